This design comes from an exercise in tuning for small area and a short achievable clock period on the open sky130 flow, not from production work.
At most, simulation tests tie the RTL to the original design; equivalence was not proved.
Runs are listed by start time; runs that overlapped did not see each other's results, and the first one shown may already differ from the original design.
Some runs may be left out. An edit can pass the tests and still lose a function that they never use.
The RTL of runs 1 to 12, 16 to 23, 25, 26, 28, 29, 36, 45, 46, 48, 58, 60, 61, 63 and 68 to 70 was laid out without a check of its function.
Power is estimated from default activity; no workload was simulated.

==> design/flow/run.sh <==
#!/bin/bash
# synth_recipe.tcl (not shown) runs the flow's synth.tcl, then flattens the netlist and writes it again
# the make line also repeats each setting of config.mk as NAME=value (left out here)
make -C /OpenROAD-flow-scripts/flow DESIGN_CONFIG=/design/flow/config.mk WORK_HOME=/design/flow/orfs CLKGATE_MAP_FILE= SYNTH_SCRIPT=/design/flow/synth_recipe.tcl finish
==> design/flow/config.mk <==
export PLATFORM = sky130hd
export DESIGN_NAME = fp_add
export DESIGN_NICKNAME = fp_add
export VERILOG_FILES = /design/flow/design.v
export SDC_FILE = /design/flow/constraint.sdc
export NUM_CORES = 8
export LEC_CHECK = 0
export CAP_MARGIN = 20
export CORE_MARGIN = 2
export CORE_UTILIZATION = 40
export SLEW_MARGIN = 20
==> design/flow/constraint.sdc <==
create_clock -name core_clock -period 12.5 [get_ports {clk}]
set_input_delay 2.5000 -clock core_clock [delete_from_list [all_inputs] [get_ports {clk}]]
set_output_delay 2.5000 -clock core_clock [all_outputs]
set_load 0.01 [all_outputs]
==> design/flow/design.v <==
module fp_add#(
    parameter pDATA_WIDTH = 64,
    parameter pEXP_WIDTH  = 11, 
    parameter pFRAC_WIDTH = 52
)
(
    in_A,
    in_B,
    clk,
    rst_n,
    in_valid,
    result,
    out_valid
);
input  [(pDATA_WIDTH-1):0]          in_A ;
input  [(pDATA_WIDTH-1):0]          in_B ;
input                               clk  ;
input                               rst_n ;
input                               in_valid ;
output [(pDATA_WIDTH-1):0]          result;
output                              out_valid ;   
localparam pADDER_WIDTH = pFRAC_WIDTH*2+3;
localparam LOD_WIDTH    = 11'd128;
wire[(pFRAC_WIDTH):0]               frac_a;
wire[(pFRAC_WIDTH):0]               frac_b;
wire                                sign_a;
wire                                sign_b;
wire                                hid_a;
wire                                hid_b;
wire[(pEXP_WIDTH-1):0]              exp_a;
wire[(pEXP_WIDTH-1):0]              exp_b;
wire[(pEXP_WIDTH-1):0]              exp_diff_ab;
wire[(pEXP_WIDTH-1):0]              exp_diff_ba;
wire                                exp_compare;
wire                                inf_a;
wire                                inf_b;
wire                                NaN  ;
wire                                mantissa_nonzero_a;
wire                                mantissa_nonzero_b;
reg [(pEXP_WIDTH-1):0]              pip1_exp_diff_ab ;
reg [(pEXP_WIDTH-1):0]              pip1_exp_diff_ba ;
reg [(pEXP_WIDTH-1):0]              pip1_exp_a  ;     
reg [(pEXP_WIDTH-1):0]              pip1_exp_b  ;        
reg [(pFRAC_WIDTH):0]               pip1_frac_a ;     
reg [(pFRAC_WIDTH):0]               pip1_frac_b ;
reg                                 pip1_sign_a ;     
reg                                 pip1_sign_b ;    
reg                                 pip1_inf_a ;
reg                                 pip1_inf_b ;
reg                                 pip1_NaN   ;
reg                                 pip1_exp_compare ;
reg                                 pip1_v; 
wire[(pADDER_WIDTH-1):0]            frac_a_expand;      
wire[(pADDER_WIDTH-1):0]            frac_b_expand;
wire[(pADDER_WIDTH-1):0]            frac_a_shifted;      
wire[(pADDER_WIDTH-1):0]            frac_b_shifted;  
wire[(pEXP_WIDTH-1):0]              exp_diff; 
reg [1:0]                           op;
wire[1:0]                           sign_ab;
reg [(pADDER_WIDTH-1):0]            pip2_frac_a;
reg [(pADDER_WIDTH-1):0]            pip2_frac_b;
reg [1:0]                           pip2_op;
reg [1:0]                           pip2_sign_ab;
reg [(pEXP_WIDTH-1):0]              pip2_exp ;
reg                                 pip2_v ;
reg                                 pip2_inf_a ;
reg                                 pip2_inf_b ;
reg                                 pip2_NaN   ;
wire signed[(pADDER_WIDTH-1):0]     frac_a_add_b;
wire signed[(pADDER_WIDTH-1):0]     frac_a_sub_b;
wire signed[(pADDER_WIDTH-1):0]     frac_b_sub_a;
reg  signed[(pADDER_WIDTH-1):0]     frac_result ;
reg [1:0]                           pip3_op;
reg [(pADDER_WIDTH-1):0]            pip3_frac_result;
reg [(pEXP_WIDTH-1):0]              pip3_exp;
reg                                 pip3_v;
reg [1:0]                           pip3_sign_ab ;
reg                                 pip3_inf_a ;
reg                                 pip3_inf_b ;
reg                                 pip3_NaN   ;
wire                                inf_case  ;
wire                                lsb         ;
wire                                guard_bit   ;
wire                                round_bit   ;
wire                                sticky_bit  ;
reg                                 result_sign ;
wire[(pADDER_WIDTH-1):0]            frac_abs    ;
wire[(LOD_WIDTH-1):0]               frac_abs_expand;
wire[(pADDER_WIDTH-1):0]            frac_normal_0;
wire[(pEXP_WIDTH-1)  :0]            exp_normal_0 ;
wire                                frac_sign;
wire[(pEXP_WIDTH-1):0]              shift;
wire[(pEXP_WIDTH-1):0]              shift_amount;
wire[(pEXP_WIDTH-1):0]              shift_frac;
wire[(pEXP_WIDTH-1):0]              maximum_shift;
reg                                 pip4_lsb;
reg                                 pip4_sticky;
reg                                 pip4_guard;
reg                                 pip4_round;
reg                                 pip4_result_sign;
reg [(pEXP_WIDTH-1)  :0]            pip4_exp ;
reg [(pFRAC_WIDTH-1):0]             pip4_frac;
reg                                 pip4_v;
reg                                 pip4_inf;
reg                                 pip4_NaN;
wire[(pFRAC_WIDTH) :0]              frac_normal_0_expand;
wire[(pFRAC_WIDTH) :0]              frac_rounded;
reg                                 round_op;
wire[(pFRAC_WIDTH) :0]              frac_normal_1;
wire[(pEXP_WIDTH-1):0]              exp_normal_1;
reg                                 pip5_result_sign;
reg [(pEXP_WIDTH-1):0]              pip5_exp;
reg [(pFRAC_WIDTH-1):0]             pip5_frac;
reg                                 pip5_v;
wire                                pip5_result_sign_nxt;
wire                                nonzero_case ;
assign NaN    = (in_A[pDATA_WIDTH-1] != in_B[pDATA_WIDTH-1])? ((inf_a & inf_b) | ( ((inf_a & mantissa_nonzero_a) | (inf_b & mantissa_nonzero_b)) )) : ((inf_a & mantissa_nonzero_a) | (inf_b & mantissa_nonzero_b));
assign exp_a  = in_A[(pDATA_WIDTH-2) : pFRAC_WIDTH]; 
assign exp_b  = in_B[(pDATA_WIDTH-2) : pFRAC_WIDTH];
assign hid_a  = |exp_a;
assign hid_b  = |exp_b;
assign inf_a  = &(exp_a);
assign inf_b  = &(exp_b);
assign frac_a = {hid_a , in_A[(pFRAC_WIDTH-1) : 0]};     
assign frac_b = {hid_b , in_B[(pFRAC_WIDTH-1) : 0]};     
assign mantissa_nonzero_a  = (| (in_A[(pFRAC_WIDTH-1):0]));
assign mantissa_nonzero_b  = (| (in_B[(pFRAC_WIDTH-1):0]));
assign sign_a = in_A[pDATA_WIDTH-1];
assign sign_b = in_B[pDATA_WIDTH-1];
assign exp_compare = (exp_a > exp_b)? 1'b1 : 1'b0;
assign exp_diff_ab = exp_a - exp_b ;
assign exp_diff_ba = exp_b - exp_a ;
always @(posedge clk or negedge rst_n) begin
    if(!rst_n)begin
        pip1_exp_compare <= 1'b0;
        pip1_exp_diff_ab <= {(pEXP_WIDTH){1'b0}}; 
        pip1_exp_diff_ba <= {(pEXP_WIDTH){1'b0}}; 
        pip1_NaN         <= 1'b0;
        pip1_inf_a       <= 1'b0 ;
        pip1_inf_b       <= 1'b0 ;
        pip1_frac_a      <= {(pFRAC_WIDTH+1){1'b0}} ;
        pip1_frac_b      <= {(pFRAC_WIDTH+1){1'b0}} ;
        pip1_sign_a      <= 1'b0;
        pip1_sign_b      <= 1'b0;
        pip1_exp_a       <= {(pEXP_WIDTH){1'b0}};
        pip1_exp_b       <= {(pEXP_WIDTH){1'b0}};
        pip1_v           <= 1'b0;
    end else begin
        pip1_exp_compare <= exp_compare;
        pip1_exp_diff_ab <= exp_diff_ab;
        pip1_exp_diff_ba <= exp_diff_ba;
        pip1_NaN         <= NaN ;
        pip1_inf_a       <= inf_a ;
        pip1_inf_b       <= inf_b ;
        pip1_frac_a      <= frac_a ;
        pip1_frac_b      <= frac_b ;
        pip1_sign_a      <= sign_a;
        pip1_sign_b      <= sign_b;
        pip1_exp_a       <= exp_a ;
        pip1_exp_b       <= exp_b ;
        pip1_v           <= in_valid;
    end
end
assign exp_diff       = (pip1_exp_compare)?   pip1_exp_diff_ab : pip1_exp_diff_ba;
assign frac_a_expand  = (|pip1_exp_a)?  {2'b00 ,pip1_frac_a , {(pADDER_WIDTH-pFRAC_WIDTH-3){1'b0}}} : {1'b0 ,pip1_frac_a , {(pADDER_WIDTH-pFRAC_WIDTH-2){1'b0}}};
assign frac_b_expand  = (|pip1_exp_b)?  {2'b00 ,pip1_frac_b , {(pADDER_WIDTH-pFRAC_WIDTH-3){1'b0}}} : {1'b0 ,pip1_frac_b , {(pADDER_WIDTH-pFRAC_WIDTH-2){1'b0}}};
assign frac_a_shifted = (pip1_exp_compare)?              frac_a_expand  : (frac_a_expand >> exp_diff);
assign frac_b_shifted = (pip1_exp_compare)? (frac_b_expand >> exp_diff) : frac_b_expand;
localparam negA_negB    = 2'b11;
localparam negA_posB    = 2'b10;
localparam posA_negB    = 2'b01;
localparam posA_posB    = 2'b00;
localparam A_SUB_B      = 2'd1 ;
localparam B_SUB_A      = 2'd2 ;
localparam A_ADD_B      = 2'd3 ;
assign sign_ab          = {pip1_sign_a , pip1_sign_b};
always @(*) begin
    case(sign_ab)
        negA_negB : op = A_ADD_B;
        negA_posB : op = B_SUB_A;
        posA_negB : op = A_SUB_B;
        posA_posB : op = A_ADD_B;
        default   : op = 2'd0;
    endcase
end
always @(posedge clk or negedge rst_n)begin
    if(!rst_n)begin
        pip2_op           <= 2'd0;
        pip2_NaN          <= 1'b0 ;
        pip2_inf_a        <= 1'b0 ;
        pip2_inf_b        <= 1'b0 ;
        pip2_sign_ab      <= 2'd0;
        pip2_frac_a       <= {(pADDER_WIDTH){1'b0}};
        pip2_frac_b       <= {(pADDER_WIDTH){1'b0}};
        pip2_exp          <= {(pEXP_WIDTH){1'b0}};
        pip2_v            <= 1'b0;
    end else begin
        pip2_op           <= op;
        pip2_sign_ab      <= sign_ab;
        pip2_NaN          <= pip1_NaN   ;
        pip2_inf_a        <= pip1_inf_a ;
        pip2_inf_b        <= pip1_inf_b ;
        pip2_frac_a       <= frac_a_shifted ;
        pip2_frac_b       <= frac_b_shifted ;
        pip2_exp          <= (pip1_exp_compare)? pip1_exp_a : pip1_exp_b ;
        pip2_v            <= pip1_v;
    end
end
    add_107  add107_01(
        .in_A( pip2_frac_a  ),
        .in_B( pip2_frac_b  ),
        .result( frac_a_add_b )
    );
    sub_107 sub_107_00(
        .in_A( pip2_frac_a  ),
        .in_B( pip2_frac_b  ),
        .result( frac_a_sub_b )
    );
    sub_107 sub_107_01(
        .in_A( pip2_frac_b  ),
        .in_B( pip2_frac_a  ),
        .result( frac_b_sub_a )
    );
always @(*)begin
    case(pip2_op)
            A_ADD_B : frac_result = frac_a_add_b;
            A_SUB_B : frac_result = frac_a_sub_b;
            B_SUB_A : frac_result = frac_b_sub_a;
            default : frac_result = frac_a_add_b;
    endcase
end
always @(posedge clk or negedge rst_n) begin
    if(!rst_n)begin
        pip3_NaN         <= 1'b0 ;
        pip3_inf_a       <= 1'b0 ;
        pip3_inf_b       <= 1'b0 ;
        pip3_frac_result <= {(pADDER_WIDTH){1'b0}};
        pip3_exp         <= {(pEXP_WIDTH){1'b0}};
        pip3_sign_ab     <= 2'd0;
        pip3_v           <= 1'b0;
    end else begin
        pip3_NaN         <= pip2_NaN   ;
        pip3_inf_a       <= pip2_inf_a ;
        pip3_inf_b       <= pip2_inf_b ;
        pip3_frac_result <= frac_result;
        pip3_exp         <= pip2_exp;
        pip3_sign_ab     <= pip2_sign_ab;
        pip3_v           <= pip2_v;
    end
end
localparam  postive      = 1'b0;
localparam  negative     = 1'b1;
assign frac_sign     = pip3_frac_result[pADDER_WIDTH-1];                                                                         
assign frac_abs      = (frac_sign)?  (((~ pip3_frac_result) + {{(pADDER_WIDTH-1){1'b0}} , 1'b1})) : (pip3_frac_result );           
assign inf_case      = pip3_inf_a | pip3_inf_b ;
assign maximum_shift = pADDER_WIDTH-1;                                                                                          
assign frac_normal_0 =   (shift > 1)?       (frac_abs << shift_amount) : (frac_abs >> 1) ;
assign exp_normal_0  =  (shift < pADDER_WIDTH)? ( (shift > 1)?    (pip3_exp - shift_amount)  : (pip3_exp + 1) ): {(pEXP_WIDTH){1'b0}}  ;
assign shift_amount  = (shift_frac > pip3_exp)?       pip3_exp  : shift_frac ;
assign shift_frac    = (shift > 1)?                 (shift - 2) : {(pEXP_WIDTH){1'b0}} ;
assign frac_abs_expand = {frac_abs , {(LOD_WIDTH-pADDER_WIDTH){1'b0}}};
LOD_128 #(LOD_WIDTH , pEXP_WIDTH) compute_zero_num(.A(frac_abs_expand) , .position(shift));
assign lsb           = frac_normal_0[(pADDER_WIDTH-pFRAC_WIDTH-3)];
assign guard_bit     = frac_normal_0[(pADDER_WIDTH-pFRAC_WIDTH-4)];
assign round_bit     = frac_normal_0[(pADDER_WIDTH-pFRAC_WIDTH-5)];
assign sticky_bit    = | frac_normal_0[(pADDER_WIDTH-pFRAC_WIDTH-6) : 0];
always @(*) begin
    if(pip3_inf_a || pip3_inf_b)begin
        result_sign = (pip3_inf_a)?  pip3_sign_ab[1] : pip3_sign_ab[0] ;   
    end else begin
        case(pip3_sign_ab)
            posA_negB : result_sign = (frac_sign)?  negative : postive;
            posA_posB : result_sign = postive ;
            negA_negB : result_sign = negative;
            negA_posB : result_sign = (frac_sign)?  negative : postive;
        endcase
    end
end
always @(posedge clk or negedge rst_n) begin
    if(!rst_n)begin
        pip4_NaN         <= 1'b0;
        pip4_inf         <= 1'b0;
        pip4_lsb         <= 1'b0;
        pip4_sticky      <= 1'b0;
        pip4_guard       <= 1'b0;
        pip4_round       <= 1'b0;
        pip4_exp         <= {(pEXP_WIDTH){1'b0}};
        pip4_frac        <= {(pFRAC_WIDTH){1'b0}};
        pip4_result_sign <= 1'b0;
        pip4_v           <= 1'b0;
    end else begin
        pip4_NaN         <= pip3_NaN;
        pip4_inf         <= inf_case;
        pip4_lsb         <= lsb;
        pip4_sticky      <= sticky_bit;
        pip4_guard       <= guard_bit;
        pip4_round       <= round_bit;
        pip4_exp         <= exp_normal_0;
        pip4_frac        <= frac_normal_0[(pADDER_WIDTH-4):(pADDER_WIDTH-pFRAC_WIDTH-3)];
        pip4_result_sign <= result_sign;
        pip4_v           <= pip3_v;
    end
end
localparam  ROUNDING        = 1'b0;
localparam  NO_ROUNDING     = 1'b1;
assign frac_normal_0_expand = {1'b0 , pip4_frac};
assign frac_rounded         = (round_op == ROUNDING)?  (frac_normal_0_expand + {{(pFRAC_WIDTH){1'b0}} , 1'b1}) : frac_normal_0_expand ;
assign frac_normal_1        = (pip4_NaN)? {{(pFRAC_WIDTH){1'b0}} , 1'b1} : ((pip4_inf)?  {(pFRAC_WIDTH+1){1'b0}} : ( (frac_rounded[pFRAC_WIDTH])?  {(pFRAC_WIDTH+1){1'b0}} : frac_rounded ) );   
assign exp_normal_1         = (pip4_NaN)? {(pEXP_WIDTH){1'b1}}           : ((pip4_inf)?  {(pEXP_WIDTH){1'b1}}    : ( (frac_rounded[pFRAC_WIDTH])?  (pip4_exp + {{(pEXP_WIDTH-1){1'b0}} , 1'b1})  : pip4_exp));
assign pip5_result_sign_nxt = (pip4_NaN)? 1'b0                           : pip4_result_sign;
always @(*) begin
    if(pip4_guard)begin
        round_op = (! pip4_lsb)?  ((pip4_round | pip4_sticky )? ROUNDING : NO_ROUNDING ) : ROUNDING;
    end else begin
        round_op = NO_ROUNDING;
    end
end
always @(posedge clk or negedge rst_n) begin
    if(!rst_n)begin
        pip5_result_sign <= 1'b0;
        pip5_exp         <= {(pEXP_WIDTH){1'b0}};
        pip5_frac        <= {(pFRAC_WIDTH){1'b0}};
        pip5_v           <= 1'b0;
    end else begin
        pip5_result_sign <= pip5_result_sign_nxt ;
        pip5_exp         <= exp_normal_1;
        pip5_frac        <= frac_normal_1[(pFRAC_WIDTH-1): 0];
        pip5_v           <= pip4_v;
    end
end
assign nonzero_case  = (| pip5_exp) | (| pip5_frac) ;
assign result        = (| pip5_exp)? {( pip5_result_sign & nonzero_case ) , pip5_exp , pip5_frac} : {( pip5_result_sign & nonzero_case ) , pip5_exp , (pip5_frac>>1)};
assign out_valid     = pip5_v;
endmodule
    module add_107 (
        input [106:0] in_A,
        input [106:0] in_B,
        output[106:0] result
    );
    wire[111:0]     result_expand;
    wire[111:0]     in_A_expand;
    wire[111:0]     in_B_expand;
    wire[7:0]       part_A[0:13];
    wire[7:0]       part_B[0:13];
    wire[8:0]       result_predict_zero[0:13];
    wire[8:0]       result_predict_one [0:13];
    wire            logic_one;
    wire            logic_zero;
    wire[8:0]       r[0:13];            
    assign logic_one   = 1'b1;
    assign logic_zero  = 1'b0;
    assign in_A_expand = {5'd0 ,in_A};
    assign in_B_expand = {5'd0 ,in_B};
    genvar i;
    generate
        for(i=0 ; i<14 ; i=i+1)begin : GEN_PART
            assign part_A[i] = in_A_expand[(8*i+7):(8*i)] ;
            assign part_B[i] = in_B_expand[(8*i+7):(8*i)] ;
        end
    endgenerate
        CLA_8 CLA8_zero(
            .Cin(logic_zero),
            .A( part_A[0] ),
            .B( part_B[0] ),
            .result(result_predict_zero[0])
        );
    genvar j;
    generate
        for(j=1 ; j<14 ; j=j+1)begin : GEN_CLA8
            CLA_8 CLA8_0(
                    .Cin(logic_zero),
                    .A( part_A[j] ),
                    .B( part_B[j] ),
                    .result(result_predict_zero[j])
            );
            CLA_8 CLA8_1(
                    .Cin(logic_one),
                    .A( part_A[j] ),
                    .B( part_B[j] ),
                    .result(result_predict_one[j])
            );
        end
    endgenerate
    assign r[0] = result_predict_zero[0];
    genvar k ;
    generate 
        for(k=1 ; k<14 ; k=k+1)begin : GEN_result
            assign r[k] = (r[k-1][8])? result_predict_one[k] : result_predict_zero[k];
        end
    endgenerate
    assign result_expand    = {r[13][7:0] , r[12][7:0] , r[11][7:0] , r[10][7:0],
                            r[9][7:0]  , r[8][7:0]  , r[7][7:0]  , r[6][7:0],
                            r[5][7:0]  , r[4][7:0]  , r[3][7:0]  , r[2][7:0],
                            r[1][7:0]  , r[0][7:0]  };
    assign result           = result_expand[106:0];
    endmodule
    module sub_107 (
        input [106:0] in_A,
        input [106:0] in_B,
        output[106:0] result
    );
    wire[106:0]     in_B_inv;
    wire[106:0]     logic_one_L;
    wire[106:0]     in_B_sub;
    wire[111:0]     result_expand;
    wire[111:0]     in_A_expand;
    wire[111:0]     in_B_expand;
    wire[7:0]       part_A[0:13];
    wire[7:0]       part_B[0:13];
    wire[8:0]       result_predict_zero[0:13];
    wire[8:0]       result_predict_one [0:13];
    wire            logic_one;
    wire            logic_zero;
    wire[8:0]       r[0:13];            
    assign in_B_inv     = ~in_B;
    assign logic_one_L  = {106'd0 , 1'b1};
    assign logic_one   = 1'b1;
    assign logic_zero  = 1'b0;
    assign in_A_expand = {5'd0     , in_A};
    assign in_B_expand = {5'b11111 , in_B_sub };
    add_107 adder(
        . in_A(in_B_inv ),
        . in_B(logic_one_L ),
        . result(in_B_sub)
    );
    genvar i;
    generate
        for(i=0 ; i<14 ; i=i+1)begin : GEN_PART
            assign part_A[i] = in_A_expand[(8*i+7):(8*i)] ;
            assign part_B[i] = in_B_expand[(8*i+7):(8*i)] ;
        end
    endgenerate
        CLA_8 CLA8_zero(
            .Cin(logic_zero),
            .A( part_A[0] ),
            .B( part_B[0] ),
            .result(result_predict_zero[0])
        );
    genvar j;
    generate
        for(j=1 ; j<14 ; j=j+1)begin : GEN_CLA8
            CLA_8 CLA8_0(
                    .Cin(logic_zero),
                    .A( part_A[j] ),
                    .B( part_B[j] ),
                    .result(result_predict_zero[j])
            );
            CLA_8 CLA8_1(
                    .Cin(logic_one),
                    .A( part_A[j] ),
                    .B( part_B[j] ),
                    .result(result_predict_one[j])
            );
        end
    endgenerate
    assign r[0] = result_predict_zero[0];
    genvar k ;
    generate 
        for(k=1 ; k<14 ; k=k+1)begin : GEN_result
            assign r[k] = (r[k-1][8])? result_predict_one[k] : result_predict_zero[k];
        end
    endgenerate
    assign result_expand    = {r[13][7:0] , r[12][7:0] , r[11][7:0] , r[10][7:0],
                            r[9][7:0]  , r[8][7:0]  , r[7][7:0]  , r[6][7:0],
                            r[5][7:0]  , r[4][7:0]  , r[3][7:0]  , r[2][7:0],
                            r[1][7:0]  , r[0][7:0]  };
    assign result           = result_expand[106:0];
    endmodule
module CLA_8(
    input  wire        Cin,
    input  wire [7:0]  A,
    input  wire [7:0]  B,
    output wire [8:0]  result
);
    reg [7:0] G, P, S;
    reg [8:0] C;  
    integer i;
    assign result = {C[8], S};
    always @(*) begin
        C[1] = G[0] | (P[0] & C[0]);
        C[2] = G[1] | (P[1] & G[0]) | (P[1] & P[0] & C[0]);
        C[3] = G[2] | (P[2] & G[1]) | (P[2] & P[1] & G[0]) | (P[2] & P[1] & P[0] & C[0]);
        C[4] = G[3] | (P[3] & G[2]) | (P[3] & P[2] & G[1]) | (P[3] & P[2] & P[1] & G[0]) | (P[3] & P[2] & P[1] & P[0] & C[0]);
        C[5] = G[4] | (P[4] & G[3]) | (P[4] & P[3] & G[2]) | (P[4] & P[3] & P[2] & G[1]) | (P[4] & P[3] & P[2] & P[1] & G[0]) | (P[4] & P[3] & P[2] & P[1] & P[0] & C[0]);
        C[6] = G[5] | (P[5] & G[4]) | (P[5] & P[4] & G[3]) | (P[5] & P[4] & P[3] & G[2]) | (P[5] & P[4] & P[3] & P[2] & G[1]) | (P[5] & P[4] & P[3] & P[2] & P[1] & G[0]) | (P[5] & P[4] & P[3] & P[2] & P[1] & P[0] & C[0]);
        C[7] = G[6] | (P[6] & G[5]) | (P[6] & P[5] & G[4]) | (P[6] & P[5] & P[4] & G[3]) | (P[6] & P[5] & P[4] & P[3] & G[2]) | (P[6] & P[5] & P[4] & P[3] & P[2] & G[1]) | (P[6] & P[5] & P[4] & P[3] & P[2] & P[1] & G[0]) | (P[6] & P[5] & P[4] & P[3] & P[2] & P[1] & P[0] & C[0]);
        C[8] = G[7] | (P[7] & G[6]) | (P[7] & P[6] & G[5]) | (P[7] & P[6] & P[5] & G[4]) | (P[7] & P[6] & P[5] & P[4] & G[3]) | (P[7] & P[6] & P[5] & P[4] & P[3] & G[2]) | (P[7] & P[6] & P[5] & P[4] & P[3] & P[2] & G[1]) | (P[7] & P[6] & P[5] & P[4] & P[3] & P[2] & P[1] & G[0]) | (P[7] & P[6] & P[5] & P[4] & P[3] & P[2] & P[1] & P[0] & C[0]);
    end
    always @(*)begin
        C[0] = Cin;
    end
    always @(*) begin
        for (i = 0; i < 8; i = i + 1) begin
            G[i] = A[i] & B[i];
            P[i] = A[i] ^ B[i];
        end
    end
    always @(*) begin
        for (i = 0; i < 8; i = i + 1)begin
            S[i] = P[i] ^ C[i];
        end
    end
endmodule
module LOD_128 #(
    parameter pDATA_WIDTH    = 128,
    parameter pCOUNTER_WIDTH = 11
)(
    input [(pDATA_WIDTH-1)   :0] A,
    output[(pCOUNTER_WIDTH-1):0] position
);
localparam pSECOND_WIDTH  = pDATA_WIDTH  /2;    
localparam pTHIRD_WIDTH   = pSECOND_WIDTH/2;    
localparam pFOURTH_WIDTH  = pTHIRD_WIDTH /2;    
localparam pFIFTH_WIDTH   = pFOURTH_WIDTH/2;    
localparam pSIXTH_WIDTH   = pFIFTH_WIDTH/2 ;    
localparam pSEVENTH_WIDTH = pSIXTH_WIDTH/2 ;    
wire [6:0]                  data_chk;
wire [(pSECOND_WIDTH-1):0]  part_1;
wire [(pTHIRD_WIDTH-1):0]   part_2;
wire [(pFOURTH_WIDTH-1):0]  part_3;
wire [(pFIFTH_WIDTH-1):0]   part_4;
wire [(pSIXTH_WIDTH-1):0]   part_5;
wire [(pSEVENTH_WIDTH-1):0] part_6;
assign data_chk[6] = |A     [(pDATA_WIDTH-1):pSECOND_WIDTH];   
assign data_chk[5] = |part_1[(pSECOND_WIDTH-1): pTHIRD_WIDTH];
assign data_chk[4] = |part_2[(pTHIRD_WIDTH-1) : pFOURTH_WIDTH];
assign data_chk[3] = |part_3[(pFOURTH_WIDTH-1): pFIFTH_WIDTH ];
assign data_chk[2] = |part_4[(pFIFTH_WIDTH-1) : pSIXTH_WIDTH ];
assign data_chk[1] = |part_5[(pSIXTH_WIDTH-1) : pSEVENTH_WIDTH];
assign data_chk[0] = |part_6[(pSEVENTH_WIDTH-1)];
assign	part_1	 = (data_chk[6]) ?      A[(pDATA_WIDTH-1):pSECOND_WIDTH]    :      A[(pSECOND_WIDTH-1):0]; 
assign	part_2 	 = (data_chk[5]) ? part_1[(pSECOND_WIDTH-1):pTHIRD_WIDTH]   : part_1[(pTHIRD_WIDTH-1):0];		
assign	part_3 	 = (data_chk[4]) ? part_2[(pTHIRD_WIDTH-1) :pFOURTH_WIDTH]  : part_2[(pFOURTH_WIDTH-1):0];		
assign	part_4 	 = (data_chk[3]) ? part_3[(pFOURTH_WIDTH-1):pFIFTH_WIDTH]   : part_3[(pFIFTH_WIDTH-1 ):0];		
assign  part_5   = (data_chk[2]) ? part_4[(pFIFTH_WIDTH-1 ):pSIXTH_WIDTH]   : part_4[(pSIXTH_WIDTH-1):0];		
assign  part_6   = (data_chk[1]) ? part_5[(pSIXTH_WIDTH-1) :pSEVENTH_WIDTH] : part_5[(pSEVENTH_WIDTH-1):0];		
assign 	position = (|A) ? {{(pCOUNTER_WIDTH-7){1'b0}}, ~data_chk} : {{(pCOUNTER_WIDTH-8){1'b0}} , 8'd128} ;
endmodule
==> impl_metrics.json, run 1 <==
{
  "cts_max_level": 3,
  "combPwrFrac": 0.763,
  "final_util": 0.482,
  "io_pins": 196,
  "worstMarginPinSlew_ns": 1.26,
  "worstSetupEndpointType": "flip-flop",
  "path_clk_slew_ns": 0.06,
  "multi_input_area_sq_mm": 0.0448,
  "placedCellCount": 10200,
  "crit_required_ns": 13.15,
  "crit_path_end": "pip4_frac[30]$_DFF_PN0_",
  "synthArstFlopShare": 1.00,
  "internal_power_w": 0.0110,
  "power_density_mw_per_mm2": 303,
  "arrival_ns": 12.75,
  "drt-pass1-iter-count": 6,
  "synthesis.area_sq_mm": 0.0629,
  "initial_core_util": 0.402,
  "routed-via-count": 64400,
  "period_share": 0.968,
  "drv_slew": 0,
  "cts_tree": "yes",
  "postCtsHoldBufs": 0,
  "fin_crit_ns": 12.09,
  "slew-limit-headroom": 0.153,
  "port_buffers": 195,
  "grt.overflow.total": 0,
  "antenna_found_initial": 34,
  "remaining_drc_errors": 0,
  "path_common_cell": "buf_4",
  "fp.dieArea_sq_mm": 0.160,
  "synth.avg_cell_area_sq_um": 8.24,
  "grt_usage": 0.370,
  "routabilityCongestion": 1.07,
  "layout-drive-gt1-share": 0.153,
  "reg2reg_depth": 57,
  "grt_max_degree": 169,
  "cts_buffers": 76,
  "coreArea_sq_mm": 0.156,
  "clockRootBuffer": "clkbuf_16",
  "p_switching_w": 0.0118,
  "seq_area_sq_mm": 0.0162,
  "rows": 145,
  "cp-startpoint": "pip3_frac_result[69]$_DFF_PN0_",
  "grt_pass1_wl_mm": 438,
  "outcome": "no timing/DRC/antenna violations",
  "clk-insertion-delay-late_ns": 0.72,
  "ys_seq_area_frac": 0.257,
  "routed_wl_mm": 308,
  "drtIter0Drc": 6715,
  "cap_violations": 0,
  "ys_warn_count": 4,
  "synthDistinctLibCells": 103,
  "area_growth_pct": 19.8,
  "dp_hpwl_mm": 249,
  "place_area_sq_mm": 0.0720,
  "seq_power_share": 0.133,
  "max_freq_mhz": 82.7,
  "synth_seq_cells": 646,
  "slowest_delay_ns": 0.56,
  "cp_max_fo": 22,
  "peakVddDrop_v": 0.000279,
  "power_frac_clock": 0.104,
  "fillers": 15200,
  "finalNetCount": 8828,
  "cp-start-kind": "flip-flop",
  "synth_edf_count": 0,
  "cts_buffer_depth": 3,
  "r2r_end": "pip4_frac[30]$_DFF_PN0_",
  "hold_viol_final": 0,
  "die_y_um": 400,
  "min_path_type": "flip-flop to flip-flop",
  "swShare": 0.519,
  "drtAntennaViolNets": 0,
  "cts_num_sinks": 646,
  "final_area_sq_mm": 0.0753,
  "worstHoldStart": "pip3_v$_DFF_PN0_",
  "syn_inst": 7624,
  "final_cells": 10400,
  "vias_per_cell": 6.20,
  "synth_flop_cell": "dfrtp_1",
  "setup_viol": 0,
  "skew_ns": 0.0420,
  "wire_per_inst_um": 29.7,
  "total_leakage_power_nw": 34.2,
  "reg2reg_slack_ns": 0.41,
  "first_global_vias": 62100,
  "dieWidth_um": 400,
  "r2r-start": "pip3_frac_result[69]$_DFF_PN0_",
  "crit_type": "flip-flop to flip-flop",
  "synth_nets": 8196,
  "slowest_stage": "or4_1"
}
==> per-stage QoR <==
stage	setup TNS (ns)	hold WS, ns	worst slack [ns]	total power, W
2_1_floorplan	0	0.331	0.0261	0.0113
3_3_place_gp	-0.228	0.333	-0.163	0.0198
3_5_place_dp	-0.0380	0.335	-0.0380	0.0198
4_1_cts	0	0.348	0.119	0.0222
5_1_grt	-0.0654	0.354	-0.0546	0.0237
6_report	0	0.347	0.406	0.0228
==> power by group through the flow <==
| stage | sequential [W] | combinational [W] | clock [W] |
|---|---|---|---|
| 3_5_place_dp | 0.00303 | 0.0167 | 0 |
| 2_1_floorplan | 0.00282 | 0.00849 | 0 |
| 5_1_grt | 0.00306 | 0.0182 | 0.00251 |
| 3_3_place_gp | 0.00302 | 0.0168 | 0 |
| 6_report | 0.00302 | 0.0174 | 0.00238 |
| 4_1_cts | 0.00300 | 0.0168 | 0.00242 |
==> what timing repair did <==
item | CTS | global route
gates cloned | 0 | 3
resized for setup | 3 | 72
setup buffers | 0 | 25
pin swaps | 0 | 18
endpoints found under the setup margin | 3 | 53
==> synthesized netlist by cell type, types with 114 or more instances <==
cell type | n | area share
nor3_1 | 142 | 0.011
nor2_1 | 777 | 0.046
xor2_1 | 284 | 0.040
nor4_1 | 117 | 0.012
inv_1 | 236 | 0.014
mux2i_1 | 659 | 0.10
mux2_2 | 152 | 0.027
a221oi_1 | 114 | 0.016
o22ai_1 | 134 | 0.013
a21o_1 | 148 | 0.018
xnor2_1 | 363 | 0.051
nand2_1 | 629 | 0.038
clkbuf_1 | 315 | 0.019
a21oi_1 | 480 | 0.038
o21ai_0 | 405 | 0.032
dfrtp_1 | 646 | 0.26
nand3_1 | 211 | 0.017
ha_1 | 435 | 0.087
==> cell type report <==
class                           count  share of cell area
Clock inverter                     38             0.00769
Clock buffer                       99              0.0279
Sequential cell                   646               0.215
Timing Repair Buffer              987               0.108
Multi-Input combinational cell   6308               0.595
Antenna cell                        9            0.000299
Tap cell                         2058              0.0342
Inverter                          237              0.0119
==> worst min path at each step <==
stage | cells past startpoint | to | slack [ns]
after CTS | 0 | pip3_inf_b$_DFF_PN0_ | 0.35
after global placement | 0 | pip5_v$_DFF_PN0_ | 0.33
after detailed placement | 0 | pip3_inf_b$_DFF_PN0_ | 0.33
after global routing | 0 | pip3_sign_ab[0]$_DFF_PN0_ | 0.35
after floorplan | 0 | pip2_NaN$_DFF_PN0_ | 0.33
final | 0 | pip4_v$_DFF_PN0_ | 0.35
==> routing by layer <==
layer	up-vias	track usage	wire (um)
met3	867	0.0551	20800
met1	31300	0.450	120000
met2	3008	0.595	139000
li1	29200	-	-
met4	8	0.278	27600
met5	-	0	48
==> flip-flops by register name, indices dropped and copies added, names as in the netlist, 52 cells and up <==
name	count
pip4_frac	52
pip1_frac_b	53
pip5_frac	52
pip2_frac_a	106
pip3_frac_result	107
pip1_frac_a	53
pip2_frac_b	106
==> kinds of logic (layout without fill, tap and decap cells) <==
logic type,after synthesis,after routing,synth area share
AO/OA/AOI/OAI,1940,1940,0.203
XOR/XNOR,647,647,0.0902
adder cells (fa/ha/maj),441,441,0.0885
buffers and inverters,673,1361,0.0414
flip-flops,646,646,0.257
multiplexers,811,811,0.132
other,0,9,0
AND/OR/NAND/NOR,2466,2469,0.187
==> critical path: cells and delay by family, from the launching register on <==
| family | cells | cell delay (ns) |
|---|---|---|
| AO/OA/AOI/OAI | 22 | 5.08 |
| XOR/XNOR | 1 | 0.35 |
| adder cells (fa/ha/maj) | 2 | 0.45 |
| buffers and inverters | 11 | 1.71 |
| flip-flops | 1 | 0.45 |
| multiplexers | 1 | 0.45 |
| AND/OR/NAND/NOR | 20 | 3.50 |
==> layout by cell type (no fill, tap or decap), drive strengths merged, types with 34 or more instances in the layout <==
cell | synthesis | final
a21o | 148 | 148
nor3 | 144 | 144
mux2i | 659 | 659
and2 | 44 | 44
a211oi | 50 | 50
nand4 | 94 | 94
or3 | 74 | 74
a221oi | 114 | 114
a21oi | 480 | 480
o211ai | 56 | 56
and3 | 56 | 56
dfrtp | 646 | 646
o21a | 50 | 50
clkdlybuf4s50 | 0 | 194
clkbuf | 315 | 100
nor4 | 131 | 131
nand2 | 629 | 629
a31o | 43 | 43
nor2b | 113 | 113
nor2 | 777 | 777
o221ai | 34 | 34
inv | 237 | 243
o21ai | 412 | 412
ha | 435 | 435
a22oi | 73 | 73
nand2b | 70 | 70
a31oi | 42 | 42
o31ai | 43 | 43
mux2 | 152 | 152
nand3 | 212 | 212
or4 | 40 | 43
o22ai | 134 | 134
xnor2 | 363 | 363
buf | 121 | 792
xor2 | 284 | 284
==> run 2, diff against run 1 <==
==> design/flow/design.v (replaced) <==
module fp_add #(
    parameter pDATA_WIDTH = 64,
    parameter pEXP_WIDTH  = 11,
    parameter pFRAC_WIDTH = 52
) (
    input  [(pDATA_WIDTH-1):0] in_A,
    input  [(pDATA_WIDTH-1):0] in_B,
    input                      clk,
    input                      rst_n,
    input                      in_valid,
    output [(pDATA_WIDTH-1):0] result,
    output                     out_valid
);
    reg v_in;
    always @(posedge clk or negedge rst_n)
        if (!rst_n) v_in <= 1'b0;
        else v_in <= in_valid;
    reg [63:0] A_in;
    always @(posedge clk) A_in <= in_A;
    reg [63:0] B_in;
    always @(posedge clk) B_in <= in_B;
    wire [10:0] ea_s0 = A_in[62:52];
    wire [10:0] eb_s0 = B_in[62:52];
    wire ha_s0 = |ea_s0;
    wire hb_s0 = |eb_s0;
    wire xa_s0 = &ea_s0;
    wire xb_s0 = &eb_s0;
    wire mza_s0 = ~|A_in[51:0];
    wire mzb_s0 = ~|B_in[51:0];
    wire nan_s0 = (xa_s0 & ~mza_s0) | (xb_s0 & ~mzb_s0) | (xa_s0 & xb_s0 & (A_in[63] ^ B_in[63]));
    wire inf_s0 = xa_s0 | xb_s0;
    wire isg_s0 = xa_s0 ? A_in[63] : B_in[63];
    wire swap_s0 = A_in[62:0] < B_in[62:0];
    wire [11:0] dab_s0 = {1'b0, ea_s0} - {1'b0, eb_s0};
    wire [10:0] dba_s0 = eb_s0 - ea_s0;
    wire [10:0] dd_s0 = dab_s0[11] ? dba_s0 : dab_s0[10:0];
    wire [5:0] sh_s0 = (|dd_s0[10:6]) ? 6'd63 : dd_s0[5:0];
    wire [52:0] bm_s0 = swap_s0 ? {hb_s0, B_in[51:0]} : {ha_s0, A_in[51:0]};
    wire [52:0] sm_s0 = swap_s0 ? {ha_s0, A_in[51:0]} : {hb_s0, B_in[51:0]};
    wire [10:0] be_s0 = swap_s0 ? eb_s0 : ea_s0;
    wire bs_s0 = swap_s0 ? B_in[63] : A_in[63];
    wire sub_s0 = A_in[63] ^ B_in[63];
    reg v_a;
    always @(posedge clk or negedge rst_n)
        if (!rst_n) v_a <= 1'b0;
        else v_a <= v_in;
    reg [10:0] be_a;
    always @(posedge clk) be_a <= be_s0;
    reg [52:0] bm_a;
    always @(posedge clk) bm_a <= bm_s0;
    reg bs_a;
    always @(posedge clk) bs_a <= bs_s0;
    reg inf_a;
    always @(posedge clk) inf_a <= inf_s0;
    reg isg_a;
    always @(posedge clk) isg_a <= isg_s0;
    reg nan_a;
    always @(posedge clk) nan_a <= nan_s0;
    reg [5:0] sh_a;
    always @(posedge clk) sh_a <= sh_s0;
    reg [52:0] sm_a;
    always @(posedge clk) sm_a <= sm_s0;
    reg sub_a;
    always @(posedge clk) sub_a <= sub_s0;
    wire [55:0] al0_s1 = {sm_a, 3'b000} >> sh_a;
    wire [52:0] stkv_s1;
    genvar gi_1;
    for (gi_1 = 0; gi_1 < 53; gi_1 = gi_1 + 1) begin : g_stk_1
        assign stkv_s1[gi_1] = sm_a[gi_1] & (sh_a >= gi_1 + 3);
    end
    wire [55:0] al_s1 = {al0_s1[55:1], |stkv_s1};
    wire [56:0] sum_s2 = {1'b0, bm_a, 3'b000} + ({1'b0, al_s1} ^ {57{sub_a}}) + {56'd0, sub_a};
    reg v_c;
    always @(posedge clk or negedge rst_n)
        if (!rst_n) v_c <= 1'b0;
        else v_c <= v_a;
    reg [10:0] be_c;
    always @(posedge clk) be_c <= be_a;
    reg bs_c;
    always @(posedge clk) bs_c <= bs_a;
    reg inf_c;
    always @(posedge clk) inf_c <= inf_a;
    reg isg_c;
    always @(posedge clk) isg_c <= isg_a;
    reg nan_c;
    always @(posedge clk) nan_c <= nan_a;
    reg [56:0] sum_c;
    always @(posedge clk) sum_c <= sum_s2;
    wire z5_s3 = ~|sum_c[56:25];
    wire [56:0] n1_s3 = z5_s3 ? {sum_c[24:0], 32'd0} : sum_c;
    wire z4_s3 = ~|n1_s3[56:41];
    wire [56:0] n2_s3 = z4_s3 ? {n1_s3[40:0], 16'd0} : n1_s3;
    wire z3_s4 = ~|n2_s3[56:49];
    wire [56:0] n3_s4 = z3_s4 ? {n2_s3[48:0], 8'd0} : n2_s3;
    wire z2_s4 = ~|n3_s4[56:53];
    wire [56:0] n4_s4 = z2_s4 ? {n3_s4[52:0], 4'd0} : n3_s4;
    reg v_n2;
    always @(posedge clk or negedge rst_n)
        if (!rst_n) v_n2 <= 1'b0;
        else v_n2 <= v_c;
    reg [10:0] be_n2;
    always @(posedge clk) be_n2 <= be_c;
    reg bs_n2;
    always @(posedge clk) bs_n2 <= bs_c;
    reg inf_n2;
    always @(posedge clk) inf_n2 <= inf_c;
    reg isg_n2;
    always @(posedge clk) isg_n2 <= isg_c;
    reg [56:0] n4_n2;
    always @(posedge clk) n4_n2 <= n4_s4;
    reg nan_n2;
    always @(posedge clk) nan_n2 <= nan_c;
    reg z2_n2;
    always @(posedge clk) z2_n2 <= z2_s4;
    reg z3_n2;
    always @(posedge clk) z3_n2 <= z3_s4;
    reg z4_n2;
    always @(posedge clk) z4_n2 <= z4_s3;
    reg z5_n2;
    always @(posedge clk) z5_n2 <= z5_s3;
    wire z1_s5 = ~|n4_n2[56:55];
    wire [56:0] n5_s5 = z1_s5 ? {n4_n2[54:0], 2'd0} : n4_n2;
    wire z0_s5 = ~n5_s5[56];
    wire [56:0] n6_s5 = z0_s5 ? {n5_s5[55:0], 1'd0} : n5_s5;
    wire [5:0] lz_s5 = {z5_n2, z4_n2, z3_n2, z2_n2, z1_s5, z0_s5};
    wire zero_s5 = ~n6_s5[56];
    wire [10:0] e1_s5 = be_n2 + 11'd1 - {5'd0, lz_s5};
    wire [52:0] mant_s5 = n6_s5[56:4];
    wire rup_s5 = n6_s5[3] & (n6_s5[4] | |n6_s5[2:0]);
    wire [53:0] mr_s6 = {1'b0, mant_s5} + {53'd0, rup_s5};
    wire [10:0] e2_s6 = e1_s5 + {10'd0, mr_s6[53]};
    wire [63:0] res_s6 = nan_n2 ? 64'h7FF0000000000001 :
                         inf_n2 ? {isg_n2, 11'h7FF, 52'd0} :
                         zero_s5 ? 64'd0 : {bs_n2, e2_s6, mr_s6[51:0]};
    reg v_o;
    always @(posedge clk or negedge rst_n)
        if (!rst_n) v_o <= 1'b0;
        else v_o <= v_n2;
    reg [63:0] res_o;
    always @(posedge clk) res_o <= res_s6;
    assign result = res_o;
    assign out_valid = v_o;
endmodule
==> run 2 against run 1 <==
Effect of this change:
- synthesized area fell by 57%
- register-to-register slack improved by 5.2 ns
- flip-flop and latch count fell by 173
- wire length fell by 72%
- total power fell by 73%
- maximum frequency rose by 76%
- final cell count fell by 60%
- critical path type unchanged
- combinational power fell by 86%
- global-route usage fell by 13 points
- clock skew fell by 0.011 ns
==> impl_metrics.json, run 2 <==
{
  "outcome": "no timing/DRC/antenna violations",
  "slowest_delay_ns": 0.55,
  "power_density_mw_per_mm2": 197,
  "cts_tree": "yes",
  "drtIter0Drc": 2022,
  "fin_setup_tns_ns": 0,
  "seq_area_sq_mm": 0.00950,
  "drv_slew": 0,
  "synth_compound_area_frac": 0.189,
  "arrival_ns": 7.33,
  "whs_path_depth": 0,
  "wl_met3_mm": 4.82,
  "dp_slack_ns": 5.53,
  "peakVddDrop_v": 0.000120,
  "slew-limit-headroom": 0.284,
  "placedCellCount": 4098,
  "final_area_sq_mm": 0.0315,
  "swShare": 0.383,
  "p_comb_w": 0.00239,
  "skew_ns": 0.0306,
  "area_growth_pct": 15.7,
  "slowest_stage": "or4b_4",
  "worstSetupEndpointType": "flip-flop",
  "cts_resized": 0,
  "total_leakage_power_nw": 13.0,
  "cts_num_sinks": 473,
  "holdPathEnd": "be_n2[0]$_DFF_P_",
  "dr.max_layer_used": "met4",
  "yosys-top-cells-count": "468 x dfxtp_1, 356 x nand2_1, 263 x a21oi_1",
  "ys_top_cells_by_area": "dfxtp_1 34%, ha_1 6.6%, mux2_2 5.6%",
  "dieWidth_um": 265,
  "synth_nets": 3466,
  "grt_pass1_wl_mm": 132,
  "max_freq_mhz": 145,
  "worstHoldStart": "be_c[0]$_DFF_P_",
  "cts_max_level": 2,
  "synthesis.area_sq_mm": 0.0272,
  "post-synth-top-count-cell": "dfxtp_1",
  "final_cells": 4190,
  "rows": 95,
  "seq_power_share": 0.371,
  "grt.busiest_layer": "met2",
  "drt-pass1-iter-count": 5,
  "p_switching_w": 0.00238,
  "fin_ws_ns": 5.61,
  "synthDistinctLibCells": 88,
  "wl_met2_mm": 40.8,
  "clockRootBuffer": "clkbuf_16",
  "reg_top3": "A_in: 64 flops, B_in: 64 flops, res_o: 64 flops",
  "ys_warn_count": 1,
  "ys_seq_area_frac": 0.349,
  "place_area_sq_mm": 0.0298,
  "grt.overflow.total": 0,
  "antenna_found_initial": 1,
  "die_y_um": 265,
  "grt_max_degree": 85,
  "synth.top_cell.area_share": 0.344,
  "cts_buffers": 51,
  "reg2reg_slack_ns": 5.61,
  "post_cts_buffers": 0,
  "fin_crit_ns": 6.89,
  "clk-insertion-delay-late_ns": 0.61,
  "routed_wl_mm": 86.2,
  "fp.dieArea_sq_mm": 0.0701,
  "internal_power_w": 0.00383,
  "period_share": 0.551,
  "power_frac_clock": 0.245,
  "yosys.area_share.simple": 0.163,
  "grt_use_met1": 0.296,
  "final_common_cell": "dfxtp_1",
  "coreArea_sq_mm": 0.0673
}
run 2: cells by family (layout without fill, tap and decap cells):
group | Yosys count | after routing
fa+ha+maj | 147 | 147
compound gates | 824 | 824
xor+xnor | 163 | 163
buf+inv | 324 | 453
simple gates | 950 | 950
flops | 473 | 473
mux | 307 | 307
run 2: per-stage QoR:
step | total power [W] | util
6_report | 0.00621 | 0.468
5_1_grt | 0.00658 | 0.468
4_1_cts | 0.00623 | 0.468
3_5_place_dp | 0.00470 | 0.443
3_3_place_gp | 0.00469 | 0.443
2_1_floorplan | 0.00380 | -
run 2: worst max-delay path by stage:
stage	start	end	slack (ns)	cells past startpoint
after floorplan	sh_a[1]$_SDFF_PP1_	sum_c[48]$_DFF_P_	7.04	24
after CTS	n4_n2[56]$_DFF_P_	res_o[61]$_SDFF_PP1_	5.51	26
after detailed placement	n4_n2[56]$_DFF_P_	res_o[61]$_SDFF_PP1_	5.53	26
final	n4_n2[56]$_DFF_P_	res_o[61]$_SDFF_PP1_	5.61	26
after global placement	n4_n2[56]$_DFF_P_	res_o[61]$_SDFF_PP1_	5.63	26
after global routing	n4_n2[56]$_DFF_P_	res_o[61]$_SDFF_PP1_	5.12	26
run 2: cell type report:
type / count / share of cell area
Clock inverter: 27 / 0.00858
Inverter: 135 / 0.0163
Clock buffer: 65 / 0.0455
Tap cell: 873 / 0.0347
Multi-Input combinational cell: 2391 / 0.524
Sequential cell: 473 / 0.302
Timing Repair Buffer: 226 / 0.0694
==> run 3, diff against run 2 <==
==> design/flow/design.v (replaced) <==
module fp_add #(
    parameter pDATA_WIDTH = 64,
    parameter pEXP_WIDTH  = 11,
    parameter pFRAC_WIDTH = 52
) (
    input  [(pDATA_WIDTH-1):0] in_A,
    input  [(pDATA_WIDTH-1):0] in_B,
    input                      clk,
    input                      rst_n,
    input                      in_valid,
    output [(pDATA_WIDTH-1):0] result,
    output                     out_valid
);
    reg v_in;
    always @(posedge clk or negedge rst_n)
        if (!rst_n) v_in <= 1'b0;
        else v_in <= in_valid;
    reg [63:0] A_in;
    always @(posedge clk) A_in <= in_A;
    reg [63:0] B_in;
    always @(posedge clk) B_in <= in_B;
    wire [10:0] ea_s0 = A_in[62:52];
    wire [10:0] eb_s0 = B_in[62:52];
    wire ha_s0 = |ea_s0;
    wire hb_s0 = |eb_s0;
    wire xa_s0 = &ea_s0;
    wire xb_s0 = &eb_s0;
    wire mza_s0 = ~|A_in[51:0];
    wire mzb_s0 = ~|B_in[51:0];
    wire nan_s0 = (xa_s0 & ~mza_s0) | (xb_s0 & ~mzb_s0) | (xa_s0 & xb_s0 & (A_in[63] ^ B_in[63]));
    wire inf_s0 = xa_s0 | xb_s0;
    wire isg_s0 = xa_s0 ? A_in[63] : B_in[63];
    wire swap_s0 = A_in[62:0] < B_in[62:0];
    wire [11:0] dab_s0 = {1'b0, ea_s0} - {1'b0, eb_s0};
    wire [10:0] dba_s0 = eb_s0 - ea_s0;
    wire [10:0] dd_s0 = dab_s0[11] ? dba_s0 : dab_s0[10:0];
    wire [5:0] sh_s0 = (|dd_s0[10:6]) ? 6'd63 : dd_s0[5:0];
    wire [52:0] bm_s0 = swap_s0 ? {hb_s0, B_in[51:0]} : {ha_s0, A_in[51:0]};
    wire [52:0] sm_s0 = swap_s0 ? {ha_s0, A_in[51:0]} : {hb_s0, B_in[51:0]};
    wire [10:0] be_s0 = swap_s0 ? eb_s0 : ea_s0;
    wire bs_s0 = swap_s0 ? B_in[63] : A_in[63];
    wire sub_s0 = A_in[63] ^ B_in[63];
    wire [55:0] al0_s1 = {sm_s0, 3'b000} >> sh_s0;
    wire [52:0] stkv_s1;
    genvar gi_1;
    for (gi_1 = 0; gi_1 < 53; gi_1 = gi_1 + 1) begin : g_stk_1
        assign stkv_s1[gi_1] = sm_s0[gi_1] & (sh_s0 >= gi_1 + 3);
    end
    wire [55:0] al_s1 = {al0_s1[55:1], |stkv_s1};
    reg v_b;
    always @(posedge clk or negedge rst_n)
        if (!rst_n) v_b <= 1'b0;
        else v_b <= v_in;
    reg [55:0] al_b;
    always @(posedge clk) al_b <= al_s1;
    reg [10:0] be_b;
    always @(posedge clk) be_b <= be_s0;
    reg [52:0] bm_b;
    always @(posedge clk) bm_b <= bm_s0;
    reg bs_b;
    always @(posedge clk) bs_b <= bs_s0;
    reg inf_b;
    always @(posedge clk) inf_b <= inf_s0;
    reg isg_b;
    always @(posedge clk) isg_b <= isg_s0;
    reg nan_b;
    always @(posedge clk) nan_b <= nan_s0;
    reg sub_b;
    always @(posedge clk) sub_b <= sub_s0;
    wire [56:0] sum_s2 = {1'b0, bm_b, 3'b000} + ({1'b0, al_b} ^ {57{sub_b}}) + {56'd0, sub_b};
    wire z5_s3 = ~|sum_s2[56:25];
    wire [56:0] n1_s3 = z5_s3 ? {sum_s2[24:0], 32'd0} : sum_s2;
    wire z4_s3 = ~|n1_s3[56:41];
    wire [56:0] n2_s3 = z4_s3 ? {n1_s3[40:0], 16'd0} : n1_s3;
    reg v_n1;
    always @(posedge clk or negedge rst_n)
        if (!rst_n) v_n1 <= 1'b0;
        else v_n1 <= v_b;
    reg [10:0] be_n1;
    always @(posedge clk) be_n1 <= be_b;
    reg bs_n1;
    always @(posedge clk) bs_n1 <= bs_b;
    reg inf_n1;
    always @(posedge clk) inf_n1 <= inf_b;
    reg isg_n1;
    always @(posedge clk) isg_n1 <= isg_b;
    reg [56:0] n2_n1;
    always @(posedge clk) n2_n1 <= n2_s3;
    reg nan_n1;
    always @(posedge clk) nan_n1 <= nan_b;
    reg z4_n1;
    always @(posedge clk) z4_n1 <= z4_s3;
    reg z5_n1;
    always @(posedge clk) z5_n1 <= z5_s3;
    wire z3_s4 = ~|n2_n1[56:49];
    wire [56:0] n3_s4 = z3_s4 ? {n2_n1[48:0], 8'd0} : n2_n1;
    wire z2_s4 = ~|n3_s4[56:53];
    wire [56:0] n4_s4 = z2_s4 ? {n3_s4[52:0], 4'd0} : n3_s4;
    wire z1_s5 = ~|n4_s4[56:55];
    wire [56:0] n5_s5 = z1_s5 ? {n4_s4[54:0], 2'd0} : n4_s4;
    wire z0_s5 = ~n5_s5[56];
    wire [56:0] n6_s5 = z0_s5 ? {n5_s5[55:0], 1'd0} : n5_s5;
    wire [5:0] lz_s5 = {z5_n1, z4_n1, z3_s4, z2_s4, z1_s5, z0_s5};
    wire zero_s5 = ~n6_s5[56];
    wire [10:0] e1_s5 = be_n1 + 11'd1 - {5'd0, lz_s5};
    wire [52:0] mant_s5 = n6_s5[56:4];
    wire rup_s5 = n6_s5[3] & (n6_s5[4] | |n6_s5[2:0]);
    wire [53:0] mr_s6 = {1'b0, mant_s5} + {53'd0, rup_s5};
    wire [10:0] e2_s6 = e1_s5 + {10'd0, mr_s6[53]};
    wire [63:0] res_s6 = nan_n1 ? 64'h7FF0000000000001 :
                         inf_n1 ? {isg_n1, 11'h7FF, 52'd0} :
                         zero_s5 ? 64'd0 : {bs_n1, e2_s6, mr_s6[51:0]};
    reg v_o;
    always @(posedge clk or negedge rst_n)
        if (!rst_n) v_o <= 1'b0;
        else v_o <= v_n1;
    reg [63:0] res_o;
    always @(posedge clk) res_o <= res_s6;
    assign result = res_o;
    assign out_valid = v_o;
endmodule
==> run 3 against run 2 <==
Effect of this change:
- maximum frequency decreased by 7.1%
- clock skew decreased by 0.012 ns
- first-iteration DRC count is 53% higher
- synthesized cell count rose by 4.1%
- clock-buffer cell count decreased by 8
- worst setup slack lost 0.52 ns
- critical path depth increased by 2
- non-clock buffer count up 3
- final cell count up 2.7%
- combinational power grew 31%
- flip-flop and latch count decreased by 78
- global-route usage grew 6.3 points
- largest power group unchanged
==> impl_metrics.json, run 3 <==
{
  "outcome": "no timing/DRC/antenna violations",
  "grt_pass1_wl_mm": 155,
  "synthesis.area_sq_mm": 0.0264,
  "grt_use_met1": 0.386,
  "synth_nets": 3596,
  "reg_top3": "A_in: 64 flops, B_in: 64 flops, res_o: 64 flops",
  "p_switching_w": 0.00276,
  "placedCellCount": 4221,
  "grt_max_degree": 85,
  "vias_per_cell": 6.00,
  "slowest_delay_ns": 0.92,
  "seq_power_share": 0.281,
  "routed_wl_mm": 105,
  "crit_path_end": "res_o[61]$_SDFF_PP1_",
  "clk-insertion-delay-late_ns": 0.59,
  "slew-limit-headroom": 0.167,
  "fin_crit_ns": 7.41,
  "peakVddDrop_v": 0.000100,
  "final_area_sq_mm": 0.0305,
  "path_depth": 28,
  "wl_met2_mm": 46.3,
  "post-synth-top-count-cell": "dfxtp_1",
  "fp.dieArea_sq_mm": 0.0682,
  "die_y_um": 261,
  "worstHoldStart": "be_b[6]$_DFF_P_",
  "power_density_mw_per_mm2": 206,
  "cts_num_sinks": 395,
  "n_antenna_cell": 0,
  "total_leakage_power_nw": 12.5,
  "swShare": 0.438,
  "cp-startpoint": "n2_n1[45]$_DFF_P_",
  "area_growth_pct": 15.6,
  "post_cts_buffers": 0,
  "clockRootBuffer": "clkbuf_16",
  "cts_max_level": 2,
  "final_util": 0.465,
  "ys_seq_area_frac": 0.300,
  "antenna_found_initial": 2,
  "fillers": 6557,
  "synthDistinctLibCells": 97,
  "dr.max_layer_used": "met5",
  "grt.overflow.total": 0,
  "arrival_ns": 7.84,
  "coreArea_sq_mm": 0.0656,
  "dieWidth_um": 261,
  "reg2reg_slack_ns": 5.09,
  "worstSetupEndpointType": "flip-flop",
  "p_total_w": 0.00630,
  "power_frac_clock": 0.221,
  "drt-pass1-iter-count": 6,
  "final_cells": 4304,
  "cts_resized": 0,
  "drv_slew": 0,
  "synth.top_cell.area_share": 0.296,
  "r2r_end": "res_o[61]$_SDFF_PP1_",
  "final_common_cell": "dfxtp_1",
  "internal_power_w": 0.00354,
  "p_comb_w": 0.00313,
  "max_freq_mhz": 135,
  "drtIter0Drc": 3093,
  "slowest_stage": "a2111oi_1",
  "grtUsageMet3": 0.0373,
  "ys_warn_count": 1,
  "whs_path_depth": 0,
  "wl_met3_mm": 7.33,
  "period_share": 0.593,
  "yosys-top-cells-count": "391 x dfxtp_1, 345 x nand2_1, 336 x nor2_1",
  "ys_top_cells_by_area": "dfxtp_1 30%, mux2i_1 6.9%, ha_1 6.8%",
  "cts_tree": "yes",
  "holdPathEnd": "be_n1[6]$_DFF_P_",
  "grt.busiest_layer": "met2"
}
run 3: cell count changes after synthesis, moves of 25 or more:
| cell | change |
|---|---|
| mux2_2 | -58 |
| xor2_1 | +51 |
| mux2i_1 | +37 |
| o22ai_1 | +36 |
| o21ai_0 | +61 |
| a21oi_1 | -26 |
| dfxtp_1 | -77 |
| xnor2_1 | -60 |
| nor3_1 | +30 |
| a211oi_1 | +25 |
| nor2_1 | +105 |
run 3: cell type report:
| type | count | area (sq um) | share of cell area |
|---|---|---|---|
| Clock buffer | 57 | 1270 | 0.0417 |
| Sequential cell | 395 | 7930 | 0.260 |
| Clock inverter | 26 | 312 | 0.0102 |
| Multi-Input combinational cell | 2608 | 17300 | 0.566 |
| Timing Repair Buffer | 229 | 2210 | 0.0723 |
| Tap cell | 864 | 1080 | 0.0354 |
| Inverter | 125 | 469 | 0.0154 |
run 3: stage by stage:
| stage | setup slack, ns | hold WS, ns |
|---|---|---|
| detailed placement | 5.14 | 0.312 |
| global route | 4.53 | 0.329 |
| CTS | 5.11 | 0.325 |
| finish | 5.09 | 0.324 |
| global placement | 5.30 | 0.311 |
| floorplan | 6.82 | 0.310 |
run 3: kinds of logic (layout without fill, tap and decap cells):
| group | after synthesis | count (layout) | share of synthesized area |
|---|---|---|---|
| mux | 261 | 261 | 0.104 |
| fa+ha+maj | 148 | 148 | 0.0711 |
| buf+inv | 315 | 437 | 0.0495 |
| xor+xnor | 154 | 154 | 0.0510 |
| flops | 395 | 395 | 0.300 |
| simple gates | 1080 | 1080 | 0.193 |
| compound gates | 965 | 965 | 0.232 |
==> run 4, diff against run 3 <==
==> design/flow/design.v (replaced) <==
module fp_add #(
    parameter pDATA_WIDTH = 64,
    parameter pEXP_WIDTH  = 11,
    parameter pFRAC_WIDTH = 52
) (
    input  [(pDATA_WIDTH-1):0] in_A,
    input  [(pDATA_WIDTH-1):0] in_B,
    input                      clk,
    input                      rst_n,
    input                      in_valid,
    output [(pDATA_WIDTH-1):0] result,
    output                     out_valid
);
    reg v_in;
    always @(posedge clk or negedge rst_n)
        if (!rst_n) v_in <= 1'b0;
        else v_in <= in_valid;
    reg [63:0] A_in;
    always @(posedge clk) A_in <= in_A;
    reg [63:0] B_in;
    always @(posedge clk) B_in <= in_B;
    wire [10:0] ea_s0 = A_in[62:52];
    wire [10:0] eb_s0 = B_in[62:52];
    wire ha_s0 = |ea_s0;
    wire hb_s0 = |eb_s0;
    wire xa_s0 = &ea_s0;
    wire xb_s0 = &eb_s0;
    wire mza_s0 = ~|A_in[51:0];
    wire mzb_s0 = ~|B_in[51:0];
    wire nan_s0 = (xa_s0 & ~mza_s0) | (xb_s0 & ~mzb_s0) | (xa_s0 & xb_s0 & (A_in[63] ^ B_in[63]));
    wire inf_s0 = xa_s0 | xb_s0;
    wire isg_s0 = xa_s0 ? A_in[63] : B_in[63];
    wire swap_s0 = A_in[62:0] < B_in[62:0];
    wire [11:0] dab_s0 = {1'b0, ea_s0} - {1'b0, eb_s0};
    wire [10:0] dba_s0 = eb_s0 - ea_s0;
    wire [10:0] dd_s0 = dab_s0[11] ? dba_s0 : dab_s0[10:0];
    wire [5:0] sh_s0 = (|dd_s0[10:6]) ? 6'd63 : dd_s0[5:0];
    wire [52:0] bm_s0 = swap_s0 ? {hb_s0, B_in[51:0]} : {ha_s0, A_in[51:0]};
    wire [52:0] sm_s0 = swap_s0 ? {ha_s0, A_in[51:0]} : {hb_s0, B_in[51:0]};
    wire [10:0] be_s0 = swap_s0 ? eb_s0 : ea_s0;
    wire bs_s0 = swap_s0 ? B_in[63] : A_in[63];
    wire sub_s0 = A_in[63] ^ B_in[63];
    reg v_a;
    always @(posedge clk or negedge rst_n)
        if (!rst_n) v_a <= 1'b0;
        else v_a <= v_in;
    reg [10:0] be_a;
    always @(posedge clk) be_a <= be_s0;
    reg [52:0] bm_a;
    always @(posedge clk) bm_a <= bm_s0;
    reg bs_a;
    always @(posedge clk) bs_a <= bs_s0;
    reg inf_a;
    always @(posedge clk) inf_a <= inf_s0;
    reg isg_a;
    always @(posedge clk) isg_a <= isg_s0;
    reg nan_a;
    always @(posedge clk) nan_a <= nan_s0;
    reg [5:0] sh_a;
    always @(posedge clk) sh_a <= sh_s0;
    reg [52:0] sm_a;
    always @(posedge clk) sm_a <= sm_s0;
    reg sub_a;
    always @(posedge clk) sub_a <= sub_s0;
    wire [55:0] al0_s1 = {sm_a, 3'b000} >> sh_a;
    wire [52:0] stkv_s1;
    genvar gi_1;
    for (gi_1 = 0; gi_1 < 53; gi_1 = gi_1 + 1) begin : g_stk_1
        assign stkv_s1[gi_1] = sm_a[gi_1] & (sh_a >= gi_1 + 3);
    end
    wire [55:0] al_s1 = {al0_s1[55:1], |stkv_s1};
    reg v_b;
    always @(posedge clk or negedge rst_n)
        if (!rst_n) v_b <= 1'b0;
        else v_b <= v_a;
    reg [55:0] al_b;
    always @(posedge clk) al_b <= al_s1;
    reg [10:0] be_b;
    always @(posedge clk) be_b <= be_a;
    reg [52:0] bm_b;
    always @(posedge clk) bm_b <= bm_a;
    reg bs_b;
    always @(posedge clk) bs_b <= bs_a;
    reg inf_b;
    always @(posedge clk) inf_b <= inf_a;
    reg isg_b;
    always @(posedge clk) isg_b <= isg_a;
    reg nan_b;
    always @(posedge clk) nan_b <= nan_a;
    reg sub_b;
    always @(posedge clk) sub_b <= sub_a;
    wire [56:0] sum_s2 = {1'b0, bm_b, 3'b000} + ({1'b0, al_b} ^ {57{sub_b}}) + {56'd0, sub_b};
    reg v_c;
    always @(posedge clk or negedge rst_n)
        if (!rst_n) v_c <= 1'b0;
        else v_c <= v_b;
    reg [10:0] be_c;
    always @(posedge clk) be_c <= be_b;
    reg bs_c;
    always @(posedge clk) bs_c <= bs_b;
    reg inf_c;
    always @(posedge clk) inf_c <= inf_b;
    reg isg_c;
    always @(posedge clk) isg_c <= isg_b;
    reg nan_c;
    always @(posedge clk) nan_c <= nan_b;
    reg [56:0] sum_c;
    always @(posedge clk) sum_c <= sum_s2;
    wire z5_s3 = ~|sum_c[56:25];
    wire [56:0] n1_s3 = z5_s3 ? {sum_c[24:0], 32'd0} : sum_c;
    wire z4_s3 = ~|n1_s3[56:41];
    wire [56:0] n2_s3 = z4_s3 ? {n1_s3[40:0], 16'd0} : n1_s3;
    reg v_n1;
    always @(posedge clk or negedge rst_n)
        if (!rst_n) v_n1 <= 1'b0;
        else v_n1 <= v_c;
    reg [10:0] be_n1;
    always @(posedge clk) be_n1 <= be_c;
    reg bs_n1;
    always @(posedge clk) bs_n1 <= bs_c;
    reg inf_n1;
    always @(posedge clk) inf_n1 <= inf_c;
    reg isg_n1;
    always @(posedge clk) isg_n1 <= isg_c;
    reg [56:0] n2_n1;
    always @(posedge clk) n2_n1 <= n2_s3;
    reg nan_n1;
    always @(posedge clk) nan_n1 <= nan_c;
    reg z4_n1;
    always @(posedge clk) z4_n1 <= z4_s3;
    reg z5_n1;
    always @(posedge clk) z5_n1 <= z5_s3;
    wire z3_s4 = ~|n2_n1[56:49];
    wire [56:0] n3_s4 = z3_s4 ? {n2_n1[48:0], 8'd0} : n2_n1;
    wire z2_s4 = ~|n3_s4[56:53];
    wire [56:0] n4_s4 = z2_s4 ? {n3_s4[52:0], 4'd0} : n3_s4;
    reg v_n2;
    always @(posedge clk or negedge rst_n)
        if (!rst_n) v_n2 <= 1'b0;
        else v_n2 <= v_n1;
    reg [10:0] be_n2;
    always @(posedge clk) be_n2 <= be_n1;
    reg bs_n2;
    always @(posedge clk) bs_n2 <= bs_n1;
    reg inf_n2;
    always @(posedge clk) inf_n2 <= inf_n1;
    reg isg_n2;
    always @(posedge clk) isg_n2 <= isg_n1;
    reg [56:0] n4_n2;
    always @(posedge clk) n4_n2 <= n4_s4;
    reg nan_n2;
    always @(posedge clk) nan_n2 <= nan_n1;
    reg z2_n2;
    always @(posedge clk) z2_n2 <= z2_s4;
    reg z3_n2;
    always @(posedge clk) z3_n2 <= z3_s4;
    reg z4_n2;
    always @(posedge clk) z4_n2 <= z4_n1;
    reg z5_n2;
    always @(posedge clk) z5_n2 <= z5_n1;
    wire z1_s5 = ~|n4_n2[56:55];
    wire [56:0] n5_s5 = z1_s5 ? {n4_n2[54:0], 2'd0} : n4_n2;
    wire z0_s5 = ~n5_s5[56];
    wire [56:0] n6_s5 = z0_s5 ? {n5_s5[55:0], 1'd0} : n5_s5;
    wire [5:0] lz_s5 = {z5_n2, z4_n2, z3_n2, z2_n2, z1_s5, z0_s5};
    wire zero_s5 = ~n6_s5[56];
    wire [10:0] e1_s5 = be_n2 + 11'd1 - {5'd0, lz_s5};
    wire [52:0] mant_s5 = n6_s5[56:4];
    wire rup_s5 = n6_s5[3] & (n6_s5[4] | |n6_s5[2:0]);
    reg v_r;
    always @(posedge clk or negedge rst_n)
        if (!rst_n) v_r <= 1'b0;
        else v_r <= v_n2;
    reg bs_r;
    always @(posedge clk) bs_r <= bs_n2;
    reg [10:0] e1_r;
    always @(posedge clk) e1_r <= e1_s5;
    reg inf_r;
    always @(posedge clk) inf_r <= inf_n2;
    reg isg_r;
    always @(posedge clk) isg_r <= isg_n2;
    reg [52:0] mant_r;
    always @(posedge clk) mant_r <= mant_s5;
    reg nan_r;
    always @(posedge clk) nan_r <= nan_n2;
    reg rup_r;
    always @(posedge clk) rup_r <= rup_s5;
    reg zero_r;
    always @(posedge clk) zero_r <= zero_s5;
    wire [53:0] mr_s6 = {1'b0, mant_r} + {53'd0, rup_r};
    wire [10:0] e2_s6 = e1_r + {10'd0, mr_s6[53]};
    wire [63:0] res_s6 = nan_r ? 64'h7FF0000000000001 :
                         inf_r ? {isg_r, 11'h7FF, 52'd0} :
                         zero_r ? 64'd0 : {bs_r, e2_s6, mr_s6[51:0]};
    reg v_o;
    always @(posedge clk or negedge rst_n)
        if (!rst_n) v_o <= 1'b0;
        else v_o <= v_r;
    reg [63:0] res_o;
    always @(posedge clk) res_o <= res_s6;
    assign result = res_o;
    assign out_valid = v_o;
endmodule
==> run 4 against run 3 <==
Effect of this change:
- utilization is 1.4 points higher
- largest power group is now sequential cells
- largest cell class unchanged
- first-iteration DRC count is 49% lower
- critical endpoint is now bm_a[36]$_DFF_P_
- still clean
- sequential power is 97% higher
==> impl_metrics.json, run 4 <==
{
  "outcome": "no timing/DRC/antenna violations",
  "swShare": 0.309,
  "synth_nets": 3393,
  "power_frac_clock": 0.317,
  "cts_max_level": 3,
  "grt.overflow.total": 0,
  "drtIter0Drc": 1575,
  "slowest_stage": "o21ai_0",
  "period_share": 0.361,
  "synth.top_cell.area_share": 0.471,
  "drtAntennaViolNets": 0,
  "fin_crit_ns": 4.52,
  "post-synth-top-count-cell": "dfxtp_1",
  "path_depth": 10,
  "initial_core_util": 0.404,
  "whs_ns": 0.320,
  "r2r_end": "bm_a[36]$_DFF_P_",
  "antenna_found_initial": 2,
  "cp-startpoint": "B_in[37]$_DFF_P_",
  "peakVddDrop_v": 0.000115,
  "slew-limit-headroom": 0.283,
  "vias_per_cell": 5.24,
  "routed_wl_mm": 87.3,
  "area_growth_pct": 18.5,
  "ys_seq_area_frac": 0.477,
  "power_density_mw_per_mm2": 218,
  "dieWidth_um": 284,
  "holdPathEnd": "bm_b[20]$_DFF_P_",
  "r2r-start": "B_in[37]$_DFF_P_",
  "max_freq_mhz": 221,
  "coreArea_sq_mm": 0.0775,
  "mostFrequentLayoutCells": "731 x dfxtp_1, 268 x nand2_1, 206 x mux2i_1, 201 x nor2_1, 195 x clkdlybuf4s50_1",
  "ys_top_cells_by_area": "dfxtp_1 47%, mux2i_1 6.6%, ha_1 6.0%",
  "p_switching_w": 0.00249,
  "yosys-top-cells-count": "737 x dfxtp_1, 268 x nand2_1, 206 x mux2i_1",
  "reg2reg_slack_ns": 7.98,
  "post_cts_buffers": 0,
  "dp_slack_ns": 8.17,
  "final_common_cell": "dfxtp_1",
  "crit_path_end": "bm_a[36]$_DFF_P_",
  "synthesis.area_sq_mm": 0.0313,
  "final_util": 0.479,
  "seq_power_share": 0.431,
  "grt_max_degree": 79,
  "clk-insertion-delay-late_ns": 0.62,
  "total_leakage_power_nw": 15.6,
  "arrival_ns": 5.02,
  "fillers": 7258,
  "worstHoldStart": "bm_a[20]$_DFF_P_",
  "drv_slew": 0,
  "worstMarginPinSlew_ns": 1.07,
  "fp.dieArea_sq_mm": 0.0806,
  "cts_num_sinks": 745,
  "internal_power_w": 0.00559,
  "grt_pass1_wl_mm": 133,
  "drt-pass1-iter-count": 6,
  "clockRootBuffer": "clkbuf_16",
  "whs_path_depth": 0,
  "cts_resized": 0,
  "hold_viol_final": 0,
  "ys_warn_count": 1,
  "rsz0062_at_grt": "false",
  "die_y_um": 284,
  "worstSetupEndpointType": "flip-flop",
  "p_total_w": 0.00809,
  "fin_ws_ns": 7.98,
  "reg_top3": "A_in: 64 flops, B_in: 64 flops, res_o: 64 flops",
  "synthDistinctLibCells": 83,
  "slowest_delay_ns": 0.92,
  "cts_tree": "yes",
  "n_antenna_cell": 0
}
-- run 4: stage by stage --
stage                     cell area (sq um)  instances
final                                 37100       4363
after CTS                             37100       4362
after floorplan                       31300       3109
after global routing                  37100       4363
after global placement                34200       4219
after detailed placement              34200       4219
-- run 4: per-layer routing --
layer,GRT usage,vias to the layer above,share of wire
met3,0.0291,209,0.042
li1,-,11300,-
met2,0.367,719,0.49
met4,0.113,0,0.057
met5,0,-,0
met1,0.256,10700,0.41
-- run 4: final cells by class --
class / count / area (sq um) / share of cell area
well taps: 1040 / 1300 / 0.0351
clock inverters: 39 / 646 / 0.0174
clock buffers: 104 / 2260 / 0.0610
flip-flops and latches: 745 / 15000 / 0.403
multi-input cells: 2096 / 15400 / 0.414
inverters: 124 / 465 / 0.0125
repair buffers: 215 / 2110 / 0.0567
-- run 4: cell families (layout without fill, tap and decap cells) --
logic type	Yosys count	in the layout	share of synthesized area
XOR/XNOR	184	184	0.0514
adder cells (fa/ha/maj)	155	155	0.0625
flip-flops	745	745	0.477
multiplexers	363	363	0.135
AND/OR/NAND/NOR	783	783	0.118
AO/OA/AOI/OAI	611	611	0.122
buffers and inverters	268	482	0.0334
-- run 4: power by group through the flow --
stage / Clock (W) / Sequential, W / Combinational (W)
6_report: 0.00256 / 0.00349 / 0.00203
5_1_grt: 0.00272 / 0.00355 / 0.00223
4_1_cts: 0.00262 / 0.00348 / 0.00204
3_5_place_dp: 0 / 0.00354 / 0.00203
3_3_place_gp: 0 / 0.00353 / 0.00203
2_1_floorplan: 0 / 0.00339 / 0.00133
==> run 5, diff against run 4 <==
--- a/design/flow/config.mk
+++ b/design/flow/config.mk
@@ -5,6 +5,7 @@
 export SDC_FILE = /design/flow/constraint.sdc
 export NUM_CORES = 8
 export LEC_CHECK = 0
+export ABC_AREA = 1
 export CAP_MARGIN = 20
 export CORE_MARGIN = 2
 export CORE_UTILIZATION = 40
==> run 5 against run 4 <==
Effect of this change:
- maximum frequency is 13% higher
- highest routed layer unchanged
- clock power up 2%
- flip-flop and latch count unchanged
- clock skew grew 0.032 ns
- final cell count rose by 36%
- via count rose by 31%
- cell area is 8.3% higher
- non-clock buffer count grew 1
- global-route usage increased by 4.1 points
- largest power group unchanged
- still clean
==> impl_metrics.json, run 5 <==
{
  "outcome": "no timing/DRC/antenna violations",
  "power_density_mw_per_mm2": 219,
  "p_comb_w": 0.00269,
  "wirelength_met1_mm": 48.7,
  "initial_core_util": 0.403,
  "worstSetupEndpointType": "output port",
  "coreArea_sq_mm": 0.0851,
  "worstMarginPinSlew_ns": 1.09,
  "synth_seq_cells": 745,
  "cts_num_sinks": 745,
  "post-synth-top-count-cell": "nand2_1",
  "clk-insertion-delay-late_ns": 0.67,
  "synth.top_cell.area_share": 0.429,
  "r2r-start": "B_in[45]$_DFF_P_",
  "grt_use_met1": 0.319,
  "crit_chain": "clkdlybuf4s50_1",
  "slowest_delay_ns": 0.53,
  "wl_met2_mm": 55.1,
  "worstHoldStart": "be_a[7]$_DFF_P_",
  "dr.max_layer_used": "met4",
  "grt_max_degree": 90,
  "holdPathEnd": "be_b[7]$_DFF_P_",
  "final_util": 0.472,
  "synthDistinctLibCells": 53,
  "routed_wl_mm": 115,
  "yosys-top-cells-count": "1222 x nand2_1, 737 x dfxtp_1, 480 x inv_1",
  "grt.busiest_layer": "met2",
  "peakVddDrop_v": 0.000129,
  "drt-pass1-iter-count": 6,
  "antenna_found_initial": 5,
  "cts_max_level": 3,
  "hold_viol_final": 0,
  "dieWidth_um": 297,
  "wl_met3_mm": 5.26,
  "grt_pass1_wl_mm": 173,
  "drtAntennaViolNets": 0,
  "area_growth_pct": 16.9,
  "cts_tree": "yes",
  "maxPowerGroup": "sequential cells",
  "p_seq_w": 0.00349,
  "swShare": 0.361,
  "vias_per_cell": 5.06,
  "power_frac_clock": 0.296,
  "fin_crit_ns": 4.01,
  "synthesis.area_sq_mm": 0.0344,
  "whs_path_depth": 0,
  "grtUsageMet2": 0.436,
  "drtIter0Drc": 2261,
  "grt.overflow.total": 0,
  "total_leakage_power_nw": 18.8,
  "rsz0062_at_grt": "false",
  "post_cts_buffers": 0,
  "ys_warn_count": 1,
  "grtUsageMet3": 0.0281,
  "max_freq_mhz": 249,
  "synth_nets": 4844,
  "p_switching_w": 0.00317,
  "period_share": 0.321,
  "reg2reg_slack_ns": 8.51,
  "pg_clk_w": 0.00260,
  "r2r_end": "bm_a[32]$_DFF_P_",
  "ys_seq_area_frac": 0.435,
  "n_antenna_cell": 0,
  "final_common_cell": "nand2_1",
  "drv_slew": 0,
  "internal_power_w": 0.00561,
  "arrival_ns": 1.51,
  "fp.dieArea_sq_mm": 0.0882,
  "slew-limit-headroom": 0.273,
  "slowest_stage": "clkdlybuf4s50_1",
  "seq_power_share": 0.397
}
## run 5: final cells by class
cell class	instances	area, sq um
multi-input combinational	3173	16900
sequential	745	15000
tap	1144	1430
clock buffer	106	2230
clock inverter	45	736
fill	8656	45000
timing repair buffer	216	2110
inverter	487	1830
## run 5: metrics by stage
stage          hold WS, ns  cells  setup slack (ns)  cell area (sq um)  total power (W)
2_1_floorplan        0.310   4560              9.62              34400          0.00509
3_3_place_gp         0.310   5765              8.63              37200          0.00622
3_5_place_dp         0.312   5765              8.63              37200          0.00621
4_1_cts              0.281   5916              8.44              40200          0.00883
5_1_grt              0.282   5916              8.33              40200          0.00928
6_report             0.291   5916              8.49              40200          0.00879
## run 5: worst max path at each step
stage,slack [ns],start,cells after the start,endpoint
2_1_floorplan,9.62,v_o$_DFF_PN0_,0,out_valid
3_3_place_gp,8.63,B_in[45]$_DFF_P_,11,bm_a[43]$_DFF_P_
3_5_place_dp,8.63,B_in[46]$_DFF_P_,11,sm_a[30]$_DFF_P_
4_1_cts,8.44,res_o[20]$_SDFF_PP0_,1,result[20]
5_1_grt,8.33,A_in[55]$_DFF_P_,12,bm_a[41]$_DFF_P_
6_report,8.49,res_o[20]$_SDFF_PP0_,1,result[20]
## run 5: cell families (layout without fill, tap and decap cells)
logic type,after synthesis,count (layout),share of synthesized area
and+or+nand+nor,2154,2154,0.266
DFF,745,745,0.435
buffers and inverters,642,854,0.0746
AOI/OAI and AO/OA,603,603,0.0955
adders and majority gates,153,153,0.0564
muxes,142,142,0.0414
xor gates and xnor gates,121,121,0.0311
## Run 6: large edit since run 5, in outline
design/flow/design.v: 203 -> 274 lines; modules unchanged: 0
  fp_add: edited, 203 -> 199 lines, not shown
  fpa_add: new, 29 lines, not shown
  fpa_inc: new, 25 lines, not shown
  fpa_lt: new, 21 lines
==> module fpa_lt as of run 6 <==
module fpa_lt #(parameter N = 8) (
    input  [N-1:0] a,
    input  [N-1:0] b,
    output         lt
);
    localparam L = $clog2(N);
    localparam W = 1 << L;
    wire [W-1:0] g0 = {{(W-N){1'b0}}, ~a & b};
    wire [W-1:0] e0 = {{(W-N){1'b1}}, ~(a ^ b)};
    wire [2*W-1:0] G, E;
    assign G[W +: W] = g0;
    assign E[W +: W] = e0;
    genvar i;
    generate
        for (i = 1; i < W; i = i + 1) begin : nd
            assign G[i] = G[2*i+1] | (E[2*i+1] & G[2*i]);
            assign E[i] = E[2*i+1] & E[2*i];
        end
    endgenerate
    assign lt = G[1];
endmodule
removed: design/flow/run.sh
==> design/flow/flow/run.sh (new file) <==
#!/bin/bash
# Standard layout, with timing repair aimed at a tighter period than the clock constraint.
bash standard.sh SETUP_SLACK_MARGIN=8.8 finish > standard.log 2>&1
==> design/flow/standard.sh (new file) <==
#!/bin/bash
# synth_recipe.tcl (not shown) runs the flow's synth.tcl, then flattens the netlist and writes it again
# the make line also repeats each setting of config.mk as NAME=value (left out here)
make -C /OpenROAD-flow-scripts/flow DESIGN_CONFIG=/design/flow/config.mk WORK_HOME=/design/flow/orfs CLKGATE_MAP_FILE= SYNTH_SCRIPT=/design/flow/synth_recipe.tcl "${@:-finish}"
--- a/design/flow/config.mk
+++ b/design/flow/config.mk
@@ -5,7 +5,6 @@
 export SDC_FILE = /design/flow/constraint.sdc
 export NUM_CORES = 8
 export LEC_CHECK = 0
-export ABC_AREA = 1
 export CAP_MARGIN = 20
 export CORE_MARGIN = 2
 export CORE_UTILIZATION = 40
==> run 6 against run 5 <==
Effect of this change:
- final cell count shrank 30%
- clock-buffer cell count grew 5
- utilization grew 0.31 points
- clock power shrank 11%
- cell area shrank 10%
- combinational power shrank 34%
- flip-flop and latch count shrank 6
- via count shrank 27%
- critical path depth is the same
- register-to-register slack gained 0.41 ns
- largest cell class is now registers
- largest power group unchanged
- highest routed layer unchanged
==> impl_metrics.json, run 6 <==
{
  "post-synth-top-count-cell": "dfxtp_1",
  "slew-limit-headroom": 0.239,
  "io_pins": 196,
  "drt-pass1-iter-count": 7,
  "synth_nets": 3243,
  "arrival_ns": 1.16,
  "die_y_um": 280,
  "clk-insertion-delay-late_ns": 0.64,
  "fillers": 7089,
  "synth_seq_cells": 739,
  "ys_warn_count": 1,
  "synth_compound_area_frac": 0.109,
  "rsz0062_at_grt": "true",
  "synth.mux.area_fraction": 0.138,
  "final_cells": 4170,
  "yosys.area_share.simple": 0.120,
  "wl_met3_mm": 3.79,
  "r2r-start": "A_in[1]$_DFF_P_",
  "wl_met2_mm": 39.8,
  "placedCellCount": 4018,
  "critPathBufInv": 1,
  "coreArea_sq_mm": 0.0758,
  "max_freq_mhz": 273,
  "grt.busiest_layer": "met2",
  "post_cts_buffers": 5,
  "slowest_delay_ns": 0.30,
  "cp-startpoint": "res_o[40]$_SDFF_PP0_",
  "fp.dieArea_sq_mm": 0.0787,
  "p_total_w": 0.00755,
  "grt.overflow.total": 0,
  "routed_wl_mm": 83.1,
  "whs_path_depth": 0,
  "wirelength_met1_mm": 35.8,
  "power_density_mw_per_mm2": 210,
  "synth-xor-area-share": 0.0447,
  "outcome": "no timing/DRC/antenna violations",
  "whs_ns": 0.323,
  "cts_max_level": 3,
  "dr.max_layer_used": "met4",
  "worstHoldStart": "be_n1[6]$_DFF_P_",
  "final_util": 0.475,
  "cp-start-kind": "flip-flop",
  "total_leakage_power_nw": 15.3,
  "crit_path_end": "result[40]",
  "period_share": 0.293,
  "r2r_end": "bm_a[46]$_DFF_P_",
  "final_common_cell": "dfxtp_1",
  "antenna_found_initial": 5,
  "dp_slack_ns": 8.01,
  "holdPathEnd": "be_n2[6]$_DFF_P_",
  "slowest_stage": "dfxtp_1",
  "dieWidth_um": 280,
  "ys_seq_area_frac": 0.485,
  "grtUsageMet2": 0.357,
  "reg2reg_slack_ns": 8.92,
  "synthDistinctLibCells": 90,
  "hold_viol_final": 0,
  "synthAdderAreaFrac": 0.0678,
  "synthesis.area_sq_mm": 0.0306,
  "fin_crit_ns": 3.66,
  "drv_slew": 0,
  "drtAntennaViolNets": 0,
  "crit_chain": "clkdlybuf4s15_1",
  "vias_per_cell": 5.24,
  "synth.top_cell.area_share": 0.479,
  "cts_num_sinks": 739,
  "grt_max_degree": 83,
  "peakVddDrop_v": 0.000100,
  "final_area_sq_mm": 0.0360,
  "drtIter0Drc": 1219,
  "area_growth_pct": 17.8
}
[run 6: cell types whose count changed after synthesis, moves of 28 or more]
| cell | previous run | this run |
|---|---|---|
| nand2_1 | 1222 | 232 |
| inv_1 | 480 | 126 |
| nand3_1 | 324 | 47 |
| nor2_1 | 373 | 187 |
| o21ai_0 | 310 | 132 |
| mux2_2 | 1 | 111 |
| mux2i_1 | 141 | 220 |
| and2_1 | 3 | 47 |
| xnor2_1 | 18 | 56 |
| a21o_1 | 5 | 39 |
| buf_2 | 55 | 24 |
| mux4_2 | 0 | 31 |
| a21oi_1 | 179 | 151 |
[run 6: report_power, final]
group	leakage, nW	total [W]	internal [W]	switching (W)
Clock	1.27	0.00232	0.00137	0.000948
Sequential	6.23	0.00346	0.00297	0.000491
Combinational	7.81	0.00177	0.000854	0.000919
Total	15.3	0.00755	0.00520	0.00236
[run 6: logic make-up after synthesis]
logic type,count (synthesis)
compound gates,524
flops,739
simple gates,748
fa+ha+maj,159
buf+inv,261
mux,368
xor+xnor,156
[run 6: area by class of cell]
cell class | instances | area (sq um) | area share
Antenna cell | 1 | 2.50 | 0.0000695
Clock buffer | 111 | 2260 | 0.0627
Clock inverter | 28 | 345 | 0.00959
Inverter | 133 | 503 | 0.0140
Multi-Input combinational cell | 1956 | 14800 | 0.410
Sequential cell | 739 | 14900 | 0.413
Tap cell | 978 | 1220 | 0.0340
Timing Repair Buffer | 224 | 2050 | 0.0569
==> run 7, diff against run 6 <==
==> design/flow/run.sh (new file) <==
#!/bin/bash
# synth_recipe.tcl (not shown) runs the flow's synth.tcl, then flattens the netlist and writes it again
# the make line also repeats each setting of config.mk as NAME=value (left out here)
make -C /OpenROAD-flow-scripts/flow DESIGN_CONFIG=/design/flow/config.mk WORK_HOME=/design/flow/orfs CLKGATE_MAP_FILE= SYNTH_SCRIPT=/design/flow/synth_recipe.tcl finish
removed: design/flow/flow/run.sh
removed: design/flow/standard.sh
==> run 7 against run 6 <==
Effect of this change:
- still clean
- cell area about the same
- synthesized area unchanged
- wire length decreased by 0.74%
- synthesized cell count unchanged
- sequential share of layout area about the same
- maximum frequency decreased by 14%
- critical path type is now flip-flop to flip-flop
==> impl_metrics.json, run 7 <==
{
  "drtIter0Drc": 1250,
  "inv_count": 133,
  "arrival_ns": 4.80,
  "multi_input_area_sq_mm": 0.0147,
  "r2r_end": "sm_a[1]$_DFF_P_",
  "p_total_w": 0.00761,
  "clk-insertion-delay-late_ns": 0.64,
  "ys_seq_area_frac": 0.485,
  "wl_met2_mm": 39.4,
  "synth_compound_area_frac": 0.109,
  "synth.top_cell.area_share": 0.479,
  "post_cts_buffers": 0,
  "final_util": 0.475,
  "clk_share": 0.0723,
  "placedCellCount": 4018,
  "period_share": 0.342,
  "fp.dieArea_sq_mm": 0.0787,
  "outcome": "no timing/DRC/antenna violations",
  "swShare": 0.309,
  "post-synth-top-count-cell": "dfxtp_1",
  "worstHoldStart": "be_b[0]$_DFF_P_",
  "seq-cell-share": 0.412,
  "max_freq_mhz": 234,
  "yosys.area_share.simple": 0.120,
  "slowest_delay_ns": 0.78,
  "largest_class": "registers",
  "synth.mux.area_fraction": 0.138,
  "crit_chain": "inv_1, ha_1, and3b_1, o21a_1, o21ai_1, a21oi_1, o41ai_1, a21oi_2, nor2_4, buf_16, buf_4, mux2_2",
  "die_y_um": 280,
  "tap_cells": 978,
  "seq_area_sq_mm": 0.0148,
  "comb.multi_input.count": 1955,
  "drt-pass1-iter-count": 6,
  "grt.overflow.total": 0,
  "peakVddDrop_v": 0.000100,
  "hold_viol_final": 0,
  "slew-limit-headroom": 0.236,
  "nonClkBufAreaFrac": 0.0595,
  "power_frac_clock": 0.305,
  "vias_per_cell": 5.23,
  "clockBufferCount": 111,
  "critPathBufInv": 3,
  "routed_wl_mm": 82.5,
  "grt_max_degree": 83,
  "area_growth_pct": 17.7,
  "dr.max_layer_used": "met4",
  "wirelength_met1_mm": 35.9,
  "coreArea_sq_mm": 0.0758,
  "cts_num_sinks": 739,
  "synthAdderAreaFrac": 0.0678,
  "holdPathEnd": "be_c[0]$_DFF_P_",
  "multi_input_area_share": 0.408,
  "seq_power_share": 0.454,
  "cts_max_level": 3,
  "final_cells": 4160,
  "antenna_found_initial": 5,
  "synth_nets": 3243,
  "cp-start-kind": "flip-flop",
  "total_leakage_power_nw": 15.2,
  "non_clock_buffer_count": 215,
  "slowest_stage": "buf_4",
  "wl_met3_mm": 3.57,
  "r2r-start": "A_in[1]$_DFF_P_",
  "final_area_sq_mm": 0.0360,
  "synth_seq_cells": 739,
  "fin_crit_ns": 4.27,
  "internal_power_w": 0.00526,
  "p_switching_w": 0.00235,
  "rsz0062_at_grt": "false",
  "whs_path_depth": 0,
  "synth-xor-area-share": 0.0447
}
-- run 7: cell counts after synthesis --
No cell type changed its count.
-- run 7: layer usage --
| layer | up-vias | GRT usage |
|---|---|---|
| met1 | 10100 | 0.256 |
| met5 | - | 0 |
| met4 | 0 | 0.0924 |
| met3 | 189 | 0.0306 |
| met2 | 638 | 0.355 |
| li1 | 10800 | - |
-- run 7: how the worst max path moves through the flow --
stage	to	slack, ns	cells after the start
final	sm_a[1]$_DFF_P_	8.23	12
after global routing	sm_a[21]$_DFF_P_	8.04	12
after CTS	sm_a[2]$_DFF_P_	7.98	11
after detailed placement	sm_a[1]$_DFF_P_	8.01	11
after global placement	bm_a[3]$_DFF_P_	8.08	11
after floorplan	sum_c[53]$_DFF_P_	8.99	12
-- run 7: worst register-to-register path: cells and delay by family, from the launching register on --
family / cells / cell delay [ns]
AO/OA/AOI/OAI: 5 / 1.18
multiplexers: 1 / 0.55
buffers and inverters: 3 / 1.08
adder cells (fa/ha/maj): 1 / 0.28
flip-flops: 1 / 0.37
AND/OR/NAND/NOR: 2 / 0.71
-- run 7: power by group through the flow --
stage / registers, W / logic, W / clock network [W]
floorplan: 0.00334 / 0.00123 / 0
global route: 0.00352 / 0.00203 / 0.00247
CTS: 0.00346 / 0.00184 / 0.00238
finish: 0.00346 / 0.00183 / 0.00232
detailed placement: 0.00351 / 0.00183 / 0
global placement: 0.00349 / 0.00181 / 0
==> run 8, diff against run 7 <==
==> design/flow/flow/run.sh (new file) <==
#!/bin/bash
bash standard.sh SETUP_SLACK_MARGIN=8.8 CTS_CLUSTER_SIZE=30 CTS_CLUSTER_DIAMETER=100 "BUFFER_PORTS_ARGS=-buffer_cell sky130_fd_sc_hd__buf_2" CORE_UTILIZATION=65 finish > standard.log 2>&1
==> design/flow/standard.sh (new file) <==
#!/bin/bash
# synth_recipe.tcl (not shown) runs the flow's synth.tcl, then flattens the netlist and writes it again
# the make line also repeats each setting of config.mk as NAME=value (left out here)
make -C /OpenROAD-flow-scripts/flow DESIGN_CONFIG=/design/flow/config.mk WORK_HOME=/design/flow/orfs CLKGATE_MAP_FILE= SYNTH_SCRIPT=/design/flow/synth_recipe.tcl "${@:-finish}"
removed: design/flow/run.sh
==> run 8 against run 7 <==
Effect of this change:
- combinational power down 5%
- global-route usage up 10 points
- non-clock buffer count up 5
- register-to-register slack better by 0.65 ns
- maximum frequency up 18%
- highest routed layer unchanged
- sequential power about the same
- largest cell class unchanged
- still clean on timing, DRC and antenna
- final cell count down 11%
==> impl_metrics.json, run 8 <==
{
  "outcome": "no timing/DRC/antenna violations",
  "p_comb_w": 0.00174,
  "routed_wl_mm": 78.4,
  "critPathBufInv": 1,
  "clk_share": 0.0226,
  "cts_buffers": 28,
  "p_total_w": 0.00627,
  "tap_cells": 607,
  "grtUsageMet3": 0.0359,
  "peakVddDrop_v": 0.000230,
  "wl_met3_mm": 4.17,
  "slowest_delay_ns": 0.34,
  "antenna_found_initial": 5,
  "seq_area_sq_mm": 0.0148,
  "cp-start-kind": "flip-flop",
  "drt-pass1-iter-count": 7,
  "cts_num_sinks": 739,
  "min_path_type": "flip-flop to flip-flop",
  "cts_max_level": 1,
  "fp.dieArea_sq_mm": 0.0488,
  "fin_crit_ns": 3.62,
  "post-synth-top-count-cell": "dfxtp_1",
  "seq-cell-share": 0.453,
  "clockBufferCount": 31,
  "ys_top_cells_by_area": "dfxtp_1 48%, mux2i_1 7.2%, ha_1 5.9%",
  "drv_slew": 0,
  "worstMarginPinSlew_ns": 1.05,
  "ys_seq_area_frac": 0.485,
  "hold_viol_final": 0,
  "slew-limit-headroom": 0.300,
  "multi_input_area_share": 0.449,
  "power_frac_clock": 0.172,
  "grt_use_met1": 0.378,
  "arrival_ns": 4.10,
  "synth.top_cell.area_share": 0.479,
  "p_switching_w": 0.00209,
  "total_leakage_power_nw": 14.3,
  "rsz0062_at_grt": "true",
  "vias_per_cell": 6.00,
  "grt_max_degree": 83,
  "crit_chain": "ha_2, nand3_4, nor4_4, nand4_1, nor2_2, nand4_1, nor4_2, and3_1, nand3_1, ha_2, inv_2, and3_4, and3_4, and3_4, and3_4, nand2_1, xor2_1, o21ai_1",
  "final_cells": 3691,
  "remaining_drc_errors": 0,
  "largest_class": "registers",
  "maxPowerGroup": "sequential cells",
  "synth_nets": 3243,
  "swShare": 0.333,
  "internal_power_w": 0.00418,
  "comb.multi_input.count": 1956,
  "synth.avg_cell_area_sq_um": 10.3,
  "drtIter0Drc": 1690,
  "placedCellCount": 3646,
  "inv_count": 133,
  "wirelength_met1_mm": 31.0,
  "pg_clk_w": 0.00108,
  "period_share": 0.290,
  "first_global_vias": 21700,
  "grtUsageMet2": 0.545,
  "grt.busiest_layer": "met2",
  "slowest_stage": "nor4_2",
  "max_freq_mhz": 276,
  "non_clock_buffer_count": 220,
  "nonClkBufAreaFrac": 0.0366,
  "seq_power_share": 0.550,
  "multi_input_area_sq_mm": 0.0147,
  "final_util": 0.706,
  "clk-insertion-delay-late_ns": 0.62,
  "die_y_um": 221,
  "grt.overflow.total": 0,
  "wl_met2_mm": 38.5,
  "synth_seq_cells": 739
}
==> run 8: cell count changes in the layout (fill, tap and decap cells not counted), sizes merged <==
cell,delta
buf,+200
clkdlybuf4s50,-195
clkbuf,-80
clkinv,-10
inv,-6
bufinv,-5
clkinvlp,-4
diode,+1
nor2,+1
==> run 8: worst paths after layout <==
kind | from | endpoint | slack, ns | cells after the start
hold reg to reg | be_b[7]$_DFF_P_ | be_c[7]$_DFF_P_ | 0.33 | 0
setup / recovery | rup_r$_DFF_P_ | res_o[62]$_SDFF_PP1_ | 8.88 | 18
max in group asynchronous | rst_n | v_a$_DFF_PN0_ | 10.63 | 1
min in group asynchronous | rst_n | v_n2$_DFF_PN0_ | 1.71 | 1
setup reg to reg | rup_r$_DFF_P_ | res_o[62]$_SDFF_PP1_ | 8.88 | 18
hold / removal | be_b[7]$_DFF_P_ | be_c[7]$_DFF_P_ | 0.33 | 0
==> run 8: cell families after synthesis <==
family | count (synthesis) | share of synthesized area
adder cells (fa/ha/maj) | 159 | 0.0678
multiplexers | 368 | 0.138
buffers and inverters | 261 | 0.0355
AND/OR/NAND/NOR | 748 | 0.120
flip-flops | 739 | 0.485
XOR/XNOR | 156 | 0.0447
AO/OA/AOI/OAI | 524 | 0.109
==> run 8: what timing repair did <==
action                     CTS  global route
cloned                       1             0
resized for setup           10            12
setup endpoints to repair   95            19
pin swaps                    6             7
setup buffers                4             2
hold buffers                 0             0
==> run 9, diff against run 8 <==
==> design/flow/flow/run.sh (replaced) <==
#!/bin/bash
bash standard.sh SETUP_SLACK_MARGIN=9.2 finish > standard.log 2>&1
==> run 9 against run 8 <==
Effect of this change:
- register-to-register slack better by 0.23 ns
- hold slack worse by 0.0045 ns
- sequential share of layout area is 4.4 points lower
- flip-flop and latch count stayed put
- clock-buffer cell count is 81 higher
- synthesized cell count stayed put
- final cell count is 13% higher
- largest cell class is now multi-input combinational cells
- highest routed layer unchanged
==> impl_metrics.json, run 9 <==
{
  "rsz0062_at_grt": "true",
  "ys_seq_area_frac": 0.485,
  "cts_num_sinks": 739,
  "path_depth": 1,
  "slew-limit-headroom": 0.321,
  "r2r-start": "mant_r[10]$_DFF_P_",
  "critPathBufInv": 1,
  "synth.top_cell.area_share": 0.479,
  "layout-drive-gt1-share": 0.151,
  "post_cts_buffers": 15,
  "arrival_ns": 1.10,
  "drtIter0Drc": 1604,
  "first_global_vias": 22000,
  "syn_inst": 2955,
  "postCtsHoldBufs": 0,
  "hold_viol_final": 0,
  "drv_slew": 0,
  "coreArea_sq_mm": 0.0758,
  "dieWidth_um": 280,
  "fin_setup_tns_ns": 0,
  "cp-start-kind": "flip-flop",
  "peakVddDrop_v": 0.000108,
  "clk-insertion-delay-late_ns": 0.62,
  "crit_chain": "buf_6",
  "setup_viol": 0,
  "worstHoldStart": "be_n1[0]$_DFF_P_",
  "yosys-top-cells-count": "731 x dfxtp_1, 232 x nand2_1, 220 x mux2i_1",
  "post-synth-top-count-cell": "dfxtp_1",
  "period_share": 0.288,
  "ys_top_cells_by_area": "dfxtp_1 48%, mux2i_1 7.2%, ha_1 5.9%",
  "slowest_delay_ns": 0.37,
  "final_util": 0.480,
  "crit_path_end": "out_valid",
  "grt.overflow.total": 0,
  "die_y_um": 280,
  "grt_max_degree": 78,
  "reg2reg_depth": 17,
  "routabilityCongestion": 0.933,
  "holdPathEnd": "be_n2[0]$_DFF_P_",
  "antenna_found_initial": 9,
  "cts_max_level": 3,
  "drtAntennaViolNets": 0,
  "vias_per_cell": 5.30,
  "synth_nets": 3243,
  "fin_crit_ns": 3.60,
  "dp_hpwl_mm": 64.9,
  "port_buffers": 195,
  "cap_violations": 0,
  "crit_required_ns": 10.00,
  "p_total_w": 0.00766,
  "remaining_drc_errors": 0,
  "routed_wl_mm": 85.1,
  "synth_seq_cells": 739,
  "whs_path_depth": 0,
  "synthesis.area_sq_mm": 0.0306,
  "worstMarginPinSlew_ns": 1.01,
  "total_leakage_power_nw": 15.5,
  "r2r_end": "res_o[62]$_SDFF_PP1_",
  "fp.dieArea_sq_mm": 0.0787,
  "cp-startpoint": "v_o$_DFF_PN0_",
  "max_freq_mhz": 278,
  "slowest_stage": "dfrtp_1",
  "synth.avg_cell_area_sq_um": 10.3,
  "crit_family": "flip-flops",
  "reg2reg_slack_ns": 9.11,
  "outcome": "no timing/DRC/antenna violations",
  "cts_buffers": 79,
  "drt-pass1-iter-count": 5,
  "min_path_type": "flip-flop to flip-flop",
  "area_growth_pct": 19.0,
  "cts_resized": 322
}
## run 9: cell types whose count changed in the layout (fill, tap and decap cells not counted), sizes merged
cell           change
clkdlybuf4s50    +130
buf              -115
clkbuf            +82
clkinv             +8
inv                +6
bufinv             +5
clkinvlp           +4
bufbuf             +1
diode              -1
nor2               -1
## run 9: logic make-up (layout without fill, tap and decap cells)
| group | Yosys count | after routing | synth area share |
|---|---|---|---|
| flops | 739 | 739 | 0.485 |
| compound gates | 524 | 524 | 0.109 |
| buf+inv | 261 | 508 | 0.0355 |
| fa+ha+maj | 159 | 159 | 0.0678 |
| other cells | 0 | 1 | 0 |
| mux | 368 | 368 | 0.138 |
| simple gates | 748 | 748 | 0.120 |
| xor+xnor | 156 | 156 | 0.0447 |
## run 9: per-layer routing
layer  GRT usage  share of wire  up-vias
met5           0              0        -
met4      0.0899          0.040        0
met3      0.0281          0.049      172
met2       0.373           0.49      674
met1       0.262           0.42    10500
li1            -              -    10800
## run 9: power breakdown
group | internal [W] | total, W | switching, W
registers | 0.00298 | 0.00347 | 0.000492
logic | 0.000882 | 0.00183 | 0.000943
clock network | 0.00142 | 0.00237 | 0.000943
## run 9: layout make-up
cell class / count / area (sq um)
diodes: 1 / 2.50
clock buffers: 112 / 2370
clock inverters: 26 / 308
fillers: 7058 / 39400
inverters: 133 / 508
multi-input cells: 1955 / 14900
flip-flops and latches: 739 / 14900
well taps: 978 / 1220
repair buffers: 237 / 2180
## run 9: through the flow
step	worst slack, ns	cells
floorplan	9.23	2955
global placement	8.15	4017
detailed placement	8.01	4017
CTS	8.85	4172
global route	8.86	4180
finish	8.90	4181
==> run 10, diff against run 9 <==
==> design/flow/design.v (replaced) <==
module fp_add #(
    parameter pDATA_WIDTH = 64,
    parameter pEXP_WIDTH  = 11,
    parameter pFRAC_WIDTH = 52
) (
    input  [(pDATA_WIDTH-1):0] in_A,
    input  [(pDATA_WIDTH-1):0] in_B,
    input                      clk,
    input                      rst_n,
    input                      in_valid,
    output [(pDATA_WIDTH-1):0] result,
    output                     out_valid
);
    reg v_pre;
    always @(posedge clk or negedge rst_n)
        if (!rst_n) v_pre <= 1'b0;
        else v_pre <= in_valid;
    reg [63:0] A_pre;
    always @(posedge clk) A_pre <= in_A;
    reg [63:0] B_pre;
    always @(posedge clk) B_pre <= in_B;
    wire [10:0] ea_s0 = A_pre[62:52];
    wire [10:0] eb_s0 = B_pre[62:52];
    wire xa_s0 = &ea_s0;
    wire xb_s0 = &eb_s0;
    wire mza_s0 = ~|A_pre[51:0];
    wire mzb_s0 = ~|B_pre[51:0];
    wire nan_s0 = (xa_s0 & ~mza_s0) | (xb_s0 & ~mzb_s0) | (xa_s0 & xb_s0 & (A_pre[63] ^ B_pre[63]));
    wire spec_s0 = xa_s0 | xb_s0;
    wire isg_s0 = xa_s0 ? A_pre[63] : B_pre[63];
    wire mlt_s0;
    fpa_lt #(.N(52)) u_mlt_0 (.a(A_pre[51:0]), .b(B_pre[51:0]), .lt(mlt_s0));
    wire eeq_s0 = (ea_s0 == eb_s0);
    wire [11:0] dab_s0;
    wire [10:0] dba_s0;
    fpa_add #(.N(12)) u_dab_0 (.a({1'b0, ea_s0}), .b({1'b1, ~eb_s0}), .ci(1'b1), .s(dab_s0));
    fpa_add #(.N(11)) u_dba_0 (.a(eb_s0), .b(~ea_s0), .ci(1'b1), .s(dba_s0));
    wire elt_s0 = dab_s0[11];
    wire [5:0] cab_s0 = (|dab_s0[10:6]) ? 6'd63 : dab_s0[5:0];
    wire [5:0] cba_s0 = (|dba_s0[10:6]) ? 6'd63 : dba_s0[5:0];
    reg v_al;
    always @(posedge clk or negedge rst_n)
        if (!rst_n) v_al <= 1'b0;
        else v_al <= v_pre;
    reg [63:0] A_al;
    always @(posedge clk) A_al <= A_pre;
    reg [63:0] B_al;
    always @(posedge clk) B_al <= B_pre;
    reg [5:0] cab_al;
    always @(posedge clk) cab_al <= cab_s0;
    reg [5:0] cba_al;
    always @(posedge clk) cba_al <= cba_s0;
    reg eeq_al;
    always @(posedge clk) eeq_al <= eeq_s0;
    reg elt_al;
    always @(posedge clk) elt_al <= elt_s0;
    reg isg_al;
    always @(posedge clk) isg_al <= isg_s0;
    reg mlt_al;
    always @(posedge clk) mlt_al <= mlt_s0;
    reg nan_al;
    always @(posedge clk) nan_al <= nan_s0;
    reg spec_al;
    always @(posedge clk) spec_al <= spec_s0;
    wire swap_s1 = elt_al | (eeq_al & mlt_al);
    wire [5:0] sh_s1 = elt_al ? cba_al : cab_al;
    wire ha_s1 = |A_al[62:52];
    wire hb_s1 = |B_al[62:52];
    wire [52:0] bm_s1 = swap_s1 ? {hb_s1, B_al[51:0]} : {ha_s1, A_al[51:0]};
    wire [52:0] sm_s1 = swap_s1 ? {ha_s1, A_al[51:0]} : {hb_s1, B_al[51:0]};
    wire [10:0] be_s1 = swap_s1 ? B_al[62:52] : A_al[62:52];
    wire sgn_s1 = spec_al ? isg_al : (swap_s1 ? B_al[63] : A_al[63]);
    wire sub_s1 = A_al[63] ^ B_al[63];
    wire [55:0] al0_s1 = {sm_s1, 3'b000} >> sh_s1;
    wire [52:0] stkv_s1;
    genvar gi_1;
    for (gi_1 = 0; gi_1 < 53; gi_1 = gi_1 + 1) begin : g_stk_1
        assign stkv_s1[gi_1] = sm_s1[gi_1] & (sh_s1 >= gi_1 + 3);
    end
    wire [56:0] alx_s1 = {1'b0, al0_s1[55:1], |stkv_s1} ^ {57{sub_s1}};
    reg v_add;
    always @(posedge clk or negedge rst_n)
        if (!rst_n) v_add <= 1'b0;
        else v_add <= v_al;
    reg [56:0] alx_add;
    always @(posedge clk) alx_add <= alx_s1;
    reg [10:0] be_add;
    always @(posedge clk) be_add <= be_s1;
    reg [52:0] bm_add;
    always @(posedge clk) bm_add <= bm_s1;
    reg nan_add;
    always @(posedge clk) nan_add <= nan_al;
    reg sgn_add;
    always @(posedge clk) sgn_add <= sgn_s1;
    reg spec_add;
    always @(posedge clk) spec_add <= spec_al;
    reg sub_add;
    always @(posedge clk) sub_add <= sub_s1;
    wire [56:0] sum_s2;
    fpa_add #(.N(57)) u_add_2 (.a({1'b0, bm_add, 3'b000}), .b(alx_add), .ci(sub_add), .s(sum_s2));
    reg v_n1;
    always @(posedge clk or negedge rst_n)
        if (!rst_n) v_n1 <= 1'b0;
        else v_n1 <= v_add;
    reg [10:0] be_n1;
    always @(posedge clk) be_n1 <= be_add;
    reg nan_n1;
    always @(posedge clk) nan_n1 <= nan_add;
    reg sgn_n1;
    always @(posedge clk) sgn_n1 <= sgn_add;
    reg spec_n1;
    always @(posedge clk) spec_n1 <= spec_add;
    reg [56:0] sum_n1;
    always @(posedge clk) sum_n1 <= sum_s2;
    wire z5_s3 = ~|sum_n1[56:25];
    wire [56:0] n1_s3 = z5_s3 ? {sum_n1[24:0], 32'd0} : sum_n1;
    wire z4_s3 = ~|n1_s3[56:41];
    wire [56:0] n2_s3 = z4_s3 ? {n1_s3[40:0], 16'd0} : n1_s3;
    wire z3_s4 = ~|n2_s3[56:49];
    wire [56:0] n3_s4 = z3_s4 ? {n2_s3[48:0], 8'd0} : n2_s3;
    reg v_n3;
    always @(posedge clk or negedge rst_n)
        if (!rst_n) v_n3 <= 1'b0;
        else v_n3 <= v_n1;
    reg [10:0] be_n3;
    always @(posedge clk) be_n3 <= be_n1;
    reg [56:0] n3_n3;
    always @(posedge clk) n3_n3 <= n3_s4;
    reg nan_n3;
    always @(posedge clk) nan_n3 <= nan_n1;
    reg sgn_n3;
    always @(posedge clk) sgn_n3 <= sgn_n1;
    reg spec_n3;
    always @(posedge clk) spec_n3 <= spec_n1;
    reg z3_n3;
    always @(posedge clk) z3_n3 <= z3_s4;
    reg z4_n3;
    always @(posedge clk) z4_n3 <= z4_s3;
    reg z5_n3;
    always @(posedge clk) z5_n3 <= z5_s3;
    wire z2_s5 = ~|n3_n3[56:53];
    wire [56:0] n4_s5 = z2_s5 ? {n3_n3[52:0], 4'd0} : n3_n3;
    wire z1_s6 = ~|n4_s5[56:55];
    wire [56:0] n5_s6 = z1_s6 ? {n4_s5[54:0], 2'd0} : n4_s5;
    wire z0_s6 = ~n5_s6[56];
    wire [56:0] n6_s6 = z0_s6 ? {n5_s6[55:0], 1'd0} : n5_s6;
    wire [5:0] lz_s6 = {z5_n3, z4_n3, z3_n3, z2_s5, z1_s6, z0_s6};
    wire zero_s6 = ~n6_s6[56];
    wire [10:0] e1_s6;
    fpa_add #(.N(11)) u_e1_6 (.a(be_n3), .b({5'b11111, ~lz_s6}), .ci(1'b1), .s(e1_s6));
    wire [52:0] mant_s6 = n6_s6[56:4];
    wire rup_s6 = n6_s6[3] & (n6_s6[4] | |n6_s6[2:0]);
    reg v_r;
    always @(posedge clk or negedge rst_n)
        if (!rst_n) v_r <= 1'b0;
        else v_r <= v_n3;
    reg [10:0] e1_r;
    always @(posedge clk) e1_r <= e1_s6;
    reg [52:0] mant_r;
    always @(posedge clk) mant_r <= mant_s6;
    reg nan_r;
    always @(posedge clk) nan_r <= nan_n3;
    reg rup_r;
    always @(posedge clk) rup_r <= rup_s6;
    reg sgn_r;
    always @(posedge clk) sgn_r <= sgn_n3;
    reg spec_r;
    always @(posedge clk) spec_r <= spec_n3;
    reg zero_r;
    always @(posedge clk) zero_r <= zero_s6;
    wire [52:0] mr_s7;
    wire mc_s7;
    fpa_inc #(.N(53)) u_inc_7 (.a(mant_r), .ci(rup_r), .s(mr_s7), .co(mc_s7));
    wire [10:0] e2_s7;
    fpa_add #(.N(11)) u_einc_7 (.a(e1_r), .b({10'd0, mc_s7}), .ci(1'b1), .s(e2_s7));
    wire [63:0] res_s7 = nan_r ? 64'h7FF0000000000001 :
                       spec_r ? {sgn_r, 11'h7FF, 52'd0} :
                       zero_r ? 64'd0 : {sgn_r, e2_s7, mr_s7[51:0]};
    reg v_o;
    always @(posedge clk or negedge rst_n)
        if (!rst_n) v_o <= 1'b0;
        else v_o <= v_r;
    reg [63:0] res_o;
    always @(posedge clk) res_o <= res_s7;
    assign result = res_o;
    assign out_valid = v_o;
endmodule
module fpa_add #(parameter N = 8) (
    input  [N-1:0] a,
    input  [N-1:0] b,
    input          ci,
    output [N-1:0] s
);
    localparam M = N + 1;
    localparam L = $clog2(M);
    wire [M-1:0] g0 = {a & b, ci};
    wire [M-1:0] p0 = {a ^ b, 1'b0};
    wire [(L+1)*M-1:0] G, P;
    assign G[M-1:0] = g0;
    assign P[M-1:0] = p0;
    genvar l, i;
    generate
        for (l = 0; l < L; l = l + 1) begin : lv
            for (i = 0; i < M; i = i + 1) begin : bt
                if ((i >> l) & 1) begin : c
                    assign G[(l+1)*M+i] = G[l*M+i] | (P[l*M+i] & G[l*M+((i>>l)<<l)-1]);
                    assign P[(l+1)*M+i] = P[l*M+i] & P[l*M+((i>>l)<<l)-1];
                end else begin : w
                    assign G[(l+1)*M+i] = G[l*M+i];
                    assign P[(l+1)*M+i] = P[l*M+i];
                end
            end
        end
    endgenerate
    assign s = p0[M-1:1] ^ G[L*M +: N];
endmodule
module fpa_inc #(parameter N = 8) (
    input  [N-1:0] a,
    input          ci,
    output [N-1:0] s,
    output         co
);
    localparam M = N + 1;
    localparam L = $clog2(M);
    wire [(L+1)*M-1:0] P;
    assign P[M-1:0] = {a, ci};
    genvar l, i;
    generate
        for (l = 0; l < L; l = l + 1) begin : lv
            for (i = 0; i < M; i = i + 1) begin : bt
                if ((i >> l) & 1) begin : c
                    assign P[(l+1)*M+i] = P[l*M+i] & P[l*M+((i>>l)<<l)-1];
                end else begin : w
                    assign P[(l+1)*M+i] = P[l*M+i];
                end
            end
        end
    endgenerate
    assign s = a ^ P[L*M +: N];
    assign co = P[L*M+N];
endmodule
module fpa_lt #(parameter N = 8) (
    input  [N-1:0] a,
    input  [N-1:0] b,
    output         lt
);
    localparam L = $clog2(N);
    localparam W = 1 << L;
    wire [W-1:0] g0 = {{(W-N){1'b0}}, ~a & b};
    wire [W-1:0] e0 = {{(W-N){1'b1}}, ~(a ^ b)};
    wire [2*W-1:0] G, E;
    assign G[W +: W] = g0;
    assign E[W +: W] = e0;
    genvar i;
    generate
        for (i = 1; i < W; i = i + 1) begin : nd
            assign G[i] = G[2*i+1] | (E[2*i+1] & G[2*i]);
            assign E[i] = E[2*i+1] & E[2*i];
        end
    endgenerate
    assign lt = G[1];
endmodule
==> design/flow/flow/run.sh (replaced) <==
#!/bin/bash
# The standard layout (standard.sh), with timing repair aimed 9.0 ns above the required slack.
bash standard.sh SETUP_SLACK_MARGIN=9.0 finish > standard.log 2>&1
==> run 10 against run 9 <==
Effect of this change:
- still clean on timing, DRC and antenna
- clock-buffer cell count fell by 14
- global-route usage rose by 1.6 points
- maximum frequency rose by 0.33%
- via count rose by 9.8%
- cell area rose by 2.9%
- register-to-register slack got worse by 0.05 ns
- sequential power fell by 8.6%
- hold slack improved by 0.0026 ns
- critical path depth did not move
- final cell count rose by 6.7%
- non-clock buffer count rose by 13
- critical endpoint unchanged
- highest routed layer unchanged
==> impl_metrics.json, run 10 <==
{
  "outcome": "no timing/DRC/antenna violations",
  "n_antenna_cell": 0,
  "drv_slew": 0,
  "grt_use_met1": 0.283,
  "drtAntennaViolNets": 0,
  "grtUsageMet2": 0.381,
  "fin_crit_ns": 3.59,
  "vias_per_cell": 5.46,
  "cts_resized": 354,
  "p_total_w": 0.00739,
  "die_y_um": 283,
  "min_path_type": "flip-flop to flip-flop",
  "syn_inst": 3183,
  "yosys-top-cells-count": "676 x dfxtp_1, 509 x nand2_1, 246 x mux2i_1",
  "grt.busiest_layer": "met2",
  "fp.dieArea_sq_mm": 0.0803,
  "setup_viol": 0,
  "crit_family": "flip-flops",
  "combPwrFrac": 0.269,
  "slowest_stage": "dfrtp_1",
  "arrival_ns": 1.09,
  "p_comb_w": 0.00199,
  "grt.overflow.total": 0,
  "fin_ws_ns": 8.91,
  "drt-pass1-iter-count": 6,
  "cp-start-kind": "flip-flop",
  "routed_wl_mm": 94.2,
  "crit_required_ns": 10.00,
  "dp_slack_ns": 7.83,
  "synth_seq_cells": 683,
  "cts_num_sinks": 683,
  "ys_warn_count": 1,
  "post_cts_buffers": 7,
  "period_share": 0.287,
  "power_frac_clock": 0.303,
  "slew-limit-headroom": 0.328,
  "first_global_vias": 23800,
  "swShare": 0.327,
  "ys_seq_area_frac": 0.439,
  "dieWidth_um": 283,
  "hold_viol_final": 0,
  "total_leakage_power_nw": 15.4,
  "area_growth_pct": 20.0,
  "max_freq_mhz": 279,
  "drtIter0Drc": 2113,
  "placedCellCount": 4297,
  "maxPowerGroup": "sequential cells",
  "crit_chain": "buf_2",
  "ys_top_cells_by_area": "dfxtp_1 43%, mux2i_1 7.9%, mux4_2 6.6%",
  "critPathBufInv": 1,
  "cts_max_level": 3,
  "antenna_found_initial": 0,
  "grtUsageMet3": 0.0413,
  "synthDistinctLibCells": 91,
  "rsz0062_at_grt": "true",
  "synth_nets": 3470,
  "remaining_drc_errors": 0,
  "fin_setup_tns_ns": 0,
  "final_util": 0.484,
  "pg_clk_w": 0.00224,
  "worstMarginPinSlew_ns": 1.01,
  "synth.avg_cell_area_sq_um": 9.80,
  "seq_power_share": 0.428,
  "internal_power_w": 0.00497,
  "postCtsHoldBufs": 0,
  "routabilityCongestion": 0.963,
  "post-synth-top-count-cell": "dfxtp_1",
  "coreArea_sq_mm": 0.0773,
  "synth.top_cell.area_share": 0.434,
  "grt_max_degree": 74,
  "layout-drive-gt1-share": 0.143
}
## run 10: path summary, 6_finish.rpt
kind                                    start           endpoint  slack (ns)  cells after the start
min in group asynchronous               rst_n    v_pre$_DFF_PN0_        2.15                      1
setup / recovery                v_o$_DFF_PN0_          out_valid        8.91                      1
setup reg to reg           sum_n1[41]$_DFF_P_  n3_n3[24]$_DFF_P_        9.06                     10
max in group asynchronous               rst_n      v_r$_DFF_PN0_       10.11                      1
hold / removal               be_n1[4]$_DFF_P_   be_n3[4]$_DFF_P_        0.32                      0
hold reg to reg              be_n1[4]$_DFF_P_   be_n3[4]$_DFF_P_        0.32                      0
## run 10: layout make-up
cell class,count,area [sq um]
clock inverters,36,457
repair buffers,250,2610
clock buffers,98,2080
fillers,7273,39900
inverters,123,474
multi-input cells,2231,16800
well taps,1040,1300
flip-flops and latches,683,13800
## run 10: worst register-to-register path: cells and delay by family (launching register included)
kind                   cells  cell delay (ns)
AOI/OAI and AO/OA          3             0.74
buffers and inverters      3             0.88
DFF                        1             0.32
muxes                      1             0.21
and+or+nand+nor            3             1.21
## run 10: logic make-up (layout without fill, tap and decap cells)
group,count (synthesis),after routing,share of synthesized area
compound gates,498,498,0.103
xor+xnor,162,162,0.0455
fa+ha+maj,156,156,0.0654
buf+inv,270,507,0.0377
flops,683,683,0.439
mux,365,365,0.157
simple gates,1049,1050,0.153
## run 10: per-layer routing
metal | part of all wire | vias up
met4 | 0.058 | 0
met2 | 0.47 | 1084
met3 | 0.069 | 305
met5 | 0 | -
li1 | - | 11700
met1 | 0.40 | 11300
==> run 11, diff against run 10 <==
--- a/design/flow/design.v
+++ b/design/flow/design.v
@@ -11,25 +11,17 @@
     output [(pDATA_WIDTH-1):0] result,
     output                     out_valid
 );
-    reg v_pre;
-    always @(posedge clk or negedge rst_n)
-        if (!rst_n) v_pre <= 1'b0;
-        else v_pre <= in_valid;
-    reg [63:0] A_pre;
-    always @(posedge clk) A_pre <= in_A;
-    reg [63:0] B_pre;
-    always @(posedge clk) B_pre <= in_B;
-    wire [10:0] ea_s0 = A_pre[62:52];
-    wire [10:0] eb_s0 = B_pre[62:52];
+    wire [10:0] ea_s0 = in_A[62:52];
+    wire [10:0] eb_s0 = in_B[62:52];
     wire xa_s0 = &ea_s0;
     wire xb_s0 = &eb_s0;
-    wire mza_s0 = ~|A_pre[51:0];
-    wire mzb_s0 = ~|B_pre[51:0];
-    wire nan_s0 = (xa_s0 & ~mza_s0) | (xb_s0 & ~mzb_s0) | (xa_s0 & xb_s0 & (A_pre[63] ^ B_pre[63]));
+    wire mza_s0 = ~|in_A[51:0];
+    wire mzb_s0 = ~|in_B[51:0];
+    wire nan_s0 = (xa_s0 & ~mza_s0) | (xb_s0 & ~mzb_s0) | (xa_s0 & xb_s0 & (in_A[63] ^ in_B[63]));
     wire spec_s0 = xa_s0 | xb_s0;
-    wire isg_s0 = xa_s0 ? A_pre[63] : B_pre[63];
+    wire isg_s0 = xa_s0 ? in_A[63] : in_B[63];
     wire mlt_s0;
-    fpa_lt #(.N(52)) u_mlt_0 (.a(A_pre[51:0]), .b(B_pre[51:0]), .lt(mlt_s0));
+    fpa_lt #(.N(52)) u_mlt_0 (.a(in_A[51:0]), .b(in_B[51:0]), .lt(mlt_s0));
     wire eeq_s0 = (ea_s0 == eb_s0);
     wire [11:0] dab_s0;
     wire [10:0] dba_s0;
@@ -41,11 +33,11 @@
     reg v_al;
     always @(posedge clk or negedge rst_n)
         if (!rst_n) v_al <= 1'b0;
-        else v_al <= v_pre;
+        else v_al <= in_valid;
     reg [63:0] A_al;
-    always @(posedge clk) A_al <= A_pre;
+    always @(posedge clk) A_al <= in_A;
     reg [63:0] B_al;
-    always @(posedge clk) B_al <= B_pre;
+    always @(posedge clk) B_al <= in_B;
     reg [5:0] cab_al;
     always @(posedge clk) cab_al <= cab_s0;
     reg [5:0] cba_al;
==> run 11 against run 10 <==
Effect of this change:
- wire length fell by 5.4%
- die area fell by 8.2%
- utilization rose by 0.25 points
- non-clock buffer count rose by 14
- still clean
- maximum frequency fell by 12%
- critical path depth rose by 12
- total power fell by 14%
- clock-buffer cell count fell by 16
- worst setup slack got worse by 0.47 ns
==> impl_metrics.json, run 11 <==
{
  "outcome": "no timing/DRC/antenna violations",
  "p_comb_w": 0.00195,
  "antenna_found_initial": 3,
  "p_total_w": 0.00636,
  "post-synth-top-count-cell": "dfxtp_1",
  "coreArea_sq_mm": 0.0711,
  "yosys-top-cells-count": "548 x dfxtp_1, 509 x nand2_1, 246 x mux2i_1",
  "ys_seq_area_frac": 0.389,
  "crit_required_ns": 13.02,
  "setup_viol": 0,
  "synth.top_cell.area_share": 0.383,
  "fin_setup_tns_ns": 0,
  "period_share": 0.325,
  "max_freq_mhz": 246,
  "first_global_vias": 22300,
  "routabilityCongestion": 0.964,
  "final_util": 0.487,
  "total_leakage_power_nw": 14.4,
  "ys_warn_count": 1,
  "internal_power_w": 0.00415,
  "reg2reg_depth": 18,
  "fp.dieArea_sq_mm": 0.0737,
  "synthDistinctLibCells": 91,
  "post_cts_buffers": 26,
  "layout-drive-gt1-share": 0.177,
  "area_growth_pct": 21.0,
  "drtAntennaViolNets": 0,
  "cp-start-kind": "input pin",
  "ys_top_cells_by_area": "dfxtp_1 38%, mux2i_1 8.6%, mux4_2 7.2%",
  "worstHoldStart": "sgn_add$_DFF_P_",
  "grtUsageMet3": 0.0337,
  "combPwrFrac": 0.306,
  "hold_viol_final": 0,
  "routed_wl_mm": 89.1,
  "grt_max_degree": 74,
  "drt-pass1-iter-count": 6,
  "seq_power_share": 0.419,
  "synth_seq_cells": 554,
  "r2r_end": "res_o[62]$_SDFF_PP1_",
  "die_y_um": 271,
  "drtIter0Drc": 2022,
  "wirelength_met1_mm": 36.8,
  "reg2reg_slack_ns": 9.02,
  "maxPowerGroup": "sequential cells",
  "placedCellCount": 4079,
  "drv_slew": 0,
  "swShare": 0.347,
  "holdPathEnd": "sgn_n1$_DFF_P_",
  "cts_max_level": 2,
  "grt.busiest_layer": "met2",
  "synth.avg_cell_area_sq_um": 9.37,
  "wl_met2_mm": 41.0,
  "power_frac_clock": 0.275,
  "fin_crit_ns": 4.06,
  "vias_per_cell": 5.56,
  "r2r-start": "mant_r[0]$_DFF_P_",
  "path_clk_slew_ns": 0.07,
  "whs_path_depth": 0,
  "dr.max_layer_used": "met5",
  "cts_buffers": 58,
  "cts_resized": 593,
  "slew-limit-headroom": 0.322,
  "min_path_type": "flip-flop to flip-flop",
  "arrival_ns": 4.57,
  "dp_slack_ns": 6.97,
  "grt.overflow.total": 0,
  "rsz0062_at_grt": "true",
  "grt_use_met1": 0.298,
  "dieWidth_um": 271,
  "fin_ws_ns": 8.44,
  "grtUsageMet2": 0.385
}
## run 11: cell types whose count changed after synthesis
cell,change
buf_1,-2
buf_2,+1
clkbuf_1,+1
dfrtp_1,-1
dfxtp_1,-128
## run 11: cell type report
type                       count  area [sq um]
clock inverter                26           300
clock buffer                  82          1690
fill                        6712         36500
timing repair buffer         264          2480
multi-input combinational   2230         17300
sequential                   554         11100
antenna                        1          2.50
inverter                     123           494
tap                          950          1190
## run 11: worst max-delay path by stage
stage	from	end	slack [ns]	cells past startpoint
floorplan	in_A[53]	cba_al[3]$_SDFF_PP1_	7.97	11
global placement	in_A[53]	cba_al[4]$_SDFF_PP1_	6.99	12
detailed placement	in_A[53]	cba_al[3]$_SDFF_PP1_	6.97	12
CTS	in_A[53]	cba_al[3]$_SDFF_PP1_	8.43	12
global route	in_A[53]	cba_al[0]$_SDFF_PP1_	8.26	13
finish	in_A[53]	cba_al[3]$_SDFF_PP1_	8.44	13
## run 11: cell families (layout without fill, tap and decap cells)
group,Yosys count,in the layout,synth area share
and+or+nand+nor,1049,1049,0.166
DFF,554,554,0.389
AOI/OAI and AO/OA,498,498,0.112
muxes,365,365,0.171
buffers and inverters,270,495,0.0411
xor gates and xnor gates,162,162,0.0496
adders and majority gates,156,156,0.0713
other,0,1,0
## run 11: worst max-delay path, cell delays in order
cell	delay (ns)
buf_12	0.09
inv_12	0.03
ha_4	0.25
nor2b_4	0.14
o21ai_2	0.07
a21o_1	0.18
a211oi_2	0.29
nor2_2	0.08
fa_2	0.36
xor2_1	0.15
o211ai_1	0.15
a21oi_4	0.21
nand2b_1	0.08
## Run 12: large edit since run 11, in outline
design/flow/design.v: 254 -> 239 lines; modules unchanged: 3
  fp_add: edited, 179 -> 164 lines, shown in part
==> module fp_add, changes in run 12, first 31 of 194 lines <==
@@ -20,9 +20,6 @@
     wire nan_s0 = (xa_s0 & ~mza_s0) | (xb_s0 & ~mzb_s0) | (xa_s0 & xb_s0 & (in_A[63] ^ in_B[63]));
     wire spec_s0 = xa_s0 | xb_s0;
     wire isg_s0 = xa_s0 ? in_A[63] : in_B[63];
-    wire mlt_s0;
-    fpa_lt #(.N(52)) u_mlt_0 (.a(in_A[51:0]), .b(in_B[51:0]), .lt(mlt_s0));
-    wire eeq_s0 = (ea_s0 == eb_s0);
     wire [11:0] dab_s0;
     wire [10:0] dba_s0;
     fpa_add #(.N(12)) u_dab_0 (.a({1'b0, ea_s0}), .b({1'b1, ~eb_s0}), .ci(1'b1), .s(dab_s0));
@@ -42,25 +39,25 @@
     always @(posedge clk) cab_al <= cab_s0;
     reg [5:0] cba_al;
     always @(posedge clk) cba_al <= cba_s0;
-    reg eeq_al;
-    always @(posedge clk) eeq_al <= eeq_s0;
     reg elt_al;
     always @(posedge clk) elt_al <= elt_s0;
     reg isg_al;
     always @(posedge clk) isg_al <= isg_s0;
-    reg mlt_al;
-    always @(posedge clk) mlt_al <= mlt_s0;
     reg nan_al;
     always @(posedge clk) nan_al <= nan_s0;
     reg spec_al;
     always @(posedge clk) spec_al <= spec_s0;
-    wire swap_s1 = elt_al | (eeq_al & mlt_al);
     wire [5:0] sh_s1 = elt_al ? cba_al : cab_al;
+    wire eeq_s1 = ~|cab_al;
     wire ha_s1 = |A_al[62:52];
     wire hb_s1 = |B_al[62:52];
==> design/flow/flow/run.sh (replaced) <==
#!/bin/bash
# The standard layout (standard.sh) with these changes:
#  - timing repair aimed well below the clock period (SETUP_SLACK_MARGIN);
#  - larger clock-tree sink clusters; port buffers of type buf_2; higher utilization.
bash standard.sh ADDER_MAP_FILE= SETUP_SLACK_MARGIN=9.2 CTS_CLUSTER_SIZE=30 CTS_CLUSTER_DIAMETER=100 \
  "BUFFER_PORTS_ARGS=-buffer_cell sky130_fd_sc_hd__buf_2" CORE_UTILIZATION=65 finish > standard.log 2>&1
--- a/design/flow/config.mk
+++ b/design/flow/config.mk
@@ -5,6 +5,7 @@
 export SDC_FILE = /design/flow/constraint.sdc
 export NUM_CORES = 8
 export LEC_CHECK = 0
+export ABC_AREA = 1
 export CAP_MARGIN = 20
 export CORE_MARGIN = 2
 export CORE_UTILIZATION = 40
==> run 12 against run 11 <==
Effect of this change:
- hold slack better by 0.021 ns
- cell area down 13%
- global-route usage up 19 points
- synthesized cell count up 30%
- still clean
- total power down 1.8%
- final cell count up 10%
- clock power down 53%
- clock-buffer cell count down 59
- sequential share of layout area up 0.25 points
- maximum frequency up 2.0%
- register-to-register slack better by 0.21 ns
- die area down 42%
==> impl_metrics.json, run 12 <==
{
  "arrival_ns": 4.46,
  "r2r-start": "n4_n4[55]$_DFF_P_",
  "first_global_vias": 26300,
  "cp-startpoint": "in_B[53]",
  "post_cts_buffers": 30,
  "setup_viol": 0,
  "largest_class": "multi-input combinational cells",
  "fin_setup_tns_ns": 0,
  "cp-start-kind": "input pin",
  "seq-cell-share": 0.324,
  "synth_seq_cells": 482,
  "non_clock_buffer_count": 277,
  "total_leakage_power_nw": 14.2,
  "critPathBufInv": 4,
  "drt-pass1-iter-count": 14,
  "grt_use_met1": 0.538,
  "crit_chain": "buf_12, inv_12, nor2_4, nor2_4, buf_4, nand2_4, a31oi_4, nand2_1, nand2_2, a21oi_2, o21ai_2, nand2_2, nand2_4, a21oi_1, xor2_1, inv_2, nand4_1",
  "wl_met2_mm": 42.5,
  "n_antenna_cell": 0,
  "seq_cells": 482,
  "seq_area_sq_mm": 0.00974,
  "wirelength_met1_mm": 37.0,
  "layout-drive-gt1-share": 0.145,
  "post-synth-top-count-cell": "nand2_1",
  "grtUsageMet2": 0.672,
  "fp.dieArea_sq_mm": 0.0426,
  "grt_max_degree": 123,
  "drtIter0Drc": 3679,
  "comb.multi_input.count": 2922,
  "area_growth_pct": 12.6,
  "slowest_stage": "a21oi_1",
  "crit_required_ns": 12.98,
  "grtUsageMet3": 0.107,
  "min_path_type": "flip-flop to flip-flop",
  "ys_top_cells_by_area": "dfxtp_1 36%, nand2_1 17%, o21ai_0 7.6%",
  "cts_resized": 147,
  "crit_family": "simple AND/OR/NAND/NOR gates",
  "cts_max_level": 1,
  "max_freq_mhz": 251,
  "ys_warn_count": 1,
  "clk_share": 0.0191,
  "inv_count": 412,
  "routed_wl_mm": 97.1,
  "multi_input_area_sq_mm": 0.0152,
  "synth.top_cell.area_share": 0.358,
  "final_util": 0.738,
  "dieWidth_um": 206,
  "antenna_found_initial": 4,
  "fin_crit_ns": 3.98,
  "die_y_um": 206,
  "multi_input_area_share": 0.508,
  "nonClkBufAreaFrac": 0.0721,
  "dr.max_layer_used": "met4",
  "fillers": 3019,
  "slew-limit-headroom": 0.309,
  "cts_buffers": 20,
  "period_share": 0.318,
  "grt.overflow.total": 0,
  "worstHoldStart": "be1_add[3]$_DFF_P_",
  "coreArea_sq_mm": 0.0406,
  "synthDistinctLibCells": 73,
  "synth_edf_count": 0,
  "drtAntennaViolNets": 0,
  "clockBufferCount": 23,
  "tap_cells": 532,
  "synth.avg_cell_area_sq_um": 6.73,
  "hold_viol_final": 0,
  "path_clk_slew_ns": 0.12,
  "vias_per_cell": 6.18,
  "outcome": "no timing/DRC/antenna violations",
  "slowest_delay_ns": 0.25
}
[run 12: cell types whose count changed in the layout (fill, tap and decap cells not counted), sizes merged, moves of 121 or more]
cell / delta
nor2: +213
nand2: +690
xor2: +121
mux2i: -231
o21ai: +339
inv: +276
buf: +123
ha: -144
[run 12: stage by stage]
step / total power [W] / setup WS (ns) / cell area [sq um]
final: 0.00625 / 8.52 / 30000
after global routing: 0.00655 / 8.47 / 30000
after CTS: 0.00582 / 8.68 / 29100
after detailed placement: 0.00483 / 7.59 / 27600
after global placement: 0.00474 / 7.60 / 27600
after floorplan: 0.00413 / 8.30 / 26700
[run 12: path summary, 6_finish.rpt]
check                                            end  slack (ns)  depth (start not counted)
worst min register to register     be1_n1[3]$_DFF_P_        0.34                          0
worst min-delay path               be1_n1[3]$_DFF_P_        0.34                          0
worst max-delay path            cab_al[1]$_SDFF_PP1_        8.52                         17
worst max register to register     res_o[46]$_DFF_P_        9.23                         15
max in group asynchronous             v_n1$_DFF_PN0_       10.66                          1
min in group asynchronous             v_al$_DFF_PN0_        1.72                          1
[run 12: cells by family (layout without fill, tap and decap cells)]
logic type               Yosys count  after routing  synth area share
AO/OA/AOI/OAI                    699            699             0.148
XOR/XNOR                         227            227            0.0746
adder cells (fa/ha/maj)            1              1          0.000376
buffers and inverters            568            716            0.0923
flip-flops                       482            482             0.363
multiplexers                      17             17           0.00639
AND/OR/NAND/NOR                 1965           1978             0.316
[run 12: report_power, final]
part | leakage (nW) | switching [W] | internal, W
sequential | 4.05 | 0.000258 | 0.00194
clock | 0.280 | 0.000506 | 0.000308
combinational | 9.85 | 0.00215 | 0.00109
==> run 13, diff against run 12 <==
--- a/design/flow/design.v
+++ b/design/flow/design.v
@@ -20,13 +20,12 @@
     wire nan_s0 = (xa_s0 & ~mza_s0) | (xb_s0 & ~mzb_s0) | (xa_s0 & xb_s0 & (in_A[63] ^ in_B[63]));
     wire spec_s0 = xa_s0 | xb_s0;
     wire isg_s0 = xa_s0 ? in_A[63] : in_B[63];
-    wire [11:0] dab_s0;
-    wire [10:0] dba_s0;
-    fpa_add #(.N(12)) u_dab_0 (.a({1'b0, ea_s0}), .b({1'b1, ~eb_s0}), .ci(1'b1), .s(dab_s0));
-    fpa_add #(.N(11)) u_dba_0 (.a(eb_s0), .b(~ea_s0), .ci(1'b1), .s(dba_s0));
-    wire elt_s0 = dab_s0[11];
-    wire [5:0] cab_s0 = (|dab_s0[10:6]) ? 6'd63 : dab_s0[5:0];
-    wire [5:0] cba_s0 = (|dba_s0[10:6]) ? 6'd63 : dba_s0[5:0];
+    wire [5:0] dab_s0;
+    wire [5:0] dba_s0;
+    fpa_add #(.N(6)) u_dab_0 (.a(ea_s0[5:0]), .b(~eb_s0[5:0]), .ci(1'b1), .s(dab_s0));
+    fpa_add #(.N(6)) u_dba_0 (.a(eb_s0[5:0]), .b(~ea_s0[5:0]), .ci(1'b1), .s(dba_s0));
+    wire elt_s0;
+    fpa_lt #(.N(11)) u_elt_0 (.a(ea_s0), .b(eb_s0), .lt(elt_s0));
     reg v_al;
     always @(posedge clk or negedge rst_n)
         if (!rst_n) v_al <= 1'b0;
@@ -35,10 +34,10 @@
     always @(posedge clk) A_al <= in_A;
     reg [63:0] B_al;
     always @(posedge clk) B_al <= in_B;
-    reg [5:0] cab_al;
-    always @(posedge clk) cab_al <= cab_s0;
-    reg [5:0] cba_al;
-    always @(posedge clk) cba_al <= cba_s0;
+    reg [5:0] dab_al;
+    always @(posedge clk) dab_al <= dab_s0;
+    reg [5:0] dba_al;
+    always @(posedge clk) dba_al <= dba_s0;
     reg elt_al;
     always @(posedge clk) elt_al <= elt_s0;
     reg isg_al;
@@ -47,8 +46,13 @@
     always @(posedge clk) nan_al <= nan_s0;
     reg spec_al;
     always @(posedge clk) spec_al <= spec_s0;
-    wire [5:0] sh_s1 = elt_al ? cba_al : cab_al;
-    wire eeq_s1 = ~|cab_al;
+    wire [5:0] sh_s1 = elt_al ? dba_al : dab_al;
+    wire [5:0] hab_s1;
+    wire [5:0] hba_s1;
+    fpa_add #(.N(6)) u_hab_1 (.a({1'b0, A_al[62:58]}), .b({1'b1, ~B_al[62:58]}), .ci(A_al[57:52] >= B_al[57:52]), .s(hab_s1));
+    fpa_add #(.N(6)) u_hba_1 (.a({1'b0, B_al[62:58]}), .b({1'b1, ~A_al[62:58]}), .ci(B_al[57:52] >= A_al[57:52]), .s(hba_s1));
+    wire sat_s1 = (~hab_s1[5] & |hab_s1[4:0]) | (~hba_s1[5] & |hba_s1[4:0]);
+    wire eeq_s1 = (A_al[62:52] == B_al[62:52]);
     wire ha_s1 = |A_al[62:52];
     wire hb_s1 = |B_al[62:52];
     wire [52:0] bm_s1 = elt_al ? {hb_s1, B_al[51:0]} : {ha_s1, A_al[51:0]};
@@ -57,7 +61,7 @@
     wire mlt_s1;
     fpa_lt #(.N(52)) u_mlt_1 (.a(A_al[51:0]), .b(B_al[51:0]), .lt(mlt_s1));
     wire swap_s1 = elt_al | (eeq_s1 & mlt_s1);
-    wire swm_s1 = eeq_s1 & (mlt_s1 ^ elt_al);
+    wire swm_s1 = eeq_s1 & mlt_s1;
     wire sgn_s1 = spec_al ? isg_al : (swap_s1 ? B_al[63] : A_al[63]);
     wire sub_s1 = A_al[63] ^ B_al[63];
     wire [55:0] al0_s1 = {sm_s1, 3'b000} >> sh_s1;
@@ -66,7 +70,7 @@
     for (gi_1 = 0; gi_1 < 53; gi_1 = gi_1 + 1) begin : g_stk_1
         assign stkv_s1[gi_1] = sm_s1[gi_1] & (sh_s1 >= gi_1 + 3);
     end
-    wire [55:0] al_s1 = {al0_s1[55:1], |stkv_s1};
+    wire [55:0] al_s1 = sat_s1 ? {55'd0, |sm_s1} : {al0_s1[55:1], |stkv_s1};
     wire [10:0] be1_s1;
     fpa_inc #(.N(11)) u_be1_1 (.a(be_s1), .ci(1'b1), .s(be1_s1), .co());
     reg v_add;
@@ -169,7 +173,7 @@
     output [N-1:0] s
 );
     localparam M = N + 1;
-    localparam L = $clog2(M);
+    localparam L = (M <= 2) ? 1 : (M <= 4) ? 2 : (M <= 8) ? 3 : (M <= 16) ? 4 : (M <= 32) ? 5 : (M <= 64) ? 6 : 7;
     wire [M-1:0] g0 = {a & b, ci};
     wire [M-1:0] p0 = {a ^ b, 1'b0};
     wire [(L+1)*M-1:0] G, P;
@@ -198,7 +202,7 @@
     output         co
 );
     localparam M = N + 1;
-    localparam L = $clog2(M);
+    localparam L = (M <= 2) ? 1 : (M <= 4) ? 2 : (M <= 8) ? 3 : (M <= 16) ? 4 : (M <= 32) ? 5 : (M <= 64) ? 6 : 7;
     wire [(L+1)*M-1:0] P;
     assign P[M-1:0] = {a, ci};
     genvar l, i;
@@ -221,7 +225,7 @@
     input  [N-1:0] b,
     output         lt
 );
-    localparam L = $clog2(N);
+    localparam L = (N <= 2) ? 1 : (N <= 4) ? 2 : (N <= 8) ? 3 : (N <= 16) ? 4 : (N <= 32) ? 5 : (N <= 64) ? 6 : 7;
     localparam W = 1 << L;
     wire [W-1:0] g0 = {{(W-N){1'b0}}, ~a & b};
     wire [W-1:0] e0 = {{(W-N){1'b1}}, ~(a ^ b)};
==> design/flow/flow/run.sh (replaced) <==
#!/bin/bash
bash standard.sh ADDER_MAP_FILE= SETUP_SLACK_MARGIN=9.2 \
  "CTS_ARGS=-sink_clustering_enable -repair_clock_nets -sink_clustering_size 24 -sink_clustering_max_diameter 80 -dont_use_dummy_load" \
  "BUFFER_PORTS_ARGS=-buffer_cell sky130_fd_sc_hd__buf_2" finish > standard.log 2>&1
--- a/design/flow/config.mk
+++ b/design/flow/config.mk
@@ -8,5 +8,5 @@
 export ABC_AREA = 1
 export CAP_MARGIN = 20
 export CORE_MARGIN = 2
-export CORE_UTILIZATION = 40
+export CORE_UTILIZATION = 50
 export SLEW_MARGIN = 20
==> run 13 against run 12 <==
Effect of this change:
- largest power group unchanged
- combinational power shrank 4%
- synthesized area up 1.8%
- synthesized cell count grew 3.4%
- non-clock buffer count increased by 1
- clock skew rose by 0.011 ns
- critical path type is now flip-flop to output port
==> impl_metrics.json, run 13 <==
{
  "crit_family": "flip-flops",
  "p_switching_w": 0.00279,
  "fin_ws_ns": 8.92,
  "swShare": 0.443,
  "final_area_sq_mm": 0.0307,
  "fin_setup_tns_ns": 0,
  "coreArea_sq_mm": 0.0537,
  "grtUsageMet3": 0.0553,
  "grt_max_degree": 83,
  "routed_wl_mm": 88.4,
  "path_clk_slew_ns": 0.08,
  "total_leakage_power_nw": 14.8,
  "power_density_mw_per_mm2": 205,
  "grtUsageMet2": 0.460,
  "pg_clk_w": 0.00100,
  "fp.dieArea_sq_mm": 0.0561,
  "drt-pass1-iter-count": 6,
  "min_path_type": "flip-flop to flip-flop",
  "ys_top_cells_by_area": "dfxtp_1 35%, nand2_1 18%, o21ai_0 7.5%",
  "crit_chain": "buf_2",
  "placedCellCount": 4844,
  "rsz0062_at_grt": "true",
  "wirelength_met1_mm": 41.6,
  "grt_use_met1": 0.432,
  "place_area_sq_mm": 0.0283,
  "setup_viol": 0,
  "dp_slack_ns": 7.96,
  "wl_met2_mm": 37.0,
  "drtIter0Drc": 2522,
  "vias_per_cell": 5.38,
  "period_share": 0.286,
  "internal_power_w": 0.00351,
  "cts_buffers": 34,
  "n_antenna_cell": 0,
  "layout-drive-gt1-share": 0.126,
  "dr.max_layer_used": "met4",
  "p_total_w": 0.00631,
  "slowest_delay_ns": 0.37,
  "seq_power_share": 0.348,
  "arrival_ns": 1.08,
  "drtAntennaViolNets": 0,
  "routed-via-count": 26600,
  "slowest_stage": "dfrtp_1",
  "max_freq_mhz": 279,
  "hold_viol_final": 0,
  "synth_seq_cells": 481,
  "post-synth-top-count-cell": "nand2_1",
  "synth.avg_cell_area_sq_um": 6.62,
  "synth.top_cell.area_share": 0.351,
  "power_frac_clock": 0.159,
  "cts_max_level": 2,
  "cp-start-kind": "flip-flop",
  "synthDistinctLibCells": 74,
  "critPathBufInv": 1,
  "crit_required_ns": 10.00,
  "synth_edf_count": 0,
  "p_comb_w": 0.00311,
  "post_cts_buffers": 11,
  "maxPowerGroup": "combinational logic",
  "mostFrequentLayoutCells": "1256 x nand2_1, 458 x dfxtp_1, 395 x inv_1, 383 x o21ai_0, 363 x nor2_1",
  "outcome": "no timing/DRC/antenna violations",
  "fin_crit_ns": 3.58,
  "die_y_um": 237,
  "grt.overflow.total": 0,
  "synth_flop_cell": "dfxtp_1",
  "first_global_vias": 24000,
  "p_seq_w": 0.00219,
  "cts_resized": 84,
  "final_util": 0.572,
  "slew-limit-headroom": 0.204,
  "antenna_found_initial": 1
}
[run 13: changes by cell type after synthesis, sizes merged, moves of 10 or more]
cell	delta
nand2	+82
inv	+21
mux2i	+11
a31oi	+15
or2	-16
xor2	-10
nand3	+14
[run 13: path summary, 6_finish.rpt]
| kind | startpoint | to | slack [ns] | cells after the start |
|---|---|---|---|---|
| max | v_o$_DFF_PN0_ | out_valid | 8.92 | 1 |
| max in group asynchronous | rst_n | v_o$_DFF_PN0_ | 10.65 | 1 |
| max reg2reg | elt_al$_DFF_P_ | al_add[0]$_DFF_P_ | 9.14 | 18 |
| min | be1_add[3]$_DFF_P_ | be1_n1[3]$_DFF_P_ | 0.32 | 0 |
| min in group asynchronous | rst_n | v_add$_DFF_PN0_ | 1.72 | 1 |
| min reg2reg | be1_add[3]$_DFF_P_ | be1_n1[3]$_DFF_P_ | 0.32 | 0 |
[run 13: layout make-up]
| cell class | instances | area (sq um) |
|---|---|---|
| fill | 5435 | 23000 |
| multi-input combinational | 3028 | 15500 |
| sequential | 481 | 9680 |
| timing repair buffer | 278 | 2060 |
| inverter | 432 | 1700 |
| tap | 696 | 871 |
| clock buffer | 34 | 851 |
[run 13: cell families after synthesis]
family	synth area share
AO/OA/AOI/OAI	0.147
AND/OR/NAND/NOR	0.321
XOR/XNOR	0.0723
multiplexers	0.0103
flip-flops	0.356
buffers and inverters	0.0938
==> run 14, diff against run 13 <==
==> design/flow/flow/run.sh (replaced) <==
#!/bin/bash
bash standard.sh ADDER_MAP_FILE= SETUP_SLACK_MARGIN=9.2 \
  "CTS_ARGS=-sink_clustering_enable -repair_clock_nets -sink_clustering_size 24 -sink_clustering_max_diameter 80 -sink_clustering_levels 1" \
  "BUFFER_PORTS_ARGS=-buffer_cell sky130_fd_sc_hd__buf_2" finish > standard.log 2>&1
==> run 14 against run 13 <==
Effect of this change:
- highest routed layer unchanged
- still clean on timing, DRC and antenna
- die area is the same
- maximum frequency shrank 0.28%
- largest power group unchanged
- combinational power is essentially flat
- worst setup slack lost 0.010 ns
- cell area grew 0.84%
- critical path type unchanged
- sequential power is essentially flat
- first-iteration DRC count grew 1.5%
- total power grew 3.8%
- clock-buffer cell count grew 3
==> impl_metrics.json, run 14 <==
{
  "path_clk_slew_ns": 0.09,
  "slew-limit-headroom": 0.212,
  "cts_max_level": 2,
  "synth.mux.area_fraction": 0.0103,
  "n_antenna_cell": 0,
  "yosys.area_share.simple": 0.321,
  "seq_area_sq_mm": 0.00968,
  "multi_input_area_sq_mm": 0.0155,
  "layout-drive-gt1-share": 0.129,
  "p_total_w": 0.00655,
  "power_density_mw_per_mm2": 211,
  "synth_top_family_by_area": "simple AND/OR/NAND/NOR gates",
  "post-synth-top-count-cell": "nand2_1",
  "seq_cells": 481,
  "critPathBufInv": 1,
  "ys_top_cells_by_area": "dfxtp_1 35%, nand2_1 18%, o21ai_0 7.5%",
  "crit_required_ns": 10.00,
  "min_path_type": "flip-flop to flip-flop",
  "multi_input_area_share": 0.500,
  "first_global_vias": 24000,
  "fin_ws_ns": 8.91,
  "drtAntennaViolNets": 0,
  "crit_chain": "buf_2",
  "inv_count": 432,
  "period_share": 0.287,
  "die_y_um": 237,
  "synthDistinctLibCells": 74,
  "dp_hpwl_mm": 65.5,
  "synth.avg_cell_area_sq_um": 6.62,
  "mostFrequentLayoutCells": "1255 x nand2_1, 459 x dfxtp_1, 395 x inv_1, 383 x o21ai_0, 362 x nor2_1",
  "synth_compound_area_frac": 0.147,
  "fp.dieArea_sq_mm": 0.0561,
  "routed-via-count": 26600,
  "clockBufferCount": 37,
  "clk_share": 0.0397,
  "crit_family": "flip-flops",
  "synthesis.area_sq_mm": 0.0271,
  "comb.multi_input.count": 3027,
  "coreArea_sq_mm": 0.0537,
  "synth_seq_cells": 481,
  "grt.overflow.total": 0,
  "synth-xor-area-share": 0.0723,
  "slowest_stage": "dfrtp_1",
  "clockRootBuffer": "clkbuf_16",
  "cts_buffers": 34,
  "fin_crit_ns": 3.59,
  "routed_wl_mm": 88.2,
  "final_area_sq_mm": 0.0310,
  "vias_per_cell": 5.36,
  "hold_viol_final": 0,
  "dp_slack_ns": 7.96,
  "cts_buffer_depth": 3,
  "arrival_ns": 1.09,
  "antenna_found_initial": 1,
  "tap_cells": 696,
  "synth_edf_count": 0,
  "fillers": 5405,
  "outcome": "no timing/DRC/antenna violations",
  "cp-start-kind": "flip-flop",
  "synth.top_cell.area_share": 0.351,
  "synth_nets": 4225,
  "place_area_sq_mm": 0.0283,
  "placedCellCount": 4844,
  "non_clock_buffer_count": 270,
  "synth_flop_cell": "dfxtp_1",
  "slowest_delay_ns": 0.38,
  "drt-pass1-iter-count": 9,
  "synthAdderAreaFrac": 0,
  "drtIter0Drc": 2560,
  "total_leakage_power_nw": 15.0,
  "largest_class": "multi-input combinational cells"
}
==> run 14: layer usage <==
metal,track usage,vias to the layer above,part of all wire
met5,0,-,0
met4,0.0786,0,0.026
met3,0.0535,135,0.086
met2,0.463,946,0.42
met1,0.434,12100,0.47
li1,-,13400,-
==> run 14: repair_timing <==
action / 4_1_cts / 5_1_grt
cloned: 6 / 14
buffers inserted: 9 / 33
pin swaps: 11 / 34
setup endpoints to repair: 279 / 246
gates resized for setup: 74 / 117
==> run 14: power by group <==
group / leakage [nW] / switching [W] / internal, W
Clock: 0.592 / 0.000618 / 0.000632
Combinational: 10.3 / 0.00203 / 0.00108
Sequential: 4.05 / 0.000239 / 0.00195
Total: 15.0 / 0.00289 / 0.00366
==> run 14: final timing paths <==
kind | start | slack, ns | end | depth (start not counted)
max | v_o$_DFF_PN0_ | 8.91 | out_valid | 1
min | be1_add[10]$_DFF_P_ | 0.33 | be1_n1[10]$_DFF_P_ | 0
max reg2reg | elt_al$_DFF_P_ | 9.12 | al_add[0]$_DFF_P_ | 18
min reg2reg | be1_add[10]$_DFF_P_ | 0.33 | be1_n1[10]$_DFF_P_ | 0
max in group asynchronous | rst_n | 10.65 | v_o$_DFF_PN0_ | 1
min in group asynchronous | rst_n | 1.72 | v_add$_DFF_PN0_ | 1
==> run 14: through the flow <==
step	hold slack (ns)	utilization
3_3_place_gp	0.310	0.527
3_5_place_dp	0.312	0.527
4_1_cts	0.333	0.558
5_1_grt	0.335	0.577
2_1_floorplan	0.310	-
6_report	0.332	0.577
==> run 15, diff against run 14 <==
==> design/flow/flow/run.sh (replaced) <==
#!/bin/bash
# The standard layout (standard.sh) with these changes:
#  - timing repair aimed well below the clock period (SETUP_SLACK_MARGIN);
#  - larger clock-tree sink clusters; port buffers of type buf_2.
bash standard.sh ADDER_MAP_FILE= SETUP_SLACK_MARGIN=9.2 CTS_CLUSTER_SIZE=30 CTS_CLUSTER_DIAMETER=100 \
  "BUFFER_PORTS_ARGS=-buffer_cell sky130_fd_sc_hd__buf_2" finish > standard.log 2>&1
==> run 15 against run 14 <==
Effect of this change:
- non-clock buffer count grew 8
- clock power shrank 24%
- cell area fell by 1.3%
- clock-buffer cell count fell by 10
- wire length is 0.70% lower
- synthesized cell count is the same
- still clean
- combinational power hardly changed
- critical endpoint unchanged
- clock skew grew 0.0066 ns
- hold slack better by 0.0011 ns
- sequential power hardly changed
==> impl_metrics.json, run 15 <==
{
  "total_leakage_power_nw": 14.8,
  "whs_ns": 0.333,
  "mostFrequentLayoutCells": "1256 x nand2_1, 456 x dfxtp_1, 395 x inv_1, 381 x o21ai_0, 362 x nor2_1",
  "final_common_cell": "nand2_1",
  "die_y_um": 237,
  "grtUsageMet2": 0.460,
  "slew-limit-headroom": 0.243,
  "period_share": 0.288,
  "cts_buffer_depth": 3,
  "fp.dieArea_sq_mm": 0.0561,
  "final_util": 0.569,
  "clockRootBuffer": "clkbuf_16",
  "final_area_sq_mm": 0.0306,
  "crit_family": "flip-flops",
  "grt_use_met1": 0.427,
  "hold_viol_final": 0,
  "clk-insertion-delay-late_ns": 0.60,
  "coreArea_sq_mm": 0.0537,
  "placedCellCount": 4844,
  "cp-start-kind": "flip-flop",
  "fillers": 5417,
  "grt.overflow.total": 0,
  "cts_resized": 70,
  "synth_seq_cells": 481,
  "vias_per_cell": 5.34,
  "outcome": "no timing/DRC/antenna violations",
  "wl_met3_mm": 7.90,
  "wl_met2_mm": 36.8,
  "first_global_vias": 23900,
  "synth_nets": 4225,
  "finalNetCount": 4375,
  "drtAntennaViolNets": 0,
  "io_pins": 196,
  "dp_hpwl_mm": 65.5,
  "drt-pass1-iter-count": 7,
  "antenna_found_initial": 5,
  "synthDistinctLibCells": 74,
  "place_area_sq_mm": 0.0283,
  "cts_buffers": 24,
  "p_total_w": 0.00625,
  "post-synth-top-count-cell": "nand2_1",
  "slowest_stage": "dfrtp_1",
  "crit_chain": "buf_2",
  "drtIter0Drc": 2646,
  "dr.max_layer_used": "met4",
  "min_path_type": "flip-flop to flip-flop",
  "grt.busiest_layer": "met2",
  "routed_wl_mm": 87.6,
  "arrival_ns": 1.09,
  "ys_top_cells_by_area": "dfxtp_1 35%, nand2_1 18%, o21ai_0 7.5%",
  "critPathBufInv": 1,
  "routed-via-count": 26500,
  "layout-drive-gt1-share": 0.126,
  "fin_crit_ns": 3.59,
  "initial_core_util": 0.505,
  "synth.avg_cell_area_sq_um": 6.62,
  "post_cts_buffers": 9,
  "synth_edf_count": 0,
  "synthesis.area_sq_mm": 0.0271,
  "rows": 85,
  "path_clk_slew_ns": 0.10,
  "synth.top_cell.area_share": 0.351,
  "synth_flop_cell": "dfxtp_1",
  "slowest_delay_ns": 0.38,
  "cts_max_level": 1,
  "dp_slack_ns": 7.96,
  "power_density_mw_per_mm2": 205,
  "wirelength_met1_mm": 40.8,
  "grtUsageMet3": 0.0569,
  "grt_max_degree": 83,
  "crit_required_ns": 10.00
}
[run 15: kinds of logic after synthesis]
family | synth area share
flip-flops | 0.356
multiplexers | 0.0103
AND/OR/NAND/NOR | 0.321
buffers and inverters | 0.0938
AO/OA/AOI/OAI | 0.147
XOR/XNOR | 0.0723
[run 15: final timing paths]
kind / cells after the start / to / slack (ns) / start
setup / recovery: 1 / out_valid / 8.91 / v_o$_DFF_PN0_
hold / removal: 0 / spec_n1$_DFF_P_ / 0.33 / spec_add$_DFF_P_
setup reg to reg: 19 / al_add[0]$_DFF_P_ / 9.15 / elt_al$_DFF_P_
hold reg to reg: 0 / spec_n1$_DFF_P_ / 0.33 / spec_add$_DFF_P_
max in group asynchronous: 1 / v_o$_DFF_PN0_ / 10.66 / rst_n
min in group asynchronous: 1 / v_al$_DFF_PN0_ / 1.72 / rst_n
[run 15: area by class of cell]
cell class / count / area, sq um / share of cell area
Antenna cell: 1 / 2.50 / 0.0000819
Clock buffer: 27 / 633 / 0.0207
Clock inverter: 13 / 186 / 0.00610
Inverter: 432 / 1690 / 0.0554
Multi-Input combinational cell: 3026 / 15500 / 0.506
Sequential cell: 481 / 9690 / 0.317
Tap cell: 696 / 871 / 0.0285
Timing Repair Buffer: 278 / 2020 / 0.0661
Timing Repair inverter: 1 / 5.00 / 0.000164
[run 15: where the power goes]
group	total [W]	internal (W)	switching, W
Combinational	0.00311	0.00108	0.00203
Sequential	0.00219	0.00195	0.000241
Clock	0.000953	0.000395	0.000558
==> run 16: too many edits to list; what changed since run 15 <==
design/flow/design.v: 243 -> 298 lines; modules unchanged: 3
  fp_add: edited, 168 -> 159 lines, not shown
  fpa_eac: new, 35 lines, not shown
  fpa_incb: new, 29 lines
==> module fpa_incb as of run 16 <==
module fpa_incb #(parameter N = 8, parameter B = 4) (
    input  [N-1:0] a,
    input          ci,
    output [N-1:0] s
);
    localparam NB = (N + B - 1) / B;
    wire [NB*B-1:0] ax = {{(NB*B-N){1'b0}}, a};
    wire [NB-1:0] ball;
    wire [NB-1:0] ps;
    genvar i, j;
    generate
        for (i = 0; i < NB; i = i + 1) begin : bl
            assign ball[i] = &ax[i*B +: B];
        end
    endgenerate
    fpa_inc #(.N(NB)) u_pre (.a(ball), .ci(ci), .s(ps), .co());
    wire [NB*B-1:0] sx;
    generate
        for (i = 0; i < NB; i = i + 1) begin : bs
            wire [B:0] c;
            assign c[0] = ps[i] ^ ball[i];
            for (j = 0; j < B; j = j + 1) begin : bt
                assign c[j+1] = c[j] & ax[i*B+j];
                assign sx[i*B+j] = ax[i*B+j] ^ c[j];
            end
        end
    endgenerate
    assign s = sx[N-1:0];
endmodule
==> run 16 against run 15 <==
Effect of this change:
- non-clock buffer count grew 37
- maximum frequency fell by 0.45%
- total power up 1.5%
==> impl_metrics.json, run 16 <==
{
  "cts_buffer_depth": 3,
  "fp.dieArea_sq_mm": 0.0555,
  "rows": 84,
  "total_leakage_power_nw": 15.9,
  "wl_met2_mm": 43.6,
  "p_total_w": 0.00635,
  "final_common_cell": "nand2_1",
  "synth_nets": 4383,
  "cp-start-kind": "flip-flop",
  "ys_top_cells_by_area": "dfxtp_1 35%, nand2_1 21%, o21ai_0 6.3%",
  "crit_required_ns": 10.00,
  "clk-insertion-delay-late_ns": 0.61,
  "combPwrFrac": 0.498,
  "slowest_stage": "dfrtp_1",
  "n_antenna_cell": 0,
  "finalNetCount": 4543,
  "reg2reg_depth": 23,
  "synth_seq_cells": 476,
  "synthDistinctLibCells": 59,
  "rsz0062_at_grt": "true",
  "grt.busiest_layer": "met2",
  "internal_power_w": 0.00347,
  "synth_flop_cell": "dfxtp_1",
  "pg_clk_w": 0.000991,
  "cts_buffers": 24,
  "synth.top_cell.area_share": 0.352,
  "place_area_sq_mm": 0.0279,
  "power_density_mw_per_mm2": 204,
  "p_comb_w": 0.00316,
  "fin_crit_ns": 3.61,
  "reg2reg_slack_ns": 9.13,
  "clockRootBuffer": "clkbuf_16",
  "synth_edf_count": 0,
  "slowest_delay_ns": 0.37,
  "crit_chain": "buf_2",
  "grtUsageMet3": 0.0279,
  "grt_use_met1": 0.359,
  "wirelength_met1_mm": 36.1,
  "whs_path_depth": 0,
  "outcome": "no timing/DRC/antenna violations",
  "drt-pass1-iter-count": 7,
  "maxPowerGroup": "combinational logic",
  "synth.avg_cell_area_sq_um": 6.31,
  "dp_hpwl_mm": 65.9,
  "initial_core_util": 0.508,
  "antenna_found_initial": 0,
  "mostFrequentLayoutCells": "1489 x nand2_1, 455 x dfxtp_1, 407 x inv_1, 359 x nor2_1, 318 x o21ai_0",
  "p_switching_w": 0.00288,
  "arrival_ns": 1.11,
  "wl_met3_mm": 4.90,
  "path_clk_slew_ns": 0.11,
  "slew-limit-headroom": 0.463,
  "coreArea_sq_mm": 0.0528,
  "fillers": 5237,
  "layout-drive-gt1-share": 0.137,
  "final_area_sq_mm": 0.0311,
  "min_path_type": "flip-flop to flip-flop",
  "routed-via-count": 26700,
  "crit_family": "flip-flops",
  "whs_ns": 0.338,
  "first_global_vias": 24500,
  "routed_wl_mm": 90.9,
  "swShare": 0.454,
  "drtIter0Drc": 2143,
  "drtAntennaViolNets": 0,
  "critPathBufInv": 1,
  "synthesis.area_sq_mm": 0.0268,
  "power_frac_clock": 0.156,
  "period_share": 0.289,
  "dp_slack_ns": 7.59,
  "grt.overflow.total": 0
}
run 16: layout make-up:
type / count / area, sq um / area share
Inverter: 442 / 1730 / 0.0555
Clock buffer: 29 / 651 / 0.0209
Timing Repair inverter: 2 / 15.0 / 0.000483
Sequential cell: 476 / 9580 / 0.308
Tap cell: 688 / 861 / 0.0277
Timing Repair Buffer: 315 / 2720 / 0.0876
Clock inverter: 11 / 209 / 0.00672
Multi-Input combinational cell: 3151 / 15300 / 0.493
run 16: kinds of logic after synthesis:
logic type	share of synthesized area
AOI/OAI and AO/OA	0.106
xor gates and xnor gates	0.0450
buffers and inverters	0.0994
DFF	0.356
muxes	0.0108
and+or+nand+nor	0.382
run 16: path summary, 6_finish.rpt:
| kind | end | startpoint |
|---|---|---|
| max | out_valid | v_o$_DFF_PN0_ |
| min | eh_n4[1]$_DFF_P_ | bex_n1[1]$_SDFF_PP1_ |
| max reg2reg | al_add[0]$_DFF_P_ | B_al[60]$_DFF_P_ |
| min reg2reg | eh_n4[1]$_DFF_P_ | bex_n1[1]$_SDFF_PP1_ |
| max in group asynchronous | v_n1$_DFF_PN0_ | rst_n |
| min in group asynchronous | v_o$_DFF_PN0_ | rst_n |
run 16: timing repair:
action,in CTS,in global routing
buffers inserted,37,33
endpoints found under the setup margin,294,236
pin swaps,29,25
cloned,14,18
resized for setup,159,126
==> run 17, diff against run 16 <==
==> design/flow/flow/run.sh (replaced) <==
#!/bin/bash
# The standard layout (standard.sh) with these changes:
#  - synthesis: synth_recipe.tcl with flow/map.abc as ABC's script (delay-constrained area
#    mapping), and without the full/half-adder extraction step (ADDER_MAP_FILE empty);
#  - timing repair aimed well below the clock period (SETUP_SLACK_MARGIN);
#  - larger clock-tree sink clusters; port buffers of type buf_2.
{ head -n 1 synth_recipe.tcl; cat flow/abc_override.tcl; tail -n +2 synth_recipe.tcl; } > synth_custom.tcl
bash standard.sh SYNTH_SCRIPT=$PWD/synth_custom.tcl ADDER_MAP_FILE= SETUP_SLACK_MARGIN=9.2 \
  "CTS_ARGS=-sink_clustering_enable -repair_clock_nets -sink_clustering_size 24 -sink_clustering_max_diameter 80" \
  "BUFFER_PORTS_ARGS=-buffer_cell sky130_fd_sc_hd__buf_2" finish > standard.log 2>&1
==> design/flow/flow/abc_override.tcl (new file) <==
# Use flow/map.abc as the ABC script of the standard synthesis (everything else unchanged).
proc abc {args} {
  set i [lsearch -exact $args -script]
  if {$i >= 0} { lset args [expr {$i + 1}] [file normalize flow/map.abc] }
  yosys abc {*}$args
}
==> design/flow/flow/map.abc (new file) <==
strash
dch
map -D 2500
topo
stime -c
buffer -c
upsize -c -D 2500
dnsize -c -D 2500
==> run 17 against run 16 <==
Effect of this change:
- the run now fails in synthesis
==> impl_metrics.json, run 17 <==
{
  "stop_stage": "synthesis",
  "ys_warn_count": 1,
  "outcome": "stopped before the end",
  "error_line": "ERROR: ABC script did not complete successfully"
}
==> run 18, diff against run 17 <==
==> design/flow/flow/map.abc (replaced) <==
strash
dch
map -D 2000
topo
stime -c
buffer -c
upsize -c -D 2000
dnsize -c -D 2000
==> run 18 against run 17 <==
Effect of this change:
- the flow again stops in synthesis
==> impl_metrics.json, run 18 <==
{
  "outcome": "stopped before the end",
  "error_line": "ERROR: ABC script did not complete successfully",
  "stop_stage": "synthesis",
  "ys_warn_count": 1
}
==> run 19, diff against run 18 <==
--- a/design/flow/flow/run.sh
+++ b/design/flow/flow/run.sh
@@ -5,6 +5,7 @@
 #  - timing repair aimed well below the clock period (SETUP_SLACK_MARGIN);
 #  - larger clock-tree sink clusters; port buffers of type buf_2.
 { head -n 1 synth_recipe.tcl; cat flow/abc_override.tcl; tail -n +2 synth_recipe.tcl; } > synth_custom.tcl
+export FLOW_ABC_SCRIPT=$PWD/flow/map.abc
 bash standard.sh SYNTH_SCRIPT=$PWD/synth_custom.tcl ADDER_MAP_FILE= SETUP_SLACK_MARGIN=9.2 \
   "CTS_ARGS=-sink_clustering_enable -repair_clock_nets -sink_clustering_size 24 -sink_clustering_max_diameter 80" \
   "BUFFER_PORTS_ARGS=-buffer_cell sky130_fd_sc_hd__buf_2" finish > standard.log 2>&1
==> design/flow/flow/abc_override.tcl (replaced) <==
# Use map.abc (in the flow folder) as the ABC script of the standard synthesis.
proc abc {args} {
  set i [lsearch -exact $args -script]
  if {$i >= 0} { lset args [expr {$i + 1}] $::env(FLOW_ABC_SCRIPT) }
  yosys abc {*}$args
}
==> run 19 against run 18 <==
Effect of this change:
- the run now finishes clean
==> impl_metrics.json, run 19 <==
{
  "routed_wl_mm": 113,
  "post-synth-top-count-cell": "nand2_1",
  "max_freq_mhz": 245,
  "yosysTopAreaCell": "dfxtp_1",
  "clk-insertion-delay-late_ns": 0.65,
  "yosys-top-cells-count": "1095 x nand2_1, 471 x dfxtp_1, 437 x inv_1",
  "grt_usage": 0.374,
  "final_area_sq_mm": 0.0361,
  "power_density_mw_per_mm2": 218,
  "grt_pass1_wl_mm": 154,
  "cts_buffer_depth": 3,
  "remaining_drc_errors": 0,
  "cp-start-kind": "flip-flop",
  "area_growth_pct": 39.7,
  "worstSetupEndpointType": "flip-flop",
  "whs_path_depth": 0,
  "slowest_delay_ns": 0.51,
  "p_total_w": 0.00784,
  "ys_warn_count": 1,
  "wirelength_met1_mm": 41.5,
  "worstMarginPinSlew_ns": 1.14,
  "port_buffers": 195,
  "peakVddDrop_v": 0.000148,
  "grt_max_degree": 74,
  "final_common_cell": "nand2_1",
  "crit_chain": "buf_12, buf_16, xnor2_4, and2_4, nor2_4, inv_2, nor3_4, nand2_2, nor3_4, nand2_4, inv_2, nand2_4, nor3_4, nor2_4, buf_12, buf_8, buf_12, buf_12, nand2_8, nand2_2, nand4_1, nand2_1, nor2_2",
  "period_share": 0.327,
  "reg2reg_depth": 23,
  "whs_ns": 0.332,
  "final_cells": 5027,
  "reg2reg_slack_ns": 8.41,
  "cts_tree": "yes",
  "synth_nets": 4051,
  "place_area_sq_mm": 0.0270,
  "crit_type": "flip-flop to flip-flop",
  "synth_seq_cells": 476,
  "ys_top_cells_by_area": "dfxtp_1 37%, nand2_1 16%, o21ai_0 7.7%",
  "worstHoldStart": "bex_n1[0]$_SDFF_PP1_",
  "cap_violations": 0,
  "postCtsHoldBufs": 0,
  "path_common_cell": "buf_12",
  "mostFrequentLayoutCells": "944 x nand2_1, 416 x dfxtp_1, 414 x inv_1, 283 x o21ai_0, 271 x nor2_1",
  "synth_flop_cell": "dfxtp_1",
  "min_path_type": "flip-flop to flip-flop",
  "fin_ws_ns": 8.41,
  "cts_max_level": 1,
  "final_util": 0.704,
  "rsz0062_at_grt": "true",
  "grt.overflow.total": 0,
  "crit_family": "simple AND/OR/NAND/NOR gates",
  "ys_seq_area_frac": 0.370,
  "wire_per_inst_um": 22.5,
  "total_leakage_power_nw": 16.7,
  "reg_top3": "A_al: 64 flops, B_al: 64 flops, res_o: 64 flops",
  "clockRootBuffer": "clkbuf_16",
  "outcome": "no timing/DRC/antenna violations",
  "coreArea_sq_mm": 0.0512,
  "synth.avg_cell_area_sq_um": 6.58,
  "r2r_end": "sum_n1[36]$_SDFF_PP0_",
  "synth_edf_count": 0,
  "dp_hpwl_mm": 68.7,
  "wl_met3_mm": 11.8,
  "cts_buffers": 30,
  "slowest_stage": "dfxtp_4",
  "dp_slack_ns": 6.17,
  "slew-limit-headroom": 0.232,
  "dr.max_layer_used": "met5",
  "placedCellCount": 4633,
  "path_clk_slew_ns": 0.09,
  "drv_slew": 0,
  "rows": 83
}
[run 19: cell type report]
type                            instances  area (sq um)
Tap cell                              680           851
Inverter                              465          1880
Timing Repair Buffer                  517          5240
Sequential cell                       476          9640
Multi-Input combinational cell       2812         17100
Clock buffer                           34           818
Antenna cell                            7          17.5
Clock inverter                         16           206
Timing Repair inverter                 20           273
Fill cell                            4001         15100
[run 19: power breakdown]
group          switching [W]  internal [W]  leakage (nW)  total, W
registers           0.000336       0.00196          4.02   0.00229
logic                0.00277       0.00168          12.2   0.00445
clock network       0.000605      0.000498         0.494   0.00110
total                0.00371       0.00413          16.7   0.00784
[run 19: routing by layer]
layer,vias to the layer above,global-route usage
met2,1807,0.621
li1,13500,-
met1,13700,0.452
met5,-,0
met4,2,0.210
met3,577,0.0743
[run 19: logic make-up after synthesis]
kind of cell	count (synthesis)	share of synthesized area
fa+ha+maj	2	0.000776
compound gates	755	0.163
simple gates	1883	0.309
flops	476	0.370
xor+xnor	129	0.0441
mux	30	0.0117
buf+inv	645	0.101
[run 19: worst max-delay path by stage]
stage | slack (ns) | end | depth (start not counted)
detailed placement | 6.17 | n4_n4[54]$_DFF_P_ | 19
global placement | 6.34 | n4_n4[55]$_DFF_P_ | 19
floorplan | 8.77 | elt_al$_DFF_P_ | 10
CTS | 8.87 | out_valid | 1
finish | 8.41 | sum_n1[36]$_SDFF_PP0_ | 23
global route | 8.42 | sum_n1[36]$_SDFF_PP0_ | 23
[run 19: repair_timing]
item,4_1_cts,5_1_grt
pin swaps,162,219
setup endpoints to repair,301,262
gates cloned,59,15
resized for setup,620,553
setup buffers,139,124
==> run 20, diff against run 19 <==
==> design/flow/flow/map.abc (replaced) <==
strash
dch
map -D 2500
topo
stime -c
buffer -c
upsize -c -D 2500
dnsize -c -D 2500
==> run 20 against run 19 <==
Effect of this change:
- final cell count decreased by 5.8%
- wire length decreased by 3.5%
- sequential power about the same
- flip-flop and latch count did not move
- via count is 6.1% lower
- synthesized cell count down 7.7%
- critical endpoint is now sum_n1[47]$_SDFF_PP0_
- hold slack improved by 0.0025 ns
- global-route usage is 0.28 points higher
- critical path depth shrank 2
- clock-buffer cell count shrank 2
- highest routed layer unchanged
==> impl_metrics.json, run 20 <==
{
  "worstHoldStart": "bex_n1[2]$_SDFF_PP1_",
  "path_depth": 21,
  "slew-limit-headroom": 0.218,
  "max_freq_mhz": 231,
  "synth_seq_cells": 476,
  "area_growth_pct": 41.3,
  "cts_tree": "yes",
  "p_switching_w": 0.00368,
  "ys_warn_count": 1,
  "p_comb_w": 0.00452,
  "p_seq_w": 0.00232,
  "post_cts_buffers": 202,
  "cts_resized": 626,
  "port_buffers": 195,
  "ys_top_cells_by_area": "dfxtp_1 38%, nand2_1 12%, o21ai_0 8.9%",
  "clk-insertion-delay-late_ns": 0.64,
  "final_util": 0.717,
  "mostFrequentLayoutCells": "705 x nand2_1, 420 x dfxtp_1, 397 x inv_1, 316 x nor2_1, 314 x o21ai_0",
  "routed_wl_mm": 109,
  "reg2reg_depth": 21,
  "outcome": "no timing/DRC/antenna violations",
  "pg_clk_w": 0.00101,
  "crit_path_end": "sum_n1[47]$_SDFF_PP0_",
  "worstMarginPinSlew_ns": 1.16,
  "yosys-top-cells-count": "776 x nand2_1, 471 x dfxtp_1, 444 x o21ai_0",
  "place_area_sq_mm": 0.0262,
  "rows": 81,
  "post-synth-top-count-cell": "nand2_1",
  "yosysTopAreaCell": "dfxtp_1",
  "cap_violations": 0,
  "final_area_sq_mm": 0.0352,
  "synth_nets": 3748,
  "cts_buffer_depth": 3,
  "path_clk_slew_ns": 0.09,
  "peakVddDrop_v": 0.000128,
  "remaining_drc_errors": 0,
  "placedCellCount": 4340,
  "final_cells": 4736,
  "seq_power_share": 0.295,
  "cts_max_level": 1,
  "power_frac_clock": 0.129,
  "whs_ns": 0.334,
  "worstSetupEndpointType": "flip-flop",
  "fillers": 3665,
  "reg_top3": "A_al: 64 flops, B_al: 64 flops, res_o: 64 flops",
  "final_common_cell": "nand2_1",
  "total_leakage_power_nw": 16.0,
  "p_total_w": 0.00785,
  "coreArea_sq_mm": 0.0491
}
run 20: cell count changes in the layout (fill, tap and decap cells not counted), sizes merged, moves of 21 or more:
| cell | delta |
|---|---|
| a21oi | +89 |
| a22oi | -39 |
| buf | +49 |
| inv | -22 |
| nand2 | -319 |
| nand3 | -40 |
| nand4 | -29 |
| o21ai | +55 |
| or2 | -21 |
run 20: logic make-up (layout without fill, tap and decap cells):
| group | count (synthesis) | count (layout) | share of synthesized area |
|---|---|---|---|
| and+or+nand+nor | 1483 | 1490 | 0.255 |
| AOI/OAI and AO/OA | 833 | 833 | 0.184 |
| buffers and inverters | 625 | 1069 | 0.103 |
| DFF | 476 | 476 | 0.384 |
| xor gates and xnor gates | 162 | 162 | 0.0591 |
| muxes | 37 | 37 | 0.0149 |
| adders and majority gates | 1 | 1 | 0.000402 |
| other | 0 | 4 | 0 |
run 20: metal layers:
metal | global-route usage | up-vias | part of all wire
li1 | - | 12500 | -
met1 | 0.427 | 12800 | 0.35
met2 | 0.651 | 1747 | 0.47
met3 | 0.0621 | 645 | 0.089
met4 | 0.253 | 6 | 0.087
met5 | 0 | - | 0.00035
run 20: cell type report:
class	instances	area [sq um]	area share
diodes	4	10.0	0.000285
clock buffers	32	736	0.0209
clock inverters	12	183	0.00519
inverters	462	1840	0.0524
multi-input cells	2523	16100	0.458
flip-flops and latches	476	9640	0.274
well taps	664	831	0.0236
repair buffers	558	5770	0.164
repair inverters	5	48.8	0.00139
==> run 21, diff against run 20 <==
--- a/design/flow/config.mk
+++ b/design/flow/config.mk
@@ -8,5 +8,5 @@
 export ABC_AREA = 1
 export CAP_MARGIN = 20
 export CORE_MARGIN = 2
-export CORE_UTILIZATION = 50
+export CORE_UTILIZATION = 60
 export SLEW_MARGIN = 20
==> run 21 against run 20 <==
Effect of this change:
- the run now fails in global routing
- synthesized area unchanged
- synthesized cell count unchanged
==> impl_metrics.json, run 21 <==
{
  "outcome": "stopped before the end",
  "stop_stage": "global routing",
  "error_line": "[ERROR GRT-0232] Routing congestion too high. Check the congestion heatmap in the GUI.",
  "ys_warn_count": 1,
  "ys_top_cells_by_area": "dfxtp_1 38%, nand2_1 12%, o21ai_0 8.9%",
  "port_buffers": 195,
  "post-synth-top-count-cell": "nand2_1",
  "cts_buffer_depth": 3,
  "dp_slack_ns": 6.92,
  "die_y_um": 208,
  "synthesis.area_sq_mm": 0.0249,
  "routabilityCongestion": 0.996,
  "grt.overflow.total": 19,
  "io_pins": 196,
  "syn_inst": 3617,
  "yosysTopAreaCell": "dfxtp_1",
  "synth.top_cell.area_share": 0.379,
  "cts_num_sinks": 476,
  "cts_max_level": 1,
  "cts_buffers": 30,
  "worst_path_end_type": "sequential cell input",
  "grt_max_degree": 136,
  "yosys-top-cells-count": "776 x nand2_1, 471 x dfxtp_1, 444 x o21ai_0",
  "clockRootBuffer": "clkbuf_16",
  "ys_seq_area_frac": 0.384,
  "synth.avg_cell_area_sq_um": 6.88,
  "synth_seq_cells": 476,
  "placedCellCount": 4204,
  "grt-worst-endpoint": "sum_n1[30]$_SDFF_PP0_/D",
  "synth_flop_cell": "dfxtp_1",
  "dp_hpwl_mm": 62.5,
  "grt_usage": 0.676,
  "dieWidth_um": 208,
  "synth_nets": 3748,
  "rows": 74,
  "synthDistinctLibCells": 73,
  "postCtsHoldBufs": 0,
  "antenna_found_initial": 22,
  "place_area_sq_mm": 0.0260,
  "synth_edf_count": 0,
  "synthArstFlopShare": 0.0105,
  "initial_core_util": 0.608
}
[run 21: cell counts after synthesis]
No cell type changed its count.
[run 21: logic make-up after synthesis]
group | count (synthesis) | synth area share
AND/OR/NAND/NOR | 1483 | 0.255
AO/OA/AOI/OAI | 833 | 0.184
buffers and inverters | 625 | 0.103
flip-flops | 476 | 0.384
XOR/XNOR | 162 | 0.0591
multiplexers | 37 | 0.0149
adder cells (fa/ha/maj) | 1 | 0.000402
[run 21: routing by layer]
layer / GRT overflow / global-route usage
met5: 2 / 0.246
met4: 6 / 0.669
met3: 4 / 0.510
met2: 7 / 0.870
met1: 0 / 0.659
[run 21: per-stage QoR]
stage | utilization | hold WS [ns]
floorplan | - | 0.310
global placement | 0.634 | 0.316
detailed placement | 0.634 | 0.318
CTS | 0.758 | 0.338
[run 21: how the worst max path moves through the flow]
stage               slack (ns)  cells past startpoint                end
floorplan                 8.77                     10     elt_al$_DFF_P_
detailed placement        6.92                     18  n4_n4[44]$_DFF_P_
CTS                       8.89                     23  n4_n4[44]$_DFF_P_
global placement          6.96                     18  n4_n4[44]$_DFF_P_
[run 21: repair_timing]
| item | in CTS |
|---|---|
| resized for setup | 466 |
| buffers inserted | 177 |
| gates cloned | 37 |
| pin swaps | 122 |
| endpoints found under the setup margin | 290 |
[run 21: power groups by stage]
stage	clock network [W]	registers, W	logic, W
detailed placement	0	0.00226	0.00274
floorplan	0	0.00216	0.00200
CTS	0.00110	0.00225	0.00342
global placement	0	0.00226	0.00268
==> run 22, diff against run 21 <==
--- a/design/flow/design.v
+++ b/design/flow/design.v
@@ -15,10 +15,10 @@
     wire [10:0] eb_s0 = in_B[62:52];
     wire [6:0] dab_s0;
     wire [6:0] dba_s0;
+    wire [5:0] dh_s0;
     fpa_add #(.N(7)) u_dab_0 (.a({1'b0, ea_s0[5:0]}), .b({1'b1, ~eb_s0[5:0]}), .ci(1'b1), .s(dab_s0));
     fpa_add #(.N(7)) u_dba_0 (.a({1'b0, eb_s0[5:0]}), .b({1'b1, ~ea_s0[5:0]}), .ci(1'b1), .s(dba_s0));
-    wire elt_s0;
-    fpa_lt #(.N(11)) u_elt_0 (.a(ea_s0), .b(eb_s0), .lt(elt_s0));
+    fpa_add #(.N(6)) u_dh_0 (.a({1'b0, ea_s0[10:6]}), .b({1'b1, ~eb_s0[10:6]}), .ci(1'b1), .s(dh_s0));
     reg v_al;
     always @(posedge clk or negedge rst_n)
         if (!rst_n) v_al <= 1'b0;
@@ -31,8 +31,8 @@
     always @(posedge clk) dab_al <= dab_s0;
     reg [6:0] dba_al;
     always @(posedge clk) dba_al <= dba_s0;
-    reg elt_al;
-    always @(posedge clk) elt_al <= elt_s0;
+    reg [5:0] dh_al;
+    always @(posedge clk) dh_al <= dh_s0;
     wire xa_s1 = &A_al[62:52];
     wire xb_s1 = &B_al[62:52];
     wire mza_s1 = ~|A_al[51:0];
@@ -40,19 +40,19 @@
     wire nan_s1 = (xa_s1 & ~mza_s1) | (xb_s1 & ~mzb_s1) | (xa_s1 & xb_s1 & (A_al[63] ^ B_al[63]));
     wire spec_s1 = xa_s1 | xb_s1;
     wire isg_s1 = xa_s1 ? A_al[63] : B_al[63];
-    wire [5:0] sh_s1 = elt_al ? dba_al[5:0] : dab_al[5:0];
-    wire [5:0] hab_s1;
-    wire [5:0] hba_s1;
-    fpa_add #(.N(6)) u_hab_1 (.a({1'b0, A_al[62:58]}), .b({1'b1, ~B_al[62:58]}), .ci(~dab_al[6]), .s(hab_s1));
-    fpa_add #(.N(6)) u_hba_1 (.a({1'b0, B_al[62:58]}), .b({1'b1, ~A_al[62:58]}), .ci(~dba_al[6]), .s(hba_s1));
-    wire sat_s1 = (~hab_s1[5] & |hab_s1[4:0]) | (~hba_s1[5] & |hba_s1[4:0]);
+    wire dh0_s1 = ~|dh_al;
+    wire dh1_s1 = (dh_al == 6'd1);
+    wire dhm_s1 = (dh_al == 6'h3F);
+    wire elt_s1 = dh_al[5] | (dh0_s1 & dab_al[6]);
+    wire sat_s1 = (~dh_al[5] & ~dh0_s1 & ~dh1_s1) | (dh1_s1 & ~dab_al[6]) | (dh_al[5] & ~dhm_s1) | (dhm_s1 & ~dba_al[6]);
+    wire [5:0] sh_s1 = elt_s1 ? dba_al[5:0] : dab_al[5:0];
     wire ha_s1 = |A_al[62:52];
     wire hb_s1 = |B_al[62:52];
-    wire [52:0] bm_s1 = elt_al ? {hb_s1, B_al[51:0]} : {ha_s1, A_al[51:0]};
-    wire [52:0] sm_s1 = elt_al ? {ha_s1, A_al[51:0]} : {hb_s1, B_al[51:0]};
-    wire [10:0] be_s1 = elt_al ? B_al[62:52] : A_al[62:52];
-    wire sgb_s1 = nan_s1 ? 1'b0 : (spec_s1 ? isg_s1 : (elt_al ? B_al[63] : A_al[63]));
-    wire sgs_s1 = elt_al ? A_al[63] : B_al[63];
+    wire [52:0] bm_s1 = elt_s1 ? {hb_s1, B_al[51:0]} : {ha_s1, A_al[51:0]};
+    wire [52:0] sm_s1 = elt_s1 ? {ha_s1, A_al[51:0]} : {hb_s1, B_al[51:0]};
+    wire [10:0] be_s1 = elt_s1 ? B_al[62:52] : A_al[62:52];
+    wire sgb_s1 = nan_s1 ? 1'b0 : (spec_s1 ? isg_s1 : (elt_s1 ? B_al[63] : A_al[63]));
+    wire sgs_s1 = elt_s1 ? A_al[63] : B_al[63];
     wire sub_s1 = A_al[63] ^ B_al[63];
     wire [55:0] r0_s1 = {sm_s1, 3'b000};
     wire [55:0] r1_s1 = sh_s1[0] ? {1'd0, r0_s1[55:1]} : r0_s1;
==> design/flow/flow/run.sh (replaced) <==
#!/bin/bash
bash standard.sh ADDER_MAP_FILE= SETUP_SLACK_MARGIN=9.2 \
  "CTS_ARGS=-sink_clustering_enable -repair_clock_nets -sink_clustering_size 24 -sink_clustering_max_diameter 80 -dont_use_dummy_load" \
  "BUFFER_PORTS_ARGS=-buffer_cell sky130_fd_sc_hd__buf_2" finish > standard.log 2>&1
--- a/design/flow/config.mk
+++ b/design/flow/config.mk
@@ -8,5 +8,5 @@
 export ABC_AREA = 1
 export CAP_MARGIN = 20
 export CORE_MARGIN = 2
-export CORE_UTILIZATION = 60
+export CORE_UTILIZATION = 50
 export SLEW_MARGIN = 20
removed: design/flow/flow/abc_override.tcl
removed: design/flow/flow/map.abc
==> run 22 against run 21 <==
Effect of this change:
- the run now finishes clean
- synthesized cell count grew 14%
- synthesized area grew 7.0%
==> impl_metrics.json, run 22 <==
{
  "ys_warn_count": 1,
  "dp_hpwl_mm": 72.9,
  "dp_slack_ns": 7.42,
  "total_leakage_power_nw": 16.1,
  "clockRootBuffer": "clkbuf_16",
  "cts_max_level": 1,
  "largest_class": "multi-input combinational cells",
  "synth.top_cell.area_share": 0.358,
  "port_buffers": 195,
  "synth_flop_cell": "dfxtp_1",
  "max_freq_mhz": 277,
  "yosysTopAreaCell": "dfxtp_1",
  "cp-start-kind": "flip-flop",
  "post-synth-top-count-cell": "nand2_1",
  "ys_seq_area_frac": 0.362,
  "postCtsHoldBufs": 0,
  "crit_chain": "buf_2",
  "synth.mux.area_fraction": 0.000376,
  "syn_inst": 4126,
  "synthArstFlopShare": 0.0104,
  "n_antenna_cell": 1,
  "final_area_sq_mm": 0.0327,
  "outcome": "no timing/DRC/antenna violations",
  "synth.avg_cell_area_sq_um": 6.46,
  "routabilityCongestion": 0.987,
  "synth_edf_count": 0,
  "coreArea_sq_mm": 0.0527,
  "synth_seq_cells": 481,
  "cts_tree": "yes",
  "wire_per_inst_um": 20.8,
  "ys_top_cells_by_area": "dfxtp_1 36%, nand2_1 17%, nand3_1 12%",
  "grt.overflow.total": 0,
  "grt_max_degree": 85,
  "io_pins": 196,
  "synthesis.area_sq_mm": 0.0266,
  "cts_buffer_depth": 3,
  "placedCellCount": 4850,
  "clk-insertion-delay-late_ns": 0.66,
  "cts_resized": 220,
  "synthAdderAreaFrac": 0,
  "fillers": 5069,
  "synth-xor-area-share": 0.0573,
  "yosys.area_share.simple": 0.396,
  "reg_top3": "A_al: 64 flops, B_al: 64 flops, res_o: 64 flops",
  "antenna_found_initial": 3,
  "die_y_um": 235,
  "min_path_type": "flip-flop to flip-flop",
  "synth_nets": 4257,
  "rows": 84,
  "synth_top_family_by_area": "simple AND/OR/NAND/NOR gates",
  "dieWidth_um": 235,
  "multi_input_area_sq_mm": 0.0159,
  "cts_num_sinks": 481,
  "reg2reg_slack_ns": 9.12,
  "cts_buffers": 31,
  "initial_core_util": 0.506,
  "first_global_vias": 25000,
  "yosys-top-cells-count": "1214 x nand2_1, 649 x nand3_1, 476 x dfxtp_1",
  "drv_slew": 0,
  "post_cts_buffers": 36,
  "place_area_sq_mm": 0.0279,
  "rsz0062_at_grt": "true",
  "synthDistinctLibCells": 57,
  "slowest_delay_ns": 0.37,
  "synth_compound_area_frac": 0.0894,
  "drt-pass1-iter-count": 7,
  "drtIter0Drc": 3130,
  "grt_usage": 0.346,
  "worstSetupEndpointType": "output port",
  "worstHoldStart": "bex_n1[3]$_SDFF_PP1_",
  "multi_input_area_share": 0.485
}
==> run 22: changes by cell type after synthesis, moves of 23 or more <==
cell | before | now
nand3_1 | 51 | 649
nand2_1 | 776 | 1214
o21ai_0 | 444 | 265
a21oi_1 | 228 | 105
nor2_1 | 401 | 338
mux2i_1 | 37 | 1
a31oi_1 | 36 | 5
inv_1 | 426 | 398
buf_2 | 21 | 47
nand4_1 | 56 | 30
o21ai_1 | 39 | 16
==> run 22: metal layers <==
| metal | vias up | track usage | wire length, um |
|---|---|---|---|
| met2 | 1376 | 0.584 | 48900 |
| li1 | 13600 | - | - |
| met3 | 311 | 0.0490 | 8650 |
| met4 | 0 | 0.166 | 6560 |
| met5 | - | 0 | 0 |
| met1 | 12900 | 0.434 | 40800 |
==> run 22: where the power goes <==
group | total (W) | internal (W) | switching (W) | leakage [nW]
clock network | 0.000951 | 0.000434 | 0.000516 | 0.382
logic | 0.00357 | 0.00130 | 0.00227 | 11.6
registers | 0.00231 | 0.00197 | 0.000342 | 4.06
==> run 22: how the worst max path moves through the flow <==
stage / from / endpoint / slack (ns)
2_1_floorplan: in_B[53] / dab_al[5]$_DFF_P_ / 8.99
3_3_place_gp: dh_al[2]$_DFF_P_ / al_add[15]$_DFF_P_ / 7.47
3_5_place_dp: sub_add$_DFF_P_ / sum_n1[11]$_SDFF_PP0_ / 7.42
4_1_cts: v_o$_DFF_PN0_ / out_valid / 8.88
5_1_grt: v_o$_DFF_PN0_ / out_valid / 8.85
6_report: v_o$_DFF_PN0_ / out_valid / 8.89
==> run 23, diff against run 22 <==
--- a/design/flow/design.v
+++ b/design/flow/design.v
@@ -19,6 +19,12 @@
     fpa_add #(.N(7)) u_dab_0 (.a({1'b0, ea_s0[5:0]}), .b({1'b1, ~eb_s0[5:0]}), .ci(1'b1), .s(dab_s0));
     fpa_add #(.N(7)) u_dba_0 (.a({1'b0, eb_s0[5:0]}), .b({1'b1, ~ea_s0[5:0]}), .ci(1'b1), .s(dba_s0));
     fpa_add #(.N(6)) u_dh_0 (.a({1'b0, ea_s0[10:6]}), .b({1'b1, ~eb_s0[10:6]}), .ci(1'b1), .s(dh_s0));
+    wire dh0_s0 = ~|dh_s0;
+    wire dh1_s0 = (dh_s0 == 6'd1);
+    wire dhm_s0 = (dh_s0 == 6'h3F);
+    wire elt_s0 = dh_s0[5] | (dh0_s0 & dab_s0[6]);
+    wire sat_s0 = (~dh_s0[5] & ~dh0_s0 & ~dh1_s0) | (dh1_s0 & ~dab_s0[6]) | (dh_s0[5] & ~dhm_s0) | (dhm_s0 & ~dba_s0[6]);
+    wire [5:0] sh_s0 = elt_s0 ? dba_s0[5:0] : dab_s0[5:0];
     reg v_al;
     always @(posedge clk or negedge rst_n)
         if (!rst_n) v_al <= 1'b0;
@@ -27,12 +33,12 @@
     always @(posedge clk) A_al <= in_A;
     reg [63:0] B_al;
     always @(posedge clk) B_al <= in_B;
-    reg [6:0] dab_al;
-    always @(posedge clk) dab_al <= dab_s0;
-    reg [6:0] dba_al;
-    always @(posedge clk) dba_al <= dba_s0;
-    reg [5:0] dh_al;
-    always @(posedge clk) dh_al <= dh_s0;
+    reg elt_al;
+    always @(posedge clk) elt_al <= elt_s0;
+    reg sat_al;
+    always @(posedge clk) sat_al <= sat_s0;
+    reg [5:0] sh_al;
+    always @(posedge clk) sh_al <= sh_s0;
     wire xa_s1 = &A_al[62:52];
     wire xb_s1 = &B_al[62:52];
     wire mza_s1 = ~|A_al[51:0];
@@ -40,30 +46,24 @@
     wire nan_s1 = (xa_s1 & ~mza_s1) | (xb_s1 & ~mzb_s1) | (xa_s1 & xb_s1 & (A_al[63] ^ B_al[63]));
     wire spec_s1 = xa_s1 | xb_s1;
     wire isg_s1 = xa_s1 ? A_al[63] : B_al[63];
-    wire dh0_s1 = ~|dh_al;
-    wire dh1_s1 = (dh_al == 6'd1);
-    wire dhm_s1 = (dh_al == 6'h3F);
-    wire elt_s1 = dh_al[5] | (dh0_s1 & dab_al[6]);
-    wire sat_s1 = (~dh_al[5] & ~dh0_s1 & ~dh1_s1) | (dh1_s1 & ~dab_al[6]) | (dh_al[5] & ~dhm_s1) | (dhm_s1 & ~dba_al[6]);
-    wire [5:0] sh_s1 = elt_s1 ? dba_al[5:0] : dab_al[5:0];
     wire ha_s1 = |A_al[62:52];
     wire hb_s1 = |B_al[62:52];
-    wire [52:0] bm_s1 = elt_s1 ? {hb_s1, B_al[51:0]} : {ha_s1, A_al[51:0]};
-    wire [52:0] sm_s1 = elt_s1 ? {ha_s1, A_al[51:0]} : {hb_s1, B_al[51:0]};
-    wire [10:0] be_s1 = elt_s1 ? B_al[62:52] : A_al[62:52];
-    wire sgb_s1 = nan_s1 ? 1'b0 : (spec_s1 ? isg_s1 : (elt_s1 ? B_al[63] : A_al[63]));
-    wire sgs_s1 = elt_s1 ? A_al[63] : B_al[63];
+    wire [52:0] bm_s1 = elt_al ? {hb_s1, B_al[51:0]} : {ha_s1, A_al[51:0]};
+    wire [52:0] sm_s1 = elt_al ? {ha_s1, A_al[51:0]} : {hb_s1, B_al[51:0]};
+    wire [10:0] be_s1 = elt_al ? B_al[62:52] : A_al[62:52];
+    wire sgb_s1 = nan_s1 ? 1'b0 : (spec_s1 ? isg_s1 : (elt_al ? B_al[63] : A_al[63]));
+    wire sgs_s1 = elt_al ? A_al[63] : B_al[63];
     wire sub_s1 = A_al[63] ^ B_al[63];
     wire [55:0] r0_s1 = {sm_s1, 3'b000};
-    wire [55:0] r1_s1 = sh_s1[0] ? {1'd0, r0_s1[55:1]} : r0_s1;
-    wire t1_s1 = sh_s1[0] & r0_s1[0];
-    wire [55:0] r2_s1 = sh_s1[1] ? {2'd0, r1_s1[55:2]} : r1_s1;
-    wire t2_s1 = sh_s1[1] & |r1_s1[1:0];
-    wire [55:0] r3_s1 = sh_s1[2] ? {4'd0, r2_s1[55:4]} : r2_s1;
-    wire t3_s1 = sh_s1[2] & |r2_s1[3:0];
-    wire s3_s1 = sh_s1[3] | sat_s1;
-    wire s4_s1 = sh_s1[4] | sat_s1;
-    wire s5_s1 = sh_s1[5] | sat_s1;
+    wire [55:0] r1_s1 = sh_al[0] ? {1'd0, r0_s1[55:1]} : r0_s1;
+    wire t1_s1 = sh_al[0] & r0_s1[0];
+    wire [55:0] r2_s1 = sh_al[1] ? {2'd0, r1_s1[55:2]} : r1_s1;
+    wire t2_s1 = sh_al[1] & |r1_s1[1:0];
+    wire [55:0] r3_s1 = sh_al[2] ? {4'd0, r2_s1[55:4]} : r2_s1;
+    wire t3_s1 = sh_al[2] & |r2_s1[3:0];
+    wire s3_s1 = sh_al[3] | sat_al;
+    wire s4_s1 = sh_al[4] | sat_al;
+    wire s5_s1 = sh_al[5] | sat_al;
     wire [55:0] r4_s1 = s3_s1 ? {8'd0, r3_s1[55:8]} : r3_s1;
     wire t4_s1 = s3_s1 & |r3_s1[7:0];
     wire [55:0] r5_s1 = s4_s1 ? {16'd0, r4_s1[55:16]} : r4_s1;
==> run 23 against run 22 <==
Effect of this change:
- sequential share of layout area increased by 0.37 points
- sequential power decreased by 5%
- maximum frequency decreased by 3.0%
- critical path type is now input pin to flip-flop
- critical endpoint is now sh_al[2]$_DFF_P_
- largest cell class unchanged
- highest routed layer unchanged
==> impl_metrics.json, run 23 <==
{
  "hold_viol_final": 0,
  "yosys-top-cells-count": "1361 x nand2_1, 465 x dfxtp_1, 452 x inv_1",
  "coreArea_sq_mm": 0.0516,
  "io_pins": 196,
  "die_y_um": 233,
  "crit_chain": "buf_2, inv_2, nor2_4, inv_2, nand2_2, nor2_2, a22oi_1, inv_1, a21oi_2, inv_2, a21oi_4, nand3_4, nand2_4, mux2i_2, xnor2_1",
  "max_freq_mhz": 269,
  "combPwrFrac": 0.506,
  "syn_inst": 4160,
  "synth_seq_cells": 470,
  "synth_nets": 4291,
  "worstHoldStart": "bex_n1[0]$_SDFF_PP1_",
  "synth.top_cell.area_share": 0.354,
  "slowest_delay_ns": 0.23,
  "total_leakage_power_nw": 15.7,
  "clockRootBuffer": "clkbuf_16",
  "port_buffers": 195,
  "synthDistinctLibCells": 60,
  "synth_flop_cell": "dfxtp_1",
  "drtIter0Drc": 2168,
  "seq_power_share": 0.347,
  "place_area_sq_mm": 0.0274,
  "reg_top3": "A_al: 64 flops, B_al: 64 flops, res_o: 64 flops",
  "worstSetupEndpointType": "flip-flop",
  "ys_top_cells_by_area": "dfxtp_1 35%, nand2_1 19%, nand3_1 7.2%",
  "wire_per_inst_um": 18.2,
  "cts_buffers": 31,
  "dieWidth_um": 233,
  "layout-drive-gt1-share": 0.177,
  "ys_seq_area_frac": 0.359,
  "synth.avg_cell_area_sq_um": 6.31,
  "synth_edf_count": 0,
  "ys_warn_count": 1,
  "grtUsageMet3": 0.0342,
  "grt.busiest_layer": "met2",
  "wl_met2_mm": 45.8,
  "first_global_vias": 24300,
  "cp-startpoint": "in_A[53]",
  "cts_num_sinks": 470,
  "drv_slew": 0,
  "cts_tree": "yes",
  "internal_power_w": 0.00354,
  "cp-start-kind": "input pin",
  "pg_clk_w": 0.000933,
  "dr.max_layer_used": "met4",
  "drt-pass1-iter-count": 8,
  "wl_met3_mm": 5.19,
  "wirelength_met1_mm": 35.4,
  "p_switching_w": 0.00282,
  "cts_max_level": 1,
  "grt.overflow.total": 0,
  "grt_usage": 0.316,
  "grt_max_degree": 127,
  "r2r-start": "sub_add$_DFF_P_",
  "crit_path_end": "sh_al[2]$_DFF_P_",
  "final_area_sq_mm": 0.0316,
  "grtUsageMet2": 0.577,
  "routabilityCongestion": 0.997,
  "reg2reg_slack_ns": 9.18,
  "p_seq_w": 0.00220,
  "cts_buffer_depth": 3,
  "routed-via-count": 27000,
  "maxPowerGroup": "combinational logic",
  "p_comb_w": 0.00322,
  "dp_hpwl_mm": 64.9,
  "clk-insertion-delay-late_ns": 0.63,
  "grt_use_met1": 0.363,
  "outcome": "no timing/DRC/antenna violations",
  "swShare": 0.443,
  "rows": 83,
  "antenna_found_initial": 2
}
-- run 23: worst register-to-register path: stages (launching register included) --
cell and delay [ns]:
dfxtp_4 0.41, buf_4 0.17, clkbuf_16 0.21, xnor2_2 0.25, nand2b_4 0.18, nand2_1 0.14
nor2_1 0.23, nand2_2 0.15, nor2_1 0.13, nand2_1 0.11, nor2_4 0.18, nand2_8 0.09
nand2_8 0.09, nand2_8 0.09, nand3_4 0.12, buf_12 0.19, buf_8 0.14, xnor2_4 0.06
nand2_1 0.06, nand2_1 0.06, nor2_2 0.18
-- run 23: through the flow --
stage	hold WS, ns	utilization	setup WS, ns	instances	power [W]
after CTS	0.333	0.567	8.83	4950	0.00592
after global placement	0.312	0.532	7.01	4871	0.00482
final	0.333	0.613	8.78	5064	0.00635
after floorplan	0.310	-	8.39	4160	0.00404
after global routing	0.338	0.613	8.68	5064	0.00681
after detailed placement	0.312	0.532	7.01	4871	0.00483
-- run 23: layout make-up --
cell class	instances	share of cell area
Timing Repair inverter	1	0.000633
Antenna cell	1	0.0000791
Timing Repair Buffer	358	0.0985
Inverter	467	0.0578
Tap cell	680	0.0269
Multi-Input combinational cell	3056	0.491
Sequential cell	470	0.301
Clock buffer	31	0.0245
-- run 23: kinds of logic after synthesis --
kind of cell / synth area share
simple gates: 0.369
buf+inv: 0.0998
compound gates: 0.118
flops: 0.359
xor+xnor: 0.0490
mux: 0.00496
-- run 23: what timing repair did --
item                       CTS  global route
hold buffers                 0             0
buffers inserted            32            96
pin swaps                   25            94
gates cloned                16            16
setup endpoints to repair  255           225
resized for setup          134           358
==> run 24, diff against run 23 <==
==> design/flow/design.v: back to that of run 13 <==
==> design/flow/flow/run.sh (replaced) <==
#!/bin/bash
bash standard.sh ADDER_MAP_FILE= SETUP_SLACK_MARGIN=8.95 \
  "CTS_ARGS=-sink_clustering_enable -repair_clock_nets -sink_clustering_size 24 -sink_clustering_max_diameter 80 -dont_use_dummy_load" \
  "BUFFER_PORTS_ARGS=-buffer_cell sky130_fd_sc_hd__buf_2" finish > standard.log 2>&1
==> run 24 against run 23 <==
Effect of this change:
- final cell count shrank 3.3%
- hold slack lost 0.0058 ns
- wire length shrank 8.5%
- combinational power shrank 8.1%
- utilization shrank 5.9 points
- synthesized cell count shrank 1.6%
- die area grew 3.2%
- register-to-register slack lost 0.15 ns
- clock skew grew 0.0034 ns
- via count shrank 4.1%
==> impl_metrics.json, run 24 <==
{
  "outcome": "no timing/DRC/antenna violations",
  "ys_warn_count": 1,
  "drv_slew": 0,
  "synth.top_cell.area_share": 0.351,
  "syn_inst": 4094,
  "rows": 85,
  "routed-via-count": 25900,
  "p_total_w": 0.00609,
  "synthAdderAreaFrac": 0,
  "grt_usage": 0.289,
  "grt_use_met1": 0.425,
  "yosys.area_share.simple": 0.321,
  "wire_per_inst_um": 17.2,
  "ys_top_cells_by_area": "dfxtp_1 35%, nand2_1 18%, o21ai_0 7.5%",
  "worstSetupEndpointType": "output port",
  "drtIter0Drc": 2209,
  "synth-xor-area-share": 0.0723,
  "synth.avg_cell_area_sq_um": 6.62,
  "swShare": 0.442,
  "ys_seq_area_frac": 0.356,
  "die_y_um": 237,
  "cp-start-kind": "flip-flop",
  "routabilityCongestion": 0.971,
  "hold_viol_final": 0,
  "coreArea_sq_mm": 0.0537,
  "place_area_sq_mm": 0.0283,
  "cts_tree": "yes",
  "p_comb_w": 0.00296,
  "placedCellCount": 4844,
  "fin_ws_ns": 8.89,
  "layout-drive-gt1-share": 0.108,
  "synth_seq_cells": 481,
  "crit_chain": "buf_2",
  "reg_top3": "A_al: 64 flops, B_al: 64 flops, res_o: 64 flops",
  "final_cells": 4899,
  "synth.mux.area_fraction": 0.0103,
  "clk-insertion-delay-late_ns": 0.63,
  "n_antenna_cell": 0,
  "slowest_delay_ns": 0.36,
  "grtUsageMet2": 0.438,
  "p_seq_w": 0.00220,
  "combPwrFrac": 0.486,
  "final_area_sq_mm": 0.0298,
  "seq_power_share": 0.360,
  "dieWidth_um": 237,
  "slew-limit-headroom": 0.217,
  "synthDistinctLibCells": 74,
  "power_density_mw_per_mm2": 205,
  "port_buffers": 195,
  "cts_max_level": 1,
  "drt-pass1-iter-count": 9,
  "maxPowerGroup": "combinational logic",
  "cts_buffers": 31,
  "whs_ns": 0.327,
  "p_switching_w": 0.00269,
  "dp_slack_ns": 7.90,
  "total_leakage_power_nw": 14.4,
  "first_global_vias": 23400,
  "synth_compound_area_frac": 0.147,
  "clockRootBuffer": "clkbuf_16",
  "cts_num_sinks": 481,
  "grt.overflow.total": 0,
  "max_freq_mhz": 277,
  "yosys-top-cells-count": "1264 x nand2_1, 476 x dfxtp_1, 404 x o21ai_0",
  "dp_hpwl_mm": 65.0,
  "synth_nets": 4225,
  "antenna_found_initial": 3,
  "io_pins": 196,
  "grt_max_degree": 89,
  "synth_top_family_by_area": "simple AND/OR/NAND/NOR gates",
  "grt.busiest_layer": "met2"
}
-- run 24: cell count changes after synthesis, sizes merged, moves of 32 or more --
cell   previous run  this run
a21oi           135        86
nor2            357       393
xor2             69       159
nand2          1371      1274
inv             461       425
a31oi            13        45
nand3           381       177
o21ai           368       456
-- run 24: cell type report --
cell class | count | area, sq um
Fill cell | 5556 | 24000
Multi-Input combinational cell | 3021 | 15200
Sequential cell | 481 | 9690
Inverter | 432 | 1680
Timing Repair Buffer | 237 | 1550
Tap cell | 696 | 871
Clock buffer | 31 | 776
Timing Repair inverter | 1 | 5.00
-- run 24: worst paths after layout --
path	cells after the start	endpoint	start	slack, ns
worst max-delay path	1	out_valid	v_o$_DFF_PN0_	8.89
max in group asynchronous	1	v_o$_DFF_PN0_	rst_n	10.69
min in group asynchronous	1	v_add$_DFF_PN0_	rst_n	1.68
worst min-delay path	0	be1_n1[9]$_DFF_P_	be1_add[9]$_DFF_P_	0.33
worst max register to register	14	al_add[7]$_SDFF_PP0_	elt_al$_DFF_P_	9.03
worst min register to register	0	be1_n1[9]$_DFF_P_	be1_add[9]$_DFF_P_	0.33
-- run 24: per-layer routing --
layer | vias up | routed length (um)
met2 | 834 | 35800
met5 | - | 0
met4 | 0 | 1970
li1 | 13300 | -
met1 | 11600 | 39900
met3 | 123 | 6540
-- run 24: repair_timing --
item                                    in CTS  in global routing
cloned                                       3                  5
pin swaps                                    4                  6
resized for setup                           53                 66
endpoints found under the setup margin     242                238
hold buffers                                 0                  0
setup buffers                                1                 15
==> run 25, diff against run 24 <==
==> design/flow/design.v: back to that of run 23 <==
==> run 25 against run 24 <==
Effect of this change:
- still clean on timing, DRC and antenna
- maximum frequency down 2.5%
- wire length up 3.3%
- combinational power down 1%
- synthesized cell count up 1.6%
- global-route usage up 1.9 points
- synthesized area down 3.1%
- clock-buffer cell count unchanged
- die area down 3.1%
- first-iteration DRC count down 6.6%
- critical path depth up 13
- largest cell class unchanged
==> impl_metrics.json, run 25 <==
{
  "outcome": "no timing/DRC/antenna violations",
  "grt_usage": 0.308,
  "ys_seq_area_frac": 0.359,
  "synth.avg_cell_area_sq_um": 6.31,
  "syn_inst": 4160,
  "cts_max_level": 1,
  "antenna_found_initial": 1,
  "final_area_sq_mm": 0.0299,
  "hold_viol_final": 0,
  "r2r-start": "sum_n1[40]$_SDFF_PP0_",
  "die_y_um": 233,
  "critPathBufInv": 4,
  "whs_ns": 0.333,
  "worstSetupEndpointType": "flip-flop",
  "drv_slew": 0,
  "whs_path_depth": 0,
  "synthDistinctLibCells": 60,
  "p_switching_w": 0.00266,
  "clk-insertion-delay-late_ns": 0.63,
  "seq_area_sq_mm": 0.00949,
  "p_total_w": 0.00604,
  "ys_top_cells_by_area": "dfxtp_1 35%, nand2_1 19%, nand3_1 7.2%",
  "power_density_mw_per_mm2": 202,
  "port_buffers": 195,
  "cts_tree": "yes",
  "routabilityCongestion": 0.997,
  "place_area_sq_mm": 0.0274,
  "slew-limit-headroom": 0.317,
  "rows": 83,
  "routed-via-count": 26100,
  "io_pins": 196,
  "first_global_vias": 24000,
  "grt_max_degree": 127,
  "ys_warn_count": 1,
  "dp_slack_ns": 7.01,
  "drt-pass1-iter-count": 7,
  "synth.top_cell.area_share": 0.354,
  "drtIter0Drc": 2063,
  "fin_ws_ns": 8.80,
  "cap_violations": 0,
  "dieWidth_um": 233,
  "reg_top3": "A_al: 64 flops, B_al: 64 flops, res_o: 64 flops",
  "cts_buffers": 31,
  "holdPathEnd": "eh_n4[0]$_DFF_P_",
  "final_cells": 4973,
  "worstHoldStart": "bex_n1[0]$_SDFF_PP1_",
  "cts_num_sinks": 470,
  "seq_power_share": 0.363,
  "fillers": 5213,
  "swShare": 0.440,
  "yosys-top-cells-count": "1361 x nand2_1, 465 x dfxtp_1, 452 x inv_1",
  "clockRootBuffer": "clkbuf_16",
  "synth_nets": 4291,
  "synth_seq_cells": 470,
  "p_comb_w": 0.00292,
  "total_leakage_power_nw": 15.0,
  "placedCellCount": 4871,
  "max_freq_mhz": 270,
  "r2r_end": "n4_n4[40]$_DFF_P_",
  "crit_chain": "buf_2, inv_2, nand2_1, nand2_2, nor2_2, a22oi_1, inv_1, a21oi_2, inv_2, a21oi_4, nand3_4, nand2_4, mux2i_2, xnor2_1",
  "slowest_delay_ns": 0.23,
  "maxPowerGroup": "combinational logic",
  "multi_input_area_sq_mm": 0.0148,
  "cp-start-kind": "input pin",
  "wire_per_inst_um": 17.5,
  "reg2reg_depth": 24,
  "coreArea_sq_mm": 0.0516,
  "combPwrFrac": 0.483,
  "layout-drive-gt1-share": 0.125,
  "reg2reg_slack_ns": 9.09,
  "dp_hpwl_mm": 64.9
}
[run 25: changes by cell type after synthesis, sizes merged, moves of 49 or more]
cell / delta
o21ai: -88
nand3: +204
xor2: -90
nand2: +97
a21oi: +49
[run 25: layer usage]
metal	GRT usage	wire, um
met5	0	0
met4	0.147	4800
met1	0.357	34500
met3	0.0302	4390
met2	0.566	43300
[run 25: what timing repair did]
| item | in CTS | in global routing |
|---|---|---|
| gates resized for setup | 84 | 168 |
| endpoints found under the setup margin | 238 | 224 |
| cloned | 10 | 9 |
| setup buffers | 16 | 33 |
| pin swaps | 19 | 28 |
| hold buffers | 0 | 0 |
[run 25: worst max-delay path by stage]
stage | end | slack [ns] | depth (start not counted)
floorplan | sh_al[2]$_DFF_P_ | 8.39 | 13
detailed placement | sum_n1[29]$_SDFF_PP0_ | 7.01 | 21
global route | sh_al[2]$_DFF_P_ | 8.68 | 15
finish | sh_al[2]$_DFF_P_ | 8.80 | 14
global placement | sum_n1[22]$_SDFF_PP0_ | 7.01 | 21
CTS | sh_al[2]$_DFF_P_ | 8.83 | 14
[run 25: cell type report]
cell class,count,area share
Antenna cell,2,0.000167
Clock buffer,31,0.0260
Inverter,467,0.0600
Multi-Input combinational cell,3051,0.496
Sequential cell,470,0.318
Tap cell,680,0.0285
Timing Repair Buffer,272,0.0716
[run 25: logic make-up after synthesis]
logic type      synth area share
compound gates             0.118
xor+xnor                  0.0490
buf+inv                   0.0998
flops                      0.359
mux                      0.00496
simple gates               0.369
==> run 26, diff against run 25 <==
==> design/flow/design.v: back to that of run 22 <==
==> run 26 against run 25 <==
Effect of this change:
- hold slack about the same
- largest cell class unchanged
- maximum frequency up 2.1%
- final cell count down 0.36%
- synthesized cell count down 0.82%
- cell area up 1.6%
- critical path type is now flip-flop to output port
- clock-buffer cell count unchanged
- critical path depth down 13
==> impl_metrics.json, run 26 <==
{
  "synthesis.area_sq_mm": 0.0266,
  "seq_area_sq_mm": 0.00972,
  "slew-limit-headroom": 0.180,
  "io_pins": 196,
  "routabilityCongestion": 0.974,
  "antenna_found_initial": 3,
  "postCtsHoldBufs": 0,
  "swShare": 0.456,
  "hold_viol_final": 0,
  "routed_wl_mm": 96.4,
  "grt_usage": 0.323,
  "die_y_um": 235,
  "final_cells": 4955,
  "total_leakage_power_nw": 15.0,
  "yosys.area_share.simple": 0.396,
  "drtIter0Drc": 2482,
  "port_buffers": 195,
  "multi_input_area_sq_mm": 0.0150,
  "clk-insertion-delay-late_ns": 0.63,
  "syn_inst": 4126,
  "wire_per_inst_um": 19.5,
  "combPwrFrac": 0.503,
  "maxPowerGroup": "combinational logic",
  "worstSetupEndpointType": "output port",
  "synth.mux.area_fraction": 0.000376,
  "synth.avg_cell_area_sq_um": 6.46,
  "layout-drive-gt1-share": 0.130,
  "synth-xor-area-share": 0.0573,
  "critPathBufInv": 1,
  "synth_compound_area_frac": 0.0894,
  "synth_nets": 4257,
  "cts_tree": "yes",
  "fillers": 5262,
  "cap_violations": 0,
  "synthAdderAreaFrac": 0,
  "slowest_delay_ns": 0.38,
  "initial_core_util": 0.506,
  "p_switching_w": 0.00294,
  "seq_power_share": 0.351,
  "dieWidth_um": 235,
  "drtAntennaViolNets": 0,
  "max_freq_mhz": 276,
  "power_density_mw_per_mm2": 213,
  "vias_per_cell": 5.39,
  "clockRootBuffer": "clkbuf_16",
  "routed-via-count": 26700,
  "crit_chain": "buf_2",
  "reg_top3": "A_al: 64 flops, B_al: 64 flops, res_o: 64 flops",
  "placedCellCount": 4850,
  "synth_top_family_by_area": "simple AND/OR/NAND/NOR gates",
  "rows": 84,
  "whs_ns": 0.333,
  "synth_seq_cells": 481,
  "fin_ws_ns": 8.87,
  "dp_hpwl_mm": 71.6,
  "dp_slack_ns": 7.13,
  "p_comb_w": 0.00325,
  "cts_buffers": 31,
  "synthDistinctLibCells": 57,
  "coreArea_sq_mm": 0.0527,
  "yosys-top-cells-count": "1214 x nand2_1, 649 x nand3_1, 476 x dfxtp_1",
  "ys_seq_area_frac": 0.362,
  "first_global_vias": 23900,
  "drv_slew": 0,
  "cp-start-kind": "flip-flop",
  "synth.top_cell.area_share": 0.358,
  "outcome": "no timing/DRC/antenna violations",
  "cts_num_sinks": 481,
  "grt_max_degree": 94,
  "ys_warn_count": 1,
  "p_total_w": 0.00645
}
run 26: final timing paths:
check	start	end	slack, ns	depth (start not counted)
setup reg to reg	sub_add$_DFF_P_	sum_n1[23]$_SDFF_PP0_	9.04	19
max in group asynchronous	rst_n	v_n1$_DFF_PN0_	10.68	1
hold / removal	bex_n1[3]$_SDFF_PP1_	eh_n4[3]$_DFF_P_	0.33	0
min in group asynchronous	rst_n	v_o$_DFF_PN0_	1.69	1
setup / recovery	v_o$_DFF_PN0_	out_valid	8.87	1
hold reg to reg	bex_n1[3]$_SDFF_PP1_	eh_n4[3]$_DFF_P_	0.33	0
run 26: what timing repair did:
item                                    4_1_cts  5_1_grt
setup buffers                                20       27
endpoints found under the setup margin      274      228
resized for setup                           145      101
pin swaps                                     4       16
gates cloned                                  6       20
run 26: kinds of logic after synthesis:
| group | after synthesis |
|---|---|
| xor gates and xnor gates | 167 |
| and+or+nand+nor | 2426 |
| buffers and inverters | 609 |
| DFF | 481 |
| AOI/OAI and AO/OA | 442 |
| muxes | 1 |
run 26: layout make-up:
class	instances	area share
repair buffers	282	0.0794
diodes	1	0.0000824
flip-flops and latches	481	0.320
multi-input cells	3046	0.493
inverters	426	0.0540
well taps	688	0.0283
clock buffers	31	0.0255
run 26: metal layers:
layer	track usage	part of all wire
met5	0	0.00013
met4	0.146	0.052
met3	0.0417	0.061
met2	0.546	0.47
met1	0.412	0.41
run 26: metrics by stage:
stage | util | cell area [sq um]
floorplan | - | 26700
global placement | 0.529 | 27900
detailed placement | 0.529 | 27900
CTS | 0.559 | 29400
global route | 0.577 | 30400
finish | 0.577 | 30400
==> run 27, diff against run 26 <==
==> design/flow/design.v: back to that of run 13 <==
--- a/design/flow/config.mk
+++ b/design/flow/config.mk
@@ -8,5 +8,5 @@
 export ABC_AREA = 1
 export CAP_MARGIN = 20
 export CORE_MARGIN = 2
-export CORE_UTILIZATION = 50
+export CORE_UTILIZATION = 55
 export SLEW_MARGIN = 20
==> run 27 against run 26 <==
Effect of this change:
- synthesized area rose by 1.8%
- global-route usage fell by 1.0 points
- critical path depth did not move
- via count fell by 2.1%
- critical path type unchanged
==> impl_metrics.json, run 27 <==
{
  "cts_buffers": 34,
  "cp-startpoint": "v_o$_DFF_PN0_",
  "total_leakage_power_nw": 14.3,
  "power_density_mw_per_mm2": 207,
  "clk-insertion-delay-late_ns": 0.58,
  "routabilityCongestion": 1.01,
  "wl_met2_mm": 33.9,
  "postCtsHoldBufs": 0,
  "reg2reg_slack_ns": 9.12,
  "post_cts_buffers": 2,
  "ys_seq_area_frac": 0.356,
  "dp_hpwl_mm": 63.1,
  "whs_path_depth": 0,
  "io_pins": 196,
  "die_y_um": 226,
  "vias_per_cell": 5.38,
  "initial_core_util": 0.555,
  "synthesis.area_sq_mm": 0.0271,
  "outcome": "no timing/DRC/antenna violations",
  "whs_ns": 0.316,
  "rows": 81,
  "worstHoldStart": "be1_add[2]$_DFF_P_",
  "wirelength_met1_mm": 38.2,
  "final_common_cell": "nand2_1",
  "n_antenna_cell": 0,
  "dieWidth_um": 226,
  "routed_wl_mm": 82.1,
  "path_depth": 1,
  "reg_top3": "A_al: 64 flops, B_al: 64 flops, res_o: 64 flops",
  "place_area_sq_mm": 0.0282,
  "drtIter0Drc": 2584,
  "cts_num_sinks": 481,
  "first_global_vias": 23400,
  "holdPathEnd": "be1_n1[2]$_DFF_P_",
  "synthDistinctLibCells": 74,
  "grt.busiest_layer": "met2",
  "port_buffers": 195,
  "max_freq_mhz": 281,
  "r2r_end": "al_add[0]$_DFF_P_",
  "synth_seq_cells": 481,
  "reg2reg_depth": 13,
  "cap_violations": 0,
  "clockRootBuffer": "clkbuf_16",
  "p_total_w": 0.00610,
  "grtUsageMet3": 0.0631,
  "routed-via-count": 26100,
  "dr.max_layer_used": "met5",
  "remaining_drc_errors": 0,
  "r2r-start": "elt_al$_DFF_P_",
  "worstSetupEndpointType": "output port",
  "syn_inst": 4094,
  "slew-limit-headroom": 0.265,
  "grt_usage": 0.313,
  "coreArea_sq_mm": 0.0488,
  "final_area_sq_mm": 0.0295,
  "synth.avg_cell_area_sq_um": 6.62,
  "hold_viol_final": 0,
  "fp.dieArea_sq_mm": 0.0511,
  "ys_warn_count": 1,
  "yosys-top-cells-count": "1264 x nand2_1, 476 x dfxtp_1, 404 x o21ai_0",
  "cts_tree": "yes",
  "cts_resized": 27,
  "grt_use_met1": 0.447,
  "cp-start-kind": "flip-flop",
  "synth.top_cell.area_share": 0.351,
  "slowest_delay_ns": 0.36,
  "grt_max_degree": 82,
  "drtAntennaViolNets": 0,
  "crit_path_end": "out_valid",
  "drv_slew": 0,
  "critPathBufInv": 1
}
## run 27: cell types whose count changed after synthesis, moves of 29 or more
cell	before	now
nand2_1	1214	1264
a31oi_1	5	40
clkbuf_1	102	73
o21ai_1	16	48
nand3_1	649	174
o21ai_0	265	404
xor2_1	96	158
nor2_1	338	374
## run 27: final cells by class
| type | instances | area [sq um] |
|---|---|---|
| Tap cell | 664 | 831 |
| Clock buffer | 34 | 851 |
| Inverter | 432 | 1670 |
| Fill cell | 4886 | 19300 |
| Timing Repair Buffer | 222 | 1310 |
| Multi-Input combinational cell | 3024 | 15200 |
| Sequential cell | 481 | 9670 |
## run 27: stage by stage
step | utilization | std cells | setup slack (ns)
2_1_floorplan | - | 4094 | 8.81
3_5_place_dp | 0.578 | 4811 | 7.85
6_report | 0.604 | 4857 | 8.94
4_1_cts | 0.598 | 4849 | 8.91
5_1_grt | 0.604 | 4857 | 8.89
3_3_place_gp | 0.578 | 4811 | 7.93
## run 27: where the power goes
part           switching [W]  total (W)  leakage [nW]  internal [W]
Clock               0.000517    0.00100         0.419      0.000483
Combinational        0.00194    0.00292          9.83      0.000979
Sequential          0.000234    0.00218          4.05       0.00195
Total                0.00269    0.00610          14.3       0.00341
## run 27: cell families (layout without fill, tap and decap cells)
kind of cell    Yosys count  after routing  synth area share
simple gates           2060           2068             0.321
compound gates          705            705             0.147
xor+xnor                223            223            0.0723
mux                      28             28            0.0103
flops                   481            481             0.356
buf+inv                 597            688            0.0938
--- run 28: outline of the changes from run 27 ---
design/flow/design.v: 243 -> 238 lines; modules unchanged: 3
  fp_add: edited, 168 -> 163 lines, not shown
--- a/design/flow/config.mk
+++ b/design/flow/config.mk
@@ -8,5 +8,5 @@
 export ABC_AREA = 1
 export CAP_MARGIN = 20
 export CORE_MARGIN = 2
-export CORE_UTILIZATION = 55
+export CORE_UTILIZATION = 50
 export SLEW_MARGIN = 20
==> run 28 against run 27 <==
Effect of this change:
- combinational power is 9.2% lower
- register-to-register slack better by 0.09 ns
- clock-buffer cell count is 5 lower
- via count fell by 1.9%
- synthesized cell count grew 3.3%
- wire length rose by 2.0%
- first-iteration DRC count fell by 19%
- hold slack better by 0.0020 ns
- flip-flop and latch count fell by 5
- sequential power hardly changed
==> impl_metrics.json, run 28 <==
{
  "outcome": "no timing/DRC/antenna violations",
  "yosys-top-cells-count": "1383 x nand2_1, 471 x dfxtp_1, 457 x inv_1",
  "r2r_end": "al_add[0]$_DFF_P_",
  "port_buffers": 195,
  "dieWidth_um": 237,
  "worstSetupEndpointType": "output port",
  "cts_buffers": 29,
  "total_leakage_power_nw": 15.1,
  "path_depth": 1,
  "rows": 85,
  "fin_ws_ns": 8.93,
  "p_switching_w": 0.00247,
  "r2r-start": "A_al[60]$_DFF_P_",
  "power_density_mw_per_mm2": 190,
  "path_clk_slew_ns": 0.09,
  "synth_seq_cells": 476,
  "routed_wl_mm": 83.7,
  "coreArea_sq_mm": 0.0536,
  "drtAntennaViolNets": 0,
  "synth.avg_cell_area_sq_um": 6.39,
  "syn_inst": 4231,
  "remaining_drc_errors": 0,
  "whs_ns": 0.318,
  "rsz0062_at_grt": "true",
  "final_util": 0.558,
  "initial_core_util": 0.504,
  "holdPathEnd": "sgn_n1$_DFF_P_",
  "slew-limit-headroom": 0.243,
  "hold_viol_final": 0,
  "postCtsHoldBufs": 0,
  "seq_power_share": 0.377,
  "final_common_cell": "nand2_1",
  "combPwrFrac": 0.465,
  "grt_max_degree": 119,
  "cts_num_sinks": 476,
  "reg2reg_depth": 19,
  "swShare": 0.434,
  "whs_path_depth": 0,
  "pg_clk_w": 0.000898,
  "synth.top_cell.area_share": 0.349,
  "io_pins": 196,
  "reg_top3": "A_al: 64 flops, B_al: 64 flops, res_o: 64 flops",
  "reg2reg_slack_ns": 9.21,
  "drv_slew": 0,
  "die_y_um": 237,
  "routed-via-count": 25600,
  "placedCellCount": 4968,
  "ys_seq_area_frac": 0.353,
  "drtIter0Drc": 2098,
  "synthesis.area_sq_mm": 0.0270,
  "cts_tree": "yes",
  "slowest_delay_ns": 0.36,
  "cap_violations": 0,
  "maxPowerGroup": "combinational logic",
  "final_area_sq_mm": 0.0299,
  "p_comb_w": 0.00265,
  "cp-startpoint": "v_o$_DFF_PN0_",
  "fillers": 5437,
  "p_total_w": 0.00570,
  "arrival_ns": 1.07,
  "internal_power_w": 0.00322,
  "area_growth_pct": 10.6,
  "critPathBufInv": 1,
  "clk-insertion-delay-late_ns": 0.61,
  "routabilityCongestion": 0.992,
  "dp_slack_ns": 7.88,
  "worstHoldStart": "sgn_add$_SDFF_PP0_",
  "power_frac_clock": 0.158,
  "synthDistinctLibCells": 59,
  "vias_per_cell": 5.09,
  "grt_usage": 0.281
}
-- run 28: cell count changes after synthesis, moves of 10 or more --
cell / before / now
o21ai_1: 48 / 36
clkbuf_1: 73 / 89
o22ai_1: 24 / 7
xnor2_1: 64 / 40
inv_1: 403 / 457
o211ai_1: 14 / 4
a21oi_1: 85 / 111
nand2_1: 1264 / 1383
nand3_1: 174 / 259
o21ai_0: 404 / 388
a31oi_1: 40 / 18
nand4_1: 29 / 58
nor3_2: 11 / 1
-- run 28: layout make-up --
| class | instances | area [sq um] | share of cell area |
|---|---|---|---|
| antenna | 7 | 17.5 | 0.000585 |
| multi-input combinational | 3107 | 15100 | 0.505 |
| sequential | 476 | 9570 | 0.320 |
| clock buffer | 29 | 726 | 0.0243 |
| timing repair buffer | 247 | 1800 | 0.0602 |
| tap | 696 | 871 | 0.0291 |
| timing repair inverter | 2 | 12.5 | 0.000418 |
| inverter | 476 | 1800 | 0.0601 |
-- run 28: what timing repair did --
item | CTS | global route
gates cloned | 2 | 17
resized for setup | 47 | 75
setup endpoints to repair | 221 | 189
pin swaps | 1 | 12
setup buffers | 9 | 8
-- run 28: logic make-up after synthesis --
group                     count (synthesis)  share of synthesized area
and+or+nand+nor                        2266                      0.353
muxes                                    19                    0.00703
AOI/OAI and AO/OA                       624                      0.124
DFF                                     476                      0.353
xor gates and xnor gates                190                     0.0615
buffers and inverters                   656                      0.101
-- run 28: layer usage --
layer,track usage,share of wire,up-vias
met2,0.471,0.46,776
li1,-,-,13600
met1,0.350,0.42,11100
met5,0,0.00013,-
met3,0.0295,0.046,228
met4,0.168,0.069,2
==> run 29, diff against run 28 <==
--- a/design/flow/design.v
+++ b/design/flow/design.v
@@ -15,10 +15,10 @@
     wire [10:0] eb_s0 = in_B[62:52];
     wire [6:0] dab_s0;
     wire [6:0] dba_s0;
+    wire [5:0] dh_s0;
     fpa_add #(.N(7)) u_dab_0 (.a({1'b0, ea_s0[5:0]}), .b({1'b1, ~eb_s0[5:0]}), .ci(1'b1), .s(dab_s0));
     fpa_add #(.N(7)) u_dba_0 (.a({1'b0, eb_s0[5:0]}), .b({1'b1, ~ea_s0[5:0]}), .ci(1'b1), .s(dba_s0));
-    wire elt_s0;
-    fpa_lt #(.N(11)) u_elt_0 (.a(ea_s0), .b(eb_s0), .lt(elt_s0));
+    fpa_add #(.N(6)) u_dh_0 (.a({1'b0, ea_s0[10:6]}), .b({1'b1, ~eb_s0[10:6]}), .ci(1'b1), .s(dh_s0));
     reg v_al;
     always @(posedge clk or negedge rst_n)
         if (!rst_n) v_al <= 1'b0;
@@ -31,8 +31,8 @@
     always @(posedge clk) dab_al <= dab_s0;
     reg [6:0] dba_al;
     always @(posedge clk) dba_al <= dba_s0;
-    reg elt_al;
-    always @(posedge clk) elt_al <= elt_s0;
+    reg [5:0] dh_al;
+    always @(posedge clk) dh_al <= dh_s0;
     wire xa_s1 = &A_al[62:52];
     wire xb_s1 = &B_al[62:52];
     wire mza_s1 = ~|A_al[51:0];
@@ -40,21 +40,21 @@
     wire nan_s1 = (xa_s1 & ~mza_s1) | (xb_s1 & ~mzb_s1) | (xa_s1 & xb_s1 & (A_al[63] ^ B_al[63]));
     wire spec_s1 = xa_s1 | xb_s1;
     wire isg_s1 = xa_s1 ? A_al[63] : B_al[63];
-    wire [5:0] sh_s1 = elt_al ? dba_al[5:0] : dab_al[5:0];
-    wire [5:0] hab_s1;
-    wire [5:0] hba_s1;
-    fpa_add #(.N(6)) u_hab_1 (.a({1'b0, A_al[62:58]}), .b({1'b1, ~B_al[62:58]}), .ci(~dab_al[6]), .s(hab_s1));
-    fpa_add #(.N(6)) u_hba_1 (.a({1'b0, B_al[62:58]}), .b({1'b1, ~A_al[62:58]}), .ci(~dba_al[6]), .s(hba_s1));
-    wire sat_s1 = (~hab_s1[5] & |hab_s1[4:0]) | (~hba_s1[5] & |hba_s1[4:0]);
-    wire eeq_s1 = (A_al[62:52] == B_al[62:52]);
+    wire dh0_s1 = ~|dh_al;
+    wire dh1_s1 = (dh_al == 6'd1);
+    wire dhm_s1 = (dh_al == 6'h3F);
+    wire elt_s1 = dh_al[5] | (dh0_s1 & dab_al[6]);
+    wire sat_s1 = (~dh_al[5] & ~dh0_s1 & ~dh1_s1) | (dh1_s1 & ~dab_al[6]) | (dh_al[5] & ~dhm_s1) | (dhm_s1 & ~dba_al[6]);
+    wire [5:0] sh_s1 = elt_s1 ? dba_al[5:0] : dab_al[5:0];
+    wire eeq_s1 = dh0_s1 & ~|dab_al[5:0];
     wire ha_s1 = |A_al[62:52];
     wire hb_s1 = |B_al[62:52];
-    wire [52:0] bm_s1 = elt_al ? {hb_s1, B_al[51:0]} : {ha_s1, A_al[51:0]};
-    wire [52:0] sm_s1 = elt_al ? {ha_s1, A_al[51:0]} : {hb_s1, B_al[51:0]};
-    wire [10:0] be_s1 = elt_al ? B_al[62:52] : A_al[62:52];
+    wire [52:0] bm_s1 = elt_s1 ? {hb_s1, B_al[51:0]} : {ha_s1, A_al[51:0]};
+    wire [52:0] sm_s1 = elt_s1 ? {ha_s1, A_al[51:0]} : {hb_s1, B_al[51:0]};
+    wire [10:0] be_s1 = elt_s1 ? B_al[62:52] : A_al[62:52];
     wire mlt_s1;
     fpa_lt #(.N(52)) u_mlt_1 (.a(A_al[51:0]), .b(B_al[51:0]), .lt(mlt_s1));
-    wire swap_s1 = elt_al | (eeq_s1 & mlt_s1);
+    wire swap_s1 = elt_s1 | (eeq_s1 & mlt_s1);
     wire swm_s1 = eeq_s1 & mlt_s1;
     wire sgn_s1 = nan_s1 ? 1'b0 : (spec_s1 ? isg_s1 : (swap_s1 ? B_al[63] : A_al[63]));
     wire sub_s1 = A_al[63] ^ B_al[63];
==> run 29 against run 28 <==
Effect of this change:
- hold slack better by 0.012 ns
- total power up 1.5%
- die area down 1.4%
- clock-buffer cell count down 2
- critical endpoint unchanged
- largest cell class unchanged
==> impl_metrics.json, run 29 <==
{
  "cap_violations": 0,
  "p_switching_w": 0.00253,
  "cts_num_sinks": 481,
  "grt.busiest_layer": "met2",
  "port_buffers": 195,
  "grt_usage": 0.305,
  "area_growth_pct": 11.5,
  "routed_wl_mm": 90.2,
  "die_y_um": 235,
  "drv_slew": 0,
  "wirelength_met1_mm": 36.8,
  "path_clk_slew_ns": 0.09,
  "rows": 84,
  "synth.top_cell.area_share": 0.358,
  "power_frac_clock": 0.150,
  "grt_max_degree": 82,
  "fin_ws_ns": 8.90,
  "combPwrFrac": 0.479,
  "yosys-top-cells-count": "1076 x nand2_1, 644 x nand3_1, 476 x dfxtp_1",
  "final_common_cell": "nand2_1",
  "n_antenna_cell": 0,
  "worstHoldStart": "bex_n1[0]$_SDFF_PP1_",
  "drtAntennaViolNets": 0,
  "reg2reg_slack_ns": 9.11,
  "placedCellCount": 4790,
  "dp_slack_ns": 7.60,
  "grtUsageMet2": 0.543,
  "remaining_drc_errors": 0,
  "period_share": 0.288,
  "reg2reg_depth": 16,
  "hold_viol_final": 0,
  "synth_top_family_by_area": "simple AND/OR/NAND/NOR gates",
  "worstSetupEndpointType": "output port",
  "crit_type": "flip-flop to output port",
  "outcome": "no timing/DRC/antenna violations",
  "critPathBufInv": 1,
  "routabilityCongestion": 1.03,
  "path_depth": 1,
  "swShare": 0.438,
  "dr.max_layer_used": "met4",
  "internal_power_w": 0.00325,
  "dieWidth_um": 235,
  "synth_compound_area_frac": 0.103,
  "whs_path_depth": 0,
  "r2r-start": "dh_al[5]$_DFF_P_",
  "coreArea_sq_mm": 0.0527,
  "synth-xor-area-share": 0.0667,
  "vias_per_cell": 5.43,
  "grtUsageMet3": 0.0278,
  "io_pins": 196,
  "grt_use_met1": 0.373,
  "slowest_delay_ns": 0.36,
  "whs_ns": 0.330,
  "synthDistinctLibCells": 58,
  "max_freq_mhz": 278,
  "routed-via-count": 26400,
  "cts_tree": "yes",
  "cp-startpoint": "v_o$_DFF_PN0_",
  "p_total_w": 0.00578,
  "total_leakage_power_nw": 14.6,
  "wl_met3_mm": 4.70,
  "synthAdderAreaFrac": 0.000751,
  "wl_met2_mm": 44.0,
  "arrival_ns": 1.10,
  "synth_seq_cells": 481,
  "syn_inst": 4058,
  "slew-limit-headroom": 0.278,
  "yosys.area_share.simple": 0.375,
  "synth.mux.area_fraction": 0.000751,
  "rsz0062_at_grt": "true",
  "final_util": 0.564
}
run 29: cell count changes after synthesis, sizes merged, moves of 7 or more:
cell | before | now
nor2 | 385 | 329
nor4 | 40 | 29
nand2 | 1398 | 1088
nor3b | 3 | 10
nand4 | 59 | 51
a21oi | 112 | 120
buf | 91 | 77
o21ai | 432 | 321
a31oi | 19 | 8
xnor2 | 40 | 54
inv | 472 | 425
mux2i | 19 | 2
nand3 | 263 | 646
run 29: final cells by class:
cell class	count	area (sq um)
Inverter	428	1650
Sequential cell	481	9670
Clock buffer	27	676
Multi-Input combinational cell	2987	15000
Fill cell	5375	23000
Timing Repair Buffer	257	1830
Tap cell	688	861
run 29: timing repair:
item,in CTS,in global routing
pin swaps,6,13
setup endpoints to repair,262,196
buffers inserted,7,27
hold buffers,0,0
gates resized for setup,67,76
gates cloned,7,10
hold endpoints to repair,0,0
run 29: cell families (layout without fill, tap and decap cells):
kind of cell,Yosys count,after routing
muxes,2,2
and+or+nand+nor,2263,2273
DFF,481,481
xor gates and xnor gates,203,203
adders and majority gates,2,2
AOI/OAI and AO/OA,507,507
buffers and inverters,600,712
run 29: power by group through the flow:
stage               clock network [W]  logic [W]  registers [W]
floorplan                           0    0.00187        0.00215
CTS                          0.000889    0.00263        0.00214
global placement                    0    0.00258        0.00217
detailed placement                  0    0.00258        0.00218
global route                 0.000934    0.00308        0.00218
finish                       0.000868    0.00277        0.00215
==> run 30, diff against run 29 <==
--- a/design/flow/design.v
+++ b/design/flow/design.v
@@ -19,6 +19,7 @@
     fpa_add #(.N(7)) u_dab_0 (.a({1'b0, ea_s0[5:0]}), .b({1'b1, ~eb_s0[5:0]}), .ci(1'b1), .s(dab_s0));
     fpa_add #(.N(7)) u_dba_0 (.a({1'b0, eb_s0[5:0]}), .b({1'b1, ~ea_s0[5:0]}), .ci(1'b1), .s(dba_s0));
     fpa_add #(.N(6)) u_dh_0 (.a({1'b0, ea_s0[10:6]}), .b({1'b1, ~eb_s0[10:6]}), .ci(1'b1), .s(dh_s0));
+    wire elt_s0 = dh_s0[5] | (~|dh_s0 & dab_s0[6]);
     reg v_al;
     always @(posedge clk or negedge rst_n)
         if (!rst_n) v_al <= 1'b0;
@@ -33,6 +34,8 @@
     always @(posedge clk) dba_al <= dba_s0;
     reg [5:0] dh_al;
     always @(posedge clk) dh_al <= dh_s0;
+    reg elt_al;
+    always @(posedge clk) elt_al <= elt_s0;
     wire xa_s1 = &A_al[62:52];
     wire xb_s1 = &B_al[62:52];
     wire mza_s1 = ~|A_al[51:0];
@@ -43,18 +46,17 @@
     wire dh0_s1 = ~|dh_al;
     wire dh1_s1 = (dh_al == 6'd1);
     wire dhm_s1 = (dh_al == 6'h3F);
-    wire elt_s1 = dh_al[5] | (dh0_s1 & dab_al[6]);
     wire sat_s1 = (~dh_al[5] & ~dh0_s1 & ~dh1_s1) | (dh1_s1 & ~dab_al[6]) | (dh_al[5] & ~dhm_s1) | (dhm_s1 & ~dba_al[6]);
-    wire [5:0] sh_s1 = elt_s1 ? dba_al[5:0] : dab_al[5:0];
+    wire [5:0] sh_s1 = elt_al ? dba_al[5:0] : dab_al[5:0];
     wire eeq_s1 = dh0_s1 & ~|dab_al[5:0];
     wire ha_s1 = |A_al[62:52];
     wire hb_s1 = |B_al[62:52];
-    wire [52:0] bm_s1 = elt_s1 ? {hb_s1, B_al[51:0]} : {ha_s1, A_al[51:0]};
-    wire [52:0] sm_s1 = elt_s1 ? {ha_s1, A_al[51:0]} : {hb_s1, B_al[51:0]};
-    wire [10:0] be_s1 = elt_s1 ? B_al[62:52] : A_al[62:52];
+    wire [52:0] bm_s1 = elt_al ? {hb_s1, B_al[51:0]} : {ha_s1, A_al[51:0]};
+    wire [52:0] sm_s1 = elt_al ? {ha_s1, A_al[51:0]} : {hb_s1, B_al[51:0]};
+    wire [10:0] be_s1 = elt_al ? B_al[62:52] : A_al[62:52];
     wire mlt_s1;
     fpa_lt #(.N(52)) u_mlt_1 (.a(A_al[51:0]), .b(B_al[51:0]), .lt(mlt_s1));
-    wire swap_s1 = elt_s1 | (eeq_s1 & mlt_s1);
+    wire swap_s1 = elt_al | (eeq_s1 & mlt_s1);
     wire swm_s1 = eeq_s1 & mlt_s1;
     wire sgn_s1 = nan_s1 ? 1'b0 : (spec_s1 ? isg_s1 : (swap_s1 ? B_al[63] : A_al[63]));
     wire sub_s1 = A_al[63] ^ B_al[63];
==> run 30 against run 29 <==
Effect of this change:
- die area increased by 0.86%
- flip-flop and latch count is 1 higher
- maximum frequency is 0.59% lower
- total power down 9.1%
- non-clock buffer count shrank 38
- synthesized area rose by 0.88%
- clock power increased by 5.6%
- worst setup slack got worse by 0.021 ns
- clock skew rose by 0.014 ns
- first-iteration DRC count down 15%
==> impl_metrics.json, run 30 <==
{
  "outcome": "no timing/DRC/antenna violations",
  "fillers": 5569,
  "ys_warn_count": 1,
  "wl_met3_mm": 5.82,
  "crit_required_ns": 10.00,
  "rsz0062_at_grt": "true",
  "grt_pass1_wl_mm": 121,
  "synthDistinctLibCells": 66,
  "place_area_sq_mm": 0.0280,
  "p_total_w": 0.00525,
  "dp_slack_ns": 8.16,
  "synth.avg_cell_area_sq_um": 6.60,
  "worstSetupEndpointType": "output port",
  "whs_ns": 0.285,
  "vias_per_cell": 5.17,
  "routabilityCongestion": 1.00,
  "dr.max_layer_used": "met4",
  "synth_seq_cells": 482,
  "yosys-top-cells-count": "1265 x nand2_1, 477 x dfxtp_1, 414 x inv_1",
  "cts_buffer_depth": 3,
  "routed_wl_mm": 79.5,
  "area_growth_pct": 9.14,
  "n_antenna_cell": 0,
  "dp_hpwl_mm": 61.3,
  "path_clk_slew_ns": 0.09,
  "final_common_cell": "nand2_1",
  "routed-via-count": 25000,
  "arrival_ns": 1.12,
  "hold_viol_final": 0,
  "placedCellCount": 4803,
  "cap_violations": 0,
  "grtUsageMet3": 0.0466,
  "power_density_mw_per_mm2": 179,
  "grtUsageMet2": 0.410,
  "yosysTopAreaCell": "dfxtp_1",
  "max_freq_mhz": 276,
  "grt_max_degree": 111,
  "cts_num_sinks": 482,
  "syn_inst": 4070,
  "slew-limit-headroom": 0.211,
  "die_y_um": 236,
  "drv_slew": 0,
  "io_pins": 196,
  "crit_type": "flip-flop to output port",
  "slowest_delay_ns": 0.37,
  "critPathBufInv": 1,
  "wl_met2_mm": 33.3,
  "final_area_sq_mm": 0.0293,
  "fin_ws_ns": 8.88,
  "remaining_drc_errors": 0,
  "synthesis.area_sq_mm": 0.0269,
  "cts_tree": "yes",
  "coreArea_sq_mm": 0.0529,
  "drtIter0Drc": 2048,
  "initial_core_util": 0.508,
  "rows": 84,
  "port_buffers": 195,
  "ys_seq_area_frac": 0.360,
  "grt.busiest_layer": "met2",
  "postCtsHoldBufs": 0,
  "drtAntennaViolNets": 0,
  "total_leakage_power_nw": 14.5,
  "grt_usage": 0.271,
  "grt.overflow.total": 0,
  "wirelength_met1_mm": 38.4,
  "grt_use_met1": 0.398,
  "dieWidth_um": 236,
  "setup_viol": 0,
  "period_share": 0.290,
  "synth.top_cell.area_share": 0.355,
  "final_util": 0.555
}
[run 30: where the power goes]
part           switching [W]  leakage [nW]  internal (W)
sequential          0.000234          4.06       0.00189
combinational        0.00144          10.1      0.000776
clock               0.000495         0.370      0.000421
total                0.00217          14.5       0.00309
[run 30: final timing paths]
path | cells after the start | slack, ns | startpoint | endpoint
min in group asynchronous | 1 | 1.67 | rst_n | v_al$_DFF_PN0_
min reg2reg | 0 | 0.28 | sgn_add$_SDFF_PP0_ | sgn_n1$_DFF_P_
max in group asynchronous | 1 | 10.69 | rst_n | v_n4$_DFF_PN0_
min | 0 | 0.28 | sgn_add$_SDFF_PP0_ | sgn_n1$_DFF_P_
max reg2reg | 16 | 9.12 | sum_n1[28]$_SDFF_PP0_ | n4_n4[54]$_DFF_P_
max | 1 | 8.88 | v_o$_DFF_PN0_ | out_valid
[run 30: area by class of cell]
type | count | area [sq um] | share of cell area
clock buffer | 30 | 751 | 0.0256
timing repair buffer | 219 | 1460 | 0.0499
sequential | 482 | 9710 | 0.331
inverter | 435 | 1660 | 0.0566
tap | 688 | 861 | 0.0293
multi-input combinational | 2990 | 14900 | 0.508
[run 30: logic make-up after synthesis]
logic type,synth area share
buffers and inverters,0.0962
multiplexers,0.00894
XOR/XNOR,0.0696
flip-flops,0.360
AO/OA/AOI/OAI,0.123
AND/OR/NAND/NOR,0.342
[run 30: what timing repair did]
| item | CTS | global route |
|---|---|---|
| setup buffers | 0 | 1 |
| resized for setup | 38 | 80 |
| gates cloned | 1 | 9 |
| pin swaps | 1 | 6 |
| setup endpoints to repair | 225 | 187 |
==> run 31, diff against run 30 <==
--- a/design/flow/config.mk
+++ b/design/flow/config.mk
@@ -8,5 +8,5 @@
 export ABC_AREA = 1
 export CAP_MARGIN = 20
 export CORE_MARGIN = 2
-export CORE_UTILIZATION = 50
+export CORE_UTILIZATION = 65
 export SLEW_MARGIN = 20
==> run 31 against run 30 <==
Effect of this change:
- critical endpoint unchanged
- register-to-register slack got worse by 0.03 ns
- final cell count fell by 3.2%
- synthesized area unchanged
- critical path type unchanged
==> impl_metrics.json, run 31 <==
{
  "syn_inst": 4070,
  "crit_required_ns": 10.00,
  "postCtsHoldBufs": 0,
  "crit_family": "flip-flops",
  "period_share": 0.290,
  "area_growth_pct": 8.33,
  "synthesis.area_sq_mm": 0.0269,
  "tap_cells": 532,
  "grt_max_degree": 123,
  "coreArea_sq_mm": 0.0408,
  "non_clock_buffer_count": 223,
  "dp_slack_ns": 8.20,
  "clockBufferCount": 28,
  "nonClkBufAreaFrac": 0.0509,
  "cts_tree": "yes",
  "place_area_sq_mm": 0.0278,
  "multi_input_area_sq_mm": 0.0149,
  "drt-pass1-iter-count": 8,
  "vias_per_cell": 5.47,
  "arrival_ns": 1.13,
  "multi_input_area_share": 0.511,
  "dieWidth_um": 207,
  "routed-via-count": 25700,
  "whs_ns": 0.334,
  "final_area_sq_mm": 0.0291,
  "seq_cells": 482,
  "seq_area_sq_mm": 0.00972,
  "cts_num_sinks": 482,
  "yosys-top-cells-count": "1265 x nand2_1, 477 x dfxtp_1, 414 x inv_1",
  "outcome": "no timing/DRC/antenna violations",
  "grt_pass1_wl_mm": 118,
  "fillers": 3615,
  "placedCellCount": 4646,
  "slowest_delay_ns": 0.37,
  "rows": 74,
  "max_freq_mhz": 276,
  "ys_seq_area_frac": 0.360,
  "drtAntennaViolNets": 0,
  "power_density_mw_per_mm2": 179,
  "critPathBufInv": 1,
  "port_buffers": 195,
  "n_antenna_cell": 0,
  "path_clk_slew_ns": 0.09,
  "clk_share": 0.0241,
  "hold_viol_final": 0,
  "total_leakage_power_nw": 14.5,
  "post-synth-top-count-cell": "nand2_1",
  "rsz0062_at_grt": "true",
  "io_pins": 196,
  "dp_hpwl_mm": 57.2,
  "p_switching_w": 0.00216,
  "synth.top_cell.area_share": 0.355,
  "grt.overflow.total": 0,
  "p_total_w": 0.00522,
  "cap_violations": 0,
  "fp.dieArea_sq_mm": 0.0430,
  "die_y_um": 207,
  "remaining_drc_errors": 0,
  "slew-limit-headroom": 0.319,
  "synth_seq_cells": 482,
  "synthDistinctLibCells": 66,
  "setup_viol": 0,
  "routabilityCongestion": 1.01,
  "final_common_cell": "nand2_1",
  "ys_warn_count": 1,
  "largest_class": "multi-input combinational cells",
  "synth.avg_cell_area_sq_um": 6.60,
  "comb.multi_input.count": 2989,
  "yosysTopAreaCell": "dfxtp_1",
  "seq_power_share": 0.407,
  "seq-cell-share": 0.334
}
## run 31: metal layers
layer	track usage	share of wire
met1	0.473	0.44
met2	0.533	0.44
met3	0.0490	0.088
met4	0.104	0.032
met5	0	0.00041
## run 31: cells by family (layout without fill, tap and decap cells)
logic type / count (synthesis) / after routing / share of synthesized area
simple gates: 2145 / 2152 / 0.342
compound gates: 611 / 611 / 0.123
buf+inv: 606 / 686 / 0.0962
flops: 482 / 482 / 0.360
xor+xnor: 202 / 202 / 0.0696
mux: 24 / 24 / 0.00894
## run 31: final timing paths
path / startpoint / end / slack [ns] / cells past startpoint
max in group asynchronous: rst_n / v_o$_DFF_PN0_ / 10.71 / 1
worst min register to register: bex_n1[3]$_SDFF_PP1_ / eh_n4[3]$_DFF_P_ / 0.33 / 0
min in group asynchronous: rst_n / v_al$_DFF_PN0_ / 1.67 / 1
worst max register to register: elt_al$_DFF_P_ / al_add[3]$_DFF_P_ / 9.09 / 14
worst min-delay path: bex_n1[3]$_SDFF_PP1_ / eh_n4[3]$_DFF_P_ / 0.33 / 0
worst max-delay path: v_o$_DFF_PN0_ / out_valid / 8.87 / 1
## run 31: power by group through the flow
stage	combinational (W)	sequential (W)	clock (W)
global placement	0.00206	0.00213	0
global route	0.00249	0.00215	0.000950
detailed placement	0.00207	0.00213	0
floorplan	0.00154	0.00209	0
finish	0.00221	0.00212	0.000889
CTS	0.00213	0.00211	0.000897
## run 31: what timing repair did
action,CTS,global route
gates cloned,3,5
setup buffers,1,6
endpoints found under the setup margin,235,211
gates resized for setup,49,59
pin swaps,3,7
==> run 32, diff against run 31 <==
--- a/design/flow/config.mk
+++ b/design/flow/config.mk
@@ -8,5 +8,5 @@
 export ABC_AREA = 1
 export CAP_MARGIN = 20
 export CORE_MARGIN = 2
-export CORE_UTILIZATION = 65
+export CORE_UTILIZATION = 55
 export SLEW_MARGIN = 20
==> run 32 against run 31 <==
Effect of this change:
- sequential power barely moved
- critical path type unchanged
- wire length rose by 3.4%
- utilization shrank 11 points
- total power barely moved
- combinational power grew 2%
- hold slack worse by 0.036 ns
- flip-flop and latch count unchanged
- cell area increased by 0.57%
- global-route usage decreased by 3.9 points
- synthesized area is the same
- worst setup slack improved by 0.0076 ns
- critical endpoint unchanged
- clock-buffer cell count fell by 1
==> impl_metrics.json, run 32 <==
{
  "finalNetCount": 4295,
  "synth-xor-area-share": 0.0696,
  "dr.max_layer_used": "met4",
  "period_share": 0.290,
  "grtUsageMet3": 0.0295,
  "max_freq_mhz": 276,
  "area_growth_pct": 8.95,
  "placedCellCount": 4733,
  "wl_met3_mm": 5.38,
  "outcome": "no timing/DRC/antenna violations",
  "synth_seq_cells": 482,
  "post-synth-top-count-cell": "nand2_1",
  "yosys.area_share.simple": 0.342,
  "vias_per_cell": 5.28,
  "seq_power_share": 0.405,
  "grtUsageMet2": 0.459,
  "grt.overflow.total": 0,
  "port_buffers": 195,
  "cap_violations": 0,
  "setup_viol": 0,
  "place_area_sq_mm": 0.0279,
  "final_common_cell": "nand2_1",
  "crit_family": "flip-flops",
  "wirelength_met1_mm": 37.2,
  "p_comb_w": 0.00225,
  "grt_max_degree": 125,
  "die_y_um": 225,
  "synth_nets": 4201,
  "synth.mux.area_fraction": 0.00894,
  "p_seq_w": 0.00211,
  "dieWidth_um": 225,
  "grt_pass1_wl_mm": 120,
  "synthAdderAreaFrac": 0,
  "maxPowerGroup": "combinational logic",
  "syn_inst": 4070,
  "yosys-top-cells-count": "1265 x nand2_1, 477 x dfxtp_1, 414 x inv_1",
  "arrival_ns": 1.12,
  "synthesis.area_sq_mm": 0.0269,
  "synthDistinctLibCells": 66,
  "hold_viol_final": 0,
  "remaining_drc_errors": 0,
  "cts_tree": "yes",
  "drt-pass1-iter-count": 8,
  "wl_met2_mm": 33.5,
  "grt.busiest_layer": "met2",
  "io_pins": 196,
  "p_total_w": 0.00522,
  "path_clk_slew_ns": 0.09,
  "crit_required_ns": 10.00,
  "pg_clk_w": 0.000858,
  "synth_compound_area_frac": 0.123,
  "slowest_delay_ns": 0.38,
  "worstSetupEndpointType": "output port",
  "power_density_mw_per_mm2": 178,
  "routed_wl_mm": 77.9,
  "postCtsHoldBufs": 0,
  "dp_hpwl_mm": 59.5,
  "yosysTopAreaCell": "dfxtp_1",
  "synth_top_family_by_area": "simple AND/OR/NAND/NOR gates",
  "routed-via-count": 25300,
  "ys_warn_count": 1,
  "rows": 81,
  "cts_num_sinks": 482,
  "routabilityCongestion": 0.970,
  "dp_slack_ns": 8.22,
  "p_switching_w": 0.00216,
  "ys_seq_area_frac": 0.360,
  "coreArea_sq_mm": 0.0485,
  "rsz0062_at_grt": "true",
  "synth.top_cell.area_share": 0.355,
  "cts_buffer_depth": 3
}
## run 32: worst register-to-register path: cells and delay by family (launching register included)
kind | cells | cell delay [ns]
simple gates | 9 | 1.05
flops | 1 | 0.43
buf+inv | 5 | 0.92
compound gates | 3 | 0.81
## run 32: worst paths after layout
kind,slack (ns),end,from,cells past startpoint
max reg2reg,9.15,al_add[0]$_DFF_P_,elt_al$_DFF_P_,17
min,0.30,sgn_n1$_DFF_P_,sgn_add$_SDFF_PP0_,0
min in group asynchronous,1.69,v_o$_DFF_PN0_,rst_n,1
max in group asynchronous,10.68,v_n1$_DFF_PN0_,rst_n,1
min reg2reg,0.30,sgn_n1$_DFF_P_,sgn_add$_SDFF_PP0_,0
max,8.88,out_valid,v_o$_DFF_PN0_,1
## run 32: kinds of logic after synthesis
logic type / after synthesis
flops: 482
buf+inv: 606
xor+xnor: 202
compound gates: 611
mux: 24
simple gates: 2145
## run 32: area by class of cell
| class | instances | area (sq um) | area share |
|---|---|---|---|
| Sequential cell | 482 | 9720 | 0.332 |
| Tap cell | 622 | 778 | 0.0266 |
| Multi-Input combinational cell | 2994 | 14900 | 0.510 |
| Inverter | 435 | 1660 | 0.0567 |
| Antenna cell | 2 | 5.00 | 0.000171 |
| Clock buffer | 27 | 676 | 0.0231 |
| Timing Repair Buffer | 224 | 1500 | 0.0511 |
## run 32: what timing repair did
item / CTS / global route
gates cloned: 4 / 8
endpoints found under the setup margin: 216 / 173
gates resized for setup: 32 / 93
buffers inserted: 4 / 8
hold endpoints to repair: 0 / 0
pin swaps: 2 / 8
==> run 33, diff against run 32 <==
--- a/design/flow/config.mk
+++ b/design/flow/config.mk
@@ -8,5 +8,5 @@
 export ABC_AREA = 1
 export CAP_MARGIN = 20
 export CORE_MARGIN = 2
-export CORE_UTILIZATION = 55
+export CORE_UTILIZATION = 60
 export SLEW_MARGIN = 20
==> run 33 against run 32 <==
Effect of this change:
- clock skew rose by 0.013 ns
- non-clock buffer count decreased by 1
- combinational power down 2%
- clock power up 0.5%
- critical path depth is the same
- cell area decreased by 0.63%
- critical path type unchanged
- largest power group unchanged
- still clean
==> impl_metrics.json, run 33 <==
{
  "grt_pass1_wl_mm": 119,
  "power_density_mw_per_mm2": 178,
  "cts_buffers": 27,
  "period_share": 0.289,
  "grt.overflow.total": 0,
  "rsz0062_at_grt": "true",
  "wirelength_met1_mm": 34.9,
  "reg2reg_depth": 15,
  "postCtsHoldBufs": 0,
  "cts_num_sinks": 482,
  "grtUsageMet3": 0.0444,
  "wl_met3_mm": 5.98,
  "dr.max_layer_used": "met5",
  "whs_path_depth": 0,
  "dp_slack_ns": 8.24,
  "die_y_um": 216,
  "reg2reg_slack_ns": 9.02,
  "routabilityCongestion": 1.02,
  "remaining_drc_errors": 0,
  "n_antenna_cell": 0,
  "final_common_cell": "nand2_1",
  "syn_inst": 4070,
  "hold_viol_final": 0,
  "port_buffers": 195,
  "p_total_w": 0.00517,
  "rows": 77,
  "max_freq_mhz": 277,
  "path_clk_slew_ns": 0.09,
  "post-synth-top-count-cell": "nand2_1",
  "finalNetCount": 4290,
  "grtUsageMet2": 0.483,
  "crit_required_ns": 10.00,
  "synthDistinctLibCells": 66,
  "setup_viol": 0,
  "cts_resized": 32,
  "p_switching_w": 0.00213,
  "synth.top_cell.area_share": 0.355,
  "r2r-start": "elt_al$_DFF_P_",
  "vias_per_cell": 5.35,
  "crit_family": "flip-flops",
  "synth_nets": 4201,
  "cts_buffer_depth": 3,
  "grt_max_degree": 97,
  "worstSetupEndpointType": "output port",
  "holdPathEnd": "sgn_n1$_DFF_P_",
  "drt-pass1-iter-count": 6,
  "slowest_delay_ns": 0.36,
  "routed-via-count": 25400,
  "yosys-top-cells-count": "1265 x nand2_1, 477 x dfxtp_1, 414 x inv_1",
  "cts_tree": "yes",
  "r2r_end": "al_add[0]$_DFF_P_",
  "coreArea_sq_mm": 0.0442,
  "post_cts_buffers": 2,
  "yosysTopAreaCell": "dfxtp_1",
  "ys_warn_count": 1,
  "place_area_sq_mm": 0.0279,
  "synth_seq_cells": 482,
  "wl_met2_mm": 31.9,
  "dieWidth_um": 216,
  "grt.busiest_layer": "met2",
  "io_pins": 196,
  "arrival_ns": 1.11,
  "dp_hpwl_mm": 57.6,
  "ys_seq_area_frac": 0.360,
  "clockRootBuffer": "clkbuf_16",
  "cap_violations": 0,
  "worstHoldStart": "sgn_add$_SDFF_PP0_",
  "routed_wl_mm": 74.9,
  "synthesis.area_sq_mm": 0.0269,
  "seq_power_share": 0.408,
  "outcome": "no timing/DRC/antenna violations"
}
==> run 33: layout make-up <==
class                           instances  area, sq um  area share
Clock buffer                           27          676      0.0232
Inverter                              435         1660      0.0570
Multi-Input combinational cell       2990        14900       0.512
Sequential cell                       482         9710       0.334
Tap cell                              592          741      0.0255
Timing Repair Buffer                  223         1430      0.0490
==> run 33: worst max path at each step <==
stage                                startpoint             endpoint  slack (ns)  depth (start not counted)
after CTS                         v_o$_DFF_PN0_            out_valid        8.87                          1
after floorplan                        in_B[53]       elt_al$_DFF_P_        8.84                         10
final                             v_o$_DFF_PN0_            out_valid        8.89                          1
after global routing              v_o$_DFF_PN0_            out_valid        8.85                          1
after detailed placement  sum_n1[56]$_SDFF_PP1_  n4_n4[3]$_SDFF_PN0_        8.24                         22
after global placement    sum_n1[41]$_SDFF_PP0_    n4_n4[43]$_DFF_P_        8.34                         22
==> run 33: power groups by stage <==
| stage | combinational, W | clock [W] | sequential, W |
|---|---|---|---|
| 5_1_grt | 0.00248 | 0.000930 | 0.00214 |
| 3_3_place_gp | 0.00208 | 0 | 0.00213 |
| 2_1_floorplan | 0.00154 | 0 | 0.00209 |
| 6_report | 0.00220 | 0.000862 | 0.00211 |
| 4_1_cts | 0.00212 | 0.000875 | 0.00209 |
| 3_5_place_dp | 0.00208 | 0 | 0.00212 |
==> run 33: logic make-up (layout without fill, tap and decap cells) <==
logic type      after synthesis  after routing  synth area share
buf+inv                     606            685            0.0962
simple gates               2145           2153             0.342
xor+xnor                    202            202            0.0696
flops                       482            482             0.360
mux                          24             24           0.00894
compound gates              611            611             0.123
==> run 34, diff against run 33 <==
==> design/flow/flow/run.sh (replaced) <==
#!/bin/bash
bash standard.sh ADDER_MAP_FILE= SETUP_SLACK_MARGIN=8.9 \
  "CTS_ARGS=-sink_clustering_enable -repair_clock_nets -sink_clustering_size 24 -sink_clustering_max_diameter 80 -dont_use_dummy_load" \
  "BUFFER_PORTS_ARGS=-buffer_cell sky130_fd_sc_hd__buf_2" finish > standard.log 2>&1
==> run 34 against run 33 <==
Effect of this change:
- sequential share of layout area is 0.089 points higher
- first-iteration DRC count is 3.8% lower
- critical path type unchanged
- still clean on timing, DRC and antenna
- total power is 0.57% lower
- maximum frequency hardly changed
- largest power group unchanged
- sequential power hardly changed
- largest cell class unchanged
- final cell count hardly changed
- combinational power hardly changed
==> impl_metrics.json, run 34 <==
{
  "critPathBufInv": 1,
  "dr.max_layer_used": "met5",
  "max_freq_mhz": 277,
  "routabilityCongestion": 1.02,
  "place_area_sq_mm": 0.0279,
  "drt-pass1-iter-count": 6,
  "skew_ns": 0.0701,
  "grt_pass1_wl_mm": 118,
  "placedCellCount": 4707,
  "cts_buffer_depth": 3,
  "drtAntennaViolNets": 0,
  "worstHoldStart": "sgn_add$_SDFF_PP0_",
  "clockRootBuffer": "clkbuf_16",
  "remaining_drc_errors": 0,
  "n_antenna_cell": 0,
  "period_share": 0.289,
  "ys_seq_area_frac": 0.360,
  "synthesis.area_sq_mm": 0.0269,
  "coreArea_sq_mm": 0.0442,
  "final_common_cell": "nand2_1",
  "port_buffers": 195,
  "yosysTopAreaCell": "dfxtp_1",
  "worstSetupEndpointType": "output port",
  "die_y_um": 216,
  "cts_buffers": 27,
  "wirelength_met1_mm": 34.7,
  "post-synth-top-count-cell": "nand2_1",
  "holdPathEnd": "sgn_n1$_DFF_P_",
  "hold_viol_final": 0,
  "final_cells": 4747,
  "dieWidth_um": 216,
  "routed_wl_mm": 74.6,
  "syn_inst": 4070,
  "finalNetCount": 4288,
  "crit_required_ns": 10.00,
  "synth_seq_cells": 482,
  "dp_hpwl_mm": 57.6,
  "vias_per_cell": 5.34,
  "p_total_w": 0.00514,
  "slowest_delay_ns": 0.36,
  "cts_num_sinks": 482,
  "ys_warn_count": 1,
  "rsz0062_at_grt": "true",
  "path_clk_slew_ns": 0.09,
  "r2r_end": "al_add[0]$_DFF_P_",
  "dp_slack_ns": 8.24,
  "io_pins": 196,
  "reg2reg_depth": 18,
  "cts_tree": "yes",
  "synth_nets": 4201,
  "whs_path_depth": 0,
  "drv_slew": 0,
  "wl_met3_mm": 6.05,
  "power_density_mw_per_mm2": 177,
  "arrival_ns": 1.11,
  "outcome": "no timing/DRC/antenna violations",
  "synthDistinctLibCells": 66,
  "synth.top_cell.area_share": 0.355,
  "yosys-top-cells-count": "1265 x nand2_1, 477 x dfxtp_1, 414 x inv_1",
  "synth_edf_count": 0,
  "setup_viol": 0,
  "r2r-start": "dh_al[5]$_DFF_P_",
  "grt_max_degree": 97,
  "grt.overflow.total": 0,
  "rows": 77,
  "grtUsageMet2": 0.478,
  "wl_met2_mm": 31.7,
  "grtUsageMet3": 0.0455,
  "grt.busiest_layer": "met2",
  "reg2reg_slack_ns": 9.14,
  "routed-via-count": 25300
}
-- run 34: cell counts after synthesis --
No cell type changed its count.
-- run 34: what timing repair did --
item	in CTS	in global routing
gates resized for setup	23	61
pin swaps	1	6
buffers inserted	2	3
cloned	1	7
setup endpoints to repair	147	142
-- run 34: cells by family after synthesis --
family,after synthesis,share of synthesized area
muxes,24,0.00894
DFF,482,0.360
and+or+nand+nor,2145,0.342
AOI/OAI and AO/OA,611,0.123
xor gates and xnor gates,202,0.0696
buffers and inverters,606,0.0962
-- run 34: layout make-up --
type                            instances  area (sq um)
Clock buffer                           27           676
Fill cell                            4213         15200
Inverter                              435          1660
Multi-Input combinational cell       2990         14900
Sequential cell                       482          9710
Tap cell                              592           741
Timing Repair Buffer                  221          1350
-- run 34: power breakdown --
| part | switching (W) | internal, W |
|---|---|---|
| logic | 0.00142 | 0.000751 |
| registers | 0.000220 | 0.00189 |
| clock network | 0.000478 | 0.000382 |
-- run 34: worst max-delay path by stage --
stage	slack [ns]	end	start	cells past startpoint
2_1_floorplan	8.84	elt_al$_DFF_P_	in_B[53]	10
3_3_place_gp	8.34	n4_n4[43]$_DFF_P_	sum_n1[41]$_SDFF_PP0_	22
3_5_place_dp	8.24	n4_n4[3]$_SDFF_PN0_	sum_n1[56]$_SDFF_PP1_	22
4_1_cts	8.87	out_valid	v_o$_DFF_PN0_	1
5_1_grt	8.85	out_valid	v_o$_DFF_PN0_	1
6_report	8.89	out_valid	v_o$_DFF_PN0_	1
==> run 35, diff against run 34 <==
==> design/flow/flow/run.sh (replaced) <==
#!/bin/bash
bash standard.sh ADDER_MAP_FILE= SETUP_SLACK_MARGIN=8.9 \
  "CTS_ARGS=-sink_clustering_enable -repair_clock_nets -sink_clustering_size 16 -sink_clustering_max_diameter 60 -dont_use_dummy_load -buf_list sky130_fd_sc_hd__clkbuf_8 -root_buf sky130_fd_sc_hd__clkbuf_16" \
  "BUFFER_PORTS_ARGS=-buffer_cell sky130_fd_sc_hd__buf_2" finish > standard.log 2>&1
==> run 35 against run 34 <==
Effect of this change:
- still clean on timing, DRC and antenna
- via count increased by 0.47%
- global-route usage increased by 0.18 points
- synthesized cell count unchanged
- first-iteration DRC count is 0.83% lower
- sequential share of layout area is 0.071 points higher
- total power shrank 1.6%
- flip-flop and latch count stayed put
- critical path type unchanged
==> impl_metrics.json, run 35 <==
{
  "port_buffers": 195,
  "synthDistinctLibCells": 66,
  "cts_num_sinks": 482,
  "period_share": 0.284,
  "die_y_um": 216,
  "worstHoldStart": "sgn_add$_SDFF_PP0_",
  "non_clock_buffer_count": 223,
  "synthesis.area_sq_mm": 0.0269,
  "synth_edf_count": 0,
  "final_common_cell": "nand2_1",
  "synth.mux.area_fraction": 0.00894,
  "io_pins": 196,
  "finalNetCount": 4303,
  "power_density_mw_per_mm2": 175,
  "dp_slack_ns": 8.24,
  "comb.multi_input.count": 2989,
  "hold_viol_final": 0,
  "synthAdderAreaFrac": 0,
  "wirelength_met1_mm": 35.0,
  "synth_top_family_by_area": "simple AND/OR/NAND/NOR gates",
  "coreArea_sq_mm": 0.0442,
  "seq_area_sq_mm": 0.00969,
  "remaining_drc_errors": 0,
  "dp_hpwl_mm": 57.6,
  "syn_inst": 4070,
  "routed_wl_mm": 74.4,
  "setup_viol": 0,
  "reg2reg_depth": 14,
  "seq_cells": 482,
  "whs_path_depth": 0,
  "drv_slew": 0,
  "grt.overflow.total": 0,
  "tap_cells": 592,
  "reg2reg_slack_ns": 9.13,
  "r2r_end": "al_add[3]$_DFF_P_",
  "seq_power_share": 0.415,
  "vias_per_cell": 5.34,
  "clockRootBuffer": "clkbuf_16",
  "drtAntennaViolNets": 0,
  "max_freq_mhz": 282,
  "critPathBufInv": 1,
  "power_frac_clock": 0.160,
  "outcome": "no timing/DRC/antenna violations",
  "yosys-top-cells-count": "1265 x nand2_1, 477 x dfxtp_1, 414 x inv_1",
  "yosys.area_share.simple": 0.342,
  "wl_met2_mm": 31.4,
  "post-synth-top-count-cell": "nand2_1",
  "synth_compound_area_frac": 0.123,
  "yosysTopAreaCell": "dfxtp_1",
  "grt_pass1_wl_mm": 118,
  "dr.max_layer_used": "met4",
  "rsz0062_at_grt": "false",
  "dieWidth_um": 216,
  "r2r-start": "elt_al$_DFF_P_",
  "nonClkBufAreaFrac": 0.0450,
  "internal_power_w": 0.00294,
  "place_area_sq_mm": 0.0279,
  "arrival_ns": 1.05,
  "grt_max_degree": 97,
  "cts_tree": "yes",
  "cts_buffer_depth": 3,
  "synth_seq_cells": 482,
  "largest_class": "multi-input combinational cells",
  "combPwrFrac": 0.425,
  "path_clk_slew_ns": 0.09,
  "slowest_delay_ns": 0.36,
  "ys_seq_area_frac": 0.360,
  "cts_buffers": 41,
  "p_total_w": 0.00505,
  "fillers": 4223,
  "routabilityCongestion": 1.02
}
## run 35: cell count changes in the layout (fill, tap and decap cells not counted), sizes merged
cell,previous run,this run
buf,219,221
nor2,362,361
clkbuf,29,43
## run 35: worst max path at each step
stage | start | end | slack, ns | depth (start not counted)
final | v_o$_DFF_PN0_ | out_valid | 8.95 | 1
after global routing | sum_n1[31]$_SDFF_PP0_ | n4_n4[1]$_SDFF_PN0_ | 8.90 | 23
after CTS | v_o$_DFF_PN0_ | out_valid | 8.92 | 1
after detailed placement | sum_n1[56]$_SDFF_PP1_ | n4_n4[3]$_SDFF_PN0_ | 8.24 | 22
after global placement | sum_n1[41]$_SDFF_PP0_ | n4_n4[43]$_DFF_P_ | 8.34 | 22
after floorplan | in_B[53] | elt_al$_DFF_P_ | 8.84 | 10
## run 35: power by group through the flow
stage          logic (W)  registers (W)  clock network (W)
4_1_cts          0.00211        0.00209           0.000834
3_5_place_dp     0.00208        0.00212                  0
2_1_floorplan    0.00154        0.00209                  0
3_3_place_gp     0.00208        0.00213                  0
6_report         0.00215        0.00210           0.000811
5_1_grt          0.00244        0.00212           0.000886
## run 35: metal layers
layer  up-vias  GRT usage
met2       899      0.475
li1      13100          -
met3       149     0.0471
met4         0     0.0977
met5         -          0
met1     11300      0.460
## run 35: timing repair
item	CTS	global route
buffers inserted	2	5
resized for setup	15	41
endpoints found under the setup margin	138	119
endpoints found under the hold margin	0	0
gates cloned	1	6
pin swaps	1	7
## run 35: logic make-up after synthesis
family	Yosys count
compound gates	611
xor+xnor	202
buf+inv	606
flops	482
mux	24
simple gates	2145
==> run 36, diff against run 35 <==
--- a/design/flow/design.v
+++ b/design/flow/design.v
@@ -13,13 +13,19 @@
 );
     wire [10:0] ea_s0 = in_A[62:52];
     wire [10:0] eb_s0 = in_B[62:52];
-    wire [6:0] dab_s0;
-    wire [6:0] dba_s0;
+    wire [6:0] dabx_s0;
+    wire [6:0] dbax_s0;
     wire [5:0] dh_s0;
-    fpa_add #(.N(7)) u_dab_0 (.a({1'b0, ea_s0[5:0]}), .b({1'b1, ~eb_s0[5:0]}), .ci(1'b1), .s(dab_s0));
-    fpa_add #(.N(7)) u_dba_0 (.a({1'b0, eb_s0[5:0]}), .b({1'b1, ~ea_s0[5:0]}), .ci(1'b1), .s(dba_s0));
+    fpa_add #(.N(7)) u_dab_0 (.a({1'b0, ea_s0[5:0]}), .b({1'b1, ~eb_s0[5:0]}), .ci(1'b1), .s(dabx_s0));
+    fpa_add #(.N(7)) u_dba_0 (.a({1'b0, eb_s0[5:0]}), .b({1'b1, ~ea_s0[5:0]}), .ci(1'b1), .s(dbax_s0));
+    wire [5:0] dab_s0 = dabx_s0[5:0];
+    wire [5:0] dba_s0 = dbax_s0[5:0];
     fpa_add #(.N(6)) u_dh_0 (.a({1'b0, ea_s0[10:6]}), .b({1'b1, ~eb_s0[10:6]}), .ci(1'b1), .s(dh_s0));
-    wire elt_s0 = dh_s0[5] | (~|dh_s0 & dab_s0[6]);
+    wire dh0_s0 = ~|dh_s0;
+    wire dh1_s0 = (dh_s0 == 6'd1);
+    wire dhm_s0 = (dh_s0 == 6'h3F);
+    wire elt_s0 = dh_s0[5] | (dh0_s0 & dabx_s0[6]);
+    wire sat_s0 = (~dh_s0[5] & ~dh0_s0 & ~dh1_s0) | (dh1_s0 & ~dabx_s0[6]) | (dh_s0[5] & ~dhm_s0) | (dhm_s0 & ~dbax_s0[6]);
     reg v_al;
     always @(posedge clk or negedge rst_n)
         if (!rst_n) v_al <= 1'b0;
@@ -28,14 +34,14 @@
     always @(posedge clk) A_al <= in_A;
     reg [63:0] B_al;
     always @(posedge clk) B_al <= in_B;
-    reg [6:0] dab_al;
+    reg [5:0] dab_al;
     always @(posedge clk) dab_al <= dab_s0;
-    reg [6:0] dba_al;
+    reg [5:0] dba_al;
     always @(posedge clk) dba_al <= dba_s0;
-    reg [5:0] dh_al;
-    always @(posedge clk) dh_al <= dh_s0;
     reg elt_al;
     always @(posedge clk) elt_al <= elt_s0;
+    reg sat_al;
+    always @(posedge clk) sat_al <= sat_s0;
     wire xa_s1 = &A_al[62:52];
     wire xb_s1 = &B_al[62:52];
     wire mza_s1 = ~|A_al[51:0];
@@ -43,12 +49,8 @@
     wire nan_s1 = (xa_s1 & ~mza_s1) | (xb_s1 & ~mzb_s1) | (xa_s1 & xb_s1 & (A_al[63] ^ B_al[63]));
     wire spec_s1 = xa_s1 | xb_s1;
     wire isg_s1 = xa_s1 ? A_al[63] : B_al[63];
-    wire dh0_s1 = ~|dh_al;
-    wire dh1_s1 = (dh_al == 6'd1);
-    wire dhm_s1 = (dh_al == 6'h3F);
-    wire sat_s1 = (~dh_al[5] & ~dh0_s1 & ~dh1_s1) | (dh1_s1 & ~dab_al[6]) | (dh_al[5] & ~dhm_s1) | (dhm_s1 & ~dba_al[6]);
-    wire [5:0] sh_s1 = elt_al ? dba_al[5:0] : dab_al[5:0];
-    wire eeq_s1 = dh0_s1 & ~|dab_al[5:0];
+    wire [5:0] sh_s1 = elt_al ? dba_al : dab_al;
+    wire eeq_s1 = (A_al[62:52] == B_al[62:52]);
     wire ha_s1 = |A_al[62:52];
     wire hb_s1 = |B_al[62:52];
     wire [52:0] bm_s1 = elt_al ? {hb_s1, B_al[51:0]} : {ha_s1, A_al[51:0]};
@@ -67,9 +69,9 @@
     wire t2_s1 = sh_s1[1] & |r1_s1[1:0];
     wire [55:0] r3_s1 = sh_s1[2] ? {4'd0, r2_s1[55:4]} : r2_s1;
     wire t3_s1 = sh_s1[2] & |r2_s1[3:0];
-    wire s3_s1 = sh_s1[3] | sat_s1;
-    wire s4_s1 = sh_s1[4] | sat_s1;
-    wire s5_s1 = sh_s1[5] | sat_s1;
+    wire s3_s1 = sh_s1[3] | sat_al;
+    wire s4_s1 = sh_s1[4] | sat_al;
+    wire s5_s1 = sh_s1[5] | sat_al;
     wire [55:0] r4_s1 = s3_s1 ? {8'd0, r3_s1[55:8]} : r3_s1;
     wire t4_s1 = s3_s1 & |r3_s1[7:0];
     wire [55:0] r5_s1 = s4_s1 ? {16'd0, r4_s1[55:16]} : r4_s1;
@@ -152,7 +154,7 @@
     wire fs_s6 = sgn_n4 & ~zero_s6;
     wire fr_s6 = rup_s6;
     wire [62:0] mr_s7;
-    fpa_inc #(.N(63)) u_inc_7 (.a({fe_s6, fm_s6}), .ci(fr_s6), .s(mr_s7), .co());
+    fpa_incb #(.N(63), .B(4)) u_inc_7 (.a({fe_s6, fm_s6}), .ci(fr_s6), .s(mr_s7));
     wire [63:0] res_s7 = {fs_s6, mr_s7};
     reg v_o;
     always @(posedge clk or negedge rst_n)
@@ -162,6 +164,35 @@
     always @(posedge clk) res_o <= res_s7;
     assign result = res_o;
     assign out_valid = v_o;
+endmodule
+module fpa_incb #(parameter N = 8, parameter B = 4) (
+    input  [N-1:0] a,
+    input          ci,
+    output [N-1:0] s
+);
+    localparam NB = (N + B - 1) / B;
+    wire [NB*B-1:0] ax = {{(NB*B-N){1'b0}}, a};
+    wire [NB-1:0] ball;
+    wire [NB-1:0] ps;
+    genvar i, j;
+    generate
+        for (i = 0; i < NB; i = i + 1) begin : bl
+            assign ball[i] = &ax[i*B +: B];
+        end
+    endgenerate
+    fpa_inc #(.N(NB)) u_pre (.a(ball), .ci(ci), .s(ps), .co());
+    wire [NB*B-1:0] sx;
+    generate
+        for (i = 0; i < NB; i = i + 1) begin : bs
+            wire [B:0] c;
+            assign c[0] = ps[i] ^ ball[i];
+            for (j = 0; j < B; j = j + 1) begin : bt
+                assign c[j+1] = c[j] & ax[i*B+j];
+                assign sx[i*B+j] = ax[i*B+j] ^ c[j];
+            end
+        end
+    endgenerate
+    assign s = sx[N-1:0];
 endmodule
 module fpa_add #(parameter N = 8) (
     input  [N-1:0] a,
==> design/flow/flow/run.sh (replaced) <==
#!/bin/bash
bash standard.sh ADDER_MAP_FILE= SETUP_SLACK_MARGIN=8.9 \
  "CTS_ARGS=-sink_clustering_enable -repair_clock_nets -sink_clustering_size 24 -sink_clustering_max_diameter 80 -dont_use_dummy_load" \
  "BUFFER_PORTS_ARGS=-buffer_cell sky130_fd_sc_hd__buf_2" finish > standard.log 2>&1
==> run 36 against run 35 <==
Effect of this change:
- register-to-register slack got worse by 0.02 ns
- first-iteration DRC count decreased by 5.7%
- global-route usage fell by 0.52 points
- maximum frequency is 2.3% lower
- cell area up 1.4%
- utilization rose by 0.65 points
- hold slack better by 0.021 ns
- sequential power up 2%
- clock skew is 0.0048 ns higher
- critical path type unchanged
- total power is 11% higher
==> impl_metrics.json, run 36 <==
{
  "outcome": "no timing/DRC/antenna violations",
  "drtAntennaViolNets": 0,
  "grt_max_degree": 130,
  "port_buffers": 195,
  "cts_tree": "yes",
  "reg_top3": "A_al: 64 flops, B_al: 64 flops, res_o: 64 flops",
  "cts_buffer_depth": 3,
  "fillers": 4248,
  "clockRootBuffer": "clkbuf_16",
  "dieWidth_um": 217,
  "die_y_um": 217,
  "maxPowerGroup": "combinational logic",
  "path_clk_slew_ns": 0.08,
  "final_common_cell": "nand2_1",
  "crit_family": "flip-flops",
  "p_seq_w": 0.00215,
  "coreArea_sq_mm": 0.0444,
  "synth_edf_count": 0,
  "vias_per_cell": 5.35,
  "cp-start-kind": "flip-flop",
  "routed_wl_mm": 74.6,
  "wl_met2_mm": 31.2,
  "p_total_w": 0.00562,
  "max_freq_mhz": 276,
  "dr.max_layer_used": "met5",
  "antenna_found_initial": 6,
  "combPwrFrac": 0.452,
  "drv_slew": 0,
  "setup_viol": 0,
  "ys_seq_area_frac": 0.352,
  "cts_num_sinks": 475,
  "synthesis.area_sq_mm": 0.0271,
  "place_area_sq_mm": 0.0281,
  "wirelength_met1_mm": 35.3,
  "arrival_ns": 1.13,
  "grt.overflow.total": 0,
  "power_density_mw_per_mm2": 192,
  "peakVddDrop_v": 0.000152,
  "critPathBufInv": 1,
  "synthDistinctLibCells": 68,
  "internal_power_w": 0.00322,
  "p_comb_w": 0.00254,
  "seq_power_share": 0.382,
  "area_growth_pct": 8.07,
  "period_share": 0.290,
  "io_pins": 196,
  "slew-limit-headroom": 0.388,
  "dp_hpwl_mm": 58.0,
  "dp_slack_ns": 8.30,
  "finalNetCount": 4315,
  "ys_top_cells_by_area": "dfxtp_1 35%, nand2_1 16%, o21ai_0 6.4%",
  "power_frac_clock": 0.166,
  "slowest_delay_ns": 0.38,
  "initial_core_util": 0.610,
  "cp_max_fo": 1,
  "cts_buffers": 31,
  "grt_pass1_wl_mm": 117,
  "crit_required_ns": 10.00,
  "post-synth-top-count-cell": "nand2_1",
  "rsz0062_at_grt": "true",
  "fp.dieArea_sq_mm": 0.0469,
  "routabilityCongestion": 1.00,
  "pg_clk_w": 0.000932,
  "yosysTopAreaCell": "dfxtp_1",
  "yosys-top-cells-count": "1183 x nand2_1, 470 x dfxtp_1, 447 x inv_1",
  "synth_seq_cells": 475,
  "final_cells": 4774,
  "seq_area_sq_mm": 0.00956,
  "hold_viol_final": 0,
  "syn_inst": 4093,
  "remaining_drc_errors": 0
}
==> run 36: final cells by class <==
class / count / area share
sequential: 475 / 0.326
multi-input combinational: 2982 / 0.511
inverter: 466 / 0.0603
timing repair buffer: 228 / 0.0504
tap: 592 / 0.0253
clock buffer: 31 / 0.0265
==> run 36: final timing paths <==
check | to | startpoint | cells past startpoint | slack, ns
min reg2reg | sgn_n1$_DFF_P_ | sgn_add$_SDFF_PP0_ | 0 | 0.33
min in group asynchronous | v_al$_DFF_PN0_ | rst_n | 1 | 1.67
max in group asynchronous | v_n4$_DFF_PN0_ | rst_n | 1 | 10.70
max | out_valid | v_o$_DFF_PN0_ | 1 | 8.87
min | sgn_n1$_DFF_P_ | sgn_add$_SDFF_PP0_ | 0 | 0.33
max reg2reg | al_add[0]$_DFF_P_ | elt_al$_DFF_P_ | 17 | 9.11
==> run 36: timing repair <==
item / in CTS / in global routing
gates resized for setup: 26 / 60
cloned: 0 / 4
setup buffers: 4 / 2
pin swaps: 0 / 2
endpoints found under the setup margin: 121 / 160
==> run 36: cell families after synthesis <==
family | count (synthesis) | synth area share
xor gates and xnor gates | 211 | 0.0701
muxes | 19 | 0.00706
AOI/OAI and AO/OA | 654 | 0.134
buffers and inverters | 638 | 0.102
and+or+nand+nor | 2096 | 0.335
DFF | 475 | 0.352
==> run 36: layer usage <==
layer	global-route usage	up-vias
met5	0	-
met4	0.0680	2
met3	0.0509	96
met2	0.469	940
met1	0.459	11300
li1	-	13200
==> run 37, diff against run 36 <==
==> design/flow/design.v: back to that of run 30 <==
==> design/flow/flow/run.sh (replaced) <==
#!/bin/bash
# The standard layout (standard.sh) with these changes:
#  - timing repair aimed below the clock period (SETUP_SLACK_MARGIN);
#  - clock tree with sink clusters of at most 24; port buffers of type buf_2.
{ head -n 1 synth_recipe.tcl; cat flow/abc_override.tcl; tail -n +2 synth_recipe.tcl; } > synth_custom.tcl
export FLOW_ABC_SCRIPT=$PWD/flow/map.abc
bash standard.sh SYNTH_SCRIPT=$PWD/synth_custom.tcl ADDER_MAP_FILE= SETUP_SLACK_MARGIN=8.9 \
  "CTS_ARGS=-sink_clustering_enable -repair_clock_nets -sink_clustering_size 24 -sink_clustering_max_diameter 80 -dont_use_dummy_load" \
  "BUFFER_PORTS_ARGS=-buffer_cell sky130_fd_sc_hd__buf_2" finish > standard.log 2>&1
==> design/flow/flow/abc_override.tcl (new file) <==
# Use map.abc (in the flow folder) as the ABC script of the standard synthesis.
proc abc {args} {
  set i [lsearch -exact $args -script]
  if {$i >= 0} { lset args [expr {$i + 1}] $::env(FLOW_ABC_SCRIPT) }
  yosys abc {*}$args
}
==> design/flow/flow/map.abc (new file) <==
strash
balance
rewrite
refactor
balance
rewrite
rewrite -z
balance
refactor -z
rewrite -z
balance
dch
map -B 0.9
topo
stime -c
buffer -c
upsize -c
dnsize -c
==> run 37 against run 36 <==
Effect of this change:
- critical path depth did not move
- clock skew fell by 0.0049 ns
- die area shrank 1.5%
- sequential share of layout area rose by 0.87 points
- clock power decreased by 4.2%
- total power is 6.7% lower
- wire length up 1.7%
- utilization fell by 0.26 points
- via count decreased by 0.30%
- final cell count decreased by 0.54%
- critical endpoint unchanged
==> impl_metrics.json, run 37 <==
{
  "outcome": "no timing/DRC/antenna violations",
  "cts_buffers": 29,
  "yosys.area_share.simple": 0.336,
  "slowest_delay_ns": 0.38,
  "cts_tree": "yes",
  "synth_edf_count": 0,
  "reg2reg_slack_ns": 9.09,
  "coreArea_sq_mm": 0.0440,
  "seq_power_share": 0.397,
  "drv_slew": 0,
  "crit_family": "flip-flops",
  "cts_num_sinks": 482,
  "slew-limit-headroom": 0.370,
  "reg2reg_depth": 16,
  "seq_cells": 482,
  "dieWidth_um": 215,
  "holdPathEnd": "eh_n4[0]$_DFF_P_",
  "dp_hpwl_mm": 58.7,
  "non_clock_buffer_count": 226,
  "crit_required_ns": 10.00,
  "hold_viol_final": 0,
  "comb.multi_input.count": 2911,
  "syn_inst": 4065,
  "clockBufferCount": 29,
  "synth_seq_cells": 482,
  "clockRootBuffer": "clkbuf_16",
  "seq_area_sq_mm": 0.00969,
  "seq-cell-share": 0.335,
  "die_y_um": 215,
  "power_density_mw_per_mm2": 181,
  "area_growth_pct": 8.38,
  "p_total_w": 0.00524,
  "port_buffers": 195,
  "whs_path_depth": 0,
  "critPathBufInv": 1,
  "r2r-start": "elt_al$_DFF_P_",
  "combPwrFrac": 0.432,
  "initial_core_util": 0.606,
  "r2r_end": "al_add[0]$_DFF_P_",
  "clk_share": 0.0251,
  "setup_viol": 0,
  "grt_max_degree": 121,
  "synthAdderAreaFrac": 0,
  "vias_per_cell": 5.36,
  "tap_cells": 592,
  "synth-xor-area-share": 0.0545,
  "synth_compound_area_frac": 0.137,
  "finalNetCount": 4289,
  "arrival_ns": 1.10,
  "cp_max_fo": 1,
  "internal_power_w": 0.00306,
  "power_frac_clock": 0.170,
  "multi_input_area_share": 0.499,
  "p_seq_w": 0.00208,
  "pg_clk_w": 0.000893,
  "reg_top3": "A_al: 64 flops, B_al: 64 flops, res_o: 64 flops",
  "max_freq_mhz": 278,
  "yosysTopAreaCell": "dfxtp_1",
  "grt.overflow.total": 0,
  "fp.dieArea_sq_mm": 0.0462,
  "inv_count": 508,
  "worstHoldStart": "bex_n1[0]$_SDFF_PP1_",
  "synthesis.area_sq_mm": 0.0267,
  "nonClkBufAreaFrac": 0.0487,
  "drtAntennaViolNets": 0,
  "yosys-top-cells-count": "1247 x nand2_1, 483 x inv_1, 477 x dfxtp_1",
  "grt_pass1_wl_mm": 117,
  "routabilityCongestion": 0.970,
  "remaining_drc_errors": 0,
  "post-synth-top-count-cell": "nand2_1",
  "synth.mux.area_fraction": 0.00637
}
-- run 37: cell types whose count changed after synthesis, sizes merged, moves of 9 or more --
cell    previous run  this run
xor2             173        57
xnor2             38       109
o21ai            431       393
o22ai              9        30
nor2             365       291
o211ai            50        69
inv              462       501
and2              12         2
buf               90        81
nand2           1202      1264
-- run 37: stage by stage --
step,cell area [sq um],hold slack (ns),setup WS (ns)
finish,28900,0.337,8.90
global route,28900,0.339,8.82
CTS,28600,0.338,8.89
detailed placement,27800,0.312,8.27
global placement,27800,0.311,8.29
floorplan,26700,0.310,8.78
-- run 37: routing by layer --
metal  part of all wire  track usage  routed length, um
met5                  0            0                  0
met2               0.47        0.538              35700
met1               0.44        0.416              33000
met4              0.037        0.104               2770
met3              0.058       0.0292               4390
-- run 37: worst max path at each step --
stage                                      from                   to  slack [ns]  cells past startpoint
after floorplan                        in_B[58]       elt_al$_DFF_P_        8.78                     11
after global placement    sum_n1[29]$_SDFF_PP0_  n4_n4[1]$_SDFF_PN0_        8.29                     23
after detailed placement  sum_n1[29]$_SDFF_PP0_  n4_n4[3]$_SDFF_PN0_        8.27                     23
after CTS                         v_o$_DFF_PN0_            out_valid        8.89                      1
after global routing             elt_al$_DFF_P_    al_add[0]$_DFF_P_        8.82                     18
final                             v_o$_DFF_PN0_            out_valid        8.90                      1
-- run 37: repair_timing --
action                                  in CTS  in global routing
gates resized for setup                     20                 54
pin swaps                                    1                  6
endpoints found under the setup margin     155                142
buffers inserted                             0                  6
endpoints found under the hold margin        0                  0
cloned                                       1                  7
==> run 38, diff against run 37 <==
==> design/flow/flow/run.sh (replaced) <==
#!/bin/bash
bash standard.sh ADDER_MAP_FILE= SETUP_SLACK_MARGIN=8.9 \
  "CTS_ARGS=-sink_clustering_enable -repair_clock_nets -sink_clustering_size 16 -sink_clustering_max_diameter 60 -dont_use_dummy_load " \
  "BUFFER_PORTS_ARGS=-buffer_cell sky130_fd_sc_hd__buf_2" finish > standard.log 2>&1
removed: design/flow/flow/abc_override.tcl
removed: design/flow/flow/map.abc
==> run 38 against run 37 <==
Effect of this change:
- flip-flop and latch count did not move
- worst setup slack better by 0.040 ns
- final cell count up 0.29%
- largest cell class unchanged
==> impl_metrics.json, run 38 <==
{
  "outcome": "no timing/DRC/antenna violations",
  "reg2reg_slack_ns": 9.13,
  "slowest_delay_ns": 0.35,
  "hold_viol_final": 0,
  "r2r_end": "al_add[3]$_DFF_P_",
  "cp-startpoint": "v_o$_DFF_PN0_",
  "crit_required_ns": 10.00,
  "reg2reg_depth": 14,
  "syn_inst": 4070,
  "wire_per_inst_um": 15.8,
  "grt.overflow.total": 0,
  "synth_flop_cell": "dfxtp_1",
  "synth_seq_cells": 482,
  "remaining_drc_errors": 0,
  "grt.busiest_layer": "met2",
  "ys_warn_count": 1,
  "dr.max_layer_used": "met5",
  "crit_path_end": "out_valid",
  "die_y_um": 216,
  "wl_met2_mm": 32.1,
  "grt_use_met1": 0.459,
  "finalNetCount": 4303,
  "power_density_mw_per_mm2": 182,
  "coreArea_sq_mm": 0.0442,
  "tap_cells": 592,
  "reg_top3": "A_al: 64 flops, B_al: 64 flops, res_o: 64 flops",
  "dieWidth_um": 216,
  "wl_met3_mm": 6.03,
  "grt_pass1_wl_mm": 119,
  "port_buffers": 195,
  "clockRootBuffer": "clkbuf_16",
  "synth_edf_count": 0,
  "area_growth_pct": 8.93,
  "initial_core_util": 0.608,
  "max_freq_mhz": 281,
  "wirelength_met1_mm": 34.8,
  "drv_slew": 0,
  "setup_viol": 0,
  "arrival_ns": 1.06,
  "critPathBufInv": 1,
  "drtAntennaViolNets": 0,
  "grtUsageMet2": 0.485,
  "vias_per_cell": 5.36,
  "grt_max_degree": 97,
  "clockBufferCount": 41,
  "cts_buffer_depth": 3,
  "fp.dieArea_sq_mm": 0.0465,
  "cts_num_sinks": 482,
  "nonClkBufAreaFrac": 0.0444,
  "grtUsageMet3": 0.0489,
  "slew-limit-headroom": 0.240,
  "post-synth-top-count-cell": "nand2_1",
  "rsz0062_at_grt": "true",
  "cts_tree": "yes",
  "routabilityCongestion": 1.02,
  "worstHoldStart": "sgn_add$_SDFF_PP0_",
  "multi_input_area_share": 0.508,
  "final_util": 0.662,
  "seq_area_sq_mm": 0.00968,
  "fin_setup_tns_ns": 0,
  "path_depth": 1,
  "holdPathEnd": "sgn_n1$_DFF_P_",
  "whs_path_depth": 0,
  "inv_count": 435,
  "seq_cells": 482,
  "dp_hpwl_mm": 57.6,
  "cp_max_fo": 1,
  "synthesis.area_sq_mm": 0.0269,
  "crit_family": "flip-flops",
  "non_clock_buffer_count": 223,
  "clk_share": 0.0350
}
run 38: cell count changes in the layout (fill, tap and decap cells not counted), moves of 17 or more:
cell	delta
nor2_1	+58
o21ai_1	-28
o21ai_0	+61
xnor2_1	-61
xor2_1	+86
or2_2	-29
inv_1	-70
o22ai_1	-22
nand2_1	+17
o211ai_1	-61
run 38: cells by family (layout without fill, tap and decap cells):
family | after synthesis | count (layout) | synth area share
xor gates and xnor gates | 202 | 202 | 0.0696
AOI/OAI and AO/OA | 611 | 611 | 0.123
muxes | 24 | 24 | 0.00894
DFF | 482 | 482 | 0.360
buffers and inverters | 606 | 699 | 0.0962
and+or+nand+nor | 2145 | 2152 | 0.342
run 38: what timing repair did:
item	CTS	global route
gates resized for setup	15	39
cloned	1	6
hold buffers	0	0
endpoints found under the setup margin	137	119
setup buffers	2	5
pin swaps	1	7
run 38: power by group:
part	switching [W]	internal [W]
clock	0.000516	0.000577
combinational	0.00142	0.000728
sequential	0.000216	0.00188
total	0.00215	0.00319
run 38: through the flow:
step / worst slack, ns / cells / area [sq um] / total power [W] / hold slack [ns]
floorplan: 8.84 / 4070 / 26900 / 0.00363 / 0.310
global placement: 8.34 / 4707 / 27900 / 0.00420 / 0.310
detailed placement: 8.24 / 4707 / 27900 / 0.00420 / 0.314
CTS: 8.91 / 4751 / 29100 / 0.00532 / 0.309
global route: 8.89 / 4762 / 29300 / 0.00574 / 0.319
finish: 8.94 / 4762 / 29300 / 0.00534 / 0.309
==> run 39, diff against run 38 <==
==> design/flow/flow/run.sh (replaced) <==
#!/bin/bash
bash standard.sh ADDER_MAP_FILE= SETUP_SLACK_MARGIN=8.9 \
  "CTS_ARGS=-sink_clustering_enable -repair_clock_nets -sink_clustering_size 12 -sink_clustering_max_diameter 50 -dont_use_dummy_load -buf_list sky130_fd_sc_hd__clkbuf_8 -root_buf sky130_fd_sc_hd__clkbuf_16" \
  "BUFFER_PORTS_ARGS=-buffer_cell sky130_fd_sc_hd__buf_2" finish > standard.log 2>&1
==> run 39 against run 38 <==
Effect of this change:
- synthesized cell count stayed put
- sequential share of layout area is 0.29 points higher
- non-clock buffer count shrank 1
- critical endpoint unchanged
==> impl_metrics.json, run 39 <==
{
  "syn_inst": 4070,
  "grt_max_degree": 97,
  "reg2reg_slack_ns": 9.16,
  "crit_family": "flip-flops",
  "cts_num_sinks": 482,
  "critPathBufInv": 1,
  "slew-limit-headroom": 0.101,
  "cts_resized": 14,
  "vias_per_cell": 5.37,
  "holdPathEnd": "sgn_n1$_DFF_P_",
  "setup_viol": 0,
  "post_cts_buffers": 2,
  "p_seq_w": 0.00210,
  "synth.avg_cell_area_sq_um": 6.60,
  "drtAntennaViolNets": 0,
  "finalNetCount": 4314,
  "slowest_delay_ns": 0.36,
  "power_density_mw_per_mm2": 178,
  "combPwrFrac": 0.416,
  "pg_clk_w": 0.000922,
  "dp_hpwl_mm": 57.6,
  "synth_flop_cell": "dfxtp_1",
  "outcome": "no timing/DRC/antenna violations",
  "ys_warn_count": 1,
  "cts_tree": "yes",
  "r2r_end": "sum_n1[35]$_SDFF_PP0_",
  "die_y_um": 216,
  "synth-xor-area-share": 0.0696,
  "port_buffers": 195,
  "path_depth": 1,
  "coreArea_sq_mm": 0.0442,
  "skew_ns": 0.0635,
  "swShare": 0.415,
  "fp.dieArea_sq_mm": 0.0465,
  "rsz0062_at_grt": "false",
  "p_switching_w": 0.00214,
  "synth_compound_area_frac": 0.123,
  "cp_max_fo": 1,
  "whs_path_depth": 0,
  "wire_per_inst_um": 15.7,
  "arrival_ns": 1.05,
  "worstSetupEndpointType": "output port",
  "routabilityCongestion": 1.02,
  "internal_power_w": 0.00302,
  "postCtsHoldBufs": 0,
  "remaining_drc_errors": 0,
  "p_total_w": 0.00517,
  "hold_viol_final": 0,
  "clockRootBuffer": "clkbuf_16",
  "grt_pass1_wl_mm": 119,
  "dieWidth_um": 216,
  "maxPowerGroup": "combinational logic",
  "p_comb_w": 0.00215,
  "reg_top3": "A_al: 64 flops, B_al: 64 flops, res_o: 64 flops",
  "grt_usage": 0.316,
  "dp_slack_ns": 8.24,
  "initial_core_util": 0.608,
  "power_frac_clock": 0.179,
  "fin_setup_tns_ns": 0,
  "seq_power_share": 0.406,
  "fin_ws_ns": 8.95,
  "crit_required_ns": 10.00,
  "synth_edf_count": 0,
  "max_freq_mhz": 282,
  "cts_buffer_depth": 3,
  "synthesis.area_sq_mm": 0.0269,
  "synth_top_family_by_area": "simple AND/OR/NAND/NOR gates",
  "post-synth-top-count-cell": "nand2_1",
  "drv_slew": 0,
  "area_growth_pct": 7.99,
  "worstHoldStart": "sgn_add$_SDFF_PP0_"
}
-- run 39: changes by cell type in the layout (fill, tap and decap cells not counted), sizes merged --
cell,change
clkbuf,+14
buf,-3
-- run 39: final cells by class --
type | instances | area (sq um) | area share
sequential | 482 | 9680 | 0.334
inverter | 435 | 1660 | 0.0570
timing repair buffer | 222 | 1280 | 0.0443
tap | 592 | 741 | 0.0255
multi-input combinational | 2989 | 14900 | 0.513
clock buffer | 53 | 786 | 0.0271
-- run 39: how the worst max path moves through the flow --
stage	startpoint	endpoint	slack (ns)
final	v_o$_DFF_PN0_	out_valid	8.95
after detailed placement	sum_n1[56]$_SDFF_PP1_	n4_n4[3]$_SDFF_PN0_	8.24
after floorplan	in_B[53]	elt_al$_DFF_P_	8.84
after CTS	n4_n4[55]$_DFF_P_	res_o[54]$_DFF_P_	8.91
after global routing	sum_n1[31]$_SDFF_PP0_	n4_n4[1]$_SDFF_PN0_	8.89
after global placement	sum_n1[41]$_SDFF_PP0_	n4_n4[43]$_DFF_P_	8.34
-- run 39: metrics by stage --
stage,std cells,util,area [sq um],hold WS (ns)
after floorplan,4070,-,26900,0.310
after global placement,4707,0.632,27900,0.310
after detailed placement,4707,0.632,27900,0.314
after CTS,4763,0.652,28800,0.314
after global routing,4773,0.656,29000,0.323
final,4773,0.656,29000,0.319
-- run 39: routing by layer --
layer | track usage | vias up | share of wire
li1 | - | 13100 | -
met1 | 0.459 | 11400 | 0.47
met2 | 0.478 | 965 | 0.42
met3 | 0.0536 | 146 | 0.083
met4 | 0.0961 | 2 | 0.029
met5 | 0 | - | 0.00017
==> run 40, diff against run 39 <==
==> design/flow/flow/run.sh (replaced) <==
#!/bin/bash
bash standard.sh ADDER_MAP_FILE= SETUP_SLACK_MARGIN=8.9 \
  "CTS_ARGS=-sink_clustering_enable -repair_clock_nets -sink_clustering_size 20 -sink_clustering_max_diameter 70 -dont_use_dummy_load -buf_list sky130_fd_sc_hd__clkbuf_8 -root_buf sky130_fd_sc_hd__clkbuf_16" \
  "BUFFER_PORTS_ARGS=-buffer_cell sky130_fd_sc_hd__buf_2" finish > standard.log 2>&1
==> run 40 against run 39 <==
Effect of this change:
- cell area is 0.73% lower
- flip-flop and latch count stayed put
- total power is 2.9% lower
- sequential share of layout area is 0.26 points higher
- synthesized area stayed put
- utilization is 0.48 points lower
- non-clock buffer count is 2 higher
- clock-buffer cell count is 17 lower
- hold slack worse by 0.029 ns
- die area stayed put
==> impl_metrics.json, run 40 <==
{
  "outcome": "no timing/DRC/antenna violations",
  "coreArea_sq_mm": 0.0442,
  "post-synth-top-count-cell": "nand2_1",
  "routed_wl_mm": 74.4,
  "area_growth_pct": 7.20,
  "seq_area_sq_mm": 0.00969,
  "multi_input_area_sq_mm": 0.0149,
  "vias_per_cell": 5.33,
  "power_density_mw_per_mm2": 174,
  "largest_class": "multi-input combinational cells",
  "cp_max_fo": 1,
  "slew-limit-headroom": 0.254,
  "synthesis.area_sq_mm": 0.0269,
  "reg_top3": "A_al: 64 flops, B_al: 64 flops, res_o: 64 flops",
  "cts_num_sinks": 482,
  "synthArstFlopShare": 0.0104,
  "worstHoldStart": "sgn_add$_SDFF_PP0_",
  "path_depth": 1,
  "initial_core_util": 0.608,
  "r2r_end": "al_add[3]$_DFF_P_",
  "die_y_um": 216,
  "yosys-top-cells-count": "1265 x nand2_1, 477 x dfxtp_1, 414 x inv_1",
  "postCtsHoldBufs": 0,
  "wire_per_inst_um": 15.6,
  "arrival_ns": 1.06,
  "whs_path_depth": 0,
  "syn_inst": 4070,
  "drv_slew": 0,
  "clockRootBuffer": "clkbuf_16",
  "fp.dieArea_sq_mm": 0.0465,
  "port_buffers": 195,
  "nonClkBufAreaFrac": 0.0457,
  "multi_input_area_share": 0.516,
  "skew_ns": 0.0909,
  "ys_warn_count": 1,
  "slowest_delay_ns": 0.37,
  "crit_required_ns": 10.00,
  "finalNetCount": 4298,
  "final_area_sq_mm": 0.0288,
  "crit_family": "flip-flops",
  "synth_edf_count": 0,
  "clockBufferCount": 36,
  "reg2reg_slack_ns": 9.11,
  "holdPathEnd": "sgn_n1$_DFF_P_",
  "place_area_sq_mm": 0.0279,
  "fillers": 4222,
  "dieWidth_um": 216,
  "routabilityCongestion": 1.02,
  "cp-startpoint": "v_o$_DFF_PN0_",
  "comb.multi_input.count": 2988,
  "grt_max_degree": 97,
  "fin_setup_tns_ns": 0,
  "worstSetupEndpointType": "output port",
  "seq_cells": 482,
  "max_freq_mhz": 281,
  "cts_buffer_depth": 3,
  "hold_viol_final": 0,
  "inv_count": 435,
  "setup_viol": 0,
  "non_clock_buffer_count": 224,
  "n_antenna_cell": 1,
  "total_leakage_power_nw": 14.4,
  "dp_hpwl_mm": 57.6,
  "crit_path_end": "out_valid",
  "critPathBufInv": 1,
  "tap_cells": 592,
  "remaining_drc_errors": 0,
  "grt_pass1_wl_mm": 118,
  "rsz0062_at_grt": "true",
  "synth.avg_cell_area_sq_um": 6.60,
  "cts_tree": "yes"
}
[run 40: cell types whose count changed in the layout (fill, tap and decap cells not counted), sizes merged]
cell and delta:
clkbuf -20, diode +1, nand3 -1, buf +5
[run 40: metal layers]
layer,share of wire,vias up,global-route usage
met4,0.029,0,0.0975
met5,0,-,0
met2,0.42,878,0.474
met1,0.47,11300,0.461
li1,-,13100,-
met3,0.077,129,0.0469
[run 40: timing repair]
action                                  in CTS  in global routing
gates resized for setup                     15                 45
pin swaps                                    1                  8
cloned                                       1                  5
endpoints found under the setup margin     137                119
buffers inserted                             2                  6
[run 40: cells by family (layout without fill, tap and decap cells)]
kind of cell,Yosys count,count (layout),share of synthesized area
AOI/OAI and AO/OA,611,611,0.123
xor gates and xnor gates,202,202,0.0696
buffers and inverters,606,695,0.0962
DFF,482,482,0.360
muxes,24,24,0.00894
other,0,1,0
and+or+nand+nor,2145,2151,0.342
[run 40: stage by stage]
stage,power (W),setup WS [ns],hold slack [ns],instances,util
2_1_floorplan,0.00363,8.84,0.310,4070,-
3_3_place_gp,0.00420,8.34,0.310,4707,0.632
3_5_place_dp,0.00420,8.24,0.314,4707,0.632
4_1_cts,0.00499,8.90,0.284,4746,0.646
5_1_grt,0.00541,8.90,0.284,4757,0.652
6_report,0.00502,8.94,0.290,4758,0.652
[run 40: report_power, final]
part / switching [W] / internal (W)
clock network: 0.000481 / 0.000297
logic: 0.00141 / 0.000729
registers: 0.000215 / 0.00188
total: 0.00211 / 0.00291
==> run 41, diff against run 40 <==
==> design/flow/flow/run.sh (replaced) <==
#!/bin/bash
bash standard.sh ADDER_MAP_FILE= SETUP_SLACK_MARGIN=8.9 \
  "CTS_ARGS=-sink_clustering_enable -repair_clock_nets -sink_clustering_size 16 -sink_clustering_max_diameter 60 -dont_use_dummy_load -buf_list sky130_fd_sc_hd__clkbuf_8 -root_buf sky130_fd_sc_hd__clkbuf_16" \
  "BUFFER_PORTS_ARGS=-buffer_cell sky130_fd_sc_hd__buf_2" finish > standard.log 2>&1
--- a/design/flow/config.mk
+++ b/design/flow/config.mk
@@ -9,4 +9,5 @@
 export CAP_MARGIN = 20
 export CORE_MARGIN = 2
 export CORE_UTILIZATION = 60
+export PLACE_DENSITY = 0.75
 export SLEW_MARGIN = 20
==> run 41 against run 40 <==
Effect of this change:
- critical path depth stayed put
- highest routed layer is now met5
- still clean
- largest cell class unchanged
- cell area shrank 0.20%
- die area unchanged
- critical endpoint unchanged
- non-clock buffer count shrank 3
- sequential share of layout area grew 0.054 points
==> impl_metrics.json, run 41 <==
{
  "wirelength_met1_mm": 33.5,
  "port_buffers": 195,
  "synthesis.area_sq_mm": 0.0269,
  "outcome": "no timing/DRC/antenna violations",
  "n_antenna_cell": 0,
  "coreArea_sq_mm": 0.0442,
  "setup_viol": 0,
  "wire_per_inst_um": 15.2,
  "die_y_um": 216,
  "rsz0062_at_grt": "true",
  "routed_wl_mm": 72.4,
  "skew_ns": 0.0505,
  "slew-limit-headroom": 0.211,
  "internal_power_w": 0.00292,
  "slowest_delay_ns": 0.37,
  "cp_max_fo": 1,
  "remaining_drc_errors": 0,
  "hold_viol_final": 0,
  "initial_core_util": 0.608,
  "dieWidth_um": 216,
  "final_cells": 4756,
  "grt_use_met1": 0.432,
  "synth_compound_area_frac": 0.123,
  "syn_inst": 4070,
  "finalNetCount": 4297,
  "arrival_ns": 1.06,
  "final_area_sq_mm": 0.0288,
  "yosys.area_share.simple": 0.342,
  "synth_top_family_by_area": "simple AND/OR/NAND/NOR gates",
  "crit_family": "flip-flops",
  "swShare": 0.416,
  "dr.max_layer_used": "met5",
  "p_switching_w": 0.00208,
  "crit_required_ns": 10.00,
  "ys_warn_count": 1,
  "yosys-top-cells-count": "1265 x nand2_1, 477 x dfxtp_1, 414 x inv_1",
  "drv_slew": 0,
  "grt_pass1_wl_mm": 115,
  "fin_setup_tns_ns": 0,
  "final_util": 0.650,
  "routabilityCongestion": 1.02,
  "reg_top3": "A_al: 64 flops, B_al: 64 flops, res_o: 64 flops",
  "p_total_w": 0.00500,
  "grtUsageMet2": 0.470,
  "max_freq_mhz": 281,
  "dp_slack_ns": 8.43,
  "worstSetupEndpointType": "output port",
  "place_area_sq_mm": 0.0279,
  "grtUsageMet3": 0.0560,
  "synth.avg_cell_area_sq_um": 6.60,
  "whs_ns": 0.329,
  "synth-xor-area-share": 0.0696,
  "critPathBufInv": 1,
  "post-synth-top-count-cell": "nand2_1",
  "crit_type": "flip-flop to output port",
  "power_frac_clock": 0.158,
  "dp_hpwl_mm": 56.1,
  "cts_num_sinks": 482,
  "placedCellCount": 4707,
  "synthArstFlopShare": 0.0104,
  "seq_power_share": 0.418,
  "synthAdderAreaFrac": 0,
  "cts_tree": "yes",
  "fin_ws_ns": 8.94,
  "total_leakage_power_nw": 14.4,
  "synth.mux.area_fraction": 0.00894,
  "vias_per_cell": 5.29,
  "power_density_mw_per_mm2": 174,
  "postCtsHoldBufs": 0,
  "grt.busiest_layer": "met2",
  "wl_met3_mm": 5.52
}
run 41: cell type report:
type,instances,area (sq um)
inverters,435,1660
clock buffers,39,593
flip-flops and latches,482,9680
repair buffers,221,1240
well taps,592,741
fillers,4215,15500
multi-input cells,2987,14800
run 41: logic make-up after synthesis:
group,Yosys count
DFF,482
AOI/OAI and AO/OA,611
xor gates and xnor gates,202
buffers and inverters,606
muxes,24
and+or+nand+nor,2145
run 41: worst paths after layout:
| check | slack [ns] | cells after the start | startpoint | endpoint |
|---|---|---|---|---|
| max in group asynchronous | 10.65 | 1 | rst_n | v_al$_DFF_PN0_ |
| min reg2reg | 0.33 | 0 | bex_n1[0]$_SDFF_PP1_ | eh_n4[0]$_DFF_P_ |
| max | 8.94 | 1 | v_o$_DFF_PN0_ | out_valid |
| min | 0.33 | 0 | bex_n1[0]$_SDFF_PP1_ | eh_n4[0]$_DFF_P_ |
| max reg2reg | 9.11 | 19 | elt_al$_DFF_P_ | al_add[0]$_DFF_P_ |
| min in group asynchronous | 1.73 | 1 | rst_n | v_o$_DFF_PN0_ |
run 41: power groups by stage:
stage | logic [W] | clock network (W) | registers, W
after floorplan | 0.00154 | 0 | 0.00209
final | 0.00212 | 0.000789 | 0.00209
after global placement | 0.00206 | 0 | 0.00212
after global routing | 0.00241 | 0.000867 | 0.00212
after detailed placement | 0.00206 | 0 | 0.00212
after CTS | 0.00208 | 0.000810 | 0.00209
run 41: what timing repair did:
action / 4_1_cts / 5_1_grt
setup buffers: 0 / 5
resized for setup: 14 / 25
setup endpoints to repair: 142 / 130
pin swaps: 0 / 6
gates cloned: 0 / 5
==> run 42, diff against run 41 <==
--- a/design/flow/config.mk
+++ b/design/flow/config.mk
@@ -9,5 +9,6 @@
 export CAP_MARGIN = 20
 export CORE_MARGIN = 2
 export CORE_UTILIZATION = 60
-export PLACE_DENSITY = 0.75
+export GPL_ROUTABILITY_DRIVEN = 0
+export PLACE_DENSITY = 0.7
 export SLEW_MARGIN = 20
==> run 42 against run 41 <==
Effect of this change:
- critical endpoint unchanged
- combinational power about the same
- still clean on timing, DRC and antenna
- clock skew rose by 0.022 ns
- critical path type unchanged
- non-clock buffer count grew 4
- first-iteration DRC count rose by 8.2%
- critical path depth unchanged
- total power rose by 1.4%
==> impl_metrics.json, run 42 <==
{
  "hold_viol_final": 0,
  "seq-cell-share": 0.335,
  "cts_tree": "yes",
  "placedCellCount": 4706,
  "multi_input_area_share": 0.514,
  "synth_top_family_by_area": "simple AND/OR/NAND/NOR gates",
  "remaining_drc_errors": 0,
  "wl_met3_mm": 6.68,
  "seq_power_share": 0.415,
  "synth_compound_area_frac": 0.123,
  "grt.busiest_layer": "met2",
  "place_area_sq_mm": 0.0279,
  "drv_slew": 0,
  "setup_viol": 0,
  "arrival_ns": 1.05,
  "grtUsageMet2": 0.477,
  "skew_ns": 0.0728,
  "comb.multi_input.count": 2989,
  "rsz0062_at_grt": "true",
  "initial_core_util": 0.608,
  "syn_inst": 4070,
  "yosys.area_share.simple": 0.342,
  "total_leakage_power_nw": 14.4,
  "p_switching_w": 0.00212,
  "p_total_w": 0.00507,
  "finalNetCount": 4308,
  "first_global_vias": 22900,
  "synth.mux.area_fraction": 0.00894,
  "yosys-top-cells-count": "1265 x nand2_1, 477 x dfxtp_1, 414 x inv_1",
  "coreArea_sq_mm": 0.0442,
  "dp_hpwl_mm": 56.9,
  "synth-xor-area-share": 0.0696,
  "grtUsageMet3": 0.0647,
  "swShare": 0.419,
  "nonClkBufAreaFrac": 0.0462,
  "slowest_delay_ns": 0.37,
  "seq_cells": 482,
  "reg_top3": "A_al: 64 flops, B_al: 64 flops, res_o: 64 flops",
  "dieWidth_um": 216,
  "synthesis.area_sq_mm": 0.0269,
  "port_buffers": 195,
  "max_freq_mhz": 281,
  "multi_input_area_sq_mm": 0.0149,
  "tap_cells": 592,
  "crit_family": "flip-flops",
  "clk_share": 0.0219,
  "ys_seq_area_frac": 0.360,
  "fillers": 4208,
  "non_clock_buffer_count": 225,
  "wire_per_inst_um": 15.6,
  "grt_use_met1": 0.446,
  "synth.avg_cell_area_sq_um": 6.60,
  "outcome": "no timing/DRC/antenna violations",
  "crit_required_ns": 10.00,
  "post-synth-top-count-cell": "nand2_1",
  "final_area_sq_mm": 0.0289,
  "power_density_mw_per_mm2": 175,
  "internal_power_w": 0.00295,
  "synthAdderAreaFrac": 0,
  "routed_wl_mm": 74.5,
  "whs_ns": 0.277,
  "final_cells": 4767,
  "cp_max_fo": 1,
  "slew-limit-headroom": 0.278,
  "power_frac_clock": 0.161,
  "grt_pass1_wl_mm": 118,
  "seq_area_sq_mm": 0.00968,
  "synthArstFlopShare": 0.0104,
  "die_y_um": 216,
  "postCtsHoldBufs": 0,
  "vias_per_cell": 5.35
}
==> run 42: through the flow <==
stage                      util  setup WS, ns
after floorplan               -          8.84
after global placement    0.631          8.40
after detailed placement  0.631          8.25
after CTS                 0.648          8.91
after global routing      0.654          8.88
final                     0.654          8.95
==> run 42: worst paths after layout <==
kind	startpoint	end	slack [ns]	cells past startpoint
max	v_o$_DFF_PN0_	out_valid	8.95	1
min	sgn_add$_SDFF_PP0_	sgn_n1$_DFF_P_	0.28	0
max reg2reg	sum_n1[28]$_SDFF_PP0_	n4_n4[55]$_DFF_P_	9.11	17
min reg2reg	sgn_add$_SDFF_PP0_	sgn_n1$_DFF_P_	0.28	0
max in group asynchronous	rst_n	v_add$_DFF_PN0_	10.63	1
min in group asynchronous	rst_n	v_o$_DFF_PN0_	1.73	1
==> run 42: worst register-to-register path: cells and delay by family (launching register included) <==
family                 cells  cell delay, ns
buffers and inverters      2            0.74
and+or+nand+nor           13            1.56
DFF                        1            0.43
AOI/OAI and AO/OA          2            0.63
==> run 42: what timing repair did <==
action,CTS,global route
setup endpoints to repair,127,102
gates cloned,3,7
setup buffers,0,9
gates resized for setup,15,37
pin swaps,2,6
==> run 42: power groups by stage <==
stage / Sequential, W / Clock (W) / Combinational [W]
finish: 0.00210 / 0.000817 / 0.00215
global route: 0.00213 / 0.000899 / 0.00243
CTS: 0.00209 / 0.000839 / 0.00210
detailed placement: 0.00212 / 0 / 0.00208
global placement: 0.00213 / 0 / 0.00207
floorplan: 0.00209 / 0 / 0.00154
==> run 43, diff against run 42 <==
==> design/flow/flow/run.sh (replaced) <==
#!/bin/bash
bash standard.sh ADDER_MAP_FILE= SETUP_SLACK_MARGIN=8.9 \
  "CTS_ARGS=-sink_clustering_enable -repair_clock_nets -sink_clustering_size 16 -sink_clustering_max_diameter 60 -dont_use_dummy_load -buf_list sky130_fd_sc_hd__clkbuf_8 -root_buf sky130_fd_sc_hd__clkbuf_16" \
  POST_GLOBAL_PLACE_TCL=$PWD/flow/post_gpl.tcl "BUFFER_PORTS_ARGS=-buffer_cell sky130_fd_sc_hd__buf_1" finish > standard.log 2>&1
==> design/flow/flow/post_gpl.tcl (new file) <==
# POST_GLOBAL_PLACE hook: every port got a buf_1 buffer (BUFFER_PORTS_ARGS); make the
# output ports' buffers buf_2, which drive the output load faster.
foreach port [get_ports -filter "direction == output"] {
  set net [get_nets [get_full_name $port]]
  foreach pin [get_pins -of_objects $net -filter "direction == output"] {
    set inst [get_cells -of_objects $pin]
    if {[get_property $inst ref_name] eq "sky130_fd_sc_hd__buf_1"} {
      replace_cell $inst sky130_fd_sc_hd__buf_2
    }
  }
}
--- a/design/flow/config.mk
+++ b/design/flow/config.mk
@@ -9,6 +9,4 @@
 export CAP_MARGIN = 20
 export CORE_MARGIN = 2
 export CORE_UTILIZATION = 60
-export GPL_ROUTABILITY_DRIVEN = 0
-export PLACE_DENSITY = 0.7
 export SLEW_MARGIN = 20
==> run 43 against run 42 <==
Effect of this change:
- still clean
- via count down 1.2%
- sequential power about the same
- wire length is 1.3% lower
==> impl_metrics.json, run 43 <==
{
  "synth.top_cell.area_share": 0.355,
  "power_density_mw_per_mm2": 176,
  "path_depth": 1,
  "slew-limit-headroom": 0.266,
  "synth_flop_cell": "dfxtp_1",
  "cp-startpoint": "v_o$_DFF_PN0_",
  "crit_required_ns": 10.00,
  "grt.busiest_layer": "met2",
  "placedCellCount": 4708,
  "io_pins": 196,
  "final_cells": 4757,
  "fillers": 4324,
  "arrival_ns": 1.05,
  "whs_path_depth": 0,
  "max_freq_mhz": 281,
  "crit_path_end": "out_valid",
  "synthesis.area_sq_mm": 0.0269,
  "rsz0062_at_grt": "true",
  "grtUsageMet2": 0.470,
  "hold_viol_final": 0,
  "r2r-start": "elt_al$_DFF_P_",
  "remaining_drc_errors": 0,
  "vias_per_cell": 5.30,
  "reg2reg_depth": 20,
  "cp-start-kind": "flip-flop",
  "crit_chain": "buf_2",
  "wire_per_inst_um": 15.5,
  "die_y_um": 216,
  "wl_met3_mm": 5.88,
  "total_leakage_power_nw": 14.0,
  "coreArea_sq_mm": 0.0442,
  "routed_wl_mm": 73.5,
  "grt_usage": 0.309,
  "setup_viol": 0,
  "layout-drive-gt1-share": 0.0807,
  "reg2reg_slack_ns": 9.11,
  "grt_use_met1": 0.453,
  "grt_pass1_wl_mm": 116,
  "fin_setup_tns_ns": 0,
  "r2r_end": "al_add[0]$_DFF_P_",
  "postCtsHoldBufs": 0,
  "outcome": "no timing/DRC/antenna violations",
  "skew_ns": 0.0465,
  "ys_seq_area_frac": 0.360,
  "cts_resized": 14,
  "grt.overflow.total": 0,
  "synth.avg_cell_area_sq_um": 6.60,
  "p_total_w": 0.00504,
  "seq_area_sq_mm": 0.00968,
  "reg_top3": "A_al: 64 flops, B_al: 64 flops, res_o: 64 flops",
  "yosys-top-cells-count": "1265 x nand2_1, 477 x dfxtp_1, 414 x inv_1",
  "drtIter0Drc": 2641,
  "post-synth-top-count-cell": "nand2_1",
  "syn_inst": 4070,
  "slowest_delay_ns": 0.38,
  "dp_hpwl_mm": 56.9,
  "first_global_vias": 22500,
  "dieWidth_um": 216,
  "grtUsageMet3": 0.0474,
  "cts_tree": "yes",
  "cp_max_fo": 1,
  "crit_family": "flip-flops",
  "initial_core_util": 0.608,
  "slowest_stage": "dfrtp_1",
  "port_buffers": 195,
  "post_cts_buffers": 0,
  "drv_slew": 0,
  "synthArstFlopShare": 0.0104,
  "whs_ns": 0.296,
  "finalNetCount": 4298,
  "multi_input_area_sq_mm": 0.0149
}
run 43: final cells by class:
type,count,share of cell area
Multi-Input combinational cell,2988,0.519
Sequential cell,482,0.338
Inverter,435,0.0578
Timing Repair Buffer,219,0.0377
Tap cell,592,0.0259
Clock buffer,41,0.0217
run 43: kinds of logic after synthesis:
family                 Yosys count  share of synthesized area
XOR/XNOR                       202                     0.0696
flip-flops                     482                      0.360
AND/OR/NAND/NOR               2145                      0.342
buffers and inverters          606                     0.0962
AO/OA/AOI/OAI                  611                      0.123
multiplexers                    24                    0.00894
run 43: worst min path at each step:
stage,start,end
finish,sgn_n1$_DFF_P_,sgn_n4$_DFF_P_
floorplan,bex_n1[0]$_SDFF_PP1_,eh_n4[0]$_DFF_P_
CTS,sgn_n1$_DFF_P_,sgn_n4$_DFF_P_
global route,sgn_n1$_DFF_P_,sgn_n4$_DFF_P_
detailed placement,bex_n1[2]$_SDFF_PP1_,eh_n4[2]$_DFF_P_
global placement,sgn_add$_SDFF_PP0_,sgn_n1$_DFF_P_
run 43: stage by stage:
| step | area (sq um) | util | worst slack [ns] |
|---|---|---|---|
| 2_1_floorplan | 26900 | - | 8.84 |
| 3_3_place_gp | 27700 | 0.626 | 8.34 |
| 3_5_place_dp | 27800 | 0.628 | 8.30 |
| 4_1_cts | 28500 | 0.644 | 8.87 |
| 5_1_grt | 28600 | 0.648 | 8.89 |
| 6_report | 28600 | 0.648 | 8.95 |
run 43: power breakdown:
part	leakage (nW)	switching [W]	internal [W]
Clock	0.320	0.000485	0.000332
Combinational	9.65	0.00141	0.000721
Sequential	4.06	0.000213	0.00188
==> run 44, diff against run 43 <==
==> design/flow/design.v: back to that of run 13 <==
==> design/flow/flow/run.sh (replaced) <==
#!/bin/bash
bash standard.sh ADDER_MAP_FILE= SETUP_SLACK_MARGIN=8.9 \
  "CTS_ARGS=-sink_clustering_enable -repair_clock_nets -sink_clustering_size 16 -sink_clustering_max_diameter 60 -dont_use_dummy_load -buf_list sky130_fd_sc_hd__clkbuf_8 -root_buf sky130_fd_sc_hd__clkbuf_16" \
  "BUFFER_PORTS_ARGS=-buffer_cell sky130_fd_sc_hd__buf_2" finish > standard.log 2>&1
removed: design/flow/flow/post_gpl.tcl
==> run 44 against run 43 <==
Effect of this change:
- synthesized area grew 0.87%
- sequential share of layout area shrank 0.84 points
- critical path type unchanged
- die area grew 0.85%
- utilization grew 1.3 points
- combinational power grew 38%
- total power grew 18%
- global-route usage grew 2.6 points
- wire length grew 11%
- hold slack gained 0.021 ns
- largest cell class unchanged
==> impl_metrics.json, run 44 <==
{
  "grt_usage": 0.334,
  "remaining_drc_errors": 0,
  "first_global_vias": 23700,
  "path_depth": 1,
  "r2r-start": "elt_al$_DFF_P_",
  "seq_power_share": 0.364,
  "dp_slack_ns": 7.35,
  "crit_chain": "buf_2",
  "io_pins": 196,
  "wire_per_inst_um": 16.9,
  "hold_viol_final": 0,
  "setup_viol": 0,
  "holdPathEnd": "eh_n4[1]$_DFF_P_",
  "path_clk_slew_ns": 0.09,
  "drtIter0Drc": 2503,
  "vias_per_cell": 5.51,
  "syn_inst": 4094,
  "reg_top3": "A_al: 64 flops, B_al: 64 flops, res_o: 64 flops",
  "total_leakage_power_nw": 14.3,
  "layout-drive-gt1-share": 0.106,
  "slew-limit-headroom": 0.246,
  "finalNetCount": 4347,
  "swShare": 0.450,
  "synth.avg_cell_area_sq_um": 6.62,
  "combPwrFrac": 0.494,
  "crit_required_ns": 10.00,
  "die_y_um": 217,
  "max_freq_mhz": 280,
  "wl_met3_mm": 8.01,
  "reg2reg_depth": 11,
  "coreArea_sq_mm": 0.0444,
  "yosys-top-cells-count": "1264 x nand2_1, 476 x dfxtp_1, 404 x o21ai_0",
  "fin_ws_ns": 8.93,
  "placedCellCount": 4737,
  "fin_setup_tns_ns": 0,
  "rsz0062_at_grt": "true",
  "final_area_sq_mm": 0.0293,
  "port_buffers": 195,
  "synthesis.area_sq_mm": 0.0271,
  "dp_hpwl_mm": 61.4,
  "maxPowerGroup": "combinational logic",
  "grt_pass1_wl_mm": 124,
  "routed_wl_mm": 81.4,
  "p_switching_w": 0.00269,
  "outcome": "no timing/DRC/antenna violations",
  "slowest_delay_ns": 0.38,
  "grt.overflow.total": 0,
  "post-synth-top-count-cell": "nand2_1",
  "power_density_mw_per_mm2": 204,
  "worstHoldStart": "be1_n1[1]$_DFF_P_",
  "whs_path_depth": 0,
  "arrival_ns": 1.07,
  "crit_family": "flip-flops",
  "drv_slew": 0,
  "cts_num_sinks": 481,
  "p_seq_w": 0.00217,
  "place_area_sq_mm": 0.0281,
  "fillers": 4215,
  "cp_max_fo": 1,
  "synth_flop_cell": "dfxtp_1",
  "skew_ns": 0.0650,
  "pg_clk_w": 0.000848,
  "mostFrequentLayoutCells": "1259 x nand2_1, 473 x dfxtp_1, 400 x o21ai_0, 396 x inv_1, 369 x nor2_1",
  "reg2reg_slack_ns": 8.98,
  "synth.top_cell.area_share": 0.351,
  "cts_tree": "yes",
  "initial_core_util": 0.610,
  "p_comb_w": 0.00295,
  "ys_seq_area_frac": 0.356,
  "cp-start-kind": "flip-flop",
  "whs_ns": 0.317
}
[run 44: worst max path at each step]
stage	from	to	slack [ns]
global placement	sum_n1[56]$_DFF_P_	n4_n4[3]$_SDFF_PN0_	7.46
floorplan	in_B[52]	elt_al$_DFF_P_	8.81
global route	elt_al$_DFF_P_	al_add[0]$_DFF_P_	8.84
finish	v_o$_DFF_PN0_	out_valid	8.93
detailed placement	sum_n1[56]$_DFF_P_	n4_n4[3]$_SDFF_PN0_	7.35
CTS	v_o$_DFF_PN0_	out_valid	8.90
[run 44: layout make-up]
class	instances	area, sq um	area share
antenna	1	2.50	0.0000853
clock buffer	43	648	0.0221
inverter	432	1670	0.0570
multi-input combinational	3026	15200	0.519
sequential	481	9670	0.330
tap	592	741	0.0253
timing repair buffer	231	1370	0.0466
timing repair inverter	1	5.00	0.000171
[run 44: kinds of logic after synthesis]
group / count (synthesis) / share of synthesized area
AO/OA/AOI/OAI: 705 / 0.147
XOR/XNOR: 223 / 0.0723
AND/OR/NAND/NOR: 2060 / 0.321
buffers and inverters: 597 / 0.0938
flip-flops: 481 / 0.356
multiplexers: 28 / 0.0103
[run 44: timing repair]
action / 4_1_cts / 5_1_grt
resized for setup: 32 / 36
cloned: 4 / 8
setup buffers: 1 / 13
setup endpoints to repair: 191 / 168
pin swaps: 3 / 11
[run 44: metal layers]
layer / vias to the layer above / GRT usage
li1: 13300 / -
met5: - / 0
met3: 174 / 0.0712
met2: 1123 / 0.512
met4: 0 / 0.114
met1: 11800 / 0.467
==> run 45, diff against run 44 <==
==> design/flow/design.v: back to that of run 36 <==
==> run 45 against run 44 <==
Effect of this change:
- global-route usage is 2.3 points lower
- flip-flop and latch count is 6 lower
- register-to-register slack better by 0.13 ns
- clock power is 2.5% lower
- die area hardly changed
- combinational power is 15% lower
- largest cell class unchanged
- critical path depth stayed put
- synthesized area hardly changed
- total power is 8.3% lower
- cell area is 0.82% lower
- clock skew is 0.00093 ns lower
==> impl_metrics.json, run 45 <==
{
  "combPwrFrac": 0.459,
  "power_density_mw_per_mm2": 188,
  "cp_max_fo": 1,
  "maxPowerGroup": "combinational logic",
  "wl_met3_mm": 6.79,
  "grt_pass1_wl_mm": 117,
  "fin_setup_tns_ns": 0,
  "remaining_drc_errors": 0,
  "port_buffers": 195,
  "placedCellCount": 4733,
  "reg_top3": "A_al: 64 flops, B_al: 64 flops, res_o: 64 flops",
  "synth.mux.area_fraction": 0.00706,
  "grt_usage": 0.311,
  "slew-limit-headroom": 0.375,
  "cts_num_sinks": 475,
  "crit_chain": "buf_2",
  "cts_buffers": 43,
  "io_pins": 196,
  "crit_required_ns": 10.00,
  "reg2reg_slack_ns": 9.11,
  "rsz0062_at_grt": "true",
  "cp-startpoint": "v_o$_DFF_PN0_",
  "outcome": "no timing/DRC/antenna violations",
  "path_clk_slew_ns": 0.09,
  "p_switching_w": 0.00238,
  "skew_ns": 0.0641,
  "wire_per_inst_um": 15.5,
  "synth-xor-area-share": 0.0701,
  "cp-start-kind": "flip-flop",
  "path_depth": 1,
  "final_area_sq_mm": 0.0291,
  "layout-drive-gt1-share": 0.116,
  "worstHoldStart": "sgn_add$_SDFF_PP0_",
  "pg_clk_w": 0.000827,
  "syn_inst": 4093,
  "initial_core_util": 0.610,
  "setup_viol": 0,
  "hold_viol_final": 0,
  "crit_family": "flip-flops",
  "p_comb_w": 0.00251,
  "routed_wl_mm": 74.4,
  "slowest_delay_ns": 0.37,
  "die_y_um": 217,
  "swShare": 0.434,
  "whs_path_depth": 0,
  "seq_power_share": 0.390,
  "r2r-start": "elt_al$_DFF_P_",
  "arrival_ns": 1.06,
  "drv_slew": 0,
  "yosys.area_share.simple": 0.335,
  "synth_flop_cell": "dfxtp_1",
  "ys_seq_area_frac": 0.352,
  "reg2reg_depth": 16,
  "grt.overflow.total": 0,
  "crit_path_end": "out_valid",
  "max_freq_mhz": 281,
  "finalNetCount": 4328,
  "synthesis.area_sq_mm": 0.0271,
  "synth_compound_area_frac": 0.134,
  "first_global_vias": 22700,
  "dp_hpwl_mm": 58.0,
  "drtIter0Drc": 2669,
  "place_area_sq_mm": 0.0281,
  "holdPathEnd": "sgn_n1$_DFF_P_",
  "wirelength_met1_mm": 35.2,
  "synth_top_family_by_area": "simple AND/OR/NAND/NOR gates",
  "yosys-top-cells-count": "1183 x nand2_1, 470 x dfxtp_1, 447 x inv_1",
  "p_seq_w": 0.00214,
  "synth.top_cell.area_share": 0.347,
  "total_leakage_power_nw": 14.6,
  "post-synth-top-count-cell": "nand2_1"
}
## run 45: cell count changes after synthesis, sizes merged, moves of 18 or more
cell / change
o211ai: +36
xnor2: -26
nor3: -20
nand2: -72
nand4: +18
a21oi: +25
or2: +43
nor2: -28
nand3: +115
o21ai: -25
inv: +37
a31oi: -37
## run 45: cell type report
type,instances,area [sq um]
flip-flops and latches,475,9540
multi-input cells,2982,15000
repair buffers,229,1390
well taps,592,741
inverters,466,1770
fillers,4279,15300
clock buffers,43,648
## run 45: repair_timing
action / in CTS / in global routing
pin swaps: 0 / 3
setup buffers: 5 / 2
gates resized for setup: 14 / 42
gates cloned: 0 / 4
setup endpoints to repair: 111 / 155
## run 45: per-stage QoR
stage / setup slack, ns / hold WS [ns]
after floorplan: 8.75 / 0.310
after global placement: 8.36 / 0.310
after detailed placement: 8.30 / 0.312
after CTS: 8.81 / 0.327
after global routing: 8.84 / 0.334
final: 8.94 / 0.327
## run 45: layer usage
metal  vias up  track usage
met5         -            0
met4         6       0.0756
met3       120       0.0651
met2       890        0.465
met1     11300        0.456
li1      13200            -
## run 45: worst reg2reg max path, cell delays in order (launching register included)
cell and delay (ns):
dfxtp_4 0.47, inv_2 0.21, or2_2 0.36, o21ai_4 0.08, buf_12 0.28, clkinvlp_4 0.26
buf_4 0.19, or2_2 0.31, a21oi_1 0.40, nand2_1 0.09, nand2_1 0.12, o21ai_0 0.12
nand2_1 0.12, nor2_1 0.05, nand3_1 0.10, o21bai_1 0.07, nand2_1 0.06
==> run 46, diff against run 45 <==
==> design/flow/design.v: back to that of run 28 <==
==> run 46 against run 45 <==
Effect of this change:
- still clean on timing, DRC and antenna
- wire length is 5.5% higher
- worst setup slack improved by 0.0081 ns
- clock skew rose by 0.0056 ns
- first-iteration DRC count decreased by 24%
- die area is 0.24% lower
- final cell count up 3.3%
- non-clock buffer count is 14 higher
- sequential power about the same
- clock power grew 1%
- largest power group unchanged
==> impl_metrics.json, run 46 <==
{
  "dp_slack_ns": 8.03,
  "synth_flop_cell": "dfxtp_1",
  "reg2reg_depth": 16,
  "initial_core_util": 0.610,
  "cts_buffers": 43,
  "slowest_delay_ns": 0.36,
  "final_area_sq_mm": 0.0294,
  "final_util": 0.663,
  "grt_usage": 0.321,
  "cp-start-kind": "flip-flop",
  "fp.dieArea_sq_mm": 0.0468,
  "drtIter0Drc": 2033,
  "r2r-start": "elt_al$_DFF_P_",
  "crit_family": "flip-flops",
  "hold_viol_final": 0,
  "swShare": 0.437,
  "seq_power_share": 0.386,
  "whs_path_depth": 0,
  "drv_slew": 0,
  "port_buffers": 195,
  "yosys-top-cells-count": "1383 x nand2_1, 471 x dfxtp_1, 457 x inv_1",
  "maxPowerGroup": "combinational logic",
  "cp-startpoint": "v_o$_DFF_PN0_",
  "p_seq_w": 0.00214,
  "whs_ns": 0.333,
  "cts_tree": "yes",
  "wire_per_inst_um": 15.9,
  "reg_top3": "A_al: 64 flops, B_al: 64 flops, res_o: 64 flops",
  "rsz0062_at_grt": "true",
  "combPwrFrac": 0.463,
  "fin_ws_ns": 8.95,
  "syn_inst": 4231,
  "peakVddDrop_v": 0.000124,
  "fin_setup_tns_ns": 0,
  "cp_max_fo": 1,
  "skew_ns": 0.0696,
  "first_global_vias": 23200,
  "cts_num_sinks": 476,
  "io_pins": 196,
  "layout-drive-gt1-share": 0.100,
  "outcome": "no timing/DRC/antenna violations",
  "post-synth-top-count-cell": "nand2_1",
  "arrival_ns": 1.05,
  "p_comb_w": 0.00257,
  "path_depth": 1,
  "crit_chain": "buf_2",
  "grt.overflow.total": 0,
  "place_area_sq_mm": 0.0281,
  "max_freq_mhz": 281,
  "power_density_mw_per_mm2": 189,
  "crit_required_ns": 10.00,
  "grt_pass1_wl_mm": 120,
  "ys_seq_area_frac": 0.353,
  "dieWidth_um": 216,
  "setup_viol": 0,
  "synthDistinctLibCells": 59,
  "die_y_um": 216,
  "dp_hpwl_mm": 60.0,
  "finalNetCount": 4478,
  "placedCellCount": 4863,
  "reg2reg_slack_ns": 9.02,
  "clockRootBuffer": "clkbuf_16",
  "final_common_cell": "nand2_1",
  "holdPathEnd": "eh_n4[3]$_DFF_P_",
  "synth.top_cell.area_share": 0.349,
  "p_switching_w": 0.00242,
  "remaining_drc_errors": 0,
  "worstHoldStart": "bex_n1[3]$_SDFF_PP1_",
  "synthesis.area_sq_mm": 0.0270,
  "synth.avg_cell_area_sq_um": 6.39,
  "total_leakage_power_nw": 14.9
}
-- run 46: per-layer routing --
metal / GRT usage / vias to the layer above / part of all wire / wire length, um
met2: 0.548 / 907 / 0.47 / 36800
met5: 0 / - / 0 / 0
met3: 0.0533 / 278 / 0.059 / 4590
met1: 0.379 / 11300 / 0.40 / 31700
met4: 0.193 / 0 / 0.070 / 5490
li1: - / 13600 / - / -
-- run 46: cell type report --
class                      instances  area, sq um
tap                              592          741
fill                            4260        14900
timing repair buffer             243         1570
clock buffer                      43          648
sequential                       476         9570
multi-input combinational       3105        15000
inverter                         476         1800
timing repair inverter             2         12.5
antenna                            6         15.0
-- run 46: repair_timing --
| item | in CTS | in global routing |
|---|---|---|
| gates resized for setup | 36 | 46 |
| setup endpoints to repair | 166 | 139 |
| pin swaps | 3 | 8 |
| gates cloned | 3 | 10 |
| buffers inserted | 4 | 14 |
| hold buffers | 0 | 0 |
-- run 46: cell families (layout without fill, tap and decap cells) --
| family | count (synthesis) | count (layout) | synth area share |
|---|---|---|---|
| XOR/XNOR | 190 | 190 | 0.0615 |
| other | 0 | 6 | 0 |
| AND/OR/NAND/NOR | 2266 | 2272 | 0.353 |
| AO/OA/AOI/OAI | 624 | 624 | 0.124 |
| flip-flops | 476 | 476 | 0.353 |
| multiplexers | 19 | 19 | 0.00703 |
| buffers and inverters | 656 | 764 | 0.101 |
==> run 47, diff against run 46 <==
--- a/design/flow/design.v
+++ b/design/flow/design.v
@@ -15,10 +15,11 @@
     wire [10:0] eb_s0 = in_B[62:52];
     wire [6:0] dab_s0;
     wire [6:0] dba_s0;
+    wire [5:0] dh_s0;
     fpa_add #(.N(7)) u_dab_0 (.a({1'b0, ea_s0[5:0]}), .b({1'b1, ~eb_s0[5:0]}), .ci(1'b1), .s(dab_s0));
     fpa_add #(.N(7)) u_dba_0 (.a({1'b0, eb_s0[5:0]}), .b({1'b1, ~ea_s0[5:0]}), .ci(1'b1), .s(dba_s0));
-    wire elt_s0;
-    fpa_lt #(.N(11)) u_elt_0 (.a(ea_s0), .b(eb_s0), .lt(elt_s0));
+    fpa_add #(.N(6)) u_dh_0 (.a({1'b0, ea_s0[10:6]}), .b({1'b1, ~eb_s0[10:6]}), .ci(1'b1), .s(dh_s0));
+    wire elt_s0 = dh_s0[5] | (~|dh_s0 & dab_s0[6]);
     reg v_al;
     always @(posedge clk or negedge rst_n)
         if (!rst_n) v_al <= 1'b0;
@@ -31,6 +32,8 @@
     always @(posedge clk) dab_al <= dab_s0;
     reg [6:0] dba_al;
     always @(posedge clk) dba_al <= dba_s0;
+    reg [5:0] dh_al;
+    always @(posedge clk) dh_al <= dh_s0;
     reg elt_al;
     always @(posedge clk) elt_al <= elt_s0;
     wire xa_s1 = &A_al[62:52];
@@ -40,13 +43,12 @@
     wire nan_s1 = (xa_s1 & ~mza_s1) | (xb_s1 & ~mzb_s1) | (xa_s1 & xb_s1 & (A_al[63] ^ B_al[63]));
     wire spec_s1 = xa_s1 | xb_s1;
     wire isg_s1 = xa_s1 ? A_al[63] : B_al[63];
+    wire dh0_s1 = ~|dh_al;
+    wire dh1_s1 = (dh_al == 6'd1);
+    wire dhm_s1 = (dh_al == 6'h3F);
+    wire sat_s1 = (~dh_al[5] & ~dh0_s1 & ~dh1_s1) | (dh1_s1 & ~dab_al[6]) | (dh_al[5] & ~dhm_s1) | (dhm_s1 & ~dba_al[6]);
     wire [5:0] sh_s1 = elt_al ? dba_al[5:0] : dab_al[5:0];
-    wire [5:0] hab_s1;
-    wire [5:0] hba_s1;
-    fpa_add #(.N(6)) u_hab_1 (.a({1'b0, A_al[62:58]}), .b({1'b1, ~B_al[62:58]}), .ci(~dab_al[6]), .s(hab_s1));
-    fpa_add #(.N(6)) u_hba_1 (.a({1'b0, B_al[62:58]}), .b({1'b1, ~A_al[62:58]}), .ci(~dba_al[6]), .s(hba_s1));
-    wire sat_s1 = (~hab_s1[5] & |hab_s1[4:0]) | (~hba_s1[5] & |hba_s1[4:0]);
-    wire eeq_s1 = (A_al[62:52] == B_al[62:52]);
+    wire eeq_s1 = dh0_s1 & ~|dab_al[5:0];
     wire ha_s1 = |A_al[62:52];
     wire hb_s1 = |B_al[62:52];
     wire [52:0] bm_s1 = elt_al ? {hb_s1, B_al[51:0]} : {ha_s1, A_al[51:0]};
==> design/flow/flow/run.sh (replaced) <==
#!/bin/bash
# The standard layout (standard.sh), with these changes:
#  - timing repair aimed below the clock period (SETUP_SLACK_MARGIN);
#  - clock tree: sink clusters of at most 16 flip-flops, clkbuf_8 below a clkbuf_16 root;
#  - port buffers: buf_1 on every port (BUFFER_PORTS_ARGS), then flow/post_gpl.tcl makes the
#    output ports' buffers buf_2.
# standard.sh's make output goes to standard.log; each step's full log is under orfs/logs.
bash standard.sh ADDER_MAP_FILE= SETUP_SLACK_MARGIN=8.9 \
  "CTS_ARGS=-sink_clustering_enable -repair_clock_nets -sink_clustering_size 16 -sink_clustering_max_diameter 60 -dont_use_dummy_load -buf_list sky130_fd_sc_hd__clkbuf_8 -root_buf sky130_fd_sc_hd__clkbuf_16" \
  POST_GLOBAL_PLACE_TCL=$PWD/flow/post_gpl.tcl "BUFFER_PORTS_ARGS=-buffer_cell sky130_fd_sc_hd__buf_1" finish > standard.log 2>&1
==> design/flow/flow/post_gpl.tcl (new file) <==
# POST_GLOBAL_PLACE hook: every port got a buf_1 buffer (BUFFER_PORTS_ARGS); make the
# output ports' buffers buf_2, which drive the output load faster.
foreach port [get_ports -filter "direction == output"] {
  set net [get_nets [get_full_name $port]]
  foreach pin [get_pins -of_objects $net -filter "direction == output"] {
    set inst [get_cells -of_objects $pin]
    if {[get_property $inst ref_name] eq "sky130_fd_sc_hd__buf_1"} {
      replace_cell $inst sky130_fd_sc_hd__buf_2
    }
  }
}
==> run 47 against run 46 <==
Effect of this change:
- synthesized area shrank 0.60%
- maximum frequency is essentially flat
- hold slack got worse by 0.037 ns
- still clean
- flip-flop and latch count increased by 6
==> impl_metrics.json, run 47 <==
{
  "path_depth": 1,
  "die_y_um": 216,
  "multi_input_area_sq_mm": 0.0149,
  "max_freq_mhz": 281,
  "cts_num_sinks": 482,
  "r2r-start": "elt_al$_DFF_P_",
  "slowest_delay_ns": 0.38,
  "rsz0062_at_grt": "true",
  "grt_usage": 0.309,
  "grt_pass1_wl_mm": 116,
  "reg_top3": "A_al: 64 flops, B_al: 64 flops, res_o: 64 flops",
  "placedCellCount": 4708,
  "synth_flop_cell": "dfxtp_1",
  "fillers": 4324,
  "peakVddDrop_v": 0.000141,
  "crit_chain": "buf_2",
  "crit_required_ns": 10.00,
  "drv_slew": 0,
  "setup_viol": 0,
  "wire_per_inst_um": 15.5,
  "fp.dieArea_sq_mm": 0.0465,
  "cts_max_level": 2,
  "layout-drive-gt1-share": 0.0807,
  "initial_core_util": 0.608,
  "synth.avg_cell_area_sq_um": 6.60,
  "fin_setup_tns_ns": 0,
  "synth.top_cell.area_share": 0.355,
  "dieWidth_um": 216,
  "seq_area_sq_mm": 0.00968,
  "total_leakage_power_nw": 14.0,
  "hold_viol_final": 0,
  "cp-startpoint": "v_o$_DFF_PN0_",
  "synthDistinctLibCells": 66,
  "power_density_mw_per_mm2": 176,
  "cp-start-kind": "flip-flop",
  "fin_ws_ns": 8.95,
  "finalNetCount": 4298,
  "grt.overflow.total": 0,
  "holdPathEnd": "sgn_n4$_DFF_P_",
  "ys_top_cells_by_area": "dfxtp_1 36%, nand2_1 18%, o21ai_0 6.8%",
  "postCtsHoldBufs": 0,
  "place_area_sq_mm": 0.0278,
  "final_common_cell": "nand2_1",
  "dp_hpwl_mm": 56.9,
  "reg2reg_slack_ns": 9.11,
  "cts_buffers": 41,
  "cp_max_fo": 1,
  "drtIter0Drc": 2641,
  "final_area_sq_mm": 0.0286,
  "port_buffers": 195,
  "ys_seq_area_frac": 0.360,
  "worstHoldStart": "sgn_n1$_DFF_P_",
  "period_share": 0.284,
  "synthesis.area_sq_mm": 0.0269,
  "yosysTopAreaCell": "dfxtp_1",
  "remaining_drc_errors": 0,
  "clockRootBuffer": "clkbuf_16",
  "reg2reg_depth": 20,
  "arrival_ns": 1.05,
  "n_antenna_cell": 0,
  "skew_ns": 0.0465,
  "syn_inst": 4070,
  "outcome": "no timing/DRC/antenna violations",
  "whs_path_depth": 0,
  "dp_slack_ns": 8.30,
  "cts_tree": "yes",
  "crit_family": "flip-flops",
  "ys_warn_count": 1,
  "post-synth-top-count-cell": "nand2_1",
  "io_pins": 196,
  "first_global_vias": 22500
}
run 47: final cells by class:
| type | instances | area share |
|---|---|---|
| repair buffers | 219 | 0.0377 |
| clock buffers | 41 | 0.0217 |
| multi-input cells | 2988 | 0.519 |
| flip-flops and latches | 482 | 0.338 |
| inverters | 435 | 0.0578 |
| well taps | 592 | 0.0259 |
run 47: what timing repair did:
action                     CTS  global route
hold endpoints to repair     0             0
cloned                       1             5
setup endpoints to repair  128           121
setup buffers                0             2
pin swaps                    1             5
resized for setup           14            31
run 47: power by group:
part | switching [W] | total (W) | leakage [nW] | internal [W]
registers | 0.000213 | 0.00209 | 4.06 | 0.00188
clock network | 0.000485 | 0.000816 | 0.320 | 0.000332
logic | 0.00141 | 0.00213 | 9.65 | 0.000721
run 47: cells by family after synthesis:
| logic type | share of synthesized area |
|---|---|
| buffers and inverters | 0.0962 |
| muxes | 0.00894 |
| and+or+nand+nor | 0.342 |
| DFF | 0.360 |
| AOI/OAI and AO/OA | 0.123 |
| xor gates and xnor gates | 0.0696 |
run 47: metal layers:
metal | up-vias | share of wire | global-route usage
met5 | - | 0 | 0
met3 | 125 | 0.080 | 0.0474
met1 | 11100 | 0.47 | 0.453
met4 | 0 | 0.024 | 0.0839
li1 | 13100 | - | -
met2 | 894 | 0.42 | 0.470
run 47: metrics by stage:
stage	util	power [W]	hold slack, ns
finish	0.648	0.00504	0.296
global route	0.648	0.00542	0.305
CTS	0.644	0.00502	0.301
detailed placement	0.628	0.00419	0.312
global placement	0.626	0.00417	0.311
floorplan	-	0.00363	0.310
==> run 48, diff against run 47 <==
--- a/design/flow/design.v
+++ b/design/flow/design.v
@@ -152,7 +152,7 @@
     wire fs_s6 = sgn_n4 & ~zero_s6;
     wire fr_s6 = rup_s6;
     wire [62:0] mr_s7;
-    fpa_inc #(.N(63)) u_inc_7 (.a({fe_s6, fm_s6}), .ci(fr_s6), .s(mr_s7), .co());
+    fpa_incb #(.N(63), .B(8)) u_inc_7 (.a({fe_s6, fm_s6}), .ci(fr_s6), .s(mr_s7));
     wire [63:0] res_s7 = {fs_s6, mr_s7};
     reg v_o;
     always @(posedge clk or negedge rst_n)
@@ -162,6 +162,35 @@
     always @(posedge clk) res_o <= res_s7;
     assign result = res_o;
     assign out_valid = v_o;
+endmodule
+module fpa_incb #(parameter N = 8, parameter B = 4) (
+    input  [N-1:0] a,
+    input          ci,
+    output [N-1:0] s
+);
+    localparam NB = (N + B - 1) / B;
+    wire [NB*B-1:0] ax = {{(NB*B-N){1'b0}}, a};
+    wire [NB-1:0] ball;
+    wire [NB-1:0] ps;
+    genvar i, j;
+    generate
+        for (i = 0; i < NB; i = i + 1) begin : bl
+            assign ball[i] = &ax[i*B +: B];
+        end
+    endgenerate
+    fpa_inc #(.N(NB)) u_pre (.a(ball), .ci(ci), .s(ps), .co());
+    wire [NB*B-1:0] sx;
+    generate
+        for (i = 0; i < NB; i = i + 1) begin : bs
+            wire [B:0] c;
+            assign c[0] = ps[i] ^ ball[i];
+            for (j = 0; j < B; j = j + 1) begin : bt
+                assign c[j+1] = c[j] & ax[i*B+j];
+                assign sx[i*B+j] = ax[i*B+j] ^ c[j];
+            end
+        end
+    endgenerate
+    assign s = sx[N-1:0];
 endmodule
 module fpa_add #(parameter N = 8) (
     input  [N-1:0] a,
==> design/flow/flow/run.sh (replaced) <==
#!/bin/bash
bash standard.sh ADDER_MAP_FILE= SETUP_SLACK_MARGIN=8.9 \
  "CTS_ARGS=-sink_clustering_enable -repair_clock_nets -sink_clustering_size 16 -sink_clustering_max_diameter 60 -dont_use_dummy_load -buf_list sky130_fd_sc_hd__clkbuf_8 -root_buf sky130_fd_sc_hd__clkbuf_16" \
  POST_GLOBAL_PLACE_TCL=$PWD/flow/post_gpl.tcl "BUFFER_PORTS_ARGS=-buffer_cell sky130_fd_sc_hd__buf_1" finish > standard.log 2>&1
==> run 48 against run 47 <==
Effect of this change:
- critical endpoint unchanged
- critical path type unchanged
- clock skew up 0.044 ns
- die area down 0.32%
- highest routed layer unchanged
- maximum frequency shrank 0.39%
- still clean
==> impl_metrics.json, run 48 <==
{
  "grt.overflow.total": 0,
  "setup_viol": 0,
  "internal_power_w": 0.00314,
  "crit_chain": "buf_2",
  "seq_area_sq_mm": 0.00969,
  "power_frac_clock": 0.150,
  "post-synth-top-count-cell": "nand2_1",
  "synth_seq_cells": 482,
  "synth-xor-area-share": 0.0627,
  "placedCellCount": 4753,
  "hold_viol_final": 0,
  "synth_top_family_by_area": "simple AND/OR/NAND/NOR gates",
  "period_share": 0.285,
  "syn_inst": 4112,
  "n_antenna_cell": 0,
  "drv_slew": 0,
  "rsz0062_at_grt": "false",
  "ys_warn_count": 1,
  "synth.avg_cell_area_sq_um": 6.52,
  "fin_ws_ns": 8.93,
  "remaining_drc_errors": 0,
  "cts_buffers": 43,
  "yosys.area_share.simple": 0.336,
  "combPwrFrac": 0.468,
  "port_buffers": 195,
  "multi_input_area_sq_mm": 0.0147,
  "cp-start-kind": "flip-flop",
  "final_area_sq_mm": 0.0289,
  "finalNetCount": 4366,
  "synthDistinctLibCells": 61,
  "grt_usage": 0.320,
  "reg_top3": "A_al: 64 flops, B_al: 64 flops, res_o: 64 flops",
  "ys_seq_area_frac": 0.361,
  "peakVddDrop_v": 0.000151,
  "die_y_um": 215,
  "seq_power_share": 0.382,
  "max_freq_mhz": 280,
  "wire_per_inst_um": 16.0,
  "slowest_delay_ns": 0.37,
  "drtIter0Drc": 2592,
  "cts_max_level": 2,
  "crit_family": "flip-flops",
  "postCtsHoldBufs": 0,
  "synth.mux.area_fraction": 0.00971,
  "cp_max_fo": 1,
  "fin_setup_tns_ns": 0,
  "post_cts_buffers": 3,
  "initial_core_util": 0.607,
  "synth.top_cell.area_share": 0.356,
  "first_global_vias": 22400,
  "cts_tree": "yes",
  "dp_hpwl_mm": 58.9,
  "dp_slack_ns": 8.04,
  "final_util": 0.656,
  "power_density_mw_per_mm2": 194,
  "total_leakage_power_nw": 14.5,
  "synth_compound_area_frac": 0.132,
  "yosysTopAreaCell": "dfxtp_1",
  "grt_pass1_wl_mm": 118,
  "layout-drive-gt1-share": 0.0796,
  "cts_num_sinks": 482,
  "dieWidth_um": 215,
  "place_area_sq_mm": 0.0277,
  "swShare": 0.441,
  "fillers": 4277,
  "outcome": "no timing/DRC/antenna violations",
  "fp.dieArea_sq_mm": 0.0464,
  "synth_flop_cell": "dfxtp_1",
  "whs_ns": 0.305,
  "arrival_ns": 1.07,
  "skew_ns": 0.0908
}
## run 48: area by class of cell
class,instances,area share
Sequential cell,482,0.335
Timing Repair Buffer,235,0.0452
Multi-Input combinational cell,2987,0.508
Clock buffer,43,0.0224
Timing Repair inverter,2,0.000432
Tap cell,592,0.0256
Inverter,484,0.0640
## run 48: final timing paths
kind	from	endpoint	slack [ns]	cells after the start
max in group asynchronous	rst_n	v_n1$_DFF_PN0_	10.55	1
min in group asynchronous	rst_n	v_o$_DFF_PN0_	1.75	1
worst min register to register	sgn_add$_SDFF_PP0_	sgn_n1$_DFF_P_	0.30	0
worst max register to register	elt_al$_DFF_P_	al_add[0]$_DFF_P_	9.10	16
worst max-delay path	v_o$_DFF_PN0_	out_valid	8.93	1
worst min-delay path	sgn_add$_SDFF_PP0_	sgn_n1$_DFF_P_	0.30	0
## run 48: per-layer routing
layer / up-vias / track usage / share of wire
met3: 127 / 0.0689 / 0.092
li1: 13200 / - / -
met1: 11300 / 0.445 / 0.45
met2: 924 / 0.505 / 0.44
met5: - / 0 / 0
met4: 0 / 0.0814 / 0.025
## run 48: power by group through the flow
stage / logic (W) / registers [W] / clock network [W]
global route: 0.00295 / 0.00218 / 0.000923
finish: 0.00263 / 0.00215 / 0.000843
detailed placement: 0.00251 / 0.00218 / 0
global placement: 0.00247 / 0.00218 / 0
floorplan: 0.00184 / 0.00215 / 0
CTS: 0.00254 / 0.00215 / 0.000862
==> run 49, diff against run 48 <==
--- a/design/flow/design.v
+++ b/design/flow/design.v
@@ -152,7 +152,7 @@
     wire fs_s6 = sgn_n4 & ~zero_s6;
     wire fr_s6 = rup_s6;
     wire [62:0] mr_s7;
-    fpa_incb #(.N(63), .B(8)) u_inc_7 (.a({fe_s6, fm_s6}), .ci(fr_s6), .s(mr_s7));
+    fpa_inc #(.N(63)) u_inc_7 (.a({fe_s6, fm_s6}), .ci(fr_s6), .s(mr_s7), .co());
     wire [63:0] res_s7 = {fs_s6, mr_s7};
     reg v_o;
     always @(posedge clk or negedge rst_n)
@@ -162,35 +162,6 @@
     always @(posedge clk) res_o <= res_s7;
     assign result = res_o;
     assign out_valid = v_o;
-endmodule
-module fpa_incb #(parameter N = 8, parameter B = 4) (
-    input  [N-1:0] a,
-    input          ci,
-    output [N-1:0] s
-);
-    localparam NB = (N + B - 1) / B;
-    wire [NB*B-1:0] ax = {{(NB*B-N){1'b0}}, a};
-    wire [NB-1:0] ball;
-    wire [NB-1:0] ps;
-    genvar i, j;
-    generate
-        for (i = 0; i < NB; i = i + 1) begin : bl
-            assign ball[i] = &ax[i*B +: B];
-        end
-    endgenerate
-    fpa_inc #(.N(NB)) u_pre (.a(ball), .ci(ci), .s(ps), .co());
-    wire [NB*B-1:0] sx;
-    generate
-        for (i = 0; i < NB; i = i + 1) begin : bs
-            wire [B:0] c;
-            assign c[0] = ps[i] ^ ball[i];
-            for (j = 0; j < B; j = j + 1) begin : bt
-                assign c[j+1] = c[j] & ax[i*B+j];
-                assign sx[i*B+j] = ax[i*B+j] ^ c[j];
-            end
-        end
-    endgenerate
-    assign s = sx[N-1:0];
 endmodule
 module fpa_add #(parameter N = 8) (
     input  [N-1:0] a,
==> design/flow/flow/run.sh (replaced) <==
#!/bin/bash
bash standard.sh ADDER_MAP_FILE= SETUP_SLACK_MARGIN=8.9 \
  "CTS_ARGS=-sink_clustering_enable -repair_clock_nets -sink_clustering_size 16 -sink_clustering_max_diameter 40 -dont_use_dummy_load -buf_list sky130_fd_sc_hd__clkbuf_8 -root_buf sky130_fd_sc_hd__clkbuf_16" \
  POST_GLOBAL_PLACE_TCL=$PWD/flow/post_gpl.tcl "BUFFER_PORTS_ARGS=-buffer_cell sky130_fd_sc_hd__buf_1" finish > standard.log 2>&1
==> run 49 against run 48 <==
Effect of this change:
- still clean on timing, DRC and antenna
- synthesized cell count fell by 1.0%
- total power fell by 7.4%
- register-to-register slack got worse by 0.02 ns
- first-iteration DRC count rose by 3.8%
- cell area barely moved
- sequential share of layout area barely moved
- critical path depth did not move
- utilization fell by 0.13 points
- non-clock buffer count fell by 15
- die area rose by 0.32%
- wire length fell by 4.5%
- synthesized area rose by 0.32%
==> impl_metrics.json, run 49 <==
{
  "grtUsageMet3": 0.0521,
  "rsz0062_at_grt": "true",
  "layout-drive-gt1-share": 0.0853,
  "cp_max_fo": 1,
  "place_area_sq_mm": 0.0278,
  "post-synth-top-count-cell": "nand2_1",
  "coreArea_sq_mm": 0.0442,
  "peakVddDrop_v": 0.000136,
  "outcome": "no timing/DRC/antenna violations",
  "total_leakage_power_nw": 14.2,
  "r2r-start": "elt_al$_DFF_P_",
  "synth.top_cell.area_share": 0.355,
  "yosys-top-cells-count": "1265 x nand2_1, 477 x dfxtp_1, 414 x inv_1",
  "rows": 77,
  "placedCellCount": 4708,
  "dr.max_layer_used": "met4",
  "grtUsageMet2": 0.471,
  "drv_slew": 0,
  "synthDistinctLibCells": 66,
  "postCtsHoldBufs": 0,
  "cp-start-kind": "flip-flop",
  "grt.overflow.total": 0,
  "max_freq_mhz": 279,
  "syn_inst": 4070,
  "power_frac_clock": 0.188,
  "synth.avg_cell_area_sq_um": 6.60,
  "cts_buffers": 61,
  "crit_family": "flip-flops",
  "cts_buffer_depth": 3,
  "hold_viol_final": 0,
  "wl_met3_mm": 6.00,
  "yosysTopAreaCell": "dfxtp_1",
  "wirelength_met1_mm": 34.7,
  "setup_viol": 0,
  "combPwrFrac": 0.410,
  "holdPathEnd": "sgn_n4$_DFF_P_",
  "cts_num_sinks": 482,
  "reg2reg_slack_ns": 9.08,
  "grt_pass1_wl_mm": 117,
  "dieWidth_um": 216,
  "cts_tree": "yes",
  "swShare": 0.410,
  "cp-startpoint": "v_o$_DFF_PN0_",
  "first_global_vias": 22800,
  "wl_met2_mm": 31.1,
  "seq_power_share": 0.402,
  "reg_top3": "A_al: 64 flops, B_al: 64 flops, res_o: 64 flops",
  "dp_hpwl_mm": 56.9,
  "dp_slack_ns": 8.30,
  "power_density_mw_per_mm2": 180,
  "arrival_ns": 1.09,
  "final_util": 0.654,
  "die_y_um": 216,
  "port_buffers": 195,
  "remaining_drc_errors": 0,
  "min_path_type": "flip-flop to flip-flop",
  "fin_setup_tns_ns": 0,
  "grt_use_met1": 0.453,
  "cts_max_level": 2,
  "worstHoldStart": "sgn_n1$_DFF_P_",
  "slowest_delay_ns": 0.37,
  "whs_ns": 0.283,
  "drtIter0Drc": 2691,
  "final_area_sq_mm": 0.0289,
  "ys_warn_count": 1,
  "ys_seq_area_frac": 0.360,
  "internal_power_w": 0.00307,
  "whs_path_depth": 0,
  "synth_flop_cell": "dfxtp_1",
  "wire_per_inst_um": 15.5,
  "period_share": 0.287
}
[run 49: cell families (layout without fill, tap and decap cells)]
group,Yosys count,after routing,synth area share
flops,482,482,0.360
xor+xnor,202,202,0.0696
compound gates,611,611,0.123
simple gates,2145,2151,0.342
mux,24,24,0.00894
buf+inv,606,716,0.0962
[run 49: power groups by stage]
stage / Sequential [W] / Combinational (W) / Clock (W)
final: 0.00210 / 0.00213 / 0.000978
after detailed placement: 0.00212 / 0.00208 / 0
after floorplan: 0.00209 / 0.00154 / 0
after global placement: 0.00212 / 0.00205 / 0
after CTS: 0.00209 / 0.00209 / 0.000997
after global routing: 0.00212 / 0.00242 / 0.00106
[run 49: layout make-up]
type                    count  area (sq um)
flip-flops and latches    482          9680
clock buffers              61           896
repair buffers            220          1090
fillers                  4283         15300
inverters                 435          1660
well taps                 592           741
multi-input cells        2988         14900
[run 49: timing repair]
item                                    CTS  global route
buffers inserted                          0             3
gates cloned                              2             4
gates resized for setup                  12            35
endpoints found under the setup margin  128           127
pin swaps                                 2             6
hold endpoints to repair                  0             0
[run 49: worst max path at each step]
stage / end / slack (ns) / cells past startpoint
after floorplan: elt_al$_DFF_P_ / 8.84 / 10
after global placement: n4_n4[43]$_DFF_P_ / 8.34 / 23
after detailed placement: elt_al$_DFF_P_ / 8.30 / 11
after CTS: out_valid / 8.89 / 1
after global routing: al_add[0]$_DFF_P_ / 8.85 / 19
final: out_valid / 8.91 / 1
==> run 50, diff against run 49 <==
==> design/flow/flow/run.sh (replaced) <==
#!/bin/bash
bash standard.sh ADDER_MAP_FILE= SETUP_SLACK_MARGIN=8.9 \
  "CTS_ARGS=-sink_clustering_enable -repair_clock_nets -sink_clustering_size 14 -sink_clustering_max_diameter 50 -balance_levels -dont_use_dummy_load -buf_list sky130_fd_sc_hd__clkbuf_8 -root_buf sky130_fd_sc_hd__clkbuf_16" \
  POST_GLOBAL_PLACE_TCL=$PWD/flow/post_gpl.tcl "BUFFER_PORTS_ARGS=-buffer_cell sky130_fd_sc_hd__buf_1" finish > standard.log 2>&1
==> run 50 against run 49 <==
Effect of this change:
- still clean on timing, DRC and antenna
- clock skew shrank 0.020 ns
- register-to-register slack gained 0.02 ns
- via count shrank 0.37%
- global-route usage is essentially flat
- utilization shrank 0.37 points
- synthesized area is the same
- sequential power is essentially flat
- total power shrank 1.9%
- clock power shrank about 10%
- cell area shrank 0.57%
- highest routed layer unchanged
==> impl_metrics.json, run 50 <==
{
  "yosys-top-cells-count": "1265 x nand2_1, 477 x dfxtp_1, 414 x inv_1",
  "slowest_delay_ns": 0.38,
  "synthesis.area_sq_mm": 0.0269,
  "post-synth-top-count-cell": "nand2_1",
  "wire_per_inst_um": 15.5,
  "grtUsageMet3": 0.0517,
  "placedCellCount": 4708,
  "fillers": 4304,
  "clockRootBuffer": "clkbuf_16",
  "final_area_sq_mm": 0.0288,
  "whs_ns": 0.275,
  "peakVddDrop_v": 0.000130,
  "setup_viol": 0,
  "postCtsHoldBufs": 0,
  "yosysTopAreaCell": "dfxtp_1",
  "synthDistinctLibCells": 66,
  "ys_seq_area_frac": 0.360,
  "min_path_type": "flip-flop to flip-flop",
  "drtIter0Drc": 2499,
  "remaining_drc_errors": 0,
  "grtUsageMet2": 0.471,
  "final_common_cell": "nand2_1",
  "cp_max_fo": 1,
  "cts_buffers": 49,
  "max_freq_mhz": 280,
  "final_util": 0.651,
  "syn_inst": 4070,
  "outcome": "no timing/DRC/antenna violations",
  "synth.top_cell.area_share": 0.355,
  "synth_flop_cell": "dfxtp_1",
  "clk-insertion-delay-late_ns": 0.56,
  "rsz0062_at_grt": "true",
  "cts_num_sinks": 482,
  "slowest_stage": "dfrtp_1",
  "arrival_ns": 1.07,
  "synth_nets": 4201,
  "cts_buffer_depth": 3,
  "cts_tree": "yes",
  "port_buffers": 195,
  "finalNetCount": 4308,
  "grt.overflow.total": 0,
  "hold_viol_final": 0,
  "reg2reg_slack_ns": 9.10,
  "grt_max_degree": 116,
  "power_density_mw_per_mm2": 178,
  "coreArea_sq_mm": 0.0442,
  "fin_setup_tns_ns": 0,
  "place_area_sq_mm": 0.0278,
  "cts_max_level": 2,
  "crit_family": "flip-flops",
  "dieWidth_um": 216,
  "drv_slew": 0,
  "period_share": 0.285,
  "ys_warn_count": 1,
  "crit_required_ns": 10.00,
  "drtAntennaViolNets": 0,
  "path_clk_slew_ns": 0.08,
  "area_growth_pct": 7.05,
  "die_y_um": 216,
  "grt_pass1_wl_mm": 117,
  "dp_slack_ns": 8.30,
  "total_leakage_power_nw": 14.1,
  "reg_top3": "A_al: 64 flops, B_al: 64 flops, res_o: 64 flops",
  "synth.avg_cell_area_sq_um": 6.60,
  "synthArstFlopShare": 0.0104,
  "first_global_vias": 22700,
  "rows": 77,
  "dp_hpwl_mm": 56.9,
  "grt_use_met1": 0.454,
  "layout-drive-gt1-share": 0.0829,
  "cp-start-kind": "flip-flop"
}
## run 50: repair_timing
item | CTS | global route
resized for setup | 11 | 34
gates cloned | 2 | 5
pin swaps | 2 | 6
buffers inserted | 0 | 3
endpoints found under the setup margin | 130 | 125
## run 50: routing by layer
metal,vias up,part of all wire
met2,932,0.42
met3,140,0.083
met5,-,0
li1,13100,-
met4,0,0.028
met1,11100,0.47
## run 50: kinds of logic (layout without fill, tap and decap cells)
logic type             count (synthesis)  after routing  share of synthesized area
AO/OA/AOI/OAI                        611            611                      0.123
flip-flops                           482            482                      0.360
multiplexers                          24             24                    0.00894
buffers and inverters                606            704                     0.0962
AND/OR/NAND/NOR                     2145           2152                      0.342
XOR/XNOR                             202            202                     0.0696
## run 50: area by class of cell
cell class	count	area, sq um	share of cell area
multi-input combinational	2989	14900	0.517
inverter	435	1660	0.0577
clock buffer	49	731	0.0254
timing repair buffer	220	1080	0.0376
sequential	482	9680	0.337
tap	592	741	0.0257
## run 50: final timing paths
kind                           startpoint                 to  cells after the start
min reg2reg                sgn_n1$_DFF_P_     sgn_n4$_DFF_P_                      0
max in group asynchronous           rst_n    v_add$_DFF_PN0_                      1
min in group asynchronous           rst_n     v_n4$_DFF_PN0_                      1
max reg2reg                elt_al$_DFF_P_  al_add[0]$_DFF_P_                     19
min                        sgn_n1$_DFF_P_     sgn_n4$_DFF_P_                      0
max                         v_o$_DFF_PN0_          out_valid                      1
## run 50: report_power, final
group	total [W]	internal (W)	switching, W
clock	0.000880	0.000386	0.000494
combinational	0.00214	0.000720	0.00142
sequential	0.00209	0.00188	0.000212
==> run 51, diff against run 50 <==
==> design/flow/flow/run.sh (replaced) <==
#!/bin/bash
bash standard.sh ADDER_MAP_FILE= SETUP_SLACK_MARGIN=8.9 \
  "CTS_ARGS=-sink_clustering_enable -repair_clock_nets -sink_clustering_size 16 -sink_clustering_max_diameter 60 -dont_use_dummy_load -buf_list sky130_fd_sc_hd__clkbuf_8 -root_buf sky130_fd_sc_hd__clkbuf_16" \
  POST_GLOBAL_PLACE_TCL=$PWD/flow/post_gpl.tcl "BUFFER_PORTS_ARGS=-buffer_cell sky130_fd_sc_hd__buf_1" finish > standard.log 2>&1
--- a/design/flow/config.mk
+++ b/design/flow/config.mk
@@ -5,7 +5,7 @@
 export SDC_FILE = /design/flow/constraint.sdc
 export NUM_CORES = 8
 export LEC_CHECK = 0
-export ABC_AREA = 1
+export ABC_AREA = 0
 export CAP_MARGIN = 20
 export CORE_MARGIN = 2
 export CORE_UTILIZATION = 60
==> run 51 against run 50 <==
Effect of this change:
- wire length rose by 43%
- die area rose by 5.8%
- still clean on timing, DRC and antenna
- critical endpoint is now res_o[56]$_DFF_P_
- combinational power rose by 19%
- largest cell class unchanged
==> impl_metrics.json, run 51 <==
{
  "outcome": "no timing/DRC/antenna violations",
  "p_seq_w": 0.00234,
  "coreArea_sq_mm": 0.0467,
  "placedCellCount": 4082,
  "synthAdderAreaFrac": 0.0254,
  "place_area_sq_mm": 0.0295,
  "grt_pass1_wl_mm": 153,
  "area_growth_pct": 15.8,
  "seq_power_share": 0.410,
  "hold_viol_final": 0,
  "r2r_end": "res_o[56]$_DFF_P_",
  "drtAntennaViolNets": 0,
  "period_share": 0.317,
  "whs_path_depth": 0,
  "dp_hpwl_mm": 73.0,
  "crit_required_ns": 12.92,
  "min_path_type": "flip-flop to flip-flop",
  "yosys.area_share.simple": 0.209,
  "remaining_drc_errors": 0,
  "cts_tree": "yes",
  "final_common_cell": "dfxtp_1",
  "max_freq_mhz": 252,
  "p_comb_w": 0.00255,
  "slowest_delay_ns": 0.56,
  "cp_max_fo": 10,
  "final_area_sq_mm": 0.0330,
  "dp_slack_ns": 7.20,
  "synth-xor-area-share": 0.0809,
  "drtIter0Drc": 3251,
  "synth.mux.area_fraction": 0.118,
  "syn_inst": 3469,
  "cts_max_level": 2,
  "power_frac_clock": 0.145,
  "synthesis.area_sq_mm": 0.0285,
  "grt.overflow.total": 0,
  "die_y_um": 222,
  "rsz0062_at_grt": "true",
  "cp-start-kind": "flip-flop",
  "swShare": 0.430,
  "yosys-top-cells-count": "477 x dfxtp_1, 411 x nand2_1, 307 x nor2_1",
  "p_switching_w": 0.00246,
  "clk-insertion-delay-late_ns": 0.56,
  "synth_compound_area_frac": 0.181,
  "dieWidth_um": 222,
  "post_cts_buffers": 54,
  "total_leakage_power_nw": 13.0,
  "wire_per_inst_um": 24.7,
  "reg2reg_depth": 13,
  "combPwrFrac": 0.446,
  "synth_flop_cell": "dfxtp_1",
  "cts_resized": 160,
  "synth_nets": 3600,
  "synth.avg_cell_area_sq_um": 8.21,
  "ys_seq_area_frac": 0.340,
  "final_util": 0.707,
  "internal_power_w": 0.00326,
  "ys_warn_count": 1,
  "synth_top_family_by_area": "simple AND/OR/NAND/NOR gates",
  "cts_buffers": 41,
  "cts_num_sinks": 482,
  "drv_slew": 0,
  "reg2reg_slack_ns": 8.54,
  "power_density_mw_per_mm2": 173,
  "synthDistinctLibCells": 103,
  "yosysTopAreaCell": "dfxtp_1",
  "clockRootBuffer": "clkbuf_16",
  "reg_top3": "A_al: 64 flops, B_al: 64 flops, res_o: 64 flops",
  "r2r-start": "n4_n4[56]$_DFF_P_",
  "holdPathEnd": "eh_n4[3]$_DFF_P_",
  "worstHoldStart": "bex_n1[3]$_SDFF_PP1_",
  "crit_family": "simple AND/OR/NAND/NOR gates"
}
run 51: cell types whose count changed after synthesis, moves of 50 or more:
cell / before / now
nand2_1: 1265 / 411
inv_1: 414 / 112
nand3_1: 282 / 93
o21ai_0: 366 / 227
xnor2_1: 47 / 182
mux2i_1: 24 / 156
a21oi_1: 108 / 229
clkbuf_1: 80 / 159
maj3_1: 0 / 71
xor2_1: 143 / 81
mux2_2: 0 / 54
nor2b_1: 0 / 54
mux4_2: 0 / 52
nand2b_1: 1 / 51
run 51: final cells by class:
cell class              instances  area, sq um
inverters                     118          482
fillers                      3634        13700
flip-flops and latches        482         9720
diodes                          2         5.00
multi-input cells            2657        18600
repair buffers                353         2750
well taps                     607          759
clock buffers                  41          621
run 51: worst max-delay path by stage:
stage	from	end	slack (ns)	depth (start not counted)
2_1_floorplan	in_B[52]	elt_al$_DFF_P_	8.60	8
3_3_place_gp	sum_n1[53]$_SDFF_PP0_	n4_n4[40]$_DFF_P_	7.31	13
3_5_place_dp	sum_n1[53]$_SDFF_PP0_	n4_n4[13]$_DFF_P_	7.20	13
4_1_cts	n4_n4[56]$_DFF_P_	res_o[56]$_DFF_P_	8.66	12
5_1_grt	n4_n4[55]$_DFF_P_	res_o[56]$_DFF_P_	8.48	14
6_report	n4_n4[56]$_DFF_P_	res_o[56]$_DFF_P_	8.54	13
run 51: per-layer routing:
metal / global-route usage / vias to the layer above / part of all wire
met5: 0 / - / 0
met4: 0.289 / 0 / 0.084
met3: 0.0667 / 523 / 0.094
met2: 0.677 / 1828 / 0.47
met1: 0.454 / 13300 / 0.35
li1: - / 12700 / -
==> run 52, diff against run 51 <==
==> design/flow/flow/run.sh (replaced) <==
#!/bin/bash
bash standard.sh SETUP_SLACK_MARGIN=8.9 \
  "CTS_ARGS=-sink_clustering_enable -repair_clock_nets -sink_clustering_size 16 -sink_clustering_max_diameter 60 -dont_use_dummy_load -buf_list sky130_fd_sc_hd__clkbuf_8 -root_buf sky130_fd_sc_hd__clkbuf_16" \
  POST_GLOBAL_PLACE_TCL=$PWD/flow/post_gpl.tcl "BUFFER_PORTS_ARGS=-buffer_cell sky130_fd_sc_hd__buf_1" finish > standard.log 2>&1
--- a/design/flow/config.mk
+++ b/design/flow/config.mk
@@ -5,7 +5,7 @@
 export SDC_FILE = /design/flow/constraint.sdc
 export NUM_CORES = 8
 export LEC_CHECK = 0
-export ABC_AREA = 0
+export ABC_AREA = 1
 export CAP_MARGIN = 20
 export CORE_MARGIN = 2
 export CORE_UTILIZATION = 60
==> run 52 against run 51 <==
Effect of this change:
- non-clock buffer count is 105 lower
- first-iteration DRC count is 37% lower
- synthesized cell count is 10% higher
- sequential share of layout area is 3.4 points higher
- critical path type is now input pin to flip-flop
- largest power group unchanged
- highest routed layer unchanged
==> impl_metrics.json, run 52 <==
{
  "outcome": "no timing/DRC/antenna violations",
  "power_density_mw_per_mm2": 187,
  "wirelength_met1_mm": 31.1,
  "combPwrFrac": 0.467,
  "die_y_um": 216,
  "crit_path_end": "elt_al$_DFF_P_",
  "grt.overflow.total": 0,
  "synthesis.area_sq_mm": 0.0270,
  "dieWidth_um": 216,
  "wire_per_inst_um": 17.8,
  "path_depth": 10,
  "n_antenna_cell": 0,
  "remaining_drc_errors": 0,
  "max_freq_mhz": 277,
  "cp_max_fo": 3,
  "swShare": 0.433,
  "wl_met2_mm": 40.3,
  "synth_compound_area_frac": 0.129,
  "synth-xor-area-share": 0.0603,
  "fillers": 3929,
  "syn_inst": 3827,
  "yosysTopAreaCell": "dfxtp_1",
  "non_clock_buffer_count": 248,
  "synth_flop_cell": "dfxtp_1",
  "dp_hpwl_mm": 61.6,
  "cp-startpoint": "in_B[60]",
  "hold_viol_final": 0,
  "crit_required_ns": 12.98,
  "seq_cells": 482,
  "power_frac_clock": 0.147,
  "grt_pass1_wl_mm": 124,
  "synth_nets": 4110,
  "clk-insertion-delay-late_ns": 0.56,
  "grt_use_met1": 0.384,
  "crit_family": "adder cells",
  "multi_input_area_sq_mm": 0.0152,
  "drv_slew": 0,
  "final_util": 0.665,
  "reg2reg_depth": 22,
  "dr.max_layer_used": "met4",
  "cts_num_sinks": 482,
  "comb.multi_input.count": 2742,
  "r2r_end": "res_o[20]$_DFF_P_",
  "dp_slack_ns": 7.85,
  "period_share": 0.288,
  "place_area_sq_mm": 0.0279,
  "cts_max_level": 2,
  "cp-start-kind": "input pin",
  "clockRootBuffer": "clkbuf_16",
  "synthAdderAreaFrac": 0.0737,
  "clk_share": 0.0206,
  "area_growth_pct": 9.16,
  "yosys-top-cells-count": "1060 x nand2_1, 477 x dfxtp_1, 422 x inv_1",
  "drtAntennaViolNets": 0,
  "rsz0062_at_grt": "true",
  "internal_power_w": 0.00313,
  "nonClkBufAreaFrac": 0.0530,
  "total_leakage_power_nw": 14.2,
  "grt.busiest_layer": "met2",
  "cts_tree": "yes",
  "drtIter0Drc": 2039,
  "seq_area_sq_mm": 0.00969,
  "seq-cell-share": 0.329,
  "synthDistinctLibCells": 60,
  "slowest_delay_ns": 0.57,
  "tap_cells": 592,
  "largest_class": "multi-input combinational cells",
  "ys_warn_count": 1,
  "placedCellCount": 4466,
  "synth.mux.area_fraction": 0.00496,
  "coreArea_sq_mm": 0.0443
}
-- run 52: worst reg2reg max path: stages (launching register included) --
cell     delay [ns]
dfxtp_4        0.38
nor2_4         0.04
buf_12         0.16
a21oi_4        0.23
buf_12         0.15
inv_2          0.05
buf_12         0.16
nand2_1        0.07
o21ai_1        0.08
nor2_2         0.15
and3_4         0.21
nand2_2        0.06
nor2_4         0.19
nand2_2        0.11
nor2_4         0.18
buf_4          0.14
buf_4          0.16
inv_2          0.08
nor2_2         0.13
nand2_1        0.11
nor2_2         0.17
a21oi_1        0.09
a21oi_1        0.30
-- run 52: worst min-delay path by stage --
stage                                     from               end  slack (ns)  depth (start not counted)
final                     bex_n1[2]$_SDFF_PP1_  eh_n4[2]$_DFF_P_        0.34                          0
after global routing      bex_n1[0]$_SDFF_PP1_  eh_n4[0]$_DFF_P_        0.35                          0
after CTS                 bex_n1[0]$_SDFF_PP1_  eh_n4[0]$_DFF_P_        0.34                          0
after detailed placement        sgn_n1$_DFF_P_    sgn_n4$_DFF_P_        0.32                          0
after global placement          sgn_n1$_DFF_P_    sgn_n4$_DFF_P_        0.32                          0
after floorplan           bex_n1[0]$_SDFF_PP1_  eh_n4[0]$_DFF_P_        0.31                          0
-- run 52: power by group through the flow --
stage | clock network (W) | logic (W) | registers, W
after floorplan | 0 | 0.00170 | 0.00213
after global placement | 0 | 0.00229 | 0.00216
after detailed placement | 0 | 0.00237 | 0.00216
after CTS | 0.000827 | 0.00246 | 0.00213
after global routing | 0.000886 | 0.00285 | 0.00216
final | 0.000811 | 0.00258 | 0.00213
==> run 53, diff against run 52 <==
--- a/design/flow/design.v
+++ b/design/flow/design.v
@@ -14,10 +14,8 @@
     wire [10:0] ea_s0 = in_A[62:52];
     wire [10:0] eb_s0 = in_B[62:52];
     wire [6:0] dab_s0;
-    wire [6:0] dba_s0;
     wire [5:0] dh_s0;
     fpa_add #(.N(7)) u_dab_0 (.a({1'b0, ea_s0[5:0]}), .b({1'b1, ~eb_s0[5:0]}), .ci(1'b1), .s(dab_s0));
-    fpa_add #(.N(7)) u_dba_0 (.a({1'b0, eb_s0[5:0]}), .b({1'b1, ~ea_s0[5:0]}), .ci(1'b1), .s(dba_s0));
     fpa_add #(.N(6)) u_dh_0 (.a({1'b0, ea_s0[10:6]}), .b({1'b1, ~eb_s0[10:6]}), .ci(1'b1), .s(dh_s0));
     wire elt_s0 = dh_s0[5] | (~|dh_s0 & dab_s0[6]);
     reg v_al;
@@ -30,8 +28,6 @@
     always @(posedge clk) B_al <= in_B;
     reg [6:0] dab_al;
     always @(posedge clk) dab_al <= dab_s0;
-    reg [6:0] dba_al;
-    always @(posedge clk) dba_al <= dba_s0;
     reg [5:0] dh_al;
     always @(posedge clk) dh_al <= dh_s0;
     reg elt_al;
@@ -46,9 +42,11 @@
     wire dh0_s1 = ~|dh_al;
     wire dh1_s1 = (dh_al == 6'd1);
     wire dhm_s1 = (dh_al == 6'h3F);
-    wire sat_s1 = (~dh_al[5] & ~dh0_s1 & ~dh1_s1) | (dh1_s1 & ~dab_al[6]) | (dh_al[5] & ~dhm_s1) | (dhm_s1 & ~dba_al[6]);
-    wire [5:0] sh_s1 = elt_al ? dba_al[5:0] : dab_al[5:0];
-    wire eeq_s1 = dh0_s1 & ~|dab_al[5:0];
+    wire dlz_s1 = ~|dab_al[5:0];
+    wire sat_s1 = (~dh_al[5] & ~dh0_s1 & ~dh1_s1) | (dh1_s1 & ~dab_al[6]) | (dh_al[5] & ~dhm_s1) | (dhm_s1 & (dab_al[6] | dlz_s1));
+    wire [5:0] ngm_s1 = {|dab_al[4:0], |dab_al[3:0], |dab_al[2:0], |dab_al[1:0], dab_al[0], 1'b0};
+    wire [5:0] sh_s1 = dab_al[5:0] ^ ({6{elt_al}} & ngm_s1);
+    wire eeq_s1 = dh0_s1 & dlz_s1;
     wire ha_s1 = |A_al[62:52];
     wire hb_s1 = |B_al[62:52];
     wire [52:0] bm_s1 = elt_al ? {hb_s1, B_al[51:0]} : {ha_s1, A_al[51:0]};
==> design/flow/flow/run.sh (replaced) <==
#!/bin/bash
bash standard.sh ADDER_MAP_FILE= SETUP_SLACK_MARGIN=8.9 \
  "CTS_ARGS=-sink_clustering_enable -repair_clock_nets -sink_clustering_size 16 -sink_clustering_max_diameter 60 -dont_use_dummy_load -buf_list sky130_fd_sc_hd__clkbuf_8 -root_buf sky130_fd_sc_hd__clkbuf_16" \
  POST_GLOBAL_PLACE_TCL=$PWD/flow/post_gpl.tcl "BUFFER_PORTS_ARGS=-buffer_cell sky130_fd_sc_hd__buf_1" finish > standard.log 2>&1
==> run 53 against run 52 <==
Effect of this change:
- still clean on timing, DRC and antenna
- sequential power shrank 3%
- worst setup slack better by 0.074 ns
- utilization shrank 1.0 points
- critical path depth down 9
- clock-buffer cell count increased by 2
- critical endpoint is now result[17]
==> impl_metrics.json, run 53 <==
{
  "outcome": "no timing/DRC/antenna violations",
  "synth_compound_area_frac": 0.129,
  "combPwrFrac": 0.450,
  "fillers": 4182,
  "r2r_end": "al_add[0]$_DFF_P_",
  "period_share": 0.282,
  "rsz0062_at_grt": "true",
  "maxPowerGroup": "combinational logic",
  "synth_nets": 4136,
  "slowest_delay_ns": 0.34,
  "dieWidth_um": 214,
  "slew-limit-headroom": 0.356,
  "drtIter0Drc": 2589,
  "wl_met2_mm": 30.9,
  "synth-xor-area-share": 0.0677,
  "postCtsHoldBufs": 0,
  "cts_tree": "yes",
  "die_y_um": 214,
  "cp_max_fo": 1,
  "reg2reg_slack_ns": 9.08,
  "crit_path_end": "result[17]",
  "clk-insertion-delay-late_ns": 0.57,
  "reg2reg_depth": 18,
  "dp_slack_ns": 8.40,
  "grt.overflow.total": 0,
  "synth_flop_cell": "dfxtp_1",
  "internal_power_w": 0.00300,
  "dr.max_layer_used": "met5",
  "crit_chain": "buf_2",
  "cts_max_level": 2,
  "hold_viol_final": 0,
  "p_comb_w": 0.00238,
  "yosys-top-cells-count": "1228 x nand2_1, 471 x dfxtp_1, 428 x inv_1",
  "syn_inst": 4005,
  "antenna_found_initial": 1,
  "path_depth": 1,
  "place_area_sq_mm": 0.0274,
  "coreArea_sq_mm": 0.0434,
  "p_seq_w": 0.00207,
  "routed_wl_mm": 74.1,
  "synthAdderAreaFrac": 0,
  "max_freq_mhz": 283,
  "remaining_drc_errors": 0,
  "synth_edf_count": 0,
  "cp-start-kind": "flip-flop",
  "area_growth_pct": 7.31,
  "power_density_mw_per_mm2": 186,
  "cts_num_sinks": 476,
  "grt.busiest_layer": "met2",
  "wire_per_inst_um": 15.8,
  "synthDistinctLibCells": 64,
  "swShare": 0.432,
  "wirelength_met1_mm": 34.9,
  "pg_clk_w": 0.000828,
  "yosysTopAreaCell": "dfxtp_1",
  "ys_warn_count": 1,
  "power_frac_clock": 0.157,
  "crit_required_ns": 10.00,
  "dp_hpwl_mm": 57.0,
  "synthesis.area_sq_mm": 0.0265,
  "crit_family": "flip-flops",
  "total_leakage_power_nw": 14.0,
  "mostFrequentLayoutCells": "1226 x nand2_1, 468 x dfxtp_1, 425 x inv_1, 348 x o21ai_0, 319 x nor2_1",
  "grt_pass1_wl_mm": 116,
  "clockRootBuffer": "clkbuf_16",
  "drv_slew": 0,
  "synth.mux.area_fraction": 0.0197,
  "grt_use_met1": 0.460,
  "drtAntennaViolNets": 0,
  "cp-startpoint": "res_o[17]$_DFF_P_",
  "post-synth-top-count-cell": "nand2_1"
}
[run 53: cell types whose count changed after synthesis, sizes merged, moves of 53 or more]
| cell | change |
|---|---|
| ha | -140 |
| nand2 | +174 |
| nor2 | +91 |
| o21ai | +53 |
| xnor2 | -77 |
| xor2 | +94 |
[run 53: final cells by class]
type	instances	area, sq um	share of cell area
multi-input combinational	2914	14500	0.511
sequential	476	9570	0.337
inverter	448	1700	0.0599
timing repair buffer	226	1260	0.0443
tap	585	732	0.0258
clock buffer	42	634	0.0223
timing repair inverter	1	5.00	0.000176
antenna	1	2.50	0.0000881
[run 53: worst min path at each step]
stage               slack [ns]  cells after the start                  from          endpoint
floorplan                 0.31                      0  bex_n1[0]$_SDFF_PP1_  eh_n4[0]$_DFF_P_
global placement          0.31                      0  bex_n1[1]$_SDFF_PP1_  eh_n4[1]$_DFF_P_
detailed placement        0.31                      0  bex_n1[1]$_SDFF_PP1_  eh_n4[1]$_DFF_P_
CTS                       0.29                      0  bex_n1[2]$_SDFF_PP1_  eh_n4[2]$_DFF_P_
global route              0.29                      0    sgn_add$_SDFF_PP0_    sgn_n1$_DFF_P_
finish                    0.29                      0  bex_n1[2]$_SDFF_PP1_  eh_n4[2]$_DFF_P_
[run 53: stage by stage]
stage,utilization,instances,hold WS (ns),total power [W]
2_1_floorplan,-,4005,0.310,0.00378
3_3_place_gp,0.629,4638,0.311,0.00436
3_5_place_dp,0.631,4638,0.312,0.00439
4_1_cts,0.648,4681,0.291,0.00523
5_1_grt,0.655,4692,0.288,0.00569
6_report,0.655,4693,0.291,0.00528
==> run 54, diff against run 53 <==
==> design/flow/flow/run.sh (replaced) <==
#!/bin/bash
bash standard.sh ADDER_MAP_FILE= SETUP_SLACK_MARGIN=8.9 \
  "CTS_ARGS=-sink_clustering_enable -repair_clock_nets -sink_clustering_size 14 -sink_clustering_max_diameter 50 -balance_levels -dont_use_dummy_load -buf_list sky130_fd_sc_hd__clkbuf_8 -root_buf sky130_fd_sc_hd__clkbuf_16" \
  POST_GLOBAL_PLACE_TCL=$PWD/flow/post_gpl.tcl "BUFFER_PORTS_ARGS=-buffer_cell sky130_fd_sc_hd__buf_1" finish > standard.log 2>&1
==> run 54 against run 53 <==
Effect of this change:
- still clean on timing, DRC and antenna
- sequential power hardly changed
- flip-flop and latch count stayed put
- final cell count is 0.26% higher
- combinational power hardly changed
- die area stayed put
- synthesized area stayed put
- clock power is 9.7% higher
- register-to-register slack worse by 0.02 ns
- worst setup slack better by 0.013 ns
- non-clock buffer count is 2 higher
- cell area is 0.57% higher
- global-route usage hardly changed
- critical path type unchanged
- largest power group unchanged
==> impl_metrics.json, run 54 <==
{
  "outcome": "no timing/DRC/antenna violations",
  "whs_path_depth": 0,
  "yosysTopAreaCell": "dfxtp_1",
  "area_growth_pct": 7.92,
  "reg2reg_depth": 18,
  "synthesis.area_sq_mm": 0.0265,
  "final_cells": 4705,
  "remaining_drc_errors": 0,
  "synth_seq_cells": 476,
  "crit_chain": "buf_2",
  "syn_inst": 4005,
  "seq_area_sq_mm": 0.00957,
  "grt.overflow.total": 0,
  "cts_tree": "yes",
  "holdPathEnd": "sgn_n1$_DFF_P_",
  "cp-start-kind": "flip-flop",
  "die_y_um": 214,
  "power_frac_clock": 0.169,
  "hold_viol_final": 0,
  "ys_warn_count": 1,
  "grt.busiest_layer": "met2",
  "yosys-top-cells-count": "1228 x nand2_1, 471 x dfxtp_1, 428 x inv_1",
  "combPwrFrac": 0.444,
  "synth.mux.area_fraction": 0.0197,
  "grt_pass1_wl_mm": 116,
  "slowest_delay_ns": 0.32,
  "maxPowerGroup": "combinational logic",
  "fillers": 4158,
  "rsz0062_at_grt": "true",
  "synth_compound_area_frac": 0.129,
  "drt-pass1-iter-count": 6,
  "cp_max_fo": 1,
  "drtAntennaViolNets": 0,
  "postCtsHoldBufs": 0,
  "multi_input_area_sq_mm": 0.0145,
  "dr.max_layer_used": "met5",
  "crit_required_ns": 10.00,
  "antenna_found_initial": 1,
  "routed_wl_mm": 74.3,
  "pg_clk_w": 0.000908,
  "cts_num_sinks": 476,
  "swShare": 0.428,
  "drtIter0Drc": 2547,
  "total_leakage_power_nw": 14.1,
  "slew-limit-headroom": 0.363,
  "synth_edf_count": 0,
  "wirelength_met1_mm": 34.8,
  "p_comb_w": 0.00238,
  "cap_violations": 0,
  "grt_use_met1": 0.459,
  "clk-insertion-delay-late_ns": 0.58,
  "reg2reg_slack_ns": 9.06,
  "ys_top_cells_by_area": "dfxtp_1 36%, nand2_1 17%, o21ai_0 6.8%",
  "wl_met2_mm": 31.2,
  "vias_per_cell": 5.31,
  "crit_family": "flip-flops",
  "period_share": 0.281,
  "cts_max_level": 2,
  "dieWidth_um": 214,
  "post-synth-top-count-cell": "nand2_1",
  "r2r_end": "al_add[0]$_DFF_P_",
  "worstHoldStart": "sgn_add$_SDFF_PP0_",
  "wire_per_inst_um": 15.8,
  "mostFrequentLayoutCells": "1226 x nand2_1, 468 x dfxtp_1, 425 x inv_1, 349 x o21ai_0, 319 x nor2_1",
  "placedCellCount": 4638,
  "clockRootBuffer": "clkbuf_16",
  "max_freq_mhz": 284,
  "dp_hpwl_mm": 57.0,
  "synthDistinctLibCells": 64,
  "coreArea_sq_mm": 0.0434,
  "drv_slew": 0
}
[run 54: metrics by stage]
stage | hold WS (ns) | worst slack (ns) | instance area (sq um) | power, W | utilization
2_1_floorplan | 0.310 | 8.81 | 26500 | 0.00378 | -
3_3_place_gp | 0.311 | 8.45 | 27300 | 0.00436 | 0.629
3_5_place_dp | 0.312 | 8.40 | 27400 | 0.00439 | 0.631
4_1_cts | 0.318 | 8.91 | 28200 | 0.00531 | 0.651
5_1_grt | 0.320 | 8.85 | 28600 | 0.00578 | 0.659
6_report | 0.320 | 8.98 | 28600 | 0.00536 | 0.659
[run 54: logic make-up after synthesis]
kind of cell,Yosys count
simple gates,2019
compound gates,637
buf+inv,618
flops,476
xor+xnor,203
mux,52
[run 54: worst max path at each step]
stage,to,slack [ns],from,depth (start not counted)
floorplan,elt_al$_DFF_P_,8.81,in_A[59],11
global placement,al_add[0]$_DFF_P_,8.45,elt_al$_DFF_P_,19
detailed placement,sum_n1[39]$_SDFF_PP0_,8.40,sub_add$_DFF_P_,17
CTS,al_add[0]$_DFF_P_,8.91,elt_al$_DFF_P_,21
global route,al_add[0]$_DFF_P_,8.85,dab_al[0]$_DFF_P_,17
finish,result[33],8.98,res_o[33]$_DFF_P_,1
[run 54: cell type report]
type                            instances  area share
Multi-Input combinational cell       2914       0.508
Sequential cell                       476       0.335
Inverter                              448      0.0595
Timing Repair Buffer                  228      0.0448
Clock buffer                           52      0.0270
Tap cell                              585      0.0256
Timing Repair inverter                  1    0.000175
Antenna cell                            1   0.0000876
==> run 55, diff against run 54 <==
==> design/flow/flow/run.sh (replaced) <==
#!/bin/bash
bash standard.sh ADDER_MAP_FILE= SETUP_SLACK_MARGIN=8.9 \
  "CTS_ARGS=-sink_clustering_enable -repair_clock_nets -sink_clustering_size 16 -sink_clustering_max_diameter 60 -dont_use_dummy_load -buf_list sky130_fd_sc_hd__clkbuf_8 -root_buf sky130_fd_sc_hd__clkbuf_16" \
  POST_GLOBAL_PLACE_TCL=$PWD/flow/post_gpl.tcl "BUFFER_PORTS_ARGS=-buffer_cell sky130_fd_sc_hd__buf_1" finish > standard.log 2>&1
--- a/design/flow/config.mk
+++ b/design/flow/config.mk
@@ -9,4 +9,5 @@
 export CAP_MARGIN = 20
 export CORE_MARGIN = 2
 export CORE_UTILIZATION = 60
+export PLACE_DENSITY = 0.75
 export SLEW_MARGIN = 20
==> run 55 against run 54 <==
Effect of this change:
- still clean
- non-clock buffer count down 3
- clock-buffer cell count fell by 11
- global-route usage down 0.79 points
- die area is the same
- worst setup slack worse by 0.0025 ns
- synthesized area did not move
- clock skew grew 0.018 ns
- clock power down about 10%
- largest cell class unchanged
==> impl_metrics.json, run 55 <==
{
  "reg_top3": "A_al: 64 flops, B_al: 64 flops, res_o: 64 flops",
  "coreArea_sq_mm": 0.0434,
  "die_y_um": 214,
  "routed_wl_mm": 73.3,
  "finalNetCount": 4242,
  "synthDistinctLibCells": 64,
  "clk-insertion-delay-late_ns": 0.56,
  "slowest_delay_ns": 0.33,
  "ys_top_cells_by_area": "dfxtp_1 36%, nand2_1 17%, o21ai_0 6.8%",
  "cap_violations": 0,
  "grt.overflow.total": 0,
  "final_common_cell": "nand2_1",
  "crit_required_ns": 10.00,
  "cp_max_fo": 1,
  "power_frac_clock": 0.155,
  "yosys-top-cells-count": "1228 x nand2_1, 471 x dfxtp_1, 428 x inv_1",
  "hold_viol_final": 0,
  "synth_edf_count": 0,
  "final_cells": 4694,
  "area_growth_pct": 7.55,
  "wl_met3_mm": 6.23,
  "worstHoldStart": "bex_n1[1]$_SDFF_PP1_",
  "cts_num_sinks": 476,
  "cp-start-kind": "flip-flop",
  "grt.busiest_layer": "met2",
  "io_pins": 196,
  "period_share": 0.282,
  "rsz0062_at_grt": "false",
  "ys_warn_count": 1,
  "cts_max_level": 2,
  "swShare": 0.431,
  "drv_slew": 0,
  "wire_per_inst_um": 15.6,
  "dieWidth_um": 214,
  "drtAntennaViolNets": 0,
  "combPwrFrac": 0.452,
  "slew-limit-headroom": 0.275,
  "synth_seq_cells": 476,
  "n_antenna_cell": 0,
  "critPathBufInv": 1,
  "clockRootBuffer": "clkbuf_16",
  "total_leakage_power_nw": 14.0,
  "postCtsHoldBufs": 0,
  "dp_hpwl_mm": 55.2,
  "grt_use_met1": 0.438,
  "max_freq_mhz": 284,
  "drt-pass1-iter-count": 7,
  "mostFrequentLayoutCells": "1225 x nand2_1, 468 x dfxtp_1, 423 x inv_1, 337 x o21ai_0, 319 x nor2_1",
  "final_area_sq_mm": 0.0285,
  "remaining_drc_errors": 0,
  "cts_tree": "yes",
  "vias_per_cell": 5.32,
  "final_util": 0.657,
  "crit_chain": "buf_2",
  "outcome": "no timing/DRC/antenna violations",
  "wirelength_met1_mm": 33.7,
  "syn_inst": 4005,
  "place_area_sq_mm": 0.0273,
  "crit_family": "flip-flops",
  "dr.max_layer_used": "met4",
  "synthesis.area_sq_mm": 0.0265,
  "post-synth-top-count-cell": "nand2_1",
  "drtIter0Drc": 2403,
  "cp-startpoint": "res_o[27]$_DFF_P_",
  "p_total_w": 0.00527,
  "antenna_found_initial": 1,
  "grt_pass1_wl_mm": 113,
  "placedCellCount": 4634,
  "fin_ws_ns": 8.98,
  "yosysTopAreaCell": "dfxtp_1",
  "dp_slack_ns": 8.10
}
==> run 55: cell counts after synthesis <==
No cell type changed its count.
==> run 55: what timing repair did <==
| action | in CTS | in global routing |
|---|---|---|
| buffers inserted | 2 | 5 |
| cloned | 3 | 9 |
| resized for setup | 33 | 62 |
| pin swaps | 1 | 5 |
| endpoints found under the setup margin | 155 | 124 |
==> run 55: final cells by class <==
type	count	area [sq um]
repair buffers	225	1270
repair inverters	2	15.0
inverters	448	1710
multi-input cells	2917	14600
well taps	585	732
clock buffers	41	621
flip-flops and latches	476	9560
fillers	4105	14900
==> run 55: power by group through the flow <==
stage	sequential (W)	combinational, W	clock, W
after CTS	0.00207	0.00231	0.000830
after detailed placement	0.00210	0.00228	0
after global routing	0.00210	0.00268	0.000885
after global placement	0.00210	0.00223	0
final	0.00207	0.00238	0.000815
after floorplan	0.00207	0.00170	0
==> run 55: worst paths after layout <==
check | to | cells past startpoint | slack, ns
worst max-delay path | result[27] | 1 | 8.98
worst min-delay path | eh_n4[1]$_DFF_P_ | 0 | 0.33
worst min register to register | eh_n4[1]$_DFF_P_ | 0 | 0.33
worst max register to register | n4_n4[37]$_DFF_P_ | 22 | 9.13
max in group asynchronous | v_o$_DFF_PN0_ | 1 | 10.51
min in group asynchronous | v_al$_DFF_PN0_ | 1 | 1.77
==> run 55: kinds of logic after synthesis <==
logic type	synth area share
buffers and inverters	0.0990
DFF	0.361
muxes	0.0197
AOI/OAI and AO/OA	0.129
xor gates and xnor gates	0.0677
and+or+nand+nor	0.324
==> run 56, diff against run 55 <==
==> design/flow/flow/run.sh (replaced) <==
#!/bin/bash
# The standard layout (standard.sh), with these changes:
#  - timing repair aimed below the clock period (SETUP_SLACK_MARGIN);
#  - clock tree: sink clusters of at most 16 flip-flops, clkbuf_8 below a clkbuf_16 root;
#  - port buffers: buf_1 on every port (BUFFER_PORTS_ARGS), then flow/post_gpl.tcl makes the
#    output ports' buffers buf_2.
# standard.sh's make output goes to standard.log; each step's full log is under orfs/logs.
bash standard.sh ADDER_MAP_FILE= SETUP_SLACK_MARGIN=8.9 \
  "CTS_ARGS=-sink_clustering_enable -repair_clock_nets -sink_clustering_size 16 -sink_clustering_max_diameter 60 -dont_use_dummy_load -buf_list sky130_fd_sc_hd__clkbuf_8 -root_buf sky130_fd_sc_hd__clkbuf_16" \
  POST_GLOBAL_PLACE_TCL=$PWD/flow/post_gpl.tcl "BUFFER_PORTS_ARGS=-buffer_cell sky130_fd_sc_hd__buf_1" finish > standard.log 2>&1
==> run 56 against run 55 <==
Effect of this change:
- via count unchanged
- wire length stayed put
- register-to-register slack about the same
- synthesized cell count stayed put
- clock skew did not move
- combinational power barely moved
- die area stayed put
- synthesized area unchanged
- maximum frequency is the same
- critical endpoint unchanged
- largest power group unchanged
- highest routed layer unchanged
==> impl_metrics.json, run 56 <==
{
  "grt_max_degree": 88,
  "period_share": 0.282,
  "finalNetCount": 4242,
  "drtIter0Drc": 2403,
  "ys_warn_count": 1,
  "holdPathEnd": "eh_n4[1]$_DFF_P_",
  "fin_setup_tns_ns": 0,
  "grt.overflow.total": 0,
  "reg2reg_slack_ns": 9.13,
  "remaining_drc_errors": 0,
  "synth_edf_count": 0,
  "postCtsHoldBufs": 0,
  "worstHoldStart": "bex_n1[1]$_SDFF_PP1_",
  "rsz0062_at_grt": "false",
  "synth.avg_cell_area_sq_um": 6.61,
  "r2r_end": "n4_n4[37]$_DFF_P_",
  "post-synth-top-count-cell": "nand2_1",
  "drv_slew": 0,
  "syn_inst": 4005,
  "slowest_delay_ns": 0.33,
  "ys_top_cells_by_area": "dfxtp_1 36%, nand2_1 17%, o21ai_0 6.8%",
  "critPathBufInv": 1,
  "drt-pass1-iter-count": 7,
  "cts_resized": 33,
  "outcome": "no timing/DRC/antenna violations",
  "hold_viol_final": 0,
  "dieWidth_um": 214,
  "total_leakage_power_nw": 14.0,
  "cts_tree": "yes",
  "drtAntennaViolNets": 0,
  "cp-startpoint": "res_o[27]$_DFF_P_",
  "synth_seq_cells": 476,
  "grt_usage": 0.305,
  "dp_hpwl_mm": 55.2,
  "crit_family": "flip-flops",
  "post_cts_buffers": 2,
  "die_y_um": 214,
  "crit_chain": "buf_2",
  "vias_per_cell": 5.32,
  "cp_max_fo": 1,
  "coreArea_sq_mm": 0.0434,
  "wire_per_inst_um": 15.6,
  "synth.top_cell.area_share": 0.356,
  "io_pins": 196,
  "yosys-top-cells-count": "1228 x nand2_1, 471 x dfxtp_1, 428 x inv_1",
  "n_antenna_cell": 0,
  "crit_required_ns": 10.00,
  "mostFrequentLayoutCells": "1225 x nand2_1, 468 x dfxtp_1, 423 x inv_1, 337 x o21ai_0, 319 x nor2_1",
  "synthesis.area_sq_mm": 0.0265,
  "clockRootBuffer": "clkbuf_16",
  "area_growth_pct": 7.55,
  "reg2reg_depth": 22,
  "routed_wl_mm": 73.3,
  "max_freq_mhz": 284,
  "reg_top3": "A_al: 64 flops, B_al: 64 flops, res_o: 64 flops",
  "yosysTopAreaCell": "dfxtp_1",
  "power_density_mw_per_mm2": 185,
  "whs_path_depth": 0,
  "clk-insertion-delay-late_ns": 0.56,
  "antenna_found_initial": 1,
  "cts_num_sinks": 476,
  "path_depth": 1,
  "grt_pass1_wl_mm": 113,
  "cp-start-kind": "flip-flop",
  "crit_path_end": "result[27]",
  "slew-limit-headroom": 0.275,
  "cap_violations": 0,
  "final_util": 0.657,
  "cts_max_level": 2,
  "final_common_cell": "nand2_1",
  "synthDistinctLibCells": 64
}
run 56: cell counts after synthesis:
No cell type changed its count.
run 56: stage by stage:
stage	instances	setup WS [ns]	power (W)	area, sq um
floorplan	4005	8.81	0.00378	26500
global placement	4634	8.20	0.00433	27300
detailed placement	4634	8.10	0.00437	27300
CTS	4680	8.94	0.00520	28200
global route	4694	8.89	0.00567	28500
finish	4694	8.98	0.00527	28500
run 56: final cells by class:
type / count / area [sq um]
Fill cell: 4105 / 14900
Multi-Input combinational cell: 2917 / 14600
Sequential cell: 476 / 9560
Inverter: 448 / 1710
Timing Repair Buffer: 225 / 1270
Tap cell: 585 / 732
Clock buffer: 41 / 621
Timing Repair inverter: 2 / 15.0
run 56: report_power, final:
group	switching [W]	internal [W]	leakage (nW)
registers	0.000205	0.00187	4.01
clock network	0.000484	0.000331	0.320
logic	0.00158	0.000800	9.70
total	0.00227	0.00300	14.0
run 56: per-layer routing:
| layer | global-route usage | up-vias | routed length [um] |
|---|---|---|---|
| met5 | 0 | - | 0 |
| met4 | 0.0750 | 0 | 1770 |
| met3 | 0.0594 | 116 | 6230 |
| met2 | 0.473 | 918 | 31600 |
| met1 | 0.438 | 11100 | 33700 |
| li1 | - | 12900 | - |
run 56: logic make-up (layout without fill, tap and decap cells):
kind of cell           Yosys count  in the layout  synth area share
multiplexers                    52             52            0.0197
buffers and inverters          618            716            0.0990
AND/OR/NAND/NOR               2019           2025             0.324
flip-flops                     476            476             0.361
AO/OA/AOI/OAI                  637            637             0.129
XOR/XNOR                       203            203            0.0677
==> run 57, diff against run 56 <==
==> design/flow/flow/run.sh (replaced) <==
#!/bin/bash
bash standard.sh ADDER_MAP_FILE= SETUP_SLACK_MARGIN=8.85 \
  "CTS_ARGS=-sink_clustering_enable -repair_clock_nets -sink_clustering_size 16 -sink_clustering_max_diameter 60 -dont_use_dummy_load -buf_list sky130_fd_sc_hd__clkbuf_8 -root_buf sky130_fd_sc_hd__clkbuf_16" \
  POST_GLOBAL_PLACE_TCL=$PWD/flow/post_gpl.tcl "BUFFER_PORTS_ARGS=-buffer_cell sky130_fd_sc_hd__buf_1" finish > standard.log 2>&1
==> run 57 against run 56 <==
Effect of this change:
- critical endpoint unchanged
- critical path type unchanged
- flip-flop and latch count is the same
- wire length down 1.2%
- clock skew fell by 0.0017 ns
- global-route usage shrank 0.12 points
- register-to-register slack got worse by 0.07 ns
- still clean
- non-clock buffer count unchanged
- critical path depth unchanged
- first-iteration DRC count is 0.87% higher
- clock power about the same
- die area unchanged
==> impl_metrics.json, run 57 <==
{
  "yosysTopAreaCell": "dfxtp_1",
  "synth_seq_cells": 476,
  "antenna_found_initial": 1,
  "arrival_ns": 1.02,
  "slew-limit-headroom": 0.272,
  "grt_usage": 0.304,
  "setup_viol": 0,
  "post-synth-top-count-cell": "nand2_1",
  "drtAntennaViolNets": 0,
  "fin_ws_ns": 8.98,
  "synth_edf_count": 0,
  "cts_num_sinks": 476,
  "rsz0062_at_grt": "false",
  "fin_setup_tns_ns": 0,
  "max_freq_mhz": 284,
  "period_share": 0.282,
  "area_growth_pct": 7.22,
  "power_density_mw_per_mm2": 185,
  "postCtsHoldBufs": 0,
  "n_antenna_cell": 0,
  "yosys-top-cells-count": "1228 x nand2_1, 471 x dfxtp_1, 428 x inv_1",
  "dp_hpwl_mm": 55.2,
  "wire_per_inst_um": 15.4,
  "ys_top_cells_by_area": "dfxtp_1 36%, nand2_1 17%, o21ai_0 6.8%",
  "synth_compound_area_frac": 0.129,
  "synthDistinctLibCells": 64,
  "mostFrequentLayoutCells": "1225 x nand2_1, 468 x dfxtp_1, 424 x inv_1, 354 x o21ai_0, 319 x nor2_1",
  "dp_slack_ns": 8.10,
  "reg_top3": "A_al: 64 flops, B_al: 64 flops, res_o: 64 flops",
  "critPathBufInv": 1,
  "drv_slew": 0,
  "synthAdderAreaFrac": 0,
  "total_leakage_power_nw": 14.0,
  "routed_wl_mm": 72.4,
  "placedCellCount": 4634,
  "cap_violations": 0,
  "grt_max_degree": 110,
  "synth.avg_cell_area_sq_um": 6.61,
  "io_pins": 196,
  "drt-pass1-iter-count": 6,
  "synth.top_cell.area_share": 0.356,
  "dieWidth_um": 214,
  "final_cells": 4690,
  "slowest_delay_ns": 0.33,
  "remaining_drc_errors": 0,
  "place_area_sq_mm": 0.0273,
  "outcome": "no timing/DRC/antenna violations",
  "cp-start-kind": "flip-flop",
  "final_common_cell": "nand2_1",
  "fillers": 4111,
  "final_area_sq_mm": 0.0284,
  "synth-xor-area-share": 0.0677,
  "grt_pass1_wl_mm": 113,
  "syn_inst": 4005,
  "ys_warn_count": 1,
  "grt.overflow.total": 0,
  "clockRootBuffer": "clkbuf_16",
  "synth_top_family_by_area": "simple AND/OR/NAND/NOR gates",
  "cts_max_level": 2,
  "hold_viol_final": 0,
  "finalNetCount": 4238,
  "cp_max_fo": 1,
  "crit_chain": "buf_2",
  "crit_family": "flip-flops",
  "crit_required_ns": 10.00,
  "cts_tree": "yes",
  "vias_per_cell": 5.29,
  "drtIter0Drc": 2424,
  "final_util": 0.655,
  "synth.mux.area_fraction": 0.0197,
  "synthesis.area_sq_mm": 0.0265
}
run 57: metal layers:
metal  wire length, um  global-route usage  vias to the layer above
met5                 0                   0                        -
met4              1670              0.0750                        0
met3              6310              0.0594                      104
met2             31300               0.470                      855
met1             33100               0.437                    11000
li1                  -                   -                    12900
run 57: repair_timing:
action | CTS | global route
gates resized for setup | 27 | 47
setup endpoints to repair | 152 | 127
buffers inserted | 1 | 8
pin swaps | 1 | 2
gates cloned | 2 | 4
run 57: worst paths after layout:
path	start	to	slack [ns]	depth (start not counted)
setup / recovery	res_o[27]$_DFF_P_	result[27]	8.98	1
hold / removal	bex_n1[1]$_SDFF_PP1_	eh_n4[1]$_DFF_P_	0.33	0
setup reg to reg	elt_al$_DFF_P_	al_add[0]$_DFF_P_	9.06	18
hold reg to reg	bex_n1[1]$_SDFF_PP1_	eh_n4[1]$_DFF_P_	0.33	0
max in group asynchronous	rst_n	v_o$_DFF_PN0_	10.51	1
min in group asynchronous	rst_n	v_al$_DFF_PN0_	1.76	1
run 57: final cells by class:
type                    instances  area (sq um)  area share
clock buffers                  41           621      0.0219
inverters                     448          1710      0.0601
multi-input cells            2914         14500       0.512
flip-flops and latches        476          9560       0.337
well taps                     585           732      0.0258
repair buffers                225          1220      0.0431
repair inverters                1          7.51    0.000264
run 57: where the power goes:
part / leakage [nW] / switching (W) / internal [W] / total [W]
Clock: 0.320 / 0.000483 / 0.000331 / 0.000814
Sequential: 4.01 / 0.000204 / 0.00187 / 0.00207
Combinational: 9.65 / 0.00157 / 0.000795 / 0.00237
Total: 14.0 / 0.00226 / 0.00299 / 0.00525
==> run 58, diff against run 57 <==
--- a/design/flow/design.v
+++ b/design/flow/design.v
@@ -150,7 +150,7 @@
     wire fs_s6 = sgn_n4 & ~zero_s6;
     wire fr_s6 = rup_s6;
     wire [62:0] mr_s7;
-    fpa_inc #(.N(63)) u_inc_7 (.a({fe_s6, fm_s6}), .ci(fr_s6), .s(mr_s7), .co());
+    fpa_incb #(.N(63), .B(4)) u_inc_7 (.a({fe_s6, fm_s6}), .ci(fr_s6), .s(mr_s7));
     wire [63:0] res_s7 = {fs_s6, mr_s7};
     reg v_o;
     always @(posedge clk or negedge rst_n)
@@ -160,6 +160,35 @@
     always @(posedge clk) res_o <= res_s7;
     assign result = res_o;
     assign out_valid = v_o;
+endmodule
+module fpa_incb #(parameter N = 8, parameter B = 4) (
+    input  [N-1:0] a,
+    input          ci,
+    output [N-1:0] s
+);
+    localparam NB = (N + B - 1) / B;
+    wire [NB*B-1:0] ax = {{(NB*B-N){1'b0}}, a};
+    wire [NB-1:0] ball;
+    wire [NB-1:0] ps;
+    genvar i, j;
+    generate
+        for (i = 0; i < NB; i = i + 1) begin : bl
+            assign ball[i] = &ax[i*B +: B];
+        end
+    endgenerate
+    fpa_inc #(.N(NB)) u_pre (.a(ball), .ci(ci), .s(ps), .co());
+    wire [NB*B-1:0] sx;
+    generate
+        for (i = 0; i < NB; i = i + 1) begin : bs
+            wire [B:0] c;
+            assign c[0] = ps[i] ^ ball[i];
+            for (j = 0; j < B; j = j + 1) begin : bt
+                assign c[j+1] = c[j] & ax[i*B+j];
+                assign sx[i*B+j] = ax[i*B+j] ^ c[j];
+            end
+        end
+    endgenerate
+    assign s = sx[N-1:0];
 endmodule
 module fpa_add #(parameter N = 8) (
     input  [N-1:0] a,
==> design/flow/flow/run.sh (replaced) <==
#!/bin/bash
bash standard.sh ADDER_MAP_FILE= SETUP_SLACK_MARGIN=8.9 \
  "CTS_ARGS=-sink_clustering_enable -repair_clock_nets -sink_clustering_size 16 -sink_clustering_max_diameter 60 -dont_use_dummy_load -buf_list sky130_fd_sc_hd__clkbuf_8 -root_buf sky130_fd_sc_hd__clkbuf_16" \
  POST_GLOBAL_PLACE_TCL=$PWD/flow/post_gpl.tcl "BUFFER_PORTS_ARGS=-buffer_cell sky130_fd_sc_hd__buf_1" finish > standard.log 2>&1
==> run 58 against run 57 <==
Effect of this change:
- non-clock buffer count shrank 3
- register-to-register slack worse by 0.07 ns
- global-route usage down 0.14 points
- critical endpoint is now out_valid
- wire length down 1.5%
- largest cell class unchanged
==> impl_metrics.json, run 58 <==
{
  "internal_power_w": 0.00298,
  "crit_required_ns": 10.00,
  "whs_path_depth": 0,
  "hold_viol_final": 0,
  "critPathBufInv": 1,
  "yosysTopAreaCell": "dfxtp_1",
  "p_seq_w": 0.00208,
  "max_freq_mhz": 281,
  "cts_max_level": 2,
  "ys_top_cells_by_area": "dfxtp_1 36%, nand2_1 18%, o21ai_0 6.6%",
  "outcome": "no timing/DRC/antenna violations",
  "drtAntennaViolNets": 0,
  "synthDistinctLibCells": 59,
  "power_frac_clock": 0.159,
  "setup_viol": 0,
  "holdPathEnd": "sgn_n1$_DFF_P_",
  "p_comb_w": 0.00229,
  "wire_per_inst_um": 15.2,
  "crit_chain": "buf_2",
  "antenna_found_initial": 2,
  "swShare": 0.425,
  "grt.overflow.total": 0,
  "area_growth_pct": 6.70,
  "synth.top_cell.area_share": 0.356,
  "synthAdderAreaFrac": 0.000378,
  "combPwrFrac": 0.441,
  "dieWidth_um": 214,
  "synthesis.area_sq_mm": 0.0265,
  "mostFrequentLayoutCells": "1292 x nand2_1, 466 x dfxtp_1, 414 x inv_1, 344 x o21ai_0, 323 x nor2_1",
  "ys_warn_count": 1,
  "n_antenna_cell": 0,
  "synth-xor-area-share": 0.0710,
  "rsz0062_at_grt": "true",
  "cap_violations": 0,
  "cts_tree": "yes",
  "total_leakage_power_nw": 14.0,
  "fin_setup_tns_ns": 0,
  "io_pins": 196,
  "dp_slack_ns": 7.79,
  "reg2reg_depth": 20,
  "yosys-top-cells-count": "1294 x nand2_1, 471 x dfxtp_1, 415 x inv_1",
  "drv_slew": 0,
  "r2r_end": "al_add[0]$_DFF_P_",
  "clk-insertion-delay-late_ns": 0.57,
  "cp-start-kind": "flip-flop",
  "maxPowerGroup": "combinational logic",
  "post-synth-top-count-cell": "nand2_1",
  "grt_pass1_wl_mm": 112,
  "crit_family": "flip-flops",
  "reg_top3": "A_al: 64 flops, B_al: 64 flops, res_o: 64 flops",
  "dp_hpwl_mm": 54.5,
  "cp_max_fo": 1,
  "vias_per_cell": 5.20,
  "final_cells": 4696,
  "slowest_delay_ns": 0.37,
  "placedCellCount": 4637,
  "drtIter0Drc": 2056,
  "period_share": 0.285,
  "grt_max_degree": 115,
  "synth.avg_cell_area_sq_um": 6.61,
  "drt-pass1-iter-count": 6,
  "slew-limit-headroom": 0.224,
  "finalNetCount": 4244,
  "synth_top_family_by_area": "simple AND/OR/NAND/NOR gates",
  "arrival_ns": 1.06,
  "place_area_sq_mm": 0.0272,
  "fin_ws_ns": 8.94,
  "final_common_cell": "nand2_1",
  "p_switching_w": 0.00220,
  "synth_compound_area_frac": 0.126,
  "seq_power_share": 0.401
}
-- run 58: cell count changes in the layout (fill, tap and decap cells not counted), sizes merged, moves of 12 or more --
cell and delta:
nand3 -28, xor2 +16, or2 +12, nor4 -16, nand2 +74, nor2 +13
-- run 58: metal layers --
layer / track usage / routed length, um / vias to the layer above
met4: 0.145 / 3610 / 0
met5: 0 / 0 / -
met1: 0.375 / 30200 / 10700
li1: - / - / 12800
met2: 0.518 / 33300 / 745
met3: 0.0447 / 4220 / 177
-- run 58: repair_timing --
action                     in CTS  in global routing
gates resized for setup        17                 31
hold buffers                    0                  0
setup buffers                  10                  0
setup endpoints to repair     158                121
pin swaps                       4                  6
cloned                          3                  4
-- run 58: worst max-delay path by stage --
stage / start / slack [ns] / cells past startpoint / endpoint
floorplan: in_A[59] / 8.79 / 11 / elt_al$_DFF_P_
finish: v_o$_DFF_PN0_ / 8.94 / 1 / out_valid
detailed placement: sum_n1[31]$_SDFF_PP0_ / 7.79 / 22 / n4_n4[1]$_SDFF_PN0_
global route: elt_al$_DFF_P_ / 8.75 / 16 / al_add[0]$_DFF_P_
CTS: sum_n1[31]$_SDFF_PP0_ / 8.89 / 23 / n4_n4[22]$_DFF_P_
global placement: sum_n1[31]$_SDFF_PP0_ / 7.87 / 22 / n4_n4[3]$_SDFF_PN0_
-- run 58: area by class of cell --
type	count	area, sq um
clock buffer	42	634
fill	4108	15000
inverter	440	1670
multi-input combinational	2931	14500
sequential	476	9560
tap	585	732
timing repair buffer	222	1130
==> run 59, diff against run 58 <==
--- a/design/flow/design.v
+++ b/design/flow/design.v
@@ -150,7 +150,7 @@
     wire fs_s6 = sgn_n4 & ~zero_s6;
     wire fr_s6 = rup_s6;
     wire [62:0] mr_s7;
-    fpa_incb #(.N(63), .B(4)) u_inc_7 (.a({fe_s6, fm_s6}), .ci(fr_s6), .s(mr_s7));
+    fpa_inc #(.N(63)) u_inc_7 (.a({fe_s6, fm_s6}), .ci(fr_s6), .s(mr_s7), .co());
     wire [63:0] res_s7 = {fs_s6, mr_s7};
     reg v_o;
     always @(posedge clk or negedge rst_n)
@@ -160,35 +160,6 @@
     always @(posedge clk) res_o <= res_s7;
     assign result = res_o;
     assign out_valid = v_o;
-endmodule
-module fpa_incb #(parameter N = 8, parameter B = 4) (
-    input  [N-1:0] a,
-    input          ci,
-    output [N-1:0] s
-);
-    localparam NB = (N + B - 1) / B;
-    wire [NB*B-1:0] ax = {{(NB*B-N){1'b0}}, a};
-    wire [NB-1:0] ball;
-    wire [NB-1:0] ps;
-    genvar i, j;
-    generate
-        for (i = 0; i < NB; i = i + 1) begin : bl
-            assign ball[i] = &ax[i*B +: B];
-        end
-    endgenerate
-    fpa_inc #(.N(NB)) u_pre (.a(ball), .ci(ci), .s(ps), .co());
-    wire [NB*B-1:0] sx;
-    generate
-        for (i = 0; i < NB; i = i + 1) begin : bs
-            wire [B:0] c;
-            assign c[0] = ps[i] ^ ball[i];
-            for (j = 0; j < B; j = j + 1) begin : bt
-                assign c[j+1] = c[j] & ax[i*B+j];
-                assign sx[i*B+j] = ax[i*B+j] ^ c[j];
-            end
-        end
-    endgenerate
-    assign s = sx[N-1:0];
 endmodule
 module fpa_add #(parameter N = 8) (
     input  [N-1:0] a,
--- a/design/flow/config.mk
+++ b/design/flow/config.mk
@@ -8,6 +8,6 @@
 export ABC_AREA = 1
 export CAP_MARGIN = 20
 export CORE_MARGIN = 2
-export CORE_UTILIZATION = 60
-export PLACE_DENSITY = 0.75
+export CORE_UTILIZATION = 65
+export PLACE_DENSITY = 0.8
 export SLEW_MARGIN = 20
==> run 59 against run 58 <==
Effect of this change:
- register-to-register slack better by 0.09 ns
- sequential power about the same
- critical endpoint is now result[47]
- wire length up 2.0%
- clock power down 3.2%
- via count up 2.7%
- clock skew down 0.017 ns
- largest cell class unchanged
- still clean on timing, DRC and antenna
- critical path depth unchanged
- maximum frequency up 0.48%
- highest routed layer unchanged
- synthesized area up 0.10%
- combinational power up 3%
==> impl_metrics.json, run 59 <==
{
  "outcome": "no timing/DRC/antenna violations",
  "post_cts_buffers": 3,
  "finalNetCount": 4241,
  "p_switching_w": 0.00226,
  "drtIter0Drc": 2775,
  "final_cells": 4633,
  "drv_slew": 0,
  "total_leakage_power_nw": 14.0,
  "placedCellCount": 4577,
  "yosysTopAreaCell": "dfxtp_1",
  "max_freq_mhz": 282,
  "place_area_sq_mm": 0.0273,
  "crit_required_ns": 10.00,
  "antenna_found_initial": 0,
  "synthDistinctLibCells": 64,
  "p_seq_w": 0.00207,
  "setup_viol": 0,
  "crit_chain": "buf_2",
  "synth.avg_cell_area_sq_um": 6.61,
  "synth_top_family_by_area": "simple AND/OR/NAND/NOR gates",
  "reg_top3": "A_al: 64 flops, B_al: 64 flops, res_o: 64 flops",
  "arrival_ns": 1.04,
  "holdPathEnd": "sgn_n1$_DFF_P_",
  "cp-start-kind": "flip-flop",
  "grt_max_degree": 110,
  "synthAdderAreaFrac": 0,
  "synth_compound_area_frac": 0.129,
  "io_pins": 196,
  "synth-xor-area-share": 0.0677,
  "post-synth-top-count-cell": "nand2_1",
  "dp_hpwl_mm": 55.7,
  "reg2reg_depth": 19,
  "r2r_end": "sum_n1[39]$_SDFF_PP0_",
  "area_growth_pct": 6.88,
  "fin_ws_ns": 8.96,
  "fin_setup_tns_ns": 0,
  "maxPowerGroup": "combinational logic",
  "swShare": 0.432,
  "cts_tree": "yes",
  "seq_power_share": 0.396,
  "yosys-top-cells-count": "1228 x nand2_1, 471 x dfxtp_1, 428 x inv_1",
  "routed_wl_mm": 72.8,
  "clk-insertion-delay-late_ns": 0.56,
  "p_comb_w": 0.00237,
  "ys_top_cells_by_area": "dfxtp_1 36%, nand2_1 17%, o21ai_0 6.8%",
  "multi_input_area_sq_mm": 0.0145,
  "mostFrequentLayoutCells": "1226 x nand2_1, 468 x dfxtp_1, 423 x inv_1, 352 x o21ai_0, 319 x nor2_1",
  "synthesis.area_sq_mm": 0.0265,
  "grt_pass1_wl_mm": 113,
  "whs_path_depth": 0,
  "crit_family": "flip-flops",
  "final_common_cell": "nand2_1",
  "slew-limit-headroom": 0.142,
  "slowest_delay_ns": 0.35,
  "wire_per_inst_um": 15.7,
  "seq_area_sq_mm": 0.00957,
  "grt.overflow.total": 0,
  "vias_per_cell": 5.42,
  "ys_warn_count": 1,
  "power_frac_clock": 0.152,
  "postCtsHoldBufs": 0,
  "cap_violations": 0,
  "cp_max_fo": 1,
  "dp_slack_ns": 8.31,
  "fillers": 3582,
  "drt-pass1-iter-count": 8,
  "cts_max_level": 2,
  "internal_power_w": 0.00297,
  "critPathBufInv": 1,
  "drtAntennaViolNets": 0,
  "hold_viol_final": 0
}
run 59: worst max path at each step:
| stage | startpoint | end | slack (ns) | cells past startpoint |
|---|---|---|---|---|
| after detailed placement | sum_n1[56]$_SDFF_PP1_ | n4_n4[46]$_DFF_P_ | 8.31 | 24 |
| after CTS | elt_al$_DFF_P_ | al_add[0]$_DFF_P_ | 8.91 | 17 |
| after floorplan | in_A[59] | elt_al$_DFF_P_ | 8.81 | 11 |
| after global routing | elt_al$_DFF_P_ | al_add[0]$_DFF_P_ | 8.77 | 17 |
| final | res_o[47]$_DFF_P_ | result[47] | 8.96 | 1 |
| after global placement | sum_n1[53]$_SDFF_PP0_ | n4_n4[45]$_DFF_P_ | 8.41 | 24 |
run 59: cells by family (layout without fill, tap and decap cells):
group                     Yosys count  after routing
buffers and inverters             618            717
muxes                              52             52
xor gates and xnor gates          203            203
and+or+nand+nor                  2019           2023
AOI/OAI and AO/OA                 637            637
DFF                               476            476
run 59: metal layers:
layer | global-route usage | part of all wire
met4 | 0.0936 | 0.028
met3 | 0.0776 | 0.096
met2 | 0.529 | 0.43
met1 | 0.473 | 0.45
met5 | 0 | 0
run 59: cell type report:
| class | instances | area share |
|---|---|---|
| timing repair inverter | 2 | 0.000531 |
| inverter | 448 | 0.0604 |
| timing repair buffer | 228 | 0.0436 |
| clock buffer | 39 | 0.0210 |
| tap | 525 | 0.0232 |
| sequential | 476 | 0.338 |
| multi-input combinational | 2915 | 0.513 |
==> run 60, diff against run 59 <==
--- a/design/flow/design.v
+++ b/design/flow/design.v
@@ -49,9 +49,10 @@
     wire eeq_s1 = dh0_s1 & dlz_s1;
     wire ha_s1 = |A_al[62:52];
     wire hb_s1 = |B_al[62:52];
-    wire [52:0] bm_s1 = elt_al ? {hb_s1, B_al[51:0]} : {ha_s1, A_al[51:0]};
+    wire ebm_s1 = dh_al[5] | (dh0_s1 & dab_al[6]);
+    wire [52:0] bm_s1 = ebm_s1 ? {hb_s1, B_al[51:0]} : {ha_s1, A_al[51:0]};
     wire [52:0] sm_s1 = elt_al ? {ha_s1, A_al[51:0]} : {hb_s1, B_al[51:0]};
-    wire [10:0] be_s1 = elt_al ? B_al[62:52] : A_al[62:52];
+    wire [10:0] be_s1 = ebm_s1 ? B_al[62:52] : A_al[62:52];
     wire mlt_s1;
     fpa_lt #(.N(52)) u_mlt_1 (.a(A_al[51:0]), .b(B_al[51:0]), .lt(mlt_s1));
     wire swap_s1 = elt_al | (eeq_s1 & mlt_s1);
==> run 60 against run 59 <==
Effect of this change:
- worst setup slack got worse by 0.028 ns
- first-iteration DRC count fell by 2.0%
- hold slack improved by 0.015 ns
- wire length rose by 3.1%
- highest routed layer unchanged
- sequential power barely moved
- clock skew rose by 0.0015 ns
- flip-flop and latch count did not move
- largest cell class unchanged
- critical endpoint is now out_valid
==> impl_metrics.json, run 60 <==
{
  "max_freq_mhz": 280,
  "outcome": "no timing/DRC/antenna violations",
  "dp_slack_ns": 8.35,
  "total_leakage_power_nw": 14.0,
  "cp_max_fo": 1,
  "cts_num_sinks": 476,
  "slew-limit-headroom": 0.417,
  "post-synth-top-count-cell": "nand2_1",
  "synth-xor-area-share": 0.0670,
  "ys_top_cells_by_area": "dfxtp_1 36%, nand2_1 18%, o21ai_0 7.1%",
  "layout-drive-gt1-share": 0.0726,
  "die_y_um": 206,
  "grt_max_degree": 109,
  "synth_seq_cells": 476,
  "io_pins": 196,
  "grt.overflow.total": 0,
  "fin_crit_ns": 3.57,
  "drtAntennaViolNets": 0,
  "dp_hpwl_mm": 57.3,
  "clk-insertion-delay-late_ns": 0.56,
  "clockRootBuffer": "clkbuf_16",
  "rsz0062_at_grt": "true",
  "wirelength_met1_mm": 33.6,
  "worstMarginPinSlew_ns": 0.865,
  "wl_met2_mm": 31.9,
  "grt_pass1_wl_mm": 116,
  "peakVddDrop_v": 0.000149,
  "final_cells": 4683,
  "synth_top_family_by_area": "simple AND/OR/NAND/NOR gates",
  "routed_wl_mm": 75.1,
  "drv_slew": 0,
  "drt-pass1-iter-count": 7,
  "crit_chain": "buf_6",
  "crit_required_ns": 10.00,
  "cap_violations": 0,
  "drtIter0Drc": 2720,
  "place_area_sq_mm": 0.0273,
  "finalNetCount": 4291,
  "final_common_cell": "nand2_1",
  "fin_setup_tns_ns": 0,
  "fillers": 3529,
  "ys_warn_count": 1,
  "dr.max_layer_used": "met4",
  "synthAdderAreaFrac": 0,
  "synthDistinctLibCells": 65,
  "mostFrequentLayoutCells": "1249 x nand2_1, 468 x dfxtp_1, 424 x inv_1, 365 x o21ai_0, 340 x nor2_1",
  "cts_max_level": 2,
  "wl_met3_mm": 7.03,
  "arrival_ns": 1.07,
  "cp-start-kind": "flip-flop",
  "synth.avg_cell_area_sq_um": 6.54,
  "area_growth_pct": 6.85,
  "synthesis.area_sq_mm": 0.0265,
  "yosys-top-cells-count": "1252 x nand2_1, 471 x dfxtp_1, 426 x inv_1",
  "synth_compound_area_frac": 0.129,
  "yosysTopAreaCell": "dfxtp_1",
  "crit_family": "flip-flops",
  "vias_per_cell": 5.46,
  "slowest_delay_ns": 0.40,
  "hold_viol_final": 0,
  "skew_ns": 0.0622,
  "wire_per_inst_um": 16.0,
  "setup_viol": 0,
  "placedCellCount": 4628,
  "critPathBufInv": 1,
  "antenna_found_initial": 3,
  "reg_top3": "A_al: 64 flops, B_al: 64 flops, res_o: 64 flops",
  "remaining_drc_errors": 0,
  "cts_tree": "yes",
  "fin_ws_ns": 8.93,
  "postCtsHoldBufs": 0
}
-- run 60: power by group --
part	internal (W)	switching [W]	total, W
Clock	0.000318	0.000482	0.000800
Combinational	0.000769	0.00155	0.00232
Sequential	0.00186	0.000216	0.00208
Total	0.00295	0.00225	0.00519
-- run 60: area by class of cell --
type	count	area [sq um]	area share
Clock buffer	39	593	0.0209
Multi-Input combinational cell	2970	14600	0.515
Timing Repair Buffer	226	1240	0.0437
Tap cell	525	657	0.0232
Sequential cell	476	9560	0.337
Inverter	447	1710	0.0602
-- run 60: path summary, 6_finish.rpt --
check / startpoint / slack, ns / to / cells after the start
setup reg to reg: sum_n1[40]$_SDFF_PP0_ / 9.09 / n4_n4[52]$_DFF_P_ / 20
hold / removal: sgn_add$_SDFF_PP0_ / 0.31 / sgn_n1$_DFF_P_ / 0
setup / recovery: v_o$_DFF_PN0_ / 8.93 / out_valid / 1
hold reg to reg: sgn_add$_SDFF_PP0_ / 0.31 / sgn_n1$_DFF_P_ / 0
max in group asynchronous: rst_n / 10.52 / v_o$_DFF_PN0_ / 1
min in group asynchronous: rst_n / 1.77 / v_add$_DFF_PN0_ / 1
-- run 60: what timing repair did --
item                       4_1_cts  5_1_grt
buffers inserted                 1        7
pin swaps                        2        4
gates cloned                     1        7
setup endpoints to repair      130      144
resized for setup               22       48
-- run 60: layer usage --
layer  vias to the layer above  GRT usage
met5                         -          0
met4                         0      0.120
met3                       164     0.0741
met2                      1038      0.526
met1                     11300      0.483
li1                      13000          -
==> run 61, diff against run 60 <==
--- a/design/flow/config.mk
+++ b/design/flow/config.mk
@@ -8,6 +8,6 @@
 export ABC_AREA = 1
 export CAP_MARGIN = 20
 export CORE_MARGIN = 2
-export CORE_UTILIZATION = 65
-export PLACE_DENSITY = 0.8
+export CORE_UTILIZATION = 60
+export PLACE_DENSITY = 0.75
 export SLEW_MARGIN = 20
==> run 61 against run 60 <==
Effect of this change:
- synthesized area did not move
- highest routed layer unchanged
- hold slack improved by 0.024 ns
- final cell count rose by 1.6%
- die area rose by 8.2%
==> impl_metrics.json, run 61 <==
{
  "outcome": "no timing/DRC/antenna violations",
  "clockRootBuffer": "clkbuf_16",
  "synthAdderAreaFrac": 0,
  "synth_compound_area_frac": 0.129,
  "synth.avg_cell_area_sq_um": 6.54,
  "synth_seq_cells": 476,
  "critPathBufInv": 1,
  "io_pins": 196,
  "remaining_drc_errors": 0,
  "place_area_sq_mm": 0.0274,
  "max_freq_mhz": 282,
  "crit_type": "flip-flop to output port",
  "drtAntennaViolNets": 0,
  "post-synth-top-count-cell": "nand2_1",
  "crit_required_ns": 10.00,
  "drt-pass1-iter-count": 6,
  "drtIter0Drc": 2315,
  "antenna_found_initial": 2,
  "fin_setup_tns_ns": 0,
  "mostFrequentLayoutCells": "1246 x nand2_1, 468 x dfxtp_1, 424 x inv_1, 356 x o21ai_0, 340 x nor2_1",
  "reg2reg_slack_ns": 9.11,
  "layout-drive-gt1-share": 0.0759,
  "cap_violations": 0,
  "fin_ws_ns": 8.96,
  "yosysTopAreaCell": "dfxtp_1",
  "final_common_cell": "nand2_1",
  "drv_slew": 0,
  "finalNetCount": 4299,
  "ys_warn_count": 1,
  "grt.overflow.total": 0,
  "yosys-top-cells-count": "1252 x nand2_1, 471 x dfxtp_1, 426 x inv_1",
  "grt_pass1_wl_mm": 115,
  "final_cells": 4760,
  "hold_viol_final": 0,
  "slowest_delay_ns": 0.36,
  "cp-startpoint": "v_o$_DFF_PN0_",
  "synth-xor-area-share": 0.0670,
  "cp-start-kind": "flip-flop",
  "setup_viol": 0,
  "postCtsHoldBufs": 0,
  "synthesis.area_sq_mm": 0.0265,
  "ys_top_cells_by_area": "dfxtp_1 36%, nand2_1 18%, o21ai_0 7.1%",
  "reg2reg_depth": 21,
  "wire_per_inst_um": 15.8,
  "cts_num_sinks": 476,
  "r2r_end": "n4_n4[25]$_DFF_P_",
  "reg_top3": "A_al: 64 flops, B_al: 64 flops, res_o: 64 flops",
  "crit_family": "flip-flops",
  "synth_top_family_by_area": "simple AND/OR/NAND/NOR gates",
  "cp_max_fo": 1,
  "worstMarginPinSlew_ns": 0.975,
  "path_depth": 1,
  "fillers": 4219,
  "dp_slack_ns": 8.34,
  "crit_path_end": "out_valid",
  "vias_per_cell": 5.33,
  "routed_wl_mm": 75.1,
  "die_y_um": 214,
  "synth.mux.area_fraction": 0.00844,
  "rsz0062_at_grt": "true",
  "synth.top_cell.area_share": 0.356,
  "clk-insertion-delay-late_ns": 0.55,
  "fin_crit_ns": 3.54,
  "cts_tree": "yes",
  "area_growth_pct": 7.35,
  "crit_chain": "buf_2",
  "arrival_ns": 1.04,
  "total_leakage_power_nw": 13.9,
  "r2r-start": "sum_n1[25]$_SDFF_PP0_",
  "placedCellCount": 4694,
  "dp_hpwl_mm": 57.2
}
## run 61: repair_timing
action                     in CTS  in global routing
setup buffers                   1                 11
setup endpoints to repair     117                115
cloned                          4                  7
gates resized for setup        25                 63
pin swaps                       2                  7
## run 61: area by class of cell
class,count,area [sq um],share of cell area
flip-flops and latches,476,9560,0.336
repair buffers,226,1160,0.0407
well taps,592,741,0.0260
repair inverters,1,5.00,0.000176
multi-input cells,2975,14700,0.515
diodes,2,5.00,0.000176
inverters,447,1710,0.0602
clock buffers,41,621,0.0218
## run 61: worst min path at each step
stage / endpoint / startpoint / cells past startpoint / slack (ns)
global route: eh_n4[3]$_DFF_P_ / bex_n1[3]$_SDFF_PP1_ / 0 / 0.34
finish: sgn_n4$_DFF_P_ / sgn_n1$_DFF_P_ / 0 / 0.33
floorplan: eh_n4[0]$_DFF_P_ / bex_n1[0]$_SDFF_PP1_ / 0 / 0.31
detailed placement: sgn_n4$_DFF_P_ / sgn_n1$_DFF_P_ / 0 / 0.31
global placement: sgn_n1$_DFF_P_ / sgn_add$_SDFF_PP0_ / 0 / 0.31
CTS: sgn_n4$_DFF_P_ / sgn_n1$_DFF_P_ / 0 / 0.33
## run 61: routing by layer
layer	track usage	vias to the layer above	routed length (um)
met5	0	-	0
met4	0.0935	0	2310
met3	0.0559	148	6150
met2	0.505	912	33200
met1	0.427	11200	33400
li1	-	13100	-
## run 61: where the power goes
part           switching, W  internal (W)
sequential         0.000199       0.00186
clock              0.000481      0.000331
combinational       0.00155      0.000775
==> run 62, diff against run 61 <==
--- a/design/flow/design.v
+++ b/design/flow/design.v
@@ -49,10 +49,9 @@
     wire eeq_s1 = dh0_s1 & dlz_s1;
     wire ha_s1 = |A_al[62:52];
     wire hb_s1 = |B_al[62:52];
-    wire ebm_s1 = dh_al[5] | (dh0_s1 & dab_al[6]);
-    wire [52:0] bm_s1 = ebm_s1 ? {hb_s1, B_al[51:0]} : {ha_s1, A_al[51:0]};
+    wire [52:0] bm_s1 = elt_al ? {hb_s1, B_al[51:0]} : {ha_s1, A_al[51:0]};
     wire [52:0] sm_s1 = elt_al ? {ha_s1, A_al[51:0]} : {hb_s1, B_al[51:0]};
-    wire [10:0] be_s1 = ebm_s1 ? B_al[62:52] : A_al[62:52];
+    wire [10:0] be_s1 = elt_al ? B_al[62:52] : A_al[62:52];
     wire mlt_s1;
     fpa_lt #(.N(52)) u_mlt_1 (.a(A_al[51:0]), .b(B_al[51:0]), .lt(mlt_s1));
     wire swap_s1 = elt_al | (eeq_s1 & mlt_s1);
==> design/flow/flow/run.sh (replaced) <==
#!/bin/bash
# The standard layout (standard.sh), with these changes:
#  - timing repair aimed below the clock period (SETUP_SLACK_MARGIN);
#  - clock tree: sink clusters of at most 16 flip-flops, clkbuf_8 below a clkbuf_16 root;
#  - port buffers: buf_1 on every port (BUFFER_PORTS_ARGS), then flow/post_gpl.tcl makes the
#    output ports' buffers buf_2.
# standard.sh's make output goes to standard.log; each step's full log is under orfs/logs.
{ head -n 1 synth_recipe.tcl; cat flow/abc_override.tcl; tail -n +2 synth_recipe.tcl; } > synth_custom.tcl
export FLOW_ABC_SCRIPT=$PWD/flow/map.abc
bash standard.sh SYNTH_SCRIPT=$PWD/synth_custom.tcl ADDER_MAP_FILE= SETUP_SLACK_MARGIN=8.9 \
  "CTS_ARGS=-sink_clustering_enable -repair_clock_nets -sink_clustering_size 16 -sink_clustering_max_diameter 60 -dont_use_dummy_load -buf_list sky130_fd_sc_hd__clkbuf_8 -root_buf sky130_fd_sc_hd__clkbuf_16" \
  POST_GLOBAL_PLACE_TCL=$PWD/flow/post_gpl.tcl "BUFFER_PORTS_ARGS=-buffer_cell sky130_fd_sc_hd__buf_1" finish > standard.log 2>&1
==> design/flow/flow/abc_override.tcl (new file) <==
# Use map.abc (in the flow folder) as the ABC script of the standard synthesis.
proc abc {args} {
  set i [lsearch -exact $args -script]
  if {$i >= 0} { lset args [expr {$i + 1}] $::env(FLOW_ABC_SCRIPT) }
  yosys abc {*}$args
}
==> design/flow/flow/map.abc (new file) <==
strash
balance
rewrite
refactor
balance
rewrite
rewrite -z
balance
refactor -z
rewrite -z
balance
dch
map -B 0.9
topo
stime -c
buffer -c
upsize -c
dnsize -c
==> run 62 against run 61 <==
Effect of this change:
- first-iteration DRC count decreased by 1.9%
- clock-buffer cell count decreased by 1
- clock power decreased by 2%
- critical path depth unchanged
- synthesized cell count decreased by 1.8%
- critical endpoint unchanged
- highest routed layer is now met5
==> impl_metrics.json, run 62 <==
{
  "outcome": "no timing/DRC/antenna violations",
  "drtAntennaViolNets": 0,
  "setup_viol": 0,
  "p_switching_w": 0.00225,
  "wl_met3_mm": 4.01,
  "finalNetCount": 4231,
  "p_comb_w": 0.00239,
  "seq_power_share": 0.393,
  "grt.busiest_layer": "met2",
  "arrival_ns": 1.06,
  "drv_slew": 0,
  "wire_per_inst_um": 15.7,
  "synthesis.area_sq_mm": 0.0262,
  "routed_wl_mm": 73.7,
  "synth.avg_cell_area_sq_um": 6.57,
  "ys_top_cells_by_area": "dfxtp_1 36%, nand2_1 18%, o21ai_0 7.5%",
  "dp_slack_ns": 7.57,
  "internal_power_w": 0.00299,
  "worstMarginPinSlew_ns": 0.896,
  "cp_max_fo": 1,
  "p_seq_w": 0.00206,
  "swShare": 0.429,
  "drtIter0Drc": 2271,
  "mostFrequentLayoutCells": "1263 x nand2_1, 467 x dfxtp_1, 464 x inv_1, 373 x o21ai_0, 244 x nor2_1",
  "yosysTopAreaCell": "dfxtp_1",
  "synth.top_cell.area_share": 0.360,
  "cp-start-kind": "flip-flop",
  "clockRootBuffer": "clkbuf_16",
  "yosys-top-cells-count": "1268 x nand2_1, 471 x dfxtp_1, 466 x inv_1",
  "crit_type": "flip-flop to output port",
  "fillers": 4119,
  "hold_viol_final": 0,
  "post-synth-top-count-cell": "nand2_1",
  "crit_chain": "buf_2",
  "drt-pass1-iter-count": 6,
  "fin_crit_ns": 3.56,
  "wl_met2_mm": 35.2,
  "pg_clk_w": 0.000795,
  "postCtsHoldBufs": 0,
  "clk-insertion-delay-late_ns": 0.56,
  "critPathBufInv": 1,
  "combPwrFrac": 0.455,
  "grt_use_met1": 0.400,
  "layout-drive-gt1-share": 0.0844,
  "io_pins": 196,
  "power_frac_clock": 0.152,
  "die_y_um": 213,
  "area_growth_pct": 8.09,
  "antenna_found_initial": 1,
  "grtUsageMet3": 0.0381,
  "remaining_drc_errors": 0,
  "ys_warn_count": 1,
  "grt_usage": 0.315,
  "n_antenna_cell": 0,
  "maxPowerGroup": "combinational logic",
  "vias_per_cell": 5.26,
  "fin_ws_ns": 8.94,
  "final_common_cell": "nand2_1",
  "grt_pass1_wl_mm": 112,
  "crit_family": "flip-flops",
  "fin_setup_tns_ns": 0,
  "final_cells": 4683,
  "total_leakage_power_nw": 14.0,
  "max_freq_mhz": 281,
  "grt.overflow.total": 0,
  "grtUsageMet2": 0.543,
  "cts_num_sinks": 476,
  "reg_top3": "A_al: 64 flops, B_al: 64 flops, res_o: 64 flops",
  "dp_hpwl_mm": 56.3,
  "cap_violations": 0,
  "synth_seq_cells": 476
}
## run 62: changes by cell type after synthesis, moves of 17 or more
cell     before  now
nor2_1      341  244
o21ai_0     376  393
or2_2        59   92
o22ai_1       7   37
inv_1       426  466
nand3_1     255  228
o21ai_1      73   39
buf_2        34   51
xnor2_1      52  100
mux2i_1      21   40
xor2_1      151   65
## run 62: worst paths after layout
check | cells past startpoint | slack [ns] | startpoint | end
max | 1 | 8.94 | v_o$_DFF_PN0_ | out_valid
min reg2reg | 0 | 0.34 | bex_n1[3]$_SDFF_PP1_ | eh_n4[3]$_DFF_P_
max in group asynchronous | 1 | 10.53 | rst_n | v_n4$_DFF_PN0_
min in group asynchronous | 1 | 1.76 | rst_n | v_n1$_DFF_PN0_
max reg2reg | 17 | 9.08 | sum_n1[29]$_SDFF_PP0_ | n4_n4[56]$_DFF_P_
min | 0 | 0.34 | bex_n1[3]$_SDFF_PP1_ | eh_n4[3]$_DFF_P_
## run 62: cells by family (layout without fill, tap and decap cells)
group           Yosys count  count (layout)  share of synthesized area
compound gates          655             655                      0.135
xor+xnor                165             165                     0.0552
buf+inv                 644             753                      0.101
flops                   476             476                      0.365
mux                      41              41                     0.0162
simple gates           2004            2008                      0.327
## run 62: final cells by class
cell class                      instances  share of cell area
Sequential cell                       476               0.338
Timing Repair Buffer                  227              0.0469
Inverter                              486              0.0660
Multi-Input combinational cell       2869               0.502
Clock buffer                           40              0.0214
Tap cell                              585              0.0259
## run 62: timing repair
action	4_1_cts	5_1_grt
pin swaps	1	9
gates resized for setup	26	68
setup buffers	1	8
endpoints found under the setup margin	151	141
gates cloned	1	7
==> run 63, diff against run 62 <==
--- a/design/flow/design.v
+++ b/design/flow/design.v
@@ -121,33 +121,31 @@
     fpa_add #(.N(11)) u_eh_3 (.a(bex_n1), .b({5'b11111, ~z5_s3, ~z4_s3, 4'b1111}), .ci(1'b1), .s(eh_s3));
     wire z3_s4 = ~|n2_s3[56:49];
     wire [56:0] n3_s4 = z3_s4 ? {n2_s3[48:0], 8'd0} : n2_s3;
-    wire z2_s5 = ~|n3_s4[56:53];
-    wire [56:0] n4_s5 = z2_s5 ? {n3_s4[52:0], 4'd0} : n3_s4;
-    reg v_n4;
-    always @(posedge clk or negedge rst_n)
-        if (!rst_n) v_n4 <= 1'b0;
-        else v_n4 <= v_n1;
-    reg [10:0] eh_n4;
-    always @(posedge clk) eh_n4 <= eh_s3;
-    reg [56:0] n4_n4;
-    always @(posedge clk) n4_n4 <= n4_s5;
-    reg sgn_n4;
-    always @(posedge clk) sgn_n4 <= sgn_n1;
-    reg z2_n4;
-    always @(posedge clk) z2_n4 <= z2_s5;
-    reg z3_n4;
-    always @(posedge clk) z3_n4 <= z3_s4;
-    wire z1_s6 = ~|n4_n4[56:55];
-    wire [56:0] n5_s6 = z1_s6 ? {n4_n4[54:0], 2'd0} : n4_n4;
+    reg v_n3;
+    always @(posedge clk or negedge rst_n)
+        if (!rst_n) v_n3 <= 1'b0;
+        else v_n3 <= v_n1;
+    reg [10:0] eh_n3;
+    always @(posedge clk) eh_n3 <= eh_s3;
+    reg [56:0] n3_n3;
+    always @(posedge clk) n3_n3 <= n3_s4;
+    reg sgn_n3;
+    always @(posedge clk) sgn_n3 <= sgn_n1;
+    reg z3_n3;
+    always @(posedge clk) z3_n3 <= z3_s4;
+    wire z2_s5 = ~|n3_n3[56:53];
+    wire [56:0] n4_s5 = z2_s5 ? {n3_n3[52:0], 4'd0} : n3_n3;
+    wire z1_s6 = ~|n4_s5[56:55];
+    wire [56:0] n5_s6 = z1_s6 ? {n4_s5[54:0], 2'd0} : n4_s5;
     wire z0_s6 = ~n5_s6[56];
     wire [56:0] n6_s6 = z0_s6 ? {n5_s6[55:0], 1'd0} : n5_s6;
     wire zero_s6 = ~n6_s6[56];
     wire [10:0] e1_s6;
-    fpa_add #(.N(11)) u_e1_6 (.a(eh_n4), .b({7'b1111111, ~z3_n4, ~z2_n4, ~z1_s6, ~z0_s6}), .ci(1'b1), .s(e1_s6));
+    fpa_add #(.N(11)) u_e1_6 (.a(eh_n3), .b({7'b1111111, ~z3_n3, ~z2_s5, ~z1_s6, ~z0_s6}), .ci(1'b1), .s(e1_s6));
     wire rup_s6 = n6_s6[3] & (n6_s6[4] | |n6_s6[2:0]);
     wire [51:0] fm_s6 = n6_s6[55:4];
     wire [10:0] fe_s6 = zero_s6 ? 11'd0 : e1_s6;
-    wire fs_s6 = sgn_n4 & ~zero_s6;
+    wire fs_s6 = sgn_n3 & ~zero_s6;
     wire fr_s6 = rup_s6;
     wire [62:0] mr_s7;
     fpa_inc #(.N(63)) u_inc_7 (.a({fe_s6, fm_s6}), .ci(fr_s6), .s(mr_s7), .co());
@@ -155,7 +153,7 @@
     reg v_o;
     always @(posedge clk or negedge rst_n)
         if (!rst_n) v_o <= 1'b0;
-        else v_o <= v_n4;
+        else v_o <= v_n3;
     reg [63:0] res_o;
     always @(posedge clk) res_o <= res_s7;
     assign result = res_o;
==> design/flow/flow/run.sh (replaced) <==
#!/bin/bash
bash standard.sh ADDER_MAP_FILE= SETUP_SLACK_MARGIN=8.9 \
  "CTS_ARGS=-sink_clustering_enable -repair_clock_nets -sink_clustering_size 16 -sink_clustering_max_diameter 60 -dont_use_dummy_load -buf_list sky130_fd_sc_hd__clkbuf_8 -root_buf sky130_fd_sc_hd__clkbuf_16" \
  POST_GLOBAL_PLACE_TCL=$PWD/flow/post_gpl.tcl "BUFFER_PORTS_ARGS=-buffer_cell sky130_fd_sc_hd__buf_1" finish > standard.log 2>&1
removed: design/flow/flow/abc_override.tcl
removed: design/flow/flow/map.abc
==> run 63 against run 62 <==
Effect of this change:
- still clean on timing, DRC and antenna
- total power shrank 0.27%
- synthesized area rose by 2.6%
- critical path depth unchanged
- via count grew 4.8%
- cell area up 0.97%
- flip-flop and latch count down 1
- critical endpoint unchanged
- largest power group unchanged
==> impl_metrics.json, run 63 <==
{
  "max_freq_mhz": 278,
  "outcome": "no timing/DRC/antenna violations",
  "post-synth-top-count-cell": "nand2_1",
  "synth-xor-area-share": 0.0660,
  "synth.avg_cell_area_sq_um": 6.58,
  "postCtsHoldBufs": 0,
  "grt_pass1_wl_mm": 124,
  "synth.top_cell.area_share": 0.350,
  "die_y_um": 216,
  "crit_type": "flip-flop to output port",
  "cp_max_fo": 1,
  "inv_count": 371,
  "cts_num_sinks": 475,
  "mostFrequentLayoutCells": "1222 x nand2_1, 467 x dfxtp_1, 460 x nand3_1, 331 x nor2_1, 329 x inv_1",
  "area_growth_pct": 6.34,
  "drtIter0Drc": 1940,
  "fin_crit_ns": 3.59,
  "largest_class": "multi-input combinational cells",
  "dp_hpwl_mm": 62.6,
  "n_antenna_cell": 1,
  "nonClkBufAreaFrac": 0.0384,
  "synth_top_family_by_area": "simple AND/OR/NAND/NOR gates",
  "routed_wl_mm": 80.5,
  "setup_viol": 0,
  "power_frac_clock": 0.161,
  "remaining_drc_errors": 0,
  "io_pins": 196,
  "finalNetCount": 4307,
  "worstMarginPinSlew_ns": 0.957,
  "synthesis.area_sq_mm": 0.0269,
  "antenna_found_initial": 0,
  "multi_input_area_share": 0.528,
  "swShare": 0.435,
  "seq_cells": 475,
  "drt-pass1-iter-count": 6,
  "clockRootBuffer": "clkbuf_16",
  "dp_slack_ns": 7.76,
  "cts_resized": 30,
  "clockBufferCount": 43,
  "seq-cell-share": 0.334,
  "drv_slew": 0,
  "grt.overflow.total": 0,
  "internal_power_w": 0.00296,
  "hold_viol_final": 0,
  "final_common_cell": "nand2_1",
  "fin_ws_ns": 8.91,
  "cp-start-kind": "flip-flop",
  "cap_violations": 0,
  "combPwrFrac": 0.451,
  "clk_share": 0.0227,
  "clk-insertion-delay-late_ns": 0.58,
  "layout-drive-gt1-share": 0.0762,
  "critPathBufInv": 1,
  "p_switching_w": 0.00228,
  "fillers": 4293,
  "synth_compound_area_frac": 0.112,
  "p_seq_w": 0.00203,
  "total_leakage_power_nw": 13.7,
  "non_clock_buffer_count": 216,
  "grt_usage": 0.339,
  "reg_top3": "A_al: 64 flops, B_al: 64 flops, res_o: 64 flops",
  "maxPowerGroup": "combinational logic",
  "ys_top_cells_by_area": "dfxtp_1 35%, nand2_1 17%, nand3_1 8.6%",
  "arrival_ns": 1.09,
  "wire_per_inst_um": 16.9,
  "p_comb_w": 0.00236,
  "drtAntennaViolNets": 0,
  "seq_power_share": 0.388,
  "crit_chain": "buf_2",
  "synth_seq_cells": 475,
  "yosys.area_share.simple": 0.375
}
==> run 63: changes by cell type after synthesis, moves of 34 or more <==
cell     delta
inv_1     -136
mux2i_1    -34
nand2_1    -43
nand3_1   +232
nor2_1     +89
o21ai_0   -120
o21ai_1    +58
o22ai_1    -34
or2_2      -57
xnor2_1    -49
xor2_1     +79
==> run 63: worst paths after layout <==
path,slack [ns],from,depth (start not counted),end
min in group asynchronous,1.75,rst_n,1,v_o$_DFF_PN0_
worst max-delay path,8.91,v_o$_DFF_PN0_,1,out_valid
worst min register to register,0.33,bex_n1[0]$_SDFF_PP1_,0,eh_n3[0]$_DFF_P_
max in group asynchronous,10.51,rst_n,1,v_n1$_DFF_PN0_
worst max register to register,9.11,sub_add$_DFF_P_,16,sum_n1[48]$_SDFF_PP0_
worst min-delay path,0.33,bex_n1[0]$_SDFF_PP1_,0,eh_n3[0]$_DFF_P_
==> run 63: per-layer routing <==
metal	part of all wire	track usage	routed length (um)	vias up
met1	0.40	0.389	32400	11500
met5	0	0	0	-
met4	0.082	0.242	6600	0
li1	-	-	-	13300
met3	0.045	0.0427	3620	212
met2	0.47	0.584	37800	749
==> run 63: through the flow <==
step	std cells	cell area, sq um	hold slack (ns)
2_1_floorplan	4085	26900	0.310
3_3_place_gp	4716	27500	0.311
4_1_cts	4761	28400	0.332
5_1_grt	4766	28600	0.337
3_5_place_dp	4716	27600	0.312
6_report	4767	28600	0.332
==> run 63: cell families after synthesis <==
family | count (synthesis)
compound gates | 562
simple gates | 2300
flops | 475
mux | 6
buf+inv | 543
xor+xnor | 199
==> run 64, diff against run 63 <==
--- a/design/flow/design.v
+++ b/design/flow/design.v
@@ -121,31 +121,33 @@
     fpa_add #(.N(11)) u_eh_3 (.a(bex_n1), .b({5'b11111, ~z5_s3, ~z4_s3, 4'b1111}), .ci(1'b1), .s(eh_s3));
     wire z3_s4 = ~|n2_s3[56:49];
     wire [56:0] n3_s4 = z3_s4 ? {n2_s3[48:0], 8'd0} : n2_s3;
-    reg v_n3;
-    always @(posedge clk or negedge rst_n)
-        if (!rst_n) v_n3 <= 1'b0;
-        else v_n3 <= v_n1;
-    reg [10:0] eh_n3;
-    always @(posedge clk) eh_n3 <= eh_s3;
-    reg [56:0] n3_n3;
-    always @(posedge clk) n3_n3 <= n3_s4;
-    reg sgn_n3;
-    always @(posedge clk) sgn_n3 <= sgn_n1;
-    reg z3_n3;
-    always @(posedge clk) z3_n3 <= z3_s4;
-    wire z2_s5 = ~|n3_n3[56:53];
-    wire [56:0] n4_s5 = z2_s5 ? {n3_n3[52:0], 4'd0} : n3_n3;
-    wire z1_s6 = ~|n4_s5[56:55];
-    wire [56:0] n5_s6 = z1_s6 ? {n4_s5[54:0], 2'd0} : n4_s5;
+    wire z2_s5 = ~|n3_s4[56:53];
+    wire [56:0] n4_s5 = z2_s5 ? {n3_s4[52:0], 4'd0} : n3_s4;
+    reg v_n4;
+    always @(posedge clk or negedge rst_n)
+        if (!rst_n) v_n4 <= 1'b0;
+        else v_n4 <= v_n1;
+    reg [10:0] eh_n4;
+    always @(posedge clk) eh_n4 <= eh_s3;
+    reg [56:0] n4_n4;
+    always @(posedge clk) n4_n4 <= n4_s5;
+    reg sgn_n4;
+    always @(posedge clk) sgn_n4 <= sgn_n1;
+    reg z2_n4;
+    always @(posedge clk) z2_n4 <= z2_s5;
+    reg z3_n4;
+    always @(posedge clk) z3_n4 <= z3_s4;
+    wire z1_s6 = ~|n4_n4[56:55];
+    wire [56:0] n5_s6 = z1_s6 ? {n4_n4[54:0], 2'd0} : n4_n4;
     wire z0_s6 = ~n5_s6[56];
     wire [56:0] n6_s6 = z0_s6 ? {n5_s6[55:0], 1'd0} : n5_s6;
     wire zero_s6 = ~n6_s6[56];
     wire [10:0] e1_s6;
-    fpa_add #(.N(11)) u_e1_6 (.a(eh_n3), .b({7'b1111111, ~z3_n3, ~z2_s5, ~z1_s6, ~z0_s6}), .ci(1'b1), .s(e1_s6));
+    fpa_add #(.N(11)) u_e1_6 (.a(eh_n4), .b({7'b1111111, ~z3_n4, ~z2_n4, ~z1_s6, ~z0_s6}), .ci(1'b1), .s(e1_s6));
     wire rup_s6 = n6_s6[3] & (n6_s6[4] | |n6_s6[2:0]);
     wire [51:0] fm_s6 = n6_s6[55:4];
     wire [10:0] fe_s6 = zero_s6 ? 11'd0 : e1_s6;
-    wire fs_s6 = sgn_n3 & ~zero_s6;
+    wire fs_s6 = sgn_n4 & ~zero_s6;
     wire fr_s6 = rup_s6;
     wire [62:0] mr_s7;
     fpa_inc #(.N(63)) u_inc_7 (.a({fe_s6, fm_s6}), .ci(fr_s6), .s(mr_s7), .co());
@@ -153,7 +155,7 @@
     reg v_o;
     always @(posedge clk or negedge rst_n)
         if (!rst_n) v_o <= 1'b0;
-        else v_o <= v_n3;
+        else v_o <= v_n4;
     reg [63:0] res_o;
     always @(posedge clk) res_o <= res_s7;
     assign result = res_o;
==> design/flow/flow/run.sh (replaced) <==
#!/bin/bash
bash standard.sh ADDER_MAP_FILE= SETUP_SLACK_MARGIN=8.95 \
  "CTS_ARGS=-sink_clustering_enable -repair_clock_nets -sink_clustering_size 16 -sink_clustering_max_diameter 60 -dont_use_dummy_load -buf_list sky130_fd_sc_hd__clkbuf_8 -root_buf sky130_fd_sc_hd__clkbuf_16" \
  POST_GLOBAL_PLACE_TCL=$PWD/flow/post_gpl.tcl "BUFFER_PORTS_ARGS=-buffer_cell sky130_fd_sc_hd__buf_1" finish > standard.log 2>&1
==> run 64 against run 63 <==
Effect of this change:
- clock power is 4.6% lower
- register-to-register slack gained 0.10 ns
- synthesized area is 1.5% lower
- maximum frequency rose by 2.5%
- worst setup slack better by 0.087 ns
- clock-buffer cell count fell by 3
- sequential power increased by 2%
- die area fell by 1.4%
- cell area fell by 0.40%
- final cell count down 1.6%
==> impl_metrics.json, run 64 <==
{
  "outcome": "no timing/DRC/antenna violations",
  "yosys.area_share.simple": 0.324,
  "crit_type": "flip-flop to output port",
  "routed_wl_mm": 71.6,
  "crit_chain": "buf_2",
  "antenna_found_initial": 0,
  "period_share": 0.281,
  "worstMarginPinSlew_ns": 1.20,
  "n_antenna_cell": 0,
  "cp-start-kind": "flip-flop",
  "drtAntennaViolNets": 0,
  "final_area_sq_mm": 0.0285,
  "fillers": 4116,
  "final_common_cell": "nand2_1",
  "dp_slack_ns": 8.24,
  "cp_max_fo": 1,
  "r2r-start": "sum_n1[26]$_SDFF_PP0_",
  "wirelength_met1_mm": 32.4,
  "area_growth_pct": 7.49,
  "wire_per_inst_um": 15.3,
  "synth_seq_cells": 476,
  "clockRootBuffer": "clkbuf_16",
  "wl_met3_mm": 6.45,
  "finalNetCount": 4238,
  "clk-insertion-delay-late_ns": 0.55,
  "synth-xor-area-share": 0.0677,
  "final_cells": 4690,
  "r2r_end": "n4_n4[0]$_SDFF_PN0_",
  "critPathBufInv": 1,
  "worstHoldStart": "sgn_n1$_DFF_P_",
  "skew_ns": 0.0665,
  "layout-drive-gt1-share": 0.0765,
  "path_depth": 1,
  "synth_compound_area_frac": 0.129,
  "drtIter0Drc": 2280,
  "grt_pass1_wl_mm": 111,
  "whs_path_depth": 0,
  "cts_num_sinks": 476,
  "grt.overflow.total": 0,
  "place_area_sq_mm": 0.0273,
  "remaining_drc_errors": 0,
  "placedCellCount": 4635,
  "synth.top_cell.area_share": 0.356,
  "dr.max_layer_used": "met4",
  "reg2reg_depth": 22,
  "grt_usage": 0.299,
  "max_freq_mhz": 285,
  "cap_violations": 0,
  "synthesis.area_sq_mm": 0.0265,
  "fin_crit_ns": 3.51,
  "reg_top3": "A_al: 64 flops, B_al: 64 flops, res_o: 64 flops",
  "die_y_um": 214,
  "hold_viol_final": 0,
  "drt-pass1-iter-count": 6,
  "arrival_ns": 1.01,
  "synth_top_family_by_area": "simple AND/OR/NAND/NOR gates",
  "fin_setup_tns_ns": 0,
  "synth.avg_cell_area_sq_um": 6.61,
  "setup_viol": 0,
  "ys_top_cells_by_area": "dfxtp_1 36%, nand2_1 17%, o21ai_0 6.8%",
  "holdPathEnd": "sgn_n4$_DFF_P_",
  "cp-startpoint": "res_o[27]$_DFF_P_",
  "total_leakage_power_nw": 14.0,
  "wl_met2_mm": 30.9,
  "reg2reg_slack_ns": 9.21,
  "postCtsHoldBufs": 0,
  "dp_hpwl_mm": 54.8,
  "drv_slew": 0,
  "io_pins": 196,
  "mostFrequentLayoutCells": "1225 x nand2_1, 462 x dfxtp_1, 425 x inv_1, 332 x o21ai_0, 319 x nor2_1",
  "peakVddDrop_v": 0.000109
}
run 64: cell count changes after synthesis, moves of 14 or more:
cell and change:
nand3_1 -232, inv_2 -14, nand2_2 -21, o21ai_1 -19
o21ai_0 +88, inv_1 +98, or2_2 +21, mux2i_1 +46
or2_1 -18, clkbuf_1 -19
run 64: cells by family after synthesis:
group,after synthesis
AO/OA/AOI/OAI,637
AND/OR/NAND/NOR,2019
multiplexers,52
XOR/XNOR,203
flip-flops,476
buffers and inverters,618
run 64: through the flow:
step                total power [W]  hold WS (ns)
floorplan                   0.00378         0.310
global placement            0.00432         0.310
detailed placement          0.00436         0.312
CTS                         0.00517         0.307
global route                0.00564         0.312
finish                      0.00524         0.309
run 64: timing repair:
action | 4_1_cts | 5_1_grt
resized for setup | 24 | 92
pin swaps | 1 | 5
cloned | 1 | 9
hold endpoints to repair | 0 | 0
setup endpoints to repair | 149 | 141
setup buffers | 0 | 5
run 64: layout make-up:
type,instances,area [sq um],share of cell area
clock buffer,40,607,0.0213
inverter,448,1700,0.0597
multi-input combinational,2917,14600,0.513
sequential,476,9570,0.336
tap,585,732,0.0257
timing repair buffer,223,1240,0.0437
timing repair inverter,1,7.51,0.000264
run 64: where the power goes:
part           switching (W)  leakage [nW]  internal [W]
Sequential          0.000198          4.01       0.00187
Clock               0.000479         0.313      0.000324
Combinational        0.00157          9.69      0.000798
run 64: metal layers:
layer  vias up  GRT usage
met1     10800      0.419
met2       870      0.468
met4         0     0.0870
met5         -          0
met3       108     0.0593
li1      12900          -
==> run 65, diff against run 64 <==
==> design/flow/flow/run.sh (replaced) <==
#!/bin/bash
# The standard layout (standard.sh), with these changes:
#  - timing repair aimed below the clock period (SETUP_SLACK_MARGIN);
#  - clock tree: sink clusters of at most 16 flip-flops, clkbuf_8 below a clkbuf_16 root;
#  - port buffers: buf_1 on every port (BUFFER_PORTS_ARGS), then flow/post_gpl.tcl makes the
#    output ports' buffers buf_2.
# standard.sh's make output goes to standard.log; each step's full log is under orfs/logs.
bash standard.sh ADDER_MAP_FILE= SETUP_SLACK_MARGIN=8.95 \
  "CTS_ARGS=-sink_clustering_enable -repair_clock_nets -sink_clustering_size 16 -sink_clustering_max_diameter 60 -dont_use_dummy_load -buf_list sky130_fd_sc_hd__clkbuf_8 -root_buf sky130_fd_sc_hd__clkbuf_16" \
  POST_GLOBAL_PLACE_TCL=$PWD/flow/post_gpl.tcl "BUFFER_PORTS_ARGS=-buffer_cell sky130_fd_sc_hd__buf_1" finish > standard.log 2>&1
==> run 65 against run 64 <==
Effect of this change:
- still clean
- flip-flop and latch count stayed put
- global-route usage stayed put
- synthesized area stayed put
- synthesized cell count stayed put
- largest cell class unchanged
- largest power group unchanged
- highest routed layer unchanged
==> impl_metrics.json, run 65 <==
{
  "outcome": "no timing/DRC/antenna violations",
  "path_depth": 1,
  "seq_cells": 476,
  "drtAntennaViolNets": 0,
  "grt_pass1_wl_mm": 111,
  "inv_count": 449,
  "period_share": 0.281,
  "ys_top_cells_by_area": "dfxtp_1 36%, nand2_1 17%, o21ai_0 6.8%",
  "fin_setup_tns_ns": 0,
  "reg2reg_depth": 22,
  "internal_power_w": 0.00299,
  "placedCellCount": 4635,
  "r2r_end": "n4_n4[0]$_SDFF_PN0_",
  "dp_slack_ns": 8.24,
  "synth.avg_cell_area_sq_um": 6.61,
  "p_switching_w": 0.00225,
  "cts_resized": 24,
  "layout-drive-gt1-share": 0.0765,
  "cap_violations": 0,
  "nonClkBufAreaFrac": 0.0437,
  "routed_wl_mm": 71.6,
  "p_total_w": 0.00524,
  "crit_chain": "buf_2",
  "antenna_found_initial": 0,
  "post_cts_buffers": 0,
  "fin_crit_ns": 3.51,
  "critPathBufInv": 1,
  "seq_power_share": 0.395,
  "worstMarginPinSlew_ns": 1.20,
  "synth_seq_cells": 476,
  "hold_viol_final": 0,
  "cp-startpoint": "res_o[27]$_DFF_P_",
  "final_area_sq_mm": 0.0285,
  "clockRootBuffer": "clkbuf_16",
  "tap_cells": 585,
  "cp-start-kind": "flip-flop",
  "p_comb_w": 0.00237,
  "grt.overflow.total": 0,
  "wire_per_inst_um": 15.3,
  "peakVddDrop_v": 0.000109,
  "drt-pass1-iter-count": 6,
  "synth.top_cell.area_share": 0.356,
  "skew_ns": 0.0665,
  "multi_input_area_share": 0.513,
  "multi_input_area_sq_mm": 0.0146,
  "swShare": 0.429,
  "clk-insertion-delay-late_ns": 0.55,
  "synthesis.area_sq_mm": 0.0265,
  "reg2reg_slack_ns": 9.21,
  "crit_type": "flip-flop to output port",
  "arrival_ns": 1.01,
  "pg_clk_w": 0.000803,
  "final_cells": 4690,
  "n_antenna_cell": 0,
  "clk_share": 0.0213,
  "setup_viol": 0,
  "r2r-start": "sum_n1[26]$_SDFF_PP0_",
  "final_common_cell": "nand2_1",
  "clockBufferCount": 40,
  "remaining_drc_errors": 0,
  "power_frac_clock": 0.153,
  "p_seq_w": 0.00207,
  "cts_num_sinks": 476,
  "dp_hpwl_mm": 54.8,
  "place_area_sq_mm": 0.0273,
  "maxPowerGroup": "combinational logic",
  "combPwrFrac": 0.452,
  "postCtsHoldBufs": 0,
  "comb.multi_input.count": 2917,
  "total_leakage_power_nw": 14.0,
  "whs_ns": 0.309
}
==> run 65: cell counts after synthesis <==
No cell type changed its count.
==> run 65: routing by layer <==
| metal | wire, um | track usage | up-vias |
|---|---|---|---|
| li1 | - | - | 12900 |
| met3 | 6450 | 0.0593 | 108 |
| met2 | 30900 | 0.468 | 870 |
| met4 | 1750 | 0.0870 | 0 |
| met5 | 0 | 0 | - |
| met1 | 32400 | 0.419 | 10800 |
==> run 65: cell families (layout without fill, tap and decap cells) <==
logic type,Yosys count,count (layout),share of synthesized area
xor gates and xnor gates,203,203,0.0677
and+or+nand+nor,2019,2025,0.324
muxes,52,52,0.0197
buffers and inverters,618,712,0.0990
DFF,476,476,0.361
AOI/OAI and AO/OA,637,637,0.129
==> run 65: worst min path at each step <==
| stage | from | slack (ns) | depth (start not counted) | end |
|---|---|---|---|---|
| after floorplan | bex_n1[0]$_SDFF_PP1_ | 0.31 | 0 | eh_n4[0]$_DFF_P_ |
| after global placement | bex_n1[2]$_SDFF_PP1_ | 0.31 | 0 | eh_n4[2]$_DFF_P_ |
| after detailed placement | bex_n1[2]$_SDFF_PP1_ | 0.31 | 0 | eh_n4[2]$_DFF_P_ |
| after CTS | sgn_n1$_DFF_P_ | 0.31 | 0 | sgn_n4$_DFF_P_ |
| after global routing | sgn_n1$_DFF_P_ | 0.31 | 0 | sgn_n4$_DFF_P_ |
| final | sgn_n1$_DFF_P_ | 0.31 | 0 | sgn_n4$_DFF_P_ |
==> run 66, diff against run 65 <==
==> design/flow/flow/run.sh (replaced) <==
#!/bin/bash
bash standard.sh ADDER_MAP_FILE= SETUP_SLACK_MARGIN=9.0 \
  "CTS_ARGS=-sink_clustering_enable -repair_clock_nets -sink_clustering_size 16 -sink_clustering_max_diameter 60 -dont_use_dummy_load -buf_list sky130_fd_sc_hd__clkbuf_8 -root_buf sky130_fd_sc_hd__clkbuf_16" \
  POST_GLOBAL_PLACE_TCL=$PWD/flow/post_gpl.tcl "BUFFER_PORTS_ARGS=-buffer_cell sky130_fd_sc_hd__buf_1" finish > standard.log 2>&1
==> run 66 against run 65 <==
Effect of this change:
- still clean on timing, DRC and antenna
- final cell count grew 0.17%
- first-iteration DRC count grew 3.7%
- critical path depth is the same
==> impl_metrics.json, run 66 <==
{
  "outcome": "no timing/DRC/antenna violations",
  "rsz0062_at_grt": "true",
  "synth_seq_cells": 476,
  "dieWidth_um": 214,
  "synth.top_cell.area_share": 0.356,
  "yosys-top-cells-count": "1228 x nand2_1, 471 x dfxtp_1, 428 x inv_1",
  "grt.overflow.total": 0,
  "clockRootBuffer": "clkbuf_16",
  "synth_nets": 4136,
  "swShare": 0.427,
  "cts_resized": 42,
  "antenna_found_initial": 0,
  "synthesis.area_sq_mm": 0.0265,
  "worstMarginPinSlew_ns": 1.18,
  "arrival_ns": 1.03,
  "p_switching_w": 0.00227,
  "internal_power_w": 0.00305,
  "drt-pass1-iter-count": 8,
  "path_clk_slew_ns": 0.09,
  "crit_chain": "buf_2",
  "routed_wl_mm": 72.6,
  "cp-start-kind": "flip-flop",
  "post_cts_buffers": 2,
  "synth.avg_cell_area_sq_um": 6.61,
  "fin_setup_tns_ns": 0,
  "drtAntennaViolNets": 0,
  "place_area_sq_mm": 0.0273,
  "crit_family": "flip-flops",
  "fin_crit_ns": 3.53,
  "fin_ws_ns": 8.97,
  "dp_hpwl_mm": 54.8,
  "synthDistinctLibCells": 64,
  "dp_slack_ns": 8.24,
  "clk-insertion-delay-late_ns": 0.55,
  "cap_violations": 0,
  "seq_power_share": 0.392,
  "whs_ns": 0.310,
  "maxPowerGroup": "combinational logic",
  "postCtsHoldBufs": 0,
  "grt_pass1_wl_mm": 112,
  "slowest_stage": "dfxtp_1",
  "skew_ns": 0.0685,
  "p_total_w": 0.00532,
  "total_leakage_power_nw": 14.2,
  "hold_viol_final": 0,
  "p_comb_w": 0.00243,
  "crit_type": "flip-flop to output port",
  "layout-drive-gt1-share": 0.0832,
  "initial_core_util": 0.611,
  "reg_top3": "A_al: 64 flops, B_al: 64 flops, res_o: 64 flops",
  "p_seq_w": 0.00209,
  "period_share": 0.282,
  "n_antenna_cell": 0,
  "synthArstFlopShare": 0.0105,
  "ys_top_cells_by_area": "dfxtp_1 36%, nand2_1 17%, o21ai_0 6.8%",
  "placedCellCount": 4635,
  "power_density_mw_per_mm2": 185,
  "wire_per_inst_um": 15.4,
  "critPathBufInv": 1,
  "cts_num_sinks": 476,
  "synth_flop_cell": "dfxtp_1",
  "final_common_cell": "nand2_1",
  "setup_viol": 0,
  "combPwrFrac": 0.456,
  "power_frac_clock": 0.152,
  "final_area_sq_mm": 0.0288,
  "remaining_drc_errors": 0,
  "pg_clk_w": 0.000806,
  "peakVddDrop_v": 0.000109,
  "slowest_delay_ns": 0.33,
  "final_cells": 4698
}
==> run 66: cell counts after synthesis <==
No cell type changed its count.
==> run 66: worst paths after layout <==
kind / slack, ns / endpoint / start / depth (start not counted)
worst min-delay path: 0.31 / sgn_n4$_DFF_P_ / sgn_n1$_DFF_P_ / 0
worst max-delay path: 8.97 / result[33] / res_o[33]$_DFF_P_ / 1
worst max register to register: 9.22 / al_add[0]$_DFF_P_ / dab_al[2]$_DFF_P_ / 19
worst min register to register: 0.31 / sgn_n4$_DFF_P_ / sgn_n1$_DFF_P_ / 0
min in group asynchronous: 1.79 / v_add$_DFF_PN0_ / rst_n / 1
max in group asynchronous: 10.49 / v_n4$_DFF_PN0_ / rst_n / 1
==> run 66: layout make-up <==
class	instances	area, sq um	area share
clock buffers	40	607	0.0211
inverters	448	1700	0.0590
multi-input cells	2917	14600	0.507
flip-flops and latches	476	9600	0.333
well taps	585	732	0.0254
repair buffers	232	1550	0.0537
==> run 66: cell families after synthesis <==
| group | synth area share |
|---|---|
| muxes | 0.0197 |
| buffers and inverters | 0.0990 |
| xor gates and xnor gates | 0.0677 |
| AOI/OAI and AO/OA | 0.129 |
| and+or+nand+nor | 0.324 |
| DFF | 0.361 |
==> run 66: metal layers <==
layer  track usage  part of all wire  vias to the layer above  wire length (um)
li1              -                 -                    12900                 -
met1         0.421              0.46                    11000             33100
met2         0.467              0.44                      920             31600
met3        0.0587             0.084                      117              6060
met4        0.0870             0.025                        0              1830
met5             0                 0                        -                 0
==> run 67, diff against run 66 <==
==> design/flow/flow/run.sh (replaced) <==
#!/bin/bash
bash standard.sh ADDER_MAP_FILE= SETUP_SLACK_MARGIN=9.05 \
  "CTS_ARGS=-sink_clustering_enable -repair_clock_nets -sink_clustering_size 16 -sink_clustering_max_diameter 60 -dont_use_dummy_load -buf_list sky130_fd_sc_hd__clkbuf_8 -root_buf sky130_fd_sc_hd__clkbuf_16" \
  POST_GLOBAL_PLACE_TCL=$PWD/flow/post_gpl.tcl "BUFFER_PORTS_ARGS=-buffer_cell sky130_fd_sc_hd__buf_1" finish > standard.log 2>&1
==> run 67 against run 66 <==
Effect of this change:
- still clean
- non-clock buffer count grew 8
- utilization is essentially flat
- final cell count grew 0.15%
- wire length grew 4.4%
- die area is the same
- combinational power is essentially flat
- maximum frequency grew 0.49%
- clock skew grew 0.00072 ns
- synthesized cell count is the same
- critical endpoint is now out_valid
==> impl_metrics.json, run 67 <==
{
  "outcome": "no timing/DRC/antenna violations",
  "wl_met2_mm": 32.2,
  "antenna_found_initial": 2,
  "period_share": 0.281,
  "clockRootBuffer": "clkbuf_16",
  "final_common_cell": "nand2_1",
  "synth_nets": 4136,
  "grtUsageMet3": 0.0560,
  "slowest_stage": "dfrtp_1",
  "synthArstFlopShare": 0.0105,
  "fin_crit_ns": 3.51,
  "synth.mux.area_fraction": 0.0197,
  "wirelength_met1_mm": 35.0,
  "grtUsageMet2": 0.484,
  "area_growth_pct": 8.81,
  "synth_top_family_by_area": "simple AND/OR/NAND/NOR gates",
  "wl_met3_mm": 6.36,
  "final_cells": 4705,
  "synth_compound_area_frac": 0.129,
  "dp_hpwl_mm": 56.6,
  "cts_num_sinks": 476,
  "dr.max_layer_used": "met4",
  "synthesis.area_sq_mm": 0.0265,
  "crit_type": "flip-flop to output port",
  "dp_slack_ns": 8.36,
  "rsz0062_at_grt": "true",
  "hold_viol_final": 0,
  "crit_family": "flip-flops",
  "yosys-top-cells-count": "1228 x nand2_1, 471 x dfxtp_1, 428 x inv_1",
  "wire_per_inst_um": 16.1,
  "crit_chain": "buf_2",
  "synthAdderAreaFrac": 0,
  "synth_flop_cell": "dfxtp_1",
  "synth.top_cell.area_share": 0.356,
  "placedCellCount": 4635,
  "worstMarginPinSlew_ns": 1.21,
  "fin_ws_ns": 8.99,
  "path_clk_slew_ns": 0.09,
  "worstSetupEndpointType": "output port",
  "critPathBufInv": 1,
  "layout-drive-gt1-share": 0.0854,
  "ys_top_cells_by_area": "dfxtp_1 36%, nand2_1 17%, o21ai_0 6.8%",
  "reg_top3": "A_al: 64 flops, B_al: 64 flops, res_o: 64 flops",
  "p_total_w": 0.00538,
  "synth.avg_cell_area_sq_um": 6.61,
  "clk-insertion-delay-late_ns": 0.55,
  "total_leakage_power_nw": 14.2,
  "skew_ns": 0.0692,
  "synth-xor-area-share": 0.0677,
  "io_pins": 196,
  "drt-pass1-iter-count": 7,
  "whs_ns": 0.334,
  "setup_viol": 0,
  "yosys.area_share.simple": 0.324,
  "cp-start-kind": "flip-flop",
  "n_antenna_cell": 0,
  "remaining_drc_errors": 0,
  "routed_wl_mm": 75.7,
  "grt.busiest_layer": "met2",
  "cap_violations": 0,
  "initial_core_util": 0.611,
  "grt_pass1_wl_mm": 117,
  "dieWidth_um": 214,
  "synth_seq_cells": 476,
  "drtAntennaViolNets": 0,
  "peakVddDrop_v": 0.000113,
  "grt_use_met1": 0.453,
  "power_density_mw_per_mm2": 187,
  "slowest_delay_ns": 0.36,
  "synthDistinctLibCells": 64,
  "fin_setup_tns_ns": 0
}
-- run 67: cell counts after synthesis --
Identical to the previous run, type by type.
-- run 67: per-stage QoR --
| stage | area [sq um] | util |
|---|---|---|
| after floorplan | 26500 | - |
| after global placement | 27300 | 0.629 |
| after detailed placement | 27300 | 0.631 |
| after CTS | 28200 | 0.651 |
| after global routing | 28800 | 0.664 |
| final | 28800 | 0.664 |
-- run 67: final cells by class --
class	instances	area (sq um)
fillers	4049	14500
clock buffers	41	621
repair buffers	240	1590
flip-flops and latches	476	9590
inverters	448	1720
repair inverters	1	5.00
well taps	585	732
multi-input cells	2914	14600
-- run 67: power by group --
part	internal (W)	switching [W]
logic	0.000854	0.00161
clock network	0.000331	0.000487
registers	0.00188	0.000220
total	0.00306	0.00231
-- run 67: path summary, 6_finish.rpt --
kind	from	endpoint	slack [ns]	cells past startpoint
min reg2reg	sgn_n1$_DFF_P_	sgn_n4$_DFF_P_	0.33	0
min in group asynchronous	rst_n	v_al$_DFF_PN0_	1.79	1
max reg2reg	elt_al$_DFF_P_	al_add[10]$_DFF_P_	9.12	9
min	sgn_n1$_DFF_P_	sgn_n4$_DFF_P_	0.33	0
max	v_o$_DFF_PN0_	out_valid	8.99	1
max in group asynchronous	rst_n	v_n1$_DFF_PN0_	10.47	1
-- run 67: repair_timing --
action | in CTS | in global routing
endpoints found under the setup margin | 228 | 186
cloned | 2 | 8
pin swaps | 2 | 10
hold buffers | 0 | 0
resized for setup | 50 | 101
buffers inserted | 4 | 15
==> run 68, diff against run 67 <==
--- a/design/flow/design.v
+++ b/design/flow/design.v
@@ -150,7 +150,7 @@
     wire fs_s6 = sgn_n4 & ~zero_s6;
     wire fr_s6 = rup_s6;
     wire [62:0] mr_s7;
-    fpa_inc #(.N(63)) u_inc_7 (.a({fe_s6, fm_s6}), .ci(fr_s6), .s(mr_s7), .co());
+    fpa_incb #(.N(63), .B(4)) u_inc_7 (.a({fe_s6, fm_s6}), .ci(fr_s6), .s(mr_s7));
     wire [63:0] res_s7 = {fs_s6, mr_s7};
     reg v_o;
     always @(posedge clk or negedge rst_n)
@@ -160,6 +160,35 @@
     always @(posedge clk) res_o <= res_s7;
     assign result = res_o;
     assign out_valid = v_o;
+endmodule
+module fpa_incb #(parameter N = 8, parameter B = 4) (
+    input  [N-1:0] a,
+    input          ci,
+    output [N-1:0] s
+);
+    localparam NB = (N + B - 1) / B;
+    wire [NB*B-1:0] ax = {{(NB*B-N){1'b0}}, a};
+    wire [NB-1:0] ball;
+    wire [NB-1:0] ps;
+    genvar i, j;
+    generate
+        for (i = 0; i < NB; i = i + 1) begin : bl
+            assign ball[i] = &ax[i*B +: B];
+        end
+    endgenerate
+    fpa_inc #(.N(NB)) u_pre (.a(ball), .ci(ci), .s(ps), .co());
+    wire [NB*B-1:0] sx;
+    generate
+        for (i = 0; i < NB; i = i + 1) begin : bs
+            wire [B:0] c;
+            assign c[0] = ps[i] ^ ball[i];
+            for (j = 0; j < B; j = j + 1) begin : bt
+                assign c[j+1] = c[j] & ax[i*B+j];
+                assign sx[i*B+j] = ax[i*B+j] ^ c[j];
+            end
+        end
+    endgenerate
+    assign s = sx[N-1:0];
 endmodule
 module fpa_add #(parameter N = 8) (
     input  [N-1:0] a,
==> design/flow/flow/run.sh (replaced) <==
#!/bin/bash
bash standard.sh ADDER_MAP_FILE= SETUP_SLACK_MARGIN=8.95 \
  "CTS_ARGS=-sink_clustering_enable -repair_clock_nets -sink_clustering_size 16 -sink_clustering_max_diameter 60 -dont_use_dummy_load -buf_list sky130_fd_sc_hd__clkbuf_8 -root_buf sky130_fd_sc_hd__clkbuf_16" \
  POST_GLOBAL_PLACE_TCL=$PWD/flow/post_gpl.tcl "BUFFER_PORTS_ARGS=-buffer_cell sky130_fd_sc_hd__buf_1" finish > standard.log 2>&1
==> run 68 against run 67 <==
Effect of this change:
- highest routed layer is now met5
- largest power group unchanged
- largest cell class unchanged
- flip-flop and latch count unchanged
- critical path type unchanged
- cell area is 1.8% lower
- critical endpoint unchanged
- combinational power down 7%
==> impl_metrics.json, run 68 <==
{
  "outcome": "no timing/DRC/antenna violations",
  "clockRootBuffer": "clkbuf_16",
  "rsz0062_at_grt": "true",
  "synth_nets": 4134,
  "worstHoldStart": "sgn_add$_SDFF_PP0_",
  "worstMarginPinSlew_ns": 1.15,
  "skew_ns": 0.0781,
  "remaining_drc_errors": 0,
  "fillers": 4088,
  "synthesis.area_sq_mm": 0.0265,
  "path_clk_slew_ns": 0.10,
  "n_antenna_cell": 0,
  "hold_viol_final": 0,
  "critPathBufInv": 1,
  "peakVddDrop_v": 0.000107,
  "fin_crit_ns": 3.56,
  "reg2reg_depth": 20,
  "synthDistinctLibCells": 59,
  "reg2reg_slack_ns": 9.11,
  "initial_core_util": 0.611,
  "mostFrequentLayoutCells": "1292 x nand2_1, 464 x dfxtp_1, 413 x inv_1, 343 x o21ai_0, 323 x nor2_1",
  "synthArstFlopShare": 0.0105,
  "whs_ns": 0.338,
  "synth.avg_cell_area_sq_um": 6.61,
  "ys_seq_area_frac": 0.361,
  "drt-pass1-iter-count": 7,
  "r2r-start": "sum_n1[31]$_SDFF_PP0_",
  "grt_pass1_wl_mm": 113,
  "final_area_sq_mm": 0.0283,
  "placedCellCount": 4637,
  "drtAntennaViolNets": 0,
  "wire_per_inst_um": 15.3,
  "antenna_found_initial": 2,
  "total_leakage_power_nw": 14.0,
  "crit_path_end": "out_valid",
  "cap_violations": 0,
  "final_util": 0.654,
  "syn_inst": 4003,
  "grt.overflow.total": 0,
  "fin_ws_ns": 8.94,
  "setup_viol": 0,
  "crit_type": "flip-flop to output port",
  "area_growth_pct": 7.00,
  "whs_path_depth": 0,
  "multi_input_area_sq_mm": 0.0145,
  "cp-startpoint": "v_o$_DFF_PN0_",
  "cts_max_level": 2,
  "yosys-top-cells-count": "1294 x nand2_1, 471 x dfxtp_1, 415 x inv_1",
  "synth.top_cell.area_share": 0.356,
  "synth_seq_cells": 476,
  "worstSetupEndpointType": "output port",
  "crit_chain": "buf_2",
  "ys_top_cells_by_area": "dfxtp_1 36%, nand2_1 18%, o21ai_0 6.6%",
  "cts_num_sinks": 476,
  "fin_setup_tns_ns": 0,
  "power_density_mw_per_mm2": 184,
  "r2r_end": "n4_n4[55]$_DFF_P_",
  "slowest_delay_ns": 0.38,
  "slowest_stage": "dfrtp_1",
  "layout-drive-gt1-share": 0.0826,
  "io_pins": 196,
  "dieWidth_um": 214,
  "place_area_sq_mm": 0.0272,
  "seq_area_sq_mm": 0.00957,
  "cp-start-kind": "flip-flop",
  "p_total_w": 0.00520,
  "final_common_cell": "nand2_1",
  "postCtsHoldBufs": 0,
  "routed_wl_mm": 72.1,
  "crit_family": "flip-flops",
  "holdPathEnd": "sgn_n1$_DFF_P_"
}
run 68: cell types whose count changed after synthesis, sizes merged, moves of 9 or more:
cell / delta
mux2i: -9
xor2: +16
nand3: -28
inv: -9
nand2: +73
xnor2: -9
a21oi: -9
nor4: -16
nor2: +10
or2: +12
run 68: what timing repair did:
item                       CTS  global route
resized for setup           21            42
setup buffers               10             1
cloned                       4             5
setup endpoints to repair  177           104
pin swaps                    5             6
run 68: power breakdown:
group          internal [W]  total, W  switching [W]
Clock              0.000338  0.000826       0.000488
Sequential          0.00187   0.00208       0.000210
Combinational      0.000779   0.00230        0.00152
Total               0.00299   0.00520        0.00222
run 68: final cells by class:
class / instances / share of cell area
tap: 585 / 0.0259
sequential: 476 / 0.338
timing repair buffer: 223 / 0.0412
inverter: 440 / 0.0592
clock buffer: 42 / 0.0224
multi-input combinational: 2933 / 0.513
run 68: kinds of logic (layout without fill, tap and decap cells):
kind of cell,after synthesis,after routing,share of synthesized area
and+or+nand+nor,2053,2062,0.326
muxes,44,44,0.0167
DFF,476,476,0.361
xor gates and xnor gates,210,210,0.0710
buffers and inverters,603,705,0.0989
AOI/OAI and AO/OA,616,616,0.126
adders and majority gates,1,1,0.000378
run 68: metal layers:
metal / track usage / vias up / part of all wire
li1: - / 12800 / -
met4: 0.144 / 2 / 0.052
met2: 0.519 / 770 / 0.46
met3: 0.0460 / 196 / 0.062
met5: 0 / - / 0.00018
met1: 0.377 / 10800 / 0.42
==> run 69, diff against run 68 <==
--- a/design/flow/design.v
+++ b/design/flow/design.v
@@ -49,9 +49,10 @@
     wire eeq_s1 = dh0_s1 & dlz_s1;
     wire ha_s1 = |A_al[62:52];
     wire hb_s1 = |B_al[62:52];
-    wire [52:0] bm_s1 = elt_al ? {hb_s1, B_al[51:0]} : {ha_s1, A_al[51:0]};
+    wire ebm_s1 = dh_al[5] | (dh0_s1 & dab_al[6]);
+    wire [52:0] bm_s1 = ebm_s1 ? {hb_s1, B_al[51:0]} : {ha_s1, A_al[51:0]};
     wire [52:0] sm_s1 = elt_al ? {ha_s1, A_al[51:0]} : {hb_s1, B_al[51:0]};
-    wire [10:0] be_s1 = elt_al ? B_al[62:52] : A_al[62:52];
+    wire [10:0] be_s1 = ebm_s1 ? B_al[62:52] : A_al[62:52];
     wire mlt_s1;
     fpa_lt #(.N(52)) u_mlt_1 (.a(A_al[51:0]), .b(B_al[51:0]), .lt(mlt_s1));
     wire swap_s1 = elt_al | (eeq_s1 & mlt_s1);
@@ -150,7 +151,7 @@
     wire fs_s6 = sgn_n4 & ~zero_s6;
     wire fr_s6 = rup_s6;
     wire [62:0] mr_s7;
-    fpa_incb #(.N(63), .B(4)) u_inc_7 (.a({fe_s6, fm_s6}), .ci(fr_s6), .s(mr_s7));
+    fpa_inc #(.N(63)) u_inc_7 (.a({fe_s6, fm_s6}), .ci(fr_s6), .s(mr_s7), .co());
     wire [63:0] res_s7 = {fs_s6, mr_s7};
     reg v_o;
     always @(posedge clk or negedge rst_n)
@@ -160,35 +161,6 @@
     always @(posedge clk) res_o <= res_s7;
     assign result = res_o;
     assign out_valid = v_o;
-endmodule
-module fpa_incb #(parameter N = 8, parameter B = 4) (
-    input  [N-1:0] a,
-    input          ci,
-    output [N-1:0] s
-);
-    localparam NB = (N + B - 1) / B;
-    wire [NB*B-1:0] ax = {{(NB*B-N){1'b0}}, a};
-    wire [NB-1:0] ball;
-    wire [NB-1:0] ps;
-    genvar i, j;
-    generate
-        for (i = 0; i < NB; i = i + 1) begin : bl
-            assign ball[i] = &ax[i*B +: B];
-        end
-    endgenerate
-    fpa_inc #(.N(NB)) u_pre (.a(ball), .ci(ci), .s(ps), .co());
-    wire [NB*B-1:0] sx;
-    generate
-        for (i = 0; i < NB; i = i + 1) begin : bs
-            wire [B:0] c;
-            assign c[0] = ps[i] ^ ball[i];
-            for (j = 0; j < B; j = j + 1) begin : bt
-                assign c[j+1] = c[j] & ax[i*B+j];
-                assign sx[i*B+j] = ax[i*B+j] ^ c[j];
-            end
-        end
-    endgenerate
-    assign s = sx[N-1:0];
 endmodule
 module fpa_add #(parameter N = 8) (
     input  [N-1:0] a,
==> run 69 against run 68 <==
Effect of this change:
- still clean on timing, DRC and antenna
- hold slack lost 0.0043 ns
- worst setup slack gained 0.021 ns
- combinational power is 2% higher
- final cell count grew 1.4%
- via count increased by 3.8%
- register-to-register slack improved by 0.08 ns
- clock-buffer cell count is 1 lower
- maximum frequency is 0.58% higher
- synthesized cell count is 1.4% higher
- clock power decreased by 2%
- critical path depth did not move
- critical endpoint unchanged
- largest cell class unchanged
==> impl_metrics.json, run 69 <==
{
  "skew_ns": 0.0543,
  "critPathBufInv": 1,
  "worstHoldStart": "sgn_n1$_DFF_P_",
  "peakVddDrop_v": 0.000104,
  "swShare": 0.430,
  "synth_compound_area_frac": 0.129,
  "reg2reg_slack_ns": 9.19,
  "internal_power_w": 0.00297,
  "synthesis.area_sq_mm": 0.0265,
  "io_pins": 196,
  "period_share": 0.283,
  "power_frac_clock": 0.156,
  "power_density_mw_per_mm2": 182,
  "whs_path_depth": 0,
  "drtAntennaViolNets": 0,
  "seq_area_sq_mm": 0.00956,
  "slowest_stage": "dfrtp_1",
  "clk-insertion-delay-late_ns": 0.55,
  "reg2reg_depth": 21,
  "crit_chain": "buf_2",
  "grtUsageMet3": 0.0559,
  "dr.max_layer_used": "met4",
  "drt-pass1-iter-count": 6,
  "fin_crit_ns": 3.54,
  "cp-startpoint": "v_o$_DFF_PN0_",
  "routed_wl_mm": 75.6,
  "p_comb_w": 0.00234,
  "grt_pass1_wl_mm": 115,
  "syn_inst": 4058,
  "worstSetupEndpointType": "output port",
  "synth.top_cell.area_share": 0.356,
  "initial_core_util": 0.604,
  "combPwrFrac": 0.449,
  "worstMarginPinSlew_ns": 1.02,
  "clockRootBuffer": "clkbuf_16",
  "synth.mux.area_fraction": 0.00844,
  "crit_type": "flip-flop to output port",
  "cts_max_level": 2,
  "crit_family": "flip-flops",
  "synthDistinctLibCells": 65,
  "outcome": "no timing/DRC/antenna violations",
  "layout-drive-gt1-share": 0.0779,
  "synth-xor-area-share": 0.0670,
  "synth_seq_cells": 476,
  "rsz0062_at_grt": "true",
  "synth_top_family_by_area": "simple AND/OR/NAND/NOR gates",
  "holdPathEnd": "sgn_n4$_DFF_P_",
  "fillers": 4212,
  "antenna_found_initial": 2,
  "slowest_delay_ns": 0.36,
  "p_seq_w": 0.00206,
  "synth.avg_cell_area_sq_um": 6.54,
  "synthArstFlopShare": 0.0105,
  "r2r-start": "sum_n1[25]$_SDFF_PP0_",
  "total_leakage_power_nw": 14.0,
  "synth_nets": 4189,
  "p_switching_w": 0.00224,
  "dieWidth_um": 214,
  "grtUsageMet2": 0.504,
  "path_clk_slew_ns": 0.10,
  "setup_viol": 0,
  "cp-start-kind": "flip-flop",
  "pg_clk_w": 0.000811,
  "grt.overflow.total": 0,
  "wirelength_met1_mm": 33.5,
  "ys_top_cells_by_area": "dfxtp_1 36%, nand2_1 18%, o21ai_0 7.1%",
  "wl_met2_mm": 33.3,
  "hold_viol_final": 0,
  "max_freq_mhz": 282,
  "remaining_drc_errors": 0,
  "ys_seq_area_frac": 0.360
}
run 69: timing repair:
action,4_1_cts,5_1_grt
endpoints found under the setup margin,140,125
cloned,4,8
buffers inserted,1,16
pin swaps,2,11
resized for setup,34,67
run 69: worst max path at each step:
stage | endpoint | slack, ns
floorplan | elt_al$_DFF_P_ | 8.79
global placement | n4_n4[45]$_DFF_P_ | 8.46
detailed placement | n4_n4[17]$_DFF_P_ | 8.34
CTS | out_valid | 8.93
global route | out_valid | 8.90
finish | out_valid | 8.96
run 69: cell type report:
| cell class | instances | area share |
|---|---|---|
| clock buffer | 41 | 0.0217 |
| multi-input combinational | 2975 | 0.514 |
| sequential | 476 | 0.334 |
| inverter | 447 | 0.0603 |
| tap | 592 | 0.0259 |
| timing repair buffer | 232 | 0.0434 |
| timing repair inverter | 1 | 0.000175 |
run 69: cell families after synthesis:
family	after synthesis
and+or+nand+nor	2099
AOI/OAI and AO/OA	641
buffers and inverters	617
DFF	476
xor gates and xnor gates	203
muxes	22
run 69: stage by stage:
stage | std cells | utilization | cell area (sq um) | total power [W] | setup WS [ns]
2_1_floorplan | 4058 | - | 26500 | 0.00372 | 8.79
3_3_place_gp | 4694 | 0.622 | 27300 | 0.00427 | 8.46
3_5_place_dp | 4694 | 0.624 | 27400 | 0.00431 | 8.34
4_1_cts | 4740 | 0.641 | 28200 | 0.00514 | 8.93
5_1_grt | 4764 | 0.651 | 28600 | 0.00560 | 8.90
6_report | 4764 | 0.651 | 28600 | 0.00521 | 8.96
==> run 70, diff against run 69 <==
--- a/design/flow/design.v
+++ b/design/flow/design.v
@@ -49,10 +49,9 @@
     wire eeq_s1 = dh0_s1 & dlz_s1;
     wire ha_s1 = |A_al[62:52];
     wire hb_s1 = |B_al[62:52];
-    wire ebm_s1 = dh_al[5] | (dh0_s1 & dab_al[6]);
-    wire [52:0] bm_s1 = ebm_s1 ? {hb_s1, B_al[51:0]} : {ha_s1, A_al[51:0]};
+    wire [52:0] bm_s1 = elt_al ? {hb_s1, B_al[51:0]} : {ha_s1, A_al[51:0]};
     wire [52:0] sm_s1 = elt_al ? {ha_s1, A_al[51:0]} : {hb_s1, B_al[51:0]};
-    wire [10:0] be_s1 = ebm_s1 ? B_al[62:52] : A_al[62:52];
+    wire [10:0] be_s1 = elt_al ? B_al[62:52] : A_al[62:52];
     wire mlt_s1;
     fpa_lt #(.N(52)) u_mlt_1 (.a(A_al[51:0]), .b(B_al[51:0]), .lt(mlt_s1));
     wire swap_s1 = elt_al | (eeq_s1 & mlt_s1);
@@ -115,15 +114,15 @@
     reg [56:0] sum_n1;
     always @(posedge clk) sum_n1 <= sum_s2;
     wire z5_s3 = ~|sum_n1[56:25];
-    wire [56:0] n1_s3 = z5_s3 ? {sum_n1[24:0], 32'd0} : sum_n1;
+    wire [56:0] n1_s3 = z5_s3 ? {sum_n1[24:2], 34'd0} : sum_n1;
     wire z4_s3 = ~|n1_s3[56:41];
-    wire [56:0] n2_s3 = z4_s3 ? {n1_s3[40:0], 16'd0} : n1_s3;
+    wire [56:0] n2_s3 = z4_s3 ? {n1_s3[40:2], 18'd0} : n1_s3;
     wire [10:0] eh_s3;
     fpa_add #(.N(11)) u_eh_3 (.a(bex_n1), .b({5'b11111, ~z5_s3, ~z4_s3, 4'b1111}), .ci(1'b1), .s(eh_s3));
     wire z3_s4 = ~|n2_s3[56:49];
-    wire [56:0] n3_s4 = z3_s4 ? {n2_s3[48:0], 8'd0} : n2_s3;
+    wire [56:0] n3_s4 = z3_s4 ? {n2_s3[48:2], 10'd0} : n2_s3;
     wire z2_s5 = ~|n3_s4[56:53];
-    wire [56:0] n4_s5 = z2_s5 ? {n3_s4[52:0], 4'd0} : n3_s4;
+    wire [56:0] n4_s5 = z2_s5 ? {n3_s4[52:2], 6'd0} : n3_s4;
     reg v_n4;
     always @(posedge clk or negedge rst_n)
         if (!rst_n) v_n4 <= 1'b0;
==> run 70 against run 69 <==
Effect of this change:
- still clean
- critical path depth is the same
- clock power is essentially flat
- via count shrank 1.1%
- flip-flop and latch count is the same
- non-clock buffer count shrank 4
- combinational power grew 2%
==> impl_metrics.json, run 70 <==
{
  "place_area_sq_mm": 0.0272,
  "fin_crit_ns": 3.54,
  "ys_seq_area_frac": 0.365,
  "slowest_delay_ns": 0.36,
  "drtAntennaViolNets": 0,
  "rsz0062_at_grt": "true",
  "mostFrequentLayoutCells": "1242 x nand2_1, 462 x dfxtp_1, 420 x inv_1, 396 x o21ai_0, 308 x nor2_1",
  "hold_viol_final": 0,
  "clockRootBuffer": "clkbuf_16",
  "total_leakage_power_nw": 13.9,
  "period_share": 0.283,
  "synthesis.area_sq_mm": 0.0262,
  "worstSetupEndpointType": "output port",
  "wirelength_met1_mm": 30.2,
  "fin_ws_ns": 8.96,
  "drt-pass1-iter-count": 9,
  "path_clk_slew_ns": 0.09,
  "yosysTopAreaCell": "dfxtp_1",
  "post_cts_buffers": 0,
  "layout-drive-gt1-share": 0.0787,
  "coreArea_sq_mm": 0.0431,
  "wl_met2_mm": 37.8,
  "yosys-top-cells-count": "1248 x nand2_1, 471 x dfxtp_1, 424 x inv_1",
  "reg_top3": "A_al: 64 flops, B_al: 64 flops, res_o: 64 flops",
  "dp_slack_ns": 8.36,
  "final_area_sq_mm": 0.0285,
  "grtUsageMet3": 0.0432,
  "grt_usage": 0.336,
  "slowest_stage": "dfrtp_1",
  "synth.mux.area_fraction": 0.00802,
  "ys_top_cells_by_area": "dfxtp_1 36%, nand2_1 18%, o21ai_0 7.9%",
  "synth_nets": 4135,
  "critPathBufInv": 1,
  "synth-xor-area-share": 0.0682,
  "skew_ns": 0.0471,
  "initial_core_util": 0.608,
  "clk-insertion-delay-late_ns": 0.56,
  "cts_max_level": 2,
  "cts_resized": 32,
  "dieWidth_um": 213,
  "power_density_mw_per_mm2": 186,
  "max_freq_mhz": 283,
  "grtUsageMet2": 0.586,
  "synth.top_cell.area_share": 0.360,
  "cp-start-kind": "flip-flop",
  "synthArstFlopShare": 0.0105,
  "peakVddDrop_v": 0.000130,
  "grt.overflow.total": 0,
  "finalNetCount": 4248,
  "p_total_w": 0.00530,
  "syn_inst": 4004,
  "antenna_found_initial": 3,
  "final_cells": 4701,
  "grt_pass1_wl_mm": 117,
  "worstMarginPinSlew_ns": 0.799,
  "synth.avg_cell_area_sq_um": 6.55,
  "io_pins": 196,
  "synth_top_family_by_area": "simple AND/OR/NAND/NOR gates",
  "synth_compound_area_frac": 0.128,
  "final_util": 0.662,
  "crit_family": "flip-flops",
  "synth_seq_cells": 476,
  "synthDistinctLibCells": 54,
  "crit_chain": "buf_2",
  "dr.max_layer_used": "met4",
  "outcome": "no timing/DRC/antenna violations",
  "setup_viol": 0,
  "remaining_drc_errors": 0,
  "crit_type": "flip-flop to output port",
  "routed_wl_mm": 79.3,
  "placedCellCount": 4639
}
[run 70: cell count changes after synthesis, sizes merged, moves of 6 or more]
cell    change
and2        -6
buf         -6
inv        -14
nand2      -16
nand3      +10
nor2       -26
nor4       +11
o211ai      +7
o21ai      -18
or2         +6
[run 70: report_power, final]
group	leakage, nW	switching [W]	internal, W
logic	9.55	0.00159	0.000801
registers	4.01	0.000223	0.00187
clock network	0.313	0.000484	0.000325
total	13.9	0.00230	0.00300
[run 70: worst paths after layout]
| check | slack, ns | depth (start not counted) | end | start |
|---|---|---|---|---|
| worst max-delay path | 8.96 | 1 | out_valid | v_o$_DFF_PN0_ |
| min in group asynchronous | 1.77 | 1 | v_n1$_DFF_PN0_ | rst_n |
| worst max register to register | 9.15 | 15 | al_add[0]$_DFF_P_ | elt_al$_DFF_P_ |
| worst min register to register | 0.33 | 0 | eh_n4[2]$_DFF_P_ | bex_n1[2]$_SDFF_PP1_ |
| worst min-delay path | 0.33 | 0 | eh_n4[2]$_DFF_P_ | bex_n1[2]$_SDFF_PP1_ |
| max in group asynchronous | 10.52 | 1 | v_o$_DFF_PN0_ | rst_n |
[run 70: final cells by class]
cell class / instances / area [sq um]
Sequential cell: 476 / 9570
Inverter: 434 / 1650
Clock buffer: 40 / 607
Multi-Input combinational cell: 2934 / 14600
Fill cell: 4071 / 14600
Timing Repair Buffer: 228 / 1310
Timing Repair inverter: 3 / 22.5
Antenna cell: 1 / 2.50
Tap cell: 585 / 732

port drivers added, routing unchanged:
Ports are ideal in the flow. The routed layouts listed here were re-timed in OpenROAD.
Step 1, drivers: a clkbuf_16 drives clk and a buf_2 each remaining input, both assumed.
Step 2 adds t to the input delays and takes it off the output delays; t is the mean of the earliest and latest rising clock arrival at the registers after step 1. Input paths then give back, and output paths get back, about the clock's delay inside the block.
a / b / c = no drivers / after step 1 / after step 2; a / b = the first two.
| run | t, ns | slack for setup (ns) | worst hold slack (ns) | worst setup path after step 2 | slew at the worst register clock pin (ns) |
|---|---|---|---|---|---|
| run 1 | 0.794 | 0.406 / 0.406 / 0.406 | 0.347 / 0.347 / 0.347 | register to register | 0.08 / 0.08 |
| run 2 | 0.654 | 5.612 / 5.612 / 5.612 | 0.324 / 0.324 / 0.324 | register to register | 0.07 / 0.07 |
| run 3 | 0.643 | 5.087 / 5.087 / 5.087 | 0.324 / 0.324 / 0.324 | register to register | 0.07 / 0.07 |
| run 4 | 0.684 | 7.982 / 7.982 / 7.982 | 0.320 / 0.320 / 0.320 | register to register | 0.07 / 0.07 |
| run 5 | 0.708 | 8.486 / 8.418 / 8.507 | 0.291 / 0.291 / 0.291 | register to register | 0.07 / 0.07 |
| run 6 | 0.688 | 8.839 / 8.778 / 8.925 | 0.323 / 0.323 / 0.323 | register to register | 0.06 / 0.06 |
| run 7 | 0.688 | 8.226 / 8.226 / 8.226 | 0.323 / 0.323 / 0.323 | register to register | 0.06 / 0.06 |
| run 8 | 0.671 | 8.878 / 8.819 / 8.878 | 0.326 / 0.326 / 0.326 | register to register | 0.12 / 0.12 |
| run 9 | 0.676 | 8.900 / 8.834 / 9.113 | 0.322 / 0.322 / 0.322 | register to register | 0.06 / 0.06 |
| run 10 | 0.674 | 8.912 / 8.849 / 9.056 | 0.324 / 0.324 / 0.324 | register to register | 0.07 / 0.07 |
| run 11 | 0.691 | 8.442 / 8.445 / 7.754 | 0.317 / 0.317 / 0.317 | input to register | 0.07 / 0.07 |
| run 12 | 0.645 | 8.523 / 8.522 / 7.876 | 0.338 / 0.338 / 0.338 | input to register | 0.12 / 0.12 |
| run 13 | 0.609 | 8.921 / 8.862 / 8.467 | 0.321 / 0.321 / 0.321 | input to register | 0.09 / 0.09 |
| run 14 | 0.631 | 8.911 / 8.850 / 8.477 | 0.332 / 0.332 / 0.332 | input to register | 0.09 / 0.09 |
| run 15 | 0.645 | 8.906 / 8.846 / 8.479 | 0.333 / 0.333 / 0.333 | input to register | 0.12 / 0.12 |
| run 16 | 0.655 | 8.890 / 8.827 / 8.365 | 0.338 / 0.338 / 0.338 | input to register | 0.11 / 0.11 |
| run 19 | 0.690 | 8.412 / 8.412 / 8.412 | 0.332 / 0.332 / 0.332 | register to register | 0.10 / 0.10 |
| run 20 | 0.676 | 8.163 / 8.163 / 8.163 | 0.334 / 0.334 / 0.334 | register to register | 0.11 / 0.11 |
| run 22 | 0.680 | 8.893 / 8.826 / 8.670 | 0.334 / 0.334 / 0.334 | input to register | 0.09 / 0.09 |
| run 23 | 0.663 | 8.781 / 8.816 / 8.158 | 0.333 / 0.333 / 0.333 | input to register | 0.09 / 0.09 |
| run 24 | 0.668 | 8.888 / 8.823 / 8.410 | 0.327 / 0.327 / 0.327 | input to register | 0.09 / 0.09 |
| run 25 | 0.663 | 8.796 / 8.814 / 8.168 | 0.333 / 0.333 / 0.333 | input to register | 0.09 / 0.09 |
| run 26 | 0.670 | 8.873 / 8.809 / 8.692 | 0.333 / 0.333 / 0.333 | input to register | 0.09 / 0.09 |
| run 27 | 0.611 | 8.941 / 8.880 / 8.441 | 0.316 / 0.316 / 0.316 | input to register | 0.09 / 0.09 |
| run 28 | 0.649 | 8.932 / 8.869 / 8.495 | 0.318 / 0.318 / 0.318 | input to register | 0.10 / 0.10 |
| run 29 | 0.641 | 8.899 / 8.837 / 8.697 | 0.330 / 0.330 / 0.330 | input to register | 0.10 / 0.10 |
| run 30 | 0.648 | 8.878 / 8.816 / 8.428 | 0.285 / 0.285 / 0.285 | input to register | 0.09 / 0.09 |
| run 31 | 0.649 | 8.871 / 8.813 / 8.468 | 0.334 / 0.334 / 0.334 | input to register | 0.10 / 0.10 |
| run 32 | 0.639 | 8.879 / 8.820 / 8.474 | 0.297 / 0.297 / 0.297 | input to register | 0.09 / 0.09 |
| run 33 | 0.642 | 8.891 / 8.834 / 8.495 | 0.287 / 0.287 / 0.287 | input to register | 0.09 / 0.09 |
| run 34 | 0.641 | 8.890 / 8.833 / 8.497 | 0.286 / 0.286 / 0.286 | input to register | 0.09 / 0.09 |
| run 35 | 0.587 | 8.954 / 8.897 / 8.491 | 0.305 / 0.305 / 0.305 | input to register | 0.10 / 0.10 |
| run 36 | 0.654 | 8.872 / 8.814 / 8.450 | 0.326 / 0.326 / 0.326 | input to register | 0.09 / 0.09 |
| run 37 | 0.641 | 8.899 / 8.840 / 8.376 | 0.337 / 0.337 / 0.337 | input to register | 0.09 / 0.09 |
| run 38 | 0.607 | 8.939 / 8.883 / 8.489 | 0.309 / 0.309 / 0.309 | input to register | 0.07 / 0.07 |
| run 39 | 0.594 | 8.952 / 8.895 / 8.493 | 0.319 / 0.319 / 0.319 | input to register | 0.08 / 0.08 |
| run 40 | 0.571 | 8.940 / 8.883 / 8.523 | 0.290 / 0.290 / 0.290 | input to register | 0.12 / 0.12 |
| run 41 | 0.588 | 8.940 / 8.885 / 8.487 | 0.329 / 0.329 / 0.329 | input to register | 0.10 / 0.10 |
| run 42 | 0.585 | 8.945 / 8.890 / 8.497 | 0.277 / 0.277 / 0.277 | input to register | 0.10 / 0.10 |
| run 43 | 0.593 | 8.945 / 8.886 / 8.497 | 0.296 / 0.296 / 0.296 | input to register | 0.10 / 0.10 |
| run 44 | 0.592 | 8.931 / 8.874 / 8.415 | 0.317 / 0.317 / 0.317 | input to register | 0.11 / 0.11 |
| run 45 | 0.595 | 8.938 / 8.874 / 8.474 | 0.327 / 0.327 / 0.327 | input to register | 0.10 / 0.10 |
| run 46 | 0.599 | 8.946 / 8.885 / 8.456 | 0.333 / 0.333 / 0.333 | input to register | 0.09 / 0.09 |
| run 47 | 0.593 | 8.945 / 8.886 / 8.497 | 0.296 / 0.296 / 0.296 | input to register | 0.10 / 0.10 |
| run 48 | 0.591 | 8.931 / 8.873 / 8.412 | 0.305 / 0.305 / 0.305 | input to register | 0.10 / 0.10 |
| run 49 | 0.617 | 8.913 / 8.854 / 8.494 | 0.283 / 0.283 / 0.283 | input to register | 0.09 / 0.09 |
| run 50 | 0.591 | 8.932 / 8.873 / 8.501 | 0.275 / 0.275 / 0.275 | input to register | 0.09 / 0.09 |
| run 51 | 0.595 | 8.539 / 8.539 / 8.333 | 0.327 / 0.327 / 0.327 | input to register | 0.11 / 0.11 |
| run 52 | 0.595 | 8.895 / 8.866 / 8.271 | 0.339 / 0.339 / 0.339 | input to register | 0.10 / 0.10 |
| run 53 | 0.601 | 8.969 / 8.910 / 8.499 | 0.291 / 0.291 / 0.291 | input to register | 0.10 / 0.10 |
| run 54 | 0.613 | 8.982 / 8.922 / 8.514 | 0.320 / 0.320 / 0.320 | input to register | 0.10 / 0.10 |
| run 55 | 0.584 | 8.980 / 8.922 / 8.464 | 0.333 / 0.333 / 0.333 | input to register | 0.11 / 0.11 |
| run 56 | 0.584 | 8.980 / 8.922 / 8.464 | 0.333 / 0.333 / 0.333 | input to register | 0.11 / 0.11 |
| run 57 | 0.582 | 8.978 / 8.920 / 8.461 | 0.333 / 0.333 / 0.333 | input to register | 0.10 / 0.10 |
| run 58 | 0.593 | 8.943 / 8.884 / 8.508 | 0.338 / 0.338 / 0.338 | input to register | 0.10 / 0.10 |
| run 59 | 0.586 | 8.960 / 8.903 / 8.523 | 0.295 / 0.295 / 0.295 | input to register | 0.10 / 0.10 |
| run 60 | 0.586 | 8.932 / 8.875 / 8.504 | 0.310 / 0.310 / 0.310 | input to register | 0.11 / 0.11 |
| run 61 | 0.586 | 8.957 / 8.899 / 8.498 | 0.334 / 0.334 / 0.334 | input to register | 0.10 / 0.10 |
| run 62 | 0.585 | 8.937 / 8.878 / 8.557 | 0.335 / 0.335 / 0.335 | input to register | 0.10 / 0.10 |
| run 63 | 0.598 | 8.906 / 8.844 / 8.402 | 0.332 / 0.332 / 0.332 | input to register | 0.11 / 0.11 |
| run 64 | 0.584 | 8.993 / 8.932 / 8.508 | 0.309 / 0.309 / 0.309 | input to register | 0.11 / 0.11 |
| run 65 | 0.584 | 8.993 / 8.932 / 8.508 | 0.309 / 0.309 / 0.309 | input to register | 0.11 / 0.11 |
| run 66 | 0.584 | 8.973 / 8.914 / 8.506 | 0.310 / 0.310 / 0.310 | input to register | 0.11 / 0.11 |
| run 67 | 0.579 | 8.991 / 8.935 / 8.556 | 0.334 / 0.334 / 0.334 | input to register | 0.10 / 0.10 |
| run 68 | 0.599 | 8.936 / 8.876 / 8.511 | 0.338 / 0.338 / 0.338 | input to register | 0.10 / 0.10 |
| run 69 | 0.586 | 8.956 / 8.898 / 8.507 | 0.334 / 0.334 / 0.334 | input to register | 0.10 / 0.10 |
| run 70 | 0.591 | 8.962 / 8.903 / 8.466 | 0.334 / 0.334 / 0.334 | input to register | 0.11 / 0.11 |
After both steps every run listed still meets setup and hold. The setup slack of run 11, which loses most, moves by +0.003 ns with the drivers and by -0.688 ns with both steps.
